From an optimization exercise on the open Yosys and OpenROAD flow, aimed at small area, a short achievable clock period and few clock cycles per item; shortcuts taken in it are not production practice. RTL that was checked went through simulation tests only; none was proved equivalent to the original. Order is by start time. A run may have started before the one above it ended, and the first run may already hold edits. The series may have gaps, and a smaller design here may also do less where the tests do not look. The RTL of runs 10 to 12 and 15 to 22 was laid out without a check of its function. Power and IR drop assume default switching activity.

$ cat run.sh
#!/bin/bash
# synth_recipe.tcl (not shown) runs the flow's synth.tcl, then flattens the netlist and writes it again
# the make line also repeats each setting of config.mk as NAME=value (left out here)
make -C /OpenROAD-flow-scripts/flow DESIGN_CONFIG=/design/flow/config.mk WORK_HOME=/design/flow/orfs CLKGATE_MAP_FILE= SYNTH_SCRIPT=/design/flow/synth_recipe.tcl finish
$ cat config.mk
export PLATFORM = sky130hd
export DESIGN_NAME = kitten_fabric_tile
export DESIGN_NICKNAME = kitten_fabric_tile
export VERILOG_FILES = /design/flow/design.v
export SDC_FILE = /design/flow/constraint.sdc
export NUM_CORES = 4
export LEC_CHECK = 0
export CAP_MARGIN = 20
export CORE_MARGIN = 2
export CORE_UTILIZATION = 40
export SLEW_MARGIN = 20
$ cat constraint.sdc
create_clock -name core_clock -period 14.0 [get_ports {clk}]
set_input_delay 2.8000 -clock core_clock [delete_from_list [all_inputs] [get_ports {clk}]]
set_output_delay 2.8000 -clock core_clock [all_outputs]
set_load 0.01 [all_outputs]
$ cat design.v
`timescale 1ns / 1ps
`default_nettype none
module csr_projection #(
    parameter N_PRE      = 4096,
    parameter N_POST     = 4096,
    parameter ADDRW_R    = 13,       
    parameter ADDRW_C    = 18,       
    parameter BRAM_DELAY = 1         
) (
    input  wire              clk,
    input  wire              rst,
    input  wire              i_start,
    output reg               o_done,
    input  wire              i_spike_valid,
    input  wire              i_spike,             
    input  wire [15:0]       i_spike_idx,         
    output reg               o_spike_ready,
    output reg  [ADDRW_R-1:0] o_indptr_addr,
    input  wire [31:0]        i_indptr_data,      
    output reg  [ADDRW_C-1:0] o_indices_addr,
    input  wire [31:0]        i_indices_data,     
    output reg  [ADDRW_C-1:0] o_values_addr,
    input  wire [15:0]        i_values_q_data,    
    input  wire [15:0]        i_scale_q,          
    output reg               o_curr_valid,
    output reg  [31:0]       o_curr_value,        
    output reg  [15:0]       o_curr_idx,          
    input  wire              i_curr_ready
);
    localparam [3:0] S_IDLE          = 4'd0;
    localparam [3:0] S_NEXT_SPIKE    = 4'd1;
    localparam [3:0] S_READ_PTR0     = 4'd2;   
    localparam [3:0] S_READ_PTR1     = 4'd3;   
    localparam [3:0] S_READ_PTR2     = 4'd4;   
    localparam [3:0] S_CHECK_SPIKE   = 4'd5;
    localparam [3:0] S_ITER_ISSUE    = 4'd6;   
    localparam [3:0] S_ITER_WAIT     = 4'd7;   
    localparam [3:0] S_ITER_EMIT     = 4'd8;   
    localparam [3:0] S_WAIT_ACC      = 4'd9;   
    localparam [3:0] S_DONE          = 4'd10;
    reg [3:0]   state;
    reg [3:0]   state_next;
    reg [15:0]  curr_j;              
    reg         curr_spike;          
    reg [31:0]  row_start;           
    reg [31:0]  row_end;             
    reg [31:0]  k;                   
    reg [BRAM_DELAY-1:0] wait_cnt;   
    wire signed [31:0] values_q_ext;
    wire signed [31:0] scale_q_ext;
    wire signed [47:0] product;
    wire signed [31:0] delta_I;
    assign values_q_ext = {{16{i_values_q_data[15]}}, i_values_q_data};   
    assign scale_q_ext  = {16'b0, i_scale_q};                             
    assign product      = values_q_ext * scale_q_ext;
    assign delta_I      = product[45:14];   
    always @(posedge clk or posedge rst) begin
        if (rst) begin
            state <= S_IDLE;
        end else begin
            state <= state_next;
        end
    end
    always @(*) begin
        state_next = state;
        case (state)
            S_IDLE: begin
                if (i_start) begin
                    state_next = S_NEXT_SPIKE;
                end
            end
            S_NEXT_SPIKE: begin
                if (i_spike_valid && o_spike_ready) begin
                    state_next = S_READ_PTR0;
                end else if (!i_spike_valid) begin
                    state_next = S_DONE;
                end
            end
            S_READ_PTR0: begin
                state_next = S_READ_PTR1;
            end
            S_READ_PTR1: begin
                state_next = S_READ_PTR2;
            end
            S_READ_PTR2: begin
                state_next = S_CHECK_SPIKE;
            end
            S_CHECK_SPIKE: begin
                if (!curr_spike || (row_start == row_end)) begin
                    state_next = S_NEXT_SPIKE;
                end else begin
                    state_next = S_ITER_ISSUE;
                end
            end
            S_ITER_ISSUE: begin
                state_next = S_ITER_WAIT;
            end
            S_ITER_WAIT: begin
                if (wait_cnt == 0) begin
                    state_next = S_ITER_EMIT;
                end
            end
            S_ITER_EMIT: begin
                state_next = S_WAIT_ACC;
            end
            S_WAIT_ACC: begin
                if (i_curr_ready) begin
                    if (k + 1 >= row_end) begin
                        state_next = S_NEXT_SPIKE;
                    end else begin
                        state_next = S_ITER_ISSUE;
                    end
                end
            end
            S_DONE: begin
                if (!i_start) begin
                    state_next = S_IDLE;
                end
            end
            default: state_next = S_IDLE;
        endcase
    end
    always @(posedge clk or posedge rst) begin
        if (rst) begin
            o_done        <= 1'b0;
            o_spike_ready <= 1'b0;
            o_curr_valid  <= 1'b0;
            o_curr_value  <= 32'd0;
            o_curr_idx    <= 16'd0;
            o_indptr_addr <= {ADDRW_R{1'b0}};
            o_indices_addr<= {ADDRW_C{1'b0}};
            o_values_addr <= {ADDRW_C{1'b0}};
            curr_j        <= 16'd0;
            curr_spike    <= 1'b0;
            row_start     <= 32'd0;
            row_end       <= 32'd0;
            k             <= 32'd0;
            wait_cnt      <= {BRAM_DELAY{1'b0}};
        end else begin
            case (state)
                S_IDLE: begin
                    o_done        <= 1'b0;
                    o_curr_valid  <= 1'b0;
                    o_spike_ready <= 1'b0;
                    if (i_start) begin
                        o_spike_ready <= 1'b1;
                    end
                end
                S_NEXT_SPIKE: begin
                    o_curr_valid <= 1'b0;
                    if (i_spike_valid && o_spike_ready) begin
                        curr_j        <= i_spike_idx;
                        curr_spike    <= i_spike;
                        o_spike_ready <= 1'b0;
                        o_indptr_addr <= i_spike_idx[ADDRW_R-1:0];
                    end else if (!i_spike_valid) begin
                        o_spike_ready <= 1'b0;
                    end
                end
                S_READ_PTR0: begin
                end
                S_READ_PTR1: begin
                    row_start     <= i_indptr_data;
                    o_indptr_addr <= curr_j[ADDRW_R-1:0] + 1'b1;
                end
                S_READ_PTR2: begin
                    row_end <= i_indptr_data;
                end
                S_CHECK_SPIKE: begin
                    if (!curr_spike || (row_start == row_end)) begin
                        o_spike_ready <= 1'b1;
                    end else begin
                        k <= row_start;
                    end
                end
                S_ITER_ISSUE: begin
                    o_indices_addr <= k[ADDRW_C-1:0];
                    o_values_addr  <= k[ADDRW_C-1:0];
                    wait_cnt       <= BRAM_DELAY - 1;
                end
                S_ITER_WAIT: begin
                    if (wait_cnt > 0) begin
                        wait_cnt <= wait_cnt - 1;
                    end
                end
                S_ITER_EMIT: begin
                    o_curr_valid <= 1'b1;
                    o_curr_idx   <= i_indices_data[15:0];
                    o_curr_value <= delta_I;
                end
                S_WAIT_ACC: begin
                    if (i_curr_ready) begin
                        o_curr_valid <= 1'b0;
                        k <= k + 1;
                        if (k + 1 >= row_end) begin
                            o_spike_ready <= 1'b1;
                        end
                    end
                end
                S_DONE: begin
                    o_done        <= 1'b1;
                    o_curr_valid  <= 1'b0;
                    o_spike_ready <= 1'b0;
                    if (!i_start) begin
                        o_done <= 1'b0;
                    end
                end
                default: begin
                    o_done        <= 1'b0;
                    o_curr_valid  <= 1'b0;
                    o_spike_ready <= 1'b0;
                end
            endcase
        end
    end
endmodule
`default_nettype wire
`timescale 1ns / 1ps
`default_nettype none
module current_accumulator #(
    parameter N_POST     = 4096,
    parameter ADDRW      = 12,       
    parameter BRAM_DELAY = 1         
) (
    input  wire         clk,
    input  wire         rst,
    input  wire         i_curr_valid,
    input  wire [15:0]  i_curr_idx,
    input  wire [31:0]  i_curr_value,    
    output wire         o_curr_ready,
    output reg  [ADDRW-1:0]  o_mem_addr,
    output reg               o_mem_we,
    output reg  [31:0]       o_mem_din,
    input  wire [31:0]       i_mem_dout,
    input  wire         i_clear,         
    output reg          o_clear_done
);
    localparam [2:0] S_IDLE       = 3'd0;
    localparam [2:0] S_READ_CURR  = 3'd1;   
    localparam [2:0] S_WAIT_READ  = 3'd2;   
    localparam [2:0] S_ADD        = 3'd3;   
    localparam [2:0] S_WRITE_BACK = 3'd4;   
    localparam [2:0] S_CLEAR      = 3'd5;   
    reg [2:0] state;
    reg [2:0] state_next;
    reg [15:0]       pending_idx;
    reg [31:0]       pending_delta;
    reg [ADDRW-1:0]  clear_addr;
    reg [BRAM_DELAY-1:0] wait_cnt;
    assign o_curr_ready = (state == S_IDLE) && !i_clear;
    always @(posedge clk or posedge rst) begin
        if (rst) begin
            state <= S_IDLE;
        end else begin
            state <= state_next;
        end
    end
    always @(*) begin
        state_next = state;
        case (state)
            S_IDLE: begin
                if (i_clear) begin
                    state_next = S_CLEAR;
                end else if (i_curr_valid) begin
                    state_next = S_READ_CURR;
                end
            end
            S_READ_CURR: begin
                state_next = S_WAIT_READ;
            end
            S_WAIT_READ: begin
                if (wait_cnt == 0) begin
                    state_next = S_ADD;
                end
            end
            S_ADD: begin
                state_next = S_WRITE_BACK;
            end
            S_WRITE_BACK: begin
                state_next = S_IDLE;
            end
            S_CLEAR: begin
                if (clear_addr == N_POST - 1) begin
                    state_next = S_IDLE;
                end
            end
            default: state_next = S_IDLE;
        endcase
    end
    always @(posedge clk or posedge rst) begin
        if (rst) begin
            o_mem_addr    <= {ADDRW{1'b0}};
            o_mem_we      <= 1'b0;
            o_mem_din     <= 32'd0;
            o_clear_done  <= 1'b0;
            pending_idx   <= 16'd0;
            pending_delta <= 32'd0;
            clear_addr    <= {ADDRW{1'b0}};
            wait_cnt      <= {BRAM_DELAY{1'b0}};
        end else begin
            case (state)
                S_IDLE: begin
                    o_mem_we     <= 1'b0;
                    o_clear_done <= 1'b0;
                    if (i_clear) begin
                        clear_addr <= {ADDRW{1'b0}};
                        o_mem_addr <= {ADDRW{1'b0}};
                        o_mem_din  <= 32'd0;
                        o_mem_we   <= 1'b1;
                    end else if (i_curr_valid) begin
                        pending_idx   <= i_curr_idx;
                        pending_delta <= i_curr_value;
                        o_mem_addr    <= i_curr_idx[ADDRW-1:0];
                        o_mem_we      <= 1'b0;
                    end
                end
                S_READ_CURR: begin
                    wait_cnt <= BRAM_DELAY - 1;
                end
                S_WAIT_READ: begin
                    if (wait_cnt > 0) begin
                        wait_cnt <= wait_cnt - 1;
                    end
                end
                S_ADD: begin
                    o_mem_din  <= $signed(i_mem_dout) + $signed(pending_delta);
                    o_mem_addr <= pending_idx[ADDRW-1:0];
                    o_mem_we   <= 1'b1;
                end
                S_WRITE_BACK: begin
                    o_mem_we <= 1'b0;
                end
                S_CLEAR: begin
                    o_mem_we  <= 1'b1;
                    o_mem_din <= 32'd0;
                    if (clear_addr == N_POST - 1) begin
                        o_clear_done <= 1'b1;
                        o_mem_we     <= 1'b0;
                    end else begin
                        clear_addr <= clear_addr + 1;
                        o_mem_addr <= clear_addr + 1;
                    end
                end
                default: begin
                    o_mem_we <= 1'b0;
                end
            endcase
        end
    end
endmodule
`default_nettype wire
`timescale 1ns / 1ps
`default_nettype none
module lif_population #(
    parameter N          = 4096,
    parameter ADDRW      = 12,       
    parameter PACK_WIDTH = 8,        
    parameter BRAM_DELAY = 1         
) (
    input  wire         clk,
    input  wire         rst,
    input  wire         i_start,
    output reg          o_done,
    input  wire [15:0]  i_alpha,         
    input  wire [15:0]  i_v_th,          
    output reg  [ADDRW-1:0]  o_curr_addr,
    output reg               o_curr_we,       
    output reg  [31:0]       o_curr_din,      
    input  wire [31:0]       i_curr_data,     
    output reg  [ADDRW-1:0]  o_v_addr,
    output reg               o_v_we,
    output reg  [31:0]       o_v_din,
    input  wire [31:0]       i_v_dout,        
    output reg               o_spike_valid,
    output reg  [PACK_WIDTH-1:0] o_spike_data,
    input  wire              i_spike_ready
);
    localparam [3:0] S_IDLE      = 4'd0;
    localparam [3:0] S_ISSUE_RD  = 4'd1;   
    localparam [3:0] S_WAIT_RD   = 4'd2;   
    localparam [3:0] S_COMPUTE   = 4'd3;   
    localparam [3:0] S_WRITE_V   = 4'd4;   
    localparam [3:0] S_CLEAR_I   = 4'd5;   
    localparam [3:0] S_PACK      = 4'd6;   
    localparam [3:0] S_EMIT      = 4'd7;   
    localparam [3:0] S_DONE      = 4'd8;
    reg [3:0] state;
    reg [3:0] state_next;
    reg [ADDRW-1:0]       neuron_idx;        
    reg [$clog2(PACK_WIDTH)-1:0] pack_idx;   
    reg [PACK_WIDTH-1:0]  spike_pack;        
    reg [BRAM_DELAY-1:0]  wait_cnt;
    reg  [31:0] v_reg;               
    reg  [31:0] I_reg;               
    wire [47:0] v_decay;             
    wire [31:0] v_decayed;           
    wire [31:0] v_new_no_reset;      
    wire        spike_out;           
    wire [31:0] v_reset;             
    wire [31:0] v_new;               
    assign v_decay    = $signed({{16{i_alpha[15]}}, i_alpha}) * $signed(v_reg);
    assign v_decayed  = v_decay[45:14];   
    assign v_new_no_reset = $signed(v_decayed) + $signed(I_reg);
    wire [31:0] v_th_ext;
    assign v_th_ext = {{16{i_v_th[15]}}, i_v_th};
    assign spike_out = ($signed(v_new_no_reset) >= $signed(v_th_ext));
    assign v_reset = spike_out ? ($signed(v_new_no_reset) - $signed(v_th_ext)) : v_new_no_reset;
    assign v_new = v_reset;
    always @(posedge clk or posedge rst) begin
        if (rst) begin
            state <= S_IDLE;
        end else begin
            state <= state_next;
        end
    end
    always @(*) begin
        state_next = state;
        case (state)
            S_IDLE: begin
                if (i_start) begin
                    state_next = S_ISSUE_RD;
                end
            end
            S_ISSUE_RD: begin
                state_next = S_WAIT_RD;
            end
            S_WAIT_RD: begin
                if (wait_cnt == 0) begin
                    state_next = S_COMPUTE;
                end
            end
            S_COMPUTE: begin
                state_next = S_WRITE_V;
            end
            S_WRITE_V: begin
                state_next = S_CLEAR_I;
            end
            S_CLEAR_I: begin
                state_next = S_PACK;
            end
            S_PACK: begin
                if (pack_idx == PACK_WIDTH - 1 || neuron_idx == N - 1) begin
                    state_next = S_EMIT;
                end else if (neuron_idx < N - 1) begin
                    state_next = S_ISSUE_RD;
                end else begin
                    state_next = S_DONE;
                end
            end
            S_EMIT: begin
                if (i_spike_ready) begin
                    if (neuron_idx >= N - 1) begin
                        state_next = S_DONE;
                    end else begin
                        state_next = S_ISSUE_RD;
                    end
                end
            end
            S_DONE: begin
                if (!i_start) begin
                    state_next = S_IDLE;
                end
            end
            default: state_next = S_IDLE;
        endcase
    end
    always @(posedge clk or posedge rst) begin
        if (rst) begin
            o_done        <= 1'b0;
            o_curr_addr   <= {ADDRW{1'b0}};
            o_curr_we     <= 1'b0;
            o_curr_din    <= 32'd0;
            o_v_addr      <= {ADDRW{1'b0}};
            o_v_we        <= 1'b0;
            o_v_din       <= 32'd0;
            o_spike_valid <= 1'b0;
            o_spike_data  <= {PACK_WIDTH{1'b0}};
            neuron_idx    <= {ADDRW{1'b0}};
            pack_idx      <= {$clog2(PACK_WIDTH){1'b0}};
            spike_pack    <= {PACK_WIDTH{1'b0}};
            wait_cnt      <= {BRAM_DELAY{1'b0}};
            v_reg         <= 32'd0;
            I_reg         <= 32'd0;
        end else begin
            case (state)
                S_IDLE: begin
                    o_done        <= 1'b0;
                    o_spike_valid <= 1'b0;
                    o_v_we        <= 1'b0;
                    o_curr_we     <= 1'b0;
                    if (i_start) begin
                        neuron_idx <= {ADDRW{1'b0}};
                        pack_idx   <= {$clog2(PACK_WIDTH){1'b0}};
                        spike_pack <= {PACK_WIDTH{1'b0}};
                    end
                end
                S_ISSUE_RD: begin
                    o_v_addr    <= neuron_idx;
                    o_curr_addr <= neuron_idx;
                    o_v_we      <= 1'b0;
                    o_curr_we   <= 1'b0;
                    wait_cnt    <= BRAM_DELAY - 1;
                end
                S_WAIT_RD: begin
                    if (wait_cnt > 0) begin
                        wait_cnt <= wait_cnt - 1;
                    end
                end
                S_COMPUTE: begin
                    v_reg <= i_v_dout;
                    I_reg <= i_curr_data;
                end
                S_WRITE_V: begin
                    o_v_addr <= neuron_idx;
                    o_v_din  <= v_new;
                    o_v_we   <= 1'b1;
                end
                S_CLEAR_I: begin
                    o_v_we      <= 1'b0;
                    o_curr_addr <= neuron_idx;
                    o_curr_din  <= 32'd0;
                    o_curr_we   <= 1'b1;
                end
                S_PACK: begin
                    o_v_we    <= 1'b0;
                    o_curr_we <= 1'b0;
                    spike_pack[pack_idx] <= spike_out;
                    if (pack_idx == PACK_WIDTH - 1 || neuron_idx == N - 1) begin
                        o_spike_data <= spike_pack;
                        o_spike_data[pack_idx] <= spike_out;   
                        o_spike_valid <= 1'b1;
                    end else begin
                        pack_idx   <= pack_idx + 1;
                        neuron_idx <= neuron_idx + 1;
                    end
                end
                S_EMIT: begin
                    if (i_spike_ready) begin
                        o_spike_valid <= 1'b0;
                        spike_pack    <= {PACK_WIDTH{1'b0}};
                        pack_idx      <= {$clog2(PACK_WIDTH){1'b0}};
                        if (neuron_idx < N - 1) begin
                            neuron_idx <= neuron_idx + 1;
                        end
                    end
                end
                S_DONE: begin
                    o_done        <= 1'b1;
                    o_spike_valid <= 1'b0;
                    o_v_we        <= 1'b0;
                    o_curr_we     <= 1'b0;
                    if (!i_start) begin
                        o_done <= 1'b0;
                    end
                end
                default: begin
                    o_v_we        <= 1'b0;
                    o_curr_we     <= 1'b0;
                    o_spike_valid <= 1'b0;
                end
            endcase
        end
    end
endmodule
`default_nettype wire
`timescale 1ns / 1ps
`default_nettype none
module kitten_fabric_tile #(
    parameter N_PRE       = 4096,
    parameter N_POST      = 4096,
    parameter ADDRW_PRE   = 13,        
    parameter ADDRW_CSR   = 18,        
    parameter ADDRW_POST  = 12,        
    parameter PACK_WIDTH  = 8,         
    parameter BRAM_DELAY  = 1          
) (
    input  wire                  clk,
    input  wire                  rst,
    input  wire                  i_step_start,    
    input  wire                  i_proj_done,     
    output reg                   o_step_done,     
    input  wire                  i_pre_spike_valid,
    input  wire [15:0]           i_pre_spike_idx,
    input  wire                  i_pre_spike,
    output wire                  o_pre_spike_ready,
    output wire                  o_post_spike_valid,
    output wire [PACK_WIDTH-1:0] o_post_spike_data,
    input  wire                  i_post_spike_ready,
    output wire [ADDRW_PRE-1:0]  o_indptr_addr,
    input  wire [31:0]           i_indptr_data,
    output wire [ADDRW_CSR-1:0]  o_indices_addr,
    input  wire [31:0]           i_indices_data,
    output wire [ADDRW_CSR-1:0]  o_values_addr,
    input  wire [15:0]           i_values_q_data,
    input  wire [15:0]           i_scale_q,
    output wire [ADDRW_POST-1:0] o_I_addr,
    output wire                  o_I_we,
    output wire [31:0]           o_I_din,
    input  wire [31:0]           i_I_dout,
    output wire [ADDRW_POST-1:0] o_v_addr,
    output wire                  o_v_we,
    output wire [31:0]           o_v_din,
    input  wire [31:0]           i_v_dout,
    input  wire [15:0]           i_alpha,         
    input  wire [15:0]           i_v_th           
);
    localparam [1:0] T_IDLE = 2'd0;
    localparam [1:0] T_PROJ = 2'd1;
    localparam [1:0] T_POP  = 2'd2;
    localparam [1:0] T_DONE = 2'd3;
    reg [1:0] state, state_next;
    reg  proj_start;
    reg  pop_start;
    wire lif_done;
    wire proj_done;
    wire        proj_curr_valid;
    wire [15:0] proj_curr_idx;
    wire [31:0] proj_curr_value;
    wire        acc_curr_ready;
    wire [ADDRW_POST-1:0] I_addr_acc;
    wire                  I_we_acc;
    wire [31:0]           I_din_acc;
    wire [ADDRW_POST-1:0] I_addr_lif;
    wire                  I_we_lif;
    wire [31:0]           I_din_lif;
    assign o_I_addr = (state == T_POP) ? I_addr_lif : I_addr_acc;
    assign o_I_we   = (state == T_POP) ? I_we_lif   : I_we_acc;
    assign o_I_din  = (state == T_POP) ? I_din_lif  : I_din_acc;
    csr_projection #(
        .N_PRE      (N_PRE),
        .N_POST     (N_POST),
        .ADDRW_R    (ADDRW_PRE),
        .ADDRW_C    (ADDRW_CSR),
        .BRAM_DELAY (BRAM_DELAY)
    ) u_csr_projection (
        .clk            (clk),
        .rst            (rst),
        .i_start        (proj_start),
        .o_done         (proj_done),
        .i_spike_valid  (i_pre_spike_valid),
        .i_spike        (i_pre_spike),
        .i_spike_idx    (i_pre_spike_idx),
        .o_spike_ready  (o_pre_spike_ready),
        .o_indptr_addr  (o_indptr_addr),
        .i_indptr_data  (i_indptr_data),
        .o_indices_addr (o_indices_addr),
        .i_indices_data (i_indices_data),
        .o_values_addr  (o_values_addr),
        .i_values_q_data(i_values_q_data),
        .i_scale_q      (i_scale_q),
        .o_curr_valid   (proj_curr_valid),
        .o_curr_idx     (proj_curr_idx),
        .o_curr_value   (proj_curr_value),
        .i_curr_ready   (acc_curr_ready)
    );
    current_accumulator #(
        .N_POST     (N_POST),
        .ADDRW      (ADDRW_POST),
        .BRAM_DELAY (BRAM_DELAY)
    ) u_current_accumulator (
        .clk         (clk),
        .rst         (rst),
        .i_curr_valid(proj_curr_valid),
        .i_curr_idx  (proj_curr_idx),
        .i_curr_value(proj_curr_value),
        .o_curr_ready(acc_curr_ready),
        .o_mem_addr  (I_addr_acc),
        .o_mem_we    (I_we_acc),
        .o_mem_din   (I_din_acc),
        .i_mem_dout  (i_I_dout),
        .i_clear     (1'b0),
        .o_clear_done( )
    );
    lif_population #(
        .N          (N_POST),
        .ADDRW      (ADDRW_POST),
        .PACK_WIDTH (PACK_WIDTH),
        .BRAM_DELAY (BRAM_DELAY)
    ) u_lif_population (
        .clk            (clk),
        .rst            (rst),
        .i_start        (pop_start),
        .o_done         (lif_done),
        .i_alpha        (i_alpha),
        .i_v_th         (i_v_th),
        .o_curr_addr    (I_addr_lif),
        .o_curr_we      (I_we_lif),
        .o_curr_din     (I_din_lif),
        .i_curr_data    (i_I_dout),
        .o_v_addr       (o_v_addr),
        .o_v_we         (o_v_we),
        .o_v_din        (o_v_din),
        .i_v_dout       (i_v_dout),
        .o_spike_valid  (o_post_spike_valid),
        .o_spike_data   (o_post_spike_data),
        .i_spike_ready  (i_post_spike_ready)
    );
    always @(posedge clk or posedge rst) begin
        if (rst) begin
            state <= T_IDLE;
        end else begin
            state <= state_next;
        end
    end
    always @(*) begin
        state_next  = state;
        proj_start  = 1'b0;
        pop_start   = 1'b0;
        o_step_done = 1'b0;
        case (state)
            T_IDLE: begin
                if (i_step_start) begin
                    state_next = T_PROJ;
                end
            end
            T_PROJ: begin
                proj_start = 1'b1;
                if (i_proj_done && proj_done && acc_curr_ready) begin
                    state_next = T_POP;
                end
            end
            T_POP: begin
                pop_start = 1'b1;
                if (lif_done) begin
                    state_next = T_DONE;
                end
            end
            T_DONE: begin
                o_step_done = 1'b1;
                if (!i_step_start) begin
                    state_next = T_IDLE;
                end
            end
            default: begin
                state_next = T_IDLE;
            end
        endcase
    end
endmodule
`default_nettype wire
==> results of run 1 <==
routing by layer:
layer | vias up | part of all wire (%)
li1 | 17500 | -
met1 | 18800 | 44
met2 | 993 | 46
met3 | 176 | 7.1
met4 | 6 | 2.7
met5 | - | 0.026
worst register-to-register path: cells and delay by family (launching register included):
kind                       cells  cell delay (ns)
and+or+nand+nor                9             1.41
xor gates and xnor gates       2             0.29
DFF                            1             0.85
adders and majority gates      9             4.06
AOI/OAI and AO/OA             18             3.98
buffers and inverters          3             0.36
path summary, 6_finish.rpt:
check                      depth (start not counted)                               start                                 end  slack, ns
setup / recovery                                  43                          i_alpha[1]      u_lif_population.spike_pack[1]       0.75
hold / removal                                     2  u_current_accumulator.o_mem_din[7]  u_current_accumulator.o_mem_din[7]       0.47
setup reg to reg                                  41          u_lif_population.v_reg[10]      u_lif_population.spike_pack[1]       2.90
hold reg to reg                                    2  u_current_accumulator.o_mem_din[7]  u_current_accumulator.o_mem_din[7]       0.47
max in group asynchronous                          5                                 rst    u_csr_projection.o_curr_value[7]       8.96
min in group asynchronous                          3                                 rst   u_csr_projection.o_indptr_addr[3]       2.68
cells in the final DEF (no fill, tap or decap), types with 7 or more instances in the layout:
cell	n
and2_1	285
a31oi_1	26
nor3_1	35
inv_1	858
clkbuf_16	51
o21ai_1	10
a21oi_1	144
mux2_2	155
or2_2	7
xnor2_1	162
o21bai_1	25
nor2_1	188
o22a_1	9
or3_1	12
mux2i_1	43
nand4_1	36
and3_1	32
clkinv_2	9
o211ai_1	11
a211oi_1	12
nor4_1	9
ha_1	367
clkbuf_8	13
a22o_1	8
nand2_1	888
clkdlybuf4s50_1	341
o31ai_1	15
o22ai_1	9
a221oi_1	12
nand3_1	54
buf_4	89
nor2b_1	59
o21a_1	28
nand2b_1	54
a22oi_1	18
fa_1	667
o21ai_0	219
xor2_1	79
dfrtp_1	434
a21o_1	72
stage by stage:
step / util [%] / cell area (µm²) / hold slack, ns / instances
3_5_place_dp: 44.4 / 54800 / 0.460 / 7219
4_1_cts: 46.0 / 56700 / 0.475 / 7312
3_3_place_gp: 44.4 / 54800 / 0.451 / 7219
6_report: 46.0 / 56700 / 0.473 / 7318
2_1_floorplan: - / 49500 / 0.433 / 5382
5_1_grt: 46.0 / 56700 / 0.492 / 7318
kinds of logic after synthesis:
logic type                 share of synthesized area (%)
adders and majority gates                           36.3
and+or+nand+nor                                     15.8
DFF                                                 21.9
muxes                                               4.40
xor gates and xnor gates                            4.26
AOI/OAI and AO/OA                                   8.82
buffers and inverters                               8.50
final cells by class:
type | count | area, µm² | area share [%]
Tap cell | 1637 | 2050 | 3.61
Sequential cell | 434 | 10900 | 19.2
Clock buffer | 66 | 1460 | 2.58
Clock inverter | 27 | 392 | 0.691
Timing Repair Buffer | 436 | 4190 | 7.40
Antenna cell | 6 | 15.0 | 0.0265
Multi-Input combinational cell | 3851 | 34500 | 60.8
Inverter | 861 | 3240 | 5.71
==> impl_results.md, run 1 <==
- Startpoint Class: primary input
- Max frequency: ~75 MHz
- Routed WL: 138 mm
- H-tree Lvls: 2
- Clock tree root buffer cell: clkbuf_16
- Final Skew: 0.0985 ns
- Final GP Congestion: 0.882
- Crit-path most repeated cell: fa_1
- Post-synth top area share: between 20% and 30%
- Core footprint: ~0.12 mm²
- Global route hottest layer: met2
- YS warnings: 4
- Sum of negative setup slack: 0 ns
- GRT overflow: 0
- Total CTS buffers: 51
- Number of flops mapped to enable cells by yosys: 0
- PortBufs: approximately 340
- Horiz. Die Dim: 356 µm
- Hpwl dp: about 110 mm
- Largest cells by area after synthesis: fa_1 27%, dfrtp_1 22%, ha_1 9.3%
- Worst-Margin Slew: around 1.0 ns
- Most used DFF post-synth: dfrtp_1
- GRT Util Overall: 22.2%
- FILL cells: 12,000
- Vias in the first global route: ~39,000
- Unique cell type count in the Yosys netlist: 84
- Largest stage delay, worst path: roughly 0.76 ns
- Synth Register Bits: roughly 430
- First-pass GRT wire length: roughly 220 mm
- Worst setup EP type: flip-flop
- I/O pin total: roughly 370
- Place WS: roughly 0.13 ns
- Hold buffers post-CTS: 0
- Post-synthesis cell count: ~5,400
- Area Overhead vs Synth: 14.5%
- Max-slew violation count: 0
- Clock sinks: 434
- First-pass DRT Iterations: 5
- RSZ-0062 raised after global routing: no
- Area leader, netlist: fa_1
- Worst-path clk slew: around 0.060 ns
- Count leader, synth: nand2_1
- Status: finished clean
- Req. time, crit path: 14.50 ns
- Met1 usage: between 30% and 40%
- Clock Latency Late Sink: a little under 0.7 ns
- Iter 0 DRT Violations: approximately 2,300
- Ratio of cells with drive above 1 in the final layout: a little under 7%
- Vias per cell: around 5.1
- Max-slew headroom: 31.6%
- Max Cap Viol: 0
- Post-route ant nets: 0
- Buf/Inv on CP: 5
- CP max FO: 12
- Hold crit path type: flip-flop to flip-flop
- Crit path max-delay family: adder cells
- Fin nets: 6,885
- Initial antenna violation count: 13
- Worst-case clock buffer depth: 3
- PostCTS Resize Cnt: 0
- Slowest CP cell: clkdlybuf4s50_1
- CTS tree: done
- # rows: 129
- Post-Syn Nets: ~6,600
- WP data arrival: between 10 and 15 ns
- Final setup vio count: 0
- Setup WS post-layout: 0.750 ns
- Mapped cell area: roughly 0.049 mm²
- Final Cycle Share: 94.6%
- Via count: about 37,000
- Initial core utilization: about two fifths
- Met3 Resource Use GR: under 10%
- Sequential share of the synthesized area: a little over a fifth
- Min Tclk post-route: between 10 and 15 ns
- Met2 Usage GRT: between 30% and 40%
- Post-CTS setup buffer count: 0
- Setup CP Type: primary input to flip-flop
- Avg WL per Cell: between 15 and 20 µm
- Largest net degree at the start of global routing: ~150
- Final Hold Vio Count: 0
- Total die area: roughly 0.13 mm²
- Share of flip-flops with an asynchronous set or reset: 100%
- Die Y: 356 µm
- Top cells by instance count after synthesis: 888 x nand2_1, 859 x inv_1, 667 x fa_1, 434 x dfrtp_1, 368 x ha_1
- Synth Area per Inst: around 9 µm²
- DR DRC count: 0
Testbench counts, summed over its fixed seeds: cycles 963,906, steps 24.
Power of run 1 is not shown: default switching activity piles up to over one toggle a cycle in this logic, so the estimate is an artifact.
==> run 2: changes to the inputs <==
==> design.v (replaced) <==
`timescale 1ns / 1ps
`default_nettype none
module kitten_fabric_tile #(
    parameter N_PRE       = 4096,
    parameter N_POST      = 4096,
    parameter ADDRW_PRE   = 13,
    parameter ADDRW_CSR   = 18,
    parameter ADDRW_POST  = 12,
    parameter PACK_WIDTH  = 8,
    parameter BRAM_DELAY  = 1
) (
    input  wire                  clk,
    input  wire                  rst,
    input  wire                  i_step_start,
    input  wire                  i_proj_done,
    output wire                  o_step_done,
    input  wire                  i_pre_spike_valid,
    input  wire [15:0]           i_pre_spike_idx,
    input  wire                  i_pre_spike,
    output wire                  o_pre_spike_ready,
    output wire                  o_post_spike_valid,
    output wire [PACK_WIDTH-1:0] o_post_spike_data,
    input  wire                  i_post_spike_ready,
    output wire [ADDRW_PRE-1:0]  o_indptr_addr,
    input  wire [31:0]           i_indptr_data,
    output wire [ADDRW_CSR-1:0]  o_indices_addr,
    input  wire [31:0]           i_indices_data,
    output wire [ADDRW_CSR-1:0]  o_values_addr,
    input  wire [15:0]           i_values_q_data,
    input  wire [15:0]           i_scale_q,
    output wire [ADDRW_POST-1:0] o_I_addr,
    output wire                  o_I_we,
    output wire [31:0]           o_I_din,
    input  wire [31:0]           i_I_dout,
    output wire [ADDRW_POST-1:0] o_v_addr,
    output wire                  o_v_we,
    output wire [31:0]           o_v_din,
    input  wire [31:0]           i_v_dout,
    input  wire [15:0]           i_alpha,
    input  wire [15:0]           i_v_th
);
    localparam [1:0] T_IDLE = 2'd0;
    localparam [1:0] T_PROJ = 2'd1;
    localparam [1:0] T_POP  = 2'd2;
    localparam [1:0] T_DONE = 2'd3;
    localparam [1:0] F_IDLE = 2'd0;    
    localparam [1:0] F_P0   = 2'd1;    
    localparam [1:0] F_P1   = 2'd2;    
    localparam [1:0] F_IT   = 2'd3;    
    reg  [1:0]  st;
    reg  [1:0]  fe;
    reg         ph;
    reg         rdy;
    reg  [12:0] pa;          
    reg  [18:0] k;           
    reg  [18:0] kend;        
    reg  [2:0]  ev;          
    reg  [3:0]  sv;          
    reg  [15:0] A;           
    reg  [16:0] B;           
    reg  [15:0] vh;
    reg  [32:0] P;           
    reg  [31:0] rd;          
    reg  [31:0] acc;
    reg  [31:0] D;           
    reg  [11:0] AD;          
    reg  [11:0] aw;          
    reg         I_we, v_we;
    reg  [8:0]  pk;          
    reg  [7:0]  ow;
    reg         owv;
    wire pop  = (st == T_POP);
    wire proj = (st == T_PROJ);
    assign o_step_done        = (st == T_DONE);
    assign o_pre_spike_ready  = rdy;
    assign o_post_spike_valid = owv;
    assign o_post_spike_data  = ow;
    assign o_indptr_addr      = pa;
    assign o_indices_addr     = k[17:0];
    assign o_values_addr      = k[17:0];
    assign o_I_addr           = AD;
    assign o_v_addr           = AD;
    assign o_I_we             = I_we;
    assign o_v_we             = v_we;
    assign o_I_din            = D & {32{proj}};
    assign o_v_din            = D;
    wire [18:0] kend_cur = (fe == F_P1) ? i_indptr_data[18:0] : kend;
    wire        has      = (k < kend_cur);
    wire        last     = ((k + 19'd1) == kend_cur);
    wire        issue    = ((fe == F_P1) && has && !ph) || ((fe == F_IT) && !ph);
    wire        acc_ev   = i_pre_spike_valid && rdy &&
                           (proj || ((st == T_IDLE) && i_step_start));
    wire        proj_idle = (fe == F_IDLE) && !(|ev) && !I_we;
    wire signed [32:0] prod  = $signed(A) * $signed(B);
    wire [31:0] p_lo  = {{13{P[32]}}, P[32:14]};
    wire [31:0] p_hi  = {P[29:0], 2'b00};
    wire [31:0] sum   = (ph ? rd : acc) + (ph ? p_lo : p_hi);
    wire [31:0] th    = {{16{kend[15]}}, kend[15:0]};
    wire [31:0] dif   = acc - th;
    wire        spk   = !(($signed(acc)) < ($signed(th)));
    wire [31:0] vnew  = spk ? dif : acc;
    wire        fwd   = !pop && I_we && (AD == aw);
    wire        rd_issue = !k[12] && !((k[2:0] == 3'd7) && owv);
    always @(posedge clk or posedge rst) begin
        if (rst) begin
            st   <= T_IDLE;
            fe   <= F_IDLE;
            ph   <= 1'b0;
            rdy  <= 1'b1;
            ev   <= 3'd0;
            sv   <= 4'd0;
            I_we <= 1'b0;
            v_we <= 1'b0;
            owv  <= 1'b0;
        end else begin
            ph <= !ph;
            ev <= {ev[1:0], issue};
            case (st)
                T_IDLE: if (i_step_start) st <= T_PROJ;
                T_PROJ: if (proj_idle && !i_pre_spike_valid && i_proj_done) st <= T_POP;
                T_POP:  if (k[12] && !(|sv) && !v_we && !owv) st <= T_DONE;
                T_DONE: if (!i_step_start) st <= T_IDLE;
            endcase
            case (fe)
                F_P0: fe <= F_P1;
                F_P1: begin
                    if (!has) begin
                        fe  <= F_IDLE;
                        rdy <= 1'b1;
                    end else if (!ph) begin
                        if (last) begin
                            fe  <= F_IDLE;
                            rdy <= 1'b1;
                        end else begin
                            fe <= F_IT;
                        end
                    end else begin
                        fe <= F_IT;
                        if (last) rdy <= 1'b1;
                    end
                end
                F_IT: begin
                    if (!ph) begin
                        if (rdy) fe <= F_IDLE;
                    end else begin
                        if (last) rdy <= 1'b1;
                    end
                end
                default: ;
            endcase
            if (acc_ev) begin
                if (i_pre_spike) begin
                    fe  <= F_P0;
                    rdy <= 1'b0;
                end else begin
                    fe  <= F_IDLE;
                end
            end
            if (pop) begin
                if (ph) begin
                    I_we <= rd_issue;
                    v_we <= 1'b0;
                    sv   <= {sv[2:0], rd_issue};
                    if (sv[2]) begin
                        if (pk[1]) owv <= 1'b1;
                    end
                end else begin
                    I_we <= 1'b0;
                    v_we <= sv[3];
                end
            end else begin
                I_we <= ph ? ev[2] : 1'b0;
                v_we <= 1'b0;
                sv   <= 4'd0;
            end
            if (owv && i_post_spike_ready) owv <= 1'b0;
        end
    end
    always @(posedge clk) begin
        if (acc_ev)
            pa <= i_pre_spike_idx[12:0];
        else if (fe == F_P0)
            pa <= pa + 13'd1;
        if (proj && (st == T_PROJ) && i_proj_done && proj_idle && !i_pre_spike_valid)
            k <= 19'd0;
        else if (pop) begin
            if (ph && rd_issue) k <= k + 19'd1;
        end else if (fe == F_P0)
            k <= i_indptr_data[18:0];
        else if (issue)
            k <= k + 19'd1;
        if (pop)
            kend <= {3'd0, i_v_th};
        else if (fe == F_P1)
            kend <= i_indptr_data[18:0];
        if (!ph) A <= pop ? i_alpha : i_values_q_data;
        if (pop) B <= ph ? {1'b0, i_v_dout[15:0]} : {vh[15], vh};
        else     B <= {1'b0, i_scale_q};
        vh <= i_v_dout[31:16];
        P  <= prod;
        if (pop ? ph : !ph) rd <= fwd ? D : i_I_dout;
        acc <= sum;
        if (ph) D <= pop ? vnew : sum;
        if (pop) begin
            if (ph) begin
                AD <= k[11:0];
            end else begin
                AD <= aw;
                if (sv[3]) aw <= aw + 12'd1;
            end
        end else begin
            if (ph) begin
                AD <= aw;
                aw <= AD;
            end else begin
                AD <= i_indices_data[11:0];
            end
            if (proj_idle && !i_pre_spike_valid && i_proj_done) aw <= 12'd0;
        end
        if (!pop) pk <= 9'h100;
        else if (ph && sv[2]) begin
            if (pk[1]) begin
                ow <= {spk, pk[8:2]};
                pk <= 9'h100;
            end else begin
                pk <= {spk, pk[8:1]};
            end
        end
    end
endmodule
`default_nettype wire
==> run 2 against run 1 <==
  * Still clean on timing, DRC and antenna
  * First-iteration DRC count is 52% lower
  * Critical path depth decreased by 25
  * Maximum frequency is 92% higher
  * Synthesized area shrank 46%
  * Utilization up 1.7 points
  * Global-route usage is 1.1 points lower
  * Largest cell class unchanged
==> impl_results.md, run 2 <==
- Multi-input logic area: 0.0176 mm² (was 0.0345 mm²)
- H-tree Lvls: 2 (unchanged)
- First-pass GRT wire length: 117 mm (was 221 mm)
- Core footprint: 0.0660 mm² (was 0.123 mm²)
- Largest register by flop count: P
- Crit-path most repeated cell: fa_1 (unchanged)
- PortBufs: 328 (was 341)
- Startpoint Class: flip-flop (was primary input)
- Vias per cell: 5.19 (was 5.11)
- Area Overhead vs Synth: 17.6% (was 14.5%)
- Ratio of cells with drive above 1 in the final layout: 6.09% (was 6.91%)
- Largest net degree at the start of global routing: 91 (was 154)
- Synth Register Bits: 285 (was 434)
- Avg WL per Cell: 18.8 µm (about the same)
- Buf/Inv on CP: 1 (was 5)
- Hold depth: 0 (was 2)
- Area leader, netlist: fa_1 (unchanged)
- R2r setup slk: 7.08 ns (was 2.90 ns)
- Via count: 20,400 (was 37,400)
- Mapped cell area: 0.0268 mm² (was 0.0495 mm²)
- Critical Path Start: B[9] (was i_alpha[1])
- Register area: 0.00692 mm² (was 0.0109 mm²)
- Met3 Resource Use GR: 2.05% (was 4.58%)
- Finished Layout Cells: 3,921 (was 7,318)
- Post-synthesis cell count: 2,819 (was 5,382)
- Unique cell type count in the Yosys netlist: 80 (was 84)
- Routed WL: 73.6 mm (was 138 mm)
- Most used DFF post-synth: dfxtp_1 (was dfrtp_1)
- Largest stage delay, worst path: 1.00 ns (was 0.76 ns)
- Largest cells by area after synthesis: fa_1 21%, edfxtp_1 13%, dfxtp_1 12% (was fa_1 27%, dfrtp_1 22%, ha_1 9.3%)
- PostCTS Resize Cnt: 0 (unchanged)
- Count leader, synth: inv_1 (was nand2_1)
- Max Cap Viol: 0 (unchanged)
- Worst r2r src: B[9] (was u_lif_population.v_reg[10])
- Met1 usage: 27.9% (was 30.1%)
- Worst setup EP type: flip-flop (unchanged)
- I/O pin total: 365 (unchanged)
- Final Cycle Share: 49.4% (was 94.6%)
- Top cells by instance count after synthesis: 372 x inv_1, 278 x fa_1, 244 x nand2_1, 181 x ha_1, 172 x and2_1 (was 888 x nand2_1, 859 x inv_1, 667 x fa_1, 434 x dfrtp_1, 368 x ha_1)
- Worst-case clock buffer depth: 3 (unchanged)
- Initial antenna violation count: 3 (was 13)
- Placed cells: 3,858 (was 7,219)
- Slowest CP cell: dfxtp_1 (was clkdlybuf4s50_1)
- Worst path depth: 18 (was 43)
- Setup CP Type: flip-flop to flip-flop (was primary input to flip-flop)
- Worst-path clk slew: 0.06 ns (about the same)
- Min Tclk post-route: 6.92 ns (was 13.25 ns)
- FILL cells: 6,103 (was 12,000)
- Area after DPL: 0.0304 mm² (was 0.0548 mm²)
- Hold buffers post-CTS: 0 (unchanged)
- Final Skew: 0.0324 ns (was 0.0985 ns)
- GRT overflow: 0 (unchanged)
- Synth Area per Inst: 9.49 µm² (was 9.20 µm²)
- Final GP Congestion: 0.918 (was 0.882)
- Worst reg2reg path depth: 18 (was 41)
- Worst path cell trace: nand2_1 -> fa_1 -> fa_1 -> fa_1 -> fa_1 -> inv_1 -> fa_1 -> fa_1 -> ha_1 -> and3_1 -> nand2_1 -> o21ai_0 -> a21oi_1 -> o21ai_0 -> a21oi_1 -> o21bai_1 -> a21oi_1 -> xnor2_1
- Max-slew violation count: 0 (unchanged)
- # rows: 94 (was 129)
- YS warnings: 1 (was 4)
- Post-Syn Nets: 3,493 (was 6,632)
- Fin nets: 3,704 (was 6,885)
- Hpwl dp: 57.0 mm (was 108 mm)
- Global route hottest layer: met2 (unchanged)
- DR DRC count: 0 (unchanged)
- CP max FO: 16 (was 12)
- Most common cell after layout, fill and taps aside: inv_1 (was nand2_1)
- Final core occ: 47.7% (was 46.0%)
- Total CTS buffers: 34 (was 51)
- Clock Latency Late Sink: 0.56 ns (was 0.69 ns)
- Vias in the first global route: 21,200 (was 39,400)
- Number of flops mapped to enable cells by yosys: 113 (was 0)
- First-pass DRT Iterations: 7 (was 5)
- Commonest non-fill, non-tap cells in the layout: 372 x inv_1, 328 x clkdlybuf4s50_1, 278 x fa_1 (was 888 x nand2_1, 858 x inv_1, 667 x fa_1)
- Post-route ant nets: 0 (unchanged)
- Horiz. Die Dim: 263 µm (was 356 µm)
- RSZ-0062 raised after global routing: no (unchanged)
- Iter 0 DRT Violations: 1,113 (was 2,325)
- CTS tree: done (unchanged)
- Share of flip-flops with an asynchronous set or reset: 5.61% (was 100%)
- Post-synth top area share: 20.8% (was 27.0%)
- Hold EP: ev[1] (was u_current_accumulator.o_mem_din[7])
- GRT Util Overall: 21.2% (was 22.2%)
- Worst Hold Launch: ev[0] (was u_current_accumulator.o_mem_din[7])
- Post-CTS setup buffer count: 0 (unchanged)
- Clock tree root buffer cell: clkbuf_16 (unchanged)
- Crit path max-delay family: adder cells (unchanged)
- R2R Path End: P[25] (was u_lif_population.spike_pack[1])
- Req. time, crit path: 14.43 ns (was 14.50 ns)
- WP data arrival: 7.35 ns (was 13.75 ns)
- Die Y: 263 µm (was 356 µm)
- Final Hold Vio Count: 0 (unchanged)
- Sum of negative setup slack: 0 ns (unchanged)
- Status: finished clean (unchanged)
- Clock sinks: 285 (was 434)
- Initial core utilization: 40.6% (was 40.1%)
- Total die area: 0.0690 mm² (was 0.127 mm²)
- Cell area after layout: 0.0315 mm² (was 0.0567 mm²)
- Max FFs per register: 33
- Final setup vio count: 0 (unchanged)
- Max-slew headroom: 29.5% (was 31.6%)
- Worst-Margin Slew: 1.06 ns (was 1.03 ns)
- Hold crit path type: flip-flop to flip-flop (unchanged)
- Sequential share of the synthesized area: 25.8% (was 21.9%)
- Max frequency: 145 MHz (was 75.5 MHz)
- Met2 Usage GRT: 36.6% (was 36.1%)
-- run 2: kinds of logic after synthesis --
kind of cell	Yosys count	synth area share, %
adder cells (fa/ha/maj)	459	29.3
multiplexers	172	6.91
AO/OA/AOI/OAI	456	10.7
buffers and inverters	537	8.30
AND/OR/NAND/NOR	744	13.5
flip-flops	285	25.8
XOR/XNOR	166	5.43
-- run 2: how the worst max path moves through the flow --
| stage | to |
|---|---|
| after global routing | P[25] |
| final | P[25] |
| after detailed placement | P[25] |
| after floorplan | P[32] |
| after CTS | P[25] |
| after global placement | P[31] |
-- run 2: metal layers --
metal / wire length (µm) / up-vias
li1: - / 9642
met5: 10 / -
met2: 35800 / 566
met1: 32800 / 10000
met3: 2920 / 102
met4: 2110 / 2
-- run 2: worst register-to-register path, stage by stage, from the launching register on --
cell and delay (ns):
dfxtp_1 1.00, nand2_1 0.22, fa_1 0.54, fa_1 0.59
fa_1 0.46, fa_1 0.56, inv_1 0.05, fa_1 0.52
fa_1 0.42, ha_1 0.36, and3_1 0.22, nand2_1 0.06
o21ai_0 0.43, a21oi_1 0.13, o21ai_0 0.60, a21oi_1 0.22
o21bai_1 0.21, a21oi_1 0.11, xnor2_1 0.13
-- run 2: layout make-up --
class / count / share of cell area [%]
tap: 864 / 3.43
antenna: 1 / 0.00795
clock inverter: 17 / 0.421
clock buffer: 45 / 2.97
sequential: 285 / 22.0
multi-input combinational: 1997 / 56.0
timing repair buffer: 339 / 10.7
inverter: 373 / 4.45
-- run 2: per-stage QoR --
step	worst slack [ns]	hold WS, ns
6_report	7.08	0.383
3_5_place_dp	7.15	0.369
5_1_grt	6.72	0.397
3_3_place_gp	7.26	0.360
4_1_cts	7.13	0.383
2_1_floorplan	7.97	0.355
Testbench counts for the RTL of run 2, summed over its fixed seeds: cycles 330,670, steps 24.
Power of run 2 is left out for the same reason.
==> run 3: changes to the inputs <==
--- a/design.v
+++ b/design.v
@@ -57,5 +57,5 @@
     reg  [2:0]  ev;          
     reg  [3:0]  sv;          
-    reg  [15:0] A;           
+    reg  [7:0]  NEG, ONE, TWO;    
     reg  [16:0] B;           
     reg  [15:0] vh;
@@ -70,4 +70,5 @@
     reg  [7:0]  ow;
     reg         owv;
+    reg         pdv;         
     wire pop  = (st == T_POP);
     wire proj = (st == T_PROJ);
@@ -86,5 +87,5 @@
     assign o_v_din            = D;
     wire [18:0] kend_cur = (fe == F_P1) ? i_indptr_data[18:0] : kend;
-    wire        has      = (k < kend_cur);
+    wire        has      = (k != kend_cur);
     wire        last     = ((k + 19'd1) == kend_cur);
     wire        issue    = ((fe == F_P1) && has && !ph) || ((fe == F_IT) && !ph);
@@ -92,11 +93,39 @@
                            (proj || ((st == T_IDLE) && i_step_start));
     wire        proj_idle = (fe == F_IDLE) && !(|ev) && !I_we;
-    wire signed [32:0] prod  = $signed(A) * $signed(B);
+    wire        go_pop    = proj && proj_idle && pdv;
+    reg  [32:0] prod;
+    reg  [17:0] m;
+    integer j;
+    always @(*) begin
+        prod = 33'd0;
+        for (j = 0; j < 8; j = j + 1) begin
+            m = ({18{ONE[j]}} & {B[16], B}) | ({18{TWO[j]}} & {B, 1'b0});
+            m = m ^ {18{NEG[j]}};
+            m[17] = ~m[17];
+            prod = prod + ({15'd0, m} << (2*j));
+            prod = prod - (33'd1 << (17 + 2*j));
+        end
+        prod = prod + {17'd0, 1'b0, NEG[7], 1'b0, NEG[6], 1'b0, NEG[5], 1'b0, NEG[4],
+                       1'b0, NEG[3], 1'b0, NEG[2], 1'b0, NEG[1], 1'b0, NEG[0]};
+    end
+    wire [15:0] a_in = pop ? i_alpha : i_values_q_data;
+    wire [16:0] a_x  = {a_in, 1'b0};
+    reg  [7:0]  neg_n, one_n, two_n;
+    integer q;
+    always @(*) begin
+        for (q = 0; q < 8; q = q + 1) begin
+            neg_n[q] = a_x[2*q+2] & ~(a_x[2*q+1] & a_x[2*q]);
+            one_n[q] = a_x[2*q+1] ^ a_x[2*q];
+            two_n[q] = (a_x[2*q+2] & ~a_x[2*q+1] & ~a_x[2*q]) |
+                       (~a_x[2*q+2] & a_x[2*q+1] & a_x[2*q]);
+        end
+    end
     wire [31:0] p_lo  = {{13{P[32]}}, P[32:14]};
     wire [31:0] p_hi  = {P[29:0], 2'b00};
     wire [31:0] sum   = (ph ? rd : acc) + (ph ? p_lo : p_hi);
     wire [31:0] th    = {{16{kend[15]}}, kend[15:0]};
-    wire [31:0] dif   = acc - th;
-    wire        spk   = !(($signed(acc)) < ($signed(th)));
+    wire [32:0] dif33 = {acc[31], acc} - {th[31], th};
+    wire [31:0] dif   = dif33[31:0];
+    wire        spk   = !dif33[32];
     wire [31:0] vnew  = spk ? dif : acc;
     wire        fwd   = !pop && I_we && (AD == aw);
@@ -113,10 +142,12 @@
             v_we <= 1'b0;
             owv  <= 1'b0;
+            pdv  <= 1'b0;
         end else begin
+            pdv <= i_proj_done && !i_pre_spike_valid;
             ph <= !ph;
             ev <= {ev[1:0], issue};
             case (st)
                 T_IDLE: if (i_step_start) st <= T_PROJ;
-                T_PROJ: if (proj_idle && !i_pre_spike_valid && i_proj_done) st <= T_POP;
+                T_PROJ: if (go_pop) st <= T_POP;
                 T_POP:  if (k[12] && !(|sv) && !v_we && !owv) st <= T_DONE;
                 T_DONE: if (!i_step_start) st <= T_IDLE;
@@ -178,9 +209,6 @@
     end
     always @(posedge clk) begin
-        if (acc_ev)
-            pa <= i_pre_spike_idx[12:0];
-        else if (fe == F_P0)
-            pa <= pa + 13'd1;
-        if (proj && (st == T_PROJ) && i_proj_done && proj_idle && !i_pre_spike_valid)
+        pa <= rdy ? i_pre_spike_idx[12:0] : pa + 13'd1;
+        if (go_pop)
             k <= 19'd0;
         else if (pop) begin
@@ -188,5 +216,5 @@
         end else if (fe == F_P0)
             k <= i_indptr_data[18:0];
-        else if (issue)
+        else if (fe[1] && !ph)
             k <= k + 19'd1;
         if (pop)
@@ -194,5 +222,9 @@
         else if (fe == F_P1)
             kend <= i_indptr_data[18:0];
-        if (!ph) A <= pop ? i_alpha : i_values_q_data;
+        if (!ph) begin
+            NEG <= neg_n;
+            ONE <= one_n;
+            TWO <= two_n;
+        end
         if (pop) B <= ph ? {1'b0, i_v_dout[15:0]} : {vh[15], vh};
         else     B <= {1'b0, i_scale_q};
@@ -216,5 +248,5 @@
                 AD <= i_indices_data[11:0];
             end
-            if (proj_idle && !i_pre_spike_valid && i_proj_done) aw <= 12'd0;
+            if (go_pop) aw <= 12'd0;
         end
         if (!pop) pk <= 9'h100;
==> run 3 against run 2 <==
  * Via count down 6.6%
  * Register-to-register slack better by 0.84 ns
  * Clock-buffer cell count increased by 6
  * Synthesized area decreased by 11%
  * Setup slack improved by 0.84 ns
  * Maximum frequency increased by 14%
  * Worst hold slack got worse by 0.028 ns
  * Routed wire length decreased by 5.7%
  * Largest cell class unchanged
  * Critical path type unchanged
  * Final area shrank 9.8%
  * Sequential share of layout area grew 2.9 points
==> impl_results.md, run 3 <==
- Worst r2r src: ONE[3] (was B[9])
- Min Tclk post-route: 6.08 ns (was 6.92 ns)
- Max FFs per register: 33 (unchanged)
- Number of flops mapped to enable cells by yosys: 108 (was 113)
- Final Skew: 0.0454 ns (was 0.0324 ns)
- First-pass GRT wire length: 107 mm (was 117 mm)
- # rows: 89 (was 94)
- FILL cells: 5,516 (was 6,103)
- Worst-case clock buffer depth: 3 (unchanged)
- Post-Syn Nets: 3,031 (was 3,493)
- Initial core utilization: 40.3% (was 40.6%)
- PostCTS Resize Cnt: 0 (unchanged)
- Area Overhead vs Synth: 19.9% (was 17.6%)
- Final Cycle Share: 43.4% (was 49.4%)
- Worst-Margin Slew: 1.10 ns (was 1.06 ns)
- First-pass DRT Iterations: 6 (was 7)
- Mapped cell area: 0.0237 mm² (was 0.0268 mm²)
- Most common cell after layout, fill and taps aside: clkdlybuf4s50_1 (was inv_1)
- Hold EP: ev[2] (was ev[1])
- R2r setup slk: 7.92 ns (was 7.08 ns)
- Final setup vio count: 0 (unchanged)
- Hold crit path type: flip-flop to flip-flop (unchanged)
- Post-synthesis adder-cell area fraction: 17.3% (was 29.3%)
- Iter 0 DRT Violations: 1,264 (was 1,113)
- Initial antenna violation count: 1 (was 3)
- Slowest CP cell: edfxtp_1 (was dfxtp_1)
- DR DRC count: 0 (unchanged)
- Register area: 0.00706 mm² (was 0.00692 mm²)
- CP max FO: 18 (was 16)
- Ant. Diodes: 0 (was 1)
- I/O pin total: 365 (unchanged)
- Most used DFF post-synth: dfxtp_1 (unchanged)
- Avg WL per Cell: 19.7 µm (was 18.8 µm)
- Worst Hold Launch: ev[1] (was ev[0])
- Count leader, synth: inv_1 (unchanged)
- Routed WL: 69.4 mm (was 73.6 mm)
- Hpwl dp: 51.5 mm (was 57.0 mm)
- Largest family of logic cells by synthesized area: adder cells (unchanged)
- Vias per cell: 5.40 (was 5.19)
- Post-synthesis cell count: 2,548 (was 2,819)
- Total die area: 0.0612 mm² (was 0.0690 mm²)
- Core footprint: 0.0588 mm² (was 0.0660 mm²)
- Commonest non-fill, non-tap cells in the layout: 328 x clkdlybuf4s50_1, 191 x inv_1, 183 x xnor2_1 (was 372 x inv_1, 328 x clkdlybuf4s50_1, 278 x fa_1)
- Mux share of post-synthesis cell area: 8.39% (was 6.91%)
- Simple-Gate Fraction of Synth Area: 10.3% (was 13.5%)
- YS warnings: 1 (unchanged)
- VDD IR max: 0.176 mV
- Largest register by flop count: P (unchanged)
- Die Y: 247 µm (was 263 µm)
- Vias in the first global route: 18,900 (was 21,200)
- GRT Util Overall: 22.4% (was 21.2%)
- Switching power: approximately 0.0028 W
- Largest stage delay, worst path: 0.90 ns (was 1.00 ns)
- Clock Latency Late Sink: 0.58 ns (was 0.56 ns)
- Sequential share of the synthesized area: 29.8% (was 25.8%)
- Area leader, netlist: dfxtp_1 (was fa_1)
- Worst reg2reg path depth: 19 (was 18)
- Worst path cell trace: a22oi_1 -> xnor2_1 -> fa_1 -> inv_1 -> fa_1 -> inv_1 -> fa_1 -> ha_1 -> ha_1 -> o21ai_0 -> a221oi_1 -> a221oi_1 -> a21oi_1 -> a21oi_1 -> o21ai_0 -> a21o_1 -> nand2_1 -> a21oi_1 -> xor2_1 (was nand2_1 -> fa_1 -> fa_1 -> fa_1 -> fa_1 -> inv_1 -> fa_1 -> fa_1 -> ha_1 -> and3_1 -> nand2_1 -> o21ai_0 -> a21oi_1 -> o21ai_0 -> a21oi_1 -> o21bai_1 -> a21oi_1 -> xnor2_1)
- Max Cap Viol: 0 (unchanged)
- CTS tree: done (unchanged)
- Cell area power density: between 200 and 250 mW/mm²
- Critical Path Start: ONE[3] (was B[9])
- Largest net degree at the start of global routing: 84 (was 91)
- Hold buffers post-CTS: 0 (unchanged)
- Max frequency: 164 MHz (was 145 MHz)
- Clock sinks: 294 (was 285)
- PortBufs: 328 (unchanged)
- Pint: about 0.0035 W
- RSZ-0062 raised after global routing: no (unchanged)
- Multi-input logic area: 0.0150 mm² (was 0.0176 mm²)
- Max-slew headroom: 26.5% (was 29.5%)
- Max-slew violation count: 0 (unchanged)
- R2R Path End: P[31] (was P[25])
- Hold depth: 0 (unchanged)
- Post-synthesis xor/xnor area fraction: 10.9% (was 5.43%)
- Synth Area per Inst: 9.30 µm² (was 9.49 µm²)
- Horiz. Die Dim: 247 µm (was 263 µm)
- Total CTS buffers: 36 (was 34)
- Ratio of cells with drive above 1 in the final layout: 6.91% (was 6.09%)
- Status: finished clean (unchanged)
- Final GP Congestion: 0.918 (about the same)
- Largest cells by area after synthesis: dfxtp_1 14%, edfxtp_1 14%, ha_1 8.9% (was fa_1 21%, edfxtp_1 13%, dfxtp_1 12%)
- Post-synth top area share: 14.3% (was 20.8%)
- Startpoint Class: flip-flop (unchanged)
- Post-route ant nets: 0 (unchanged)
- Post-CTS setup buffer count: 0 (unchanged)
- Clock share of power: ~16%
- Sequential power share: 19.2%
- Compound-cell area share of the yosys netlist: 16.2% (was 10.7%)
- GRT overflow: 0 (unchanged)
- Leakage: roughly 12 nW
- Top cells by instance count after synthesis: 192 x inv_1, 183 x xnor2_1, 169 x dfxtp_1, 168 x ha_1, 160 x nand2_1 (was 372 x inv_1, 278 x fa_1, 244 x nand2_1, 181 x ha_1, 172 x and2_1)
- Unique cell type count in the Yosys netlist: 72 (was 80)
- Sum of negative setup slack: 0 ns (unchanged)
- Share of flip-flops with an asynchronous set or reset: 5.78% (was 5.61%)
- Worst-path clk slew: 0.06 ns (about the same)
- Setup CP Type: flip-flop to flip-flop (unchanged)
- Req. time, crit path: 14.47 ns (was 14.43 ns)
- Clock tree root buffer cell: clkbuf_16 (unchanged)
- WP data arrival: 6.55 ns (was 7.35 ns)
- Sw frac: about 44%
- Via count: 19,000 (was 20,400)
- H-tree Lvls: 2 (unchanged)
- Gate power share: between 60% and 70%
- Final Hold Vio Count: 0 (unchanged)
- Total Power: 0.00629 W
- Worst setup EP type: flip-flop (unchanged)
- Synth Register Bits: 294 (was 285)
- Fin nets: 3,203 (was 3,704)
run 3: changes by cell type in the layout (fill, tap and decap cells not counted), moves of 33 or more:
cell / delta
a22oi_1: +140
and2_1: -134
fa_1: -178
inv_1: -181
nand2_1: -84
o21ai_0: +33
xnor2_1: +81
xor2_1: +47
run 3: how the worst max path moves through the flow:
| stage | slack, ns | cells after the start | end |
|---|---|---|---|
| 6_report | 7.92 | 19 | P[31] |
| 5_1_grt | 7.71 | 19 | P[31] |
| 4_1_cts | 8.06 | 18 | P[31] |
| 3_5_place_dp | 8.12 | 16 | P[31] |
| 3_3_place_gp | 8.03 | 18 | P[31] |
| 2_1_floorplan | 8.45 | 20 | P[26] |
run 3: through the flow:
| step | cells | hold WS, ns | worst slack (ns) | util (%) | area [µm²] |
|---|---|---|---|---|---|
| global placement | 3453 | 0.362 | 8.03 | 46.1 | 27100 |
| global route | 3521 | 0.369 | 7.71 | 48.3 | 28400 |
| floorplan | 2548 | 0.354 | 8.45 | - | 23700 |
| detailed placement | 3454 | 0.370 | 8.12 | 46.1 | 27100 |
| finish | 3521 | 0.354 | 7.92 | 48.3 | 28400 |
| CTS | 3520 | 0.367 | 8.06 | 48.2 | 28400 |
run 3: area by class of cell:
cell class                      instances  share of cell area (%)
Inverter                              192                    2.54
Sequential cell                       294                    24.9
Clock inverter                         15                   0.718
Multi-Input combinational cell       1852                    52.7
Tap cell                              773                    3.41
Clock buffer                           51                    3.66
Timing Repair Buffer                  344                    12.1
run 3: worst max-delay path, delay by kind of cell (launching register included):
family                   cells  cell delay (ns)
AO/OA/AOI/OAI                9             2.46
XOR/XNOR                     2             0.36
adder cells (fa/ha/maj)      5             2.11
buffers and inverters        2             0.10
flip-flops                   1             0.90
AND/OR/NAND/NOR              1             0.06
run 3: cells by family after synthesis:
family,count (synthesis)
mux,185
buf+inv,402
xor+xnor,294
simple gates,519
fa+ha+maj,268
compound gates,586
flops,294
run 3: layer usage:
metal	track usage [%]	up-vias	wire, µm
met3	3.13	104	4050
met1	29.2	9158	30600
met4	6.20	0	1580
met2	38.5	581	33200
li1	-	9169	-
met5	0	-	0
run 3: power by group through the flow:
stage	Sequential, W	Clock [W]	Combinational, W
5_1_grt	0.00122	0.00104	0.00461
2_1_floorplan	0.00115	0	0.00319
4_1_cts	0.00121	0.00101	0.00409
6_report	0.00121	0.000982	0.00410
3_5_place_dp	0.00123	0	0.00405
3_3_place_gp	0.00122	0	0.00399
Testbench counts for the RTL of run 3, summed over its fixed seeds: cycles 330,670, steps 24.
==> run 4: changes to the inputs <==
--- a/design.v
+++ b/design.v
@@ -1,4 +1,260 @@
 `timescale 1ns / 1ps
 `default_nettype none
+module booth_csa (
+    input  wire [7:0]  NEG,
+    input  wire [7:0]  ONE,
+    input  wire [7:0]  TWO,
+    input  wire [16:0] B,
+    output wire [32:0] S,
+    output wire [32:0] C
+);
+    wire [17:0] bx  = {B[16], B};
+    wire [17:0] bx2 = {B, 1'b0};
+    wire [17:0] pp0r = (({18{ONE[0]}} & bx) | ({18{TWO[0]}} & bx2)) ^ {18{NEG[0]}};
+    wire [17:0] pp0 = {~pp0r[17], pp0r[16:0]};
+    wire [17:0] pp1r = (({18{ONE[1]}} & bx) | ({18{TWO[1]}} & bx2)) ^ {18{NEG[1]}};
+    wire [17:0] pp1 = {~pp1r[17], pp1r[16:0]};
+    wire [17:0] pp2r = (({18{ONE[2]}} & bx) | ({18{TWO[2]}} & bx2)) ^ {18{NEG[2]}};
+    wire [17:0] pp2 = {~pp2r[17], pp2r[16:0]};
+    wire [17:0] pp3r = (({18{ONE[3]}} & bx) | ({18{TWO[3]}} & bx2)) ^ {18{NEG[3]}};
+    wire [17:0] pp3 = {~pp3r[17], pp3r[16:0]};
+    wire [17:0] pp4r = (({18{ONE[4]}} & bx) | ({18{TWO[4]}} & bx2)) ^ {18{NEG[4]}};
+    wire [17:0] pp4 = {~pp4r[17], pp4r[16:0]};
+    wire [17:0] pp5r = (({18{ONE[5]}} & bx) | ({18{TWO[5]}} & bx2)) ^ {18{NEG[5]}};
+    wire [17:0] pp5 = {~pp5r[17], pp5r[16:0]};
+    wire [17:0] pp6r = (({18{ONE[6]}} & bx) | ({18{TWO[6]}} & bx2)) ^ {18{NEG[6]}};
+    wire [17:0] pp6 = {~pp6r[17], pp6r[16:0]};
+    wire [17:0] pp7r = (({18{ONE[7]}} & bx) | ({18{TWO[7]}} & bx2)) ^ {18{NEG[7]}};
+    wire [17:0] pp7 = {~pp7r[17], pp7r[16:0]};
+    wire hs0 = pp0[10] ^ pp1[8];
+    wire hc0 = pp0[10] & pp1[8];
+    wire hs1 = pp0[11] ^ pp1[9];
+    wire hc1 = pp0[11] & pp1[9];
+    wire fs0 = pp0[12] ^ pp1[10] ^ pp2[8];
+    wire fc0 = (pp0[12] & pp1[10]) | (pp0[12] & pp2[8]) | (pp1[10] & pp2[8]);
+    wire hs2 = pp3[6] ^ pp4[4];
+    wire hc2 = pp3[6] & pp4[4];
+    wire fs1 = pp0[13] ^ pp1[11] ^ pp2[9];
+    wire fc1 = (pp0[13] & pp1[11]) | (pp0[13] & pp2[9]) | (pp1[11] & pp2[9]);
+    wire hs3 = pp3[7] ^ pp4[5];
+    wire hc3 = pp3[7] & pp4[5];
+    wire fs2 = pp0[14] ^ pp1[12] ^ pp2[10];
+    wire fc2 = (pp0[14] & pp1[12]) | (pp0[14] & pp2[10]) | (pp1[12] & pp2[10]);
+    wire fs3 = pp3[8] ^ pp4[6] ^ pp5[4];
+    wire fc3 = (pp3[8] & pp4[6]) | (pp3[8] & pp5[4]) | (pp4[6] & pp5[4]);
+    wire hs4 = pp6[2] ^ pp7[0];
+    wire hc4 = pp6[2] & pp7[0];
+    wire fs4 = pp0[15] ^ pp1[13] ^ pp2[11];
+    wire fc4 = (pp0[15] & pp1[13]) | (pp0[15] & pp2[11]) | (pp1[13] & pp2[11]);
+    wire fs5 = pp3[9] ^ pp4[7] ^ pp5[5];
+    wire fc5 = (pp3[9] & pp4[7]) | (pp3[9] & pp5[5]) | (pp4[7] & pp5[5]);
+    wire hs5 = pp6[3] ^ pp7[1];
+    wire hc5 = pp6[3] & pp7[1];
+    wire fs6 = pp0[16] ^ pp1[14] ^ pp2[12];
+    wire fc6 = (pp0[16] & pp1[14]) | (pp0[16] & pp2[12]) | (pp1[14] & pp2[12]);
+    wire fs7 = pp3[10] ^ pp4[8] ^ pp5[6];
+    wire fc7 = (pp3[10] & pp4[8]) | (pp3[10] & pp5[6]) | (pp4[8] & pp5[6]);
+    wire hs6 = pp6[4] ^ pp7[2];
+    wire hc6 = pp6[4] & pp7[2];
+    wire fs8 = pp0[17] ^ pp1[15] ^ pp2[13];
+    wire fc8 = (pp0[17] & pp1[15]) | (pp0[17] & pp2[13]) | (pp1[15] & pp2[13]);
+    wire fs9 = pp3[11] ^ pp4[9] ^ pp5[7];
+    wire fc9 = (pp3[11] & pp4[9]) | (pp3[11] & pp5[7]) | (pp4[9] & pp5[7]);
+    wire hs7 = pp6[5] ^ pp7[3];
+    wire hc7 = pp6[5] & pp7[3];
+    wire fs10 = pp1[16] ^ pp2[14] ^ pp3[12];
+    wire fc10 = (pp1[16] & pp2[14]) | (pp1[16] & pp3[12]) | (pp2[14] & pp3[12]);
+    wire fs11 = pp4[10] ^ pp5[8] ^ pp6[6];
+    wire fc11 = (pp4[10] & pp5[8]) | (pp4[10] & pp6[6]) | (pp5[8] & pp6[6]);
+    wire fs12 = pp1[17] ^ pp2[15] ^ pp3[13];
+    wire fc12 = (pp1[17] & pp2[15]) | (pp1[17] & pp3[13]) | (pp2[15] & pp3[13]);
+    wire hs8 = pp4[11] ^ pp5[9];
+    wire hc8 = pp4[11] & pp5[9];
+    wire fs13 = pp2[16] ^ pp3[14] ^ pp4[12];
+    wire fc13 = (pp2[16] & pp3[14]) | (pp2[16] & pp4[12]) | (pp3[14] & pp4[12]);
+    wire hs9 = pp2[17] ^ pp3[15];
+    wire hc9 = pp2[17] & pp3[15];
+    wire hs10 = pp0[6] ^ pp1[4];
+    wire hc10 = pp0[6] & pp1[4];
+    wire hs11 = pp0[7] ^ pp1[5];
+    wire hc11 = pp0[7] & pp1[5];
+    wire fs14 = pp0[8] ^ pp1[6] ^ pp2[4];
+    wire fc14 = (pp0[8] & pp1[6]) | (pp0[8] & pp2[4]) | (pp1[6] & pp2[4]);
+    wire hs12 = pp3[2] ^ pp4[0];
+    wire hc12 = pp3[2] & pp4[0];
+    wire fs15 = pp0[9] ^ pp1[7] ^ pp2[5];
+    wire fc15 = (pp0[9] & pp1[7]) | (pp0[9] & pp2[5]) | (pp1[7] & pp2[5]);
+    wire hs13 = pp3[3] ^ pp4[1];
+    wire hc13 = pp3[3] & pp4[1];
+    wire fs16 = pp2[6] ^ pp3[4] ^ pp4[2];
+    wire fc16 = (pp2[6] & pp3[4]) | (pp2[6] & pp4[2]) | (pp3[4] & pp4[2]);
+    wire fs17 = pp5[0] ^ NEG[5] ^ hs0;
+    wire fc17 = (pp5[0] & NEG[5]) | (pp5[0] & hs0) | (NEG[5] & hs0);
+    wire fs18 = pp2[7] ^ pp3[5] ^ pp4[3];
+    wire fc18 = (pp2[7] & pp3[5]) | (pp2[7] & pp4[3]) | (pp3[5] & pp4[3]);
+    wire fs19 = pp5[1] ^ hs1 ^ hc0;
+    wire fc19 = (pp5[1] & hs1) | (pp5[1] & hc0) | (hs1 & hc0);
+    wire fs20 = pp5[2] ^ pp6[0] ^ NEG[6];
+    wire fc20 = (pp5[2] & pp6[0]) | (pp5[2] & NEG[6]) | (pp6[0] & NEG[6]);
+    wire fs21 = fs0 ^ hs2 ^ hc1;
+    wire fc21 = (fs0 & hs2) | (fs0 & hc1) | (hs2 & hc1);
+    wire fs22 = pp5[3] ^ pp6[1] ^ fs1;
+    wire fc22 = (pp5[3] & pp6[1]) | (pp5[3] & fs1) | (pp6[1] & fs1);
+    wire fs23 = hs3 ^ fc0 ^ hc2;
+    wire fc23 = (hs3 & fc0) | (hs3 & hc2) | (fc0 & hc2);
+    wire fs24 = NEG[7] ^ fs2 ^ fs3;
+    wire fc24 = (NEG[7] & fs2) | (NEG[7] & fs3) | (fs2 & fs3);
+    wire fs25 = hs4 ^ fc1 ^ hc3;
+    wire fc25 = (hs4 & fc1) | (hs4 & hc3) | (fc1 & hc3);
+    wire fs26 = fs4 ^ fs5 ^ hs5;
+    wire fc26 = (fs4 & fs5) | (fs4 & hs5) | (fs5 & hs5);
+    wire fs27 = fc2 ^ fc3 ^ hc4;
+    wire fc27 = (fc2 & fc3) | (fc2 & hc4) | (fc3 & hc4);
+    wire fs28 = fs6 ^ fs7 ^ hs6;
+    wire fc28 = (fs6 & fs7) | (fs6 & hs6) | (fs7 & hs6);
+    wire fs29 = fc4 ^ fc5 ^ hc5;
+    wire fc29 = (fc4 & fc5) | (fc4 & hc5) | (fc5 & hc5);
+    wire fs30 = fs8 ^ fs9 ^ hs7;
+    wire fc30 = (fs8 & fs9) | (fs8 & hs7) | (fs9 & hs7);
+    wire fs31 = fc6 ^ fc7 ^ hc6;
+    wire fc31 = (fc6 & fc7) | (fc6 & hc6) | (fc7 & hc6);
+    wire fs32 = pp7[4] ^ fs10 ^ fs11;
+    wire fc32 = (pp7[4] & fs10) | (pp7[4] & fs11) | (fs10 & fs11);
+    wire fs33 = fc8 ^ fc9 ^ hc7;
+    wire fc33 = (fc8 & fc9) | (fc8 & hc7) | (fc9 & hc7);
+    wire fs34 = pp6[7] ^ pp7[5] ^ fs12;
+    wire fc34 = (pp6[7] & pp7[5]) | (pp6[7] & fs12) | (pp7[5] & fs12);
+    wire fs35 = hs8 ^ fc10 ^ fc11;
+    wire fc35 = (hs8 & fc10) | (hs8 & fc11) | (fc10 & fc11);
+    wire fs36 = pp5[10] ^ pp6[8] ^ pp7[6];
+    wire fc36 = (pp5[10] & pp6[8]) | (pp5[10] & pp7[6]) | (pp6[8] & pp7[6]);
+    wire fs37 = fs13 ^ fc12 ^ hc8;
+    wire fc37 = (fs13 & fc12) | (fs13 & hc8) | (fc12 & hc8);
+    wire fs38 = pp4[13] ^ pp5[11] ^ pp6[9];
+    wire fc38 = (pp4[13] & pp5[11]) | (pp4[13] & pp6[9]) | (pp5[11] & pp6[9]);
+    wire fs39 = pp7[7] ^ hs9 ^ fc13;
+    wire fc39 = (pp7[7] & hs9) | (pp7[7] & fc13) | (hs9 & fc13);
+    wire fs40 = pp3[16] ^ pp4[14] ^ pp5[12];
+    wire fc40 = (pp3[16] & pp4[14]) | (pp3[16] & pp5[12]) | (pp4[14] & pp5[12]);
+    wire fs41 = pp6[10] ^ pp7[8] ^ hc9;
+    wire fc41 = (pp6[10] & pp7[8]) | (pp6[10] & hc9) | (pp7[8] & hc9);
+    wire fs42 = pp3[17] ^ pp4[15] ^ pp5[13];
+    wire fc42 = (pp3[17] & pp4[15]) | (pp3[17] & pp5[13]) | (pp4[15] & pp5[13]);
+    wire hs14 = pp6[11] ^ pp7[9];
+    wire hc14 = pp6[11] & pp7[9];
+    wire fs43 = pp4[16] ^ pp5[14] ^ pp6[12];
+    wire fc43 = (pp4[16] & pp5[14]) | (pp4[16] & pp6[12]) | (pp5[14] & pp6[12]);
+    wire hs15 = pp4[17] ^ pp5[15];
+    wire hc15 = pp4[17] & pp5[15];
+    wire hs16 = pp0[4] ^ pp1[2];
+    wire hc16 = pp0[4] & pp1[2];
+    wire hs17 = pp0[5] ^ pp1[3];
+    wire hc17 = pp0[5] & pp1[3];
+    wire fs44 = pp2[2] ^ pp3[0] ^ NEG[3];
+    wire fc44 = (pp2[2] & pp3[0]) | (pp2[2] & NEG[3]) | (pp3[0] & NEG[3]);
+    wire fs45 = pp2[3] ^ pp3[1] ^ hs11;
+    wire fc45 = (pp2[3] & pp3[1]) | (pp2[3] & hs11) | (pp3[1] & hs11);
+    wire fs46 = NEG[4] ^ fs14 ^ hs12;
+    wire fc46 = (NEG[4] & fs14) | (NEG[4] & hs12) | (fs14 & hs12);
+    wire fs47 = fs15 ^ hs13 ^ fc14;
+    wire fc47 = (fs15 & hs13) | (fs15 & fc14) | (hs13 & fc14);
+    wire fs48 = fs16 ^ fs17 ^ fc15;
+    wire fc48 = (fs16 & fs17) | (fs16 & fc15) | (fs17 & fc15);
+    wire fs49 = fs18 ^ fs19 ^ fc16;
+    wire fc49 = (fs18 & fs19) | (fs18 & fc16) | (fs19 & fc16);
+    wire fs50 = fs20 ^ fs21 ^ fc18;
+    wire fc50 = (fs20 & fs21) | (fs20 & fc18) | (fs21 & fc18);
+    wire fs51 = fs22 ^ fs23 ^ fc20;
+    wire fc51 = (fs22 & fs23) | (fs22 & fc20) | (fs23 & fc20);
+    wire fs52 = fs24 ^ fs25 ^ fc22;
+    wire fc52 = (fs24 & fs25) | (fs24 & fc22) | (fs25 & fc22);
+    wire fs53 = fs26 ^ fs27 ^ fc24;
+    wire fc53 = (fs26 & fs27) | (fs26 & fc24) | (fs27 & fc24);
+    wire fs54 = fs28 ^ fs29 ^ fc26;
+    wire fc54 = (fs28 & fs29) | (fs28 & fc26) | (fs29 & fc26);
+    wire fs55 = fs30 ^ fs31 ^ fc28;
+    wire fc55 = (fs30 & fs31) | (fs30 & fc28) | (fs31 & fc28);
+    wire fs56 = fs32 ^ fs33 ^ fc30;
+    wire fc56 = (fs32 & fs33) | (fs32 & fc30) | (fs33 & fc30);
+    wire fs57 = fs34 ^ fs35 ^ fc32;
+    wire fc57 = (fs34 & fs35) | (fs34 & fc32) | (fs35 & fc32);
+    wire fs58 = fs36 ^ fs37 ^ fc34;
+    wire fc58 = (fs36 & fs37) | (fs36 & fc34) | (fs37 & fc34);
+    wire fs59 = fs38 ^ fs39 ^ fc36;
+    wire fc59 = (fs38 & fs39) | (fs38 & fc36) | (fs39 & fc36);
+    wire fs60 = fs40 ^ fs41 ^ fc38;
+    wire fc60 = (fs40 & fs41) | (fs40 & fc38) | (fs41 & fc38);
+    wire fs61 = fs42 ^ hs14 ^ fc40;
+    wire fc61 = (fs42 & hs14) | (fs42 & fc40) | (hs14 & fc40);
+    wire fs62 = pp7[10] ^ fs43 ^ fc42;
+    wire fc62 = (pp7[10] & fs43) | (pp7[10] & fc42) | (fs43 & fc42);
+    wire fs63 = pp6[13] ^ pp7[11] ^ hs15;
+    wire fc63 = (pp6[13] & pp7[11]) | (pp6[13] & hs15) | (pp7[11] & hs15);
+    wire fs64 = pp5[16] ^ pp6[14] ^ pp7[12];
+    wire fc64 = (pp5[16] & pp6[14]) | (pp5[16] & pp7[12]) | (pp6[14] & pp7[12]);
+    wire hs18 = pp5[17] ^ pp6[15];
+    wire hc18 = pp5[17] & pp6[15];
+    wire hs19 = pp0[2] ^ pp1[0];
+    wire hc19 = pp0[2] & pp1[0];
+    wire hs20 = pp0[3] ^ pp1[1];
+    wire hc20 = pp0[3] & pp1[1];
+    wire fs65 = pp2[0] ^ NEG[2] ^ hs16;
+    wire fc65 = (pp2[0] & NEG[2]) | (pp2[0] & hs16) | (NEG[2] & hs16);
+    wire fs66 = pp2[1] ^ hs17 ^ hc16;
+    wire fc66 = (pp2[1] & hs17) | (pp2[1] & hc16) | (hs17 & hc16);
+    wire fs67 = hs10 ^ fs44 ^ hc17;
+    wire fc67 = (hs10 & fs44) | (hs10 & hc17) | (fs44 & hc17);
+    wire fs68 = hc10 ^ fs45 ^ fc44;
+    wire fc68 = (hc10 & fs45) | (hc10 & fc44) | (fs45 & fc44);
+    wire fs69 = hc11 ^ fs46 ^ fc45;
+    wire fc69 = (hc11 & fs46) | (hc11 & fc45) | (fs46 & fc45);
+    wire fs70 = hc12 ^ fs47 ^ fc46;
+    wire fc70 = (hc12 & fs47) | (hc12 & fc46) | (fs47 & fc46);
+    wire fs71 = hc13 ^ fs48 ^ fc47;
+    wire fc71 = (hc13 & fs48) | (hc13 & fc47) | (fs48 & fc47);
+    wire fs72 = fc17 ^ fs49 ^ fc48;
+    wire fc72 = (fc17 & fs49) | (fc17 & fc48) | (fs49 & fc48);
+    wire fs73 = fc19 ^ fs50 ^ fc49;
+    wire fc73 = (fc19 & fs50) | (fc19 & fc49) | (fs50 & fc49);
+    wire fs74 = fc21 ^ fs51 ^ fc50;
+    wire fc74 = (fc21 & fs51) | (fc21 & fc50) | (fs51 & fc50);
+    wire fs75 = fc23 ^ fs52 ^ fc51;
+    wire fc75 = (fc23 & fs52) | (fc23 & fc51) | (fs52 & fc51);
+    wire fs76 = fc25 ^ fs53 ^ fc52;
+    wire fc76 = (fc25 & fs53) | (fc25 & fc52) | (fs53 & fc52);
+    wire fs77 = fc27 ^ fs54 ^ fc53;
+    wire fc77 = (fc27 & fs54) | (fc27 & fc53) | (fs54 & fc53);
+    wire fs78 = fc29 ^ fs55 ^ fc54;
+    wire fc78 = (fc29 & fs55) | (fc29 & fc54) | (fs55 & fc54);
+    wire fs79 = fc31 ^ fs56 ^ fc55;
+    wire fc79 = (fc31 & fs56) | (fc31 & fc55) | (fs56 & fc55);
+    wire fs80 = fc33 ^ fs57 ^ fc56;
+    wire fc80 = (fc33 & fs57) | (fc33 & fc56) | (fs57 & fc56);
+    wire fs81 = fc35 ^ fs58 ^ fc57;
+    wire fc81 = (fc35 & fs58) | (fc35 & fc57) | (fs58 & fc57);
+    wire fs82 = fc37 ^ fs59 ^ fc58;
+    wire fc82 = (fc37 & fs59) | (fc37 & fc58) | (fs59 & fc58);
+    wire fs83 = fc39 ^ fs60 ^ fc59;
+    wire fc83 = (fc39 & fs60) | (fc39 & fc59) | (fs60 & fc59);
+    wire fs84 = fc41 ^ fs61 ^ fc60;
+    wire fc84 = (fc41 & fs61) | (fc41 & fc60) | (fs61 & fc60);
+    wire fs85 = hc14 ^ fs62 ^ fc61;
+    wire fc85 = (hc14 & fs62) | (hc14 & fc61) | (fs62 & fc61);
+    wire fs86 = fc43 ^ fs63 ^ fc62;
+    wire fc86 = (fc43 & fs63) | (fc43 & fc62) | (fs63 & fc62);
+    wire fs87 = hc15 ^ fs64 ^ fc63;
+    wire fc87 = (hc15 & fs64) | (hc15 & fc63) | (fs64 & fc63);
+    wire fs88 = pp7[13] ^ hs18 ^ fc64;
+    wire fc88 = (pp7[13] & hs18) | (pp7[13] & fc64) | (hs18 & fc64);
+    wire fs89 = pp6[16] ^ pp7[14] ^ hc18;
+    wire fc89 = (pp6[16] & pp7[14]) | (pp6[16] & hc18) | (pp7[14] & hc18);
+    wire hs21 = pp6[17] ^ pp7[15];
+    wire hc21 = pp6[17] & pp7[15];
+    assign S = {1'b0, pp7[17], pp7[16], hs21, fs89, fs88, fs87, fs86, fs85, fs84, fs83, fs82, fs81, fs80, fs79, fs78, fs77, fs76, fs75, fs74, fs73, fs72, fs71, fs70, fs69, fs68, fs67, fs66, fs65, hs20, NEG[1], pp0[1], pp0[0]};
+    assign C = {1'b0, 1'b0, hc21, fc89, fc88, fc87, fc86, fc85, fc84, fc83, fc82, fc81, fc80, fc79, fc78, fc77, fc76, fc75, fc74, fc73, fc72, fc71, fc70, fc69, fc68, fc67, fc66, fc65, hc20, hc19, hs19, 1'b0, NEG[0]};
+endmodule
+`default_nettype wire
+`timescale 1ns / 1ps
+`default_nettype none
 module kitten_fabric_tile #(
     parameter N_PRE       = 4096,
@@ -60,5 +316,6 @@
     reg  [16:0] B;           
     reg  [15:0] vh;
-    reg  [32:0] P;           
+    reg  [32:0] S, C;        
+    reg         phm, phd;    
     reg  [31:0] rd;          
     reg  [31:0] acc;
@@ -86,7 +343,7 @@
     assign o_I_din            = D & {32{proj}};
     assign o_v_din            = D;
-    wire [18:0] kend_cur = (fe == F_P1) ? i_indptr_data[18:0] : kend;
-    wire        has      = (k != kend_cur);
-    wire        last     = ((k + 19'd1) == kend_cur);
+    wire [18:0] k1       = k + 19'd1;
+    wire        has      = (k != i_indptr_data[18:0]);           
+    wire        last     = (fe == F_P1) ? (k1 == i_indptr_data[18:0]) : (k1 == kend);
     wire        issue    = ((fe == F_P1) && has && !ph) || ((fe == F_IT) && !ph);
     wire        acc_ev   = i_pre_spike_valid && rdy &&
@@ -94,19 +351,6 @@
     wire        proj_idle = (fe == F_IDLE) && !(|ev) && !I_we;
     wire        go_pop    = proj && proj_idle && pdv;
-    reg  [32:0] prod;
-    reg  [17:0] m;
-    integer j;
-    always @(*) begin
-        prod = 33'd0;
-        for (j = 0; j < 8; j = j + 1) begin
-            m = ({18{ONE[j]}} & {B[16], B}) | ({18{TWO[j]}} & {B, 1'b0});
-            m = m ^ {18{NEG[j]}};
-            m[17] = ~m[17];
-            prod = prod + ({15'd0, m} << (2*j));
-            prod = prod - (33'd1 << (17 + 2*j));
-        end
-        prod = prod + {17'd0, 1'b0, NEG[7], 1'b0, NEG[6], 1'b0, NEG[5], 1'b0, NEG[4],
-                       1'b0, NEG[3], 1'b0, NEG[2], 1'b0, NEG[1], 1'b0, NEG[0]};
-    end
+    wire [32:0] s_n, c_n;
+    booth_csa u_mul (.NEG(NEG), .ONE(ONE), .TWO(TWO), .B(B), .S(s_n), .C(c_n));
     wire [15:0] a_in = pop ? i_alpha : i_values_q_data;
     wire [16:0] a_x  = {a_in, 1'b0};
@@ -121,7 +365,10 @@
         end
     end
-    wire [31:0] p_lo  = {{13{P[32]}}, P[32:14]};
-    wire [31:0] p_hi  = {P[29:0], 2'b00};
-    wire [31:0] sum   = (ph ? rd : acc) + (ph ? p_lo : p_hi);
+    wire [14:0] c14_t = {1'b0, S[13:0]} + {1'b0, C[13:0]};
+    wire [31:0] ys    = phm ? {13'd0, S[32:14]} : {S[29:0], 2'b00};
+    wire [31:0] yc    = phm ? {13'd0, C[32:14]} : {C[29:0], 2'b00};
+    wire [31:0] kc    = phm ? (32'd0 - 32'd174760) : (32'd0 - (32'd21845 << 19));
+    wire [31:0] xo    = phm ? rd : acc;
+    wire [31:0] sum   = xo + kc + ys + yc + {31'd0, phm & c14_t[14]};
     wire [31:0] th    = {{16{kend[15]}}, kend[15:0]};
     wire [32:0] dif33 = {acc[31], acc} - {th[31], th};
@@ -136,4 +383,6 @@
             fe   <= F_IDLE;
             ph   <= 1'b0;
+            phm  <= 1'b0;
+            phd  <= 1'b0;
             rdy  <= 1'b1;
             ev   <= 3'd0;
@@ -145,5 +394,7 @@
         end else begin
             pdv <= i_proj_done && !i_pre_spike_valid;
-            ph <= !ph;
+            ph  <= !ph;
+            phm <= !phm;
+            phd <= !phd;
             ev <= {ev[1:0], issue};
             case (st)
@@ -213,25 +464,26 @@
             k <= 19'd0;
         else if (pop) begin
-            if (ph && rd_issue) k <= k + 19'd1;
+            if (ph && rd_issue) k <= k1;
         end else if (fe == F_P0)
             k <= i_indptr_data[18:0];
         else if (fe[1] && !ph)
-            k <= k + 19'd1;
+            k <= k1;
         if (pop)
             kend <= {3'd0, i_v_th};
         else if (fe == F_P1)
             kend <= i_indptr_data[18:0];
-        if (!ph) begin
+        if (!phd) begin
             NEG <= neg_n;
             ONE <= one_n;
             TWO <= two_n;
         end
-        if (pop) B <= ph ? {1'b0, i_v_dout[15:0]} : {vh[15], vh};
+        if (pop) B <= phd ? {1'b0, i_v_dout[15:0]} : {vh[15], vh};
         else     B <= {1'b0, i_scale_q};
         vh <= i_v_dout[31:16];
-        P  <= prod;
-        if (pop ? ph : !ph) rd <= fwd ? D : i_I_dout;
+        S  <= s_n;
+        C  <= c_n;
+        if (pop ? phd : !phd) rd <= fwd ? D : i_I_dout;
         acc <= sum;
-        if (ph) D <= pop ? vnew : sum;
+        if (phd) D <= pop ? vnew : sum;
         if (pop) begin
             if (ph) begin
==> run 4 against run 3 <==
  * Die area grew 2.1%
  * Critical path depth is 4 lower
  * Critical endpoint is now D[29]
  * Synthesized area is 2.1% higher
==> impl_results.md, run 4 <==
- Status: finished clean (unchanged)
- Horiz. Die Dim: 250 µm (was 247 µm)
- Sequential share of the synthesized area: 32.4% (was 29.8%)
- CP max FO: 49 (was 18)
- Hold depth: 0 (unchanged)
- Post-route ant nets: 0 (unchanged)
- Ratio of cells with drive above 1 in the final layout: 7.28% (was 6.91%)
- Total CTS buffers: 39 (was 36)
- PostCTS Resize Cnt: 0 (unchanged)
- Min Tclk post-route: 5.77 ns (was 6.08 ns)
- Post-synth top area share: 15.4% (was 14.3%)
- Final Cycle Share: 41.2% (was 43.4%)
- Die Y: 250 µm (was 247 µm)
- Final Hold Vio Count: 0 (unchanged)
- Startpoint Class: flip-flop (unchanged)
- WP data arrival: 6.04 ns (was 6.55 ns)
- GRT overflow: 0 (unchanged)
- Clock sinks: 325 (was 294)
- Worst r2r src: phm (was ONE[3])
- # rows: 90 (was 89)
- Share of flip-flops with an asynchronous set or reset: 5.85% (was 5.78%)
- Most used DFF post-synth: dfxtp_1 (unchanged)
- Most common cell after layout, fill and taps aside: clkdlybuf4s50_1 (unchanged)
- Final GP Congestion: 0.891 (was 0.918)
- Core footprint: 0.0601 mm² (was 0.0588 mm²)
- RSZ-0062 raised after global routing: no (unchanged)
- Worst setup EP type: flip-flop (unchanged)
- Fin nets: 3,110 (was 3,203)
- Req. time, crit path: 14.27 ns (was 14.47 ns)
- YS warnings: 1 (unchanged)
- Hold crit path type: flip-flop to flip-flop (unchanged)
- Clock Latency Late Sink: 0.57 ns (was 0.58 ns)
- Final Skew: 0.0193 ns (was 0.0454 ns)
- Routed WL: 68.5 mm (was 69.4 mm)
- Worst Hold Launch: ev[0] (was ev[1])
- Max Cap Viol: 0 (unchanged)
- Synth Register Bits: 325 (was 294)
- Hpwl dp: 51.0 mm (was 51.5 mm)
- Mapped cell area: 0.0242 mm² (was 0.0237 mm²)
- First-pass DRT Iterations: 5 (was 6)
- Hold EP: ev[1] (was ev[2])
- Hold buffers post-CTS: 0 (unchanged)
- Iter 0 DRT Violations: 1,246 (was 1,264)
- Unique cell type count in the Yosys netlist: 76 (was 72)
- Post-CTS setup buffer count: 0 (unchanged)
- PortBufs: 328 (unchanged)
- Vias per cell: 5.36 (was 5.40)
- DR DRC count: 0 (unchanged)
- Area Overhead vs Synth: 19.1% (was 19.9%)
- H-tree Lvls: 2 (unchanged)
- Count leader, synth: inv_1 (unchanged)
- Max-slew headroom: 21.8% (was 26.5%)
- Worst reg2reg path depth: 15 (was 19)
- Sum of negative setup slack: 0 ns (unchanged)
- Avg WL per Cell: 19.9 µm (was 19.7 µm)
- Worst-Margin Slew: 1.17 ns (was 1.10 ns)
- Total die area: 0.0625 mm² (was 0.0612 mm²)
- Post-Syn Nets: 2,948 (was 3,031)
- Worst-path clk slew: 0.06 ns (about the same)
- First-pass GRT wire length: 107 mm (about the same)
- Initial core utilization: 40.2% (was 40.3%)
- Top cells by instance count after synthesis: 185 x inv_1, 182 x dfxtp_1, 178 x xnor2_1, 136 x clkbuf_1, 136 x ha_1 (was 192 x inv_1, 183 x xnor2_1, 169 x dfxtp_1, 168 x ha_1, 160 x nand2_1)
- CTS tree: done (unchanged)
- Via count: 18,500 (was 19,000)
- I/O pin total: 365 (unchanged)
- Number of flops mapped to enable cells by yosys: 124 (was 108)
- Post-synthesis cell count: 2,471 (was 2,548)
- Worst-case clock buffer depth: 3 (unchanged)
- Setup CP Type: flip-flop to flip-flop (unchanged)
- Vias in the first global route: 18,700 (was 18,900)
- Clock tree root buffer cell: clkbuf_16 (unchanged)
- Max-slew violation count: 0 (unchanged)
- Initial antenna violation count: 4 (was 1)
- Largest cells by area after synthesis: edfxtp_1 15%, dfxtp_1 15%, fa_1 10% (was dfxtp_1 14%, edfxtp_1 14%, ha_1 8.9%)
- Synth Area per Inst: 9.79 µm² (was 9.30 µm²)
- Commonest non-fill, non-tap cells in the layout: 328 x clkdlybuf4s50_1, 185 x inv_1, 182 x dfxtp_1 (was 328 x clkdlybuf4s50_1, 191 x inv_1, 183 x xnor2_1)
- Final setup vio count: 0 (unchanged)
- R2r setup slk: 8.23 ns (was 7.92 ns)
- R2R Path End: D[29] (was P[31])
- Max frequency: 173 MHz (was 164 MHz)
- Largest net degree at the start of global routing: 144 (was 84)
- Area leader, netlist: edfxtp_1 (was dfxtp_1)
- GRT Util Overall: 21.4% (was 22.4%)
==> run 4: worst max path at each step <==
stage | start | endpoint | slack [ns] | cells after the start
after global routing | phm | D[31] | 7.86 | 16
after detailed placement | phm | D[29] | 8.27 | 15
after CTS | phm | D[29] | 8.25 | 15
after global placement | phm | D[31] | 8.21 | 16
after floorplan | phm | D[29] | 9.40 | 16
final | phm | D[29] | 8.23 | 15
==> run 4: worst max-delay path: stages, from the launching register on <==
cell and delay [ns]:
dfrtp_4 0.79, buf_4 0.60, inv_2 0.41, fa_1 0.62, inv_1 0.05, fa_1 0.44, ha_1 0.40, and4_1 0.30
nand3_1 0.13, nor4_1 0.33, nor3_1 0.17, a21oi_1 0.30, a31o_2 0.26, a41oi_1 0.20, o31ai_1 0.34, a311oi_2 0.07
==> run 4: final cells by class <==
cell class,instances,area (µm²)
inverters,186,698
flip-flops and latches,325,7850
clock inverters,18,143
clock buffers,54,1100
fillers,5659,31300
diodes,4,10.0
multi-input cells,1735,14600
well taps,782,978
repair buffers,346,3440
==> run 4: metrics by stage <==
stage	hold WS (ns)	setup slack, ns	instance area [µm²]	util, %	std cells
final	0.383	8.23	28800	47.9	3450
after CTS	0.388	8.25	28800	47.9	3445
after global placement	0.361	8.21	27500	45.8	3372
after global routing	0.397	7.86	28800	47.9	3449
after detailed placement	0.369	8.27	27500	45.8	3373
after floorplan	0.346	9.40	24200	-	2471
==> run 4: kinds of logic (layout without fill, tap and decap cells) <==
group / Yosys count / after routing / share of synthesized area, %
mux: 215 / 215 / 9.45
simple gates: 486 / 486 / 9.84
other cells: 0 / 4 / 0
xor+xnor: 286 / 286 / 10.4
buf+inv: 411 / 604 / 7.35
compound gates: 486 / 486 / 13.1
flops: 325 / 325 / 32.4
fa+ha+maj: 262 / 262 / 17.5
==> run 4: metal layers <==
layer,share of wire (%),vias to the layer above,wire [µm],track usage [%]
met5,0.019,-,13,0
met1,46,9017,31300,29.4
met2,47,538,32500,35.5
met3,5.1,86,3470,2.92
li1,-,8832,-,-
met4,1.8,2,1240,5.92
Testbench counts for the RTL of run 4, summed over its fixed seeds: cycles 330,670, steps 24.
Power of run 4 is not shown: default switching activity piles up to over one toggle a cycle in this logic, so the estimate is an artifact.
==> run 5: changes to the inputs <==
--- a/config.mk
+++ b/config.mk
@@ -6,6 +6,6 @@
 export NUM_CORES = 4
 export LEC_CHECK = 0
-export CAP_MARGIN = 20
+export CAP_MARGIN = 40
 export CORE_MARGIN = 2
 export CORE_UTILIZATION = 40
-export SLEW_MARGIN = 20
+export SLEW_MARGIN = 60
==> run 5 against run 4 <==
  * Setup slack better by 0.29 ns
  * Synthesized area stayed put
  * Via count is 0.67% higher
  * Clock-buffer cell count is 3 lower
  * Flip-flop and latch count stayed put
  * First-iteration DRC count is 3.9% lower
  * Synthesized cell count stayed put
  * Critical endpoint is now D[31]
  * Register-to-register slack better by 0.29 ns
  * Maximum frequency is 5.3% higher
==> impl_results.md, run 5 <==
- Vias per cell: 5.34 (was 5.36)
- GRT overflow: 0 (unchanged)
- Hold_ws: 0.375 ns (was 0.383 ns)
- Synth Area per Inst: 9.79 µm² (unchanged)
- Most common cell after layout, fill and taps aside: clkdlybuf4s50_1 (unchanged)
- Area leader, netlist: edfxtp_1 (unchanged)
- Final setup vio count: 0 (unchanged)
- Largest cells by area after synthesis: edfxtp_1 15%, dfxtp_1 15%, fa_1 10% (unchanged)
- Worst r2r src: C[2] (was phm)
- Post-route ant nets: 0 (unchanged)
- Total CTS buffers: 39 (unchanged)
- Initial core utilization: 40.2% (unchanged)
- Min Tclk post-route: 5.48 ns (was 5.77 ns)
- Worst setup EP type: flip-flop (unchanged)
- CTS tree: done (unchanged)
- Sum of negative setup slack: 0 ns (unchanged)
- Die Y: 250 µm (unchanged)
- Vias in the first global route: 18,800 (was 18,700)
- Setup CP Type: flip-flop to flip-flop (unchanged)
- Multi-input logic area: 0.0146 mm² (about the same)
- Register area: 0.00788 mm² (was 0.00785 mm²)
- Mapped cell area: 0.0242 mm² (unchanged)
- Clock sinks: 325 (unchanged)
- YS warnings: 1 (unchanged)
- Worst-Margin Slew: 0.580 ns (was 1.17 ns)
- Core footprint: 0.0601 mm² (unchanged)
- Sequential share of the synthesized area: 32.4% (unchanged)
- Unique cell type count in the Yosys netlist: 76 (unchanged)
- R2R Path End: D[31] (was D[29])
- Ratio of cells with drive above 1 in the final layout: 9.89% (was 7.28%)
- Post-Syn Nets: 2,948 (unchanged)
- Count leader, synth: inv_1 (unchanged)
- Worst path cell trace: ha_1 -> a41o_1 -> a21o_1 -> a21o_1 -> a21oi_1 -> nor2b_1 -> o21ai_0 -> a21oi_1 -> o21a_1 -> o21ai_0 -> a21oi_1 -> ha_1 -> ha_1 -> fa_1 -> a21oi_1 -> o211a_1 -> nor4_1 -> nor3_1 -> a21oi_1 -> a31o_2 -> a211oi_1 -> xnor2_1 -> nor2_1 -> a211oi_1 (was buf_4 -> inv_2 -> fa_1 -> inv_1 -> fa_1 -> ha_1 -> and4_1 -> nand3_1 -> nor4_1 -> nor3_1 -> a21oi_1 -> a31o_2 -> a41oi_1 -> o31ai_1 -> a311oi_2)
- Final Skew: 0.0190 ns (was 0.0193 ns)
- H-tree Lvls: 2 (unchanged)
- Horiz. Die Dim: 250 µm (unchanged)
- Largest net degree at the start of global routing: 89 (was 144)
- R2r setup slk: 8.52 ns (was 8.23 ns)
- Status: finished clean (unchanged)
- Area Overhead vs Synth: 21.0% (was 19.1%)
- Post-synthesis cell count: 2,471 (unchanged)
- Worst-path clk slew: 0.06 ns (about the same)
- Most used DFF post-synth: dfxtp_1 (unchanged)
- PostCTS Resize Cnt: 0 (unchanged)
- Clock Latency Late Sink: 0.56 ns (was 0.57 ns)
- Worst-case clock buffer depth: 3 (unchanged)
- Hold buffers post-CTS: 0 (unchanged)
- I/O pin total: 365 (unchanged)
- Crit-path most repeated cell: a21oi_1 (was fa_1)
- # rows: 90 (unchanged)
- Post-CTS setup buffer count: 0 (unchanged)
- Slowest CP cell: fa_1 (was dfrtp_4)
- Final GP Congestion: 0.891 (unchanged)
- Critical Path Sink: D[31] (was D[29])
- Max Cap Viol: 0 (unchanged)
- Req. time, crit path: 14.36 ns (was 14.27 ns)
- Top cells by instance count after synthesis: 185 x inv_1, 182 x dfxtp_1, 178 x xnor2_1, 136 x clkbuf_1, 136 x ha_1 (unchanged)
- First-pass GRT wire length: 107 mm (about the same)
- Largest stage delay, worst path: 0.50 ns (was 0.79 ns)
- Hpwl dp: 52.7 mm (was 51.0 mm)
- Total die area: 0.0625 mm² (unchanged)
- WP data arrival: 5.84 ns (was 6.04 ns)
- Synth Register Bits: 325 (unchanged)
- Critical Path Start: C[2] (was phm)
- Max frequency: 183 MHz (was 173 MHz)
- Routed WL: 68.8 mm (was 68.5 mm)
- Hold crit path type: flip-flop to flip-flop (unchanged)
- CP max FO: 4 (was 49)
- Final Cycle Share: 39.1% (was 41.2%)
- First-pass DRT Iterations: 6 (was 5)
- Fin nets: 3,146 (was 3,110)
- FILL cells: 5,563 (was 5,659)
- Max-slew violation count: 0 (unchanged)
- Worst reg2reg path depth: 24 (was 15)
- Initial antenna violation count: 4 (unchanged)
- GRT Util Overall: 21.7% (was 21.4%)
- Iter 0 DRT Violations: 1,198 (was 1,246)
- Startpoint Class: flip-flop (unchanged)
- PortBufs: 328 (unchanged)
- DR DRC count: 0 (unchanged)
- Share of flip-flops with an asynchronous set or reset: 5.85% (unchanged)
- RSZ-0062 raised after global routing: no (unchanged)
- Post-synth top area share: 15.4% (unchanged)
- Via count: 18,600 (was 18,500)
- Commonest non-fill, non-tap cells in the layout: 328 x clkdlybuf4s50_1, 182 x inv_1, 178 x xnor2_1 (was 328 x clkdlybuf4s50_1, 185 x inv_1, 182 x dfxtp_1)
- Clock tree root buffer cell: clkbuf_16 (unchanged)
- Final Hold Vio Count: 0 (unchanged)
- Avg WL per Cell: 19.7 µm (was 19.9 µm)
- Max-slew headroom: 61.0% (was 21.8%)
- Number of flops mapped to enable cells by yosys: 124 (unchanged)
==> run 5: worst max-delay path: cells and delay by family (launching register included) <==
| kind | cells | cell delay (ns) |
|---|---|---|
| compound gates | 15 | 2.99 |
| xor+xnor | 1 | 0.17 |
| fa+ha+maj | 4 | 1.27 |
| flops | 1 | 0.31 |
| simple gates | 4 | 0.54 |
==> run 5: kinds of logic (layout without fill, tap and decap cells) <==
family          count (synthesis)  after routing  share of synthesized area, %
fa+ha+maj                     262            262                          17.5
simple gates                  486            486                          9.84
flops                         325            325                          32.4
buf+inv                       411            640                          7.35
compound gates                486            486                          13.1
xor+xnor                      286            286                          10.4
mux                           215            215                          9.45
other cells                     0              3                             0
==> run 5: area by class of cell <==
| type | instances | share of cell area [%] |
|---|---|---|
| Multi-Input combinational cell | 1735 | 50.0 |
| Clock buffer | 51 | 3.77 |
| Tap cell | 782 | 3.34 |
| Timing Repair Buffer | 382 | 12.9 |
| Clock inverter | 21 | 0.748 |
| Inverter | 186 | 2.40 |
| Antenna cell | 3 | 0.0256 |
| Sequential cell | 325 | 26.9 |
==> run 5: through the flow <==
| stage | setup WS (ns) | instance area (µm²) | utilization [%] | instances |
|---|---|---|---|---|
| 2_1_floorplan | 9.40 | 24200 | - | 2471 |
| 3_3_place_gp | 8.21 | 27500 | 45.8 | 3372 |
| 3_5_place_dp | 8.27 | 27900 | 46.3 | 3407 |
| 4_1_cts | 8.24 | 29200 | 48.5 | 3479 |
| 5_1_grt | 8.12 | 29300 | 48.7 | 3485 |
| 6_report | 8.52 | 29300 | 48.7 | 3485 |
==> run 5: metal layers <==
metal | up-vias | global-route usage (%) | routed length (µm)
met5 | - | 0 | 0
li1 | 8899 | - | -
met2 | 579 | 35.6 | 32200
met3 | 122 | 2.65 | 3630
met4 | 0 | 7.19 | 1920
met1 | 8998 | 29.6 | 31000
==> run 5: how the worst min path moves through the flow <==
stage | from | end | slack (ns) | cells after the start
final | ev[0] | ev[1] | 0.37 | 0
after global routing | ev[0] | ev[1] | 0.39 | 0
after CTS | ev[0] | ev[1] | 0.38 | 0
after detailed placement | ev[0] | ev[1] | 0.37 | 0
after global placement | ev[0] | ev[1] | 0.36 | 0
after floorplan | NEG[0] | C[0] | 0.35 | 0
Power of run 5 is left out for the same reason.
==> run 6: changes to the inputs <==
==> flow/run.sh (new file) <==
#!/bin/bash
# Standard layout, with plain buffers on the ports.
set -o pipefail
cp standard.sh standard_copy.log
export BUFFER_PORTS_ARGS="-buffer_cell sky130_fd_sc_hd__buf_2"
bash standard.sh 2>&1 | tee standard_flow.log
==> standard.sh (new file) <==
#!/bin/bash
# synth_recipe.tcl (not shown) runs the flow's synth.tcl, then flattens the netlist and writes it again
# the make line also repeats each setting of config.mk as NAME=value (left out here)
make -C /OpenROAD-flow-scripts/flow DESIGN_CONFIG=/design/flow/config.mk WORK_HOME=/design/flow/orfs CLKGATE_MAP_FILE= SYNTH_SCRIPT=/design/flow/synth_recipe.tcl "${@:-finish}"
removed: run.sh
==> run 6 against run 5 <==
  * Still clean
  * Global-route usage fell by 0.53 points
  * Clock-buffer cell count is 5 higher
  * Flip-flop and latch count stayed put
  * Highest routed layer unchanged
==> impl_results.md, run 6 <==
- Crit-path most repeated cell: a21oi_1 (unchanged)
- Synth Register Bits: 325 (unchanged)
- Register area: 0.00788 mm² (unchanged)
- Final core occ: 46.0% (was 48.7%)
- Final Skew: 0.0213 ns (was 0.0190 ns)
- Sum of negative setup slack: 0 ns (unchanged)
- Total CTS buffers: 39 (unchanged)
- Vias in the first global route: 18,600 (was 18,800)
- Post-Syn Nets: 2,948 (unchanged)
- PortBufs: 328 (unchanged)
- CTS tree: done (unchanged)
- # rows: 90 (unchanged)
- Synth Area per Inst: 9.79 µm² (unchanged)
- Iter 0 DRT Violations: 1,221 (was 1,198)
- First-pass DRT Iterations: 5 (was 6)
- Worst-case clock buffer depth: 3 (unchanged)
- Worst-path clk slew: 0.06 ns (about the same)
- Number of flops mapped to enable cells by yosys: 124 (unchanged)
- WP data arrival: 5.82 ns (was 5.84 ns)
- Top cells by instance count after synthesis: 185 x inv_1, 182 x dfxtp_1, 178 x xnor2_1, 136 x clkbuf_1, 136 x ha_1 (unchanged)
- Sequential share of the synthesized area: 32.4% (unchanged)
- Routed WL: 67.2 mm (was 68.8 mm)
- Commonest non-fill, non-tap cells in the layout: 329 x buf_2, 182 x inv_1, 178 x xnor2_1 (was 328 x clkdlybuf4s50_1, 182 x inv_1, 178 x xnor2_1)
- Initial core utilization: 40.2% (unchanged)
- Area Overhead vs Synth: 14.4% (was 21.0%)
- Count leader, synth: inv_1 (unchanged)
- Slowest CP cell: fa_1 (unchanged)
- Area leader, netlist: edfxtp_1 (unchanged)
- Fin nets: 3,152 (was 3,146)
- Min Tclk post-route: 5.45 ns (was 5.48 ns)
- Max-slew headroom: 61.9% (was 61.0%)
- YS warnings: 1 (unchanged)
- Most used DFF post-synth: dfxtp_1 (unchanged)
- Post-synth top area share: 15.4% (unchanged)
- FILL cells: 5,736 (was 5,563)
- Hpwl dp: 51.2 mm (was 52.7 mm)
- Hold crit path type: flip-flop to flip-flop (unchanged)
- Largest net degree at the start of global routing: 76 (was 89)
- CP max FO: 4 (unchanged)
- Via count: 18,500 (was 18,600)
- Total die area: 0.0625 mm² (unchanged)
- Setup CP Type: flip-flop to flip-flop (unchanged)
- Max-slew violation count: 0 (unchanged)
- Most common cell after layout, fill and taps aside: buf_2 (was clkdlybuf4s50_1)
- Hold buffers post-CTS: 0 (unchanged)
- Max frequency: 184 MHz (was 183 MHz)
- Place WS: 8.29 ns (was 8.27 ns)
- RSZ-0062 raised after global routing: no (unchanged)
- PostCTS Resize Cnt: 0 (unchanged)
- GRT overflow: 0 (unchanged)
- Post-route ant nets: 0 (unchanged)
- Worst-Margin Slew: 0.571 ns (was 0.580 ns)
- Clock sinks: 325 (unchanged)
- Largest cells by area after synthesis: edfxtp_1 15%, dfxtp_1 15%, fa_1 10% (unchanged)
- Horiz. Die Dim: 250 µm (unchanged)
- Share of flip-flops with an asynchronous set or reset: 5.85% (unchanged)
- Ratio of cells with drive above 1 in the final layout: 22.0% (was 9.89%)
- Post-CTS setup buffer count: 0 (unchanged)
- Startpoint Class: flip-flop (unchanged)
- Core footprint: 0.0601 mm² (unchanged)
- Final Cycle Share: 38.9% (was 39.1%)
- Final setup vio count: 0 (unchanged)
- Post-synthesis cell count: 2,471 (unchanged)
- I/O pin total: 365 (unchanged)
- Worst setup EP type: flip-flop (unchanged)
- Mapped cell area: 0.0242 mm² (unchanged)
- Multi-input logic area: 0.0146 mm² (unchanged)
- Unique cell type count in the Yosys netlist: 76 (unchanged)
- Req. time, crit path: 14.37 ns (was 14.36 ns)
- GRT Util Overall: 21.1% (was 21.7%)
- Worst path cell trace: ha_1 -> a41o_1 -> a21o_1 -> a21o_1 -> a21oi_1 -> nor2b_1 -> o21ai_0 -> a21oi_1 -> o21a_1 -> o21ai_0 -> a21oi_1 -> ha_1 -> ha_1 -> fa_1 -> a21oi_1 -> o211a_1 -> nor4_1 -> nor3_1 -> a21oi_1 -> a31o_2 -> a211oi_1 -> xnor2_1 -> nor2_1 -> a211oi_1 (unchanged)
- First-pass GRT wire length: 105 mm (was 107 mm)
- Largest stage delay, worst path: 0.49 ns (was 0.50 ns)
- DR DRC count: 0 (unchanged)
- Status: finished clean (unchanged)
- Final Hold Vio Count: 0 (unchanged)
- Initial antenna violation count: 1 (was 4)
- Clock Latency Late Sink: 0.57 ns (was 0.56 ns)
- Final GP Congestion: 0.904 (was 0.891)
- Die Y: 250 µm (unchanged)
- Max Cap Viol: 0 (unchanged)
- Clock tree root buffer cell: clkbuf_16 (unchanged)
- H-tree Lvls: 2 (unchanged)
- Setup WS post-layout: 8.55 ns (was 8.52 ns)
- Avg WL per Cell: 19.3 µm (was 19.7 µm)
- Vias per cell: 5.31 (was 5.34)
## run 6: cell count changes in the layout (fill, tap and decap cells not counted)
cell             previous run  this run
clkdlybuf4s50_1           328         0
clkinv_2                    9         7
buf_6                       3        10
buf_4                      45        44
clkbuf_8                    4         7
clkinv_1                    1         3
diode_2                     3         1
clkbuf_1                    6         9
clkinv_4                    3         1
clkinvlp_4                  5         2
buf_2                       1       329
buf_16                      1         0
## run 6: logic make-up (layout without fill, tap and decap cells)
logic type / Yosys count / after routing / share of synthesized area, %
and+or+nand+nor: 486 / 486 / 9.84
adders and majority gates: 262 / 262 / 17.5
muxes: 215 / 215 / 9.45
other: 0 / 1 / 0
buffers and inverters: 411 / 646 / 7.35
AOI/OAI and AO/OA: 486 / 486 / 13.1
DFF: 325 / 325 / 32.4
xor gates and xnor gates: 286 / 286 / 10.4
## run 6: per-stage QoR
step / cell area [µm²] / hold slack (ns) / instances
5_1_grt: 27700 / 0.389 / 3489
3_5_place_dp: 26300 / 0.368 / 3412
4_1_cts: 27600 / 0.382 / 3484
3_3_place_gp: 25900 / 0.361 / 3372
6_report: 27700 / 0.378 / 3489
2_1_floorplan: 24200 / 0.346 / 2471
## run 6: area by class of cell
type | count | area share [%]
multi-input cells | 1735 | 52.8
flip-flops and latches | 325 | 28.4
repair buffers | 388 | 7.89
clock buffers | 56 | 4.13
well taps | 782 | 3.53
inverters | 186 | 2.54
clock inverters | 16 | 0.637
diodes | 1 | 0.00904
## run 6: critical path: cells and delay by family (launching register included)
kind	cells	cell delay, ns
XOR/XNOR	1	0.20
flip-flops	1	0.31
AO/OA/AOI/OAI	15	3.01
AND/OR/NAND/NOR	4	0.48
adder cells (fa/ha/maj)	4	1.24
## run 6: path summary, 6_finish.rpt
check | slack, ns | end | start | cells after the start
setup / recovery | 8.55 | D[31] | C[2] | 24
hold / removal | 0.38 | ev[2] | ev[1] | 0
setup reg to reg | 8.55 | D[31] | C[2] | 24
hold reg to reg | 0.38 | ev[2] | ev[1] | 0
max in group asynchronous | 11.44 | phm | rst | 2
min in group asynchronous | 2.22 | phd | rst | 2
## run 6: metal layers
| layer | global-route usage, % | vias up | wire (µm) |
|---|---|---|---|
| li1 | - | 8910 | - |
| met1 | 29.7 | 8902 | 30900 |
| met2 | 34.3 | 602 | 31100 |
| met3 | 2.63 | 110 | 3700 |
| met4 | 5.78 | 0 | 1510 |
| met5 | 0 | - | 0 |
Power of run 6 is left out for the same reason.
==> run 7: changes to the inputs <==
==> flow/run.sh (replaced) <==
#!/bin/bash
# Standard layout, with plain buffers on the ports.
set -o pipefail
cp standard.sh standard_copy.log
export BUFFER_PORTS_ARGS="-buffer_cell sky130_fd_sc_hd__buf_1"
bash standard.sh 2>&1 | tee standard_flow.log
==> run 7 against run 6 <==
  * Critical path type unchanged
  * Largest cell class unchanged
  * Via count decreased by 0.72%
  * Highest routed layer unchanged
  * Routed wire length decreased by 1.0%
  * Critical endpoint unchanged
  * Clock skew decreased by 0.0089 ns
==> impl_results.md, run 7 <==
- Share of flip-flops with an asynchronous set or reset: 5.85% (unchanged)
- I/O pin total: 365 (unchanged)
- Area Overhead vs Synth: 13.1% (was 14.4%)
- Clock sinks: 325 (unchanged)
- R2r setup slk: 8.49 ns (was 8.55 ns)
- Largest cells by area after synthesis: edfxtp_1 15%, dfxtp_1 15%, fa_1 10% (unchanged)
- Total CTS buffers: 39 (unchanged)
- Buf/Inv on CP: 0 (unchanged)
- Crit path max-delay family: compound AO/OA/AOI/OAI gates (unchanged)
- Final Hold Vio Count: 0 (unchanged)
- Area after DPL: 0.0258 mm² (was 0.0263 mm²)
- Top cells by instance count after synthesis: 185 x inv_1, 182 x dfxtp_1, 178 x xnor2_1, 136 x clkbuf_1, 136 x ha_1 (unchanged)
- Initial antenna violation count: 0 (was 1)
- Req. time, crit path: 14.36 ns (was 14.37 ns)
- Worst path cell trace: ha_1 -> a41o_1 -> a21o_1 -> a21o_1 -> a21oi_1 -> nor2b_1 -> o21ai_0 -> a21oi_1 -> o21a_1 -> o21ai_0 -> a21oi_1 -> ha_1 -> ha_1 -> fa_1 -> a21oi_1 -> o211a_1 -> nor4_1 -> nor3_1 -> a21oi_1 -> a31o_2 -> a211oi_1 -> xnor2_1 -> nor2_1 -> a211oi_1 (unchanged)
- Max-slew violation count: 0 (unchanged)
- WP data arrival: 5.87 ns (was 5.82 ns)
- Max-slew headroom: 61.3% (was 61.9%)
- Startpoint Class: flip-flop (unchanged)
- Ratio of cells with drive above 1 in the final layout: 10.0% (was 22.0%)
- Synth Area per Inst: 9.79 µm² (unchanged)
- PostCTS Resize Cnt: 0 (unchanged)
- Post-Syn Nets: 2,948 (unchanged)
- Post-synthesis cell count: 2,471 (unchanged)
- Final setup vio count: 0 (unchanged)
- Crit-path most repeated cell: a21oi_1 (unchanged)
- H-tree Lvls: 2 (unchanged)
- First-pass DRT Iterations: 5 (unchanged)
- Clock tree root buffer cell: clkbuf_16 (unchanged)
- Final Skew: 0.0124 ns (was 0.0213 ns)
- Setup CP Type: flip-flop to flip-flop (unchanged)
- Sum of negative setup slack: 0 ns (unchanged)
- GRT overflow: 0 (unchanged)
- Vias per cell: 5.28 (was 5.31)
- CP max FO: 4 (unchanged)
- Largest net degree at the start of global routing: 76 (unchanged)
- Hpwl dp: 50.7 mm (was 51.2 mm)
- PortBufs: 328 (unchanged)
- Worst-path clk slew: 0.06 ns (about the same)
- Worst setup EP type: flip-flop (unchanged)
- Vias in the first global route: 18,500 (was 18,600)
- Hold buffers post-CTS: 0 (unchanged)
- Max frequency: 182 MHz (was 184 MHz)
- Avg WL per Cell: 19.1 µm (was 19.3 µm)
- RSZ-0062 raised after global routing: no (unchanged)
- Unique cell type count in the Yosys netlist: 76 (unchanged)
- # rows: 90 (unchanged)
- Status: finished clean (unchanged)
- YS warnings: 1 (unchanged)
- Area leader, netlist: edfxtp_1 (unchanged)
- Initial core utilization: 40.2% (unchanged)
- Worst-case clock buffer depth: 3 (unchanged)
- Post-synth top area share: 15.4% (unchanged)
- Count leader, synth: inv_1 (unchanged)
- Fin nets: 3,150 (was 3,152)
- Routed WL: 66.5 mm (was 67.2 mm)
- Post-route ant nets: 0 (unchanged)
- Cell area after layout: 0.0274 mm² (was 0.0277 mm²)
- CTS tree: done (unchanged)
- Slowest CP cell: fa_1 (unchanged)
- Max Cap Viol: 0 (unchanged)
- FILL cells: 5,756 (was 5,736)
- Final Cycle Share: 39.3% (was 38.9%)
- Post-CTS setup buffer count: 0 (unchanged)
- Horiz. Die Dim: 250 µm (unchanged)
- Number of flops mapped to enable cells by yosys: 124 (unchanged)
- Most common cell after layout, fill and taps aside: buf_1 (was buf_2)
- Ant. Diodes: 0 (was 1)
- Final GP Congestion: 0.900 (was 0.904)
- Via count: 18,400 (was 18,500)
- Hold crit path type: flip-flop to flip-flop (unchanged)
- Largest stage delay, worst path: 0.50 ns (was 0.49 ns)
- Mapped cell area: 0.0242 mm² (unchanged)
- GRT Util Overall: 21.0% (was 21.1%)
- Total die area: 0.0625 mm² (unchanged)
- Worst-Margin Slew: 0.575 ns (was 0.571 ns)
- Die Y: 250 µm (unchanged)
- Clock Latency Late Sink: 0.56 ns (was 0.57 ns)
- Iter 0 DRT Violations: 1,293 (was 1,221)
- Most used DFF post-synth: dfxtp_1 (unchanged)
- DR DRC count: 0 (unchanged)
- Min Tclk post-route: 5.51 ns (was 5.45 ns)
- Commonest non-fill, non-tap cells in the layout: 328 x buf_1, 182 x inv_1, 178 x xnor2_1 (was 329 x buf_2, 182 x inv_1, 178 x xnor2_1)
- First-pass GRT wire length: 105 mm (about the same)
- Core footprint: 0.0601 mm² (unchanged)
- Synth Register Bits: 325 (unchanged)
- Sequential share of the synthesized area: 32.4% (unchanged)
-- run 7: area by class of cell --
class / instances / area, µm² / area share, %
clock inverter: 23 / 299 / 1.09
timing repair buffer: 386 / 1750 / 6.41
inverter: 186 / 702 / 2.57
multi-input combinational: 1735 / 14600 / 53.5
sequential: 325 / 7880 / 28.8
clock buffer: 49 / 1120 / 4.08
tap: 782 / 978 / 3.58
-- run 7: path summary, 6_finish.rpt --
kind	from	to	depth (start not counted)
setup / recovery	C[2]	D[31]	24
hold / removal	ev[1]	ev[2]	0
setup reg to reg	C[2]	D[31]	24
hold reg to reg	ev[1]	ev[2]	0
max in group asynchronous	rst	phm	2
min in group asynchronous	rst	phd	2
-- run 7: cells by family after synthesis --
group                      count (synthesis)  share of synthesized area [%]
AOI/OAI and AO/OA                        486                           13.1
and+or+nand+nor                          486                           9.84
buffers and inverters                    411                           7.35
DFF                                      325                           32.4
xor gates and xnor gates                 286                           10.4
adders and majority gates                262                           17.5
muxes                                    215                           9.45
-- run 7: stage by stage --
| step | setup slack [ns] | cells | utilization [%] | hold WS [ns] |
|---|---|---|---|---|
| finish | 8.49 | 3486 | 45.5 | 0.381 |
| global placement | 8.26 | 3371 | 42.4 | 0.360 |
| CTS | 8.24 | 3482 | 45.3 | 0.385 |
| detailed placement | 8.31 | 3410 | 43.0 | 0.371 |
| floorplan | 9.40 | 2471 | - | 0.346 |
| global route | 8.13 | 3486 | 45.5 | 0.397 |
-- run 7: routing by layer --
layer	vias to the layer above	global-route usage, %	wire length (µm)
met1	8806	29.3	30600
li1	8879	-	-
met3	120	2.60	3460
met4	0	7.34	1990
met5	-	0	0
met2	586	33.6	30500
Power of run 7 is left out for the same reason.
==> run 8: changes to the inputs <==
==> flow/run.sh (replaced) <==
#!/bin/bash
# Standard layout with plain buffers on the ports; timing repair aims
# SETUP_MARGIN ns beyond the clock period.
set -o pipefail
export BUFFER_PORTS_ARGS="-buffer_cell sky130_fd_sc_hd__buf_1"
bash standard.sh SETUP_SLACK_MARGIN=10.5 finish 2>&1 | tee standard_flow.log
==> run 8 against run 7 <==
  * Clock-buffer cell count is 5 higher
  * Global-route usage is 1.5 points higher
  * Still clean
  * Flip-flop and latch count stayed put
  * First-iteration DRC count is 2.6% lower
  * Critical endpoint is now D[27]
  * Utilization is 5.7 points higher
  * Routed wire length is 9.8% higher
  * Largest cell class unchanged
  * Critical path depth is 1 higher
  * Setup slack better by 0.89 ns
==> impl_results.md, run 8 <==
- Clock Latency Late Sink: 0.56 ns (about the same)
- Final core occ: 51.2% (was 45.5%)
- CTS tree: done (unchanged)
- WP data arrival: 4.93 ns (was 5.87 ns)
- Largest stage delay, worst path: 0.35 ns (was 0.50 ns)
- H-tree Lvls: 2 (unchanged)
- Min Tclk post-route: 4.62 ns (was 5.51 ns)
- Final Cycle Share: 33.0% (was 39.3%)
- Vias in the first global route: 19,500 (was 18,500)
- Final Skew: 0.0222 ns (was 0.0124 ns)
- Max frequency: 217 MHz (was 182 MHz)
- Hold buffers post-CTS: 0 (unchanged)
- GRT overflow: 0 (unchanged)
- Avg WL per Cell: 20.2 µm (was 19.1 µm)
- Req. time, crit path: 14.31 ns (was 14.36 ns)
- Initial antenna violation count: 4 (was 0)
- Post-Syn Nets: 2,948 (unchanged)
- Area after DPL: 0.0263 mm² (was 0.0258 mm²)
- Most used DFF post-synth: dfxtp_1 (unchanged)
- Count leader, synth: inv_1 (unchanged)
- # rows: 90 (unchanged)
- Worst-path clk slew: 0.06 ns (about the same)
- Post-synth top area share: 15.4% (unchanged)
- Sequential share of the synthesized area: 32.4% (unchanged)
- Die Y: 250 µm (unchanged)
- YS warnings: 1 (unchanged)
- Max-slew headroom: 62.6% (was 61.3%)
- Cell area after layout: 0.0308 mm² (was 0.0274 mm²)
- First-pass GRT wire length: 111 mm (was 105 mm)
- Ratio of cells with drive above 1 in the final layout: 27.2% (was 10.0%)
- CP max FO: 4 (unchanged)
- Hold crit path type: flip-flop to flip-flop (unchanged)
- Sum of negative setup slack: 0 ns (unchanged)
- Clock sinks: 325 (unchanged)
- Max-slew violation count: 0 (unchanged)
- Worst-case clock buffer depth: 3 (unchanged)
- Status: finished clean (unchanged)
- PortBufs: 328 (unchanged)
- I/O pin total: 365 (unchanged)
- Initial core utilization: 40.2% (unchanged)
- Mapped cell area: 0.0242 mm² (unchanged)
- FILL cells: 5,423 (was 5,756)
- Total CTS buffers: 39 (unchanged)
- Unique cell type count in the Yosys netlist: 76 (unchanged)
- Share of flip-flops with an asynchronous set or reset: 5.85% (unchanged)
- Top cells by instance count after synthesis: 185 x inv_1, 182 x dfxtp_1, 178 x xnor2_1, 136 x clkbuf_1, 136 x ha_1 (unchanged)
- Synth Register Bits: 325 (unchanged)
- GRT Util Overall: 22.5% (was 21.0%)
- Synth Area per Inst: 9.79 µm² (unchanged)
- Area leader, netlist: edfxtp_1 (unchanged)
- Hpwl dp: 51.4 mm (was 50.7 mm)
- Final setup vio count: 0 (unchanged)
- First-pass DRT Iterations: 6 (was 5)
- Setup CP Type: flip-flop to flip-flop (unchanged)
- Startpoint Class: flip-flop (unchanged)
- DR DRC count: 0 (unchanged)
- Vias per cell: 5.37 (was 5.28)
- RSZ-0062 raised after global routing: yes (was no)
- Number of flops mapped to enable cells by yosys: 124 (unchanged)
- Final GP Congestion: 0.897 (was 0.900)
- Clock tree root buffer cell: clkbuf_16 (unchanged)
- Crit-path most repeated cell: ha_4 (was a21oi_1)
- Area Overhead vs Synth: 27.3% (was 13.1%)
- Max Cap Viol: 0 (unchanged)
- Worst setup EP type: flip-flop (unchanged)
- Commonest non-fill, non-tap cells in the layout: 179 x buf_1, 169 x inv_1, 161 x xnor2_1 (was 328 x buf_1, 182 x inv_1, 178 x xnor2_1)
- Post-synthesis cell count: 2,471 (unchanged)
- Worst-Margin Slew: 0.558 ns (was 0.575 ns)
- Final Hold Vio Count: 0 (unchanged)
- Total die area: 0.0625 mm² (unchanged)
- Horiz. Die Dim: 250 µm (unchanged)
- Iter 0 DRT Violations: 1,260 (was 1,293)
- Core footprint: 0.0601 mm² (unchanged)
- Largest cells by area after synthesis: edfxtp_1 15%, dfxtp_1 15%, fa_1 10% (unchanged)
- Routed WL: 73.1 mm (was 66.5 mm)
- Slowest CP cell: fa_2 (was fa_1)
- Largest net degree at the start of global routing: 76 (unchanged)
- Fin nets: 3,272 (was 3,150)
- Post-route ant nets: 0 (unchanged)
- Most common cell after layout, fill and taps aside: buf_1 (unchanged)
- Via count: 19,400 (was 18,400)
## run 8: critical path, delay by kind of cell, from the launching register on
kind	cells	cell delay, ns
adder cells (fa/ha/maj)	4	0.92
XOR/XNOR	1	0.15
flip-flops	1	0.33
AND/OR/NAND/NOR	5	0.39
AO/OA/AOI/OAI	13	2.18
multiplexers	1	0.28
buffers and inverters	1	0.15
## run 8: cell families (layout without fill, tap and decap cells)
| logic type | Yosys count | count (layout) | synth area share, % |
|---|---|---|---|
| buffers and inverters | 411 | 766 | 7.35 |
| adders and majority gates | 262 | 262 | 17.5 |
| DFF | 325 | 325 | 32.4 |
| xor gates and xnor gates | 286 | 286 | 10.4 |
| AOI/OAI and AO/OA | 486 | 486 | 13.1 |
| and+or+nand+nor | 486 | 486 | 9.84 |
| other | 0 | 2 | 0 |
| muxes | 215 | 215 | 9.45 |
## run 8: worst paths after layout
kind | startpoint | end | slack (ns) | depth (start not counted)
max in group asynchronous | rst | phm | 11.48 | 2
max | S[2] | D[27] | 9.38 | 25
min | ev[0] | ev[1] | 0.38 | 0
max reg2reg | S[2] | D[27] | 9.38 | 25
min reg2reg | ev[0] | ev[1] | 0.38 | 0
min in group asynchronous | rst | phd | 2.19 | 2
## run 8: per-stage QoR
stage | setup slack [ns] | cells | hold slack (ns)
detailed placement | 8.70 | 3408 | 0.374
global route | 9.16 | 3610 | 0.399
CTS | 9.33 | 3566 | 0.388
global placement | 8.50 | 3371 | 0.362
floorplan | 9.60 | 2471 | 0.346
finish | 9.38 | 3610 | 0.382
## run 8: final cells by class
class                      count  area (µm²)  area share [%]
timing repair buffer         508        3920            12.7
clock inverter                18         244           0.792
antenna                        2        5.00          0.0162
tap                          782         978            3.18
sequential                   325        8000            26.0
clock buffer                  54        1170            3.79
multi-input combinational   1735       15800            51.2
inverter                     186         711            2.31
## run 8: what timing repair did
| item | 4_1_cts | 5_1_grt |
|---|---|---|
| endpoints found under the setup margin | 215 | 217 |
| hold endpoints to repair | 0 | 0 |
| gates resized for setup | 348 | 180 |
| pin swaps | 50 | 45 |
| buffers inserted | 81 | 33 |
| cloned | 5 | 5 |
## run 8: routing by layer
layer	track usage, %	vias to the layer above	share of wire [%]	wire (µm)
met1	30.8	9443	44	32000
li1	-	9164	-	-
met3	3.17	130	6.1	4480
met5	0	-	0.027	20
met2	36.8	657	47	34500
met4	7.19	4	2.9	2100
Power of run 8 is left out for the same reason.
==> run 9: changes to the inputs <==
==> flow/run.sh (replaced) <==
#!/bin/bash
# Standard layout with plain buffers on the ports; timing repair aims
# SETUP_MARGIN ns beyond the clock period.
set -o pipefail
export BUFFER_PORTS_ARGS="-buffer_cell sky130_fd_sc_hd__buf_1"
bash standard.sh SETUP_SLACK_MARGIN=9.5 finish 2>&1 | tee standard_flow.log
==> run 9 against run 8 <==
  * Sequential share of layout area increased by 2.0 points
  * Worst hold slack improved by 0.0086 ns
  * Critical endpoint is now D[29]
  * Still clean
  * Routed wire length decreased by 5.4%
  * Synthesized cell count unchanged
  * Critical path type unchanged
  * Maximum frequency increased by 0.30%
  * Cell count decreased by 2.7%
==> impl_results.md, run 9 <==
- Status: finished clean (unchanged)
- WP data arrival: 4.87 ns (was 4.93 ns)
- RSZ-0062 raised after global routing: yes (unchanged)
- # rows: 90 (unchanged)
- Startpoint Class: flip-flop (unchanged)
- Largest cells by area after synthesis: edfxtp_1 15%, dfxtp_1 15%, fa_1 10% (unchanged)
- Buf/Inv on CP: 2 (was 1)
- H-tree Lvls: 2 (unchanged)
- Synth Register Bits: 325 (unchanged)
- Worst-case clock buffer depth: 3 (unchanged)
- Final GP Congestion: 0.928 (was 0.897)
- Most used DFF post-synth: dfxtp_1 (unchanged)
- Register area: 0.00788 mm² (was 0.00800 mm²)
- Ratio of cells with drive above 1 in the final layout: 14.8% (was 27.2%)
- Avg WL per Cell: 19.7 µm (was 20.2 µm)
- Final setup vio count: 0 (unchanged)
- Via count: 18,800 (was 19,400)
- Crit path max-delay family: adder cells (was compound AO/OA/AOI/OAI gates)
- Share of flip-flops with an asynchronous set or reset: 5.85% (unchanged)
- Iter 0 DRT Violations: 1,409 (was 1,260)
- Area leader, netlist: edfxtp_1 (unchanged)
- Clock tree root buffer cell: clkbuf_16 (unchanged)
- Max-slew headroom: 59.4% (was 62.6%)
- Unique cell type count in the Yosys netlist: 76 (unchanged)
- Count leader, synth: inv_1 (unchanged)
- Worst setup EP type: flip-flop (unchanged)
- FILL cells: 5,687 (was 5,423)
- Number of flops mapped to enable cells by yosys: 124 (unchanged)
- Die Y: 250 µm (unchanged)
- PortBufs: 328 (unchanged)
- Worst-path clk slew: 0.06 ns (about the same)
- Clock Latency Late Sink: 0.56 ns (about the same)
- GRT overflow: 0 (unchanged)
- GRT Util Overall: 21.3% (was 22.5%)
- Worst path cell trace: buf_8 -> mux2_2 -> fa_1 -> fa_1 -> ha_1 -> and4_2 -> nand3_1 -> nor4_4 -> nor3_2 -> a21oi_2 -> a31o_4 -> buf_4 -> a41oi_4 -> o31ai_1 -> a311oi_2
- Commonest non-fill, non-tap cells in the layout: 293 x buf_1, 181 x inv_1, 177 x xnor2_1 (was 179 x buf_1, 169 x inv_1, 161 x xnor2_1)
- DR DRC count: 0 (unchanged)
- Crit-path most repeated cell: fa_1 (was ha_4)
- Total CTS buffers: 39 (unchanged)
- Placed cells: 3,412 (was 3,408)
- Horiz. Die Dim: 250 µm (unchanged)
- Top cells by instance count after synthesis: 185 x inv_1, 182 x dfxtp_1, 178 x xnor2_1, 136 x clkbuf_1, 136 x ha_1 (unchanged)
- Total die area: 0.0625 mm² (unchanged)
- Worst-Margin Slew: 0.608 ns (was 0.558 ns)
- Max Cap Viol: 0 (unchanged)
- Clock sinks: 325 (unchanged)
- Largest net degree at the start of global routing: 59 (was 76)
- Largest stage delay, worst path: 0.49 ns (was 0.35 ns)
- Vias in the first global route: 18,500 (was 19,500)
- Post-Syn Nets: 2,948 (unchanged)
- Hold crit path type: flip-flop to flip-flop (unchanged)
- Synth Area per Inst: 9.79 µm² (unchanged)
- Slowest CP cell: dfrtp_4 (was fa_2)
- Sum of negative setup slack: 0 ns (unchanged)
- Max frequency: 217 MHz (about the same)
- Vias per cell: 5.34 (was 5.37)
- Initial core utilization: 40.2% (unchanged)
- Fin nets: 3,180 (was 3,272)
- Setup CP Type: flip-flop to flip-flop (unchanged)
- First-pass DRT Iterations: 6 (unchanged)
- Final Cycle Share: 32.9% (was 33.0%)
- Final Skew: 0.0111 ns (was 0.0222 ns)
- First-pass GRT wire length: 106 mm (was 111 mm)
- Area Overhead vs Synth: 16.4% (was 27.3%)
- Max-slew violation count: 0 (unchanged)
- CP max FO: 12 (was 4)
- Post-route ant nets: 0 (unchanged)
- Finished Layout Cells: 3,514 (was 3,610)
- Multi-input logic area: 0.0150 mm² (was 0.0158 mm²)
- Initial antenna violation count: 1 (was 4)
- Routed WL: 69.1 mm (was 73.1 mm)
- YS warnings: 1 (unchanged)
- Post-synthesis cell count: 2,471 (unchanged)
- Mapped cell area: 0.0242 mm² (unchanged)
- Min Tclk post-route: 4.60 ns (was 4.62 ns)
- Req. time, crit path: 14.27 ns (was 14.31 ns)
- Post-synth top area share: 15.4% (unchanged)
- I/O pin total: 365 (unchanged)
- Hpwl dp: 51.4 mm (about the same)
- CTS tree: done (unchanged)
- Sequential share of the synthesized area: 32.4% (unchanged)
- Final Hold Vio Count: 0 (unchanged)
- Core footprint: 0.0601 mm² (unchanged)
- Most common cell after layout, fill and taps aside: buf_1 (unchanged)
-- run 9: repair_timing --
action | in CTS | in global routing
gates cloned | 1 | 5
hold buffers | 0 | 0
buffers inserted | 15 | 9
gates resized for setup | 42 | 141
pin swaps | 25 | 32
setup endpoints to repair | 77 | 72
-- run 9: cell families (layout without fill, tap and decap cells) --
family / after synthesis / in the layout / share of synthesized area [%]
XOR/XNOR: 286 / 286 / 10.4
buffers and inverters: 411 / 671 / 7.35
AO/OA/AOI/OAI: 486 / 486 / 13.1
AND/OR/NAND/NOR: 486 / 486 / 9.84
adder cells (fa/ha/maj): 262 / 262 / 17.5
multiplexers: 215 / 215 / 9.45
other: 0 / 1 / 0
flip-flops: 325 / 325 / 32.4
-- run 9: worst paths after layout --
| path | startpoint | to | slack [ns] | depth (start not counted) |
|---|---|---|---|---|
| max | phm | D[29] | 9.40 | 15 |
| min | ev[0] | ev[1] | 0.39 | 0 |
| max reg2reg | phm | D[29] | 9.40 | 15 |
| min reg2reg | ev[0] | ev[1] | 0.39 | 0 |
| max in group asynchronous | rst | phm | 11.40 | 2 |
| min in group asynchronous | rst | ev[2] | 2.23 | 2 |
-- run 9: metrics by stage --
stage | worst slack (ns) | utilization (%) | instance area (µm²) | hold WS, ns
4_1_cts | 9.27 | 45.6 | 27400 | 0.388
3_3_place_gp | 8.28 | 42.4 | 25500 | 0.361
3_5_place_dp | 8.30 | 43.0 | 25900 | 0.370
2_1_floorplan | 9.48 | - | 24200 | 0.346
6_report | 9.40 | 46.8 | 28200 | 0.391
5_1_grt | 9.21 | 46.8 | 28200 | 0.402
-- run 9: worst register-to-register path, stage by stage, from the launching register on --
cell and delay, ns:
dfrtp_4 0.49, buf_8 0.20, mux2_2 0.42, fa_1 0.47, fa_1 0.46, ha_1 0.39, and4_2 0.30, nand3_1 0.18
nor4_4 0.29, nor3_2 0.10, a21oi_2 0.18, a31o_4 0.21, buf_4 0.12, a41oi_4 0.09, o31ai_1 0.32, a311oi_2 0.08
-- run 9: cell type report --
type / instances / area share (%)
diodes: 1 / 0.00889
well taps: 782 / 3.47
multi-input cells: 1735 / 53.1
repair buffers: 416 / 8.42
clock buffers: 49 / 3.86
flip-flops and latches: 325 / 28.0
inverters: 186 / 2.51
clock inverters: 20 / 0.609
-- run 9: per-layer routing --
| layer | up-vias | global-route usage, % | wire length (µm) | share of wire (%) |
|---|---|---|---|---|
| li1 | 8959 | - | - | - |
| met1 | 9110 | 30.3 | 31600 | 46 |
| met2 | 603 | 34.3 | 32500 | 47 |
| met3 | 87 | 2.66 | 3640 | 5.3 |
| met4 | 0 | 5.46 | 1370 | 2.0 |
| met5 | - | 0 | 0 | 0 |
Power of run 9 is left out for the same reason.
==> run 10: changes to the inputs <==
--- a/design.v
+++ b/design.v
@@ -296,13 +296,9 @@
     input  wire [15:0]           i_v_th
 );
-    localparam [1:0] T_IDLE = 2'd0;
-    localparam [1:0] T_PROJ = 2'd1;
-    localparam [1:0] T_POP  = 2'd2;
-    localparam [1:0] T_DONE = 2'd3;
     localparam [1:0] F_IDLE = 2'd0;    
     localparam [1:0] F_P0   = 2'd1;    
     localparam [1:0] F_P1   = 2'd2;    
     localparam [1:0] F_IT   = 2'd3;    
-    reg  [1:0]  st;
+    reg         proj, pop, done;    
     reg  [1:0]  fe;
     reg         ph;
@@ -310,5 +306,5 @@
     reg  [12:0] pa;          
     reg  [18:0] k;           
-    reg  [18:0] kend;        
+    reg  [15:0] th_r;        
     reg  [2:0]  ev;          
     reg  [3:0]  sv;          
@@ -317,4 +313,5 @@
     reg  [15:0] vh;
     reg  [32:0] S, C;        
+    reg         c14;         
     reg         phm, phd;    
     reg  [31:0] rd;          
@@ -328,7 +325,6 @@
     reg         owv;
     reg         pdv;         
-    wire pop  = (st == T_POP);
-    wire proj = (st == T_PROJ);
-    assign o_step_done        = (st == T_DONE);
+    wire idle = !(proj || pop || done);
+    assign o_step_done        = done;
     assign o_pre_spike_ready  = rdy;
     assign o_post_spike_valid = owv;
@@ -345,8 +341,8 @@
     wire [18:0] k1       = k + 19'd1;
     wire        has      = (k != i_indptr_data[18:0]);           
-    wire        last     = (fe == F_P1) ? (k1 == i_indptr_data[18:0]) : (k1 == kend);
+    wire        last     = (k1 == i_indptr_data[18:0]);
     wire        issue    = ((fe == F_P1) && has && !ph) || ((fe == F_IT) && !ph);
     wire        acc_ev   = i_pre_spike_valid && rdy &&
-                           (proj || ((st == T_IDLE) && i_step_start));
+                           (proj || (idle && i_step_start));
     wire        proj_idle = (fe == F_IDLE) && !(|ev) && !I_we;
     wire        go_pop    = proj && proj_idle && pdv;
@@ -365,11 +361,11 @@
         end
     end
-    wire [14:0] c14_t = {1'b0, S[13:0]} + {1'b0, C[13:0]};
+    wire [14:0] c14_t = {1'b0, s_n[13:0]} + {1'b0, c_n[13:0]};
     wire [31:0] ys    = phm ? {13'd0, S[32:14]} : {S[29:0], 2'b00};
     wire [31:0] yc    = phm ? {13'd0, C[32:14]} : {C[29:0], 2'b00};
     wire [31:0] kc    = phm ? (32'd0 - 32'd174760) : (32'd0 - (32'd21845 << 19));
     wire [31:0] xo    = phm ? rd : acc;
-    wire [31:0] sum   = xo + kc + ys + yc + {31'd0, phm & c14_t[14]};
-    wire [31:0] th    = {{16{kend[15]}}, kend[15:0]};
+    wire [31:0] sum   = xo + kc + ys + yc + {31'd0, phm & c14};
+    wire [31:0] th    = {{16{th_r[15]}}, th_r};
     wire [32:0] dif33 = {acc[31], acc} - {th[31], th};
     wire [31:0] dif   = dif33[31:0];
@@ -380,5 +376,7 @@
     always @(posedge clk or posedge rst) begin
         if (rst) begin
-            st   <= T_IDLE;
+            proj <= 1'b0;
+            pop  <= 1'b0;
+            done <= 1'b0;
             fe   <= F_IDLE;
             ph   <= 1'b0;
@@ -398,10 +396,14 @@
             phd <= !phd;
             ev <= {ev[1:0], issue};
-            case (st)
-                T_IDLE: if (i_step_start) st <= T_PROJ;
-                T_PROJ: if (go_pop) st <= T_POP;
-                T_POP:  if (k[12] && !(|sv) && !v_we && !owv) st <= T_DONE;
-                T_DONE: if (!i_step_start) st <= T_IDLE;
-            endcase
+            if (idle && i_step_start) proj <= 1'b1;
+            if (go_pop) begin
+                proj <= 1'b0;
+                pop  <= 1'b1;
+            end
+            if (pop && k[12] && !(|sv) && !v_we && !owv) begin
+                pop  <= 1'b0;
+                done <= 1'b1;
+            end
+            if (done && !i_step_start) done <= 1'b0;
             case (fe)
                 F_P0: fe <= F_P1;
@@ -460,5 +462,8 @@
     end
     always @(posedge clk) begin
-        pa <= rdy ? i_pre_spike_idx[12:0] : pa + 13'd1;
+        if (rdy)
+            pa <= i_pre_spike_idx[12:0];
+        else if (fe == F_P0)
+            pa <= pa + 13'd1;
         if (go_pop)
             k <= 19'd0;
@@ -469,8 +474,5 @@
         else if (fe[1] && !ph)
             k <= k1;
-        if (pop)
-            kend <= {3'd0, i_v_th};
-        else if (fe == F_P1)
-            kend <= i_indptr_data[18:0];
+        th_r <= i_v_th;
         if (!phd) begin
             NEG <= neg_n;
@@ -482,4 +484,5 @@
         vh <= i_v_dout[31:16];
         S  <= s_n;
+        c14 <= c14_t[14];
         C  <= c_n;
         if (pop ? phd : !phd) rd <= fwd ? D : i_I_dout;
==> run 10 against run 9 <==
  * Still clean on timing, DRC and antenna
  * Global-route usage rose by 0.084 points
  * Non-clock buffer count down 20
  * Flip-flop and latch count down 1
  * Die area fell by 2.1%
  * Synthesized area decreased by 2.2%
  * Via count grew 0.21%
  * Setup slack gained 0.10 ns
  * First-iteration DRC count fell by 10%
  * Largest cell class unchanged
  * Highest routed layer is now met5
==> impl_results.md, run 10 <==
- Status: finished clean (unchanged)
- YS warnings: 1 (unchanged)
- I/O pin total: 365 (unchanged)
- Worst setup EP type: flip-flop (unchanged)
- Post-synthesis cell count: 2,460 (was 2,471)
- Post-synthesis adder-cell area fraction: 17.5% (about the same)
- Horiz. Die Dim: 247 µm (was 250 µm)
- Slowest CP cell: dfrtp_4 (unchanged)
- Share of flip-flops with an asynchronous set or reset: 6.17% (was 5.85%)
- Largest cells by area after synthesis: dfxtp_1 15%, edfxtp_1 15%, fa_1 10% (was edfxtp_1 15%, dfxtp_1 15%, fa_1 10%)
- Initial antenna violation count: 1 (unchanged)
- Synth Register Bits: 324 (was 325)
- GRT Util Overall: 21.4% (was 21.3%)
- Ratio of cells with drive above 1 in the final layout: 11.4% (was 14.8%)
- Max-slew violation count: 0 (unchanged)
- WP data arrival: 4.80 ns (was 4.87 ns)
- Largest stage delay, worst path: 0.57 ns (was 0.49 ns)
- Synth Area per Inst: 9.62 µm² (was 9.79 µm²)
- Fin nets: 3,162 (was 3,180)
- Vias in the first global route: 18,700 (was 18,500)
- Post-route ant nets: 0 (unchanged)
- Compound-cell area share of the yosys netlist: 14.1% (was 13.1%)
- First-pass DRT Iterations: 5 (was 6)
- Final Hold Vio Count: 0 (unchanged)
- Sequential share of the synthesized area: 32.9% (was 32.4%)
- First-pass GRT wire length: 103 mm (was 106 mm)
- Most used DFF post-synth: dfxtp_1 (unchanged)
- Mapped cell area: 0.0237 mm² (was 0.0242 mm²)
- Die Y: 247 µm (was 250 µm)
- Worst Hold Launch: ev[0] (unchanged)
- Hold_ws: 0.379 ns (was 0.391 ns)
- Vias per cell: 5.39 (was 5.34)
- Register area: 0.00784 mm² (was 0.00788 mm²)
- Post-synthesis xor/xnor area fraction: 9.62% (was 10.4%)
- Top cells by instance count after synthesis: 204 x inv_1, 183 x dfxtp_1, 177 x nand2_1, 145 x xnor2_1, 139 x ha_1 (was 185 x inv_1, 182 x dfxtp_1, 178 x xnor2_1, 136 x clkbuf_1, 136 x ha_1)
- Finished Layout Cells: 3,490 (was 3,514)
- Clock Latency Late Sink: 0.58 ns (was 0.56 ns)
- Iter 0 DRT Violations: 1,268 (was 1,409)
- Area leader, netlist: dfxtp_1 (was edfxtp_1)
- Worst path cell trace: buf_16 -> mux2_2 -> ha_1 -> fa_1 -> ha_2 -> nand4_1 -> buf_4 -> a2111oi_4 -> o211ai_1 -> buf_4 -> a31o_4 -> o21bai_1 -> a21o_1 -> xor2_2 -> o32ai_2 (was buf_8 -> mux2_2 -> fa_1 -> fa_1 -> ha_1 -> and4_2 -> nand3_1 -> nor4_4 -> nor3_2 -> a21oi_2 -> a31o_4 -> buf_4 -> a41oi_4 -> o31ai_1 -> a311oi_2)
- # rows: 89 (was 90)
- Worst-Margin Slew: 0.553 ns (was 0.608 ns)
- GRT overflow: 0 (unchanged)
- Core footprint: 0.0588 mm² (was 0.0601 mm²)
- CTS tree: done (unchanged)
- Final Cycle Share: 32.1% (was 32.9%)
- Worst r2r src: phm (unchanged)
- Total die area: 0.0611 mm² (was 0.0625 mm²)
- Multi-input logic area: 0.0146 mm² (was 0.0150 mm²)
- Clock sinks: 324 (was 325)
- Ant. Diodes: 0 (was 1)
- Unique cell type count in the Yosys netlist: 75 (was 76)
- Worst-case clock buffer depth: 3 (unchanged)
- Max frequency: 222 MHz (was 217 MHz)
- Largest net degree at the start of global routing: 69 (was 59)
- Via count: 18,800 (about the same)
- Hold crit path type: flip-flop to flip-flop (unchanged)
- CP max FO: 8 (was 12)
- Final core occ: 46.7% (was 46.8%)
- Initial core utilization: 40.3% (was 40.2%)
- H-tree Lvls: 2 (unchanged)
- Hpwl dp: 49.6 mm (was 51.4 mm)
- Simple-Gate Fraction of Synth Area: 11.4% (was 9.84%)
- Min Tclk post-route: 4.50 ns (was 4.60 ns)
- Area Overhead vs Synth: 16.1% (was 16.4%)
- Routed WL: 67.5 mm (was 69.1 mm)
- Mux share of post-synthesis cell area: 6.99% (was 9.45%)
- Buf/Inv on CP: 3 (was 2)
- RSZ-0062 raised after global routing: yes (unchanged)
- Setup CP Type: flip-flop to flip-flop (unchanged)
- Post-synth top area share: 15.5% (was 15.4%)
- Crit path max-delay family: adder cells (unchanged)
- Final setup vio count: 0 (unchanged)
- Clock tree root buffer cell: clkbuf_16 (unchanged)
- DR DRC count: 0 (unchanged)
- Sum of negative setup slack: 0 ns (unchanged)
- Max-slew headroom: 63.1% (was 59.4%)
- Count leader, synth: inv_1 (unchanged)
- Final GP Congestion: 0.882 (was 0.928)
- Commonest non-fill, non-tap cells in the layout: 328 x buf_1, 197 x inv_1, 172 x nand2_1 (was 293 x buf_1, 181 x inv_1, 177 x xnor2_1)
- Most common cell after layout, fill and taps aside: buf_1 (unchanged)
- Worst-path clk slew: 0.06 ns (about the same)
- Max Cap Viol: 0 (unchanged)
- Critical Path Start: phm (unchanged)
- Avg WL per Cell: 19.3 µm (was 19.7 µm)
- Largest family of logic cells by synthesized area: adder cells (unchanged)
- Number of flops mapped to enable cells by yosys: 121 (was 124)
- FILL cells: 5,675 (was 5,687)
- Placed cells: 3,396 (was 3,412)
- Final Skew: 0.0235 ns (was 0.0111 ns)
- Total CTS buffers: 38 (was 39)
- PortBufs: 328 (unchanged)
- Post-Syn Nets: 2,934 (was 2,948)
- Req. time, crit path: 14.30 ns (was 14.27 ns)
- Crit-path most repeated cell: buf_4 (was fa_1)
- Startpoint Class: flip-flop (unchanged)
- Hold buffers post-CTS: 0 (unchanged)
run 10: cell types whose count changed after synthesis, sizes merged, moves of 11 or more:
| cell | previous run | this run |
|---|---|---|
| a21o | 28 | 40 |
| a31oi | 14 | 32 |
| a211oi | 20 | 32 |
| a221oi | 12 | 1 |
| nand2 | 135 | 177 |
| xnor2 | 178 | 145 |
| mux2 | 94 | 65 |
| o21ai | 99 | 85 |
| inv | 186 | 205 |
| mux2i | 121 | 90 |
| a21oi | 118 | 99 |
run 10: what timing repair did:
action,CTS,global route
gates resized for setup,25,70
pin swaps,3,22
buffers inserted,8,10
setup endpoints to repair,63,15
gates cloned,1,2
hold endpoints to repair,0,0
run 10: final timing paths:
check                        end  slack, ns  cells past startpoint
setup / recovery           D[31]       9.50                     15
hold / removal             ev[1]       0.38                      0
setup reg to reg           D[31]       9.50                     15
hold reg to reg            ev[1]       0.38                      0
max in group asynchronous    phd      11.37                      2
min in group asynchronous    pop       2.26                      2
run 10: kinds of logic after synthesis:
| group | count (synthesis) |
|---|---|
| and+or+nand+nor | 549 |
| AOI/OAI and AO/OA | 500 |
| buffers and inverters | 413 |
| DFF | 324 |
| xor gates and xnor gates | 260 |
| adders and majority gates | 259 |
| muxes | 155 |
run 10: layout make-up:
class                           count  share of cell area, %
Clock buffer                       51                   3.98
Sequential cell                   324                   28.5
Inverter                          205                   2.86
Clock inverter                     18                  0.856
Tap cell                          773                   3.52
Multi-Input combinational cell   1723                   53.1
Timing Repair Buffer              396                   7.17
run 10: per-stage QoR:
stage | cell area, µm² | worst slack (ns)
after CTS | 26900 | 9.50
after global placement | 25000 | 8.15
after floorplan | 23700 | 9.55
final | 27500 | 9.50
after global routing | 27500 | 9.41
after detailed placement | 25300 | 8.54
run 10: metal layers:
layer	part of all wire, %	global-route usage, %	vias up
met5	0.013	0	-
met4	2.3	5.44	2
met3	6.2	4.04	105
met2	49	38.0	659
met1	42	26.6	9125
li1	-	-	8908
Power of run 10 is not shown: the default activity estimate is doubtful for this run.
==> run 11: changes to the inputs <==
--- a/config.mk
+++ b/config.mk
@@ -8,4 +8,4 @@
 export CAP_MARGIN = 40
 export CORE_MARGIN = 2
-export CORE_UTILIZATION = 40
+export CORE_UTILIZATION = 55
 export SLEW_MARGIN = 60
==> run 11 against run 10 <==
  * Clock skew down 0.0098 ns
  * Final area decreased by 1.7%
  * Synthesized area stayed put
  * Cell count shrank 6.6%
  * Synthesized cell count is the same
  * Setup slack got worse by 0.037 ns
  * Critical path depth increased by 3
  * Die area decreased by 27%
  * Clock-buffer cell count shrank 5
  * Non-clock buffer count down 8
  * Global-route usage up 8.0 points
  * Maximum frequency fell by 0.82%
  * Critical path type unchanged
==> impl_results.md, run 11 <==
- Final GP Congestion: 0.876 (was 0.882)
- PortBufs: 328 (unchanged)
- Post-synthesis cell count: 2,460 (unchanged)
- First-pass DRT Iterations: 8 (was 5)
- Number of flops mapped to enable cells by yosys: 121 (unchanged)
- Most common cell after layout, fill and taps aside: buf_1 (unchanged)
- Vias per cell: 5.77 (was 5.39)
- Synth Register Bits: 324 (unchanged)
- Core footprint: 0.0428 mm² (was 0.0588 mm²)
- First-pass GRT wire length: 102 mm (was 103 mm)
- Synth Area per Inst: 9.62 µm² (unchanged)
- Avg WL per Cell: 20.5 µm (was 19.3 µm)
- Area leader, netlist: dfxtp_1 (unchanged)
- Sum of negative setup slack: 0 ns (unchanged)
- RSZ-0062 raised after global routing: yes (unchanged)
- Worst path cell trace: buf_6 -> clkbuf_16 -> mux2i_2 -> fa_1 -> inv_2 -> ha_4 -> inv_1 -> fa_2 -> nor2b_4 -> o31ai_4 -> a2111oi_4 -> o211ai_1 -> buf_4 -> a31o_4 -> o21bai_4 -> a21o_1 -> xor2_2 -> o32ai_2 (was buf_16 -> mux2_2 -> ha_1 -> fa_1 -> ha_2 -> nand4_1 -> buf_4 -> a2111oi_4 -> o211ai_1 -> buf_4 -> a31o_4 -> o21bai_1 -> a21o_1 -> xor2_2 -> o32ai_2)
- R2R Path End: D[31] (unchanged)
- Post-Syn Nets: 2,934 (unchanged)
- Max frequency: 220 MHz (was 222 MHz)
- Fin nets: 3,155 (was 3,162)
- Largest cells by area after synthesis: dfxtp_1 15%, edfxtp_1 15%, fa_1 10% (unchanged)
- Routed WL: 66.9 mm (was 67.5 mm)
- Post-synth top area share: 15.5% (unchanged)
- Horiz. Die Dim: 211 µm (was 247 µm)
- Worst-Margin Slew: 0.575 ns (was 0.553 ns)
- CP max FO: 10 (was 8)
- Startpoint Class: flip-flop (unchanged)
- Via count: 18,800 (about the same)
- DR DRC count: 0 (unchanged)
- GRT overflow: 0 (unchanged)
- Worst setup EP type: flip-flop (unchanged)
- Hold buffers post-CTS: 0 (unchanged)
- Setup CP Type: flip-flop to flip-flop (unchanged)
- Total CTS buffers: 39 (was 38)
- Commonest non-fill, non-tap cells in the layout: 328 x buf_1, 199 x inv_1, 174 x nand2_1 (was 328 x buf_1, 197 x inv_1, 172 x nand2_1)
- Hpwl dp: 50.0 mm (was 49.6 mm)
- Hold depth: 0 (unchanged)
- Worst-path clk slew: 0.06 ns (about the same)
- Final Cycle Share: 32.4% (was 32.1%)
- CTS tree: done (unchanged)
- Vias in the first global route: 18,300 (was 18,700)
- Worst r2r src: phm (unchanged)
- Total die area: 0.0447 mm² (was 0.0611 mm²)
- Post-route ant nets: 0 (unchanged)
- Max-slew violation count: 0 (unchanged)
- I/O pin total: 365 (unchanged)
- Clock sinks: 324 (unchanged)
- WP data arrival: 4.82 ns (was 4.80 ns)
- Ratio of cells with drive above 1 in the final layout: 11.1% (was 11.4%)
- Register area: 0.00784 mm² (about the same)
- Max Cap Viol: 0 (unchanged)
- Final Skew: 0.0138 ns (was 0.0235 ns)
- Largest net degree at the start of global routing: 59 (was 69)
- R2r setup slk: 9.46 ns (was 9.50 ns)
- Sequential share of the synthesized area: 32.9% (unchanged)
- Largest stage delay, worst path: 0.55 ns (was 0.57 ns)
- Final setup vio count: 0 (unchanged)
- Slowest CP cell: fa_1 (was dfrtp_4)
- Initial antenna violation count: 2 (was 1)
- Unique cell type count in the Yosys netlist: 75 (unchanged)
- Hold EP: ev[2] (was ev[1])
- Share of flip-flops with an asynchronous set or reset: 6.17% (unchanged)
- FILL cells: 3,633 (was 5,675)
- Initial core utilization: 55.3% (was 40.3%)
- Most used DFF post-synth: dfxtp_1 (unchanged)
- Iter 0 DRT Violations: 1,335 (was 1,268)
- Worst-case clock buffer depth: 3 (unchanged)
- Area Overhead vs Synth: 14.1% (was 16.1%)
- Worst reg2reg path depth: 18 (was 15)
- GRT Util Overall: 29.4% (was 21.4%)
- Die Y: 211 µm (was 247 µm)
- Worst Hold Launch: ev[1] (was ev[0])
- Status: finished clean (unchanged)
- H-tree Lvls: 2 (unchanged)
- Mapped cell area: 0.0237 mm² (unchanged)
- Max-slew headroom: 61.2% (was 63.1%)
- Clock Latency Late Sink: 0.56 ns (was 0.58 ns)
- Min Tclk post-route: 4.54 ns (was 4.50 ns)
- # rows: 76 (was 89)
- Clock tree root buffer cell: clkbuf_16 (unchanged)
- Hold crit path type: flip-flop to flip-flop (unchanged)
- Count leader, synth: inv_1 (unchanged)
- Multi-input logic area: 0.0145 mm² (was 0.0146 mm²)
- Req. time, crit path: 14.28 ns (was 14.30 ns)
- Top cells by instance count after synthesis: 204 x inv_1, 183 x dfxtp_1, 177 x nand2_1, 145 x xnor2_1, 139 x ha_1 (unchanged)
- Final Hold Vio Count: 0 (unchanged)
- YS warnings: 1 (unchanged)
[run 11: changes by cell type in the layout (fill, tap and decap cells not counted), sizes merged]
cell,before,now
buf,393,385
clkbuf,54,49
clkinv,8,10
clkinvlp,2,4
diode,0,1
inv,209,212
[run 11: timing repair]
action	CTS	global route
cloned	0	2
endpoints found under the setup margin	38	15
buffers inserted	4	12
resized for setup	15	58
pin swaps	1	14
[run 11: routing by layer]
layer	wire length (µm)	GRT usage, %
met5	0	0
met4	1640	9.08
met3	4200	4.52
met2	32600	50.0
met1	28500	38.5
[run 11: cell type report]
cell class                      count  share of cell area [%]
Antenna cell                        1                 0.00927
Clock buffer                       46                    3.90
Clock inverter                     25                    1.02
Inverter                          205                    2.88
Multi-Input combinational cell   1723                    53.8
Sequential cell                   324                    29.0
Tap cell                          546                    2.53
Timing Repair Buffer              388                    6.86
[run 11: worst max-delay path by stage]
| stage | slack (ns) | startpoint | end | cells past startpoint |
|---|---|---|---|---|
| after detailed placement | 8.67 | phm | D[31] | 16 |
| after floorplan | 9.55 | i_indptr_data[3] | rdy | 8 |
| after global routing | 9.33 | phm | D[31] | 18 |
| final | 9.46 | phm | D[31] | 18 |
| after CTS | 9.44 | phm | D[31] | 17 |
| after global placement | 8.31 | phm | D[31] | 16 |
[run 11: metrics by stage]
step | hold WS (ns) | setup WS (ns) | utilization (%) | area, µm² | cells
final | 0.390 | 9.46 | 63.1 | 27000 | 3258
after global routing | 0.406 | 9.33 | 63.1 | 27000 | 3257
after CTS | 0.385 | 9.44 | 61.9 | 26500 | 3242
after detailed placement | 0.368 | 8.67 | 58.5 | 25000 | 3167
after global placement | 0.365 | 8.31 | 57.9 | 24800 | 3144
after floorplan | 0.355 | 9.55 | - | 23700 | 2460
[run 11: critical path: cells and delay by family (launching register included)]
family / cells / cell delay [ns]
AO/OA/AOI/OAI: 7 / 1.35
adder cells (fa/ha/maj): 3 / 1.23
buffers and inverters: 5 / 0.59
flip-flops: 1 / 0.54
XOR/XNOR: 1 / 0.23
multiplexers: 1 / 0.16
AND/OR/NAND/NOR: 1 / 0.15
[run 11: cell families (layout without fill, tap and decap cells)]
group           Yosys count  count (layout)  share of synthesized area, %
simple gates            549             549                          11.4
compound gates          500             500                          14.1
buf+inv                 413             664                          7.38
flops                   324             324                          32.9
xor+xnor                260             260                          9.62
fa+ha+maj               259             259                          17.5
mux                     155             155                          6.99
other cells               0               1                             0
Power of run 11 is not shown: the default activity estimate is doubtful for this run.
==> run 12: changes to the inputs <==
==> flow/run.sh (replaced) <==
#!/bin/bash
# Standard layout with plain buffers on the ports; timing repair aims
# SETUP_MARGIN ns beyond the clock period.
set -o pipefail
export BUFFER_PORTS_ARGS="-buffer_cell sky130_fd_sc_hd__buf_1"
bash standard.sh SETUP_SLACK_MARGIN=9.9 finish 2>&1 | tee standard_flow.log
--- a/config.mk
+++ b/config.mk
@@ -8,4 +8,4 @@
 export CAP_MARGIN = 40
 export CORE_MARGIN = 2
-export CORE_UTILIZATION = 55
+export CORE_UTILIZATION = 40
 export SLEW_MARGIN = 60
==> run 12 against run 11 <==
  * Synthesized area is the same
  * Worst hold slack lost 0.010 ns
  * Largest cell class unchanged
  * Cell count grew 8.4%
  * Utilization shrank 15 points
==> impl_results.md, run 12 <==
- Status: finished clean (unchanged)
- Worst setup EP type: flip-flop (unchanged)
- GRT Util Overall: 22.1% (was 29.4%)
- H-tree Lvls: 2 (unchanged)
- Mapped cell area: 0.0237 mm² (unchanged)
- GRT overflow: 0 (unchanged)
- Core footprint: 0.0588 mm² (was 0.0428 mm²)
- Worst Hold Launch: ev[0] (was ev[1])
- Worst path cell trace: buf_8 -> and2_1 -> fa_1 -> ha_1 -> ha_4 -> inv_2 -> fa_2 -> nor2b_4 -> o31ai_4 -> a2111oi_4 -> o211ai_1 -> buf_4 -> a31o_4 -> o21bai_1 -> a21o_1 -> xor2_2 -> o32ai_2 (was buf_6 -> clkbuf_16 -> mux2i_2 -> fa_1 -> inv_2 -> ha_4 -> inv_1 -> fa_2 -> nor2b_4 -> o31ai_4 -> a2111oi_4 -> o211ai_1 -> buf_4 -> a31o_4 -> o21bai_4 -> a21o_1 -> xor2_2 -> o32ai_2)
- Final Cycle Share: 31.8% (was 32.4%)
- Largest cells by area after synthesis: dfxtp_1 15%, edfxtp_1 15%, fa_1 10% (unchanged)
- Setup CP Type: flip-flop to flip-flop (unchanged)
- Initial antenna violation count: 2 (unchanged)
- Min Tclk post-route: 4.45 ns (was 4.54 ns)
- WP data arrival: 4.73 ns (was 4.82 ns)
- PortBufs: 328 (unchanged)
- Commonest non-fill, non-tap cells in the layout: 312 x buf_1, 190 x inv_1, 171 x nand2_1 (was 328 x buf_1, 199 x inv_1, 174 x nand2_1)
- Worst-case clock buffer depth: 3 (unchanged)
- Number of flops mapped to enable cells by yosys: 121 (unchanged)
- Area Overhead vs Synth: 19.7% (was 14.1%)
- Post-Syn Nets: 2,934 (unchanged)
- Synth Register Bits: 324 (unchanged)
- Horiz. Die Dim: 247 µm (was 211 µm)
- Hpwl dp: 49.8 mm (was 50.0 mm)
- Sequential share of the synthesized area: 32.9% (unchanged)
- Area leader, netlist: dfxtp_1 (unchanged)
- Startpoint Class: flip-flop (unchanged)
- Clock sinks: 324 (unchanged)
- Largest stage delay, worst path: 0.52 ns (was 0.55 ns)
- Sum of negative setup slack: 0 ns (unchanged)
- Max Cap Viol: 0 (unchanged)
- Max-slew violation count: 0 (unchanged)
- Unique cell type count in the Yosys netlist: 75 (unchanged)
- Post-synthesis cell count: 2,460 (unchanged)
- Top cells by instance count after synthesis: 204 x inv_1, 183 x dfxtp_1, 177 x nand2_1, 145 x xnor2_1, 139 x ha_1 (unchanged)
- Final Skew: 0.0172 ns (was 0.0138 ns)
- Largest net degree at the start of global routing: 59 (unchanged)
- Final setup vio count: 0 (unchanged)
- Most used DFF post-synth: dfxtp_1 (unchanged)
- Final Hold Vio Count: 0 (unchanged)
- Max-slew headroom: 59.9% (was 61.2%)
- Worst-path clk slew: 0.06 ns (about the same)
- CP max FO: 8 (was 10)
- RSZ-0062 raised after global routing: yes (unchanged)
- Clock tree root buffer cell: clkbuf_16 (unchanged)
- Post-route ant nets: 0 (unchanged)
- Routed WL: 69.2 mm (was 66.9 mm)
- First-pass DRT Iterations: 6 (was 8)
- Synth Area per Inst: 9.62 µm² (unchanged)
- Total CTS buffers: 40 (was 39)
- Final GP Congestion: 0.900 (was 0.876)
- YS warnings: 1 (unchanged)
- Total die area: 0.0611 mm² (was 0.0447 mm²)
- Critical Path Start: phm (unchanged)
- Share of flip-flops with an asynchronous set or reset: 6.17% (unchanged)
- Iter 0 DRT Violations: 1,206 (was 1,335)
- First-pass GRT wire length: 105 mm (was 102 mm)
- Count leader, synth: inv_1 (unchanged)
- Worst-Margin Slew: 0.597 ns (was 0.575 ns)
- Clock Latency Late Sink: 0.57 ns (was 0.56 ns)
- Die Y: 247 µm (was 211 µm)
- Hold crit path type: flip-flop to flip-flop (unchanged)
- Initial core utilization: 40.3% (was 55.3%)
- Via count: 18,900 (was 18,800)
- Worst r2r src: phm (unchanged)
- CTS tree: done (unchanged)
- Slowest CP cell: dfrtp_4 (was fa_1)
- I/O pin total: 365 (unchanged)
- Max frequency: 225 MHz (was 220 MHz)
- Post-synth top area share: 15.5% (unchanged)
- Hold buffers post-CTS: 0 (unchanged)
- Most common cell after layout, fill and taps aside: buf_1 (unchanged)
- Ant. Diodes: 0 (was 1)
- Ratio of cells with drive above 1 in the final layout: 16.1% (was 11.1%)
- Vias per cell: 5.36 (was 5.77)
- Crit path max-delay family: adder cells (was compound AO/OA/AOI/OAI gates)
- DR DRC count: 0 (unchanged)
- # rows: 89 (was 76)
- Fin nets: 3,200 (was 3,155)
- Vias in the first global route: 18,900 (was 18,300)
- Buf/Inv on CP: 3 (was 5)
- Req. time, crit path: 14.27 ns (was 14.28 ns)
- Avg WL per Cell: 19.6 µm (was 20.5 µm)
[run 12: cells by family (layout without fill, tap and decap cells)]
group / Yosys count / after routing / share of synthesized area [%]
AO/OA/AOI/OAI: 500 / 500 / 14.1
buffers and inverters: 413 / 711 / 7.38
XOR/XNOR: 260 / 260 / 9.62
flip-flops: 324 / 324 / 32.9
multiplexers: 155 / 155 / 6.99
AND/OR/NAND/NOR: 549 / 549 / 11.4
adder cells (fa/ha/maj): 259 / 259 / 17.5
[run 12: what timing repair did]
action | in CTS | in global routing
gates resized for setup | 143 | 73
pin swaps | 44 | 48
buffers inserted | 33 | 27
endpoints found under the setup margin | 103 | 59
cloned | 3 | 0
[run 12: worst register-to-register path: cells and delay by family (launching register included)]
family / cells / cell delay (ns)
adders and majority gates: 4 / 1.40
AOI/OAI and AO/OA: 7 / 1.36
DFF: 1 / 0.52
buffers and inverters: 3 / 0.37
and+or+nand+nor: 2 / 0.32
xor gates and xnor gates: 1 / 0.21
[run 12: per-layer routing]
layer	wire length [µm]	vias to the layer above	share of wire, %	track usage [%]
li1	-	8965	-	-
met1	28800	9150	42	27.6
met2	35200	690	51	39.5
met3	3810	108	5.5	3.20
met4	1390	4	2.0	5.95
met5	27	-	0.039	0
[run 12: worst paths after layout]
path	slack [ns]	end	cells past startpoint
worst max register to register	9.55	D[31]	17
worst min register to register	0.38	ev[1]	0
min in group asynchronous	2.25	phd	2
max in group asynchronous	11.37	phm	2
worst max-delay path	9.55	D[31]	17
worst min-delay path	0.38	ev[1]	0
[run 12: area by class of cell]
class / count / area [µm²]
flip-flops and latches: 324 / 7860
inverters: 205 / 786
fillers: 5495 / 30500
clock inverters: 24 / 277
multi-input cells: 1723 / 15100
repair buffers: 432 / 2270
well taps: 773 / 967
clock buffers: 50 / 1100
[run 12: metrics by stage]
stage | setup slack [ns] | util, % | hold slack (ns) | area (µm²) | std cells
2_1_floorplan | 9.63 | - | 0.355 | 23700 | 2460
3_5_place_dp | 8.68 | 43.1 | 0.364 | 25300 | 3393
6_report | 9.55 | 48.2 | 0.379 | 28300 | 3531
3_3_place_gp | 8.40 | 42.6 | 0.359 | 25000 | 3367
5_1_grt | 9.45 | 48.2 | 0.385 | 28300 | 3531
4_1_cts | 9.64 | 47.3 | 0.375 | 27800 | 3503
Power of run 12 is not shown: the default activity estimate is doubtful for this run.
==> run 13: changes to the inputs <==
--- a/design.v
+++ b/design.v
@@ -306,5 +306,6 @@
     reg  [12:0] pa;          
     reg  [18:0] k;           
-    reg  [15:0] th_r;        
+    reg  [18:0] kend;        
+    reg         sp;          
     reg  [2:0]  ev;          
     reg  [3:0]  sv;          
@@ -314,5 +315,5 @@
     reg  [32:0] S, C;        
     reg         c14;         
-    reg         phm, phd;    
+    reg         phm, phs, phc, phd, phe;    
     reg  [31:0] rd;          
     reg  [31:0] acc;
@@ -340,7 +341,8 @@
     assign o_v_din            = D;
     wire [18:0] k1       = k + 19'd1;
-    wire        has      = (k != i_indptr_data[18:0]);           
-    wire        last     = (k1 == i_indptr_data[18:0]);
-    wire        issue    = ((fe == F_P1) && has && !ph) || ((fe == F_IT) && !ph);
+    wire        hasr     = (k != kend);
+    wire        lastr    = (k1 == kend);
+    wire        issue    = !ph && ((fe == F_P1) || ((fe == F_IT) && hasr));
+    wire        kill     = (fe == F_IT) && ph && sp && !hasr;
     wire        acc_ev   = i_pre_spike_valid && rdy &&
                            (proj || (idle && i_step_start));
@@ -362,10 +364,10 @@
     end
     wire [14:0] c14_t = {1'b0, s_n[13:0]} + {1'b0, c_n[13:0]};
-    wire [31:0] ys    = phm ? {13'd0, S[32:14]} : {S[29:0], 2'b00};
-    wire [31:0] yc    = phm ? {13'd0, C[32:14]} : {C[29:0], 2'b00};
+    wire [31:0] ys    = phs ? {13'd0, S[32:14]} : {S[29:0], 2'b00};
+    wire [31:0] yc    = phc ? {13'd0, C[32:14]} : {C[29:0], 2'b00};
     wire [31:0] kc    = phm ? (32'd0 - 32'd174760) : (32'd0 - (32'd21845 << 19));
     wire [31:0] xo    = phm ? rd : acc;
     wire [31:0] sum   = xo + kc + ys + yc + {31'd0, phm & c14};
-    wire [31:0] th    = {{16{th_r[15]}}, th_r};
+    wire [31:0] th    = {{16{kend[15]}}, kend[15:0]};
     wire [32:0] dif33 = {acc[31], acc} - {th[31], th};
     wire [31:0] dif   = dif33[31:0];
@@ -382,6 +384,10 @@
             ph   <= 1'b0;
             phm  <= 1'b0;
+            phs  <= 1'b0;
+            phc  <= 1'b0;
             phd  <= 1'b0;
+            phe  <= 1'b0;
             rdy  <= 1'b1;
+            sp   <= 1'b0;
             ev   <= 3'd0;
             sv   <= 4'd0;
@@ -394,6 +400,9 @@
             ph  <= !ph;
             phm <= !phm;
+            phs <= !phs;
+            phc <= !phc;
             phd <= !phd;
-            ev <= {ev[1:0], issue};
+            phe <= !phe;
+            ev <= {ev[1], ev[0] && !kill, issue};
             if (idle && i_step_start) proj <= 1'b1;
             if (go_pop) begin
@@ -409,18 +418,6 @@
                 F_P0: fe <= F_P1;
                 F_P1: begin
-                    if (!has) begin
-                        fe  <= F_IDLE;
-                        rdy <= 1'b1;
-                    end else if (!ph) begin
-                        if (last) begin
-                            fe  <= F_IDLE;
-                            rdy <= 1'b1;
-                        end else begin
-                            fe <= F_IT;
-                        end
-                    end else begin
-                        fe <= F_IT;
-                        if (last) rdy <= 1'b1;
-                    end
+                    fe <= F_IT;
+                    sp <= !ph;
                 end
                 F_IT: begin
@@ -428,5 +425,11 @@
                         if (rdy) fe <= F_IDLE;
                     end else begin
-                        if (last) rdy <= 1'b1;
+                        sp <= 1'b0;
+                        if (!hasr || (sp && lastr)) begin
+                            fe  <= F_IDLE;
+                            rdy <= 1'b1;
+                        end else if (lastr && !sp) begin
+                            rdy <= 1'b1;
+                        end
                     end
                 end
@@ -462,8 +465,5 @@
     end
     always @(posedge clk) begin
-        if (rdy)
-            pa <= i_pre_spike_idx[12:0];
-        else if (fe == F_P0)
-            pa <= pa + 13'd1;
+        pa <= rdy ? i_pre_spike_idx[12:0] : pa + 13'd1;
         if (go_pop)
             k <= 19'd0;
@@ -472,8 +472,11 @@
         end else if (fe == F_P0)
             k <= i_indptr_data[18:0];
-        else if (fe[1] && !ph)
+        else if ((fe == F_IT) && (ph ? (sp && hasr) : hasr))
             k <= k1;
-        th_r <= i_v_th;
-        if (!phd) begin
+        if (pop)
+            kend <= {3'd0, i_v_th};
+        else if (fe == F_P1)
+            kend <= i_indptr_data[18:0];
+        if (!phe) begin
             NEG <= neg_n;
             ONE <= one_n;
==> flow/run.sh (replaced) <==
#!/bin/bash
# Standard layout with plain buffers on the ports; timing repair aims
# SETUP_MARGIN ns beyond the clock period.
set -o pipefail
export BUFFER_PORTS_ARGS="-buffer_cell sky130_fd_sc_hd__buf_1"
bash standard.sh SETUP_SLACK_MARGIN=9.5 finish 2>&1 | tee standard_flow.log
--- a/config.mk
+++ b/config.mk
@@ -8,4 +8,5 @@
 export CAP_MARGIN = 40
 export CORE_MARGIN = 2
-export CORE_UTILIZATION = 40
+export CORE_UTILIZATION = 55
+export CTS_BUF_LIST = sky130_fd_sc_hd__clkbuf_4
 export SLEW_MARGIN = 60
==> run 13 against run 12 <==
  * Global-route usage grew 7.4 points
  * Flip-flop and latch count grew 7
  * Setup slack worse by 0.15 ns
  * Synthesized area grew 1.8%
  * First-iteration DRC count is 24% higher
  * Via count increased by 1.8%
  * Critical path type is now flip-flop to output port
  * Largest cell class unchanged
==> impl_results.md, run 13 <==
- Status: finished clean (unchanged)
- WL met2: 30.3 mm (was 35.2 mm)
- Setup CP Type: flip-flop to output port (was flip-flop to flip-flop)
- Initial core utilization: 55.8% (was 40.3%)
- # rows: 76 (was 89)
- Cell area power density: roughly 180 mW/mm²
- Hold buffers post-CTS: 0 (unchanged)
- Vias per cell: 5.58 (was 5.36)
- First-pass DRT Iterations: 5 (was 6)
- Worst reg2reg path depth: 15 (was 17)
- Finished Layout Cells: 3,453 (was 3,531)
- Max-slew violation count: 0 (unchanged)
- Core footprint: 0.0432 mm² (was 0.0588 mm²)
- Clock sinks: 331 (was 324)
- Hold crit path type: flip-flop to flip-flop (unchanged)
- Final Skew: 0.0651 ns (was 0.0172 ns)
- Sequential share of the synthesized area: 33.2% (was 32.9%)
- H-tree Lvls: 3 (was 2)
- Met3 wire len: 4.60 mm (was 3.81 mm)
- GRT Util Overall: 29.5% (was 22.1%)
- Largest cells by area after synthesis: edfxtp_1 15%, dfxtp_1 15%, fa_1 11% (was dfxtp_1 15%, edfxtp_1 15%, fa_1 10%)
- Vias in the first global route: 18,700 (was 18,900)
- Clock Latency Late Sink: 0.86 ns (was 0.57 ns)
- Multi-input logic area: 0.0145 mm² (was 0.0151 mm²)
- Leakage: between 10 and 15 nW
- VDD IR max: around 0.14 mV
- Area after DPL: 0.0256 mm² (was 0.0253 mm²)
- Horiz. Die Dim: 213 µm (was 247 µm)
- Final Cycle Share: 32.9% (was 31.8%)
- Max frequency: 217 MHz (was 225 MHz)
- GRT overflow: 0 (unchanged)
- Worst-path clk slew: 0.07 ns (was 0.06 ns)
- Final GP Congestion: 0.956 (was 0.900)
- Hold depth: 0 (unchanged)
- Fin nets: 3,259 (was 3,200)
- Worst r2r src: phm (unchanged)
- Final Hold Vio Count: 0 (unchanged)
- Commonest non-fill, non-tap cells in the layout: 298 x buf_1, 206 x inv_1, 200 x nand2_1 (was 312 x buf_1, 190 x inv_1, 171 x nand2_1)
- CTS tree: done (unchanged)
- FILL cells: 3,802 (was 5,495)
- Worst-case clock buffer depth: 3 (unchanged)
- First-pass GRT wire length: 103 mm (was 105 mm)
- Synth Register Bits: 331 (was 324)
- Iter 0 DRT Violations: 1,497 (was 1,206)
- Top cells by instance count after synthesis: 211 x inv_1, 202 x nand2_1, 183 x dfxtp_1, 163 x xnor2_1, 142 x a22oi_1 (was 204 x inv_1, 183 x dfxtp_1, 177 x nand2_1, 145 x xnor2_1, 139 x ha_1)
- Max-slew headroom: 59.1% (was 59.9%)
- PortBufs: 328 (unchanged)
- Cell area after layout: 0.0273 mm² (was 0.0283 mm²)
- Avg WL per Cell: 19.4 µm (was 19.6 µm)
- Hold EP: ev[2] (was ev[1])
- Synth Area per Inst: 9.61 µm² (was 9.62 µm²)
- DR DRC count: 0 (unchanged)
- Sum of negative setup slack: 0 ns (unchanged)
- R2R Path End: D[31] (unchanged)
- Largest net degree at the start of global routing: 60 (was 59)
- Count leader, synth: inv_1 (unchanged)
- Most used DFF post-synth: dfxtp_1 (unchanged)
- Worst setup EP type: output port (was flip-flop)
- I/O pin total: 365 (unchanged)
- RSZ-0062 raised after global routing: yes (unchanged)
- Die Y: 213 µm (was 247 µm)
- Total die area: 0.0455 mm² (was 0.0611 mm²)
- Clock tree root buffer cell: clkbuf_4 (was clkbuf_16)
- Req. time, crit path: 11.20 ns (was 14.27 ns)
- Post-synthesis cell count: 2,506 (was 2,460)
- Final setup vio count: 0 (unchanged)
- Via count: 19,300 (was 18,900)
- Ratio of cells with drive above 1 in the final layout: 14.6% (was 16.1%)
- YS warnings: 1 (unchanged)
- Total CTS buffers: 90 (was 40)
- Routed WL: 66.9 mm (was 69.2 mm)
- CP max FO: 17 (was 8)
- Share of flip-flops with an asynchronous set or reset: 7.25% (was 6.17%)
- Post-synth top area share: 15.5% (about the same)
- Unique cell type count in the Yosys netlist: 78 (was 75)
- Setup WS post-layout: 9.39 ns (was 9.55 ns)
- Hpwl dp: 49.5 mm (was 49.8 mm)
- DRT met1 WL: 29.7 mm (was 28.8 mm)
- Placed cells: 3,249 (was 3,393)
- Number of flops mapped to enable cells by yosys: 124 (was 121)
- Area Overhead vs Synth: 13.4% (was 19.7%)
- Most common cell after layout, fill and taps aside: buf_1 (unchanged)
- R2r setup slk: 9.53 ns (was 9.55 ns)
- Initial antenna violation count: 4 (was 2)
- Area leader, netlist: edfxtp_1 (was dfxtp_1)
- DR top layer: met5 (unchanged)
- Worst-Margin Slew: 0.597 ns (about the same)
- Max Cap Viol: 0 (unchanged)
- Min Tclk post-route: 4.61 ns (was 4.45 ns)
- Worst Hold Launch: ev[1] (was ev[0])
- Register area: 0.00805 mm² (was 0.00786 mm²)
- Post-route ant nets: 0 (unchanged)
- WP data arrival: 1.81 ns (was 4.73 ns)
- Final core occ: 63.3% (was 48.2%)
- Post-Syn Nets: 2,980 (was 2,934)
- Startpoint Class: flip-flop (unchanged)
- Place WS: 8.76 ns (was 8.68 ns)
- Mapped cell area: 0.0241 mm² (was 0.0237 mm²)
==> run 13: cell types whose count changed after synthesis, sizes merged, moves of 9 or more <==
cell | before | now
o21ai | 85 | 95
xor2 | 115 | 102
a22oi | 130 | 142
ha | 139 | 126
nor2 | 113 | 129
a21o | 40 | 26
fa | 120 | 133
nor2b | 38 | 18
nand2 | 177 | 202
xnor2 | 145 | 163
a311oi | 11 | 2
clkbuf | 126 | 135
mux2i | 90 | 105
==> run 13: worst max-delay path: stages (launching register included) <==
cell      delay [ns]
dfrtp_4         0.50
buf_12          0.16
and2_1          0.15
clkbuf_2        0.12
==> run 13: final cells by class <==
type                       count  area share [%]
antenna                        6          0.0550
clock buffer                 135            3.71
clock inverter                34           0.760
inverter                     213            2.97
multi-input combinational   1745            53.2
sequential                   331            29.5
tap                          585            2.68
timing repair buffer         404            7.15
==> run 13: worst max-delay path by stage <==
| stage | start | endpoint | cells after the start |
|---|---|---|---|
| after floorplan | phm | D[31] | 16 |
| final | proj | o_I_din[30] | 3 |
| after CTS | proj | o_I_din[15] | 3 |
| after global routing | proj | o_I_din[9] | 3 |
| after detailed placement | phm | D[26] | 14 |
| after global placement | phm | D[26] | 14 |
==> run 13: cells by family after synthesis <==
logic type      after synthesis  synth area share, %
mux                         172                 7.49
simple gates                541                 10.5
buf+inv                     430                 7.53
xor+xnor                    265                 9.63
fa+ha+maj                   259                 17.6
compound gates              508                 14.0
flops                       331                 33.2
==> run 13: stage by stage <==
stage               hold WS [ns]  power, W
finish                     0.405   0.00503
global route               0.413   0.00545
CTS                        0.398   0.00496
detailed placement         0.374   0.00398
global placement           0.378   0.00390
floorplan                  0.355   0.00325
==> run 13: metal layers <==
| layer | vias up | global-route usage (%) |
|---|---|---|
| li1 | 9185 | - |
| met1 | 9185 | 40.6 |
| met2 | 729 | 46.1 |
| met3 | 156 | 5.53 |
| met4 | 2 | 11.4 |
| met5 | - | 0 |
==> run 13: timing repair <==
item | 4_1_cts | 5_1_grt
setup buffers | 20 | 5
setup endpoints to repair | 77 | 45
resized for setup | 32 | 48
pin swaps | 9 | 9
==> run 13: power breakdown <==
| group | leakage, nW | total, W | switching [W] | internal [W] |
|---|---|---|---|---|
| Sequential | 3.03 | 0.00142 | 0.000183 | 0.00123 |
| Clock | 0.718 | 0.000916 | 0.000433 | 0.000483 |
| Combinational | 8.09 | 0.00270 | 0.00156 | 0.00114 |
| Total | 11.8 | 0.00503 | 0.00218 | 0.00285 |
Testbench counts for the RTL of run 13, summed over its fixed seeds: cycles 332,068, steps 24.
==> run 14: changes to the inputs <==
--- a/config.mk
+++ b/config.mk
@@ -9,4 +9,3 @@
 export CORE_MARGIN = 2
 export CORE_UTILIZATION = 55
-export CTS_BUF_LIST = sky130_fd_sc_hd__clkbuf_4
 export SLEW_MARGIN = 60
==> run 14 against run 13 <==
  * Synthesized cell count stayed put
  * Clock skew is 0.047 ns lower
  * Register-to-register slack better by 0.04 ns
  * Cell count is 2.8% lower
  * Critical path type unchanged
  * Highest routed layer is now met4
==> impl_results.md, run 14 <==
- CTS tree: done (unchanged)
- Hold crit path type: flip-flop to flip-flop (unchanged)
- GRT Util Overall: 28.9% (was 29.5%)
- Via count: 18,700 (was 19,300)
- Initial antenna violation count: 1 (was 4)
- Worst-path clk slew: 0.06 ns (was 0.07 ns)
- Worst setup EP type: output port (unchanged)
- RSZ-0062 raised after global routing: yes (unchanged)
- Final Cycle Share: 31.7% (was 32.9%)
- Max Cap Viol: 0 (unchanged)
- Post-synthesis cell count: 2,506 (unchanged)
- Synth Area per Inst: 9.61 µm² (unchanged)
- YS warnings: 1 (unchanged)
- # rows: 76 (unchanged)
- First-pass GRT wire length: 102 mm (was 103 mm)
- I/O pin total: 365 (unchanged)
- Initial core utilization: 55.8% (unchanged)
- Max frequency: 225 MHz (was 217 MHz)
- Setup CP Type: flip-flop to output port (unchanged)
- Sw frac: 42.4% (was 43.3%)
- Core footprint: 0.0432 mm² (unchanged)
- Max-slew violation count: 0 (unchanged)
- Fin nets: 3,213 (was 3,259)
- Horiz. Die Dim: 213 µm (unchanged)
- Commonest non-fill, non-tap cells in the layout: 328 x buf_1, 206 x inv_1, 200 x nand2_1 (was 298 x buf_1, 206 x inv_1, 200 x nand2_1)
- Avg WL per Cell: 19.7 µm (was 19.4 µm)
- Hold buffers post-CTS: 0 (unchanged)
- Min Tclk post-route: 4.44 ns (was 4.61 ns)
- Post-Syn Nets: 2,980 (unchanged)
- Count leader, synth: inv_1 (unchanged)
- Worst-Margin Slew: 0.615 ns (was 0.597 ns)
- Largest net degree at the start of global routing: 60 (unchanged)
- Iter 0 DRT Violations: 1,327 (was 1,497)
- Vias in the first global route: 18,200 (was 18,700)
- Pint: 0.00297 W (was 0.00285 W)
- Area leader, netlist: edfxtp_1 (unchanged)
- Placed cells: 3,249 (unchanged)
- Slowest CP cell: dfstp_2 (was dfrtp_4)
- Worst path cell trace: buf_1 (was buf_12 -> and2_1 -> clkbuf_2)
- Max-slew headroom: 57.8% (was 59.1%)
- Clock share of power: 20.3% (was 18.2%)
- Final setup vio count: 0 (unchanged)
- Area Overhead vs Synth: 13.5% (was 13.4%)
- Cell area power density: 189 mW/mm² (was 184 mW/mm²)
- Largest cells by area after synthesis: edfxtp_1 15%, dfxtp_1 15%, fa_1 11% (unchanged)
- Final GP Congestion: 0.956 (unchanged)
- PortBufs: 328 (unchanged)
- Clock sinks: 331 (unchanged)
- Hold_ws: 0.398 ns (was 0.405 ns)
- Ant. Diodes: 0 (was 6)
- FILL cells: 3,735 (was 3,802)
- Post-synth top area share: 15.5% (unchanged)
- Post-route ant nets: 0 (unchanged)
- Final Hold Vio Count: 0 (unchanged)
- Most used DFF post-synth: dfxtp_1 (unchanged)
- Startpoint Class: flip-flop (unchanged)
- Sequential power share: 27.4% (was 28.2%)
- Leakage: 11.7 nW (was 11.8 nW)
- Number of flops mapped to enable cells by yosys: 124 (unchanged)
- H-tree Lvls: 2 (was 3)
- Switching power: 0.00219 W (was 0.00218 W)
- Ratio of cells with drive above 1 in the final layout: 10.9% (was 14.6%)
- Clock tree root buffer cell: clkbuf_16 (was clkbuf_4)
- Sequential share of the synthesized area: 33.2% (unchanged)
- GRT overflow: 0 (unchanged)
- Vias per cell: 5.58 (about the same)
- Synth Register Bits: 331 (unchanged)
- Sum of negative setup slack: 0 ns (unchanged)
- Clock Latency Late Sink: 0.57 ns (was 0.86 ns)
- Top cells by instance count after synthesis: 211 x inv_1, 202 x nand2_1, 183 x dfxtp_1, 163 x xnor2_1, 142 x a22oi_1 (unchanged)
- Req. time, crit path: 11.20 ns (about the same)
- Most common cell after layout, fill and taps aside: buf_1 (unchanged)
- WP data arrival: 1.64 ns (was 1.81 ns)
- Total die area: 0.0455 mm² (unchanged)
- Total CTS buffers: 39 (was 90)
- Final core occ: 63.3% (about the same)
- Die Y: 213 µm (unchanged)
- Routed WL: 66.1 mm (was 66.9 mm)
- Final Skew: 0.0176 ns (was 0.0651 ns)
- First-pass DRT Iterations: 6 (was 5)
- Finished Layout Cells: 3,355 (was 3,453)
- DR DRC count: 0 (unchanged)
- Crit path max-delay family: flip-flops (unchanged)
- Unique cell type count in the Yosys netlist: 78 (unchanged)
- Largest stage delay, worst path: 0.87 ns (was 0.50 ns)
- Gate power share: 52.3% (was 53.6%)
- CP max FO: 29 (was 17)
- Worst-case clock buffer depth: 3 (unchanged)
- Hpwl dp: 49.5 mm (unchanged)
- Buf/Inv on CP: 1 (was 2)
- Mapped cell area: 0.0241 mm² (unchanged)
- VDD IR max: 0.147 mV (was 0.136 mV)
- Share of flip-flops with an asynchronous set or reset: 7.25% (unchanged)
- Status: finished clean (unchanged)
-- run 14: per-layer routing --
metal / vias to the layer above / track usage, % / wire length (µm)
met5: - / 0 / 0
met1: 8912 / 40.7 / 30000
li1: 9030 / - / -
met4: 0 / 10.6 / 2180
met2: 682 / 45.8 / 29800
met3: 113 / 3.57 / 4030
-- run 14: power groups by stage --
stage / Sequential, W / Clock [W] / Combinational (W)
after floorplan: 0.00132 / 0 / 0.00193
final: 0.00142 / 0.00104 / 0.00270
after global routing: 0.00143 / 0.00110 / 0.00302
after CTS: 0.00141 / 0.00106 / 0.00260
after global placement: 0.00144 / 0 / 0.00245
after detailed placement: 0.00143 / 0 / 0.00254
-- run 14: path summary, 6_finish.rpt --
| kind | startpoint | to | slack (ns) | depth (start not counted) |
|---|---|---|---|---|
| worst min register to register | ev[1] | ev[2] | 0.40 | 0 |
| max in group asynchronous | rst | phm | 11.33 | 3 |
| worst max register to register | phm | D[31] | 9.57 | 15 |
| worst min-delay path | ev[1] | ev[2] | 0.40 | 0 |
| min in group asynchronous | rst | phe | 2.30 | 3 |
| worst max-delay path | rdy | o_pre_spike_ready | 9.56 | 1 |
-- run 14: cell type report --
| class | instances | area, µm² | share of cell area (%) |
|---|---|---|---|
| Multi-Input combinational cell | 1745 | 14500 | 53.1 |
| Sequential cell | 331 | 8040 | 29.4 |
| Timing Repair Buffer | 409 | 1930 | 7.06 |
| Clock buffer | 49 | 1070 | 3.93 |
| Inverter | 213 | 811 | 2.97 |
| Tap cell | 585 | 732 | 2.68 |
| Clock inverter | 23 | 233 | 0.851 |
-- run 14: logic make-up after synthesis --
kind of cell / Yosys count / share of synthesized area, %
AND/OR/NAND/NOR: 541 / 10.5
AO/OA/AOI/OAI: 508 / 14.0
buffers and inverters: 430 / 7.53
flip-flops: 331 / 33.2
XOR/XNOR: 265 / 9.63
adder cells (fa/ha/maj): 259 / 17.6
multiplexers: 172 / 7.49
-- run 14: what timing repair did --
item                       4_1_cts  5_1_grt
buffers inserted                15       16
pin swaps                        7       10
setup endpoints to repair       28       42
gates resized for setup         17       18
-- run 14: through the flow --
stage	setup slack, ns	power (W)	instance area [µm²]
after floorplan	9.51	0.00325	24200
after global placement	8.57	0.00390	25200
after detailed placement	8.76	0.00398	25600
after CTS	9.51	0.00508	27100
after global routing	9.43	0.00554	27300
final	9.56	0.00516	27300
==> run 15: changes to the inputs <==
--- a/design.v
+++ b/design.v
@@ -308,4 +308,5 @@
     reg  [18:0] kend;        
     reg         sp;          
+    reg         izero;       
     reg  [2:0]  ev;          
     reg  [3:0]  sv;          
@@ -313,5 +314,5 @@
     reg  [16:0] B;           
     reg  [15:0] vh;
-    reg  [32:0] S, C;        
+    reg  [31:0] S, C;        
     reg         c14;         
     reg         phm, phs, phc, phd, phe;    
@@ -338,5 +339,5 @@
     assign o_I_we             = I_we;
     assign o_v_we             = v_we;
-    assign o_I_din            = D & {32{proj}};
+    assign o_I_din            = izero ? 32'd0 : D;
     assign o_v_din            = D;
     wire [18:0] k1       = k + 19'd1;
@@ -364,6 +365,6 @@
     end
     wire [14:0] c14_t = {1'b0, s_n[13:0]} + {1'b0, c_n[13:0]};
-    wire [31:0] ys    = phs ? {13'd0, S[32:14]} : {S[29:0], 2'b00};
-    wire [31:0] yc    = phc ? {13'd0, C[32:14]} : {C[29:0], 2'b00};
+    wire [31:0] ys    = S;
+    wire [31:0] yc    = C;
     wire [31:0] kc    = phm ? (32'd0 - 32'd174760) : (32'd0 - (32'd21845 << 19));
     wire [31:0] xo    = phm ? rd : acc;
@@ -390,4 +391,5 @@
             rdy  <= 1'b1;
             sp   <= 1'b0;
+            izero <= 1'b0;
             ev   <= 3'd0;
             sv   <= 4'd0;
@@ -415,4 +417,5 @@
             end
             if (done && !i_step_start) done <= 1'b0;
+            izero <= pop || go_pop;
             case (fe)
                 F_P0: fe <= F_P1;
@@ -465,5 +468,5 @@
     end
     always @(posedge clk) begin
-        pa <= rdy ? i_pre_spike_idx[12:0] : pa + 13'd1;
+        pa <= (fe == F_P0) ? pa + 13'd1 : i_pre_spike_idx[12:0];
         if (go_pop)
             k <= 19'd0;
@@ -486,7 +489,7 @@
         else     B <= {1'b0, i_scale_q};
         vh <= i_v_dout[31:16];
-        S  <= s_n;
+        S  <= phs ? {s_n[29:0], 2'b00} : {13'd0, s_n[32:14]};
         c14 <= c14_t[14];
-        C  <= c_n;
+        C  <= phc ? {c_n[29:0], 2'b00} : {13'd0, c_n[32:14]};
         if (pop ? phd : !phd) rd <= fwd ? D : i_I_dout;
         acc <= sum;
==> run 15 against run 14 <==
  * Flip-flop and latch count increased by 3
  * Worst hold slack worse by 0.0061 ns
  * Global-route usage is 1.6 points higher
  * First-iteration DRC count rose by 31%
  * Maximum frequency increased by 0.56%
==> impl_results.md, run 15 <==
- Count leader, synth: inv_1 (unchanged)
- Leakage: 11.7 nW (about the same)
- Clock sinks: 334 (was 331)
- Critical Path Start: izero (was rdy)
- R2R Path End: c14 (was D[31])
- Die Y: 218 µm (was 213 µm)
- Largest cells by area after synthesis: edfxtp_1 15%, dfxtp_1 15%, fa_1 11% (unchanged)
- Fin nets: 3,360 (was 3,213)
- Startpoint Class: flip-flop (unchanged)
- # rows: 78 (was 76)
- Total die area: 0.0474 mm² (was 0.0455 mm²)
- Top cells by instance count after synthesis: 280 x inv_1, 185 x dfxtp_1, 166 x nand2_1, 155 x xnor2_1, 145 x nor2_1 (was 211 x inv_1, 202 x nand2_1, 183 x dfxtp_1, 163 x xnor2_1, 142 x a22oi_1)
- WP data arrival: 1.61 ns (was 1.64 ns)
- YS warnings: 1 (unchanged)
- Final Skew: 0.0270 ns (was 0.0176 ns)
- Via count: 20,300 (was 18,700)
- Worst setup EP type: output port (unchanged)
- Initial antenna violation count: 1 (unchanged)
- Max-slew headroom: 61.5% (was 57.8%)
- Max frequency: 227 MHz (was 225 MHz)
- Clock share of power: 19.1% (was 20.3%)
- Most used DFF post-synth: dfxtp_1 (unchanged)
- Vias in the first global route: 19,700 (was 18,200)
- Setup CP Type: flip-flop to output port (unchanged)
- Horiz. Die Dim: 218 µm (was 213 µm)
- Sequential power share: 24.7% (was 27.4%)
- Max-slew violation count: 0 (unchanged)
- CTS tree: done (unchanged)
- Synth Register Bits: 334 (was 331)
- Hold crit path type: flip-flop to flip-flop (unchanged)
- Largest net degree at the start of global routing: 76 (was 60)
- Pint: 0.00309 W (was 0.00297 W)
- Hold buffers post-CTS: 0 (unchanged)
- Min Tclk post-route: 4.41 ns (was 4.44 ns)
- First-pass DRT Iterations: 6 (unchanged)
- Sequential share of the synthesized area: 32.1% (was 33.2%)
- Clock tree root buffer cell: clkbuf_16 (unchanged)
- Post-synthesis cell count: 2,679 (was 2,506)
- Clock Latency Late Sink: 0.58 ns (was 0.57 ns)
- Worst-path clk slew: 0.06 ns (about the same)
- Critical Path Sink: o_I_din[2] (was o_pre_spike_ready)
- Ratio of cells with drive above 1 in the final layout: 9.98% (was 10.9%)
- Sw frac: 43.7% (was 42.4%)
- Area leader, netlist: edfxtp_1 (unchanged)
- Final GP Congestion: 0.910 (was 0.956)
- Avg WL per Cell: 20.7 µm (was 19.7 µm)
- H-tree Lvls: 2 (unchanged)
- RSZ-0062 raised after global routing: yes (unchanged)
- Area Overhead vs Synth: 11.9% (was 13.5%)
- Total CTS buffers: 38 (was 39)
- Core footprint: 0.0453 mm² (was 0.0432 mm²)
- I/O pin total: 365 (unchanged)
- Final Hold Vio Count: 0 (unchanged)
- Worst r2r src: ONE[2] (was phm)
- Hpwl dp: 54.3 mm (was 49.5 mm)
- Post-route ant nets: 0 (unchanged)
- Worst-case clock buffer depth: 3 (unchanged)
- Most common cell after layout, fill and taps aside: buf_1 (unchanged)
- GRT Util Overall: 30.5% (was 28.9%)
- Hold_ws: 0.392 ns (was 0.398 ns)
- Share of flip-flops with an asynchronous set or reset: 7.49% (was 7.25%)
- FILL cells: 4,009 (was 3,735)
- First-pass GRT wire length: 112 mm (was 102 mm)
- Routed WL: 72.8 mm (was 66.1 mm)
- Post-Syn Nets: 3,153 (was 2,980)
- Worst-Margin Slew: 0.573 ns (was 0.615 ns)
- Final Cycle Share: 31.5% (was 31.7%)
- DR DRC count: 0 (unchanged)
- Worst Hold Launch: ev[1] (unchanged)
- Initial core utilization: 55.5% (was 55.8%)
- Gate power share: 56.2% (was 52.3%)
- Commonest non-fill, non-tap cells in the layout: 328 x buf_1, 276 x inv_1, 174 x dfxtp_1 (was 328 x buf_1, 206 x inv_1, 200 x nand2_1)
- Final setup vio count: 0 (unchanged)
- Unique cell type count in the Yosys netlist: 87 (was 78)
- VDD IR max: 0.128 mV (was 0.147 mV)
- Number of flops mapped to enable cells by yosys: 124 (unchanged)
- Switching power: 0.00240 W (was 0.00219 W)
- Mapped cell area: 0.0251 mm² (was 0.0241 mm²)
- Sum of negative setup slack: 0 ns (unchanged)
- Vias per cell: 5.76 (was 5.58)
- Post-synth top area share: 14.8% (was 15.5%)
- Synth Area per Inst: 9.38 µm² (was 9.61 µm²)
- Max Cap Viol: 0 (unchanged)
- Status: finished clean (unchanged)
- PortBufs: 328 (unchanged)
- Req. time, crit path: 11.20 ns (about the same)
- Worst reg2reg path depth: 16 (was 15)
- Cell area power density: 195 mW/mm² (was 189 mW/mm²)
- Iter 0 DRT Violations: 1,740 (was 1,327)
- R2r setup slk: 9.60 ns (was 9.57 ns)
- CP max FO: 32 (was 29)
- GRT overflow: 0 (unchanged)
## run 15: cell count changes after synthesis, moves of 14 or more
cell | previous run | this run
nor2_1 | 129 | 145
and2_1 | 42 | 28
a21oi_1 | 102 | 127
nand2_1 | 202 | 166
mux2i_1 | 105 | 81
inv_1 | 211 | 280
mux2_2 | 67 | 84
nand3_1 | 41 | 60
nor2b_1 | 18 | 60
## run 15: repair_timing
action	CTS	global route
setup endpoints to repair	16	9
pin swaps	1	5
gates cloned	1	0
gates resized for setup	13	15
buffers inserted	9	5
## run 15: metrics by stage
stage | std cells | util [%] | instance area [µm²] | setup slack (ns) | total power, W
after floorplan | 2679 | - | 25100 | 9.53 | 0.00350
after detailed placement | 3429 | 58.5 | 26500 | 9.24 | 0.00433
after global placement | 3405 | 57.9 | 26200 | 8.87 | 0.00427
after CTS | 3509 | 61.7 | 27900 | 9.51 | 0.00542
final | 3517 | 62.1 | 28100 | 9.59 | 0.00548
after global routing | 3517 | 62.1 | 28100 | 9.45 | 0.00588
## run 15: per-layer routing
| metal | global-route usage [%] | up-vias | routed length [µm] |
|---|---|---|---|
| li1 | - | 9561 | - |
| met1 | 41.9 | 9844 | 32000 |
| met2 | 50.5 | 737 | 34500 |
| met3 | 3.95 | 120 | 4560 |
| met4 | 9.12 | 0 | 1750 |
| met5 | 0 | - | 0 |
## run 15: cells by family after synthesis
family	Yosys count	share of synthesized area [%]
xor gates and xnor gates	255	8.89
adders and majority gates	259	16.9
DFF	334	32.1
AOI/OAI and AO/OA	559	14.7
buffers and inverters	511	8.61
and+or+nand+nor	593	11.7
muxes	168	7.13
## run 15: area by class of cell
type                            instances  area [µm²]  share of cell area (%)
Inverter                              282        1070                    3.80
Tap cell                              600         751                    2.67
Antenna cell                            1        2.50                 0.00890
Multi-Input combinational cell       1834       15100                    53.6
Timing Repair Buffer                  396        1850                    6.59
Clock buffer                           49        1020                    3.64
Sequential cell                       334        8080                    28.7
Clock inverter                         21         265                   0.943
## run 15: power by group through the flow
stage / Clock (W) / Combinational (W) / Sequential (W)
final: 0.00105 / 0.00308 / 0.00136
after global routing: 0.00110 / 0.00341 / 0.00137
after CTS: 0.00106 / 0.00300 / 0.00135
after detailed placement: 0 / 0.00296 / 0.00137
after floorplan: 0 / 0.00221 / 0.00130
after global placement: 0 / 0.00288 / 0.00138
## run 15: worst min path at each step
stage	slack, ns	end	cells after the start
finish	0.39	ev[2]	0
global route	0.41	ev[2]	0
detailed placement	0.37	ev[2]	0
CTS	0.39	ev[2]	0
floorplan	0.35	ev[2]	0
global placement	0.37	ev[2]	0
## run 15: worst max-delay path, cell delays in order (launching register included)
cell	delay, ns
dfrtp_4	0.62
nor2b_2	0.24
buf_1	0.18
==> run 16: changes to the inputs <==
--- a/config.mk
+++ b/config.mk
@@ -9,3 +9,5 @@
 export CORE_MARGIN = 2
 export CORE_UTILIZATION = 55
+export CTS_CLUSTER_DIAMETER = 100
+export CTS_CLUSTER_SIZE = 30
 export SLEW_MARGIN = 60
==> run 16 against run 15 <==
  * Still clean
  * Maximum frequency shrank 1.5%
  * Flip-flop and latch count is the same
  * Sequential power is essentially flat
  * Combinational power is essentially flat
  * Routed wire length shrank 0.80%
  * Critical endpoint is now o_I_din[23]
  * Highest routed layer unchanged
==> impl_results.md, run 16 <==
- Status: finished clean (unchanged)
- Unique cell type count in the Yosys netlist: 87 (unchanged)
- Simple-Gate Fraction of Synth Area: 11.7% (unchanged)
- Number of flops mapped to enable cells by yosys: 124 (unchanged)
- Buf/Inv on CP: 2 (was 1)
- Clock Latency Late Sink: 0.55 ns (was 0.58 ns)
- Synth Area per Inst: 9.38 µm² (unchanged)
- Largest family of logic cells by synthesized area: adder cells (unchanged)
- Finished Layout Cells: 3,478 (was 3,517)
- Avg WL per Cell: 20.8 µm (was 20.7 µm)
- Sequential share of the synthesized area: 32.1% (unchanged)
- Ratio of cells with drive above 1 in the final layout: 8.86% (was 9.98%)
- Cell area power density: 184 mW/mm² (was 195 mW/mm²)
- Final GP Congestion: 0.910 (unchanged)
- VDD IR max: 0.132 mV (was 0.128 mV)
- Post-Syn Nets: 3,153 (unchanged)
- GRT Util Overall: 30.0% (was 30.5%)
- Synth Register Bits: 334 (unchanged)
- Share of flip-flops with an asynchronous set or reset: 7.49% (unchanged)
- Post-route ant nets: 0 (unchanged)
- Setup WS post-layout: 9.52 ns (was 9.59 ns)
- Critical Path Start: izero (unchanged)
- FILL cells: 4,086 (was 4,009)
- Worst setup EP type: output port (unchanged)
- Total die area: 0.0474 mm² (unchanged)
- CP max FO: 17 (was 32)
- Via count: 20,100 (was 20,300)
- Iter 0 DRT Violations: 1,624 (was 1,740)
- Initial antenna violation count: 1 (unchanged)
- PortBufs: 328 (unchanged)
- Vias per cell: 5.79 (was 5.76)
- Area Overhead vs Synth: 9.27% (was 11.9%)
- Core footprint: 0.0453 mm² (unchanged)
- Final Hold Vio Count: 0 (unchanged)
- Post-synth top area share: 14.8% (unchanged)
- Final setup vio count: 0 (unchanged)
- Setup CP Type: flip-flop to output port (unchanged)
- Total CTS buffers: 18 (was 38)
- First-pass DRT Iterations: 6 (unchanged)
- Mux share of post-synthesis cell area: 7.13% (unchanged)
- Final Skew: 0.0337 ns (was 0.0270 ns)
- Hold buffers post-CTS: 0 (unchanged)
- WP data arrival: 1.68 ns (was 1.61 ns)
- Leakage: 11.4 nW (was 11.7 nW)
- Max-slew violation count: 0 (unchanged)
- YS warnings: 1 (unchanged)
- Worst r2r src: ONE[2] (unchanged)
- Die Y: 218 µm (unchanged)
- Post-synthesis xor/xnor area fraction: 8.89% (unchanged)
- Worst-Margin Slew: 0.579 ns (was 0.573 ns)
- Commonest non-fill, non-tap cells in the layout: 328 x buf_1, 276 x inv_1, 174 x dfxtp_1 (unchanged)
- Routed WL: 72.2 mm (was 72.8 mm)
- Post-synthesis cell count: 2,679 (unchanged)
- Sum of negative setup slack: 0 ns (unchanged)
- Hold crit path type: flip-flop to flip-flop (unchanged)
- Top cells by instance count after synthesis: 280 x inv_1, 185 x dfxtp_1, 166 x nand2_1, 155 x xnor2_1, 145 x nor2_1 (unchanged)
- Worst path depth: 3 (was 2)
- Mapped cell area: 0.0251 mm² (unchanged)
- Most common cell after layout, fill and taps aside: buf_1 (unchanged)
- H-tree Lvls: 1 (was 2)
- CTS tree: done (unchanged)
- Min Tclk post-route: 4.48 ns (was 4.41 ns)
- Clock tree root buffer cell: clkbuf_16 (unchanged)
- Most used DFF post-synth: dfxtp_1 (unchanged)
- R2r setup slk: 9.55 ns (was 9.60 ns)
- Max Cap Viol: 0 (unchanged)
- GRT overflow: 0 (unchanged)
- Place WS: 9.24 ns (unchanged)
- R2R Path End: c14 (unchanged)
- Worst path cell trace: buf_8 -> nor2b_1 -> buf_1 (was nor2b_2 -> buf_1)
- First-pass GRT wire length: 111 mm (was 112 mm)
- I/O pin total: 365 (unchanged)
- Crit path max-delay family: flip-flops (unchanged)
- Placed cells: 3,429 (unchanged)
- Horiz. Die Dim: 218 µm (unchanged)
- Hpwl dp: 54.3 mm (unchanged)
- Compound-cell area share of the yosys netlist: 14.7% (unchanged)
- Critical Path Sink: o_I_din[23] (was o_I_din[2])
- Vias in the first global route: 19,400 (was 19,700)
- Slowest CP cell: dfrtp_4 (unchanged)
- Req. time, crit path: 11.20 ns (about the same)
- Largest stage delay, worst path: 0.62 ns (about the same)
- Max-slew headroom: 61.2% (was 61.5%)
- Area leader, netlist: edfxtp_1 (unchanged)
- Startpoint Class: flip-flop (unchanged)
- Final Cycle Share: 32.0% (was 31.5%)
- Worst reg2reg path depth: 16 (unchanged)
- Initial core utilization: 55.5% (unchanged)
- DR DRC count: 0 (unchanged)
- Worst-case clock buffer depth: 3 (unchanged)
- Largest cells by area after synthesis: edfxtp_1 15%, dfxtp_1 15%, fa_1 11% (unchanged)
- Count leader, synth: inv_1 (unchanged)
- RSZ-0062 raised after global routing: yes (unchanged)
- Clock sinks: 334 (unchanged)
- Max frequency: 223 MHz (was 227 MHz)
- Hold depth: 0 (unchanged)
- Worst-path clk slew: 0.10 ns (was 0.06 ns)
- # rows: 78 (unchanged)
- Largest net degree at the start of global routing: 76 (unchanged)
- Fin nets: 3,339 (was 3,360)
- Post-synthesis adder-cell area fraction: 16.9% (unchanged)
run 16: final cells by class:
cell class,count,area [µm²],share of cell area [%]
Tap cell,600,751,2.73
Multi-Input combinational cell,1834,15100,54.9
Sequential cell,334,8080,29.4
Antenna cell,1,2.50,0.00911
Clock inverter,8,148,0.538
Clock buffer,24,494,1.80
Inverter,282,1070,3.89
Timing Repair Buffer,395,1850,6.75
run 16: how the worst min path moves through the flow:
stage	slack, ns	startpoint	end
6_report	0.40	ev[1]	ev[2]
5_1_grt	0.41	ev[1]	ev[2]
3_5_place_dp	0.37	ev[1]	ev[2]
2_1_floorplan	0.35	ev[1]	ev[2]
3_3_place_gp	0.37	ev[1]	ev[2]
4_1_cts	0.40	ev[1]	ev[2]
run 16: worst reg2reg max path: stages (launching register included):
cell and delay [ns]:
edfxtp_1 0.41, buf_6 0.17, buf_4 0.17, a22oi_2 0.21
xnor2_2 0.11, fa_1 0.54, inv_1 0.05, fa_1 0.46
fa_1 0.51, fa_1 0.52, inv_1 0.05, ha_1 0.30
a21o_1 0.18, a21oi_2 0.16, nor3b_2 0.20, o21ai_1 0.10
and2_1 0.21
run 16: logic make-up after synthesis:
kind of cell | after synthesis
multiplexers | 168
adder cells (fa/ha/maj) | 259
buffers and inverters | 511
AND/OR/NAND/NOR | 593
flip-flops | 334
XOR/XNOR | 255
AO/OA/AOI/OAI | 559
run 16: where the power goes:
group | internal, W | switching [W]
Clock | 0.000274 | 0.000376
Combinational | 0.00124 | 0.00181
Sequential | 0.00122 | 0.000139
Total | 0.00273 | 0.00232
run 16: stage by stage:
| stage | power (W) | util (%) | area (µm²) | hold WS [ns] |
|---|---|---|---|---|
| 2_1_floorplan | 0.00350 | - | 25100 | 0.354 |
| 3_3_place_gp | 0.00427 | 57.9 | 26200 | 0.368 |
| 3_5_place_dp | 0.00433 | 58.5 | 26500 | 0.375 |
| 4_1_cts | 0.00501 | 60.2 | 27300 | 0.404 |
| 5_1_grt | 0.00545 | 60.6 | 27500 | 0.414 |
| 6_report | 0.00506 | 60.6 | 27500 | 0.403 |
run 16: metal layers:
layer / share of wire [%] / routed length [µm] / global-route usage, % / up-vias
li1: - / - / - / 9507
met3: 6.0 / 4340 / 3.32 / 112
met4: 2.4 / 1740 / 7.89 / 0
met5: 0 / 0 / 0 / -
met1: 44 / 31800 / 41.7 / 9761
met2: 48 / 34300 / 50.0 / 761
run 16: timing repair:
action	in CTS	in global routing
gates cloned	1	0
endpoints found under the setup margin	15	12
hold endpoints to repair	0	0
pin swaps	1	5
setup buffers	8	5
resized for setup	10	14
==> run 17: changes to the inputs <==
--- a/design.v
+++ b/design.v
@@ -314,5 +314,5 @@
     reg  [16:0] B;           
     reg  [15:0] vh;
-    reg  [31:0] S, C;        
+    reg  [32:0] S, C;        
     reg         c14;         
     reg         phm, phs, phc, phd, phe;    
@@ -365,6 +365,6 @@
     end
     wire [14:0] c14_t = {1'b0, s_n[13:0]} + {1'b0, c_n[13:0]};
-    wire [31:0] ys    = S;
-    wire [31:0] yc    = C;
+    wire [31:0] ys    = phs ? {13'd0, S[32:14]} : {S[29:0], 2'b00};
+    wire [31:0] yc    = phc ? {13'd0, C[32:14]} : {C[29:0], 2'b00};
     wire [31:0] kc    = phm ? (32'd0 - 32'd174760) : (32'd0 - (32'd21845 << 19));
     wire [31:0] xo    = phm ? rd : acc;
@@ -489,7 +489,7 @@
         else     B <= {1'b0, i_scale_q};
         vh <= i_v_dout[31:16];
-        S  <= phs ? {s_n[29:0], 2'b00} : {13'd0, s_n[32:14]};
+        S  <= s_n;
         c14 <= c14_t[14];
-        C  <= phc ? {c_n[29:0], 2'b00} : {13'd0, c_n[32:14]};
+        C  <= c_n;
         if (pop ? phd : !phd) rd <= fwd ? D : i_I_dout;
         acc <= sum;
==> run 17 against run 16 <==
  * Still clean
  * Flip-flop and latch count shrank 2
  * Final area shrank 2.5%
  * Maximum frequency grew 1.8%
  * Die area shrank 3.5%
  * Routed wire length shrank 9.6%
  * Register-to-register slack gained 0.05 ns
  * Global-route usage shrank 1.7 points
  * Clock skew shrank 0.011 ns
  * Highest routed layer unchanged
==> impl_results.md, run 17 <==
- Unique cell type count in the Yosys netlist: 87 (unchanged)
- DR DRC count: 0 (unchanged)
- Horiz. Die Dim: 214 µm (was 218 µm)
- Max-slew headroom: 59.9% (was 61.2%)
- Final setup vio count: 0 (unchanged)
- Final GP Congestion: 0.913 (was 0.910)
- Startpoint Class: flip-flop (unchanged)
- Core footprint: 0.0433 mm² (was 0.0453 mm²)
- Hpwl dp: 49.5 mm (was 54.3 mm)
- Number of flops mapped to enable cells by yosys: 124 (unchanged)
- Max-slew violation count: 0 (unchanged)
- PortBufs: 328 (unchanged)
- Sequential share of the synthesized area: 33.1% (was 32.1%)
- Max frequency: 227 MHz (was 223 MHz)
- Most common cell after layout, fill and taps aside: buf_1 (unchanged)
- Most used DFF post-synth: dfxtp_1 (unchanged)
- Area Overhead vs Synth: 10.5% (was 9.27%)
- Hold crit path type: flip-flop to flip-flop (unchanged)
- Worst-Margin Slew: 0.593 ns (was 0.579 ns)
- Worst reg2reg path depth: 16 (unchanged)
- I/O pin total: 365 (unchanged)
- Synth Area per Inst: 9.67 µm² (was 9.38 µm²)
- Post-route ant nets: 0 (unchanged)
- Top cells by instance count after synthesis: 215 x inv_1, 183 x dfxtp_1, 165 x nand2_1, 152 x xnor2_1, 138 x clkbuf_1 (was 280 x inv_1, 185 x dfxtp_1, 166 x nand2_1, 155 x xnor2_1, 145 x nor2_1)
- Vias in the first global route: 18,200 (was 19,400)
- Critical Path Sink: D[30] (was o_I_din[23])
- Worst-case clock buffer depth: 3 (unchanged)
- Met3 Resource Use GR: 3.35% (was 3.32%)
- Clock sinks: 332 (was 334)
- Setup CP Type: flip-flop to flip-flop (was flip-flop to output port)
- Status: finished clean (unchanged)
- CTS tree: done (unchanged)
- Post-synthesis cell count: 2,505 (was 2,679)
- Clock Latency Late Sink: 0.56 ns (was 0.55 ns)
- Post-synth top area share: 15.4% (was 14.8%)
- FILL cells: 3,724 (was 4,086)
- Routed WL: 65.3 mm (was 72.2 mm)
- CP max FO: 12 (was 17)
- Critical Path Start: phs (was izero)
- Setup WS post-layout: 9.60 ns (was 9.52 ns)
- Sum of negative setup slack: 0 ns (unchanged)
- Initial core utilization: 56.0% (was 55.5%)
- Min Tclk post-route: 4.40 ns (was 4.48 ns)
- Commonest non-fill, non-tap cells in the layout: 328 x buf_1, 209 x inv_1, 164 x dfxtp_1, 164 x nand2_1, 151 x xnor2_1 (was 328 x buf_1, 276 x inv_1, 174 x dfxtp_1)
- Total die area: 0.0457 mm² (was 0.0474 mm²)
- H-tree Lvls: 1 (unchanged)
- Die Y: 214 µm (was 218 µm)
- Mapped cell area: 0.0242 mm² (was 0.0251 mm²)
- Via count: 18,700 (was 20,100)
- Largest cells by area after synthesis: edfxtp_1 15%, dfxtp_1 15%, fa_1 11% (unchanged)
- Final Cycle Share: 31.4% (was 32.0%)
- Largest net degree at the start of global routing: 55 (was 76)
- Total CTS buffers: 16 (was 18)
- Post-Syn Nets: 2,979 (was 3,153)
- GRT overflow: 0 (unchanged)
- Count leader, synth: inv_1 (unchanged)
- Area after DPL: 0.0257 mm² (was 0.0265 mm²)
- Req. time, crit path: 14.31 ns (was 11.20 ns)
- Area leader, netlist: edfxtp_1 (unchanged)
- Final Skew: 0.0226 ns (was 0.0337 ns)
- First-pass DRT Iterations: 7 (was 6)
- Worst r2r src: phs (was ONE[2])
- YS warnings: 1 (unchanged)
- Ratio of cells with drive above 1 in the final layout: 9.30% (was 8.86%)
- Worst setup EP type: flip-flop (was output port)
- Final Hold Vio Count: 0 (unchanged)
- Vias per cell: 5.63 (was 5.79)
- Max Cap Viol: 0 (unchanged)
- Met1 usage: 40.2% (was 41.7%)
- Worst-path clk slew: 0.12 ns (was 0.10 ns)
- Met2 Usage GRT: 45.5% (was 50.0%)
- WP data arrival: 4.71 ns (was 1.68 ns)
- GRT Util Overall: 28.3% (was 30.0%)
- Cell area after layout: 0.0268 mm² (was 0.0275 mm²)
- Clock tree root buffer cell: clkbuf_16 (unchanged)
- Initial antenna violation count: 2 (was 1)
- Global route hottest layer: met2 (unchanged)
- R2R Path End: D[30] (was c14)
- RSZ-0062 raised after global routing: yes (unchanged)
- Avg WL per Cell: 19.7 µm (was 20.8 µm)
- Hold buffers post-CTS: 0 (unchanged)
- Iter 0 DRT Violations: 1,201 (was 1,624)
- First-pass GRT wire length: 101 mm (was 111 mm)
- Share of flip-flops with an asynchronous set or reset: 7.53% (was 7.49%)
- Synth Register Bits: 332 (was 334)
- # rows: 76 (was 78)
- Place WS: 8.98 ns (was 9.24 ns)
- Fin nets: 3,196 (was 3,339)
- R2r setup slk: 9.60 ns (was 9.55 ns)
run 17: changes by cell type in the layout (fill, tap and decap cells not counted), moves of 10 or more:
cell | before | now
a31oi_1 | 24 | 11
and2_1 | 28 | 11
dfxtp_1 | 174 | 164
inv_1 | 276 | 209
mux2_2 | 84 | 54
mux2i_1 | 77 | 119
nand3_1 | 58 | 43
nand4_1 | 21 | 10
nor2_1 | 143 | 133
run 17: per-layer routing:
metal  share of wire, %  wire length (µm)  vias up
met3                5.7              3740      111
met1                 45             29700     8926
met4                2.9              1910        0
met5                  0                 0        -
li1                   -                 -     8992
met2                 46             29900      661
run 17: cell type report:
type | instances | area [µm²] | area share, %
antenna | 2 | 5.00 | 0.0187
clock buffer | 20 | 415 | 1.55
clock inverter | 8 | 86.3 | 0.322
inverter | 216 | 825 | 3.08
multi-input combinational | 1745 | 14600 | 54.6
sequential | 332 | 8060 | 30.1
tap | 585 | 732 | 2.73
timing repair buffer | 411 | 2030 | 7.58
run 17: worst min path at each step:
stage          start  cells past startpoint     to  slack [ns]
6_report       ev[1]                      0  ev[2]        0.42
3_5_place_dp   ev[1]                      0  ev[2]        0.38
4_1_cts        ev[1]                      0  ev[2]        0.41
5_1_grt        ev[1]                      0  ev[2]        0.42
2_1_floorplan  ev[1]                      0  ev[2]        0.35
3_3_place_gp   ev[1]                      0  ev[2]        0.39
run 17: cells by family after synthesis:
kind of cell,count (synthesis),share of synthesized area [%]
mux,189,8.15
simple gates,520,10.3
xor+xnor,261,9.44
flops,332,33.1
compound gates,516,14.0
fa+ha+maj,259,17.5
buf+inv,428,7.50
run 17: what timing repair did:
| item | CTS | global route |
|---|---|---|
| resized for setup | 11 | 22 |
| setup buffers | 17 | 17 |
| cloned | 0 | 1 |
| setup endpoints to repair | 24 | 27 |
| pin swaps | 2 | 9 |
run 17: critical path, cell delays in order (launching register included):
cell and delay, ns:
dfrtp_4 0.57, buf_4 0.18, clkinvlp_4 0.11, nand2_1 0.09
fa_1 0.54, inv_1 0.05, fa_1 0.48, ha_2 0.31
a21o_1 0.17, a21o_1 0.16, a21o_1 0.19, a31o_2 0.26
or4_1 0.46, o211ai_1 0.14, o21ai_1 0.12, xor2_1 0.19
a2bb2oi_2 0.14
run 17: metrics by stage:
stage                     std cells  util, %  hold WS, ns
after detailed placement       3251     59.3        0.378
after global placement         3221     58.5        0.394
final                          3319     61.9        0.418
after global routing           3319     61.9        0.416
after floorplan                2505        -        0.355
after CTS                      3296     61.0        0.405
Power of run 17 is not shown: default switching activity piles up to over one toggle a cycle in this logic, so the estimate is an artifact.
==> run 18: changes to the inputs <==
--- a/config.mk
+++ b/config.mk
@@ -9,5 +9,3 @@
 export CORE_MARGIN = 2
 export CORE_UTILIZATION = 55
-export CTS_CLUSTER_DIAMETER = 100
-export CTS_CLUSTER_SIZE = 30
 export SLEW_MARGIN = 60
==> run 18 against run 17 <==
  * Sequential share of layout area decreased by 0.79 points
  * Critical path depth decreased by 14
  * Synthesized area unchanged
  * Die area unchanged
  * Final area increased by 2.7%
  * First-iteration DRC count increased by 3.1%
  * Register-to-register slack improved by 0.03 ns
  * Clock-buffer cell count increased by 34
  * Non-clock buffer count decreased by 1
  * Utilization increased by 1.7 points
  * Critical endpoint is now o_I_din[0]
  * Highest routed layer unchanged
==> impl_results.md, run 18 <==
- Via count: 18,800 (was 18,700)
- Core footprint: 0.0433 mm² (unchanged)
- R2r setup slk: 9.63 ns (was 9.60 ns)
- GRT Util Overall: 28.8% (was 28.3%)
- Final Skew: 0.0163 ns (was 0.0226 ns)
- Critical Path Start: izero (was phs)
- Final GP Congestion: 0.913 (unchanged)
- Commonest non-fill, non-tap cells in the layout: 328 x buf_1, 209 x inv_1, 164 x dfxtp_1, 164 x nand2_1, 152 x xnor2_1 (was 328 x buf_1, 209 x inv_1, 164 x dfxtp_1, 164 x nand2_1, 151 x xnor2_1)
- R2R Path End: D[30] (unchanged)
- First-pass GRT wire length: 102 mm (was 101 mm)
- Multi-input logic area: 0.0146 mm² (about the same)
- Hpwl dp: 49.5 mm (unchanged)
- Number of flops mapped to enable cells by yosys: 124 (unchanged)
- Clock Latency Late Sink: 0.58 ns (was 0.56 ns)
- Horiz. Die Dim: 214 µm (unchanged)
- Hold crit path type: flip-flop to flip-flop (unchanged)
- Largest net degree at the start of global routing: 55 (unchanged)
- Share of flip-flops with an asynchronous set or reset: 7.53% (unchanged)
- DR DRC count: 0 (unchanged)
- Synth Area per Inst: 9.67 µm² (unchanged)
- Vias in the first global route: 18,400 (was 18,200)
- Area leader, netlist: edfxtp_1 (unchanged)
- Total CTS buffers: 39 (was 16)
- Max-slew violation count: 0 (unchanged)
- PortBufs: 328 (unchanged)
- Finished Layout Cells: 3,361 (was 3,319)
- Sequential share of the synthesized area: 33.1% (unchanged)
- Area Overhead vs Synth: 13.5% (was 10.5%)
- Unique cell type count in the Yosys netlist: 87 (unchanged)
- # rows: 76 (unchanged)
- Worst reg2reg path depth: 15 (was 16)
- Max-slew headroom: 61.9% (was 59.9%)
- Ratio of cells with drive above 1 in the final layout: 10.3% (was 9.30%)
- CP max FO: 32 (was 12)
- Fin nets: 3,218 (was 3,196)
- Register area: 0.00806 mm² (unchanged)
- Top cells by instance count after synthesis: 215 x inv_1, 183 x dfxtp_1, 165 x nand2_1, 152 x xnor2_1, 138 x clkbuf_1 (unchanged)
- Sum of negative setup slack: 0 ns (unchanged)
- Routed WL: 65.9 mm (was 65.3 mm)
- Iter 0 DRT Violations: 1,238 (was 1,201)
- Post-synthesis cell count: 2,505 (unchanged)
- Final Hold Vio Count: 0 (unchanged)
- Status: finished clean (unchanged)
- YS warnings: 1 (unchanged)
- Synth Register Bits: 332 (unchanged)
- Setup CP Type: flip-flop to output port (was flip-flop to flip-flop)
- H-tree Lvls: 2 (was 1)
- Max Cap Viol: 0 (unchanged)
- Largest stage delay, worst path: 0.63 ns (was 0.57 ns)
- Post-route ant nets: 0 (unchanged)
- CTS tree: done (unchanged)
- Post-synth top area share: 15.4% (unchanged)
- GRT overflow: 0 (unchanged)
- Final setup vio count: 0 (unchanged)
- Largest cells by area after synthesis: edfxtp_1 15%, dfxtp_1 15%, fa_1 11% (unchanged)
- Count leader, synth: inv_1 (unchanged)
- Initial antenna violation count: 1 (was 2)
- First-pass DRT Iterations: 6 (was 7)
- Buf/Inv on CP: 1 (was 3)
- FILL cells: 3,678 (was 3,724)
- Worst-case clock buffer depth: 3 (unchanged)
- Clock tree root buffer cell: clkbuf_16 (unchanged)
- Max frequency: 228 MHz (was 227 MHz)
- Req. time, crit path: 11.20 ns (was 14.31 ns)
- Total die area: 0.0457 mm² (unchanged)
- Crit path max-delay family: flip-flops (was adder cells)
- Clock sinks: 332 (unchanged)
- Hold buffers post-CTS: 0 (unchanged)
- Min Tclk post-route: 4.39 ns (was 4.40 ns)
- WP data arrival: 1.59 ns (was 4.71 ns)
- Startpoint Class: flip-flop (unchanged)
- Initial core utilization: 56.0% (unchanged)
- Worst-Margin Slew: 0.563 ns (was 0.593 ns)
- Final Cycle Share: 31.4% (about the same)
- Worst setup EP type: output port (was flip-flop)
- Worst path depth: 2 (was 16)
- Worst path cell trace: nor2b_2 -> buf_1 (was buf_4 -> clkinvlp_4 -> nand2_1 -> fa_1 -> inv_1 -> fa_1 -> ha_2 -> a21o_1 -> a21o_1 -> a21o_1 -> a31o_2 -> or4_1 -> o211ai_1 -> o21ai_1 -> xor2_1 -> a2bb2oi_2)
- Worst r2r src: phm (was phs)
- Worst-path clk slew: 0.06 ns (was 0.12 ns)
- Most used DFF post-synth: dfxtp_1 (unchanged)
- Most common cell after layout, fill and taps aside: buf_1 (unchanged)
- I/O pin total: 365 (unchanged)
- Post-Syn Nets: 2,979 (unchanged)
- Placed cells: 3,251 (unchanged)
- Cell area after layout: 0.0275 mm² (was 0.0268 mm²)
- Mapped cell area: 0.0242 mm² (unchanged)
- Area after DPL: 0.0257 mm² (unchanged)
- Vias per cell: 5.60 (was 5.63)
- RSZ-0062 raised after global routing: yes (unchanged)
- Avg WL per Cell: 19.6 µm (was 19.7 µm)
- Hold_ws: 0.404 ns (was 0.418 ns)
- Slowest CP cell: dfrtp_4 (unchanged)
- Die Y: 214 µm (unchanged)
- Critical Path Sink: o_I_din[0] (was D[30])
run 18: cell counts after synthesis:
Identical to the previous run, type by type.
run 18: what timing repair did:
action,4_1_cts,5_1_grt
endpoints found under the setup margin,22,11
buffers inserted,17,14
gates resized for setup,12,20
cloned,0,1
pin swaps,2,7
run 18: worst min-delay path by stage:
stage	to	start	depth (start not counted)	slack, ns
final	ev[2]	ev[1]	0	0.40
after global routing	ev[2]	ev[1]	0	0.41
after CTS	ev[2]	ev[1]	0	0.40
after detailed placement	ev[2]	ev[1]	0	0.38
after global placement	ev[2]	ev[1]	0	0.39
after floorplan	ev[2]	ev[1]	0	0.35
run 18: kinds of logic after synthesis:
family          after synthesis  share of synthesized area [%]
compound gates              516                           14.0
fa+ha+maj                   259                           17.5
flops                       332                           33.1
mux                         189                           8.15
xor+xnor                    261                           9.44
simple gates                520                           10.3
buf+inv                     428                           7.50
run 18: layout make-up:
cell class | instances | area share [%]
antenna | 1 | 0.00910
sequential | 332 | 29.3
clock buffer | 54 | 3.91
timing repair buffer | 410 | 7.40
multi-input combinational | 1745 | 53.1
inverter | 216 | 3.00
tap | 585 | 2.66
clock inverter | 18 | 0.596
run 18: per-layer routing:
metal  wire [µm]  GRT usage [%]
met1       29700           40.4
met2       30100           45.6
met3        3950           4.17
met4        2110           10.5
met5           0              0
run 18: per-stage QoR:
step / util [%] / worst slack, ns
CTS: 62.7 / 9.53
detailed placement: 59.3 / 8.98
global placement: 58.5 / 8.95
global route: 63.5 / 9.42
floorplan: - / 9.50
finish: 63.5 / 9.61
run 18: worst reg2reg max path, cell delays in order, from the launching register on:
cell and delay (ns):
dfrtp_2 0.49, buf_12 0.19, mux2i_1 0.21, fa_1 0.48
fa_1 0.52, inv_1 0.04, ha_2 0.31, o21ai_1 0.14
a21oi_1 0.07, o41ai_2 0.28, o211ai_1 0.23, a311o_1 0.48
o211ai_1 0.26, o21ai_1 0.12, xor2_1 0.16, a2bb2oi_1 0.13
Power of run 18 is left out for the same reason.
==> run 19: changes to the inputs <==
--- a/config.mk
+++ b/config.mk
@@ -9,3 +9,5 @@
 export CORE_MARGIN = 2
 export CORE_UTILIZATION = 55
+export CTS_CLUSTER_DIAMETER = 100
+export CTS_CLUSTER_SIZE = 22
 export SLEW_MARGIN = 60
==> run 19 against run 18 <==
  * Via count is 1.0% lower
  * Synthesized area unchanged
  * Utilization is 1.4 points lower
  * Non-clock buffer count down 6
  * Global-route usage fell by 0.43 points
  * Die area stayed put
  * Final area is 2.3% lower
  * Cell count shrank 1.2%
  * Critical path depth up 13
  * Sequential share of layout area rose by 0.68 points
  * Routed wire length decreased by 0.85%
  * Flip-flop and latch count did not move
  * Largest cell class unchanged
==> impl_results.md, run 19 <==
- Post-synthesis xor/xnor area fraction: 9.44% (unchanged)
- Place WS: 8.98 ns (unchanged)
- Register area: 0.00806 mm² (unchanged)
- Synth Area per Inst: 9.67 µm² (unchanged)
- Final Hold Vio Count: 0 (unchanged)
- Fin nets: 3,193 (was 3,218)
- Slowest CP cell: dfrtp_2 (was dfrtp_4)
- Compound-cell area share of the yosys netlist: 14.0% (unchanged)
- Share of flip-flops with an asynchronous set or reset: 7.53% (unchanged)
- Largest net degree at the start of global routing: 55 (unchanged)
- Commonest non-fill, non-tap cells in the layout: 328 x buf_1, 209 x inv_1, 164 x dfxtp_1, 164 x nand2_1, 151 x xnor2_1 (was 328 x buf_1, 209 x inv_1, 164 x dfxtp_1, 164 x nand2_1, 152 x xnor2_1)
- Global route hottest layer: met2 (unchanged)
- Clock tree root buffer cell: clkbuf_16 (unchanged)
- Count leader, synth: inv_1 (unchanged)
- Horiz. Die Dim: 214 µm (unchanged)
- Worst Hold Launch: ev[1] (unchanged)
- Min Tclk post-route: 4.42 ns (was 4.39 ns)
- Max Cap Viol: 0 (unchanged)
- Top cells by instance count after synthesis: 215 x inv_1, 183 x dfxtp_1, 165 x nand2_1, 152 x xnor2_1, 138 x clkbuf_1 (unchanged)
- Initial antenna violation count: 1 (unchanged)
- Setup WS post-layout: 9.58 ns (was 9.61 ns)
- Worst-Margin Slew: 0.592 ns (was 0.563 ns)
- Multi-input logic area: 0.0146 mm² (about the same)
- Unique cell type count in the Yosys netlist: 87 (unchanged)
- Final setup vio count: 0 (unchanged)
- Total CTS buffers: 20 (was 39)
- Worst-case clock buffer depth: 3 (unchanged)
- GRT Util Overall: 28.4% (was 28.8%)
- Worst reg2reg path depth: 15 (unchanged)
- Post-synthesis cell count: 2,505 (unchanged)
- Largest family of logic cells by synthesized area: adder cells (unchanged)
- Largest stage delay, worst path: 0.51 ns (was 0.63 ns)
- Final Skew: 0.0335 ns (was 0.0163 ns)
- Core footprint: 0.0433 mm² (unchanged)
- Synth Register Bits: 332 (unchanged)
- PortBufs: 328 (unchanged)
- Vias per cell: 5.62 (was 5.60)
- # rows: 76 (unchanged)
- First-pass DRT Iterations: 8 (was 6)
- DR DRC count: 0 (unchanged)
- Avg WL per Cell: 19.7 µm (was 19.6 µm)
- Status: finished clean (unchanged)
- Most common cell after layout, fill and taps aside: buf_1 (unchanged)
- R2r setup slk: 9.58 ns (was 9.63 ns)
- WP data arrival: 4.74 ns (was 1.59 ns)
- Post-Syn Nets: 2,979 (unchanged)
- Post-route ant nets: 0 (unchanged)
- R2R Path End: D[30] (unchanged)
- Setup CP Type: flip-flop to flip-flop (was flip-flop to output port)
- Initial core utilization: 56.0% (unchanged)
- First-pass GRT wire length: 101 mm (was 102 mm)
- Iter 0 DRT Violations: 1,166 (was 1,238)
- Hold EP: ev[2] (unchanged)
- Max-slew violation count: 0 (unchanged)
- Sequential share of the synthesized area: 33.1% (unchanged)
- Hold crit path type: flip-flop to flip-flop (unchanged)
- FILL cells: 3,723 (was 3,678)
- I/O pin total: 365 (unchanged)
- Most used DFF post-synth: dfxtp_1 (unchanged)
- Clock sinks: 332 (unchanged)
- Area Overhead vs Synth: 10.9% (was 13.5%)
- Ratio of cells with drive above 1 in the final layout: 9.11% (was 10.3%)
- Via count: 18,600 (was 18,800)
- Mapped cell area: 0.0242 mm² (unchanged)
- YS warnings: 1 (unchanged)
- RSZ-0062 raised after global routing: yes (unchanged)
- Max frequency: 226 MHz (was 228 MHz)
- Sum of negative setup slack: 0 ns (unchanged)
- Met1 usage: 40.1% (was 40.4%)
- Post-synthesis adder-cell area fraction: 17.5% (unchanged)
- Total die area: 0.0457 mm² (unchanged)
- Vias in the first global route: 18,200 (was 18,400)
- GRT overflow: 0 (unchanged)
- Met3 Resource Use GR: 3.81% (was 4.17%)
- Worst-path clk slew: 0.10 ns (was 0.06 ns)
- Area leader, netlist: edfxtp_1 (unchanged)
- Worst path cell trace: buf_12 -> mux2i_1 -> fa_1 -> fa_1 -> inv_1 -> ha_2 -> o21ai_1 -> a21oi_1 -> o41ai_2 -> o211ai_1 -> a311o_1 -> o211ai_1 -> o21ai_1 -> xor2_1 -> a2bb2oi_2 (was nor2b_2 -> buf_1)
- Hpwl dp: 49.5 mm (unchanged)
- Final GP Congestion: 0.913 (unchanged)
- H-tree Lvls: 1 (was 2)
- Req. time, crit path: 14.32 ns (was 11.20 ns)
- CTS tree: done (unchanged)
- Startpoint Class: flip-flop (unchanged)
- Worst r2r src: phm (unchanged)
- Final Cycle Share: 31.5% (was 31.4%)
- Largest cells by area after synthesis: edfxtp_1 15%, dfxtp_1 15%, fa_1 11% (unchanged)
- Number of flops mapped to enable cells by yosys: 124 (unchanged)
- Mux share of post-synthesis cell area: 8.15% (unchanged)
- Simple-Gate Fraction of Synth Area: 10.3% (unchanged)
- CP max FO: 14 (was 32)
- Max-slew headroom: 60.0% (was 61.9%)
- Routed WL: 65.3 mm (was 65.9 mm)
- Die Y: 214 µm (unchanged)
- Met2 Usage GRT: 45.8% (was 45.6%)
- Post-synth top area share: 15.4% (unchanged)
- Hold depth: 0 (unchanged)
- Worst setup EP type: flip-flop (was output port)
- Clock Latency Late Sink: 0.58 ns (about the same)
[run 19: cell counts after synthesis]
Identical to the previous run, type by type.
[run 19: how the worst max path moves through the flow]
stage	start	endpoint	slack, ns	cells past startpoint
finish	phm	D[30]	9.58	15
global route	phm	D[31]	9.33	16
CTS	phm	D[30]	9.50	15
detailed placement	phm	D[30]	8.98	14
global placement	phc	D[30]	8.95	15
floorplan	phm	D[30]	9.50	16
[run 19: through the flow]
step | cells | utilization (%) | area [µm²] | hold WS (ns)
final | 3319 | 62.1 | 26900 | 0.386
after global routing | 3319 | 62.1 | 26900 | 0.397
after detailed placement | 3251 | 59.3 | 25700 | 0.378
after CTS | 3305 | 61.3 | 26500 | 0.387
after global placement | 3221 | 58.5 | 25300 | 0.394
after floorplan | 2505 | - | 24300 | 0.355
[run 19: kinds of logic after synthesis]
kind of cell | count (synthesis)
fa+ha+maj | 259
compound gates | 516
mux | 189
flops | 332
buf+inv | 428
xor+xnor | 261
simple gates | 520
[run 19: timing repair]
| item | CTS | global route |
|---|---|---|
| setup endpoints to repair | 24 | 20 |
| endpoints found under the hold margin | 0 | 0 |
| buffers inserted | 18 | 8 |
| cloned | 0 | 1 |
| hold buffers | 0 | 0 |
| resized for setup | 12 | 25 |
| pin swaps | 2 | 9 |
[run 19: cell type report]
cell class                      count  share of cell area [%]
Clock buffer                       32                    2.11
Inverter                          216                    3.07
Tap cell                          585                    2.72
Clock inverter                      4                   0.214
Timing Repair Buffer              404                    7.37
Antenna cell                        1                 0.00931
Sequential cell                   332                    30.0
Multi-Input combinational cell   1745                    54.5
[run 19: metal layers]
layer	routed length [µm]	up-vias	part of all wire, %
met5	0	-	0
met1	29700	8881	45
met2	30000	668	46
met3	3870	114	5.9
li1	-	8980	-
met4	1820	0	2.8
[run 19: worst max-delay path: cells and delay by family, from the launching register on]
family,cells,cell delay [ns]
xor gates and xnor gates,1,0.19
muxes,1,0.20
AOI/OAI and AO/OA,8,1.72
buffers and inverters,2,0.23
DFF,1,0.51
adders and majority gates,3,1.30
Power of run 19 is left out for the same reason.
==> run 20: changes to the inputs <==
--- a/config.mk
+++ b/config.mk
@@ -9,5 +9,5 @@
 export CORE_MARGIN = 2
 export CORE_UTILIZATION = 55
-export CTS_CLUSTER_DIAMETER = 100
-export CTS_CLUSTER_SIZE = 22
+export CTS_CLUSTER_DIAMETER = 70
+export CTS_CLUSTER_SIZE = 26
 export SLEW_MARGIN = 60
==> run 20 against run 19 <==
  * Utilization increased by 0.93 points
  * First-iteration DRC count increased by 8.1%
  * Critical path depth decreased by 13
  * Synthesized area unchanged
  * Worst hold slack improved by 0.010 ns
  * Routed wire length about the same
  * Cell count increased by 0.66%
  * Clock skew decreased by 0.014 ns
  * Flip-flop and latch count unchanged
  * Clock-buffer cell count decreased by 3
==> impl_results.md, run 20 <==
- Post-synth top area share: 15.4% (unchanged)
- Sequential share of the synthesized area: 33.1% (unchanged)
- Largest cells by area after synthesis: edfxtp_1 15%, dfxtp_1 15%, fa_1 11% (unchanged)
- Area Overhead vs Synth: 12.6% (was 10.9%)
- Placed cells: 3,251 (unchanged)
- DR DRC count: 0 (unchanged)
- CP max FO: 32 (was 14)
- Final GP Congestion: 0.913 (unchanged)
- Worst-case clock buffer depth: 3 (unchanged)
- Worst r2r src: phc (was phm)
- Hold crit path type: flip-flop to flip-flop (unchanged)
- Worst-Margin Slew: 0.591 ns (was 0.592 ns)
- Number of flops mapped to enable cells by yosys: 124 (unchanged)
- Req. time, crit path: 11.20 ns (was 14.32 ns)
- First-pass GRT wire length: 101 mm (about the same)
- Mapped cell area: 0.0242 mm² (unchanged)
- FILL cells: 3,682 (was 3,723)
- Fin nets: 3,206 (was 3,193)
- Multi-input logic area: 0.0146 mm² (about the same)
- CTS tree: done (unchanged)
- Sum of negative setup slack: 0 ns (unchanged)
- YS warnings: 1 (unchanged)
- Via count: 18,800 (was 18,600)
- WP data arrival: 1.62 ns (was 4.74 ns)
- Vias in the first global route: 18,300 (was 18,200)
- Clock sinks: 332 (unchanged)
- Final Skew: 0.0196 ns (was 0.0335 ns)
- Top cells by instance count after synthesis: 215 x inv_1, 183 x dfxtp_1, 165 x nand2_1, 152 x xnor2_1, 138 x clkbuf_1 (unchanged)
- Total die area: 0.0457 mm² (unchanged)
- Share of flip-flops with an asynchronous set or reset: 7.53% (unchanged)
- H-tree Lvls: 1 (unchanged)
- First-pass DRT Iterations: 6 (was 8)
- Ratio of cells with drive above 1 in the final layout: 10.2% (was 9.11%)
- Final Hold Vio Count: 0 (unchanged)
- Post-synthesis cell count: 2,505 (unchanged)
- Vias per cell: 5.62 (about the same)
- Max-slew headroom: 60.1% (was 60.0%)
- Total CTS buffers: 29 (was 20)
- Clock Latency Late Sink: 0.58 ns (about the same)
- GRT overflow: 0 (unchanged)
- Worst reg2reg path depth: 15 (unchanged)
- Worst setup EP type: output port (was flip-flop)
- Worst path cell trace: nor2b_2 -> buf_1 (was buf_12 -> mux2i_1 -> fa_1 -> fa_1 -> inv_1 -> ha_2 -> o21ai_1 -> a21oi_1 -> o41ai_2 -> o211ai_1 -> a311o_1 -> o211ai_1 -> o21ai_1 -> xor2_1 -> a2bb2oi_2)
- # rows: 76 (unchanged)
- Final setup vio count: 0 (unchanged)
- Core footprint: 0.0433 mm² (unchanged)
- PortBufs: 328 (unchanged)
- Slowest CP cell: dfrtp_4 (was dfrtp_2)
- Status: finished clean (unchanged)
- Avg WL per Cell: 19.6 µm (was 19.7 µm)
- R2r setup slk: 9.61 ns (was 9.58 ns)
- Critical Path Start: izero (was phm)
- Largest net degree at the start of global routing: 55 (unchanged)
- Synth Register Bits: 332 (unchanged)
- Startpoint Class: flip-flop (unchanged)
- Hold buffers post-CTS: 0 (unchanged)
- Post-Syn Nets: 2,979 (unchanged)
- Max frequency: 226 MHz (about the same)
- Clock tree root buffer cell: clkbuf_16 (unchanged)
- Min Tclk post-route: 4.42 ns (about the same)
- Routed WL: 65.3 mm (about the same)
- Most used DFF post-synth: dfxtp_1 (unchanged)
- Finished Layout Cells: 3,341 (was 3,319)
- Setup CP Type: flip-flop to output port (was flip-flop to flip-flop)
- Hpwl dp: 49.5 mm (unchanged)
- Max Cap Viol: 0 (unchanged)
- Most common cell after layout, fill and taps aside: buf_1 (unchanged)
- I/O pin total: 365 (unchanged)
- Register area: 0.00806 mm² (unchanged)
- Count leader, synth: inv_1 (unchanged)
- Max-slew violation count: 0 (unchanged)
- R2R Path End: D[30] (unchanged)
- GRT Util Overall: 28.4% (about the same)
- Commonest non-fill, non-tap cells in the layout: 328 x buf_1, 209 x inv_1, 164 x dfxtp_1, 164 x nand2_1, 152 x xnor2_1 (was 328 x buf_1, 209 x inv_1, 164 x dfxtp_1, 164 x nand2_1, 151 x xnor2_1)
- Die Y: 214 µm (unchanged)
- Unique cell type count in the Yosys netlist: 87 (unchanged)
- Horiz. Die Dim: 214 µm (unchanged)
- Worst-path clk slew: 0.09 ns (was 0.10 ns)
- Iter 0 DRT Violations: 1,260 (was 1,166)
- Largest stage delay, worst path: 0.64 ns (was 0.51 ns)
- Post-route ant nets: 0 (unchanged)
- Critical Path Sink: o_I_din[0] (was D[30])
- Area leader, netlist: edfxtp_1 (unchanged)
- RSZ-0062 raised after global routing: yes (unchanged)
- Synth Area per Inst: 9.67 µm² (unchanged)
- Initial core utilization: 56.0% (unchanged)
- Initial antenna violation count: 2 (was 1)
- Final Cycle Share: 31.6% (was 31.5%)
run 20: cell types whose count changed in the layout (fill, tap and decap cells not counted), moves of 4 or more:
cell	delta
buf_4	+4
clkbuf_1	-11
clkbuf_16	+8
inv_6	+5
run 20: layout make-up:
cell class	count	share of cell area, %
Clock buffer	29	2.66
Tap cell	585	2.68
Timing Repair Buffer	408	7.37
Sequential cell	332	29.6
Multi-Input combinational cell	1745	53.7
Antenna cell	2	0.0184
Inverter	216	3.02
Clock inverter	24	1.01
run 20: how the worst min path moves through the flow:
stage / from / to / slack [ns] / cells past startpoint
after floorplan: ev[1] / ev[2] / 0.35 / 0
after global placement: ev[1] / ev[2] / 0.39 / 0
after detailed placement: ev[1] / ev[2] / 0.38 / 0
after CTS: ev[1] / ev[2] / 0.38 / 0
after global routing: ev[1] / ev[2] / 0.40 / 0
final: ev[1] / ev[2] / 0.40 / 0
run 20: cell families (layout without fill, tap and decap cells):
logic type	count (synthesis)	in the layout	share of synthesized area [%]
compound gates	516	516	14.0
xor+xnor	261	261	9.44
simple gates	520	520	10.3
other cells	0	2	0
fa+ha+maj	259	259	17.5
buf+inv	428	677	7.50
flops	332	332	33.1
mux	189	189	8.15
run 20: timing repair:
item	in CTS	in global routing
pin swaps	2	9
resized for setup	12	24
endpoints found under the hold margin	0	0
setup endpoints to repair	24	22
cloned	0	1
setup buffers	19	11
run 20: critical path: cells and delay by family, from the launching register on:
kind | cells | cell delay [ns]
flip-flops | 1 | 0.64
buffers and inverters | 1 | 0.17
AND/OR/NAND/NOR | 1 | 0.22
run 20: layer usage:
| metal | part of all wire [%] | wire, µm | vias up | track usage, % |
|---|---|---|---|---|
| li1 | - | - | 9040 | - |
| met1 | 45 | 29500 | 8929 | 40.4 |
| met2 | 46 | 29800 | 690 | 45.4 |
| met3 | 6.0 | 3910 | 121 | 3.21 |
| met4 | 3.2 | 2110 | 0 | 9.77 |
| met5 | 0 | 0 | - | 0 |
run 20: stage by stage:
step	cell area, µm²	hold WS [ns]	setup WS [ns]	utilization, %
final	27300	0.397	9.58	63.0
after global routing	27300	0.400	9.39	63.0
after CTS	26900	0.385	9.50	62.2
after detailed placement	25700	0.378	8.98	59.3
after global placement	25300	0.394	8.95	58.5
after floorplan	24300	0.355	9.50	-
Power of run 20 is left out for the same reason.
==> run 21: changes to the inputs <==
--- a/config.mk
+++ b/config.mk
@@ -9,5 +9,6 @@
 export CORE_MARGIN = 2
 export CORE_UTILIZATION = 55
-export CTS_CLUSTER_DIAMETER = 70
-export CTS_CLUSTER_SIZE = 26
+export CTS_CLUSTER_DIAMETER = 100
+export CTS_CLUSTER_SIZE = 22
+export GPL_TIMING_DRIVEN = 1
 export SLEW_MARGIN = 60
==> run 21 against run 20 <==
  * Cell count shrank 0.66%
  * Flip-flop and latch count stayed put
  * Synthesized area unchanged
  * Still clean on timing, DRC and antenna
  * Final area decreased by 1.5%
  * Via count fell by 0.73%
  * Setup slack improved by 0.0020 ns
  * Worst hold slack got worse by 0.010 ns
  * Register-to-register slack lost 0.03 ns
  * Sequential share of layout area grew 0.44 points
  * Synthesized cell count unchanged
  * Non-clock buffer count decreased by 4
==> impl_results.md, run 21 <==
- Synth Register Bits: 332 (unchanged)
- Initial antenna violation count: 1 (was 2)
- Count leader, synth: inv_1 (unchanged)
- Most common cell after layout, fill and taps aside: buf_1 (unchanged)
- Post-route ant nets: 0 (unchanged)
- Mapped cell area: 0.0242 mm² (unchanged)
- Clock tree root buffer cell: clkbuf_16 (unchanged)
- Final Skew: 0.0335 ns (was 0.0196 ns)
- Final core occ: 62.1% (was 63.0%)
- Worst-Margin Slew: 0.592 ns (was 0.591 ns)
- Sum of negative setup slack: 0 ns (unchanged)
- Top cells by instance count after synthesis: 215 x inv_1, 183 x dfxtp_1, 165 x nand2_1, 152 x xnor2_1, 138 x clkbuf_1 (unchanged)
- Clock Latency Late Sink: 0.58 ns (about the same)
- Post-synth top area share: 15.4% (unchanged)
- Synth Area per Inst: 9.67 µm² (unchanged)
- Area leader, netlist: edfxtp_1 (unchanged)
- Post-synthesis cell count: 2,505 (unchanged)
- WP data arrival: 4.74 ns (was 1.62 ns)
- Unique cell type count in the Yosys netlist: 87 (unchanged)
- Post-Syn Nets: 2,979 (unchanged)
- Iter 0 DRT Violations: 1,166 (was 1,260)
- Setup CP Type: flip-flop to flip-flop (was flip-flop to output port)
- R2r setup slk: 9.58 ns (was 9.61 ns)
- Commonest non-fill, non-tap cells in the layout: 328 x buf_1, 209 x inv_1, 164 x dfxtp_1, 164 x nand2_1, 151 x xnor2_1 (was 328 x buf_1, 209 x inv_1, 164 x dfxtp_1, 164 x nand2_1, 152 x xnor2_1)
- Most used DFF post-synth: dfxtp_1 (unchanged)
- Sequential share of the synthesized area: 33.1% (unchanged)
- Vias in the first global route: 18,200 (was 18,300)
- Startpoint Class: flip-flop (unchanged)
- Ratio of cells with drive above 1 in the final layout: 9.11% (was 10.2%)
- Initial core utilization: 56.0% (unchanged)
- Finished Layout Cells: 3,319 (was 3,341)
- Final GP Congestion: 0.913 (unchanged)
- Min Tclk post-route: 4.42 ns (about the same)
- Horiz. Die Dim: 214 µm (unchanged)
- RSZ-0062 raised after global routing: yes (unchanged)
- Place WS: 8.98 ns (unchanged)
- Final Hold Vio Count: 0 (unchanged)
- Share of flip-flops with an asynchronous set or reset: 7.53% (unchanged)
- Hold crit path type: flip-flop to flip-flop (unchanged)
- DR DRC count: 0 (unchanged)
- Routed WL: 65.3 mm (about the same)
- Area Overhead vs Synth: 10.9% (was 12.6%)
- Worst-case clock buffer depth: 3 (unchanged)
- Worst-path clk slew: 0.10 ns (was 0.09 ns)
- Vias per cell: 5.62 (about the same)
- GRT overflow: 0 (unchanged)
- H-tree Lvls: 1 (unchanged)
- Final Cycle Share: 31.5% (was 31.6%)
- Largest net degree at the start of global routing: 55 (unchanged)
- Die Y: 214 µm (unchanged)
- Number of flops mapped to enable cells by yosys: 124 (unchanged)
- CP max FO: 14 (was 32)
- PortBufs: 328 (unchanged)
- Hpwl dp: 49.5 mm (unchanged)
- # rows: 76 (unchanged)
- Via count: 18,600 (was 18,800)
- Total die area: 0.0457 mm² (unchanged)
- First-pass GRT wire length: 101 mm (about the same)
- Clock sinks: 332 (unchanged)
- Worst setup EP type: flip-flop (was output port)
- FILL cells: 3,723 (was 3,682)
- Max frequency: 226 MHz (about the same)
- GRT Util Overall: 28.4% (about the same)
- CTS tree: done (unchanged)
- Total CTS buffers: 20 (was 29)
- Max-slew violation count: 0 (unchanged)
- Fin nets: 3,193 (was 3,206)
- Max-slew headroom: 60.0% (was 60.1%)
- First-pass DRT Iterations: 8 (was 6)
- Placed cells: 3,251 (unchanged)
- Final setup vio count: 0 (unchanged)
- I/O pin total: 365 (unchanged)
- Largest cells by area after synthesis: edfxtp_1 15%, dfxtp_1 15%, fa_1 11% (unchanged)
- YS warnings: 1 (unchanged)
- Req. time, crit path: 14.32 ns (was 11.20 ns)
- Max Cap Viol: 0 (unchanged)
- Status: finished clean (unchanged)
- Core footprint: 0.0433 mm² (unchanged)
- Setup WS post-layout: 9.58 ns (about the same)
- Avg WL per Cell: 19.7 µm (was 19.6 µm)
==> run 21: final cells by class <==
type | instances | area, µm² | area share, %
inverter | 216 | 825 | 3.07
tap | 585 | 732 | 2.72
timing repair buffer | 404 | 1980 | 7.37
antenna | 1 | 2.50 | 0.00931
clock inverter | 4 | 57.6 | 0.214
sequential | 332 | 8060 | 30.0
multi-input combinational | 1745 | 14600 | 54.5
clock buffer | 32 | 567 | 2.11
==> run 21: cells by family (layout without fill, tap and decap cells) <==
kind of cell	count (synthesis)	in the layout	share of synthesized area [%]
AO/OA/AOI/OAI	516	516	14.0
multiplexers	189	189	8.15
other	0	1	0
buffers and inverters	428	656	7.50
adder cells (fa/ha/maj)	259	259	17.5
flip-flops	332	332	33.1
XOR/XNOR	261	261	9.44
AND/OR/NAND/NOR	520	520	10.3
==> run 21: final timing paths <==
path / startpoint / endpoint / depth (start not counted)
max: phm / D[30] / 15
min in group asynchronous: rst / phd / 2
min reg2reg: ev[1] / ev[2] / 0
max in group asynchronous: rst / rdy / 2
max reg2reg: phm / D[30] / 15
min: ev[1] / ev[2] / 0
==> run 21: timing repair <==
action	4_1_cts	5_1_grt
gates resized for setup	12	25
setup buffers	18	8
cloned	0	1
pin swaps	2	9
endpoints found under the setup margin	24	20
hold buffers	0	0
==> run 21: routing by layer <==
layer	vias up	track usage [%]	share of wire, %	wire length [µm]
met5	-	0	0	0
li1	8980	-	-	-
met4	0	8.31	2.8	1820
met1	8881	40.1	45	29700
met3	114	3.81	5.9	3870
met2	668	45.8	46	30000
==> run 21: critical path: stages, from the launching register on <==
cell	delay [ns]
dfrtp_2	0.51
buf_12	0.19
mux2i_1	0.20
fa_1	0.48
fa_1	0.51
inv_1	0.04
ha_2	0.31
o21ai_1	0.14
a21oi_1	0.07
o41ai_2	0.27
o211ai_1	0.24
a311o_1	0.48
o211ai_1	0.26
o21ai_1	0.12
xor2_1	0.19
a2bb2oi_2	0.14
==> run 21: metrics by stage <==
step | hold WS (ns) | instance area [µm²]
floorplan | 0.355 | 24300
global placement | 0.394 | 25300
detailed placement | 0.378 | 25700
CTS | 0.387 | 26500
global route | 0.397 | 26900
finish | 0.386 | 26900
Power of run 21 is left out for the same reason.
==> run 22: changes to the inputs <==
--- a/config.mk
+++ b/config.mk
@@ -6,9 +6,8 @@
 export NUM_CORES = 4
 export LEC_CHECK = 0
-export CAP_MARGIN = 40
+export CAP_MARGIN = 20
 export CORE_MARGIN = 2
 export CORE_UTILIZATION = 55
 export CTS_CLUSTER_DIAMETER = 100
 export CTS_CLUSTER_SIZE = 22
-export GPL_TIMING_DRIVEN = 1
-export SLEW_MARGIN = 60
+export SLEW_MARGIN = 20
==> run 22 against run 21 <==
  * Still clean
  * Worst hold slack gained 0.035 ns
  * Synthesized area stayed put
  * Maximum frequency decreased by 0.14%
  * Largest cell class unchanged
==> impl_results.md, run 22 <==
- Status: finished clean (unchanged)
- # rows: 76 (unchanged)
- Worst path cell trace: buf_4 -> mux2i_2 -> fa_1 -> fa_1 -> inv_1 -> ha_2 -> o21ai_1 -> a21oi_1 -> o41ai_2 -> o211ai_1 -> a311o_1 -> o211ai_1 -> o21ai_1 -> xor2_1 -> a2bb2oi_2 (was buf_12 -> mux2i_1 -> fa_1 -> fa_1 -> inv_1 -> ha_2 -> o21ai_1 -> a21oi_1 -> o41ai_2 -> o211ai_1 -> a311o_1 -> o211ai_1 -> o21ai_1 -> xor2_1 -> a2bb2oi_2)
- Ratio of cells with drive above 1 in the final layout: 8.43% (was 9.11%)
- GRT Util Overall: 28.3% (was 28.4%)
- Synth Area per Inst: 9.67 µm² (unchanged)
- Final Cycle Share: 31.6% (was 31.5%)
- Final GP Congestion: 0.913 (unchanged)
- R2R Path End: D[30] (unchanged)
- Worst-path clk slew: 0.10 ns (about the same)
- Max Cap Viol: 0 (unchanged)
- Post-Syn Nets: 2,979 (unchanged)
- Via count: 18,700 (was 18,600)
- Worst reg2reg path depth: 15 (unchanged)
- Ant. Diodes: 0 (was 1)
- R2r setup slk: 9.58 ns (about the same)
- Hold buffers post-CTS: 0 (unchanged)
- Horiz. Die Dim: 214 µm (unchanged)
- Initial antenna violation count: 0 (was 1)
- Number of flops mapped to enable cells by yosys: 124 (unchanged)
- Setup CP Type: flip-flop to flip-flop (unchanged)
- DR DRC count: 0 (unchanged)
- Post-synthesis cell count: 2,505 (unchanged)
- Area leader, netlist: edfxtp_1 (unchanged)
- Clock sinks: 332 (unchanged)
- Unique cell type count in the Yosys netlist: 87 (unchanged)
- Register area: 0.00804 mm² (was 0.00806 mm²)
- Worst-Margin Slew: 1.04 ns (was 0.592 ns)
- Commonest non-fill, non-tap cells in the layout: 328 x buf_1, 210 x inv_1, 176 x dfxtp_1 (was 328 x buf_1, 209 x inv_1, 164 x dfxtp_1, 164 x nand2_1, 151 x xnor2_1)
- Sequential share of the synthesized area: 33.1% (unchanged)
- Iter 0 DRT Violations: 1,394 (was 1,166)
- FILL cells: 3,732 (was 3,723)
- Slowest CP cell: dfrtp_4 (was dfrtp_2)
- Largest cells by area after synthesis: edfxtp_1 15%, dfxtp_1 15%, fa_1 11% (unchanged)
- RSZ-0062 raised after global routing: yes (unchanged)
- Worst setup EP type: flip-flop (unchanged)
- Avg WL per Cell: 19.7 µm (about the same)
- Worst Hold Launch: ev[1] (unchanged)
- Vias in the first global route: 18,000 (was 18,200)
- Hold depth: 0 (unchanged)
- Worst r2r src: phs (was phm)
- Post-route ant nets: 0 (unchanged)
- Core footprint: 0.0433 mm² (unchanged)
- Final setup vio count: 0 (unchanged)
- Hold crit path type: flip-flop to flip-flop (unchanged)
- Routed WL: 65.5 mm (was 65.3 mm)
- WP data arrival: 4.74 ns (about the same)
- Die Y: 214 µm (unchanged)
- Total die area: 0.0457 mm² (unchanged)
- Final core occ: 61.7% (was 62.1%)
- Sum of negative setup slack: 0 ns (unchanged)
- Startpoint Class: flip-flop (unchanged)
- Min Tclk post-route: 4.42 ns (about the same)
- H-tree Lvls: 1 (unchanged)
- Mapped cell area: 0.0242 mm² (unchanged)
- CP max FO: 7 (was 14)
- Hold EP: ev[2] (unchanged)
- Worst-case clock buffer depth: 3 (unchanged)
- Synth Register Bits: 332 (unchanged)
- First-pass GRT wire length: 100 mm (was 101 mm)
- Clock tree root buffer cell: clkbuf_16 (unchanged)
- Share of flip-flops with an asynchronous set or reset: 7.53% (unchanged)
- Max-slew violation count: 0 (unchanged)
- First-pass DRT Iterations: 5 (was 8)
- Max-slew headroom: 30.9% (was 60.0%)
- Area Overhead vs Synth: 10.2% (was 10.9%)
- Clock Latency Late Sink: 0.56 ns (was 0.58 ns)
- Count leader, synth: inv_1 (unchanged)
- Multi-input logic area: 0.0145 mm² (was 0.0146 mm²)
- Largest net degree at the start of global routing: 96 (was 55)
- Final Skew: 0.0253 ns (was 0.0335 ns)
- Max frequency: 226 MHz (about the same)
- GRT overflow: 0 (unchanged)
- YS warnings: 1 (unchanged)
- Most used DFF post-synth: dfxtp_1 (unchanged)
- CTS tree: done (unchanged)
- Initial core utilization: 56.0% (unchanged)
- I/O pin total: 365 (unchanged)
- Most common cell after layout, fill and taps aside: buf_1 (unchanged)
- PortBufs: 328 (unchanged)
- Largest stage delay, worst path: 0.49 ns (was 0.51 ns)
- Post-synth top area share: 15.4% (unchanged)
- Top cells by instance count after synthesis: 215 x inv_1, 183 x dfxtp_1, 165 x nand2_1, 152 x xnor2_1, 138 x clkbuf_1 (unchanged)
- Total CTS buffers: 20 (unchanged)
- Fin nets: 3,200 (was 3,193)
- Hpwl dp: 48.0 mm (was 49.5 mm)
- Req. time, crit path: 14.32 ns (about the same)
- Vias per cell: 5.63 (was 5.62)
- Final Hold Vio Count: 0 (unchanged)
-- run 22: cell counts after synthesis --
Identical to the previous run, type by type.
-- run 22: final cells by class --
type                            instances  area share (%)
Inverter                              216            3.09
Clock inverter                          5           0.239
Clock buffer                           31            2.04
Timing Repair Buffer                  411            7.39
Multi-Input combinational cell       1745            54.4
Tap cell                              585            2.74
Sequential cell                       332            30.1
-- run 22: through the flow --
step                      cell area [µm²]  hold WS, ns  std cells  setup slack (ns)
after global routing                26700        0.434       3325              9.46
after detailed placement            25300        0.385       3221              8.93
after floorplan                     24300        0.355       2505              9.50
after global placement              25300        0.394       3221              8.95
after CTS                           26200        0.422       3284              9.41
final                               26700        0.421       3325              9.58
-- run 22: worst max-delay path, delay by kind of cell (launching register included) --
kind / cells / cell delay [ns]
AO/OA/AOI/OAI: 8 / 1.71
XOR/XNOR: 1 / 0.20
adder cells (fa/ha/maj): 3 / 1.27
buffers and inverters: 2 / 0.26
flip-flops: 1 / 0.49
multiplexers: 1 / 0.26
-- run 22: worst max-delay path by stage --
| stage | from | to | slack, ns | cells past startpoint |
|---|---|---|---|---|
| finish | phs | D[30] | 9.58 | 15 |
| detailed placement | phc | D[30] | 8.93 | 15 |
| global route | phm | D[30] | 9.46 | 15 |
| global placement | phc | D[30] | 8.95 | 15 |
| floorplan | phm | D[30] | 9.50 | 16 |
| CTS | phc | D[30] | 9.41 | 15 |
-- run 22: logic make-up (layout without fill, tap and decap cells) --
kind of cell             Yosys count  count (layout)  share of synthesized area [%]
AO/OA/AOI/OAI                    516             516                           14.0
XOR/XNOR                         261             261                           9.44
flip-flops                       332             332                           33.1
multiplexers                     189             189                           8.15
buffers and inverters            428             663                           7.50
adder cells (fa/ha/maj)          259             259                           17.5
AND/OR/NAND/NOR                  520             520                           10.3
-- run 22: what timing repair did --
item | CTS | global route
resized for setup | 23 | 20
endpoints found under the setup margin | 57 | 13
buffers inserted | 27 | 39
gates cloned | 0 | 1
hold endpoints to repair | 0 | 0
pin swaps | 3 | 8
-- run 22: per-layer routing --
| metal | global-route usage, % | up-vias | routed length, µm |
|---|---|---|---|
| li1 | - | 9000 | - |
| met2 | 46.3 | 654 | 30300 |
| met5 | 0 | - | 0 |
| met4 | 8.50 | 0 | 1760 |
| met3 | 2.69 | 93 | 3390 |
| met1 | 39.9 | 8969 | 30100 |
Power of run 22 is left out for the same reason.
==> run 23: changes to the inputs <==
--- a/design.v
+++ b/design.v
@@ -339,5 +339,5 @@
     assign o_I_we             = I_we;
     assign o_v_we             = v_we;
-    assign o_I_din            = izero ? 32'd0 : D;
+    assign o_I_din            = izero ? 32'd0 : acc;    
     assign o_v_din            = D;
     wire [18:0] k1       = k + 19'd1;
@@ -492,7 +492,7 @@
         c14 <= c14_t[14];
         C  <= c_n;
-        if (pop ? phd : !phd) rd <= fwd ? D : i_I_dout;
+        if (pop ? phd : !phd) rd <= fwd ? acc : i_I_dout;
         acc <= sum;
-        if (phd) D <= pop ? vnew : sum;
+        if (phd) D <= vnew;
         if (pop) begin
             if (ph) begin
==> run 23 against run 22 <==
  * Setup slack got worse by 0.096 ns
  * Clock-buffer cell count unchanged
  * Final area decreased by 2.3%
  * Worst hold slack got worse by 0.026 ns
  * Sequential share of layout area increased by 0.72 points
  * Critical path depth decreased by 13
  * Synthesized cell count decreased by 2.4%
  * Critical path type is now flip-flop to output port
  * Largest cell class unchanged
  * Highest routed layer is now met5
==> impl_results.md, run 23 <==
- Worst-path clk slew: 0.10 ns (about the same)
- R2r setup slk: 9.71 ns (was 9.58 ns)
- Worst r2r src: phm (was phs)
- Max frequency: 221 MHz (was 226 MHz)
- Mapped cell area: 0.0239 mm² (was 0.0242 mm²)
- Total die area: 0.0452 mm² (was 0.0457 mm²)
- Most used DFF post-synth: dfxtp_1 (unchanged)
- Top cells by instance count after synthesis: 211 x inv_1, 183 x dfxtp_1, 167 x nand2_1, 162 x xnor2_1, 142 x a22oi_1 (was 215 x inv_1, 183 x dfxtp_1, 165 x nand2_1, 152 x xnor2_1, 138 x clkbuf_1)
- Final Cycle Share: 32.3% (was 31.6%)
- Post-route ant nets: 0 (unchanged)
- Buf/Inv on CP: 1 (was 2)
- Initial core utilization: 55.6% (was 56.0%)
- First-pass DRT Iterations: 7 (was 5)
- DR DRC count: 0 (unchanged)
- Core footprint: 0.0430 mm² (was 0.0433 mm²)
- Share of flip-flops with an asynchronous set or reset: 7.53% (unchanged)
- H-tree Lvls: 1 (unchanged)
- Min Tclk post-route: 4.52 ns (was 4.42 ns)
- Die Y: 213 µm (was 214 µm)
- Post-synthesis xor/xnor area fraction: 9.60% (was 9.44%)
- Worst-Margin Slew: 1.00 ns (was 1.04 ns)
- PortBufs: 328 (unchanged)
- Post-synthesis adder-cell area fraction: 17.7% (was 17.5%)
- Synth Area per Inst: 9.78 µm² (was 9.67 µm²)
- Sum of negative setup slack: 0 ns (unchanged)
- Finished Layout Cells: 3,244 (was 3,325)
- Commonest non-fill, non-tap cells in the layout: 328 x buf_1, 208 x inv_1, 176 x dfxtp_1 (was 328 x buf_1, 210 x inv_1, 176 x dfxtp_1)
- Total CTS buffers: 19 (was 20)
- Post-synth top area share: 15.6% (was 15.4%)
- Avg WL per Cell: 20.8 µm (was 19.7 µm)
- Worst path cell trace: nor2_1 -> buf_1 (was buf_4 -> mux2i_2 -> fa_1 -> fa_1 -> inv_1 -> ha_2 -> o21ai_1 -> a21oi_1 -> o41ai_2 -> o211ai_1 -> a311o_1 -> o211ai_1 -> o21ai_1 -> xor2_1 -> a2bb2oi_2)
- Vias in the first global route: 17,700 (was 18,000)
- Ratio of cells with drive above 1 in the final layout: 7.19% (was 8.43%)
- Crit path max-delay family: flip-flops (was compound AO/OA/AOI/OAI gates)
- Slowest CP cell: dfrtp_4 (unchanged)
- # rows: 76 (unchanged)
- Hold crit path type: flip-flop to flip-flop (unchanged)
- Final setup vio count: 0 (unchanged)
- GRT Util Overall: 29.6% (was 28.3%)
- Clock sinks: 332 (unchanged)
- I/O pin total: 365 (unchanged)
- Worst-case clock buffer depth: 3 (unchanged)
- Req. time, crit path: 11.20 ns (was 14.32 ns)
- Sequential share of the synthesized area: 33.5% (was 33.1%)
- Area Overhead vs Synth: 9.05% (was 10.2%)
- Largest net degree at the start of global routing: 89 (was 96)
- Simple-Gate Fraction of Synth Area: 10.3% (about the same)
- CP max FO: 32 (was 7)
- Count leader, synth: inv_1 (unchanged)
- Unique cell type count in the Yosys netlist: 83 (was 87)
- Setup CP Type: flip-flop to output port (was flip-flop to flip-flop)
- Clock tree root buffer cell: clkbuf_16 (unchanged)
- Most common cell after layout, fill and taps aside: buf_1 (unchanged)
- Post-Syn Nets: 2,919 (was 2,979)
- Largest stage delay, worst path: 0.64 ns (was 0.49 ns)
- GRT overflow: 0 (unchanged)
- Max Cap Viol: 0 (unchanged)
- Final Hold Vio Count: 0 (unchanged)
- Status: finished clean (unchanged)
- Critical Path Start: izero (was phs)
- Max-slew violation count: 0 (unchanged)
- Hold buffers post-CTS: 0 (unchanged)
- First-pass GRT wire length: 102 mm (was 100 mm)
- Fin nets: 3,119 (was 3,200)
- Synth Register Bits: 332 (unchanged)
- CTS tree: done (unchanged)
- Iter 0 DRT Violations: 1,534 (was 1,394)
- Final core occ: 60.7% (was 61.7%)
- Initial antenna violation count: 4 (was 0)
- Vias per cell: 5.69 (was 5.63)
- Clock Latency Late Sink: 0.54 ns (was 0.56 ns)
- Hpwl dp: 50.4 mm (was 48.0 mm)
- Worst setup EP type: output port (was flip-flop)
- RSZ-0062 raised after global routing: yes (unchanged)
- Max-slew headroom: 33.2% (was 30.9%)
- Largest cells by area after synthesis: edfxtp_1 16%, dfxtp_1 15%, fa_1 11% (was edfxtp_1 15%, dfxtp_1 15%, fa_1 11%)
- Routed WL: 67.6 mm (was 65.5 mm)
- Area leader, netlist: edfxtp_1 (unchanged)
- Worst Hold Launch: ev[1] (unchanged)
- Horiz. Die Dim: 213 µm (was 214 µm)
- YS warnings: 1 (unchanged)
- Mux share of post-synthesis cell area: 7.53% (was 8.15%)
- Largest family of logic cells by synthesized area: adder cells (unchanged)
- Post-synthesis cell count: 2,445 (was 2,505)
- Placed cells: 3,173 (was 3,221)
- Startpoint Class: flip-flop (unchanged)
- Final GP Congestion: 0.911 (was 0.913)
- Number of flops mapped to enable cells by yosys: 124 (unchanged)
- WP data arrival: 1.72 ns (was 4.74 ns)
- Final Skew: 0.0169 ns (was 0.0253 ns)
- Via count: 18,500 (was 18,700)
- Compound-cell area share of the yosys netlist: 14.0% (about the same)
run 23: cell count changes in the layout (fill, tap and decap cells not counted), moves of 9 or more:
cell     before  now
buf_4        72   50
o21ai_0      88  111
nor3_1       25   13
xnor2_1     152  162
nor2b_1      59   69
nor2_1      134  109
a21o_1       31   20
xor2_1      109  100
mux2i_1     119  107
a21oi_1     121   84
run 23: final timing paths:
kind,end,depth (start not counted)
worst max-delay path,o_I_din[0],2
worst min-delay path,ev[2],0
worst max register to register,acc[30],16
worst min register to register,ev[2],0
max in group asynchronous,phc,2
min in group asynchronous,owv,2
run 23: area by class of cell:
type,count,area (µm²)
fill,3801,16900
multi-input combinational,1696,14200
sequential,332,8040
timing repair buffer,384,1720
inverter,212,803
tap,585,732
clock buffer,31,551
clock inverter,2,21.3
antenna,2,5.00
run 23: cells by family (layout without fill, tap and decap cells):
| group | Yosys count | in the layout |
|---|---|---|
| buf+inv | 417 | 629 |
| compound gates | 500 | 500 |
| mux | 172 | 172 |
| simple gates | 503 | 503 |
| fa+ha+maj | 259 | 259 |
| flops | 332 | 332 |
| other cells | 0 | 2 |
| xor+xnor | 262 | 262 |
run 23: through the flow:
| stage | hold slack, ns | setup slack, ns | cell area, µm² |
|---|---|---|---|
| finish | 0.395 | 9.48 | 26100 |
| global route | 0.406 | 9.47 | 26100 |
| CTS | 0.393 | 9.30 | 25700 |
| detailed placement | 0.371 | 8.56 | 25100 |
| global placement | 0.364 | 8.52 | 25100 |
| floorplan | 0.355 | 9.45 | 23900 |
run 23: timing repair:
action | 4_1_cts | 5_1_grt
pin swaps | 1 | 8
endpoints found under the setup margin | 54 | 15
setup buffers | 4 | 31
gates resized for setup | 9 | 22
cloned | 1 | 0
run 23: worst reg2reg max path: stages, from the launching register on:
cell and delay (ns):
dfrtp_2 0.43, buf_12 0.16, buf_4 0.18, mux2i_1 0.19
fa_1 0.46, inv_1 0.08, fa_1 0.42, ha_1 0.24
a21o_1 0.22, a2111oi_2 0.37, o211ai_1 0.23, a41oi_2 0.33
o21ai_2 0.15, a221oi_2 0.32, o21ai_1 0.13, a21oi_1 0.19
xnor2_1 0.13
run 23: routing by layer:
metal	up-vias	wire length, µm	global-route usage, %	part of all wire (%)
li1	8750	-	-	-
met1	8865	30100	41.6	45
met2	725	31100	48.4	46
met3	109	4360	3.56	6.5
met4	4	1940	8.39	2.9
met5	-	33	0	0.049
Testbench counts for the RTL of run 23, summed over its fixed seeds: cycles 332,068, steps 24.
Power of run 23 is not shown: the default activity estimate is doubtful for this run.
==> run 24: changes to the inputs <==
==> flow/run.sh (replaced) <==
#!/bin/bash
# Standard layout with plain buffers on the ports; timing repair aims
# SETUP_MARGIN ns beyond the clock period.
set -o pipefail
export BUFFER_PORTS_ARGS="-buffer_cell sky130_fd_sc_hd__buf_1"
bash standard.sh SETUP_SLACK_MARGIN=9.65 finish 2>&1 | tee standard_flow.log
==> run 24 against run 23 <==
  * Critical path depth increased by 1
  * Non-clock buffer count is 14 higher
  * Critical endpoint unchanged
  * First-iteration DRC count grew 3.4%
  * Via count up 0.40%
  * Utilization grew 1.1 points
  * Clock skew grew 0.020 ns
  * Cell count is 0.49% higher
  * Register-to-register slack is essentially flat
  * Global-route usage is 0.27 points higher
  * Die area did not move
  * Still clean
  * Clock-buffer cell count is 2 lower
==> impl_results.md, run 24 <==
- Status: finished clean (unchanged)
- Horiz. Die Dim: 213 µm (unchanged)
- Top cells by instance count after synthesis: 211 x inv_1, 183 x dfxtp_1, 167 x nand2_1, 162 x xnor2_1, 142 x a22oi_1 (unchanged)
- Min Tclk post-route: 4.38 ns (was 4.52 ns)
- Startpoint Class: flip-flop (unchanged)
- Fin nets: 3,134 (was 3,119)
- Req. time, crit path: 11.20 ns (about the same)
- Number of flops mapped to enable cells by yosys: 124 (unchanged)
- Final Hold Vio Count: 0 (unchanged)
- Met3 Resource Use GR: 3.50% (was 3.56%)
- Post-Syn Nets: 2,919 (unchanged)
- Most common cell after layout, fill and taps aside: buf_1 (unchanged)
- Post-synthesis cell count: 2,445 (unchanged)
- CP max FO: 7 (was 32)
- Crit path max-delay family: flip-flops (unchanged)
- Worst-case clock buffer depth: 3 (unchanged)
- Largest net degree at the start of global routing: 84 (was 89)
- DR DRC count: 0 (unchanged)
- Unique cell type count in the Yosys netlist: 83 (unchanged)
- Hpwl dp: 50.7 mm (was 50.4 mm)
- Met1 usage: 42.3% (was 41.6%)
- Worst reg2reg path depth: 16 (unchanged)
- Vias in the first global route: 17,800 (was 17,700)
- Avg WL per Cell: 20.9 µm (was 20.8 µm)
- Buf/Inv on CP: 2 (was 1)
- Worst r2r src: phm (unchanged)
- Core footprint: 0.0430 mm² (unchanged)
- Largest stage delay, worst path: 0.57 ns (was 0.64 ns)
- YS warnings: 1 (unchanged)
- Sum of negative setup slack: 0 ns (unchanged)
- WP data arrival: 1.58 ns (was 1.72 ns)
- Most used DFF post-synth: dfxtp_1 (unchanged)
- Final setup vio count: 0 (unchanged)
- R2R Path End: acc[31] (was acc[30])
- Multi-input logic area: 0.0143 mm² (was 0.0142 mm²)
- Iter 0 DRT Violations: 1,586 (was 1,534)
- Worst path depth: 3 (was 2)
- Routed WL: 68.2 mm (was 67.6 mm)
- Vias per cell: 5.68 (was 5.69)
- Max-slew violation count: 0 (unchanged)
- Die Y: 213 µm (unchanged)
- Sequential share of the synthesized area: 33.5% (unchanged)
- I/O pin total: 365 (unchanged)
- Post-synth top area share: 15.6% (unchanged)
- Critical Path Sink: o_I_din[0] (unchanged)
- CTS tree: done (unchanged)
- Final Skew: 0.0369 ns (was 0.0169 ns)
- Hold depth: 0 (unchanged)
- Clock tree root buffer cell: clkbuf_16 (unchanged)
- FILL cells: 3,779 (was 3,801)
- # rows: 76 (unchanged)
- Post-route ant nets: 0 (unchanged)
- Count leader, synth: inv_1 (unchanged)
- Register area: 0.00804 mm² (about the same)
- Initial antenna violation count: 3 (was 4)
- Hold buffers post-CTS: 0 (unchanged)
- Critical Path Start: izero (unchanged)
- Met2 Usage GRT: 48.8% (was 48.4%)
- Ratio of cells with drive above 1 in the final layout: 9.54% (was 7.19%)
- Area Overhead vs Synth: 10.9% (was 9.05%)
- RSZ-0062 raised after global routing: yes (unchanged)
- GRT overflow: 0 (unchanged)
- PortBufs: 328 (unchanged)
- Worst-Margin Slew: 1.01 ns (was 1.00 ns)
- First-pass GRT wire length: 103 mm (was 102 mm)
- First-pass DRT Iterations: 6 (was 7)
- Max Cap Viol: 0 (unchanged)
- Area leader, netlist: edfxtp_1 (unchanged)
- Setup CP Type: flip-flop to output port (unchanged)
- Synth Register Bits: 332 (unchanged)
- Clock Latency Late Sink: 0.57 ns (was 0.54 ns)
- Final GP Congestion: 0.909 (was 0.911)
- Final Cycle Share: 31.3% (was 32.3%)
- Setup WS post-layout: 9.62 ns (was 9.48 ns)
- Mapped cell area: 0.0239 mm² (unchanged)
- Hold crit path type: flip-flop to flip-flop (unchanged)
- Max-slew headroom: 32.6% (was 33.2%)
- Largest cells by area after synthesis: edfxtp_1 16%, dfxtp_1 15%, fa_1 11% (unchanged)
- Total die area: 0.0452 mm² (unchanged)
- Via count: 18,500 (about the same)
- Place WS: 8.96 ns (was 8.56 ns)
- Max frequency: 228 MHz (was 221 MHz)
- GRT Util Overall: 29.9% (was 29.6%)
- Commonest non-fill, non-tap cells in the layout: 297 x buf_1, 209 x inv_1, 173 x dfxtp_1 (was 328 x buf_1, 208 x inv_1, 176 x dfxtp_1)
- Placed cells: 3,173 (unchanged)
- Slowest CP cell: dfrtp_4 (unchanged)
- Worst setup EP type: output port (unchanged)
- H-tree Lvls: 1 (unchanged)
- Initial core utilization: 55.6% (unchanged)
- Total CTS buffers: 20 (was 19)
- Global route hottest layer: met2 (unchanged)
- R2r setup slk: 9.71 ns (about the same)
- Clock sinks: 332 (unchanged)
- Share of flip-flops with an asynchronous set or reset: 7.53% (unchanged)
- Synth Area per Inst: 9.78 µm² (unchanged)
- Finished Layout Cells: 3,260 (was 3,244)
- Worst path cell trace: buf_12 -> nor2_4 -> buf_6 (was nor2_1 -> buf_1)
- Worst-path clk slew: 0.09 ns (was 0.10 ns)
-- run 24: what timing repair did --
action	in CTS	in global routing
pin swaps	6	10
endpoints found under the setup margin	47	64
buffers inserted	23	25
gates resized for setup	63	40
cloned	1	0
-- run 24: worst min-delay path by stage --
stage                 end  startpoint
floorplan           ev[2]       ev[1]
global placement    ev[2]       ev[1]
detailed placement  ev[2]       ev[1]
CTS                 ev[2]       ev[1]
global route        ev[2]       ev[1]
finish              ev[2]       ev[1]
-- run 24: layer usage --
metal	vias up	wire [µm]
met1	8909	31000
met5	-	8
met4	2	1760
met2	720	31200
met3	104	4230
li1	8791	-
-- run 24: kinds of logic (layout without fill, tap and decap cells) --
kind of cell,count (synthesis),after routing,synth area share (%)
xor+xnor,262,262,9.60
flops,332,332,33.5
other cells,0,2,0
fa+ha+maj,259,259,17.7
buf+inv,417,645,7.38
simple gates,503,503,10.3
mux,172,172,7.53
compound gates,500,500,14.0
-- run 24: final cells by class --
cell class	count	share of cell area, %
Tap cell	585	2.76
Clock inverter	6	0.255
Clock buffer	29	2.05
Antenna cell	2	0.0189
Multi-Input combinational cell	1696	53.9
Sequential cell	332	30.3
Timing Repair Buffer	398	7.66
Inverter	212	3.03
-- run 24: stage by stage --
step | hold WS [ns] | util, % | instance area, µm²
global route | 0.422 | 61.7 | 26500
finish | 0.389 | 61.7 | 26500
CTS | 0.400 | 60.7 | 26100
floorplan | 0.355 | - | 23900
global placement | 0.385 | 58.4 | 25100
detailed placement | 0.364 | 58.4 | 25100
-- run 24: worst register-to-register path, cell delays in order, from the launching register on --
cell and delay (ns):
dfrtp_2 0.43, buf_12 0.17, mux2i_2 0.19, fa_1 0.54
inv_1 0.04, ha_1 0.27, ha_1 0.23, fa_2 0.39
a211oi_2 0.28, o21ai_1 0.13, a221oi_2 0.35, o21a_1 0.22
o21ai_2 0.11, o211ai_1 0.33, a31oi_2 0.17, and4_1 0.22
nor3_1 0.17
Power of run 24 is not shown: the default activity estimate is doubtful for this run.
==> run 25: changes to the inputs <==
==> flow/run.sh (replaced) <==
#!/bin/bash
# Standard layout with plain buffers on the ports; timing repair aims
# SETUP_MARGIN ns beyond the clock period.
set -o pipefail
export BUFFER_PORTS_ARGS="-buffer_cell sky130_fd_sc_hd__buf_1"
bash standard.sh SETUP_SLACK_MARGIN=9.8 finish 2>&1 | tee standard_flow.log
==> run 25 against run 24 <==
  * First-iteration DRC count down 20%
  * Via count up 1.4%
  * Cell count up 1.0%
  * Critical path depth up 1
  * Maximum frequency up 0.43%
  * Critical endpoint is now o_I_din[20]
  * Routed wire length up 1.6%
  * Largest cell class unchanged
==> impl_results.md, run 25 <==
- Total CTS buffers: 20 (unchanged)
- Clock tree root buffer cell: clkbuf_16 (unchanged)
- Crit-path most repeated cell: buf_12
- Total die area: 0.0452 mm² (unchanged)
- Cell area after layout: 0.0270 mm² (was 0.0265 mm²)
- Core footprint: 0.0430 mm² (unchanged)
- Via count: 18,800 (was 18,500)
- Avg WL per Cell: 21.0 µm (was 20.9 µm)
- Worst-case clock buffer depth: 3 (unchanged)
- Top cells by instance count after synthesis: 211 x inv_1, 183 x dfxtp_1, 167 x nand2_1, 162 x xnor2_1, 142 x a22oi_1 (unchanged)
- Post-synth top area share: 15.6% (unchanged)
- Synth Area per Inst: 9.78 µm² (unchanged)
- Initial antenna violation count: 2 (was 3)
- First-pass GRT wire length: 105 mm (was 103 mm)
- Max-slew violation count: 0 (unchanged)
- H-tree Lvls: 1 (unchanged)
- Horiz. Die Dim: 213 µm (unchanged)
- Hpwl dp: 50.6 mm (was 50.7 mm)
- Hold EP: ev[2] (unchanged)
- CP max FO: 5 (was 7)
- # rows: 76 (unchanged)
- Req. time, crit path: 11.20 ns (about the same)
- Clock Latency Late Sink: 0.54 ns (was 0.57 ns)
- Vias in the first global route: 18,000 (was 17,800)
- Worst path cell trace: buf_12 -> buf_12 -> nor2b_1 -> buf_2 (was buf_12 -> nor2_4 -> buf_6)
- Initial core utilization: 55.6% (unchanged)
- Final Skew: 0.0196 ns (was 0.0369 ns)
- Post-route ant nets: 0 (unchanged)
- CTS tree: done (unchanged)
- Setup CP Type: flip-flop to output port (unchanged)
- GRT overflow: 0 (unchanged)
- Worst-path clk slew: 0.10 ns (was 0.09 ns)
- Commonest non-fill, non-tap cells in the layout: 296 x buf_1, 206 x inv_1, 167 x nand2_1 (was 297 x buf_1, 209 x inv_1, 173 x dfxtp_1)
- Largest net degree at the start of global routing: 89 (was 84)
- Fin nets: 3,166 (was 3,134)
- Area Overhead vs Synth: 12.9% (was 10.9%)
- Worst Hold Launch: ev[1] (unchanged)
- Max Cap Viol: 0 (unchanged)
- Final setup vio count: 0 (unchanged)
- WP data arrival: 1.57 ns (was 1.58 ns)
- Final Cycle Share: 31.2% (was 31.3%)
- Sum of negative setup slack: 0 ns (unchanged)
- Ratio of cells with drive above 1 in the final layout: 12.0% (was 9.54%)
- Die Y: 213 µm (unchanged)
- Most used DFF post-synth: dfxtp_1 (unchanged)
- Mapped cell area: 0.0239 mm² (unchanged)
- R2R Path End: acc[30] (was acc[31])
- Worst reg2reg path depth: 16 (unchanged)
- Most common cell after layout, fill and taps aside: buf_1 (unchanged)
- RSZ-0062 raised after global routing: yes (unchanged)
- DR DRC count: 0 (unchanged)
- Unique cell type count in the Yosys netlist: 83 (unchanged)
- I/O pin total: 365 (unchanged)
- Startpoint Class: flip-flop (unchanged)
- Hold crit path type: flip-flop to flip-flop (unchanged)
- PortBufs: 328 (unchanged)
- Number of flops mapped to enable cells by yosys: 124 (unchanged)
- Largest cells by area after synthesis: edfxtp_1 16%, dfxtp_1 15%, fa_1 11% (unchanged)
- YS warnings: 1 (unchanged)
- Min Tclk post-route: 4.37 ns (was 4.38 ns)
- Area leader, netlist: edfxtp_1 (unchanged)
- Post-Syn Nets: 2,919 (unchanged)
- GRT Util Overall: 30.4% (was 29.9%)
- Routed WL: 69.3 mm (was 68.2 mm)
- Vias per cell: 5.70 (was 5.68)
- Synth Register Bits: 332 (unchanged)
- Sequential share of the synthesized area: 33.5% (unchanged)
- Status: finished clean (unchanged)
- Hold depth: 0 (unchanged)
- Clock sinks: 332 (unchanged)
- Max-slew headroom: 32.5% (was 32.6%)
- Count leader, synth: inv_1 (unchanged)
- Final GP Congestion: 0.908 (was 0.909)
- Final Hold Vio Count: 0 (unchanged)
- Slowest CP cell: dfrtp_4 (unchanged)
- Share of flip-flops with an asynchronous set or reset: 7.53% (unchanged)
- R2r setup slk: 9.90 ns (was 9.71 ns)
- Max frequency: 229 MHz (was 228 MHz)
- Area after DPL: 0.0251 mm² (about the same)
- Iter 0 DRT Violations: 1,268 (was 1,586)
- Post-synthesis cell count: 2,445 (unchanged)
- Worst r2r src: phc (was phm)
- Worst setup EP type: output port (unchanged)
- Worst-Margin Slew: 1.01 ns (about the same)
- Final core occ: 62.8% (was 61.7%)
- First-pass DRT Iterations: 6 (unchanged)
- Hold_ws: 0.397 ns (was 0.389 ns)
- Largest stage delay, worst path: 0.51 ns (was 0.57 ns)
-- run 25: changes by cell type in the layout (fill, tap and decap cells not counted), sizes merged --
cell,previous run,this run
buf,397,428
clkbuf,29,32
clkinvlp,2,4
clkinv,2,1
inv,214,212
-- run 25: metal layers --
| layer | wire length [µm] | track usage, % |
|---|---|---|
| met2 | 31900 | 49.5 |
| met1 | 30600 | 42.4 |
| met3 | 4540 | 3.63 |
| met4 | 2150 | 9.21 |
| met5 | 0 | 0 |
-- run 25: final cells by class --
cell class                      instances  area, µm²
Clock inverter                          5       48.8
Sequential cell                       332       8080
Antenna cell                            2       5.00
Clock buffer                           31        573
Timing Repair Buffer                  430       2290
Tap cell                              585        732
Inverter                              212        811
Fill cell                            3815      16000
Multi-Input combinational cell       1696      14400
-- run 25: logic make-up after synthesis --
family / synth area share (%)
buffers and inverters: 7.38
XOR/XNOR: 9.60
AO/OA/AOI/OAI: 14.0
flip-flops: 33.5
adder cells (fa/ha/maj): 17.7
multiplexers: 7.53
AND/OR/NAND/NOR: 10.3
-- run 25: what timing repair did --
| item | in CTS | in global routing |
|---|---|---|
| hold endpoints to repair | 0 | 0 |
| buffers inserted | 44 | 35 |
| gates cloned | 1 | 1 |
| setup endpoints to repair | 73 | 55 |
| pin swaps | 11 | 31 |
| hold buffers | 0 | 0 |
| resized for setup | 74 | 64 |
-- run 25: per-stage QoR --
stage                     setup slack [ns]  std cells
after detailed placement              8.97       3174
after floorplan                       9.79       2445
final                                 9.63       3293
after global routing                  9.59       3292
after global placement                9.04       3173
after CTS                             9.63       3255
-- run 25: critical path: cells and delay by family (launching register included) --
family	cells	cell delay (ns)
AND/OR/NAND/NOR	1	0.10
flip-flops	1	0.51
buffers and inverters	3	0.42
-- run 25: worst max path at each step --
stage          cells past startpoint          end  slack (ns)  startpoint
2_1_floorplan                     16      acc[30]        9.79         phm
3_3_place_gp                      15      acc[31]        9.04         phc
3_5_place_dp                      16      acc[31]        8.97         phm
4_1_cts                            4  o_I_din[30]        9.63       izero
5_1_grt                            4  o_I_din[29]        9.59       izero
6_report                           4  o_I_din[20]        9.63       izero
Power of run 25 is not shown: the default activity estimate is doubtful for this run.
==> run 26: changes to the inputs <==
==> flow/run.sh (replaced) <==
#!/bin/bash
# Standard layout with plain buffers on the ports; timing repair aims
# SETUP_MARGIN ns beyond the clock period.
set -o pipefail
export BUFFER_PORTS_ARGS="-buffer_cell sky130_fd_sc_hd__buf_1"
bash standard.sh SETUP_SLACK_MARGIN=9.65 finish 2>&1 | tee standard_flow.log
--- a/config.mk
+++ b/config.mk
@@ -6,4 +6,5 @@
 export NUM_CORES = 4
 export LEC_CHECK = 0
+export ABC_AREA = 1
 export CAP_MARGIN = 20
 export CORE_MARGIN = 2
==> run 26 against run 25 <==
  * Clock skew up 0.025 ns
  * Cell count up 14%
  * Routed wire length up 8.4%
  * Critical endpoint is now o_I_din[12]
  * Largest cell class unchanged
==> impl_results.md, run 26 <==
- Vias per cell: 5.57 (was 5.70)
- Setup CP Type: flip-flop to output port (unchanged)
- Worst reg2reg path depth: 14 (was 16)
- Final Skew: 0.0445 ns (was 0.0196 ns)
- Final core occ: 61.1% (was 62.8%)
- Register area: 0.00803 mm² (was 0.00808 mm²)
- Max frequency: 227 MHz (was 229 MHz)
- Cell area after layout: 0.0264 mm² (was 0.0270 mm²)
- Post-route ant nets: 0 (unchanged)
- Largest net degree at the start of global routing: 80 (was 89)
- H-tree Lvls: 1 (unchanged)
- DR top layer: met4 (unchanged)
- Horiz. Die Dim: 214 µm (was 213 µm)
- Max-slew violation count: 0 (unchanged)
- Ratio of cells with drive above 1 in the final layout: 6.29% (was 12.0%)
- Finished Layout Cells: 3,747 (was 3,293)
- Placed cells: 3,694 (was 3,174)
- GRT overflow: 0 (unchanged)
- Post-synth top area share: 15.4% (was 15.6%)
- Buf/Inv on CP: 2 (was 3)
- Final setup vio count: 0 (unchanged)
- Share of flip-flops with an asynchronous set or reset: 7.53% (unchanged)
- Iter 0 DRT Violations: 1,792 (was 1,268)
- Routed WL: 75.1 mm (was 69.3 mm)
- Worst-Margin Slew: 1.07 ns (was 1.01 ns)
- Commonest non-fill, non-tap cells in the layout: 523 x nand2_1, 403 x inv_1, 298 x buf_1 (was 296 x buf_1, 206 x inv_1, 167 x nand2_1)
- Startpoint Class: flip-flop (unchanged)
- Req. time, crit path: 11.20 ns (about the same)
- Clock tree root buffer cell: clkbuf_16 (unchanged)
- First-pass DRT Iterations: 6 (unchanged)
- Worst-case clock buffer depth: 3 (unchanged)
- Max-slew headroom: 28.4% (was 32.5%)
- Via count: 20,900 (was 18,800)
- Sum of negative setup slack: 0 ns (unchanged)
- Crit path max-delay family: flip-flops (unchanged)
- Total die area: 0.0458 mm² (was 0.0452 mm²)
- DR DRC count: 0 (unchanged)
- Clock Latency Late Sink: 0.56 ns (was 0.54 ns)
- Final Cycle Share: 31.4% (was 31.2%)
- Count leader, synth: nand2_1 (was inv_1)
- PortBufs: 328 (unchanged)
- Largest stage delay, worst path: 0.57 ns (was 0.51 ns)
- Post-synthesis cell count: 2,924 (was 2,445)
- Met3 wire len: 5.48 mm (was 4.54 mm)
- Most common cell after layout, fill and taps aside: nand2_1 (was buf_1)
- Top cells by instance count after synthesis: 524 x nand2_1, 412 x inv_1, 213 x o21ai_0, 209 x nor2_1, 202 x xor2_1 (was 211 x inv_1, 183 x dfxtp_1, 167 x nand2_1, 162 x xnor2_1, 142 x a22oi_1)
- Core footprint: 0.0433 mm² (was 0.0430 mm²)
- Synth Register Bits: 332 (unchanged)
- Hpwl dp: 58.5 mm (was 50.6 mm)
- Status: finished clean (unchanged)
- Area leader, netlist: edfxtp_1 (unchanged)
- Worst setup EP type: output port (unchanged)
- Initial antenna violation count: 0 (was 2)
- Number of flops mapped to enable cells by yosys: 124 (unchanged)
- DRT met1 WL: 31.5 mm (was 30.6 mm)
- Min Tclk post-route: 4.40 ns (was 4.37 ns)
- GRT Util Overall: 32.3% (was 30.4%)
- Slowest CP cell: dfrtp_4 (unchanged)
- Clock sinks: 332 (unchanged)
- Vias in the first global route: 20,500 (was 18,000)
- Hold crit path type: flip-flop to flip-flop (unchanged)
- Max Cap Viol: 0 (unchanged)
- Ant. Diodes: 0 (was 2)
- First-pass GRT wire length: 116 mm (was 105 mm)
- I/O pin total: 365 (unchanged)
- CP max FO: 6 (was 5)
- Area Overhead vs Synth: 8.91% (was 12.9%)
- Unique cell type count in the Yosys netlist: 57 (was 83)
- CTS tree: done (unchanged)
- Multi-input logic area: 0.0139 mm² (was 0.0144 mm²)
- RSZ-0062 raised after global routing: yes (unchanged)
- Worst-path clk slew: 0.10 ns (about the same)
- Sequential share of the synthesized area: 33.0% (was 33.5%)
- Hold buffers post-CTS: 0 (unchanged)
- FILL cells: 3,964 (was 3,815)
- Fin nets: 3,626 (was 3,166)
- Final Hold Vio Count: 0 (unchanged)
- Avg WL per Cell: 20.0 µm (was 21.0 µm)
- Largest cells by area after synthesis: edfxtp_1 15%, dfxtp_1 15%, fa_1 11% (was edfxtp_1 16%, dfxtp_1 15%, fa_1 11%)
- Hold depth: 0 (unchanged)
- Area after DPL: 0.0255 mm² (was 0.0251 mm²)
- Total CTS buffers: 19 (was 20)
- Synth Area per Inst: 8.30 µm² (was 9.78 µm²)
- Die Y: 214 µm (was 213 µm)
- Final GP Congestion: 0.952 (was 0.908)
- Initial core utilization: 56.1% (was 55.6%)
- WL met2: 35.1 mm (was 31.9 mm)
- Worst path depth: 3 (was 4)
- # rows: 76 (unchanged)
- WP data arrival: 1.60 ns (was 1.57 ns)
- Mapped cell area: 0.0243 mm² (was 0.0239 mm²)
- Post-Syn Nets: 3,398 (was 2,919)
- Worst path cell trace: buf_8 -> nor2_2 -> buf_2 (was buf_12 -> buf_12 -> nor2b_1 -> buf_2)
- Most used DFF post-synth: dfxtp_1 (unchanged)
- YS warnings: 1 (unchanged)
## run 26: per-stage QoR
| step | hold slack, ns | setup slack [ns] |
|---|---|---|
| finish | 0.398 | 9.60 |
| global route | 0.404 | 9.60 |
| CTS | 0.399 | 9.63 |
| detailed placement | 0.368 | 9.01 |
| global placement | 0.355 | 9.02 |
| floorplan | 0.347 | 10.01 |
## run 26: final cells by class
cell class | instances | area share (%)
multi-input cells | 2011 | 52.5
flip-flops and latches | 332 | 30.4
clock inverters | 3 | 0.128
well taps | 585 | 2.77
inverters | 427 | 6.17
repair buffers | 361 | 6.06
clock buffers | 28 | 1.93
## run 26: logic make-up (layout without fill, tap and decap cells)
kind of cell | Yosys count | count (layout) | synth area share [%]
adder cells (fa/ha/maj) | 259 | 259 | 17.5
XOR/XNOR | 237 | 237 | 8.56
flip-flops | 332 | 332 | 33.0
buffers and inverters | 581 | 819 | 10.1
AND/OR/NAND/NOR | 906 | 906 | 15.4
multiplexers | 33 | 33 | 1.37
AO/OA/AOI/OAI | 576 | 576 | 14.0
## run 26: timing repair
| action | in CTS | in global routing |
|---|---|---|
| pin swaps | 0 | 2 |
| buffers inserted | 4 | 18 |
| setup endpoints to repair | 52 | 47 |
| resized for setup | 52 | 40 |
## run 26: worst paths after layout
| kind | start | endpoint | slack (ns) |
|---|---|---|---|
| setup / recovery | izero | o_I_din[12] | 9.60 |
| hold / removal | ev[1] | ev[2] | 0.40 |
| max in group asynchronous | rst | izero | 11.17 |
| hold reg to reg | ev[1] | ev[2] | 0.40 |
| min in group asynchronous | rst | phm | 2.30 |
| setup reg to reg | TWO[1] | c14 | 9.83 |
## run 26: routing by layer
metal | global-route usage [%] | up-vias
met3 | 4.09 | 151
met4 | 11.0 | 0
met1 | 43.4 | 9826
li1 | - | 9973
met2 | 53.9 | 904
met5 | 0 | -
## run 26: worst reg2reg max path: cells and delay by family (launching register included)
kind            cells  cell delay (ns)
compound gates      6             1.11
xor+xnor            1             0.23
fa+ha+maj           4             1.87
buf+inv             3             0.48
flops               1             0.41
Power of run 26 is not shown: default switching activity piles up to over one toggle a cycle in this logic, so the estimate is an artifact.
==> run 27: changes to the inputs <==
--- a/config.mk
+++ b/config.mk
@@ -6,8 +6,7 @@
 export NUM_CORES = 4
 export LEC_CHECK = 0
-export ABC_AREA = 1
 export CAP_MARGIN = 20
 export CORE_MARGIN = 2
-export CORE_UTILIZATION = 55
+export CORE_UTILIZATION = 68
 export CTS_CLUSTER_DIAMETER = 100
 export CTS_CLUSTER_SIZE = 22
==> run 27 against run 26 <==
  * Global-route usage is 3.2 points higher
  * Critical endpoint is now o_I_din[28]
  * Utilization increased by 15 points
  * Synthesized area shrank 1.4%
  * Largest cell class unchanged
  * Non-clock buffer count grew 51
==> impl_results.md, run 27 <==
- First-pass DRT Iterations: 6 (unchanged)
- Clock Latency Late Sink: 0.53 ns (was 0.56 ns)
- Worst Hold Launch: ev[1] (unchanged)
- Via count: 19,100 (was 20,900)
- Ratio of cells with drive above 1 in the final layout: 9.83% (was 6.29%)
- Max frequency: 227 MHz (about the same)
- R2r setup slk: 9.72 ns (was 9.83 ns)
- Post-synth top area share: 15.6% (was 15.4%)
- WP data arrival: 1.61 ns (was 1.60 ns)
- Worst-Margin Slew: 1.02 ns (was 1.07 ns)
- DR DRC count: 0 (unchanged)
- Clock tree root buffer cell: clkbuf_16 (unchanged)
- Area Overhead vs Synth: 10.7% (was 8.91%)
- CP max FO: 5 (was 6)
- Commonest non-fill, non-tap cells in the layout: 300 x buf_1, 207 x inv_1, 177 x dfxtp_1 (was 523 x nand2_1, 403 x inv_1, 298 x buf_1)
- Status: finished clean (unchanged)
- Worst setup EP type: output port (unchanged)
- R2R Path End: acc[30] (was c14)
- Worst-case clock buffer depth: 3 (unchanged)
- Total die area: 0.0367 mm² (was 0.0458 mm²)
- Min Tclk post-route: 4.41 ns (was 4.40 ns)
- Post-synthesis cell count: 2,445 (was 2,924)
- YS warnings: 1 (unchanged)
- Startpoint Class: flip-flop (unchanged)
- Max-slew violation count: 0 (unchanged)
- Post-Syn Nets: 2,919 (was 3,398)
- Most used DFF post-synth: dfxtp_1 (unchanged)
- Initial core utilization: 69.1% (was 56.1%)
- Final setup vio count: 0 (unchanged)
- DR top layer: met4 (unchanged)
- Setup CP Type: flip-flop to output port (unchanged)
- I/O pin total: 365 (unchanged)
- First-pass GRT wire length: 100 mm (was 116 mm)
- Synth Register Bits: 332 (unchanged)
- Hold depth: 0 (unchanged)
- Post-route ant nets: 0 (unchanged)
- Area leader, netlist: edfxtp_1 (unchanged)
- Unique cell type count in the Yosys netlist: 83 (was 57)
- Fin nets: 3,147 (was 3,626)
- Avg WL per Cell: 21.3 µm (was 20.0 µm)
- Top cells by instance count after synthesis: 211 x inv_1, 183 x dfxtp_1, 167 x nand2_1, 162 x xnor2_1, 142 x a22oi_1 (was 524 x nand2_1, 412 x inv_1, 213 x o21ai_0, 209 x nor2_1, 202 x xor2_1)
- Req. time, crit path: 11.20 ns (about the same)
- Initial antenna violation count: 5 (was 0)
- Most common cell after layout, fill and taps aside: buf_1 (was nand2_1)
- Horiz. Die Dim: 192 µm (was 214 µm)
- Iter 0 DRT Violations: 2,011 (was 1,792)
- Routed WL: 67.0 mm (was 75.1 mm)
- Hold buffers post-CTS: 0 (unchanged)
- Max Cap Viol: 0 (unchanged)
- Number of flops mapped to enable cells by yosys: 124 (unchanged)
- Final GP Congestion: 0.936 (was 0.952)
- WL met2: 31.9 mm (was 35.1 mm)
- Critical Path Start: izero (unchanged)
- Clock sinks: 332 (unchanged)
- GRT Util Overall: 35.4% (was 32.3%)
- Core footprint: 0.0346 mm² (was 0.0433 mm²)
- FILL cells: 2,483 (was 3,964)
- Hpwl dp: 48.3 mm (was 58.5 mm)
- Die Y: 192 µm (was 214 µm)
- Worst-path clk slew: 0.09 ns (was 0.10 ns)
- Worst r2r src: phm (was TWO[1])
- # rows: 68 (was 76)
- DRT met1 WL: 27.1 mm (was 31.5 mm)
- Max-slew headroom: 32.1% (was 28.4%)
- Hold EP: ev[2] (unchanged)
- Vias in the first global route: 18,300 (was 20,500)
- CTS tree: done (unchanged)
- Total CTS buffers: 19 (unchanged)
- GRT overflow: 0 (unchanged)
- Vias per cell: 6.07 (was 5.57)
- RSZ-0062 raised after global routing: yes (unchanged)
- H-tree Lvls: 1 (unchanged)
- Final Hold Vio Count: 0 (unchanged)
- Synth Area per Inst: 9.78 µm² (was 8.30 µm²)
- Count leader, synth: inv_1 (was nand2_1)
- Sum of negative setup slack: 0 ns (unchanged)
- Sequential share of the synthesized area: 33.5% (was 33.0%)
- Met3 wire len: 5.52 mm (was 5.48 mm)
- Final Skew: 0.0138 ns (was 0.0445 ns)
- Mapped cell area: 0.0239 mm² (was 0.0243 mm²)
- Hold crit path type: flip-flop to flip-flop (unchanged)
- Worst reg2reg path depth: 15 (was 14)
- Multi-input logic area: 0.0143 mm² (was 0.0139 mm²)
- Largest net degree at the start of global routing: 86 (was 80)
- Final Cycle Share: 31.5% (was 31.4%)
- Register area: 0.00804 mm² (was 0.00803 mm²)
- PortBufs: 328 (unchanged)
- Share of flip-flops with an asynchronous set or reset: 7.53% (unchanged)
- Largest cells by area after synthesis: edfxtp_1 16%, dfxtp_1 15%, fa_1 11% (was edfxtp_1 15%, dfxtp_1 15%, fa_1 11%)
[run 27: cell types whose count changed after synthesis, sizes merged, moves of 76 or more]
| cell | previous run | this run |
|---|---|---|
| mux2i | 32 | 108 |
| nand2 | 547 | 168 |
| o21ai | 247 | 124 |
| xnor2 | 35 | 162 |
| inv | 423 | 212 |
| nor2 | 213 | 110 |
| xor2 | 202 | 100 |
| o22ai | 140 | 2 |
| a22oi | 0 | 142 |
[run 27: cell families (layout without fill, tap and decap cells)]
| logic type | Yosys count | after routing | synth area share, % |
|---|---|---|---|
| xor gates and xnor gates | 262 | 262 | 9.60 |
| and+or+nand+nor | 503 | 503 | 10.3 |
| AOI/OAI and AO/OA | 500 | 500 | 14.0 |
| muxes | 172 | 172 | 7.53 |
| DFF | 332 | 332 | 33.5 |
| buffers and inverters | 417 | 658 | 7.38 |
| other | 0 | 5 | 0 |
| adders and majority gates | 259 | 259 | 17.7 |
[run 27: per-stage QoR]
stage | area [µm²] | util, % | hold WS, ns | cells | setup slack (ns)
after floorplan | 23900 | - | 0.355 | 2445 | 9.69
after global placement | 24900 | 71.8 | 0.385 | 3037 | 9.09
after detailed placement | 24900 | 71.8 | 0.394 | 3037 | 9.03
after CTS | 25700 | 74.4 | 0.418 | 3088 | 9.47
after global routing | 26500 | 76.5 | 0.421 | 3145 | 9.54
final | 26500 | 76.5 | 0.415 | 3146 | 9.59
[run 27: layer usage]
layer	GRT usage, %	vias to the layer above
met4	13.0	0
li1	-	8824
met2	59.4	978
met1	46.8	9135
met3	5.12	162
met5	0	-
[run 27: timing repair]
| item | in CTS | in global routing |
|---|---|---|
| endpoints found under the hold margin | 0 | 0 |
| pin swaps | 6 | 12 |
| setup buffers | 15 | 51 |
| resized for setup | 35 | 64 |
| endpoints found under the setup margin | 51 | 38 |
| gates cloned | 2 | 1 |
[run 27: worst max path at each step]
stage | slack (ns) | end
floorplan | 9.69 | acc[31]
global placement | 9.09 | acc[31]
detailed placement | 9.03 | acc[30]
CTS | 9.47 | acc[30]
global route | 9.54 | o_I_din[28]
finish | 9.59 | o_I_din[28]
[run 27: final cells by class]
type	instances	share of cell area [%]
clock inverters	4	0.189
repair buffers	412	8.12
well taps	455	2.15
inverters	212	3.05
clock buffers	30	1.99
multi-input cells	1696	54.1
flip-flops and latches	332	30.4
diodes	5	0.0473
[run 27: worst max-delay path: stages (launching register included)]
cell	delay, ns
dfrtp_4	0.53
buf_12	0.16
buf_12	0.13
nor2b_1	0.11
buf_2	0.14
Power of run 27 is not shown: the default activity estimate is doubtful for this run.
==> run 28: changes to the inputs <==
--- a/config.mk
+++ b/config.mk
@@ -6,4 +6,5 @@
 export NUM_CORES = 4
 export LEC_CHECK = 0
+export ABC_AREA = 1
 export CAP_MARGIN = 20
 export CORE_MARGIN = 2
==> run 28 against run 27 <==
  * Synthesized cell count increased by 20%
  * Non-clock buffer count decreased by 37
  * Critical path depth decreased by 1
  * Register-to-register slack about the same
  * Clock-buffer cell count decreased by 1
  * Worst hold slack got worse by 0.043 ns
  * Global-route usage increased by 4.7 points
  * Highest routed layer is now met5
==> impl_results.md, run 28 <==
- Worst-path clk slew: 0.10 ns (was 0.09 ns)
- Number of flops mapped to enable cells by yosys: 124 (unchanged)
- Mapped cell area: 0.0243 mm² (was 0.0239 mm²)
- GRT Util Overall: 40.1% (was 35.4%)
- Status: finished clean (unchanged)
- R2R Path End: c14 (was acc[30])
- Max-slew violation count: 0 (unchanged)
- Ant. Diodes: 0 (was 5)
- WP data arrival: 1.55 ns (was 1.61 ns)
- Avg WL per Cell: 21.0 µm (was 21.3 µm)
- Most used DFF post-synth: dfxtp_1 (unchanged)
- Worst setup EP type: output port (unchanged)
- Worst reg2reg path depth: 13 (was 15)
- Count leader, synth: nand2_1 (was inv_1)
- Hold EP: ev[2] (unchanged)
- Area leader, netlist: edfxtp_1 (unchanged)
- Post-route ant nets: 0 (unchanged)
- Post-synthesis cell count: 2,924 (was 2,445)
- YS warnings: 1 (unchanged)
- R2r setup slk: 9.73 ns (was 9.72 ns)
- Routed WL: 76.5 mm (was 67.0 mm)
- Startpoint Class: flip-flop (unchanged)
- Vias in the first global route: 21,000 (was 18,300)
- Top cells by instance count after synthesis: 524 x nand2_1, 412 x inv_1, 213 x o21ai_0, 209 x nor2_1, 202 x xor2_1 (was 211 x inv_1, 183 x dfxtp_1, 167 x nand2_1, 162 x xnor2_1, 142 x a22oi_1)
- Req. time, crit path: 11.20 ns (about the same)
- RSZ-0062 raised after global routing: yes (unchanged)
- Max Cap Viol: 0 (unchanged)
- H-tree Lvls: 1 (unchanged)
- First-pass GRT wire length: 114 mm (was 100 mm)
- Post-synth top area share: 15.4% (was 15.6%)
- CP max FO: 3 (was 5)
- CTS tree: done (unchanged)
- Total CTS buffers: 19 (unchanged)
- Worst-case clock buffer depth: 3 (unchanged)
- FILL cells: 2,683 (was 2,483)
- PortBufs: 328 (unchanged)
- Hold_ws: 0.372 ns (was 0.415 ns)
- Sequential share of the synthesized area: 33.0% (was 33.5%)
- First-pass DRT Iterations: 6 (unchanged)
- GRT overflow: 0 (unchanged)
- Register area: 0.00804 mm² (about the same)
- Synth Area per Inst: 8.30 µm² (was 9.78 µm²)
- Ratio of cells with drive above 1 in the final layout: 5.95% (was 9.83%)
- Clock sinks: 332 (unchanged)
- Worst r2r src: B[10] (was phm)
- Initial core utilization: 68.7% (was 69.1%)
- Final setup vio count: 0 (unchanged)
- Worst Hold Launch: ev[1] (unchanged)
- Iter 0 DRT Violations: 2,150 (was 2,011)
- Via count: 21,900 (was 19,100)
- Clock Latency Late Sink: 0.58 ns (was 0.53 ns)
- Max-slew headroom: 25.8% (was 32.1%)
- Max frequency: 230 MHz (was 227 MHz)
- Die Y: 193 µm (was 192 µm)
- Sum of negative setup slack: 0 ns (unchanged)
- Share of flip-flops with an asynchronous set or reset: 7.53% (unchanged)
- Final GP Congestion: 0.995 (was 0.936)
- Final Skew: 0.0448 ns (was 0.0138 ns)
- Hold depth: 0 (unchanged)
- Hpwl dp: 57.9 mm (was 48.3 mm)
- Synth Register Bits: 332 (unchanged)
- Unique cell type count in the Yosys netlist: 57 (was 83)
- # rows: 69 (was 68)
- Min Tclk post-route: 4.35 ns (was 4.41 ns)
- Final Hold Vio Count: 0 (unchanged)
- Commonest non-fill, non-tap cells in the layout: 523 x nand2_1, 397 x inv_1, 323 x buf_1 (was 300 x buf_1, 207 x inv_1, 177 x dfxtp_1)
- Vias per cell: 6.03 (was 6.07)
- Final Cycle Share: 31.0% (was 31.5%)
- Horiz. Die Dim: 193 µm (was 192 µm)
- Worst-Margin Slew: 1.11 ns (was 1.02 ns)
- I/O pin total: 365 (unchanged)
- Hold crit path type: flip-flop to flip-flop (unchanged)
- Fin nets: 3,640 (was 3,147)
- Initial antenna violation count: 1 (was 5)
- Clock tree root buffer cell: clkbuf_16 (unchanged)
- Total die area: 0.0372 mm² (was 0.0367 mm²)
- Area Overhead vs Synth: 8.31% (was 10.7%)
- Core footprint: 0.0353 mm² (was 0.0346 mm²)
- Post-Syn Nets: 3,398 (was 2,919)
- Largest cells by area after synthesis: edfxtp_1 15%, dfxtp_1 15%, fa_1 11% (was edfxtp_1 16%, dfxtp_1 15%, fa_1 11%)
- DR DRC count: 0 (unchanged)
- Setup CP Type: flip-flop to output port (unchanged)
- Most common cell after layout, fill and taps aside: nand2_1 (was buf_1)
- Multi-input logic area: 0.0138 mm² (was 0.0143 mm²)
- Largest net degree at the start of global routing: 67 (was 86)
- Hold buffers post-CTS: 0 (unchanged)
run 28: critical path, stage by stage (launching register included):
cell and delay, ns:
dfxtp_4 0.44, clkinvlp_4 0.23, nor2_1 0.15, buf_1 0.16
run 28: kinds of logic after synthesis:
family | Yosys count | synth area share [%]
flip-flops | 332 | 33.0
adder cells (fa/ha/maj) | 259 | 17.5
AO/OA/AOI/OAI | 576 | 14.0
AND/OR/NAND/NOR | 906 | 15.4
multiplexers | 33 | 1.37
XOR/XNOR | 237 | 8.56
buffers and inverters | 581 | 10.1
run 28: cell type report:
| class | instances | share of cell area (%) |
|---|---|---|
| Clock buffer | 29 | 1.95 |
| Clock inverter | 4 | 0.143 |
| Inverter | 427 | 6.24 |
| Multi-Input combinational cell | 2011 | 52.6 |
| Sequential cell | 332 | 30.6 |
| Tap cell | 461 | 2.20 |
| Timing Repair Buffer | 375 | 6.26 |
run 28: stage by stage:
step	instances	util (%)	worst slack [ns]	instance area [µm²]
6_report	3639	74.4	9.65	26300
5_1_grt	3639	74.4	9.59	26300
4_1_cts	3609	73.4	9.65	25900
3_5_place_dp	3571	71.7	9.14	25300
3_3_place_gp	3571	71.7	9.21	25300
2_1_floorplan	2924	-	10.01	24300
run 28: timing repair:
action | CTS | global route
buffers inserted | 5 | 28
gates resized for setup | 17 | 29
gates cloned | 0 | 1
endpoints found under the setup margin | 29 | 23
run 28: how the worst max path moves through the flow:
stage / end / cells after the start / start
detailed placement: acc[28] / 17 / phm
CTS: o_I_din[22] / 3 / acc[22]
finish: o_I_din[22] / 3 / acc[22]
global placement: acc[28] / 16 / phm
global route: c14 / 13 / B[12]
floorplan: c14 / 13 / NEG[1]
run 28: per-layer routing:
| metal | vias to the layer above | track usage [%] | share of wire, % |
|---|---|---|---|
| li1 | 10000 | - | - |
| met1 | 10300 | 48.9 | 37 |
| met2 | 1365 | 66.4 | 46 |
| met3 | 297 | 7.46 | 10 |
| met4 | 2 | 23.4 | 6.6 |
| met5 | - | 0 | 0.014 |
Power of run 28 is left out: the tool's default activity adds up to more than one toggle a clock period on the data nets, which glitch-free logic cannot reach.
==> run 29: changes to the inputs <==
==> flow/run.sh (replaced) <==
#!/bin/bash
# Standard layout with plain buffers on the ports; timing repair aims
# SETUP_MARGIN ns beyond the clock period.
set -o pipefail
export BUFFER_PORTS_ARGS="-buffer_cell sky130_fd_sc_hd__buf_1"
bash standard.sh SETUP_SLACK_MARGIN=9.8 finish 2>&1 | tee standard_flow.log
==> run 29 against run 28 <==
  * Still clean on timing, DRC and antenna
  * Utilization up 1.2 points
  * Maximum frequency up 1.9%
  * Die area unchanged
  * Via count up 1.1%
  * Critical path type unchanged
  * Largest cell class unchanged
  * Highest routed layer unchanged
==> impl_results.md, run 29 <==
- Status: finished clean (unchanged)
- Critical Path Start: acc[24] (was acc[22])
- YS warnings: 1 (unchanged)
- Total die area: 0.0372 mm² (unchanged)
- Post-Syn Nets: 3,398 (unchanged)
- Worst-path clk slew: 0.10 ns (about the same)
- Initial core utilization: 68.7% (unchanged)
- Sequential share of the synthesized area: 33.0% (unchanged)
- GRT overflow: 0 (unchanged)
- Final setup vio count: 0 (unchanged)
- Worst-case clock buffer depth: 3 (unchanged)
- Post-route ant nets: 0 (unchanged)
- Largest cells by area after synthesis: edfxtp_1 15%, dfxtp_1 15%, fa_1 11% (unchanged)
- Compound-cell area share of the yosys netlist: 14.0% (unchanged)
- Largest family of logic cells by synthesized area: adder cells (unchanged)
- Max-slew violation count: 0 (unchanged)
- RSZ-0062 raised after global routing: yes (unchanged)
- GRT Util Overall: 40.4% (was 40.1%)
- Min Tclk post-route: 4.26 ns (was 4.35 ns)
- Max frequency: 235 MHz (was 230 MHz)
- Final Cycle Share: 30.5% (was 31.0%)
- Ratio of cells with drive above 1 in the final layout: 8.60% (was 5.95%)
- Fin nets: 3,672 (was 3,640)
- CP max FO: 4 (was 3)
- First-pass GRT wire length: 114 mm (about the same)
- Max Cap Viol: 0 (unchanged)
- Iter 0 DRT Violations: 2,319 (was 2,150)
- Worst reg2reg path depth: 13 (unchanged)
- Final GP Congestion: 0.995 (unchanged)
- Synth Area per Inst: 8.30 µm² (unchanged)
- Max-slew headroom: 27.6% (was 25.8%)
- Count leader, synth: nand2_1 (unchanged)
- Worst-Margin Slew: 1.08 ns (was 1.11 ns)
- Post-synthesis cell count: 2,924 (unchanged)
- Top cells by instance count after synthesis: 524 x nand2_1, 412 x inv_1, 213 x o21ai_0, 209 x nor2_1, 202 x xor2_1 (unchanged)
- Worst Hold Launch: ev[1] (unchanged)
- Avg WL per Cell: 21.1 µm (was 21.0 µm)
- Hold buffers post-CTS: 0 (unchanged)
- Startpoint Class: flip-flop (unchanged)
- Hpwl dp: 57.9 mm (unchanged)
- Crit path max-delay family: flip-flops (unchanged)
- Core footprint: 0.0353 mm² (unchanged)
- Largest net degree at the start of global routing: 67 (unchanged)
- Post-synthesis xor/xnor area fraction: 8.56% (unchanged)
- Worst r2r src: TWO[2] (was B[10])
- Final Skew: 0.0429 ns (was 0.0448 ns)
- Worst setup EP type: output port (unchanged)
- Post-synth top area share: 15.4% (unchanged)
- Worst path depth: 3 (unchanged)
- PortBufs: 328 (unchanged)
- Vias in the first global route: 21,200 (was 21,000)
- Largest stage delay, worst path: 0.45 ns (was 0.44 ns)
- Clock sinks: 332 (unchanged)
- Area Overhead vs Synth: 10.0% (was 8.31%)
- Die Y: 193 µm (unchanged)
- Vias per cell: 6.04 (was 6.03)
- Synth Register Bits: 332 (unchanged)
- Post-synthesis adder-cell area fraction: 17.5% (unchanged)
- WP data arrival: 1.46 ns (was 1.55 ns)
- Share of flip-flops with an asynchronous set or reset: 7.53% (unchanged)
- Via count: 22,200 (was 21,900)
- DR DRC count: 0 (unchanged)
- R2R Path End: c14 (unchanged)
- Clock Latency Late Sink: 0.57 ns (was 0.58 ns)
- Simple-Gate Fraction of Synth Area: 15.4% (unchanged)
- Routed WL: 77.5 mm (was 76.5 mm)
- Hold crit path type: flip-flop to flip-flop (unchanged)
- Setup CP Type: flip-flop to output port (unchanged)
- Initial antenna violation count: 2 (was 1)
- Total CTS buffers: 19 (unchanged)
- Mux share of post-synthesis cell area: 1.37% (unchanged)
- CTS tree: done (unchanged)
- I/O pin total: 365 (unchanged)
- Req. time, crit path: 11.20 ns (about the same)
- Unique cell type count in the Yosys netlist: 57 (unchanged)
- Buf/Inv on CP: 2 (unchanged)
- Most common cell after layout, fill and taps aside: nand2_1 (unchanged)
- Final Hold Vio Count: 0 (unchanged)
- Commonest non-fill, non-tap cells in the layout: 523 x nand2_1, 387 x inv_1, 296 x buf_1 (was 523 x nand2_1, 397 x inv_1, 323 x buf_1)
- Sum of negative setup slack: 0 ns (unchanged)
- R2r setup slk: 9.84 ns (was 9.73 ns)
- H-tree Lvls: 1 (unchanged)
- Most used DFF post-synth: dfxtp_1 (unchanged)
- Mapped cell area: 0.0243 mm² (unchanged)
- First-pass DRT Iterations: 8 (was 6)
- Area leader, netlist: edfxtp_1 (unchanged)
- Number of flops mapped to enable cells by yosys: 124 (unchanged)
- Horiz. Die Dim: 193 µm (unchanged)
- Worst path cell trace: inv_1 -> nor2_1 -> buf_2 (was clkinvlp_4 -> nor2_1 -> buf_1)
- # rows: 69 (unchanged)
- Slowest CP cell: dfxtp_2 (was dfxtp_4)
- Critical Path Sink: o_I_din[24] (was o_I_din[22])
- Clock tree root buffer cell: clkbuf_16 (unchanged)
-- run 29: cell counts after synthesis --
Identical to the previous run, type by type.
-- run 29: how the worst min path moves through the flow --
stage,depth (start not counted),to
2_1_floorplan,0,ev[2]
3_3_place_gp,0,ev[2]
3_5_place_dp,0,ev[2]
4_1_cts,0,ev[2]
5_1_grt,0,ev[2]
6_report,0,ev[2]
-- run 29: metrics by stage --
step / worst slack [ns] / cells / util [%] / hold slack (ns) / area, µm²
after floorplan: 10.01 / 2924 / - / 0.347 / 24300
after global placement: 9.21 / 3571 / 71.7 / 0.353 / 25300
after detailed placement: 9.14 / 3571 / 71.7 / 0.365 / 25300
after CTS: 9.74 / 3611 / 73.8 / 0.371 / 26100
after global routing: 9.71 / 3671 / 75.6 / 0.378 / 26700
final: 9.74 / 3672 / 75.6 / 0.374 / 26700
-- run 29: cell type report --
class	count	area, µm²
Antenna cell	1	2.50
Clock buffer	29	513
Clock inverter	4	37.5
Fill cell	2591	8620
Inverter	427	1680
Multi-Input combinational cell	2011	13900
Sequential cell	332	8050
Tap cell	461	577
Timing Repair Buffer	407	1950
-- run 29: timing repair --
action / CTS / global route
resized for setup: 73 / 38
pin swaps: 0 / 0
cloned: 0 / 1
endpoints found under the setup margin: 57 / 47
buffers inserted: 7 / 58
-- run 29: kinds of logic after synthesis --
family,Yosys count
AOI/OAI and AO/OA,576
buffers and inverters,581
adders and majority gates,259
muxes,33
DFF,332
and+or+nand+nor,906
xor gates and xnor gates,237
-- run 29: worst reg2reg max path: cells and delay by family, from the launching register on --
family	cells	cell delay, ns
buffers and inverters	3	0.41
AO/OA/AOI/OAI	4	0.73
XOR/XNOR	1	0.13
flip-flops	1	0.40
adder cells (fa/ha/maj)	5	2.37
-- run 29: routing by layer --
| layer | track usage [%] | vias up | wire [µm] |
|---|---|---|---|
| met1 | 49.4 | 10400 | 28600 |
| met2 | 66.6 | 1409 | 35800 |
| met5 | 0 | - | 34 |
| met4 | 23.8 | 4 | 5310 |
| li1 | - | 10100 | - |
| met3 | 7.73 | 324 | 7640 |
Power of run 29 is left out for the same reason.
==> run 30: changes to the inputs <==
==> flow/run.sh (replaced) <==
#!/bin/bash
# Standard layout with plain buffers on the ports; timing repair aims
# SETUP_MARGIN ns beyond the clock period.
set -o pipefail
export BUFFER_PORTS_ARGS="-buffer_cell sky130_fd_sc_hd__buf_1"
bash standard.sh SETUP_SLACK_MARGIN=9.65 finish 2>&1 | tee standard_flow.log
--- a/config.mk
+++ b/config.mk
@@ -9,5 +9,5 @@
 export CAP_MARGIN = 20
 export CORE_MARGIN = 2
-export CORE_UTILIZATION = 68
+export CORE_UTILIZATION = 75
 export CTS_CLUSTER_DIAMETER = 100
 export CTS_CLUSTER_SIZE = 22
==> run 30 against run 29 <==
  * Still clean
  * Flip-flop and latch count stayed put
  * Register-to-register slack worse by 0.44 ns
  * Synthesized area stayed put
  * Sequential share of layout area is 0.40 points higher
  * Clock-buffer cell count up 1
  * Utilization increased by 7.3 points
  * Synthesized cell count unchanged
  * Setup slack got worse by 0.34 ns
  * Non-clock buffer count is 26 lower
  * Final area down 1.5%
  * Critical path type is now flip-flop to flip-flop
==> impl_results.md, run 30 <==
- Status: finished clean (unchanged)
- First-pass GRT wire length: 118 mm (was 114 mm)
- Buf/Inv on CP: 3 (was 2)
- CTS tree: done (unchanged)
- Die Y: 184 µm (was 193 µm)
- Worst-path clk slew: 0.10 ns (about the same)
- # rows: 65 (was 69)
- CP max FO: 9 (was 4)
- DR DRC count: 0 (unchanged)
- Final setup vio count: 0 (unchanged)
- Setup CP Type: flip-flop to flip-flop (was flip-flop to output port)
- Sum of negative setup slack: 0 ns (unchanged)
- WP data arrival: 5.02 ns (was 1.46 ns)
- Area leader, netlist: edfxtp_1 (unchanged)
- Count leader, synth: nand2_1 (unchanged)
- Hold crit path type: flip-flop to flip-flop (unchanged)
- Vias in the first global route: 22,000 (was 21,200)
- Largest net degree at the start of global routing: 80 (was 67)
- Avg WL per Cell: 22.4 µm (was 21.1 µm)
- Ratio of cells with drive above 1 in the final layout: 6.00% (was 8.60%)
- Post-route ant nets: 0 (unchanged)
- YS warnings: 1 (unchanged)
- PortBufs: 328 (unchanged)
- Horiz. Die Dim: 184 µm (was 193 µm)
- Worst-Margin Slew: 0.992 ns (was 1.08 ns)
- Post-synth top area share: 15.4% (unchanged)
- Hold_ws: 0.394 ns (was 0.374 ns)
- Synth Area per Inst: 8.30 µm² (unchanged)
- Iter 0 DRT Violations: 3,020 (was 2,319)
- GRT Util Overall: 45.1% (was 40.4%)
- Largest cells by area after synthesis: edfxtp_1 15%, dfxtp_1 15%, fa_1 11% (unchanged)
- Area after DPL: 0.0252 mm² (was 0.0253 mm²)
- Unique cell type count in the Yosys netlist: 57 (unchanged)
- Max-slew violation count: 0 (unchanged)
- Final Hold Vio Count: 0 (unchanged)
- Final core occ: 82.9% (was 75.6%)
- Final Cycle Share: 32.9% (was 30.5%)
- Fin nets: 3,646 (was 3,672)
- Commonest non-fill, non-tap cells in the layout: 523 x nand2_1, 395 x inv_1, 327 x buf_1 (was 523 x nand2_1, 387 x inv_1, 296 x buf_1)
- Routed WL: 80.3 mm (was 77.5 mm)
- Post-Syn Nets: 3,398 (unchanged)
- Final GP Congestion: 1.06 (was 0.995)
- Req. time, crit path: 14.42 ns (was 11.20 ns)
- Max frequency: 217 MHz (was 235 MHz)
- Synth Register Bits: 332 (unchanged)
- Worst setup EP type: flip-flop (was output port)
- Core footprint: 0.0317 mm² (was 0.0353 mm²)
- Initial core utilization: 76.5% (was 68.7%)
- H-tree Lvls: 1 (unchanged)
- Clock sinks: 332 (unchanged)
- First-pass DRT Iterations: 7 (was 8)
- Total die area: 0.0338 mm² (was 0.0372 mm²)
- Top cells by instance count after synthesis: 524 x nand2_1, 412 x inv_1, 213 x o21ai_0, 209 x nor2_1, 202 x xor2_1 (unchanged)
- RSZ-0062 raised after global routing: yes (unchanged)
- Post-synthesis cell count: 2,924 (unchanged)
- Slowest CP cell: fa_1 (was dfxtp_2)
- Hpwl dp: 58.1 mm (was 57.9 mm)
- Number of flops mapped to enable cells by yosys: 124 (unchanged)
- GRT overflow: 0 (unchanged)
- Cell area after layout: 0.0263 mm² (was 0.0267 mm²)
- Max-slew headroom: 33.8% (was 27.6%)
- Area Overhead vs Synth: 8.35% (was 10.0%)
- Crit-path most repeated cell: fa_1
- Vias per cell: 6.43 (was 6.04)
- Clock Latency Late Sink: 0.54 ns (was 0.57 ns)
- Largest stage delay, worst path: 0.57 ns (was 0.45 ns)
- Most common cell after layout, fill and taps aside: nand2_1 (unchanged)
- Share of flip-flops with an asynchronous set or reset: 7.53% (unchanged)
- Max Cap Viol: 0 (unchanged)
- I/O pin total: 365 (unchanged)
- Total CTS buffers: 19 (unchanged)
- Clock tree root buffer cell: clkbuf_16 (unchanged)
- Most used DFF post-synth: dfxtp_1 (unchanged)
- Crit path max-delay family: adder cells (was flip-flops)
- Startpoint Class: flip-flop (unchanged)
- Final Skew: 0.0205 ns (was 0.0429 ns)
- Via count: 23,100 (was 22,200)
- Mapped cell area: 0.0243 mm² (unchanged)
- Worst-case clock buffer depth: 3 (unchanged)
- Worst path cell trace: clkinvlp_4 -> o22ai_1 -> xor2_1 -> fa_1 -> fa_1 -> inv_1 -> fa_1 -> inv_1 -> ha_1 -> a21oi_1 -> o31ai_1 -> a21o_1 -> a21oi_1 -> o21ai_0 (was inv_1 -> nor2_1 -> buf_2)
- Sequential share of the synthesized area: 33.0% (unchanged)
- Hold buffers post-CTS: 0 (unchanged)
- Min Tclk post-route: 4.60 ns (was 4.26 ns)
- Initial antenna violation count: 0 (was 2)
[run 30: changes by cell type in the layout (fill, tap and decap cells not counted), moves of 6 or more]
cell        before  now
nor2_2          10    3
dfxtp_1        172  178
nor2_1         198  208
clkinvlp_4      19   11
inv_1          387  395
buf_4           74   47
buf_2           31    0
buf_1          296  327
[run 30: path summary, 6_finish.rpt]
path,from,end,slack [ns],cells after the start
max,TWO[1],c14,9.40,14
min in group asynchronous,rst,owv,2.30,2
min reg2reg,ev[1],ev[2],0.39,0
max in group asynchronous,rst,phm,11.23,2
max reg2reg,TWO[1],c14,9.40,14
min,ev[1],ev[2],0.39,0
[run 30: per-stage QoR]
stage | setup slack [ns] | instances
6_report | 9.40 | 3587
4_1_cts | 9.65 | 3547
5_1_grt | 9.27 | 3586
2_1_floorplan | 10.01 | 2924
3_3_place_gp | 9.26 | 3511
3_5_place_dp | 9.07 | 3511
[run 30: cell families (layout without fill, tap and decap cells)]
| group | Yosys count | after routing | share of synthesized area (%) |
|---|---|---|---|
| fa+ha+maj | 259 | 259 | 17.5 |
| compound gates | 576 | 576 | 14.0 |
| simple gates | 906 | 906 | 15.4 |
| mux | 33 | 33 | 1.37 |
| buf+inv | 581 | 841 | 10.1 |
| other cells | 0 | 1 | 0 |
| flops | 332 | 332 | 33.0 |
| xor+xnor | 237 | 237 | 8.56 |
[run 30: layer usage]
| layer | GRT usage, % | vias up | part of all wire, % |
|---|---|---|---|
| li1 | - | 10000 | - |
| met1 | 53.4 | 10500 | 33 |
| met2 | 74.2 | 1940 | 45 |
| met3 | 10.3 | 580 | 12 |
| met4 | 29.6 | 0 | 8.9 |
| met5 | 0 | - | 0 |
[run 30: worst reg2reg max path, stage by stage, from the launching register on]
cell and delay (ns):
edfxtp_1 0.46, clkinvlp_4 0.30, o22ai_1 0.44, xor2_1 0.35, fa_1 0.51, fa_1 0.49
inv_1 0.05, fa_1 0.57, inv_1 0.08, ha_1 0.30, a21oi_1 0.18, o31ai_1 0.13
a21o_1 0.18, a21oi_1 0.32, o21ai_0 0.13
[run 30: area by class of cell]
type	instances	area (µm²)
Timing Repair Buffer	381	1700
Antenna cell	1	2.50
Multi-Input combinational cell	2011	13800
Clock buffer	30	558
Tap cell	402	503
Fill cell	1931	5440
Inverter	427	1650
Clock inverter	3	23.8
Sequential cell	332	8030
[run 30: repair_timing]
item,CTS,global route
hold endpoints to repair,0,0
gates resized for setup,9,27
cloned,0,1
setup endpoints to repair,27,23
setup buffers,3,38
Power of run 30 is left out for the same reason.
==> run 31: changes to the inputs <==
==> flow/run.sh (replaced) <==
#!/bin/bash
# The standard layout (standard.sh), with two changes:
#  - the port buffers are plain buf_1 cells instead of the delay buffers
#    buffer_ports picks by default;
#  - timing repair aims for 9.8 ns of setup slack at the design's clock
#    period (the SDC is unchanged), so the layout is optimised for speed.
# All tool output goes to standard_flow.log (and ORFS's own logs).
set -o pipefail
export BUFFER_PORTS_ARGS="-buffer_cell sky130_fd_sc_hd__buf_1"
bash standard.sh SETUP_SLACK_MARGIN=9.8 finish 2>&1 | tee standard_flow.log
--- a/config.mk
+++ b/config.mk
@@ -9,5 +9,5 @@
 export CAP_MARGIN = 20
 export CORE_MARGIN = 2
-export CORE_UTILIZATION = 75
+export CORE_UTILIZATION = 68
 export CTS_CLUSTER_DIAMETER = 100
 export CTS_CLUSTER_SIZE = 22
==> run 31 against run 30 <==
  * Non-clock buffer count up 26
  * Die area up 10%
  * Register-to-register slack better by 0.44 ns
  * Utilization down 7.3 points
  * Clock-buffer cell count shrank 1
  * Critical path type is now flip-flop to output port
  * Largest cell class unchanged
==> impl_results.md, run 31 <==
- Status: finished clean (unchanged)
- First-pass DRT Iterations: 8 (was 7)
- Max frequency: 235 MHz (was 217 MHz)
- Core footprint: 0.0353 mm² (was 0.0317 mm²)
- Vias per cell: 6.04 (was 6.43)
- Clock Latency Late Sink: 0.57 ns (was 0.54 ns)
- Buf/Inv on CP: 2 (was 3)
- Clock tree root buffer cell: clkbuf_16 (unchanged)
- Horiz. Die Dim: 193 µm (was 184 µm)
- CP max FO: 4 (was 9)
- Commonest non-fill, non-tap cells in the layout: 523 x nand2_1, 387 x inv_1, 296 x buf_1 (was 523 x nand2_1, 395 x inv_1, 327 x buf_1)
- Area Overhead vs Synth: 10.0% (was 8.35%)
- Max-slew headroom: 27.6% (was 33.8%)
- Finished Layout Cells: 3,672 (was 3,587)
- Ratio of cells with drive above 1 in the final layout: 8.60% (was 6.00%)
- Hpwl dp: 57.9 mm (was 58.1 mm)
- Unique cell type count in the Yosys netlist: 57 (unchanged)
- FILL cells: 2,591 (was 1,931)
- Clock sinks: 332 (unchanged)
- CTS tree: done (unchanged)
- YS warnings: 1 (unchanged)
- Cell area after layout: 0.0267 mm² (was 0.0263 mm²)
- Worst-path clk slew: 0.10 ns (about the same)
- First-pass GRT wire length: 114 mm (was 118 mm)
- Final setup vio count: 0 (unchanged)
- Final GP Congestion: 0.995 (was 1.06)
- DR DRC count: 0 (unchanged)
- Req. time, crit path: 11.20 ns (was 14.42 ns)
- Largest net degree at the start of global routing: 67 (was 80)
- Startpoint Class: flip-flop (unchanged)
- Worst-Margin Slew: 1.08 ns (was 0.992 ns)
- Fin nets: 3,672 (was 3,646)
- Most common cell after layout, fill and taps aside: nand2_1 (unchanged)
- Max-slew violation count: 0 (unchanged)
- Routed WL: 77.5 mm (was 80.3 mm)
- H-tree Lvls: 1 (unchanged)
- Largest stage delay, worst path: 0.45 ns (was 0.57 ns)
- RSZ-0062 raised after global routing: yes (unchanged)
- Placed cells: 3,571 (was 3,511)
- Initial antenna violation count: 2 (was 0)
- Crit path max-delay family: flip-flops (was adder cells)
- I/O pin total: 365 (unchanged)
- Sum of negative setup slack: 0 ns (unchanged)
- Iter 0 DRT Violations: 2,319 (was 3,020)
- Slowest CP cell: dfxtp_2 (was fa_1)
- R2r setup slk: 9.84 ns (was 9.40 ns)
- Synth Register Bits: 332 (unchanged)
- Register area: 0.00805 mm² (was 0.00803 mm²)
- Post-route ant nets: 0 (unchanged)
- Final Cycle Share: 30.5% (was 32.9%)
- Total CTS buffers: 19 (unchanged)
- Final Hold Vio Count: 0 (unchanged)
- Area after DPL: 0.0253 mm² (was 0.0252 mm²)
- Number of flops mapped to enable cells by yosys: 124 (unchanged)
- Top cells by instance count after synthesis: 524 x nand2_1, 412 x inv_1, 213 x o21ai_0, 209 x nor2_1, 202 x xor2_1 (unchanged)
- Area leader, netlist: edfxtp_1 (unchanged)
- Multi-input logic area: 0.0139 mm² (was 0.0138 mm²)
- # rows: 69 (was 65)
- Worst path cell trace: inv_1 -> nor2_1 -> buf_2 (was clkinvlp_4 -> o22ai_1 -> xor2_1 -> fa_1 -> fa_1 -> inv_1 -> fa_1 -> inv_1 -> ha_1 -> a21oi_1 -> o31ai_1 -> a21o_1 -> a21oi_1 -> o21ai_0)
- Post-synth top area share: 15.4% (unchanged)
- PortBufs: 328 (unchanged)
- Worst setup EP type: output port (was flip-flop)
- Mapped cell area: 0.0243 mm² (unchanged)
- Synth Area per Inst: 8.30 µm² (unchanged)
- Hold crit path type: flip-flop to flip-flop (unchanged)
- Count leader, synth: nand2_1 (unchanged)
- Hold_ws: 0.374 ns (was 0.394 ns)
- Final Skew: 0.0429 ns (was 0.0205 ns)
- Worst-case clock buffer depth: 3 (unchanged)
- Sequential share of the synthesized area: 33.0% (unchanged)
- Via count: 22,200 (was 23,100)
- Setup CP Type: flip-flop to output port (was flip-flop to flip-flop)
- Post-Syn Nets: 3,398 (unchanged)
- WP data arrival: 1.46 ns (was 5.02 ns)
- Largest cells by area after synthesis: edfxtp_1 15%, dfxtp_1 15%, fa_1 11% (unchanged)
- Die Y: 193 µm (was 184 µm)
- Most used DFF post-synth: dfxtp_1 (unchanged)
- GRT overflow: 0 (unchanged)
- Total die area: 0.0372 mm² (was 0.0338 mm²)
- Max Cap Viol: 0 (unchanged)
- GRT Util Overall: 40.4% (was 45.1%)
- Min Tclk post-route: 4.26 ns (was 4.60 ns)
- Post-synthesis cell count: 2,924 (unchanged)
- Vias in the first global route: 21,200 (was 22,000)
- Share of flip-flops with an asynchronous set or reset: 7.53% (unchanged)
- Initial core utilization: 68.7% (was 76.5%)
- Avg WL per Cell: 21.1 µm (was 22.4 µm)
==> run 31: metrics by stage <==
| step | util (%) | setup slack, ns |
|---|---|---|
| 2_1_floorplan | - | 10.01 |
| 3_3_place_gp | 71.7 | 9.21 |
| 3_5_place_dp | 71.7 | 9.14 |
| 4_1_cts | 73.8 | 9.74 |
| 5_1_grt | 75.6 | 9.71 |
| 6_report | 75.6 | 9.74 |
==> run 31: final cells by class <==
cell class	instances	area share, %
sequential	332	30.2
timing repair buffer	407	7.32
multi-input combinational	2011	52.0
inverter	427	6.29
antenna	1	0.00938
tap	461	2.16
clock buffer	29	1.92
clock inverter	4	0.141
==> run 31: repair_timing <==
action	4_1_cts	5_1_grt
pin swaps	0	0
cloned	0	1
endpoints found under the setup margin	57	47
hold buffers	0	0
resized for setup	73	38
setup buffers	7	58
==> run 31: cell families (layout without fill, tap and decap cells) <==
family                     Yosys count  count (layout)  share of synthesized area, %
other                                0               1                             0
adders and majority gates          259             259                          17.5
DFF                                332             332                          33.0
and+or+nand+nor                    906             906                          15.4
buffers and inverters              581             867                          10.1
muxes                               33              33                          1.37
xor gates and xnor gates           237             237                          8.56
AOI/OAI and AO/OA                  576             576                          14.0
==> run 31: per-layer routing <==
metal | up-vias | GRT usage (%) | wire [µm]
met4 | 4 | 23.8 | 5310
met1 | 10400 | 49.4 | 28600
met3 | 324 | 7.73 | 7640
met2 | 1409 | 66.6 | 35800
li1 | 10100 | - | -
met5 | - | 0 | 34
==> run 31: worst paths after layout <==
path	from	endpoint	cells after the start
worst max register to register	TWO[2]	c14	13
worst min register to register	ev[1]	ev[2]	0
min in group asynchronous	rst	done	2
worst min-delay path	ev[1]	ev[2]	0
max in group asynchronous	rst	rdy	3
worst max-delay path	acc[24]	o_I_din[24]	3
Power of run 31 is left out for the same reason.
==> run 32: changes to the inputs <==
==> flow/run.sh (replaced) <==
#!/bin/bash
# Standard layout with plain buffers on the ports; timing repair aims
# SETUP_MARGIN ns beyond the clock period.
set -o pipefail
export BUFFER_PORTS_ARGS="-buffer_cell sky130_fd_sc_hd__buf_1"
bash standard.sh SETUP_SLACK_MARGIN=10.0 finish 2>&1 | tee standard_flow.log
==> run 32 against run 31 <==
  * Still clean
  * Routed wire length grew 6.6%
  * Global-route usage grew 1.1 points
  * Sequential share of layout area shrank 0.33 points
  * Register-to-register slack lost 0.41 ns
  * First-iteration DRC count grew 8.3%
  * Utilization grew 1.4 points
  * Clock skew shrank 0.0064 ns
  * Flip-flop and latch count is the same
  * Synthesized cell count is the same
  * Via count grew 2.6%
  * Worst hold slack lost 0.0023 ns
  * Critical endpoint is now c14
==> impl_results.md, run 32 <==
- Most used DFF post-synth: dfxtp_1 (unchanged)
- Post-synthesis cell count: 2,924 (unchanged)
- Max Cap Viol: 0 (unchanged)
- Die Y: 193 µm (unchanged)
- Area Overhead vs Synth: 12.0% (was 10.0%)
- Req. time, crit path: 14.45 ns (was 11.20 ns)
- Via count: 22,800 (was 22,200)
- FILL cells: 2,481 (was 2,591)
- Final Cycle Share: 32.6% (was 30.5%)
- Post-synth top area share: 15.4% (unchanged)
- Initial antenna violation count: 4 (was 2)
- GRT Util Overall: 41.5% (was 40.4%)
- Max-slew violation count: 0 (unchanged)
- Worst-case clock buffer depth: 3 (unchanged)
- Fin nets: 3,702 (was 3,672)
- Hold buffers post-CTS: 0 (unchanged)
- Vias in the first global route: 21,500 (was 21,200)
- Core footprint: 0.0353 mm² (unchanged)
- Total CTS buffers: 19 (unchanged)
- Mapped cell area: 0.0243 mm² (unchanged)
- GRT overflow: 0 (unchanged)
- Share of flip-flops with an asynchronous set or reset: 7.53% (unchanged)
- Hpwl dp: 57.9 mm (unchanged)
- DRT met1 WL: 29.0 mm (was 28.6 mm)
- Worst-path clk slew: 0.12 ns (was 0.10 ns)
- PortBufs: 328 (unchanged)
- Synth Area per Inst: 8.30 µm² (unchanged)
- Initial core utilization: 68.7% (unchanged)
- Post-Syn Nets: 3,398 (unchanged)
- Largest net degree at the start of global routing: 67 (unchanged)
- Worst setup EP type: flip-flop (was output port)
- Unique cell type count in the Yosys netlist: 57 (unchanged)
- Min Tclk post-route: 4.57 ns (was 4.26 ns)
- YS warnings: 1 (unchanged)
- First-pass GRT wire length: 118 mm (was 114 mm)
- H-tree Lvls: 1 (unchanged)
- Commonest non-fill, non-tap cells in the layout: 523 x nand2_1, 380 x inv_1, 290 x buf_1 (was 523 x nand2_1, 387 x inv_1, 296 x buf_1)
- Routed WL: 82.6 mm (was 77.5 mm)
- Clock sinks: 332 (unchanged)
- Worst-Margin Slew: 1.08 ns (about the same)
- Count leader, synth: nand2_1 (unchanged)
- I/O pin total: 365 (unchanged)
- Top cells by instance count after synthesis: 524 x nand2_1, 412 x inv_1, 213 x o21ai_0, 209 x nor2_1, 202 x xor2_1 (unchanged)
- Avg WL per Cell: 22.3 µm (was 21.1 µm)
- Hold crit path type: flip-flop to flip-flop (unchanged)
- Vias per cell: 6.15 (was 6.04)
- RSZ-0062 raised after global routing: yes (unchanged)
- Ratio of cells with drive above 1 in the final layout: 11.1% (was 8.60%)
- Post-route ant nets: 0 (unchanged)
- Status: finished clean (unchanged)
- Final Skew: 0.0365 ns (was 0.0429 ns)
- Total die area: 0.0372 mm² (unchanged)
- Iter 0 DRT Violations: 2,512 (was 2,319)
- DR top layer: met5 (unchanged)
- Area leader, netlist: edfxtp_1 (unchanged)
- Final Hold Vio Count: 0 (unchanged)
- # rows: 69 (unchanged)
- DR DRC count: 0 (unchanged)
- Final setup vio count: 0 (unchanged)
- Startpoint Class: flip-flop (unchanged)
- Clock Latency Late Sink: 0.58 ns (was 0.57 ns)
- Met3 wire len: 9.68 mm (was 7.64 mm)
- Max frequency: 219 MHz (was 235 MHz)
- First-pass DRT Iterations: 7 (was 8)
- Largest cells by area after synthesis: edfxtp_1 15%, dfxtp_1 15%, fa_1 11% (unchanged)
- Setup CP Type: flip-flop to flip-flop (was flip-flop to output port)
- Final GP Congestion: 0.995 (unchanged)
- Clock tree root buffer cell: clkbuf_16 (unchanged)
- Max-slew headroom: 27.8% (was 27.6%)
- Number of flops mapped to enable cells by yosys: 124 (unchanged)
- Sum of negative setup slack: 0 ns (unchanged)
- WL met2: 37.1 mm (was 35.8 mm)
- Sequential share of the synthesized area: 33.0% (unchanged)
- Most common cell after layout, fill and taps aside: nand2_1 (unchanged)
- Synth Register Bits: 332 (unchanged)
- CTS tree: done (unchanged)
- Horiz. Die Dim: 193 µm (unchanged)
- WP data arrival: 5.02 ns (was 1.46 ns)
- CP max FO: 4 (unchanged)
[run 32: cell types whose count changed in the layout (fill, tap and decap cells not counted), moves of 4 or more]
cell,change
clkinvlp_4,+7
dfxtp_4,+12
o22ai_1,-7
dfxtp_1,-22
buf_4,+26
inv_1,-7
buf_1,-6
clkbuf_2,+4
dfxtp_2,+10
o22ai_2,+7
[run 32: kinds of logic (layout without fill, tap and decap cells)]
group / Yosys count / count (layout) / synth area share [%]
and+or+nand+nor: 906 / 906 / 15.4
other: 0 / 2 / 0
AOI/OAI and AO/OA: 576 / 576 / 14.0
adders and majority gates: 259 / 259 / 17.5
xor gates and xnor gates: 237 / 237 / 8.56
buffers and inverters: 581 / 897 / 10.1
muxes: 33 / 33 / 1.37
DFF: 332 / 332 / 33.0
[run 32: stage by stage]
| stage | setup WS, ns | area, µm² | std cells | hold WS [ns] | util (%) |
|---|---|---|---|---|---|
| after detailed placement | 9.14 | 25300 | 3571 | 0.365 | 71.7 |
| after global routing | 9.46 | 27200 | 3702 | 0.379 | 76.9 |
| after global placement | 9.21 | 25300 | 3571 | 0.353 | 71.7 |
| after CTS | 9.75 | 26500 | 3645 | 0.371 | 75.0 |
| final | 9.43 | 27200 | 3703 | 0.372 | 77.0 |
| after floorplan | 10.01 | 24300 | 2924 | 0.347 | - |
[run 32: layer usage]
metal | vias to the layer above | global-route usage (%)
li1 | 10100 | -
met1 | 10500 | 50.2
met2 | 1664 | 68.0
met3 | 483 | 8.82
met4 | 4 | 25.4
met5 | - | 0
[run 32: worst paths after layout]
check	start	to	slack (ns)	cells past startpoint
setup reg to reg	ONE[2]	c14	9.43	12
max in group asynchronous	rst	rdy	11.33	3
setup / recovery	ONE[2]	c14	9.43	12
min in group asynchronous	rst	pop	2.16	2
hold reg to reg	ev[1]	ev[2]	0.37	0
hold / removal	ev[1]	ev[2]	0.37	0
[run 32: final cells by class]
cell class	count	area [µm²]	share of cell area [%]
multi-input cells	2011	14000	51.5
diodes	2	5.00	0.0184
inverters	427	1710	6.28
repair buffers	437	2230	8.21
well taps	461	577	2.12
flip-flops and latches	332	8100	29.8
clock inverters	4	37.5	0.138
clock buffers	29	513	1.89
[run 32: timing repair]
| item | in CTS | in global routing |
|---|---|---|
| setup endpoints to repair | 95 | 74 |
| cloned | 1 | 1 |
| pin swaps | 1 | 19 |
| hold endpoints to repair | 0 | 0 |
| buffers inserted | 40 | 54 |
| gates resized for setup | 129 | 52 |
[run 32: critical path: stages, from the launching register on]
cell	delay (ns)
edfxtp_1	0.45
clkinvlp_4	0.17
buf_4	0.16
o22ai_1	0.22
xor2_1	0.62
fa_1	0.66
fa_1	0.56
fa_1	0.44
fa_1	0.55
inv_1	0.07
ha_1	0.31
a21oi_2	0.17
o21ai_2	0.07
Power of run 32 is left out for the same reason.

==> port drivers added, routing unchanged <==
The results above use ideal ports. As a check the final layouts listed here were re-extracted and re-timed, cells and wires unchanged. Step 1 (the two cells are an assumption about what drives the block):
set clk [get_ports {clk}]
set_driving_cell -lib_cell sky130_fd_sc_hd__clkbuf_16 $clk
set_driving_cell -lib_cell sky130_fd_sc_hd__buf_2 [delete_from_list [all_inputs] $clk]
Step 2 moves the port delays by t, midway between the first and last clock arrival at a register: inputs arrive t later, outputs are due t later. That takes back most of the time a late clock gives input paths. Slacks: ideal ports / drivers / drivers and shift; pairs: ideal ports / drivers.
run	shift t [ns]	setup slack, ns	worst hold slack (ns)
run 1	0.717	0.750 / 0.781 / 0.065	0.473 / 0.473 / 0.473
run 2	0.597	7.081 / 7.081 / 7.081	0.383 / 0.383 / 0.383
run 3	0.613	7.921 / 7.921 / 7.921	0.354 / 0.354 / 0.354
run 4	0.613	8.228 / 8.228 / 8.228	0.383 / 0.383 / 0.383
run 5	0.605	8.521 / 8.521 / 8.401	0.375 / 0.375 / 0.375
run 6	0.609	8.552 / 8.552 / 8.552	0.378 / 0.378 / 0.378
run 7	0.609	8.493 / 8.493 / 8.493	0.381 / 0.381 / 0.381
run 8	0.609	9.385 / 9.362 / 9.198	0.382 / 0.382 / 0.382
run 9	0.611	9.399 / 9.393 / 8.980	0.391 / 0.391 / 0.391
run 10	0.632	9.499 / 9.499 / 9.045	0.379 / 0.379 / 0.379
run 11	0.613	9.462 / 9.462 / 9.109	0.390 / 0.390 / 0.390
run 12	0.623	9.546 / 9.546 / 9.372	0.379 / 0.379 / 0.379
run 13	0.887	9.394 / 9.339 / 9.529	0.405 / 0.405 / 0.405
run 14	0.621	9.564 / 9.503 / 9.565	0.398 / 0.398 / 0.398
run 15	0.619	9.589 / 9.532 / 9.601	0.392 / 0.392 / 0.392
run 16	0.603	9.522 / 9.461 / 9.547	0.403 / 0.403 / 0.403
run 17	0.607	9.603 / 9.580 / 9.603	0.418 / 0.418 / 0.418
run 18	0.628	9.605 / 9.548 / 9.626	0.404 / 0.404 / 0.404
run 19	0.619	9.584 / 9.537 / 9.584	0.386 / 0.386 / 0.386
run 20	0.633	9.582 / 9.523 / 9.614	0.397 / 0.397 / 0.397
run 21	0.619	9.584 / 9.537 / 9.584	0.386 / 0.386 / 0.386
run 22	0.609	9.577 / 9.547 / 9.577	0.421 / 0.421 / 0.421
run 23	0.591	9.482 / 9.421 / 9.709	0.395 / 0.395 / 0.395
run 24	0.617	9.615 / 9.553 / 9.707	0.389 / 0.389 / 0.389
run 25	0.589	9.634 / 9.576 / 9.904	0.397 / 0.397 / 0.397
run 26	0.603	9.603 / 9.543 / 9.804	0.398 / 0.398 / 0.398
run 27	0.583	9.586 / 9.530 / 9.718	0.415 / 0.415 / 0.415
run 28	0.609	9.655 / 9.600 / 9.732	0.372 / 0.372 / 0.372
run 29	0.607	9.737 / 9.683 / 9.759	0.374 / 0.374 / 0.374
run 30	0.591	9.398 / 9.398 / 9.398	0.394 / 0.394 / 0.394
run 31	0.607	9.737 / 9.683 / 9.759	0.374 / 0.374 / 0.374
run 32	0.615	9.431 / 9.431 / 9.360	0.372 / 0.372 / 0.372
After both steps every run listed still meets setup and hold. The setup slack of run 1, which loses most, moves by +0.031 ns with the drivers and by -0.685 ns with both steps.
